This design comes from an exercise in tuning for small area, a short achievable clock period and few clock cycles per item on the open sky130 flow, not from production work. The RTL was checked by simulation tests, not by an equivalence proof against the original design. The runs stand in the order in which they began. Some may have run side by side, so a run need not build on the results above it, and the first need not be the original design. Not every run is shown, and edits may drop behaviour that the tests do not exercise.

<file path="flow/design.v">
module JAM (
input CLK,
input RST,
output reg [2:0] W,
output reg [2:0] J,
input [6:0] Cost,
output reg [3:0] MatchCount,
output reg [9:0] MinCost,
output Valid );
reg [2:0] a [7:0];
reg [3:0] state,next_state;
reg [2:0] swap;
reg [9:0] cost_all; 
wire [3:0] b [7:0];
wire [2:0] position [5:0];
wire [9:0] cost_plus_Cost;
assign cost_plus_Cost = cost_all + Cost;
assign b[0] = 8;
assign b[1] = swap>=1||a[1]<a[swap] ? 8 : a[1];
assign b[2] = swap>=2||a[2]<a[swap] ? 8 : a[2];
assign b[3] = swap>=3||a[3]<a[swap] ? 8 : a[3];
assign b[4] = swap>=4||a[4]<a[swap] ? 8 : a[4];
assign b[5] = swap>=5||a[5]<a[swap] ? 8 : a[5];
assign b[6] = swap>=6||a[6]<a[swap] ? 8 : a[6];
assign b[7] = a[7]<=a[swap] ? 8 : a[7];
assign position[0] = b[2]<b[3] ? 2:3;
assign position[1] = b[4]<b[5] ? 4:5;
assign position[2] = b[6]<b[7] ? 6:7;
assign position[3] = b[1]<b[position[0]] ? 1:position[0];
assign position[4] = b[position[1]]<b[position[2]] ? position[1]:position[2];
assign position[5] = b[position[3]]<b[position[4]] ? position[3]:position[4];
always@(*) begin
	if(a[6]<a[7]) begin
		swap = 6;
	end
	else if(a[5]<a[6]) begin
		swap = 5;
	end
	else if(a[4]<a[5]) begin
		swap = 4;
	end
	else if(a[3]<a[4]) begin
		swap = 3;
	end
	else if(a[2]<a[3]) begin
		swap = 2;
	end
	else if(a[1]<a[2]) begin
		swap = 1;
	end
	else if(a[0]<a[1]) begin
		swap = 0;
	end
	else begin
		swap = 7;
	end
end
assign Valid = (state == 9)?1'b1:0;
always@(*) begin
	next_state = 4'dx;
	case (state)
		0 : next_state = 1;
		1 : next_state = 2;
		2 : next_state = 3;
		3 : next_state = 4;
		4 : next_state = 5;
		5 : next_state = 6;
		6 : next_state = 7;
		7 : next_state = 8;
		8 : next_state = (&W) ? 4'd9 : 4'd0;
		9 : next_state = 9;
	endcase
end
always@(posedge CLK or posedge RST) begin
	if(RST) state <= 0;
	else state <= next_state;
end
always@(posedge CLK or posedge RST) begin
	if(RST) begin
		a[0] <= 0;
		a[1] <= 1;
		a[2] <= 2;
		a[3] <= 3;
		a[4] <= 4;
		a[5] <= 5;
		a[6] <= 6;
		a[7] <= 7;
		MinCost <= 10'b1111111111;
		W <= 0;
		J <= 0;
	end
	else begin
		case(state)
			0: begin
				W <= a[1];
				J <= 1;
				cost_all <= 0;
			end
			1: begin
				W <= a[2];
				J <= 2;
				cost_all <= cost_plus_Cost;
			end
			2: begin
				W <= a[3];
				J <= 3;
				cost_all <= cost_plus_Cost;
			end
			3: begin
				W <= a[4];
				J <= 4;
				cost_all <= cost_plus_Cost;
			end
			4: begin
				W <= a[5];
				J <= 5;
				cost_all <= cost_plus_Cost;
			end
			5: begin
				W <= a[6];
				J <= 6;
				cost_all <= cost_plus_Cost;
			end
			6: begin
				W <= a[7];
				J <= 7;
				cost_all <= cost_plus_Cost;
			end
			7: begin
				cost_all <= cost_plus_Cost;
				a[swap] <= a[position[5]];
				a[position[5]] <= a[swap];
				W <= swap;
			end
			8:begin
				if(MinCost > cost_plus_Cost) begin
					MinCost <= cost_plus_Cost;
					MatchCount <= 1;
				end
				else if (MinCost == cost_plus_Cost) begin
					MatchCount <= MatchCount + 1;
				end
				case(W)
					0: begin
						a[1] <= a[7];
						a[2] <= a[6];
						a[3] <= a[5];
						a[4] <= a[4];
						a[5] <= a[3];
						a[6] <= a[2];
						a[7] <= a[1];
					end
					1: begin
						a[2] <= a[7];
						a[3] <= a[6];
						a[4] <= a[5];
						a[5] <= a[4];
						a[6] <= a[3];
						a[7] <= a[2];
					end
					2: begin
						a[3] <= a[7];
						a[4] <= a[6];
						a[6] <= a[4];
						a[7] <= a[3];
					end
					3: begin
						a[4] <= a[7];
						a[5] <= a[6];
						a[6] <= a[5];
						a[7] <= a[4];
					end
					4: begin
						a[5] <= a[7];
						a[7] <= a[5];
					end
					5: begin
						a[6] <= a[7];
						a[7] <= a[6];
					end
				endcase
				W <= a[0];
				J <= 0;
			end
		endcase
	end
end
endmodule
</file>
<file path="flow/run.sh">
#!/bin/bash
# synth_recipe.tcl (not shown) runs the flow's synth.tcl, then flattens the netlist and writes it again
# the make line also repeats each setting of config.mk as NAME=value (left out here)
make -C /OpenROAD-flow-scripts/flow DESIGN_CONFIG=/design/flow/config.mk WORK_HOME=/design/flow/orfs CLKGATE_MAP_FILE= SYNTH_SCRIPT=/design/flow/synth_recipe.tcl finish
</file>
<file path="flow/config.mk">
export PLATFORM = sky130hd
export DESIGN_NAME = JAM
export DESIGN_NICKNAME = JAM
export VERILOG_FILES = /design/flow/design.v
export SDC_FILE = /design/flow/constraint.sdc
export NUM_CORES = 4
export LEC_CHECK = 0
export CAP_MARGIN = 20
export CORE_MARGIN = 2
export CORE_UTILIZATION = 40
export SLEW_MARGIN = 20
</file>
<file path="flow/constraint.sdc">
create_clock -name core_clock -period 12.0 [get_ports {CLK}]
set_input_delay 2.4000 -clock core_clock [delete_from_list [all_inputs] [get_ports {CLK}]]
set_output_delay 2.4000 -clock core_clock [all_outputs]
set_load 0.01 [all_outputs]
</file>
==> reports/qor.csv, run 1 <==
metric;value;unit
drtIter0Drc;812;
crit_type;reg2reg;
port_buffers;29;
fillers;1659;
endpoint_kind;register;
die_x;134.8;um
setup-violations-final;0;
grt_pass1_wl;38210;um
via_per_inst;6.480;
final_core_util;0.4552;
cpMostUsedCell;ha_1;
arrival;11.32;ns
critPathMaxStageDelay;0.97;ns
dieArea;0.01816;sq mm
drt-pass1-iter-count;7;
start_util;0.4109;
cts_max_level;3;
syn_inst;874;
synthTopCellsByCount;nor2_1 (95), a21oi_1 (69), ha_1 (68);
path_clk_slew;0.05;ns
clk_root_buffer_cell;clkbuf_16;
wirelength;24100;um
ios;30;
cts_hold_buf;0;
num_rows;47;
grt_max_degree;45;
ys.warnings.count;2;
synthTopCellsByArea;ha_1 (12%), dfstp_2 (8.5%), dfrtp_1 (8.0%);
grt_pass1_vias;6619;
cts_sinks;58;
numCtsBuffers;9;
worstPathRequired;12.21;ns
syn_nets;952;
worstMarginPinSlew;1.100;ns
grt_use_total;0.2695;
dr.max_layer_used;met4;
layout.nets;956;
rsz0062_at_grt;false;
gp_congestion;0.9901;
ctsResizeCount;0;
path_delay_family;compound AO/OA/AOI/OAI gates;
yosysTopAreaCell;ha_1;
cts_tree;yes;
ys_ff_latch;58;
dp_slack;1.358;ns
clk_latency;0.33;ns
yosysTopAreaCellShare;0.1244;
synth_edf_count;14;
core_area;0.01664;sq mm
start_kind;register;
syn_to_final_growth;10.78;%
yosysMostFrequentCell;nor2_1;
fin_skew;0.006619;ns
wl_per_cell;21.85;um
die_y;134.8;um
avgSynthCellArea;7.825;sq um
crit_slowest_cell;o32ai_1;
max-cap-violations;0;
antennaDiodeCount;0;
cts_setup_buffers;0;
setup_ws;0.8830;ns
drv_slew;0;
hold_path.class;reg2reg;
path_buf_inv;3;
hold_violations;0;
vias;7147;
finalSetupTns;0;ns
period_share;0.9264;
syn-cell-area;0.006839;sq mm
critical_path.max_fanout;11;
ctsLongestPathBuffers;2;
synthFlopType;dfstp_2;
ys_types;86;
ant_nets;0;
grt_antenna_before_repair;0;
slew_headroom;0.2641;
synth-async-reset-ratio;0.7586;
met2_length;10470;um
max_freq;0.08995;GHz
place.detailed.hpwl;17710;um
fin_crit;11.12;ns
synth_seq_area_share;0.2265;
drc;0;
status;no timing/DRC/antenna violations;
hold_slack;0.4823;ns
wl_met1;10070;um
wl_met3;2448;um
grt-ovfl-total;0;
drive_gt1_frac;0.08947;
==> sequential cells by signal, indices dropped and copies added, names as in the netlist <==
name / count
W: 3
a: 24
cost_all: 10
MatchCount: 4
J: 3
state: 4
MinCost: 10
==> worst min-delay path, stage by stage (launching register included) <==
cell and delay [ns]:
dfstp_2 0.37, inv_1 0.05, mux2i_1 0.06
==> metrics by stage <==
| step | cell area (sq um) | instances |
|---|---|---|
| global placement | 7296 | 1087 |
| CTS | 7576 | 1103 |
| detailed placement | 7296 | 1087 |
| global route | 7576 | 1103 |
| finish | 7576 | 1103 |
| floorplan | 6839 | 874 |
==> metal layers <==
layer | track usage | vias to the layer above
met2 | 0.4174 | 418
met4 | 0.1082 | 0
met1 | 0.3750 | 3329
met5 | 0 | -
li1 | - | 3297
met3 | 0.04279 | 103
==> kinds of logic after synthesis <==
kind of cell / after synthesis / synth area share
AO/OA/AOI/OAI: 321 / 0.3293
XOR/XNOR: 11 / 0.01409
adder cells (fa/ha/maj): 70 / 0.1288
buffers and inverters: 101 / 0.05836
flip-flops: 58 / 0.2265
multiplexers: 34 / 0.05086
AND/OR/NAND/NOR: 279 / 0.1921
==> cells in the final DEF, fill, tap and decap left out, types with 5 or more instances in the layout <==
master | synthesis | final
a211oi_1 | 24 | 24
a21o_1 | 11 | 11
a21oi_1 | 69 | 69
a221oi_1 | 6 | 6
a22oi_1 | 9 | 9
a31oi_1 | 17 | 17
a32oi_1 | 5 | 5
and2_1 | 8 | 8
buf_4 | 0 | 11
clkbuf_16 | 0 | 9
clkdlybuf4s50_1 | 0 | 29
dfrtp_1 | 22 | 22
dfstp_2 | 22 | 22
edfxtp_1 | 14 | 14
ha_1 | 68 | 68
inv_1 | 52 | 51
mux2_2 | 6 | 6
mux2i_1 | 28 | 28
nand2_1 | 64 | 64
nand2b_1 | 7 | 7
nand3_1 | 26 | 26
nand4_1 | 7 | 7
nor2_1 | 95 | 95
nor2b_1 | 15 | 15
nor3_1 | 23 | 22
o211ai_1 | 18 | 18
o21a_1 | 23 | 23
o21ai_0 | 46 | 46
o21ai_1 | 8 | 8
o221ai_1 | 5 | 5
o22ai_1 | 11 | 11
o31a_1 | 5 | 5
o31ai_1 | 5 | 5
or2_2 | 6 | 6
or3_1 | 11 | 11
xnor2_1 | 6 | 6
xor2_1 | 5 | 5
==> final timing paths <==
kind	from	end	slack, ns	depth (start not counted)
max reg2reg	a[7][2]	a[2][0]	0.88	36
min	MinCost[2]	MinCost[2]	0.48	2
min in group asynchronous	RST	J[1]	2.69	2
min reg2reg	MinCost[2]	MinCost[2]	0.48	2
max in group asynchronous	RST	state[2]	8.70	2
max	a[7][2]	a[2][0]	0.88	36
==> area by class of cell <==
class | count | area (sq um) | share of cell area
Clock inverter | 4 | 43.79 | 0.005780
Timing Repair Buffer | 40 | 372.9 | 0.04922
Multi-Input combinational cell | 715 | 4896 | 0.6462
Tap cell | 220 | 275.3 | 0.03633
Inverter | 54 | 202.7 | 0.02675
Sequential cell | 58 | 1549 | 0.2045
Clock buffer | 12 | 236.5 | 0.03121
Testbench counts, summed over its fixed seeds: cycles 4,354,572, jobs 12.
Power of run 1 is not shown: the default activity estimate is doubtful for this run.
==> run 2: changes to the inputs <==
==> flow/design.v (replaced) <==
module JAM (
input CLK,
input RST,
output [2:0] W,
output [2:0] J,
input [6:0] Cost,
output [3:0] MatchCount,
output [9:0] MinCost,
output Valid );
reg [6:0] cnt;
reg [6:0] cr;
wire [5:0] q = cnt[5:0] - 6'd2;
wire run = (cnt >= 7'd2) && (cnt <= 7'd65);
wire [2:0] col = q[5:3];
wire [2:0] wk = q[2:0];
assign W = cnt[2:0];
assign J = cnt[5:3];
assign Valid = (cnt == 7'd66);
always @(posedge CLK or posedge RST)
  if (RST) cnt <= 7'd0;
  else if (cnt != 7'd66) cnt <= cnt + 7'd1;
always @(posedge CLK) cr <= Cost;
wire [7:0] act;
genvar gi;
generate for (gi = 0; gi < 8; gi = gi + 1) begin : ga
  assign act[gi] = run && (col == gi);
end endgenerate
wire [7:0] fle;
generate for (gi = 0; gi < 8; gi = gi + 1) begin : gf
  assign fle[gi] = (wk <= gi);
end endgenerate
reg [6:0] v1;
reg [6:0] v2;
reg [7:0] v3;
reg [1:0] n3;
reg [6:0] v4;
reg [7:0] v5;
reg [1:0] n5;
reg [7:0] v6;
reg [1:0] n6;
reg [8:0] v7;
reg [2:0] n7;
reg [6:0] v8;
reg [7:0] v9;
reg [1:0] n9;
reg [7:0] v10;
reg [1:0] n10;
reg [8:0] v11;
reg [2:0] n11;
reg [7:0] v12;
reg [1:0] n12;
reg [8:0] v13;
reg [2:0] n13;
reg [8:0] v14;
reg [2:0] n14;
reg [8:0] v15;
reg [3:0] n15;
reg [6:0] v16;
reg [7:0] v17;
reg [1:0] n17;
reg [7:0] v18;
reg [1:0] n18;
reg [8:0] v19;
reg [2:0] n19;
reg [7:0] v20;
reg [1:0] n20;
reg [8:0] v21;
reg [2:0] n21;
reg [8:0] v22;
reg [2:0] n22;
reg [8:0] v23;
reg [3:0] n23;
reg [7:0] v24;
reg [1:0] n24;
reg [8:0] v25;
reg [2:0] n25;
reg [8:0] v26;
reg [2:0] n26;
reg [8:0] v27;
reg [3:0] n27;
reg [8:0] v28;
reg [2:0] n28;
reg [8:0] v29;
reg [3:0] n29;
reg [8:0] v30;
reg [3:0] n30;
reg [9:0] v31;
reg [3:0] n31;
reg [6:0] v32;
reg [7:0] v33;
reg [1:0] n33;
reg [7:0] v34;
reg [1:0] n34;
reg [8:0] v35;
reg [2:0] n35;
reg [7:0] v36;
reg [1:0] n36;
reg [8:0] v37;
reg [2:0] n37;
reg [8:0] v38;
reg [2:0] n38;
reg [8:0] v39;
reg [3:0] n39;
reg [7:0] v40;
reg [1:0] n40;
reg [8:0] v41;
reg [2:0] n41;
reg [8:0] v42;
reg [2:0] n42;
reg [8:0] v43;
reg [3:0] n43;
reg [8:0] v44;
reg [2:0] n44;
reg [8:0] v45;
reg [3:0] n45;
reg [8:0] v46;
reg [3:0] n46;
reg [9:0] v47;
reg [3:0] n47;
reg [7:0] v48;
reg [1:0] n48;
reg [8:0] v49;
reg [2:0] n49;
reg [8:0] v50;
reg [2:0] n50;
reg [8:0] v51;
reg [3:0] n51;
reg [8:0] v52;
reg [2:0] n52;
reg [8:0] v53;
reg [3:0] n53;
reg [8:0] v54;
reg [3:0] n54;
reg [9:0] v55;
reg [3:0] n55;
reg [8:0] v56;
reg [2:0] n56;
reg [8:0] v57;
reg [3:0] n57;
reg [8:0] v58;
reg [3:0] n58;
reg [9:0] v59;
reg [3:0] n59;
reg [8:0] v60;
reg [3:0] n60;
reg [9:0] v61;
reg [3:0] n61;
reg [9:0] v62;
reg [3:0] n62;
reg [9:0] v63;
reg [3:0] n63;
reg [6:0] v64;
reg [7:0] v65;
reg [1:0] n65;
reg [7:0] v66;
reg [1:0] n66;
reg [8:0] v67;
reg [2:0] n67;
reg [7:0] v68;
reg [1:0] n68;
reg [8:0] v69;
reg [2:0] n69;
reg [8:0] v70;
reg [2:0] n70;
reg [8:0] v71;
reg [3:0] n71;
reg [7:0] v72;
reg [1:0] n72;
reg [8:0] v73;
reg [2:0] n73;
reg [8:0] v74;
reg [2:0] n74;
reg [8:0] v75;
reg [3:0] n75;
reg [8:0] v76;
reg [2:0] n76;
reg [8:0] v77;
reg [3:0] n77;
reg [8:0] v78;
reg [3:0] n78;
reg [9:0] v79;
reg [3:0] n79;
reg [7:0] v80;
reg [1:0] n80;
reg [8:0] v81;
reg [2:0] n81;
reg [8:0] v82;
reg [2:0] n82;
reg [8:0] v83;
reg [3:0] n83;
reg [8:0] v84;
reg [2:0] n84;
reg [8:0] v85;
reg [3:0] n85;
reg [8:0] v86;
reg [3:0] n86;
reg [9:0] v87;
reg [3:0] n87;
reg [8:0] v88;
reg [2:0] n88;
reg [8:0] v89;
reg [3:0] n89;
reg [8:0] v90;
reg [3:0] n90;
reg [9:0] v91;
reg [3:0] n91;
reg [8:0] v92;
reg [3:0] n92;
reg [9:0] v93;
reg [3:0] n93;
reg [9:0] v94;
reg [3:0] n94;
reg [9:0] v95;
reg [3:0] n95;
reg [7:0] v96;
reg [1:0] n96;
reg [8:0] v97;
reg [2:0] n97;
reg [8:0] v98;
reg [2:0] n98;
reg [8:0] v99;
reg [3:0] n99;
reg [8:0] v100;
reg [2:0] n100;
reg [8:0] v101;
reg [3:0] n101;
reg [8:0] v102;
reg [3:0] n102;
reg [9:0] v103;
reg [3:0] n103;
reg [8:0] v104;
reg [2:0] n104;
reg [8:0] v105;
reg [3:0] n105;
reg [8:0] v106;
reg [3:0] n106;
reg [9:0] v107;
reg [3:0] n107;
reg [8:0] v108;
reg [3:0] n108;
reg [9:0] v109;
reg [3:0] n109;
reg [9:0] v110;
reg [3:0] n110;
reg [9:0] v111;
reg [3:0] n111;
reg [8:0] v112;
reg [2:0] n112;
reg [8:0] v113;
reg [3:0] n113;
reg [8:0] v114;
reg [3:0] n114;
reg [9:0] v115;
reg [3:0] n115;
reg [8:0] v116;
reg [3:0] n116;
reg [9:0] v117;
reg [3:0] n117;
reg [9:0] v118;
reg [3:0] n118;
reg [9:0] v119;
reg [3:0] n119;
reg [8:0] v120;
reg [3:0] n120;
reg [9:0] v121;
reg [3:0] n121;
reg [9:0] v122;
reg [3:0] n122;
reg [9:0] v123;
reg [3:0] n123;
reg [9:0] v124;
reg [3:0] n124;
reg [9:0] v125;
reg [3:0] n125;
reg [9:0] v126;
reg [3:0] n126;
reg [9:0] v127;
reg [3:0] n127;
reg [6:0] v128;
reg [7:0] v129;
reg [1:0] n129;
reg [7:0] v130;
reg [1:0] n130;
reg [8:0] v131;
reg [2:0] n131;
reg [7:0] v132;
reg [1:0] n132;
reg [8:0] v133;
reg [2:0] n133;
reg [8:0] v134;
reg [2:0] n134;
reg [8:0] v135;
reg [3:0] n135;
reg [7:0] v136;
reg [1:0] n136;
reg [8:0] v137;
reg [2:0] n137;
reg [8:0] v138;
reg [2:0] n138;
reg [8:0] v139;
reg [3:0] n139;
reg [8:0] v140;
reg [2:0] n140;
reg [8:0] v141;
reg [3:0] n141;
reg [8:0] v142;
reg [3:0] n142;
reg [9:0] v143;
reg [3:0] n143;
reg [7:0] v144;
reg [1:0] n144;
reg [8:0] v145;
reg [2:0] n145;
reg [8:0] v146;
reg [2:0] n146;
reg [8:0] v147;
reg [3:0] n147;
reg [8:0] v148;
reg [2:0] n148;
reg [8:0] v149;
reg [3:0] n149;
reg [8:0] v150;
reg [3:0] n150;
reg [9:0] v151;
reg [3:0] n151;
reg [8:0] v152;
reg [2:0] n152;
reg [8:0] v153;
reg [3:0] n153;
reg [8:0] v154;
reg [3:0] n154;
reg [9:0] v155;
reg [3:0] n155;
reg [8:0] v156;
reg [3:0] n156;
reg [9:0] v157;
reg [3:0] n157;
reg [9:0] v158;
reg [3:0] n158;
reg [9:0] v159;
reg [3:0] n159;
reg [7:0] v160;
reg [1:0] n160;
reg [8:0] v161;
reg [2:0] n161;
reg [8:0] v162;
reg [2:0] n162;
reg [8:0] v163;
reg [3:0] n163;
reg [8:0] v164;
reg [2:0] n164;
reg [8:0] v165;
reg [3:0] n165;
reg [8:0] v166;
reg [3:0] n166;
reg [9:0] v167;
reg [3:0] n167;
reg [8:0] v168;
reg [2:0] n168;
reg [8:0] v169;
reg [3:0] n169;
reg [8:0] v170;
reg [3:0] n170;
reg [9:0] v171;
reg [3:0] n171;
reg [8:0] v172;
reg [3:0] n172;
reg [9:0] v173;
reg [3:0] n173;
reg [9:0] v174;
reg [3:0] n174;
reg [9:0] v175;
reg [3:0] n175;
reg [8:0] v176;
reg [2:0] n176;
reg [8:0] v177;
reg [3:0] n177;
reg [8:0] v178;
reg [3:0] n178;
reg [9:0] v179;
reg [3:0] n179;
reg [8:0] v180;
reg [3:0] n180;
reg [9:0] v181;
reg [3:0] n181;
reg [9:0] v182;
reg [3:0] n182;
reg [9:0] v183;
reg [3:0] n183;
reg [8:0] v184;
reg [3:0] n184;
reg [9:0] v185;
reg [3:0] n185;
reg [9:0] v186;
reg [3:0] n186;
reg [9:0] v187;
reg [3:0] n187;
reg [9:0] v188;
reg [3:0] n188;
reg [9:0] v189;
reg [3:0] n189;
reg [9:0] v190;
reg [3:0] n190;
reg [9:0] v191;
reg [3:0] n191;
reg [7:0] v192;
reg [1:0] n192;
reg [8:0] v193;
reg [2:0] n193;
reg [8:0] v194;
reg [2:0] n194;
reg [8:0] v195;
reg [3:0] n195;
reg [8:0] v196;
reg [2:0] n196;
reg [8:0] v197;
reg [3:0] n197;
reg [8:0] v198;
reg [3:0] n198;
reg [9:0] v199;
reg [3:0] n199;
reg [8:0] v200;
reg [2:0] n200;
reg [8:0] v201;
reg [3:0] n201;
reg [8:0] v202;
reg [3:0] n202;
reg [9:0] v203;
reg [3:0] n203;
reg [8:0] v204;
reg [3:0] n204;
reg [9:0] v205;
reg [3:0] n205;
reg [9:0] v206;
reg [3:0] n206;
reg [9:0] v207;
reg [3:0] n207;
reg [8:0] v208;
reg [2:0] n208;
reg [8:0] v209;
reg [3:0] n209;
reg [8:0] v210;
reg [3:0] n210;
reg [9:0] v211;
reg [3:0] n211;
reg [8:0] v212;
reg [3:0] n212;
reg [9:0] v213;
reg [3:0] n213;
reg [9:0] v214;
reg [3:0] n214;
reg [9:0] v215;
reg [3:0] n215;
reg [8:0] v216;
reg [3:0] n216;
reg [9:0] v217;
reg [3:0] n217;
reg [9:0] v218;
reg [3:0] n218;
reg [9:0] v219;
reg [3:0] n219;
reg [9:0] v220;
reg [3:0] n220;
reg [9:0] v221;
reg [3:0] n221;
reg [9:0] v222;
reg [3:0] n222;
reg [9:0] v223;
reg [3:0] n223;
reg [8:0] v224;
reg [2:0] n224;
reg [8:0] v225;
reg [3:0] n225;
reg [8:0] v226;
reg [3:0] n226;
reg [9:0] v227;
reg [3:0] n227;
reg [8:0] v228;
reg [3:0] n228;
reg [9:0] v229;
reg [3:0] n229;
reg [9:0] v230;
reg [3:0] n230;
reg [9:0] v231;
reg [3:0] n231;
reg [8:0] v232;
reg [3:0] n232;
reg [9:0] v233;
reg [3:0] n233;
reg [9:0] v234;
reg [3:0] n234;
reg [9:0] v235;
reg [3:0] n235;
reg [9:0] v236;
reg [3:0] n236;
reg [9:0] v237;
reg [3:0] n237;
reg [9:0] v238;
reg [3:0] n238;
reg [9:0] v239;
reg [3:0] n239;
reg [8:0] v240;
reg [3:0] n240;
reg [9:0] v241;
reg [3:0] n241;
reg [9:0] v242;
reg [3:0] n242;
reg [9:0] v243;
reg [3:0] n243;
reg [9:0] v244;
reg [3:0] n244;
reg [9:0] v245;
reg [3:0] n245;
reg [9:0] v246;
reg [3:0] n246;
reg [9:0] v247;
reg [3:0] n247;
reg [9:0] v248;
reg [3:0] n248;
reg [9:0] v249;
reg [3:0] n249;
reg [9:0] v250;
reg [3:0] n250;
reg [9:0] v251;
reg [3:0] n251;
reg [9:0] v252;
reg [3:0] n252;
reg [9:0] v253;
reg [3:0] n253;
reg [9:0] v254;
reg [3:0] n254;
reg [9:0] v255;
reg [3:0] n255;
wire [6:0] f_v1 = v1;
wire [6:0] f_v2 = v2;
wire [7:0] f_v3 = v3;
wire [1:0] f_n3 = n3;
wire [6:0] f_v4 = v4;
wire [7:0] f_v5 = v5;
wire [1:0] f_n5 = n5;
wire [7:0] f_v6 = v6;
wire [1:0] f_n6 = n6;
wire [8:0] f_v7 = v7;
wire [2:0] f_n7 = n7;
wire [6:0] f_v8 = v8;
wire [7:0] f_v9 = v9;
wire [1:0] f_n9 = n9;
wire [7:0] f_v10 = v10;
wire [1:0] f_n10 = n10;
wire [8:0] f_v11 = v11;
wire [2:0] f_n11 = n11;
wire [7:0] f_v12 = v12;
wire [1:0] f_n12 = n12;
wire [8:0] f_v13 = v13;
wire [2:0] f_n13 = n13;
wire [8:0] f_v14 = v14;
wire [2:0] f_n14 = n14;
wire [8:0] f_v15 = v15;
wire [3:0] f_n15 = n15;
wire [6:0] f_v16 = v16;
wire [7:0] f_v17 = v17;
wire [1:0] f_n17 = n17;
wire [7:0] f_v18 = v18;
wire [1:0] f_n18 = n18;
wire [8:0] f_v19 = v19;
wire [2:0] f_n19 = n19;
wire [7:0] f_v20 = v20;
wire [1:0] f_n20 = n20;
wire [8:0] f_v21 = v21;
wire [2:0] f_n21 = n21;
wire [8:0] f_v22 = v22;
wire [2:0] f_n22 = n22;
wire [8:0] f_v23 = v23;
wire [3:0] f_n23 = n23;
wire [7:0] f_v24 = v24;
wire [1:0] f_n24 = n24;
wire [8:0] f_v25 = v25;
wire [2:0] f_n25 = n25;
wire [8:0] f_v26 = v26;
wire [2:0] f_n26 = n26;
wire [8:0] f_v27 = v27;
wire [3:0] f_n27 = n27;
wire [8:0] f_v28 = v28;
wire [2:0] f_n28 = n28;
wire [8:0] f_v29 = v29;
wire [3:0] f_n29 = n29;
wire [8:0] f_v30 = v30;
wire [3:0] f_n30 = n30;
wire [9:0] f_v31 = v31;
wire [3:0] f_n31 = n31;
wire [6:0] f_v32 = v32;
wire [7:0] f_v33 = v33;
wire [1:0] f_n33 = n33;
wire [7:0] f_v34 = v34;
wire [1:0] f_n34 = n34;
wire [8:0] f_v35 = v35;
wire [2:0] f_n35 = n35;
wire [7:0] f_v36 = v36;
wire [1:0] f_n36 = n36;
wire [8:0] f_v37 = v37;
wire [2:0] f_n37 = n37;
wire [8:0] f_v38 = v38;
wire [2:0] f_n38 = n38;
wire [8:0] f_v39 = v39;
wire [3:0] f_n39 = n39;
wire [7:0] f_v40 = v40;
wire [1:0] f_n40 = n40;
wire [8:0] f_v41 = v41;
wire [2:0] f_n41 = n41;
wire [8:0] f_v42 = v42;
wire [2:0] f_n42 = n42;
wire [8:0] f_v43 = v43;
wire [3:0] f_n43 = n43;
wire [8:0] f_v44 = v44;
wire [2:0] f_n44 = n44;
wire [8:0] f_v45 = v45;
wire [3:0] f_n45 = n45;
wire [8:0] f_v46 = v46;
wire [3:0] f_n46 = n46;
wire [9:0] f_v47 = v47;
wire [3:0] f_n47 = n47;
wire [7:0] f_v48 = v48;
wire [1:0] f_n48 = n48;
wire [8:0] f_v49 = v49;
wire [2:0] f_n49 = n49;
wire [8:0] f_v50 = v50;
wire [2:0] f_n50 = n50;
wire [8:0] f_v51 = v51;
wire [3:0] f_n51 = n51;
wire [8:0] f_v52 = v52;
wire [2:0] f_n52 = n52;
wire [8:0] f_v53 = v53;
wire [3:0] f_n53 = n53;
wire [8:0] f_v54 = v54;
wire [3:0] f_n54 = n54;
wire [9:0] f_v55 = v55;
wire [3:0] f_n55 = n55;
wire [8:0] f_v56 = v56;
wire [2:0] f_n56 = n56;
wire [8:0] f_v57 = v57;
wire [3:0] f_n57 = n57;
wire [8:0] f_v58 = v58;
wire [3:0] f_n58 = n58;
wire [9:0] f_v59 = v59;
wire [3:0] f_n59 = n59;
wire [8:0] f_v60 = v60;
wire [3:0] f_n60 = n60;
wire [9:0] f_v61 = v61;
wire [3:0] f_n61 = n61;
wire [9:0] f_v62 = v62;
wire [3:0] f_n62 = n62;
wire [9:0] f_v63 = v63;
wire [3:0] f_n63 = n63;
wire [6:0] f_v64 = v64;
wire [7:0] f_v65 = v65;
wire [1:0] f_n65 = n65;
wire [7:0] f_v66 = v66;
wire [1:0] f_n66 = n66;
wire [8:0] f_v67 = v67;
wire [2:0] f_n67 = n67;
wire [7:0] f_v68 = v68;
wire [1:0] f_n68 = n68;
wire [8:0] f_v69 = v69;
wire [2:0] f_n69 = n69;
wire [8:0] f_v70 = v70;
wire [2:0] f_n70 = n70;
wire [8:0] f_v71 = v71;
wire [3:0] f_n71 = n71;
wire [7:0] f_v72 = v72;
wire [1:0] f_n72 = n72;
wire [8:0] f_v73 = v73;
wire [2:0] f_n73 = n73;
wire [8:0] f_v74 = v74;
wire [2:0] f_n74 = n74;
wire [8:0] f_v75 = v75;
wire [3:0] f_n75 = n75;
wire [8:0] f_v76 = v76;
wire [2:0] f_n76 = n76;
wire [8:0] f_v77 = v77;
wire [3:0] f_n77 = n77;
wire [8:0] f_v78 = v78;
wire [3:0] f_n78 = n78;
wire [9:0] f_v79 = v79;
wire [3:0] f_n79 = n79;
wire [7:0] f_v80 = v80;
wire [1:0] f_n80 = n80;
wire [8:0] f_v81 = v81;
wire [2:0] f_n81 = n81;
wire [8:0] f_v82 = v82;
wire [2:0] f_n82 = n82;
wire [8:0] f_v83 = v83;
wire [3:0] f_n83 = n83;
wire [8:0] f_v84 = v84;
wire [2:0] f_n84 = n84;
wire [8:0] f_v85 = v85;
wire [3:0] f_n85 = n85;
wire [8:0] f_v86 = v86;
wire [3:0] f_n86 = n86;
wire [9:0] f_v87 = v87;
wire [3:0] f_n87 = n87;
wire [8:0] f_v88 = v88;
wire [2:0] f_n88 = n88;
wire [8:0] f_v89 = v89;
wire [3:0] f_n89 = n89;
wire [8:0] f_v90 = v90;
wire [3:0] f_n90 = n90;
wire [9:0] f_v91 = v91;
wire [3:0] f_n91 = n91;
wire [8:0] f_v92 = v92;
wire [3:0] f_n92 = n92;
wire [9:0] f_v93 = v93;
wire [3:0] f_n93 = n93;
wire [9:0] f_v94 = v94;
wire [3:0] f_n94 = n94;
wire [9:0] f_v95 = v95;
wire [3:0] f_n95 = n95;
wire [7:0] f_v96 = v96;
wire [1:0] f_n96 = n96;
wire [8:0] f_v97 = v97;
wire [2:0] f_n97 = n97;
wire [8:0] f_v98 = v98;
wire [2:0] f_n98 = n98;
wire [8:0] f_v99 = v99;
wire [3:0] f_n99 = n99;
wire [8:0] f_v100 = v100;
wire [2:0] f_n100 = n100;
wire [8:0] f_v101 = v101;
wire [3:0] f_n101 = n101;
wire [8:0] f_v102 = v102;
wire [3:0] f_n102 = n102;
wire [9:0] f_v103 = v103;
wire [3:0] f_n103 = n103;
wire [8:0] f_v104 = v104;
wire [2:0] f_n104 = n104;
wire [8:0] f_v105 = v105;
wire [3:0] f_n105 = n105;
wire [8:0] f_v106 = v106;
wire [3:0] f_n106 = n106;
wire [9:0] f_v107 = v107;
wire [3:0] f_n107 = n107;
wire [8:0] f_v108 = v108;
wire [3:0] f_n108 = n108;
wire [9:0] f_v109 = v109;
wire [3:0] f_n109 = n109;
wire [9:0] f_v110 = v110;
wire [3:0] f_n110 = n110;
wire [9:0] f_v111 = v111;
wire [3:0] f_n111 = n111;
wire [8:0] f_v112 = v112;
wire [2:0] f_n112 = n112;
wire [8:0] f_v113 = v113;
wire [3:0] f_n113 = n113;
wire [8:0] f_v114 = v114;
wire [3:0] f_n114 = n114;
wire [9:0] f_v115 = v115;
wire [3:0] f_n115 = n115;
wire [8:0] f_v116 = v116;
wire [3:0] f_n116 = n116;
wire [9:0] f_v117 = v117;
wire [3:0] f_n117 = n117;
wire [9:0] f_v118 = v118;
wire [3:0] f_n118 = n118;
wire [9:0] f_v119 = v119;
wire [3:0] f_n119 = n119;
wire [8:0] f_v120 = v120;
wire [3:0] f_n120 = n120;
wire [9:0] f_v121 = v121;
wire [3:0] f_n121 = n121;
wire [9:0] f_v122 = v122;
wire [3:0] f_n122 = n122;
wire [9:0] f_v123 = v123;
wire [3:0] f_n123 = n123;
wire [9:0] f_v124 = v124;
wire [3:0] f_n124 = n124;
wire [9:0] f_v125 = v125;
wire [3:0] f_n125 = n125;
wire [9:0] f_v126 = v126;
wire [3:0] f_n126 = n126;
wire [9:0] f_v127 = v127;
wire [3:0] f_n127 = n127;
wire [6:0] f_v128 = act[0] ? cr : v128;
wire [7:0] c129 = v1 + cr;
wire l129 = fle[6] || (c129 < v129);
wire e129 = (c129 == v129);
wire [7:0] f_v129 = (act[1] && l129) ? c129 : v129;
wire [1:0] f_n129 = !act[1] ? n129 : l129 ? 1'b1 : e129 ? n129 + 1'b1 : n129;
wire [7:0] c130 = v2 + cr;
wire l130 = fle[5] || (c130 < v130);
wire e130 = (c130 == v130);
wire [7:0] f_v130 = (act[1] && l130) ? c130 : v130;
wire [1:0] f_n130 = !act[1] ? n130 : l130 ? 1'b1 : e130 ? n130 + 1'b1 : n130;
wire [8:0] c131 = v3 + cr;
wire l131 = fle[5] || (c131 < v131);
wire e131 = (c131 == v131);
wire [8:0] f_v131 = (act[2] && l131) ? c131 : v131;
wire [2:0] f_n131 = !act[2] ? n131 : l131 ? n3 : e131 ? n131 + n3 : n131;
wire [7:0] c132 = v4 + cr;
wire l132 = fle[4] || (c132 < v132);
wire e132 = (c132 == v132);
wire [7:0] f_v132 = (act[1] && l132) ? c132 : v132;
wire [1:0] f_n132 = !act[1] ? n132 : l132 ? 1'b1 : e132 ? n132 + 1'b1 : n132;
wire [8:0] c133 = v5 + cr;
wire l133 = fle[4] || (c133 < v133);
wire e133 = (c133 == v133);
wire [8:0] f_v133 = (act[2] && l133) ? c133 : v133;
wire [2:0] f_n133 = !act[2] ? n133 : l133 ? n5 : e133 ? n133 + n5 : n133;
wire [8:0] c134 = v6 + cr;
wire l134 = fle[4] || (c134 < v134);
wire e134 = (c134 == v134);
wire [8:0] f_v134 = (act[2] && l134) ? c134 : v134;
wire [2:0] f_n134 = !act[2] ? n134 : l134 ? n6 : e134 ? n134 + n6 : n134;
wire [8:0] c135 = v7 + cr;
wire l135 = fle[4] || (c135 < v135);
wire e135 = (c135 == v135);
wire [8:0] f_v135 = (act[3] && l135) ? c135 : v135;
wire [3:0] f_n135 = !act[3] ? n135 : l135 ? n7 : e135 ? n135 + n7 : n135;
wire [7:0] c136 = v8 + cr;
wire l136 = fle[3] || (c136 < v136);
wire e136 = (c136 == v136);
wire [7:0] f_v136 = (act[1] && l136) ? c136 : v136;
wire [1:0] f_n136 = !act[1] ? n136 : l136 ? 1'b1 : e136 ? n136 + 1'b1 : n136;
wire [8:0] c137 = v9 + cr;
wire l137 = fle[3] || (c137 < v137);
wire e137 = (c137 == v137);
wire [8:0] f_v137 = (act[2] && l137) ? c137 : v137;
wire [2:0] f_n137 = !act[2] ? n137 : l137 ? n9 : e137 ? n137 + n9 : n137;
wire [8:0] c138 = v10 + cr;
wire l138 = fle[3] || (c138 < v138);
wire e138 = (c138 == v138);
wire [8:0] f_v138 = (act[2] && l138) ? c138 : v138;
wire [2:0] f_n138 = !act[2] ? n138 : l138 ? n10 : e138 ? n138 + n10 : n138;
wire [8:0] c139 = v11 + cr;
wire l139 = fle[3] || (c139 < v139);
wire e139 = (c139 == v139);
wire [8:0] f_v139 = (act[3] && l139) ? c139 : v139;
wire [3:0] f_n139 = !act[3] ? n139 : l139 ? n11 : e139 ? n139 + n11 : n139;
wire [8:0] c140 = v12 + cr;
wire l140 = fle[3] || (c140 < v140);
wire e140 = (c140 == v140);
wire [8:0] f_v140 = (act[2] && l140) ? c140 : v140;
wire [2:0] f_n140 = !act[2] ? n140 : l140 ? n12 : e140 ? n140 + n12 : n140;
wire [8:0] c141 = v13 + cr;
wire l141 = fle[3] || (c141 < v141);
wire e141 = (c141 == v141);
wire [8:0] f_v141 = (act[3] && l141) ? c141 : v141;
wire [3:0] f_n141 = !act[3] ? n141 : l141 ? n13 : e141 ? n141 + n13 : n141;
wire [8:0] c142 = v14 + cr;
wire l142 = fle[3] || (c142 < v142);
wire e142 = (c142 == v142);
wire [8:0] f_v142 = (act[3] && l142) ? c142 : v142;
wire [3:0] f_n142 = !act[3] ? n142 : l142 ? n14 : e142 ? n142 + n14 : n142;
wire [9:0] c143 = v15 + cr;
wire l143 = fle[3] || (c143 < v143);
wire e143 = (c143 == v143);
wire [9:0] f_v143 = (act[4] && l143) ? c143 : v143;
wire [3:0] f_n143 = !act[4] ? n143 : l143 ? n15 : e143 ? n143 + n15 : n143;
wire [7:0] c144 = v16 + cr;
wire l144 = fle[2] || (c144 < v144);
wire e144 = (c144 == v144);
wire [7:0] f_v144 = (act[1] && l144) ? c144 : v144;
wire [1:0] f_n144 = !act[1] ? n144 : l144 ? 1'b1 : e144 ? n144 + 1'b1 : n144;
wire [8:0] c145 = v17 + cr;
wire l145 = fle[2] || (c145 < v145);
wire e145 = (c145 == v145);
wire [8:0] f_v145 = (act[2] && l145) ? c145 : v145;
wire [2:0] f_n145 = !act[2] ? n145 : l145 ? n17 : e145 ? n145 + n17 : n145;
wire [8:0] c146 = v18 + cr;
wire l146 = fle[2] || (c146 < v146);
wire e146 = (c146 == v146);
wire [8:0] f_v146 = (act[2] && l146) ? c146 : v146;
wire [2:0] f_n146 = !act[2] ? n146 : l146 ? n18 : e146 ? n146 + n18 : n146;
wire [8:0] c147 = v19 + cr;
wire l147 = fle[2] || (c147 < v147);
wire e147 = (c147 == v147);
wire [8:0] f_v147 = (act[3] && l147) ? c147 : v147;
wire [3:0] f_n147 = !act[3] ? n147 : l147 ? n19 : e147 ? n147 + n19 : n147;
wire [8:0] c148 = v20 + cr;
wire l148 = fle[2] || (c148 < v148);
wire e148 = (c148 == v148);
wire [8:0] f_v148 = (act[2] && l148) ? c148 : v148;
wire [2:0] f_n148 = !act[2] ? n148 : l148 ? n20 : e148 ? n148 + n20 : n148;
wire [8:0] c149 = v21 + cr;
wire l149 = fle[2] || (c149 < v149);
wire e149 = (c149 == v149);
wire [8:0] f_v149 = (act[3] && l149) ? c149 : v149;
wire [3:0] f_n149 = !act[3] ? n149 : l149 ? n21 : e149 ? n149 + n21 : n149;
wire [8:0] c150 = v22 + cr;
wire l150 = fle[2] || (c150 < v150);
wire e150 = (c150 == v150);
wire [8:0] f_v150 = (act[3] && l150) ? c150 : v150;
wire [3:0] f_n150 = !act[3] ? n150 : l150 ? n22 : e150 ? n150 + n22 : n150;
wire [9:0] c151 = v23 + cr;
wire l151 = fle[2] || (c151 < v151);
wire e151 = (c151 == v151);
wire [9:0] f_v151 = (act[4] && l151) ? c151 : v151;
wire [3:0] f_n151 = !act[4] ? n151 : l151 ? n23 : e151 ? n151 + n23 : n151;
wire [8:0] c152 = v24 + cr;
wire l152 = fle[2] || (c152 < v152);
wire e152 = (c152 == v152);
wire [8:0] f_v152 = (act[2] && l152) ? c152 : v152;
wire [2:0] f_n152 = !act[2] ? n152 : l152 ? n24 : e152 ? n152 + n24 : n152;
wire [8:0] c153 = v25 + cr;
wire l153 = fle[2] || (c153 < v153);
wire e153 = (c153 == v153);
wire [8:0] f_v153 = (act[3] && l153) ? c153 : v153;
wire [3:0] f_n153 = !act[3] ? n153 : l153 ? n25 : e153 ? n153 + n25 : n153;
wire [8:0] c154 = v26 + cr;
wire l154 = fle[2] || (c154 < v154);
wire e154 = (c154 == v154);
wire [8:0] f_v154 = (act[3] && l154) ? c154 : v154;
wire [3:0] f_n154 = !act[3] ? n154 : l154 ? n26 : e154 ? n154 + n26 : n154;
wire [9:0] c155 = v27 + cr;
wire l155 = fle[2] || (c155 < v155);
wire e155 = (c155 == v155);
wire [9:0] f_v155 = (act[4] && l155) ? c155 : v155;
wire [3:0] f_n155 = !act[4] ? n155 : l155 ? n27 : e155 ? n155 + n27 : n155;
wire [8:0] c156 = v28 + cr;
wire l156 = fle[2] || (c156 < v156);
wire e156 = (c156 == v156);
wire [8:0] f_v156 = (act[3] && l156) ? c156 : v156;
wire [3:0] f_n156 = !act[3] ? n156 : l156 ? n28 : e156 ? n156 + n28 : n156;
wire [9:0] c157 = v29 + cr;
wire l157 = fle[2] || (c157 < v157);
wire e157 = (c157 == v157);
wire [9:0] f_v157 = (act[4] && l157) ? c157 : v157;
wire [3:0] f_n157 = !act[4] ? n157 : l157 ? n29 : e157 ? n157 + n29 : n157;
wire [9:0] c158 = v30 + cr;
wire l158 = fle[2] || (c158 < v158);
wire e158 = (c158 == v158);
wire [9:0] f_v158 = (act[4] && l158) ? c158 : v158;
wire [3:0] f_n158 = !act[4] ? n158 : l158 ? n30 : e158 ? n158 + n30 : n158;
wire [9:0] c159 = v31 + cr;
wire l159 = fle[2] || (c159 < v159);
wire e159 = (c159 == v159);
wire [9:0] f_v159 = (act[5] && l159) ? c159 : v159;
wire [3:0] f_n159 = !act[5] ? n159 : l159 ? n31 : e159 ? n159 + n31 : n159;
wire [7:0] c160 = v32 + cr;
wire l160 = fle[1] || (c160 < v160);
wire e160 = (c160 == v160);
wire [7:0] f_v160 = (act[1] && l160) ? c160 : v160;
wire [1:0] f_n160 = !act[1] ? n160 : l160 ? 1'b1 : e160 ? n160 + 1'b1 : n160;
wire [8:0] c161 = v33 + cr;
wire l161 = fle[1] || (c161 < v161);
wire e161 = (c161 == v161);
wire [8:0] f_v161 = (act[2] && l161) ? c161 : v161;
wire [2:0] f_n161 = !act[2] ? n161 : l161 ? n33 : e161 ? n161 + n33 : n161;
wire [8:0] c162 = v34 + cr;
wire l162 = fle[1] || (c162 < v162);
wire e162 = (c162 == v162);
wire [8:0] f_v162 = (act[2] && l162) ? c162 : v162;
wire [2:0] f_n162 = !act[2] ? n162 : l162 ? n34 : e162 ? n162 + n34 : n162;
wire [8:0] c163 = v35 + cr;
wire l163 = fle[1] || (c163 < v163);
wire e163 = (c163 == v163);
wire [8:0] f_v163 = (act[3] && l163) ? c163 : v163;
wire [3:0] f_n163 = !act[3] ? n163 : l163 ? n35 : e163 ? n163 + n35 : n163;
wire [8:0] c164 = v36 + cr;
wire l164 = fle[1] || (c164 < v164);
wire e164 = (c164 == v164);
wire [8:0] f_v164 = (act[2] && l164) ? c164 : v164;
wire [2:0] f_n164 = !act[2] ? n164 : l164 ? n36 : e164 ? n164 + n36 : n164;
wire [8:0] c165 = v37 + cr;
wire l165 = fle[1] || (c165 < v165);
wire e165 = (c165 == v165);
wire [8:0] f_v165 = (act[3] && l165) ? c165 : v165;
wire [3:0] f_n165 = !act[3] ? n165 : l165 ? n37 : e165 ? n165 + n37 : n165;
wire [8:0] c166 = v38 + cr;
wire l166 = fle[1] || (c166 < v166);
wire e166 = (c166 == v166);
wire [8:0] f_v166 = (act[3] && l166) ? c166 : v166;
wire [3:0] f_n166 = !act[3] ? n166 : l166 ? n38 : e166 ? n166 + n38 : n166;
wire [9:0] c167 = v39 + cr;
wire l167 = fle[1] || (c167 < v167);
wire e167 = (c167 == v167);
wire [9:0] f_v167 = (act[4] && l167) ? c167 : v167;
wire [3:0] f_n167 = !act[4] ? n167 : l167 ? n39 : e167 ? n167 + n39 : n167;
wire [8:0] c168 = v40 + cr;
wire l168 = fle[1] || (c168 < v168);
wire e168 = (c168 == v168);
wire [8:0] f_v168 = (act[2] && l168) ? c168 : v168;
wire [2:0] f_n168 = !act[2] ? n168 : l168 ? n40 : e168 ? n168 + n40 : n168;
wire [8:0] c169 = v41 + cr;
wire l169 = fle[1] || (c169 < v169);
wire e169 = (c169 == v169);
wire [8:0] f_v169 = (act[3] && l169) ? c169 : v169;
wire [3:0] f_n169 = !act[3] ? n169 : l169 ? n41 : e169 ? n169 + n41 : n169;
wire [8:0] c170 = v42 + cr;
wire l170 = fle[1] || (c170 < v170);
wire e170 = (c170 == v170);
wire [8:0] f_v170 = (act[3] && l170) ? c170 : v170;
wire [3:0] f_n170 = !act[3] ? n170 : l170 ? n42 : e170 ? n170 + n42 : n170;
wire [9:0] c171 = v43 + cr;
wire l171 = fle[1] || (c171 < v171);
wire e171 = (c171 == v171);
wire [9:0] f_v171 = (act[4] && l171) ? c171 : v171;
wire [3:0] f_n171 = !act[4] ? n171 : l171 ? n43 : e171 ? n171 + n43 : n171;
wire [8:0] c172 = v44 + cr;
wire l172 = fle[1] || (c172 < v172);
wire e172 = (c172 == v172);
wire [8:0] f_v172 = (act[3] && l172) ? c172 : v172;
wire [3:0] f_n172 = !act[3] ? n172 : l172 ? n44 : e172 ? n172 + n44 : n172;
wire [9:0] c173 = v45 + cr;
wire l173 = fle[1] || (c173 < v173);
wire e173 = (c173 == v173);
wire [9:0] f_v173 = (act[4] && l173) ? c173 : v173;
wire [3:0] f_n173 = !act[4] ? n173 : l173 ? n45 : e173 ? n173 + n45 : n173;
wire [9:0] c174 = v46 + cr;
wire l174 = fle[1] || (c174 < v174);
wire e174 = (c174 == v174);
wire [9:0] f_v174 = (act[4] && l174) ? c174 : v174;
wire [3:0] f_n174 = !act[4] ? n174 : l174 ? n46 : e174 ? n174 + n46 : n174;
wire [9:0] c175 = v47 + cr;
wire l175 = fle[1] || (c175 < v175);
wire e175 = (c175 == v175);
wire [9:0] f_v175 = (act[5] && l175) ? c175 : v175;
wire [3:0] f_n175 = !act[5] ? n175 : l175 ? n47 : e175 ? n175 + n47 : n175;
wire [8:0] c176 = v48 + cr;
wire l176 = fle[1] || (c176 < v176);
wire e176 = (c176 == v176);
wire [8:0] f_v176 = (act[2] && l176) ? c176 : v176;
wire [2:0] f_n176 = !act[2] ? n176 : l176 ? n48 : e176 ? n176 + n48 : n176;
wire [8:0] c177 = v49 + cr;
wire l177 = fle[1] || (c177 < v177);
wire e177 = (c177 == v177);
wire [8:0] f_v177 = (act[3] && l177) ? c177 : v177;
wire [3:0] f_n177 = !act[3] ? n177 : l177 ? n49 : e177 ? n177 + n49 : n177;
wire [8:0] c178 = v50 + cr;
wire l178 = fle[1] || (c178 < v178);
wire e178 = (c178 == v178);
wire [8:0] f_v178 = (act[3] && l178) ? c178 : v178;
wire [3:0] f_n178 = !act[3] ? n178 : l178 ? n50 : e178 ? n178 + n50 : n178;
wire [9:0] c179 = v51 + cr;
wire l179 = fle[1] || (c179 < v179);
wire e179 = (c179 == v179);
wire [9:0] f_v179 = (act[4] && l179) ? c179 : v179;
wire [3:0] f_n179 = !act[4] ? n179 : l179 ? n51 : e179 ? n179 + n51 : n179;
wire [8:0] c180 = v52 + cr;
wire l180 = fle[1] || (c180 < v180);
wire e180 = (c180 == v180);
wire [8:0] f_v180 = (act[3] && l180) ? c180 : v180;
wire [3:0] f_n180 = !act[3] ? n180 : l180 ? n52 : e180 ? n180 + n52 : n180;
wire [9:0] c181 = v53 + cr;
wire l181 = fle[1] || (c181 < v181);
wire e181 = (c181 == v181);
wire [9:0] f_v181 = (act[4] && l181) ? c181 : v181;
wire [3:0] f_n181 = !act[4] ? n181 : l181 ? n53 : e181 ? n181 + n53 : n181;
wire [9:0] c182 = v54 + cr;
wire l182 = fle[1] || (c182 < v182);
wire e182 = (c182 == v182);
wire [9:0] f_v182 = (act[4] && l182) ? c182 : v182;
wire [3:0] f_n182 = !act[4] ? n182 : l182 ? n54 : e182 ? n182 + n54 : n182;
wire [9:0] c183 = v55 + cr;
wire l183 = fle[1] || (c183 < v183);
wire e183 = (c183 == v183);
wire [9:0] f_v183 = (act[5] && l183) ? c183 : v183;
wire [3:0] f_n183 = !act[5] ? n183 : l183 ? n55 : e183 ? n183 + n55 : n183;
wire [8:0] c184 = v56 + cr;
wire l184 = fle[1] || (c184 < v184);
wire e184 = (c184 == v184);
wire [8:0] f_v184 = (act[3] && l184) ? c184 : v184;
wire [3:0] f_n184 = !act[3] ? n184 : l184 ? n56 : e184 ? n184 + n56 : n184;
wire [9:0] c185 = v57 + cr;
wire l185 = fle[1] || (c185 < v185);
wire e185 = (c185 == v185);
wire [9:0] f_v185 = (act[4] && l185) ? c185 : v185;
wire [3:0] f_n185 = !act[4] ? n185 : l185 ? n57 : e185 ? n185 + n57 : n185;
wire [9:0] c186 = v58 + cr;
wire l186 = fle[1] || (c186 < v186);
wire e186 = (c186 == v186);
wire [9:0] f_v186 = (act[4] && l186) ? c186 : v186;
wire [3:0] f_n186 = !act[4] ? n186 : l186 ? n58 : e186 ? n186 + n58 : n186;
wire [9:0] c187 = v59 + cr;
wire l187 = fle[1] || (c187 < v187);
wire e187 = (c187 == v187);
wire [9:0] f_v187 = (act[5] && l187) ? c187 : v187;
wire [3:0] f_n187 = !act[5] ? n187 : l187 ? n59 : e187 ? n187 + n59 : n187;
wire [9:0] c188 = v60 + cr;
wire l188 = fle[1] || (c188 < v188);
wire e188 = (c188 == v188);
wire [9:0] f_v188 = (act[4] && l188) ? c188 : v188;
wire [3:0] f_n188 = !act[4] ? n188 : l188 ? n60 : e188 ? n188 + n60 : n188;
wire [9:0] c189 = v61 + cr;
wire l189 = fle[1] || (c189 < v189);
wire e189 = (c189 == v189);
wire [9:0] f_v189 = (act[5] && l189) ? c189 : v189;
wire [3:0] f_n189 = !act[5] ? n189 : l189 ? n61 : e189 ? n189 + n61 : n189;
wire [9:0] c190 = v62 + cr;
wire l190 = fle[1] || (c190 < v190);
wire e190 = (c190 == v190);
wire [9:0] f_v190 = (act[5] && l190) ? c190 : v190;
wire [3:0] f_n190 = !act[5] ? n190 : l190 ? n62 : e190 ? n190 + n62 : n190;
wire [9:0] c191 = v63 + cr;
wire l191 = fle[1] || (c191 < v191);
wire e191 = (c191 == v191);
wire [9:0] f_v191 = (act[6] && l191) ? c191 : v191;
wire [3:0] f_n191 = !act[6] ? n191 : l191 ? n63 : e191 ? n191 + n63 : n191;
wire [7:0] c192 = v64 + cr;
wire l192 = fle[0] || (c192 < v192);
wire e192 = (c192 == v192);
wire [7:0] f_v192 = (act[1] && l192) ? c192 : v192;
wire [1:0] f_n192 = !act[1] ? n192 : l192 ? 1'b1 : e192 ? n192 + 1'b1 : n192;
wire [8:0] c193 = v65 + cr;
wire l193 = fle[0] || (c193 < v193);
wire e193 = (c193 == v193);
wire [8:0] f_v193 = (act[2] && l193) ? c193 : v193;
wire [2:0] f_n193 = !act[2] ? n193 : l193 ? n65 : e193 ? n193 + n65 : n193;
wire [8:0] c194 = v66 + cr;
wire l194 = fle[0] || (c194 < v194);
wire e194 = (c194 == v194);
wire [8:0] f_v194 = (act[2] && l194) ? c194 : v194;
wire [2:0] f_n194 = !act[2] ? n194 : l194 ? n66 : e194 ? n194 + n66 : n194;
wire [8:0] c195 = v67 + cr;
wire l195 = fle[0] || (c195 < v195);
wire e195 = (c195 == v195);
wire [8:0] f_v195 = (act[3] && l195) ? c195 : v195;
wire [3:0] f_n195 = !act[3] ? n195 : l195 ? n67 : e195 ? n195 + n67 : n195;
wire [8:0] c196 = v68 + cr;
wire l196 = fle[0] || (c196 < v196);
wire e196 = (c196 == v196);
wire [8:0] f_v196 = (act[2] && l196) ? c196 : v196;
wire [2:0] f_n196 = !act[2] ? n196 : l196 ? n68 : e196 ? n196 + n68 : n196;
wire [8:0] c197 = v69 + cr;
wire l197 = fle[0] || (c197 < v197);
wire e197 = (c197 == v197);
wire [8:0] f_v197 = (act[3] && l197) ? c197 : v197;
wire [3:0] f_n197 = !act[3] ? n197 : l197 ? n69 : e197 ? n197 + n69 : n197;
wire [8:0] c198 = v70 + cr;
wire l198 = fle[0] || (c198 < v198);
wire e198 = (c198 == v198);
wire [8:0] f_v198 = (act[3] && l198) ? c198 : v198;
wire [3:0] f_n198 = !act[3] ? n198 : l198 ? n70 : e198 ? n198 + n70 : n198;
wire [9:0] c199 = v71 + cr;
wire l199 = fle[0] || (c199 < v199);
wire e199 = (c199 == v199);
wire [9:0] f_v199 = (act[4] && l199) ? c199 : v199;
wire [3:0] f_n199 = !act[4] ? n199 : l199 ? n71 : e199 ? n199 + n71 : n199;
wire [8:0] c200 = v72 + cr;
wire l200 = fle[0] || (c200 < v200);
wire e200 = (c200 == v200);
wire [8:0] f_v200 = (act[2] && l200) ? c200 : v200;
wire [2:0] f_n200 = !act[2] ? n200 : l200 ? n72 : e200 ? n200 + n72 : n200;
wire [8:0] c201 = v73 + cr;
wire l201 = fle[0] || (c201 < v201);
wire e201 = (c201 == v201);
wire [8:0] f_v201 = (act[3] && l201) ? c201 : v201;
wire [3:0] f_n201 = !act[3] ? n201 : l201 ? n73 : e201 ? n201 + n73 : n201;
wire [8:0] c202 = v74 + cr;
wire l202 = fle[0] || (c202 < v202);
wire e202 = (c202 == v202);
wire [8:0] f_v202 = (act[3] && l202) ? c202 : v202;
wire [3:0] f_n202 = !act[3] ? n202 : l202 ? n74 : e202 ? n202 + n74 : n202;
wire [9:0] c203 = v75 + cr;
wire l203 = fle[0] || (c203 < v203);
wire e203 = (c203 == v203);
wire [9:0] f_v203 = (act[4] && l203) ? c203 : v203;
wire [3:0] f_n203 = !act[4] ? n203 : l203 ? n75 : e203 ? n203 + n75 : n203;
wire [8:0] c204 = v76 + cr;
wire l204 = fle[0] || (c204 < v204);
wire e204 = (c204 == v204);
wire [8:0] f_v204 = (act[3] && l204) ? c204 : v204;
wire [3:0] f_n204 = !act[3] ? n204 : l204 ? n76 : e204 ? n204 + n76 : n204;
wire [9:0] c205 = v77 + cr;
wire l205 = fle[0] || (c205 < v205);
wire e205 = (c205 == v205);
wire [9:0] f_v205 = (act[4] && l205) ? c205 : v205;
wire [3:0] f_n205 = !act[4] ? n205 : l205 ? n77 : e205 ? n205 + n77 : n205;
wire [9:0] c206 = v78 + cr;
wire l206 = fle[0] || (c206 < v206);
wire e206 = (c206 == v206);
wire [9:0] f_v206 = (act[4] && l206) ? c206 : v206;
wire [3:0] f_n206 = !act[4] ? n206 : l206 ? n78 : e206 ? n206 + n78 : n206;
wire [9:0] c207 = v79 + cr;
wire l207 = fle[0] || (c207 < v207);
wire e207 = (c207 == v207);
wire [9:0] f_v207 = (act[5] && l207) ? c207 : v207;
wire [3:0] f_n207 = !act[5] ? n207 : l207 ? n79 : e207 ? n207 + n79 : n207;
wire [8:0] c208 = v80 + cr;
wire l208 = fle[0] || (c208 < v208);
wire e208 = (c208 == v208);
wire [8:0] f_v208 = (act[2] && l208) ? c208 : v208;
wire [2:0] f_n208 = !act[2] ? n208 : l208 ? n80 : e208 ? n208 + n80 : n208;
wire [8:0] c209 = v81 + cr;
wire l209 = fle[0] || (c209 < v209);
wire e209 = (c209 == v209);
wire [8:0] f_v209 = (act[3] && l209) ? c209 : v209;
wire [3:0] f_n209 = !act[3] ? n209 : l209 ? n81 : e209 ? n209 + n81 : n209;
wire [8:0] c210 = v82 + cr;
wire l210 = fle[0] || (c210 < v210);
wire e210 = (c210 == v210);
wire [8:0] f_v210 = (act[3] && l210) ? c210 : v210;
wire [3:0] f_n210 = !act[3] ? n210 : l210 ? n82 : e210 ? n210 + n82 : n210;
wire [9:0] c211 = v83 + cr;
wire l211 = fle[0] || (c211 < v211);
wire e211 = (c211 == v211);
wire [9:0] f_v211 = (act[4] && l211) ? c211 : v211;
wire [3:0] f_n211 = !act[4] ? n211 : l211 ? n83 : e211 ? n211 + n83 : n211;
wire [8:0] c212 = v84 + cr;
wire l212 = fle[0] || (c212 < v212);
wire e212 = (c212 == v212);
wire [8:0] f_v212 = (act[3] && l212) ? c212 : v212;
wire [3:0] f_n212 = !act[3] ? n212 : l212 ? n84 : e212 ? n212 + n84 : n212;
wire [9:0] c213 = v85 + cr;
wire l213 = fle[0] || (c213 < v213);
wire e213 = (c213 == v213);
wire [9:0] f_v213 = (act[4] && l213) ? c213 : v213;
wire [3:0] f_n213 = !act[4] ? n213 : l213 ? n85 : e213 ? n213 + n85 : n213;
wire [9:0] c214 = v86 + cr;
wire l214 = fle[0] || (c214 < v214);
wire e214 = (c214 == v214);
wire [9:0] f_v214 = (act[4] && l214) ? c214 : v214;
wire [3:0] f_n214 = !act[4] ? n214 : l214 ? n86 : e214 ? n214 + n86 : n214;
wire [9:0] c215 = v87 + cr;
wire l215 = fle[0] || (c215 < v215);
wire e215 = (c215 == v215);
wire [9:0] f_v215 = (act[5] && l215) ? c215 : v215;
wire [3:0] f_n215 = !act[5] ? n215 : l215 ? n87 : e215 ? n215 + n87 : n215;
wire [8:0] c216 = v88 + cr;
wire l216 = fle[0] || (c216 < v216);
wire e216 = (c216 == v216);
wire [8:0] f_v216 = (act[3] && l216) ? c216 : v216;
wire [3:0] f_n216 = !act[3] ? n216 : l216 ? n88 : e216 ? n216 + n88 : n216;
wire [9:0] c217 = v89 + cr;
wire l217 = fle[0] || (c217 < v217);
wire e217 = (c217 == v217);
wire [9:0] f_v217 = (act[4] && l217) ? c217 : v217;
wire [3:0] f_n217 = !act[4] ? n217 : l217 ? n89 : e217 ? n217 + n89 : n217;
wire [9:0] c218 = v90 + cr;
wire l218 = fle[0] || (c218 < v218);
wire e218 = (c218 == v218);
wire [9:0] f_v218 = (act[4] && l218) ? c218 : v218;
wire [3:0] f_n218 = !act[4] ? n218 : l218 ? n90 : e218 ? n218 + n90 : n218;
wire [9:0] c219 = v91 + cr;
wire l219 = fle[0] || (c219 < v219);
wire e219 = (c219 == v219);
wire [9:0] f_v219 = (act[5] && l219) ? c219 : v219;
wire [3:0] f_n219 = !act[5] ? n219 : l219 ? n91 : e219 ? n219 + n91 : n219;
wire [9:0] c220 = v92 + cr;
wire l220 = fle[0] || (c220 < v220);
wire e220 = (c220 == v220);
wire [9:0] f_v220 = (act[4] && l220) ? c220 : v220;
wire [3:0] f_n220 = !act[4] ? n220 : l220 ? n92 : e220 ? n220 + n92 : n220;
wire [9:0] c221 = v93 + cr;
wire l221 = fle[0] || (c221 < v221);
wire e221 = (c221 == v221);
wire [9:0] f_v221 = (act[5] && l221) ? c221 : v221;
wire [3:0] f_n221 = !act[5] ? n221 : l221 ? n93 : e221 ? n221 + n93 : n221;
wire [9:0] c222 = v94 + cr;
wire l222 = fle[0] || (c222 < v222);
wire e222 = (c222 == v222);
wire [9:0] f_v222 = (act[5] && l222) ? c222 : v222;
wire [3:0] f_n222 = !act[5] ? n222 : l222 ? n94 : e222 ? n222 + n94 : n222;
wire [9:0] c223 = v95 + cr;
wire l223 = fle[0] || (c223 < v223);
wire e223 = (c223 == v223);
wire [9:0] f_v223 = (act[6] && l223) ? c223 : v223;
wire [3:0] f_n223 = !act[6] ? n223 : l223 ? n95 : e223 ? n223 + n95 : n223;
wire [8:0] c224 = v96 + cr;
wire l224 = fle[0] || (c224 < v224);
wire e224 = (c224 == v224);
wire [8:0] f_v224 = (act[2] && l224) ? c224 : v224;
wire [2:0] f_n224 = !act[2] ? n224 : l224 ? n96 : e224 ? n224 + n96 : n224;
wire [8:0] c225 = v97 + cr;
wire l225 = fle[0] || (c225 < v225);
wire e225 = (c225 == v225);
wire [8:0] f_v225 = (act[3] && l225) ? c225 : v225;
wire [3:0] f_n225 = !act[3] ? n225 : l225 ? n97 : e225 ? n225 + n97 : n225;
wire [8:0] c226 = v98 + cr;
wire l226 = fle[0] || (c226 < v226);
wire e226 = (c226 == v226);
wire [8:0] f_v226 = (act[3] && l226) ? c226 : v226;
wire [3:0] f_n226 = !act[3] ? n226 : l226 ? n98 : e226 ? n226 + n98 : n226;
wire [9:0] c227 = v99 + cr;
wire l227 = fle[0] || (c227 < v227);
wire e227 = (c227 == v227);
wire [9:0] f_v227 = (act[4] && l227) ? c227 : v227;
wire [3:0] f_n227 = !act[4] ? n227 : l227 ? n99 : e227 ? n227 + n99 : n227;
wire [8:0] c228 = v100 + cr;
wire l228 = fle[0] || (c228 < v228);
wire e228 = (c228 == v228);
wire [8:0] f_v228 = (act[3] && l228) ? c228 : v228;
wire [3:0] f_n228 = !act[3] ? n228 : l228 ? n100 : e228 ? n228 + n100 : n228;
wire [9:0] c229 = v101 + cr;
wire l229 = fle[0] || (c229 < v229);
wire e229 = (c229 == v229);
wire [9:0] f_v229 = (act[4] && l229) ? c229 : v229;
wire [3:0] f_n229 = !act[4] ? n229 : l229 ? n101 : e229 ? n229 + n101 : n229;
wire [9:0] c230 = v102 + cr;
wire l230 = fle[0] || (c230 < v230);
wire e230 = (c230 == v230);
wire [9:0] f_v230 = (act[4] && l230) ? c230 : v230;
wire [3:0] f_n230 = !act[4] ? n230 : l230 ? n102 : e230 ? n230 + n102 : n230;
wire [9:0] c231 = v103 + cr;
wire l231 = fle[0] || (c231 < v231);
wire e231 = (c231 == v231);
wire [9:0] f_v231 = (act[5] && l231) ? c231 : v231;
wire [3:0] f_n231 = !act[5] ? n231 : l231 ? n103 : e231 ? n231 + n103 : n231;
wire [8:0] c232 = v104 + cr;
wire l232 = fle[0] || (c232 < v232);
wire e232 = (c232 == v232);
wire [8:0] f_v232 = (act[3] && l232) ? c232 : v232;
wire [3:0] f_n232 = !act[3] ? n232 : l232 ? n104 : e232 ? n232 + n104 : n232;
wire [9:0] c233 = v105 + cr;
wire l233 = fle[0] || (c233 < v233);
wire e233 = (c233 == v233);
wire [9:0] f_v233 = (act[4] && l233) ? c233 : v233;
wire [3:0] f_n233 = !act[4] ? n233 : l233 ? n105 : e233 ? n233 + n105 : n233;
wire [9:0] c234 = v106 + cr;
wire l234 = fle[0] || (c234 < v234);
wire e234 = (c234 == v234);
wire [9:0] f_v234 = (act[4] && l234) ? c234 : v234;
wire [3:0] f_n234 = !act[4] ? n234 : l234 ? n106 : e234 ? n234 + n106 : n234;
wire [9:0] c235 = v107 + cr;
wire l235 = fle[0] || (c235 < v235);
wire e235 = (c235 == v235);
wire [9:0] f_v235 = (act[5] && l235) ? c235 : v235;
wire [3:0] f_n235 = !act[5] ? n235 : l235 ? n107 : e235 ? n235 + n107 : n235;
wire [9:0] c236 = v108 + cr;
wire l236 = fle[0] || (c236 < v236);
wire e236 = (c236 == v236);
wire [9:0] f_v236 = (act[4] && l236) ? c236 : v236;
wire [3:0] f_n236 = !act[4] ? n236 : l236 ? n108 : e236 ? n236 + n108 : n236;
wire [9:0] c237 = v109 + cr;
wire l237 = fle[0] || (c237 < v237);
wire e237 = (c237 == v237);
wire [9:0] f_v237 = (act[5] && l237) ? c237 : v237;
wire [3:0] f_n237 = !act[5] ? n237 : l237 ? n109 : e237 ? n237 + n109 : n237;
wire [9:0] c238 = v110 + cr;
wire l238 = fle[0] || (c238 < v238);
wire e238 = (c238 == v238);
wire [9:0] f_v238 = (act[5] && l238) ? c238 : v238;
wire [3:0] f_n238 = !act[5] ? n238 : l238 ? n110 : e238 ? n238 + n110 : n238;
wire [9:0] c239 = v111 + cr;
wire l239 = fle[0] || (c239 < v239);
wire e239 = (c239 == v239);
wire [9:0] f_v239 = (act[6] && l239) ? c239 : v239;
wire [3:0] f_n239 = !act[6] ? n239 : l239 ? n111 : e239 ? n239 + n111 : n239;
wire [8:0] c240 = v112 + cr;
wire l240 = fle[0] || (c240 < v240);
wire e240 = (c240 == v240);
wire [8:0] f_v240 = (act[3] && l240) ? c240 : v240;
wire [3:0] f_n240 = !act[3] ? n240 : l240 ? n112 : e240 ? n240 + n112 : n240;
wire [9:0] c241 = v113 + cr;
wire l241 = fle[0] || (c241 < v241);
wire e241 = (c241 == v241);
wire [9:0] f_v241 = (act[4] && l241) ? c241 : v241;
wire [3:0] f_n241 = !act[4] ? n241 : l241 ? n113 : e241 ? n241 + n113 : n241;
wire [9:0] c242 = v114 + cr;
wire l242 = fle[0] || (c242 < v242);
wire e242 = (c242 == v242);
wire [9:0] f_v242 = (act[4] && l242) ? c242 : v242;
wire [3:0] f_n242 = !act[4] ? n242 : l242 ? n114 : e242 ? n242 + n114 : n242;
wire [9:0] c243 = v115 + cr;
wire l243 = fle[0] || (c243 < v243);
wire e243 = (c243 == v243);
wire [9:0] f_v243 = (act[5] && l243) ? c243 : v243;
wire [3:0] f_n243 = !act[5] ? n243 : l243 ? n115 : e243 ? n243 + n115 : n243;
wire [9:0] c244 = v116 + cr;
wire l244 = fle[0] || (c244 < v244);
wire e244 = (c244 == v244);
wire [9:0] f_v244 = (act[4] && l244) ? c244 : v244;
wire [3:0] f_n244 = !act[4] ? n244 : l244 ? n116 : e244 ? n244 + n116 : n244;
wire [9:0] c245 = v117 + cr;
wire l245 = fle[0] || (c245 < v245);
wire e245 = (c245 == v245);
wire [9:0] f_v245 = (act[5] && l245) ? c245 : v245;
wire [3:0] f_n245 = !act[5] ? n245 : l245 ? n117 : e245 ? n245 + n117 : n245;
wire [9:0] c246 = v118 + cr;
wire l246 = fle[0] || (c246 < v246);
wire e246 = (c246 == v246);
wire [9:0] f_v246 = (act[5] && l246) ? c246 : v246;
wire [3:0] f_n246 = !act[5] ? n246 : l246 ? n118 : e246 ? n246 + n118 : n246;
wire [9:0] c247 = v119 + cr;
wire l247 = fle[0] || (c247 < v247);
wire e247 = (c247 == v247);
wire [9:0] f_v247 = (act[6] && l247) ? c247 : v247;
wire [3:0] f_n247 = !act[6] ? n247 : l247 ? n119 : e247 ? n247 + n119 : n247;
wire [9:0] c248 = v120 + cr;
wire l248 = fle[0] || (c248 < v248);
wire e248 = (c248 == v248);
wire [9:0] f_v248 = (act[4] && l248) ? c248 : v248;
wire [3:0] f_n248 = !act[4] ? n248 : l248 ? n120 : e248 ? n248 + n120 : n248;
wire [9:0] c249 = v121 + cr;
wire l249 = fle[0] || (c249 < v249);
wire e249 = (c249 == v249);
wire [9:0] f_v249 = (act[5] && l249) ? c249 : v249;
wire [3:0] f_n249 = !act[5] ? n249 : l249 ? n121 : e249 ? n249 + n121 : n249;
wire [9:0] c250 = v122 + cr;
wire l250 = fle[0] || (c250 < v250);
wire e250 = (c250 == v250);
wire [9:0] f_v250 = (act[5] && l250) ? c250 : v250;
wire [3:0] f_n250 = !act[5] ? n250 : l250 ? n122 : e250 ? n250 + n122 : n250;
wire [9:0] c251 = v123 + cr;
wire l251 = fle[0] || (c251 < v251);
wire e251 = (c251 == v251);
wire [9:0] f_v251 = (act[6] && l251) ? c251 : v251;
wire [3:0] f_n251 = !act[6] ? n251 : l251 ? n123 : e251 ? n251 + n123 : n251;
wire [9:0] c252 = v124 + cr;
wire l252 = fle[0] || (c252 < v252);
wire e252 = (c252 == v252);
wire [9:0] f_v252 = (act[5] && l252) ? c252 : v252;
wire [3:0] f_n252 = !act[5] ? n252 : l252 ? n124 : e252 ? n252 + n124 : n252;
wire [9:0] c253 = v125 + cr;
wire l253 = fle[0] || (c253 < v253);
wire e253 = (c253 == v253);
wire [9:0] f_v253 = (act[6] && l253) ? c253 : v253;
wire [3:0] f_n253 = !act[6] ? n253 : l253 ? n125 : e253 ? n253 + n125 : n253;
wire [9:0] c254 = v126 + cr;
wire l254 = fle[0] || (c254 < v254);
wire e254 = (c254 == v254);
wire [9:0] f_v254 = (act[6] && l254) ? c254 : v254;
wire [3:0] f_n254 = !act[6] ? n254 : l254 ? n126 : e254 ? n254 + n126 : n254;
wire [9:0] c255 = v127 + cr;
wire l255 = fle[0] || (c255 < v255);
wire e255 = (c255 == v255);
wire [9:0] f_v255 = (act[7] && l255) ? c255 : v255;
wire [3:0] f_n255 = !act[7] ? n255 : l255 ? n127 : e255 ? n255 + n127 : n255;
always @(posedge CLK) begin
  v1 <= f_v2;
  v2 <= f_v4;
  v3 <= f_v6;
  n3 <= f_n6;
  v4 <= f_v8;
  v5 <= f_v10;
  n5 <= f_n10;
  v6 <= f_v12;
  n6 <= f_n12;
  v7 <= f_v14;
  n7 <= f_n14;
  v8 <= f_v16;
  v9 <= f_v18;
  n9 <= f_n18;
  v10 <= f_v20;
  n10 <= f_n20;
  v11 <= f_v22;
  n11 <= f_n22;
  v12 <= f_v24;
  n12 <= f_n24;
  v13 <= f_v26;
  n13 <= f_n26;
  v14 <= f_v28;
  n14 <= f_n28;
  v15 <= f_v30;
  n15 <= f_n30;
  v16 <= f_v32;
  v17 <= f_v34;
  n17 <= f_n34;
  v18 <= f_v36;
  n18 <= f_n36;
  v19 <= f_v38;
  n19 <= f_n38;
  v20 <= f_v40;
  n20 <= f_n40;
  v21 <= f_v42;
  n21 <= f_n42;
  v22 <= f_v44;
  n22 <= f_n44;
  v23 <= f_v46;
  n23 <= f_n46;
  v24 <= f_v48;
  n24 <= f_n48;
  v25 <= f_v50;
  n25 <= f_n50;
  v26 <= f_v52;
  n26 <= f_n52;
  v27 <= f_v54;
  n27 <= f_n54;
  v28 <= f_v56;
  n28 <= f_n56;
  v29 <= f_v58;
  n29 <= f_n58;
  v30 <= f_v60;
  n30 <= f_n60;
  v31 <= f_v62;
  n31 <= f_n62;
  v32 <= f_v64;
  v33 <= f_v66;
  n33 <= f_n66;
  v34 <= f_v68;
  n34 <= f_n68;
  v35 <= f_v70;
  n35 <= f_n70;
  v36 <= f_v72;
  n36 <= f_n72;
  v37 <= f_v74;
  n37 <= f_n74;
  v38 <= f_v76;
  n38 <= f_n76;
  v39 <= f_v78;
  n39 <= f_n78;
  v40 <= f_v80;
  n40 <= f_n80;
  v41 <= f_v82;
  n41 <= f_n82;
  v42 <= f_v84;
  n42 <= f_n84;
  v43 <= f_v86;
  n43 <= f_n86;
  v44 <= f_v88;
  n44 <= f_n88;
  v45 <= f_v90;
  n45 <= f_n90;
  v46 <= f_v92;
  n46 <= f_n92;
  v47 <= f_v94;
  n47 <= f_n94;
  v48 <= f_v96;
  n48 <= f_n96;
  v49 <= f_v98;
  n49 <= f_n98;
  v50 <= f_v100;
  n50 <= f_n100;
  v51 <= f_v102;
  n51 <= f_n102;
  v52 <= f_v104;
  n52 <= f_n104;
  v53 <= f_v106;
  n53 <= f_n106;
  v54 <= f_v108;
  n54 <= f_n108;
  v55 <= f_v110;
  n55 <= f_n110;
  v56 <= f_v112;
  n56 <= f_n112;
  v57 <= f_v114;
  n57 <= f_n114;
  v58 <= f_v116;
  n58 <= f_n116;
  v59 <= f_v118;
  n59 <= f_n118;
  v60 <= f_v120;
  n60 <= f_n120;
  v61 <= f_v122;
  n61 <= f_n122;
  v62 <= f_v124;
  n62 <= f_n124;
  v63 <= f_v126;
  n63 <= f_n126;
  v64 <= f_v128;
  v65 <= f_v130;
  n65 <= f_n130;
  v66 <= f_v132;
  n66 <= f_n132;
  v67 <= f_v134;
  n67 <= f_n134;
  v68 <= f_v136;
  n68 <= f_n136;
  v69 <= f_v138;
  n69 <= f_n138;
  v70 <= f_v140;
  n70 <= f_n140;
  v71 <= f_v142;
  n71 <= f_n142;
  v72 <= f_v144;
  n72 <= f_n144;
  v73 <= f_v146;
  n73 <= f_n146;
  v74 <= f_v148;
  n74 <= f_n148;
  v75 <= f_v150;
  n75 <= f_n150;
  v76 <= f_v152;
  n76 <= f_n152;
  v77 <= f_v154;
  n77 <= f_n154;
  v78 <= f_v156;
  n78 <= f_n156;
  v79 <= f_v158;
  n79 <= f_n158;
  v80 <= f_v160;
  n80 <= f_n160;
  v81 <= f_v162;
  n81 <= f_n162;
  v82 <= f_v164;
  n82 <= f_n164;
  v83 <= f_v166;
  n83 <= f_n166;
  v84 <= f_v168;
  n84 <= f_n168;
  v85 <= f_v170;
  n85 <= f_n170;
  v86 <= f_v172;
  n86 <= f_n172;
  v87 <= f_v174;
  n87 <= f_n174;
  v88 <= f_v176;
  n88 <= f_n176;
  v89 <= f_v178;
  n89 <= f_n178;
  v90 <= f_v180;
  n90 <= f_n180;
  v91 <= f_v182;
  n91 <= f_n182;
  v92 <= f_v184;
  n92 <= f_n184;
  v93 <= f_v186;
  n93 <= f_n186;
  v94 <= f_v188;
  n94 <= f_n188;
  v95 <= f_v190;
  n95 <= f_n190;
  v96 <= f_v192;
  n96 <= f_n192;
  v97 <= f_v194;
  n97 <= f_n194;
  v98 <= f_v196;
  n98 <= f_n196;
  v99 <= f_v198;
  n99 <= f_n198;
  v100 <= f_v200;
  n100 <= f_n200;
  v101 <= f_v202;
  n101 <= f_n202;
  v102 <= f_v204;
  n102 <= f_n204;
  v103 <= f_v206;
  n103 <= f_n206;
  v104 <= f_v208;
  n104 <= f_n208;
  v105 <= f_v210;
  n105 <= f_n210;
  v106 <= f_v212;
  n106 <= f_n212;
  v107 <= f_v214;
  n107 <= f_n214;
  v108 <= f_v216;
  n108 <= f_n216;
  v109 <= f_v218;
  n109 <= f_n218;
  v110 <= f_v220;
  n110 <= f_n220;
  v111 <= f_v222;
  n111 <= f_n222;
  v112 <= f_v224;
  n112 <= f_n224;
  v113 <= f_v226;
  n113 <= f_n226;
  v114 <= f_v228;
  n114 <= f_n228;
  v115 <= f_v230;
  n115 <= f_n230;
  v116 <= f_v232;
  n116 <= f_n232;
  v117 <= f_v234;
  n117 <= f_n234;
  v118 <= f_v236;
  n118 <= f_n236;
  v119 <= f_v238;
  n119 <= f_n238;
  v120 <= f_v240;
  n120 <= f_n240;
  v121 <= f_v242;
  n121 <= f_n242;
  v122 <= f_v244;
  n122 <= f_n244;
  v123 <= f_v246;
  n123 <= f_n246;
  v124 <= f_v248;
  n124 <= f_n248;
  v125 <= f_v250;
  n125 <= f_n250;
  v126 <= f_v252;
  n126 <= f_n252;
  v127 <= f_v254;
  n127 <= f_n254;
  v128 <= f_v1;
  v129 <= f_v3;
  n129 <= f_n3;
  v130 <= f_v5;
  n130 <= f_n5;
  v131 <= f_v7;
  n131 <= f_n7;
  v132 <= f_v9;
  n132 <= f_n9;
  v133 <= f_v11;
  n133 <= f_n11;
  v134 <= f_v13;
  n134 <= f_n13;
  v135 <= f_v15;
  n135 <= f_n15;
  v136 <= f_v17;
  n136 <= f_n17;
  v137 <= f_v19;
  n137 <= f_n19;
  v138 <= f_v21;
  n138 <= f_n21;
  v139 <= f_v23;
  n139 <= f_n23;
  v140 <= f_v25;
  n140 <= f_n25;
  v141 <= f_v27;
  n141 <= f_n27;
  v142 <= f_v29;
  n142 <= f_n29;
  v143 <= f_v31;
  n143 <= f_n31;
  v144 <= f_v33;
  n144 <= f_n33;
  v145 <= f_v35;
  n145 <= f_n35;
  v146 <= f_v37;
  n146 <= f_n37;
  v147 <= f_v39;
  n147 <= f_n39;
  v148 <= f_v41;
  n148 <= f_n41;
  v149 <= f_v43;
  n149 <= f_n43;
  v150 <= f_v45;
  n150 <= f_n45;
  v151 <= f_v47;
  n151 <= f_n47;
  v152 <= f_v49;
  n152 <= f_n49;
  v153 <= f_v51;
  n153 <= f_n51;
  v154 <= f_v53;
  n154 <= f_n53;
  v155 <= f_v55;
  n155 <= f_n55;
  v156 <= f_v57;
  n156 <= f_n57;
  v157 <= f_v59;
  n157 <= f_n59;
  v158 <= f_v61;
  n158 <= f_n61;
  v159 <= f_v63;
  n159 <= f_n63;
  v160 <= f_v65;
  n160 <= f_n65;
  v161 <= f_v67;
  n161 <= f_n67;
  v162 <= f_v69;
  n162 <= f_n69;
  v163 <= f_v71;
  n163 <= f_n71;
  v164 <= f_v73;
  n164 <= f_n73;
  v165 <= f_v75;
  n165 <= f_n75;
  v166 <= f_v77;
  n166 <= f_n77;
  v167 <= f_v79;
  n167 <= f_n79;
  v168 <= f_v81;
  n168 <= f_n81;
  v169 <= f_v83;
  n169 <= f_n83;
  v170 <= f_v85;
  n170 <= f_n85;
  v171 <= f_v87;
  n171 <= f_n87;
  v172 <= f_v89;
  n172 <= f_n89;
  v173 <= f_v91;
  n173 <= f_n91;
  v174 <= f_v93;
  n174 <= f_n93;
  v175 <= f_v95;
  n175 <= f_n95;
  v176 <= f_v97;
  n176 <= f_n97;
  v177 <= f_v99;
  n177 <= f_n99;
  v178 <= f_v101;
  n178 <= f_n101;
  v179 <= f_v103;
  n179 <= f_n103;
  v180 <= f_v105;
  n180 <= f_n105;
  v181 <= f_v107;
  n181 <= f_n107;
  v182 <= f_v109;
  n182 <= f_n109;
  v183 <= f_v111;
  n183 <= f_n111;
  v184 <= f_v113;
  n184 <= f_n113;
  v185 <= f_v115;
  n185 <= f_n115;
  v186 <= f_v117;
  n186 <= f_n117;
  v187 <= f_v119;
  n187 <= f_n119;
  v188 <= f_v121;
  n188 <= f_n121;
  v189 <= f_v123;
  n189 <= f_n123;
  v190 <= f_v125;
  n190 <= f_n125;
  v191 <= f_v127;
  n191 <= f_n127;
  v192 <= f_v129;
  n192 <= f_n129;
  v193 <= f_v131;
  n193 <= f_n131;
  v194 <= f_v133;
  n194 <= f_n133;
  v195 <= f_v135;
  n195 <= f_n135;
  v196 <= f_v137;
  n196 <= f_n137;
  v197 <= f_v139;
  n197 <= f_n139;
  v198 <= f_v141;
  n198 <= f_n141;
  v199 <= f_v143;
  n199 <= f_n143;
  v200 <= f_v145;
  n200 <= f_n145;
  v201 <= f_v147;
  n201 <= f_n147;
  v202 <= f_v149;
  n202 <= f_n149;
  v203 <= f_v151;
  n203 <= f_n151;
  v204 <= f_v153;
  n204 <= f_n153;
  v205 <= f_v155;
  n205 <= f_n155;
  v206 <= f_v157;
  n206 <= f_n157;
  v207 <= f_v159;
  n207 <= f_n159;
  v208 <= f_v161;
  n208 <= f_n161;
  v209 <= f_v163;
  n209 <= f_n163;
  v210 <= f_v165;
  n210 <= f_n165;
  v211 <= f_v167;
  n211 <= f_n167;
  v212 <= f_v169;
  n212 <= f_n169;
  v213 <= f_v171;
  n213 <= f_n171;
  v214 <= f_v173;
  n214 <= f_n173;
  v215 <= f_v175;
  n215 <= f_n175;
  v216 <= f_v177;
  n216 <= f_n177;
  v217 <= f_v179;
  n217 <= f_n179;
  v218 <= f_v181;
  n218 <= f_n181;
  v219 <= f_v183;
  n219 <= f_n183;
  v220 <= f_v185;
  n220 <= f_n185;
  v221 <= f_v187;
  n221 <= f_n187;
  v222 <= f_v189;
  n222 <= f_n189;
  v223 <= f_v191;
  n223 <= f_n191;
  v224 <= f_v193;
  n224 <= f_n193;
  v225 <= f_v195;
  n225 <= f_n195;
  v226 <= f_v197;
  n226 <= f_n197;
  v227 <= f_v199;
  n227 <= f_n199;
  v228 <= f_v201;
  n228 <= f_n201;
  v229 <= f_v203;
  n229 <= f_n203;
  v230 <= f_v205;
  n230 <= f_n205;
  v231 <= f_v207;
  n231 <= f_n207;
  v232 <= f_v209;
  n232 <= f_n209;
  v233 <= f_v211;
  n233 <= f_n211;
  v234 <= f_v213;
  n234 <= f_n213;
  v235 <= f_v215;
  n235 <= f_n215;
  v236 <= f_v217;
  n236 <= f_n217;
  v237 <= f_v219;
  n237 <= f_n219;
  v238 <= f_v221;
  n238 <= f_n221;
  v239 <= f_v223;
  n239 <= f_n223;
  v240 <= f_v225;
  n240 <= f_n225;
  v241 <= f_v227;
  n241 <= f_n227;
  v242 <= f_v229;
  n242 <= f_n229;
  v243 <= f_v231;
  n243 <= f_n231;
  v244 <= f_v233;
  n244 <= f_n233;
  v245 <= f_v235;
  n245 <= f_n235;
  v246 <= f_v237;
  n246 <= f_n237;
  v247 <= f_v239;
  n247 <= f_n239;
  v248 <= f_v241;
  n248 <= f_n241;
  v249 <= f_v243;
  n249 <= f_n243;
  v250 <= f_v245;
  n250 <= f_n245;
  v251 <= f_v247;
  n251 <= f_n247;
  v252 <= f_v249;
  n252 <= f_n249;
  v253 <= f_v251;
  n253 <= f_n251;
  v254 <= f_v253;
  n254 <= f_n253;
  v255 <= f_v255;
  n255 <= f_n255;
end
assign MinCost = v255;
assign MatchCount = n255;
endmodule
==> reports/qor.csv, run 2 <==
metric;value;unit;change
ctsResizeCount;0;;unchanged
syn_nets;20420;;+2000%
clk_latency;0.98;ns;+0.65 ns
drv_slew;0;;unchanged
fin_cells;23790;;+2100%
period_share;0.5226;;-0.4038
timing.critical_path.from;cr[1];;
worstMarginPinSlew;1.177;ns;+0.07619 ns
ant_nets;0;;unchanged
worstPathRequired;12.81;ns;+0.60 ns
die_x;653.0;um;+380%
port_buffers;29;;unchanged
place.detailed.hpwl;468300;um;+2500%
hold_path.class;reg2reg;;
finalSetupTns;0;ns;unchanged
ys.warnings.count;1;;-1
synth_seq_area_share;0.3853;;+0.1588
via_per_inst;5.394;;-17%
syn_inst;17750;;+1900%
ctsLongestPathBuffers;4;;+2
critical_path.max_fanout;64;;+53
grt_use_total;0.2684;;-0.001070
synth_edf_count;14;;unchanged
gp_congestion;0.9696;;-2.1%
cts_max_level;5;;+2
fin_skew;0.07635;ns;+0.06973 ns
max-cap-violations;0;;unchanged
drive_gt1_frac;0.08557;;-0.003896
start_util;0.4013;;-0.009689
cts_sinks;3234;;+5500%
vias;128300;;+1700%
grt_antenna_before_repair;77;;+77
ys_types;88;;+2.3%
cts_hold_buf;0;;unchanged
numCtsBuffers;352;;+343
synthFlopType;dfxtp_1;;
core_area;0.4199;sq mm;+2400%
clk_root_buffer_cell;clkbuf_16;;
grt_max_degree;106;;+140%
dieArea;0.4264;sq mm;+2200%
rsz0062_at_grt;false;;
num_rows;238;;+410%
avgSynthCellArea;9.494;sq um;+21%
slew_headroom;0.2156;;-0.04852
fillers;39880;;+2300%
die_y;653.0;um;+380%
grt_pass1_wl;831000;um;+2100%
crit_type;reg2reg;;
path_clk_slew;0.06;ns;about the same
start_kind;register;;
synth-async-reset-ratio;0.002165;;-0.7565
drtIter0Drc;11790;;+1400%
multi_input_area;0.09407;sq mm;+1800%
grt_pass1_vias;121100;;+1700%
yosysMostFrequentCell;dfxtp_1;;
status;no timing/DRC/antenna violations;;
ios;30;;unchanged
yosysTopAreaCell;dfxtp_1;;
layout.nets;20620;;+2100%
endpoint_kind;register;;
syn_to_final_growth;11.48;%;
drt-pass1-iter-count;9;;+2
hold_violations;0;;unchanged
syn-cell-area;0.1685;sq mm;+2400%
register_area;0.06494;sq mm;+4100%
setup-violations-final;0;;unchanged
layout_common_cells;dfxtp_1 (3,206), ha_1 (2,416), inv_1 (2,216), o21ai_0 (1,144), nand2_1 (1,109);;
ys_ff_latch;3234;;+5500%
min_from;v63[6];;
wl_per_cell;24.81;um;+14%
dp.cells;23110;;+2000%
yosysTopAreaCellShare;0.3818;;+0.2574
cts_tree;yes;;
synthTopCellsByArea;dfxtp_1 (38%), ha_1 (18%), inv_1 (4.9%);;
fin_crit;6.271;ns;-4.846 ns
grt-ovfl-total;0;;unchanged
synthTopCellsByCount;dfxtp_1 (3,213), ha_1 (2,416), inv_1 (2,217);;
wirelength;590300;um;+2300%
arrival;7.08;ns;-4.24 ns
drc;0;;unchanged
r2r-start;cr[1];;
max_freq;0.1595;GHz;+77%
cts_setup_buffers;0;;unchanged
layout_commonest_cell;dfxtp_1;;
-- run 2: worst max-delay path, stage by stage, from the launching register on --
cell and delay, ns:
dfxtp_4 0.87, buf_12 0.50, buf_4 0.77, ha_1 0.35, a21oi_1 0.15, nor2b_1 0.07
o21ai_0 0.13, a21boi_0 0.12, o41ai_1 0.84, nor2_1 0.17, ha_1 0.35, nand3_1 0.10
nor2_1 0.19, a21boi_0 0.22, o21a_1 0.30, nand2b_1 0.50, mux2_2 0.40
-- run 2: kinds of logic after synthesis --
group	share of synthesized area
DFF	0.3853
muxes	0.04887
and+or+nand+nor	0.1085
adders and majority gates	0.2088
buffers and inverters	0.05698
AOI/OAI and AO/OA	0.1474
xor gates and xnor gates	0.04418
-- run 2: path summary, 6_finish.rpt --
check	endpoint	slack, ns	cells past startpoint
min reg2reg	v159[6]	0.33	0
max	v91[8]	5.73	16
min in group asynchronous	cnt[0]	1.67	2
min	v159[6]	0.33	0
max in group asynchronous	cnt[4]	10.11	2
max reg2reg	v91[8]	5.73	16
-- run 2: metal layers --
metal	share of wire	vias up	global-route usage
li1	-	61930	-
met1	0.44	60940	0.3620
met2	0.43	4366	0.4153
met3	0.068	1052	0.03674
met4	0.062	12	0.1440
met5	0.00014	-	0
-- run 2: stage by stage --
stage                       util  setup WS [ns]  cell area, sq um  hold WS, ns
after floorplan                -          1.222            168500       0.3308
after global placement    0.4172          5.856            175200       0.3408
after detailed placement  0.4172          5.835            175200       0.3432
after CTS                 0.4471          5.789            187700       0.3189
after global routing      0.4472          5.388            187800       0.3204
final                     0.4473          5.729            187800       0.3345
-- run 2: final cells by class --
type / count / share of cell area
Clock inverter: 198 / 0.01460
Sequential cell: 3234 / 0.3458
Clock buffer: 451 / 0.05235
Tap cell: 5520 / 0.03677
Inverter: 2217 / 0.04435
Timing Repair Buffer: 97 / 0.004950
Multi-Input combinational cell: 12050 / 0.5008
Antenna cell: 27 / 0.0003597
Testbench counts for the RTL of run 2, summed over its fixed seeds: cycles 804, jobs 12.
Power of run 2 is not shown: the default activity estimate is doubtful for this run.
==> run 3: changes to the inputs <==
==> flow/design.v (replaced) <==
module JAM (
input CLK,
input RST,
output [2:0] W,
output [2:0] J,
input [6:0] Cost,
output [3:0] MatchCount,
output [9:0] MinCost,
output Valid );
reg [6:0] cnt;
reg [6:0] cr;
wire [5:0] q = cnt[5:0] - 6'd2;
wire run = (cnt >= 7'd2) && (cnt <= 7'd65);
wire [2:0] col = q[5:3];
wire [2:0] wk = q[2:0];
assign W = cnt[2:0];
assign J = cnt[5:3];
assign Valid = (cnt == 7'd66);
always @(posedge CLK or posedge RST)
  if (RST) cnt <= 7'd0;
  else if (cnt != 7'd66) cnt <= cnt + 7'd1;
always @(posedge CLK) cr <= Cost;
wire [7:0] act;
genvar gi;
generate for (gi = 0; gi < 8; gi = gi + 1) begin : ga
  assign act[gi] = run && (col == gi);
end endgenerate
wire [7:0] fle;
generate for (gi = 0; gi < 8; gi = gi + 1) begin : gf
  assign fle[gi] = (wk <= gi);
end endgenerate
reg [9:0] v0;
reg [3:0] n0;
reg [9:0] v1;
reg [3:0] n1;
reg [9:0] v2;
reg [3:0] n2;
reg [9:0] v3;
reg [3:0] n3;
reg [9:0] v4;
reg [3:0] n4;
reg [9:0] v5;
reg [3:0] n5;
reg [9:0] v6;
reg [3:0] n6;
reg [9:0] v7;
reg [3:0] n7;
reg [9:0] v8;
reg [3:0] n8;
reg [9:0] v9;
reg [3:0] n9;
reg [9:0] v10;
reg [3:0] n10;
reg [9:0] v11;
reg [3:0] n11;
reg [9:0] v12;
reg [3:0] n12;
reg [9:0] v13;
reg [3:0] n13;
reg [9:0] v14;
reg [3:0] n14;
reg [8:0] v15;
reg [3:0] n15;
reg [9:0] v16;
reg [3:0] n16;
reg [9:0] v17;
reg [3:0] n17;
reg [9:0] v18;
reg [3:0] n18;
reg [9:0] v19;
reg [3:0] n19;
reg [9:0] v20;
reg [3:0] n20;
reg [9:0] v21;
reg [3:0] n21;
reg [9:0] v22;
reg [3:0] n22;
reg [8:0] v23;
reg [3:0] n23;
reg [9:0] v24;
reg [3:0] n24;
reg [9:0] v25;
reg [3:0] n25;
reg [9:0] v26;
reg [3:0] n26;
reg [8:0] v27;
reg [3:0] n27;
reg [9:0] v28;
reg [3:0] n28;
reg [8:0] v29;
reg [3:0] n29;
reg [8:0] v30;
reg [3:0] n30;
reg [9:0] v32;
reg [3:0] n32;
reg [9:0] v33;
reg [3:0] n33;
reg [9:0] v34;
reg [3:0] n34;
reg [9:0] v35;
reg [3:0] n35;
reg [9:0] v36;
reg [3:0] n36;
reg [9:0] v37;
reg [3:0] n37;
reg [9:0] v38;
reg [3:0] n38;
reg [8:0] v39;
reg [3:0] n39;
reg [9:0] v40;
reg [3:0] n40;
reg [9:0] v41;
reg [3:0] n41;
reg [9:0] v42;
reg [3:0] n42;
reg [8:0] v43;
reg [3:0] n43;
reg [9:0] v44;
reg [3:0] n44;
reg [8:0] v45;
reg [3:0] n45;
reg [8:0] v46;
reg [3:0] n46;
reg [9:0] v48;
reg [3:0] n48;
reg [9:0] v49;
reg [3:0] n49;
reg [9:0] v50;
reg [3:0] n50;
reg [8:0] v51;
reg [3:0] n51;
reg [9:0] v52;
reg [3:0] n52;
reg [8:0] v53;
reg [3:0] n53;
reg [8:0] v54;
reg [3:0] n54;
reg [9:0] v56;
reg [3:0] n56;
reg [8:0] v57;
reg [3:0] n57;
reg [8:0] v58;
reg [3:0] n58;
reg [8:0] v60;
reg [3:0] n60;
reg [9:0] v64;
reg [3:0] n64;
reg [9:0] v65;
reg [3:0] n65;
reg [9:0] v66;
reg [3:0] n66;
reg [9:0] v67;
reg [3:0] n67;
reg [9:0] v68;
reg [3:0] n68;
reg [9:0] v69;
reg [3:0] n69;
reg [9:0] v70;
reg [3:0] n70;
reg [8:0] v71;
reg [3:0] n71;
reg [9:0] v72;
reg [3:0] n72;
reg [9:0] v73;
reg [3:0] n73;
reg [9:0] v74;
reg [3:0] n74;
reg [8:0] v75;
reg [3:0] n75;
reg [9:0] v76;
reg [3:0] n76;
reg [8:0] v77;
reg [3:0] n77;
reg [8:0] v78;
reg [3:0] n78;
reg [9:0] v80;
reg [3:0] n80;
reg [9:0] v81;
reg [3:0] n81;
reg [9:0] v82;
reg [3:0] n82;
reg [8:0] v83;
reg [3:0] n83;
reg [9:0] v84;
reg [3:0] n84;
reg [8:0] v85;
reg [3:0] n85;
reg [8:0] v86;
reg [3:0] n86;
reg [9:0] v88;
reg [3:0] n88;
reg [8:0] v89;
reg [3:0] n89;
reg [8:0] v90;
reg [3:0] n90;
reg [8:0] v92;
reg [3:0] n92;
reg [9:0] v96;
reg [3:0] n96;
reg [9:0] v97;
reg [3:0] n97;
reg [9:0] v98;
reg [3:0] n98;
reg [8:0] v99;
reg [3:0] n99;
reg [9:0] v100;
reg [3:0] n100;
reg [8:0] v101;
reg [3:0] n101;
reg [8:0] v102;
reg [3:0] n102;
reg [9:0] v104;
reg [3:0] n104;
reg [8:0] v105;
reg [3:0] n105;
reg [8:0] v106;
reg [3:0] n106;
reg [8:0] v108;
reg [3:0] n108;
reg [9:0] v112;
reg [3:0] n112;
reg [8:0] v113;
reg [3:0] n113;
reg [8:0] v114;
reg [3:0] n114;
reg [8:0] v116;
reg [3:0] n116;
reg [8:0] v120;
reg [3:0] n120;
reg [9:0] v128;
reg [3:0] n128;
reg [9:0] v129;
reg [3:0] n129;
reg [9:0] v130;
reg [3:0] n130;
reg [9:0] v131;
reg [3:0] n131;
reg [9:0] v132;
reg [3:0] n132;
reg [9:0] v133;
reg [3:0] n133;
reg [9:0] v134;
reg [3:0] n134;
reg [8:0] v135;
reg [3:0] n135;
reg [9:0] v136;
reg [3:0] n136;
reg [9:0] v137;
reg [3:0] n137;
reg [9:0] v138;
reg [3:0] n138;
reg [8:0] v139;
reg [3:0] n139;
reg [9:0] v140;
reg [3:0] n140;
reg [8:0] v141;
reg [3:0] n141;
reg [8:0] v142;
reg [3:0] n142;
reg [9:0] v144;
reg [3:0] n144;
reg [9:0] v145;
reg [3:0] n145;
reg [9:0] v146;
reg [3:0] n146;
reg [8:0] v147;
reg [3:0] n147;
reg [9:0] v148;
reg [3:0] n148;
reg [8:0] v149;
reg [3:0] n149;
reg [8:0] v150;
reg [3:0] n150;
reg [9:0] v152;
reg [3:0] n152;
reg [8:0] v153;
reg [3:0] n153;
reg [8:0] v154;
reg [3:0] n154;
reg [8:0] v156;
reg [3:0] n156;
reg [9:0] v160;
reg [3:0] n160;
reg [9:0] v161;
reg [3:0] n161;
reg [9:0] v162;
reg [3:0] n162;
reg [8:0] v163;
reg [3:0] n163;
reg [9:0] v164;
reg [3:0] n164;
reg [8:0] v165;
reg [3:0] n165;
reg [8:0] v166;
reg [3:0] n166;
reg [9:0] v168;
reg [3:0] n168;
reg [8:0] v169;
reg [3:0] n169;
reg [8:0] v170;
reg [3:0] n170;
reg [8:0] v172;
reg [3:0] n172;
reg [9:0] v176;
reg [3:0] n176;
reg [8:0] v177;
reg [3:0] n177;
reg [8:0] v178;
reg [3:0] n178;
reg [8:0] v180;
reg [3:0] n180;
reg [8:0] v184;
reg [3:0] n184;
reg [9:0] v192;
reg [3:0] n192;
reg [9:0] v193;
reg [3:0] n193;
reg [9:0] v194;
reg [3:0] n194;
reg [8:0] v195;
reg [3:0] n195;
reg [9:0] v196;
reg [3:0] n196;
reg [8:0] v197;
reg [3:0] n197;
reg [8:0] v198;
reg [3:0] n198;
reg [9:0] v200;
reg [3:0] n200;
reg [8:0] v201;
reg [3:0] n201;
reg [8:0] v202;
reg [3:0] n202;
reg [8:0] v204;
reg [3:0] n204;
reg [9:0] v208;
reg [3:0] n208;
reg [8:0] v209;
reg [3:0] n209;
reg [8:0] v210;
reg [3:0] n210;
reg [8:0] v212;
reg [3:0] n212;
reg [8:0] v216;
reg [3:0] n216;
reg [9:0] v224;
reg [3:0] n224;
reg [8:0] v225;
reg [3:0] n225;
reg [8:0] v226;
reg [3:0] n226;
reg [8:0] v228;
reg [3:0] n228;
reg [8:0] v232;
reg [3:0] n232;
reg [8:0] v240;
reg [3:0] n240;
wire [9:0] c0 = v128[9:0] + cr;
wire l0 = fle[0] || (c0 < v0[9:0]);
wire e0 = (c0 == v0[9:0]);
wire [9:0] u_v0 = l0 ? c0 : v0[9:0];
wire [3:0] u_n0 = l0 ? n128[3:0] : e0 ? n0[3:0] + n128[3:0] : n0[3:0];
wire [9:0] f_v0 = act[7] ? u_v0 : v0;
wire [3:0] f_n0 = act[7] ? u_n0 : n0;
wire [9:0] c1 = v129[9:0] + cr;
wire l1 = fle[0] || (c1 < v1[9:0]);
wire e1 = (c1 == v1[9:0]);
wire [9:0] u_v1 = l1 ? c1 : v1[9:0];
wire [3:0] u_n1 = l1 ? n129[3:0] : e1 ? n1[3:0] + n129[3:0] : n1[3:0];
wire [9:0] f_v1 = act[6] ? u_v1 : v1;
wire [3:0] f_n1 = act[6] ? u_n1 : n1;
wire [9:0] c2 = v130[9:0] + cr;
wire l2 = fle[0] || (c2 < v2[9:0]);
wire e2 = (c2 == v2[9:0]);
wire [9:0] u_v2 = l2 ? c2 : v2[9:0];
wire [3:0] u_n2 = l2 ? n130[3:0] : e2 ? n2[3:0] + n130[3:0] : n2[3:0];
wire [9:0] f_v2 = act[6] ? u_v2 : v2;
wire [3:0] f_n2 = act[6] ? u_n2 : n2;
wire [9:0] c3 = v131[9:0] + cr;
wire l3 = fle[0] || (c3 < v3[9:0]);
wire e3 = (c3 == v3[9:0]);
wire [9:0] u_v3 = l3 ? c3 : v3[9:0];
wire [3:0] u_n3 = l3 ? n131[3:0] : e3 ? n3[3:0] + n131[3:0] : n3[3:0];
wire [9:0] f_v3 = act[5] ? u_v3 : v3;
wire [3:0] f_n3 = act[5] ? u_n3 : n3;
wire [9:0] c4 = v132[9:0] + cr;
wire l4 = fle[0] || (c4 < v4[9:0]);
wire e4 = (c4 == v4[9:0]);
wire [9:0] u_v4 = l4 ? c4 : v4[9:0];
wire [3:0] u_n4 = l4 ? n132[3:0] : e4 ? n4[3:0] + n132[3:0] : n4[3:0];
wire [9:0] f_v4 = act[6] ? u_v4 : v4;
wire [3:0] f_n4 = act[6] ? u_n4 : n4;
wire [9:0] c5 = v133[9:0] + cr;
wire l5 = fle[0] || (c5 < v5[9:0]);
wire e5 = (c5 == v5[9:0]);
wire [9:0] u_v5 = l5 ? c5 : v5[9:0];
wire [3:0] u_n5 = l5 ? n133[3:0] : e5 ? n5[3:0] + n133[3:0] : n5[3:0];
wire [9:0] f_v5 = act[5] ? u_v5 : v5;
wire [3:0] f_n5 = act[5] ? u_n5 : n5;
wire [9:0] c6 = v134[9:0] + cr;
wire l6 = fle[0] || (c6 < v6[9:0]);
wire e6 = (c6 == v6[9:0]);
wire [9:0] u_v6 = l6 ? c6 : v6[9:0];
wire [3:0] u_n6 = l6 ? n134[3:0] : e6 ? n6[3:0] + n134[3:0] : n6[3:0];
wire [9:0] f_v6 = act[5] ? u_v6 : v6;
wire [3:0] f_n6 = act[5] ? u_n6 : n6;
wire [9:0] c7 = v120[8:0] + cr;
wire l7 = fle[0] || (c7 < v7[9:0]);
wire e7 = (c7 == v7[9:0]);
wire [9:0] u_v7 = l7 ? c7 : v7[9:0];
wire [3:0] u_n7 = l7 ? n120[3:0] : e7 ? n7[3:0] + n120[3:0] : n7[3:0];
wire [9:0] f_v7 = act[4] ? u_v7 : v7;
wire [3:0] f_n7 = act[4] ? u_n7 : n7;
wire [9:0] c8 = v136[9:0] + cr;
wire l8 = fle[0] || (c8 < v8[9:0]);
wire e8 = (c8 == v8[9:0]);
wire [9:0] u_v8 = l8 ? c8 : v8[9:0];
wire [3:0] u_n8 = l8 ? n136[3:0] : e8 ? n8[3:0] + n136[3:0] : n8[3:0];
wire [9:0] f_v8 = act[6] ? u_v8 : v8;
wire [3:0] f_n8 = act[6] ? u_n8 : n8;
wire [9:0] c9 = v137[9:0] + cr;
wire l9 = fle[0] || (c9 < v9[9:0]);
wire e9 = (c9 == v9[9:0]);
wire [9:0] u_v9 = l9 ? c9 : v9[9:0];
wire [3:0] u_n9 = l9 ? n137[3:0] : e9 ? n9[3:0] + n137[3:0] : n9[3:0];
wire [9:0] f_v9 = act[5] ? u_v9 : v9;
wire [3:0] f_n9 = act[5] ? u_n9 : n9;
wire [9:0] c10 = v138[9:0] + cr;
wire l10 = fle[0] || (c10 < v10[9:0]);
wire e10 = (c10 == v10[9:0]);
wire [9:0] u_v10 = l10 ? c10 : v10[9:0];
wire [3:0] u_n10 = l10 ? n138[3:0] : e10 ? n10[3:0] + n138[3:0] : n10[3:0];
wire [9:0] f_v10 = act[5] ? u_v10 : v10;
wire [3:0] f_n10 = act[5] ? u_n10 : n10;
wire [9:0] c11 = v116[8:0] + cr;
wire l11 = fle[0] || (c11 < v11[9:0]);
wire e11 = (c11 == v11[9:0]);
wire [9:0] u_v11 = l11 ? c11 : v11[9:0];
wire [3:0] u_n11 = l11 ? n116[3:0] : e11 ? n11[3:0] + n116[3:0] : n11[3:0];
wire [9:0] f_v11 = act[4] ? u_v11 : v11;
wire [3:0] f_n11 = act[4] ? u_n11 : n11;
wire [9:0] c12 = v140[9:0] + cr;
wire l12 = fle[0] || (c12 < v12[9:0]);
wire e12 = (c12 == v12[9:0]);
wire [9:0] u_v12 = l12 ? c12 : v12[9:0];
wire [3:0] u_n12 = l12 ? n140[3:0] : e12 ? n12[3:0] + n140[3:0] : n12[3:0];
wire [9:0] f_v12 = act[5] ? u_v12 : v12;
wire [3:0] f_n12 = act[5] ? u_n12 : n12;
wire [9:0] c13 = v114[8:0] + cr;
wire l13 = fle[0] || (c13 < v13[9:0]);
wire e13 = (c13 == v13[9:0]);
wire [9:0] u_v13 = l13 ? c13 : v13[9:0];
wire [3:0] u_n13 = l13 ? n114[3:0] : e13 ? n13[3:0] + n114[3:0] : n13[3:0];
wire [9:0] f_v13 = act[4] ? u_v13 : v13;
wire [3:0] f_n13 = act[4] ? u_n13 : n13;
wire [9:0] c14 = v113[8:0] + cr;
wire l14 = fle[0] || (c14 < v14[9:0]);
wire e14 = (c14 == v14[9:0]);
wire [9:0] u_v14 = l14 ? c14 : v14[9:0];
wire [3:0] u_n14 = l14 ? n113[3:0] : e14 ? n14[3:0] + n113[3:0] : n14[3:0];
wire [9:0] f_v14 = act[4] ? u_v14 : v14;
wire [3:0] f_n14 = act[4] ? u_n14 : n14;
wire [8:0] f_v15 = v15;
wire [3:0] f_n15 = n15;
wire [9:0] c16 = v144[9:0] + cr;
wire l16 = fle[0] || (c16 < v16[9:0]);
wire e16 = (c16 == v16[9:0]);
wire [9:0] u_v16 = l16 ? c16 : v16[9:0];
wire [3:0] u_n16 = l16 ? n144[3:0] : e16 ? n16[3:0] + n144[3:0] : n16[3:0];
wire [9:0] f_v16 = act[6] ? u_v16 : v16;
wire [3:0] f_n16 = act[6] ? u_n16 : n16;
wire [9:0] c17 = v145[9:0] + cr;
wire l17 = fle[0] || (c17 < v17[9:0]);
wire e17 = (c17 == v17[9:0]);
wire [9:0] u_v17 = l17 ? c17 : v17[9:0];
wire [3:0] u_n17 = l17 ? n145[3:0] : e17 ? n17[3:0] + n145[3:0] : n17[3:0];
wire [9:0] f_v17 = act[5] ? u_v17 : v17;
wire [3:0] f_n17 = act[5] ? u_n17 : n17;
wire [9:0] c18 = v146[9:0] + cr;
wire l18 = fle[0] || (c18 < v18[9:0]);
wire e18 = (c18 == v18[9:0]);
wire [9:0] u_v18 = l18 ? c18 : v18[9:0];
wire [3:0] u_n18 = l18 ? n146[3:0] : e18 ? n18[3:0] + n146[3:0] : n18[3:0];
wire [9:0] f_v18 = act[5] ? u_v18 : v18;
wire [3:0] f_n18 = act[5] ? u_n18 : n18;
wire [9:0] c19 = v108[8:0] + cr;
wire l19 = fle[0] || (c19 < v19[9:0]);
wire e19 = (c19 == v19[9:0]);
wire [9:0] u_v19 = l19 ? c19 : v19[9:0];
wire [3:0] u_n19 = l19 ? n108[3:0] : e19 ? n19[3:0] + n108[3:0] : n19[3:0];
wire [9:0] f_v19 = act[4] ? u_v19 : v19;
wire [3:0] f_n19 = act[4] ? u_n19 : n19;
wire [9:0] c20 = v148[9:0] + cr;
wire l20 = fle[0] || (c20 < v20[9:0]);
wire e20 = (c20 == v20[9:0]);
wire [9:0] u_v20 = l20 ? c20 : v20[9:0];
wire [3:0] u_n20 = l20 ? n148[3:0] : e20 ? n20[3:0] + n148[3:0] : n20[3:0];
wire [9:0] f_v20 = act[5] ? u_v20 : v20;
wire [3:0] f_n20 = act[5] ? u_n20 : n20;
wire [9:0] c21 = v106[8:0] + cr;
wire l21 = fle[0] || (c21 < v21[9:0]);
wire e21 = (c21 == v21[9:0]);
wire [9:0] u_v21 = l21 ? c21 : v21[9:0];
wire [3:0] u_n21 = l21 ? n106[3:0] : e21 ? n21[3:0] + n106[3:0] : n21[3:0];
wire [9:0] f_v21 = act[4] ? u_v21 : v21;
wire [3:0] f_n21 = act[4] ? u_n21 : n21;
wire [9:0] c22 = v105[8:0] + cr;
wire l22 = fle[0] || (c22 < v22[9:0]);
wire e22 = (c22 == v22[9:0]);
wire [9:0] u_v22 = l22 ? c22 : v22[9:0];
wire [3:0] u_n22 = l22 ? n105[3:0] : e22 ? n22[3:0] + n105[3:0] : n22[3:0];
wire [9:0] f_v22 = act[4] ? u_v22 : v22;
wire [3:0] f_n22 = act[4] ? u_n22 : n22;
wire [8:0] f_v23 = v23;
wire [3:0] f_n23 = n23;
wire [9:0] c24 = v152[9:0] + cr;
wire l24 = fle[0] || (c24 < v24[9:0]);
wire e24 = (c24 == v24[9:0]);
wire [9:0] u_v24 = l24 ? c24 : v24[9:0];
wire [3:0] u_n24 = l24 ? n152[3:0] : e24 ? n24[3:0] + n152[3:0] : n24[3:0];
wire [9:0] f_v24 = act[5] ? u_v24 : v24;
wire [3:0] f_n24 = act[5] ? u_n24 : n24;
wire [9:0] c25 = v102[8:0] + cr;
wire l25 = fle[0] || (c25 < v25[9:0]);
wire e25 = (c25 == v25[9:0]);
wire [9:0] u_v25 = l25 ? c25 : v25[9:0];
wire [3:0] u_n25 = l25 ? n102[3:0] : e25 ? n25[3:0] + n102[3:0] : n25[3:0];
wire [9:0] f_v25 = act[4] ? u_v25 : v25;
wire [3:0] f_n25 = act[4] ? u_n25 : n25;
wire [9:0] c26 = v101[8:0] + cr;
wire l26 = fle[0] || (c26 < v26[9:0]);
wire e26 = (c26 == v26[9:0]);
wire [9:0] u_v26 = l26 ? c26 : v26[9:0];
wire [3:0] u_n26 = l26 ? n101[3:0] : e26 ? n26[3:0] + n101[3:0] : n26[3:0];
wire [9:0] f_v26 = act[4] ? u_v26 : v26;
wire [3:0] f_n26 = act[4] ? u_n26 : n26;
wire [8:0] f_v27 = v27;
wire [3:0] f_n27 = n27;
wire [9:0] c28 = v99[8:0] + cr;
wire l28 = fle[0] || (c28 < v28[9:0]);
wire e28 = (c28 == v28[9:0]);
wire [9:0] u_v28 = l28 ? c28 : v28[9:0];
wire [3:0] u_n28 = l28 ? n99[3:0] : e28 ? n28[3:0] + n99[3:0] : n28[3:0];
wire [9:0] f_v28 = act[4] ? u_v28 : v28;
wire [3:0] f_n28 = act[4] ? u_n28 : n28;
wire [8:0] f_v29 = v29;
wire [3:0] f_n29 = n29;
wire [8:0] f_v30 = v30;
wire [3:0] f_n30 = n30;
wire [9:0] c32 = v160[9:0] + cr;
wire l32 = fle[0] || (c32 < v32[9:0]);
wire e32 = (c32 == v32[9:0]);
wire [9:0] u_v32 = l32 ? c32 : v32[9:0];
wire [3:0] u_n32 = l32 ? n160[3:0] : e32 ? n32[3:0] + n160[3:0] : n32[3:0];
wire [9:0] f_v32 = act[6] ? u_v32 : v32;
wire [3:0] f_n32 = act[6] ? u_n32 : n32;
wire [9:0] c33 = v161[9:0] + cr;
wire l33 = fle[0] || (c33 < v33[9:0]);
wire e33 = (c33 == v33[9:0]);
wire [9:0] u_v33 = l33 ? c33 : v33[9:0];
wire [3:0] u_n33 = l33 ? n161[3:0] : e33 ? n33[3:0] + n161[3:0] : n33[3:0];
wire [9:0] f_v33 = act[5] ? u_v33 : v33;
wire [3:0] f_n33 = act[5] ? u_n33 : n33;
wire [9:0] c34 = v162[9:0] + cr;
wire l34 = fle[0] || (c34 < v34[9:0]);
wire e34 = (c34 == v34[9:0]);
wire [9:0] u_v34 = l34 ? c34 : v34[9:0];
wire [3:0] u_n34 = l34 ? n162[3:0] : e34 ? n34[3:0] + n162[3:0] : n34[3:0];
wire [9:0] f_v34 = act[5] ? u_v34 : v34;
wire [3:0] f_n34 = act[5] ? u_n34 : n34;
wire [9:0] c35 = v92[8:0] + cr;
wire l35 = fle[0] || (c35 < v35[9:0]);
wire e35 = (c35 == v35[9:0]);
wire [9:0] u_v35 = l35 ? c35 : v35[9:0];
wire [3:0] u_n35 = l35 ? n92[3:0] : e35 ? n35[3:0] + n92[3:0] : n35[3:0];
wire [9:0] f_v35 = act[4] ? u_v35 : v35;
wire [3:0] f_n35 = act[4] ? u_n35 : n35;
wire [9:0] c36 = v164[9:0] + cr;
wire l36 = fle[0] || (c36 < v36[9:0]);
wire e36 = (c36 == v36[9:0]);
wire [9:0] u_v36 = l36 ? c36 : v36[9:0];
wire [3:0] u_n36 = l36 ? n164[3:0] : e36 ? n36[3:0] + n164[3:0] : n36[3:0];
wire [9:0] f_v36 = act[5] ? u_v36 : v36;
wire [3:0] f_n36 = act[5] ? u_n36 : n36;
wire [9:0] c37 = v90[8:0] + cr;
wire l37 = fle[0] || (c37 < v37[9:0]);
wire e37 = (c37 == v37[9:0]);
wire [9:0] u_v37 = l37 ? c37 : v37[9:0];
wire [3:0] u_n37 = l37 ? n90[3:0] : e37 ? n37[3:0] + n90[3:0] : n37[3:0];
wire [9:0] f_v37 = act[4] ? u_v37 : v37;
wire [3:0] f_n37 = act[4] ? u_n37 : n37;
wire [9:0] c38 = v89[8:0] + cr;
wire l38 = fle[0] || (c38 < v38[9:0]);
wire e38 = (c38 == v38[9:0]);
wire [9:0] u_v38 = l38 ? c38 : v38[9:0];
wire [3:0] u_n38 = l38 ? n89[3:0] : e38 ? n38[3:0] + n89[3:0] : n38[3:0];
wire [9:0] f_v38 = act[4] ? u_v38 : v38;
wire [3:0] f_n38 = act[4] ? u_n38 : n38;
wire [8:0] f_v39 = v39;
wire [3:0] f_n39 = n39;
wire [9:0] c40 = v168[9:0] + cr;
wire l40 = fle[0] || (c40 < v40[9:0]);
wire e40 = (c40 == v40[9:0]);
wire [9:0] u_v40 = l40 ? c40 : v40[9:0];
wire [3:0] u_n40 = l40 ? n168[3:0] : e40 ? n40[3:0] + n168[3:0] : n40[3:0];
wire [9:0] f_v40 = act[5] ? u_v40 : v40;
wire [3:0] f_n40 = act[5] ? u_n40 : n40;
wire [9:0] c41 = v86[8:0] + cr;
wire l41 = fle[0] || (c41 < v41[9:0]);
wire e41 = (c41 == v41[9:0]);
wire [9:0] u_v41 = l41 ? c41 : v41[9:0];
wire [3:0] u_n41 = l41 ? n86[3:0] : e41 ? n41[3:0] + n86[3:0] : n41[3:0];
wire [9:0] f_v41 = act[4] ? u_v41 : v41;
wire [3:0] f_n41 = act[4] ? u_n41 : n41;
wire [9:0] c42 = v85[8:0] + cr;
wire l42 = fle[0] || (c42 < v42[9:0]);
wire e42 = (c42 == v42[9:0]);
wire [9:0] u_v42 = l42 ? c42 : v42[9:0];
wire [3:0] u_n42 = l42 ? n85[3:0] : e42 ? n42[3:0] + n85[3:0] : n42[3:0];
wire [9:0] f_v42 = act[4] ? u_v42 : v42;
wire [3:0] f_n42 = act[4] ? u_n42 : n42;
wire [8:0] f_v43 = v43;
wire [3:0] f_n43 = n43;
wire [9:0] c44 = v83[8:0] + cr;
wire l44 = fle[0] || (c44 < v44[9:0]);
wire e44 = (c44 == v44[9:0]);
wire [9:0] u_v44 = l44 ? c44 : v44[9:0];
wire [3:0] u_n44 = l44 ? n83[3:0] : e44 ? n44[3:0] + n83[3:0] : n44[3:0];
wire [9:0] f_v44 = act[4] ? u_v44 : v44;
wire [3:0] f_n44 = act[4] ? u_n44 : n44;
wire [8:0] f_v45 = v45;
wire [3:0] f_n45 = n45;
wire [8:0] f_v46 = v46;
wire [3:0] f_n46 = n46;
wire [9:0] c48 = v176[9:0] + cr;
wire l48 = fle[0] || (c48 < v48[9:0]);
wire e48 = (c48 == v48[9:0]);
wire [9:0] u_v48 = l48 ? c48 : v48[9:0];
wire [3:0] u_n48 = l48 ? n176[3:0] : e48 ? n48[3:0] + n176[3:0] : n48[3:0];
wire [9:0] f_v48 = act[5] ? u_v48 : v48;
wire [3:0] f_n48 = act[5] ? u_n48 : n48;
wire [9:0] c49 = v78[8:0] + cr;
wire l49 = fle[0] || (c49 < v49[9:0]);
wire e49 = (c49 == v49[9:0]);
wire [9:0] u_v49 = l49 ? c49 : v49[9:0];
wire [3:0] u_n49 = l49 ? n78[3:0] : e49 ? n49[3:0] + n78[3:0] : n49[3:0];
wire [9:0] f_v49 = act[4] ? u_v49 : v49;
wire [3:0] f_n49 = act[4] ? u_n49 : n49;
wire [9:0] c50 = v77[8:0] + cr;
wire l50 = fle[0] || (c50 < v50[9:0]);
wire e50 = (c50 == v50[9:0]);
wire [9:0] u_v50 = l50 ? c50 : v50[9:0];
wire [3:0] u_n50 = l50 ? n77[3:0] : e50 ? n50[3:0] + n77[3:0] : n50[3:0];
wire [9:0] f_v50 = act[4] ? u_v50 : v50;
wire [3:0] f_n50 = act[4] ? u_n50 : n50;
wire [8:0] f_v51 = v51;
wire [3:0] f_n51 = n51;
wire [9:0] c52 = v75[8:0] + cr;
wire l52 = fle[0] || (c52 < v52[9:0]);
wire e52 = (c52 == v52[9:0]);
wire [9:0] u_v52 = l52 ? c52 : v52[9:0];
wire [3:0] u_n52 = l52 ? n75[3:0] : e52 ? n52[3:0] + n75[3:0] : n52[3:0];
wire [9:0] f_v52 = act[4] ? u_v52 : v52;
wire [3:0] f_n52 = act[4] ? u_n52 : n52;
wire [8:0] f_v53 = v53;
wire [3:0] f_n53 = n53;
wire [8:0] f_v54 = v54;
wire [3:0] f_n54 = n54;
wire [9:0] c56 = v71[8:0] + cr;
wire l56 = fle[0] || (c56 < v56[9:0]);
wire e56 = (c56 == v56[9:0]);
wire [9:0] u_v56 = l56 ? c56 : v56[9:0];
wire [3:0] u_n56 = l56 ? n71[3:0] : e56 ? n56[3:0] + n71[3:0] : n56[3:0];
wire [9:0] f_v56 = act[4] ? u_v56 : v56;
wire [3:0] f_n56 = act[4] ? u_n56 : n56;
wire [8:0] f_v57 = v57;
wire [3:0] f_n57 = n57;
wire [8:0] f_v58 = v58;
wire [3:0] f_n58 = n58;
wire [8:0] f_v60 = v60;
wire [3:0] f_n60 = n60;
wire [9:0] c64 = v192[9:0] + cr;
wire l64 = fle[1] || (c64 < v64[9:0]);
wire e64 = (c64 == v64[9:0]);
wire [9:0] u_v64 = l64 ? c64 : v64[9:0];
wire [3:0] u_n64 = l64 ? n192[3:0] : e64 ? n64[3:0] + n192[3:0] : n64[3:0];
wire [9:0] f_v64 = act[6] ? u_v64 : v64;
wire [3:0] f_n64 = act[6] ? u_n64 : n64;
wire [9:0] c65 = v193[9:0] + cr;
wire l65 = fle[1] || (c65 < v65[9:0]);
wire e65 = (c65 == v65[9:0]);
wire [9:0] u_v65 = l65 ? c65 : v65[9:0];
wire [3:0] u_n65 = l65 ? n193[3:0] : e65 ? n65[3:0] + n193[3:0] : n65[3:0];
wire [9:0] f_v65 = act[5] ? u_v65 : v65;
wire [3:0] f_n65 = act[5] ? u_n65 : n65;
wire [9:0] c66 = v194[9:0] + cr;
wire l66 = fle[1] || (c66 < v66[9:0]);
wire e66 = (c66 == v66[9:0]);
wire [9:0] u_v66 = l66 ? c66 : v66[9:0];
wire [3:0] u_n66 = l66 ? n194[3:0] : e66 ? n66[3:0] + n194[3:0] : n66[3:0];
wire [9:0] f_v66 = act[5] ? u_v66 : v66;
wire [3:0] f_n66 = act[5] ? u_n66 : n66;
wire [9:0] c67 = v60[8:0] + cr;
wire l67 = fle[1] || (c67 < v67[9:0]);
wire e67 = (c67 == v67[9:0]);
wire [9:0] u_v67 = l67 ? c67 : v67[9:0];
wire [3:0] u_n67 = l67 ? n60[3:0] : e67 ? n67[3:0] + n60[3:0] : n67[3:0];
wire [9:0] f_v67 = act[4] ? u_v67 : v67;
wire [3:0] f_n67 = act[4] ? u_n67 : n67;
wire [9:0] c68 = v196[9:0] + cr;
wire l68 = fle[1] || (c68 < v68[9:0]);
wire e68 = (c68 == v68[9:0]);
wire [9:0] u_v68 = l68 ? c68 : v68[9:0];
wire [3:0] u_n68 = l68 ? n196[3:0] : e68 ? n68[3:0] + n196[3:0] : n68[3:0];
wire [9:0] f_v68 = act[5] ? u_v68 : v68;
wire [3:0] f_n68 = act[5] ? u_n68 : n68;
wire [9:0] c69 = v58[8:0] + cr;
wire l69 = fle[1] || (c69 < v69[9:0]);
wire e69 = (c69 == v69[9:0]);
wire [9:0] u_v69 = l69 ? c69 : v69[9:0];
wire [3:0] u_n69 = l69 ? n58[3:0] : e69 ? n69[3:0] + n58[3:0] : n69[3:0];
wire [9:0] f_v69 = act[4] ? u_v69 : v69;
wire [3:0] f_n69 = act[4] ? u_n69 : n69;
wire [9:0] c70 = v57[8:0] + cr;
wire l70 = fle[1] || (c70 < v70[9:0]);
wire e70 = (c70 == v70[9:0]);
wire [9:0] u_v70 = l70 ? c70 : v70[9:0];
wire [3:0] u_n70 = l70 ? n57[3:0] : e70 ? n70[3:0] + n57[3:0] : n70[3:0];
wire [9:0] f_v70 = act[4] ? u_v70 : v70;
wire [3:0] f_n70 = act[4] ? u_n70 : n70;
wire [8:0] f_v71 = v71;
wire [3:0] f_n71 = n71;
wire [9:0] c72 = v200[9:0] + cr;
wire l72 = fle[1] || (c72 < v72[9:0]);
wire e72 = (c72 == v72[9:0]);
wire [9:0] u_v72 = l72 ? c72 : v72[9:0];
wire [3:0] u_n72 = l72 ? n200[3:0] : e72 ? n72[3:0] + n200[3:0] : n72[3:0];
wire [9:0] f_v72 = act[5] ? u_v72 : v72;
wire [3:0] f_n72 = act[5] ? u_n72 : n72;
wire [9:0] c73 = v54[8:0] + cr;
wire l73 = fle[1] || (c73 < v73[9:0]);
wire e73 = (c73 == v73[9:0]);
wire [9:0] u_v73 = l73 ? c73 : v73[9:0];
wire [3:0] u_n73 = l73 ? n54[3:0] : e73 ? n73[3:0] + n54[3:0] : n73[3:0];
wire [9:0] f_v73 = act[4] ? u_v73 : v73;
wire [3:0] f_n73 = act[4] ? u_n73 : n73;
wire [9:0] c74 = v53[8:0] + cr;
wire l74 = fle[1] || (c74 < v74[9:0]);
wire e74 = (c74 == v74[9:0]);
wire [9:0] u_v74 = l74 ? c74 : v74[9:0];
wire [3:0] u_n74 = l74 ? n53[3:0] : e74 ? n74[3:0] + n53[3:0] : n74[3:0];
wire [9:0] f_v74 = act[4] ? u_v74 : v74;
wire [3:0] f_n74 = act[4] ? u_n74 : n74;
wire [8:0] f_v75 = v75;
wire [3:0] f_n75 = n75;
wire [9:0] c76 = v51[8:0] + cr;
wire l76 = fle[1] || (c76 < v76[9:0]);
wire e76 = (c76 == v76[9:0]);
wire [9:0] u_v76 = l76 ? c76 : v76[9:0];
wire [3:0] u_n76 = l76 ? n51[3:0] : e76 ? n76[3:0] + n51[3:0] : n76[3:0];
wire [9:0] f_v76 = act[4] ? u_v76 : v76;
wire [3:0] f_n76 = act[4] ? u_n76 : n76;
wire [8:0] f_v77 = v77;
wire [3:0] f_n77 = n77;
wire [8:0] f_v78 = v78;
wire [3:0] f_n78 = n78;
wire [9:0] c80 = v208[9:0] + cr;
wire l80 = fle[1] || (c80 < v80[9:0]);
wire e80 = (c80 == v80[9:0]);
wire [9:0] u_v80 = l80 ? c80 : v80[9:0];
wire [3:0] u_n80 = l80 ? n208[3:0] : e80 ? n80[3:0] + n208[3:0] : n80[3:0];
wire [9:0] f_v80 = act[5] ? u_v80 : v80;
wire [3:0] f_n80 = act[5] ? u_n80 : n80;
wire [9:0] c81 = v46[8:0] + cr;
wire l81 = fle[1] || (c81 < v81[9:0]);
wire e81 = (c81 == v81[9:0]);
wire [9:0] u_v81 = l81 ? c81 : v81[9:0];
wire [3:0] u_n81 = l81 ? n46[3:0] : e81 ? n81[3:0] + n46[3:0] : n81[3:0];
wire [9:0] f_v81 = act[4] ? u_v81 : v81;
wire [3:0] f_n81 = act[4] ? u_n81 : n81;
wire [9:0] c82 = v45[8:0] + cr;
wire l82 = fle[1] || (c82 < v82[9:0]);
wire e82 = (c82 == v82[9:0]);
wire [9:0] u_v82 = l82 ? c82 : v82[9:0];
wire [3:0] u_n82 = l82 ? n45[3:0] : e82 ? n82[3:0] + n45[3:0] : n82[3:0];
wire [9:0] f_v82 = act[4] ? u_v82 : v82;
wire [3:0] f_n82 = act[4] ? u_n82 : n82;
wire [8:0] f_v83 = v83;
wire [3:0] f_n83 = n83;
wire [9:0] c84 = v43[8:0] + cr;
wire l84 = fle[1] || (c84 < v84[9:0]);
wire e84 = (c84 == v84[9:0]);
wire [9:0] u_v84 = l84 ? c84 : v84[9:0];
wire [3:0] u_n84 = l84 ? n43[3:0] : e84 ? n84[3:0] + n43[3:0] : n84[3:0];
wire [9:0] f_v84 = act[4] ? u_v84 : v84;
wire [3:0] f_n84 = act[4] ? u_n84 : n84;
wire [8:0] f_v85 = v85;
wire [3:0] f_n85 = n85;
wire [8:0] f_v86 = v86;
wire [3:0] f_n86 = n86;
wire [9:0] c88 = v39[8:0] + cr;
wire l88 = fle[1] || (c88 < v88[9:0]);
wire e88 = (c88 == v88[9:0]);
wire [9:0] u_v88 = l88 ? c88 : v88[9:0];
wire [3:0] u_n88 = l88 ? n39[3:0] : e88 ? n88[3:0] + n39[3:0] : n88[3:0];
wire [9:0] f_v88 = act[4] ? u_v88 : v88;
wire [3:0] f_n88 = act[4] ? u_n88 : n88;
wire [8:0] f_v89 = v89;
wire [3:0] f_n89 = n89;
wire [8:0] f_v90 = v90;
wire [3:0] f_n90 = n90;
wire [8:0] f_v92 = v92;
wire [3:0] f_n92 = n92;
wire [9:0] c96 = v224[9:0] + cr;
wire l96 = fle[2] || (c96 < v96[9:0]);
wire e96 = (c96 == v96[9:0]);
wire [9:0] u_v96 = l96 ? c96 : v96[9:0];
wire [3:0] u_n96 = l96 ? n224[3:0] : e96 ? n96[3:0] + n224[3:0] : n96[3:0];
wire [9:0] f_v96 = act[5] ? u_v96 : v96;
wire [3:0] f_n96 = act[5] ? u_n96 : n96;
wire [9:0] c97 = v30[8:0] + cr;
wire l97 = fle[2] || (c97 < v97[9:0]);
wire e97 = (c97 == v97[9:0]);
wire [9:0] u_v97 = l97 ? c97 : v97[9:0];
wire [3:0] u_n97 = l97 ? n30[3:0] : e97 ? n97[3:0] + n30[3:0] : n97[3:0];
wire [9:0] f_v97 = act[4] ? u_v97 : v97;
wire [3:0] f_n97 = act[4] ? u_n97 : n97;
wire [9:0] c98 = v29[8:0] + cr;
wire l98 = fle[2] || (c98 < v98[9:0]);
wire e98 = (c98 == v98[9:0]);
wire [9:0] u_v98 = l98 ? c98 : v98[9:0];
wire [3:0] u_n98 = l98 ? n29[3:0] : e98 ? n98[3:0] + n29[3:0] : n98[3:0];
wire [9:0] f_v98 = act[4] ? u_v98 : v98;
wire [3:0] f_n98 = act[4] ? u_n98 : n98;
wire [8:0] f_v99 = v99;
wire [3:0] f_n99 = n99;
wire [9:0] c100 = v27[8:0] + cr;
wire l100 = fle[2] || (c100 < v100[9:0]);
wire e100 = (c100 == v100[9:0]);
wire [9:0] u_v100 = l100 ? c100 : v100[9:0];
wire [3:0] u_n100 = l100 ? n27[3:0] : e100 ? n100[3:0] + n27[3:0] : n100[3:0];
wire [9:0] f_v100 = act[4] ? u_v100 : v100;
wire [3:0] f_n100 = act[4] ? u_n100 : n100;
wire [8:0] f_v101 = v101;
wire [3:0] f_n101 = n101;
wire [8:0] f_v102 = v102;
wire [3:0] f_n102 = n102;
wire [9:0] c104 = v23[8:0] + cr;
wire l104 = fle[2] || (c104 < v104[9:0]);
wire e104 = (c104 == v104[9:0]);
wire [9:0] u_v104 = l104 ? c104 : v104[9:0];
wire [3:0] u_n104 = l104 ? n23[3:0] : e104 ? n104[3:0] + n23[3:0] : n104[3:0];
wire [9:0] f_v104 = act[4] ? u_v104 : v104;
wire [3:0] f_n104 = act[4] ? u_n104 : n104;
wire [8:0] f_v105 = v105;
wire [3:0] f_n105 = n105;
wire [8:0] f_v106 = v106;
wire [3:0] f_n106 = n106;
wire [8:0] f_v108 = v108;
wire [3:0] f_n108 = n108;
wire [9:0] c112 = v15[8:0] + cr;
wire l112 = fle[3] || (c112 < v112[9:0]);
wire e112 = (c112 == v112[9:0]);
wire [9:0] u_v112 = l112 ? c112 : v112[9:0];
wire [3:0] u_n112 = l112 ? n15[3:0] : e112 ? n112[3:0] + n15[3:0] : n112[3:0];
wire [9:0] f_v112 = act[4] ? u_v112 : v112;
wire [3:0] f_n112 = act[4] ? u_n112 : n112;
wire [8:0] f_v113 = v113;
wire [3:0] f_n113 = n113;
wire [8:0] f_v114 = v114;
wire [3:0] f_n114 = n114;
wire [8:0] f_v116 = v116;
wire [3:0] f_n116 = n116;
wire [8:0] f_v120 = v120;
wire [3:0] f_n120 = n120;
wire [9:0] f_v128 = act[0] ? cr : v128;
wire [3:0] f_n128 = n128;
wire [7:0] c129 = v1[6:0] + cr;
wire l129 = fle[6] || (c129 < v129[7:0]);
wire e129 = (c129 == v129[7:0]);
wire [7:0] u_v129 = l129 ? c129 : v129[7:0];
wire [1:0] u_n129 = l129 ? 1'b1 : e129 ? n129[1:0] + 1'b1 : n129[1:0];
wire [9:0] f_v129 = act[1] ? u_v129 : v129;
wire [3:0] f_n129 = act[1] ? u_n129 : n129;
wire [7:0] c130 = v2[6:0] + cr;
wire l130 = fle[5] || (c130 < v130[7:0]);
wire e130 = (c130 == v130[7:0]);
wire [7:0] u_v130 = l130 ? c130 : v130[7:0];
wire [1:0] u_n130 = l130 ? 1'b1 : e130 ? n130[1:0] + 1'b1 : n130[1:0];
wire [9:0] f_v130 = act[1] ? u_v130 : v130;
wire [3:0] f_n130 = act[1] ? u_n130 : n130;
wire [8:0] c131 = v3[7:0] + cr;
wire l131 = fle[5] || (c131 < v131[8:0]);
wire e131 = (c131 == v131[8:0]);
wire [8:0] u_v131 = l131 ? c131 : v131[8:0];
wire [2:0] u_n131 = l131 ? n3[1:0] : e131 ? n131[2:0] + n3[1:0] : n131[2:0];
wire [9:0] f_v131 = act[2] ? u_v131 : v131;
wire [3:0] f_n131 = act[2] ? u_n131 : n131;
wire [7:0] c132 = v4[6:0] + cr;
wire l132 = fle[4] || (c132 < v132[7:0]);
wire e132 = (c132 == v132[7:0]);
wire [7:0] u_v132 = l132 ? c132 : v132[7:0];
wire [1:0] u_n132 = l132 ? 1'b1 : e132 ? n132[1:0] + 1'b1 : n132[1:0];
wire [9:0] f_v132 = act[1] ? u_v132 : v132;
wire [3:0] f_n132 = act[1] ? u_n132 : n132;
wire [8:0] c133 = v5[7:0] + cr;
wire l133 = fle[4] || (c133 < v133[8:0]);
wire e133 = (c133 == v133[8:0]);
wire [8:0] u_v133 = l133 ? c133 : v133[8:0];
wire [2:0] u_n133 = l133 ? n5[1:0] : e133 ? n133[2:0] + n5[1:0] : n133[2:0];
wire [9:0] f_v133 = act[2] ? u_v133 : v133;
wire [3:0] f_n133 = act[2] ? u_n133 : n133;
wire [8:0] c134 = v6[7:0] + cr;
wire l134 = fle[4] || (c134 < v134[8:0]);
wire e134 = (c134 == v134[8:0]);
wire [8:0] u_v134 = l134 ? c134 : v134[8:0];
wire [2:0] u_n134 = l134 ? n6[1:0] : e134 ? n134[2:0] + n6[1:0] : n134[2:0];
wire [9:0] f_v134 = act[2] ? u_v134 : v134;
wire [3:0] f_n134 = act[2] ? u_n134 : n134;
wire [8:0] c135 = v7[8:0] + cr;
wire l135 = fle[4] || (c135 < v135[8:0]);
wire e135 = (c135 == v135[8:0]);
wire [8:0] u_v135 = l135 ? c135 : v135[8:0];
wire [3:0] u_n135 = l135 ? n7[2:0] : e135 ? n135[3:0] + n7[2:0] : n135[3:0];
wire [8:0] f_v135 = act[3] ? u_v135 : v135;
wire [3:0] f_n135 = act[3] ? u_n135 : n135;
wire [7:0] c136 = v8[6:0] + cr;
wire l136 = fle[3] || (c136 < v136[7:0]);
wire e136 = (c136 == v136[7:0]);
wire [7:0] u_v136 = l136 ? c136 : v136[7:0];
wire [1:0] u_n136 = l136 ? 1'b1 : e136 ? n136[1:0] + 1'b1 : n136[1:0];
wire [9:0] f_v136 = act[1] ? u_v136 : v136;
wire [3:0] f_n136 = act[1] ? u_n136 : n136;
wire [8:0] c137 = v9[7:0] + cr;
wire l137 = fle[3] || (c137 < v137[8:0]);
wire e137 = (c137 == v137[8:0]);
wire [8:0] u_v137 = l137 ? c137 : v137[8:0];
wire [2:0] u_n137 = l137 ? n9[1:0] : e137 ? n137[2:0] + n9[1:0] : n137[2:0];
wire [9:0] f_v137 = act[2] ? u_v137 : v137;
wire [3:0] f_n137 = act[2] ? u_n137 : n137;
wire [8:0] c138 = v10[7:0] + cr;
wire l138 = fle[3] || (c138 < v138[8:0]);
wire e138 = (c138 == v138[8:0]);
wire [8:0] u_v138 = l138 ? c138 : v138[8:0];
wire [2:0] u_n138 = l138 ? n10[1:0] : e138 ? n138[2:0] + n10[1:0] : n138[2:0];
wire [9:0] f_v138 = act[2] ? u_v138 : v138;
wire [3:0] f_n138 = act[2] ? u_n138 : n138;
wire [8:0] c139 = v11[8:0] + cr;
wire l139 = fle[3] || (c139 < v139[8:0]);
wire e139 = (c139 == v139[8:0]);
wire [8:0] u_v139 = l139 ? c139 : v139[8:0];
wire [3:0] u_n139 = l139 ? n11[2:0] : e139 ? n139[3:0] + n11[2:0] : n139[3:0];
wire [8:0] f_v139 = act[3] ? u_v139 : v139;
wire [3:0] f_n139 = act[3] ? u_n139 : n139;
wire [8:0] c140 = v12[7:0] + cr;
wire l140 = fle[3] || (c140 < v140[8:0]);
wire e140 = (c140 == v140[8:0]);
wire [8:0] u_v140 = l140 ? c140 : v140[8:0];
wire [2:0] u_n140 = l140 ? n12[1:0] : e140 ? n140[2:0] + n12[1:0] : n140[2:0];
wire [9:0] f_v140 = act[2] ? u_v140 : v140;
wire [3:0] f_n140 = act[2] ? u_n140 : n140;
wire [8:0] c141 = v13[8:0] + cr;
wire l141 = fle[3] || (c141 < v141[8:0]);
wire e141 = (c141 == v141[8:0]);
wire [8:0] u_v141 = l141 ? c141 : v141[8:0];
wire [3:0] u_n141 = l141 ? n13[2:0] : e141 ? n141[3:0] + n13[2:0] : n141[3:0];
wire [8:0] f_v141 = act[3] ? u_v141 : v141;
wire [3:0] f_n141 = act[3] ? u_n141 : n141;
wire [8:0] c142 = v14[8:0] + cr;
wire l142 = fle[3] || (c142 < v142[8:0]);
wire e142 = (c142 == v142[8:0]);
wire [8:0] u_v142 = l142 ? c142 : v142[8:0];
wire [3:0] u_n142 = l142 ? n14[2:0] : e142 ? n142[3:0] + n14[2:0] : n142[3:0];
wire [8:0] f_v142 = act[3] ? u_v142 : v142;
wire [3:0] f_n142 = act[3] ? u_n142 : n142;
wire [7:0] c144 = v16[6:0] + cr;
wire l144 = fle[2] || (c144 < v144[7:0]);
wire e144 = (c144 == v144[7:0]);
wire [7:0] u_v144 = l144 ? c144 : v144[7:0];
wire [1:0] u_n144 = l144 ? 1'b1 : e144 ? n144[1:0] + 1'b1 : n144[1:0];
wire [9:0] f_v144 = act[1] ? u_v144 : v144;
wire [3:0] f_n144 = act[1] ? u_n144 : n144;
wire [8:0] c145 = v17[7:0] + cr;
wire l145 = fle[2] || (c145 < v145[8:0]);
wire e145 = (c145 == v145[8:0]);
wire [8:0] u_v145 = l145 ? c145 : v145[8:0];
wire [2:0] u_n145 = l145 ? n17[1:0] : e145 ? n145[2:0] + n17[1:0] : n145[2:0];
wire [9:0] f_v145 = act[2] ? u_v145 : v145;
wire [3:0] f_n145 = act[2] ? u_n145 : n145;
wire [8:0] c146 = v18[7:0] + cr;
wire l146 = fle[2] || (c146 < v146[8:0]);
wire e146 = (c146 == v146[8:0]);
wire [8:0] u_v146 = l146 ? c146 : v146[8:0];
wire [2:0] u_n146 = l146 ? n18[1:0] : e146 ? n146[2:0] + n18[1:0] : n146[2:0];
wire [9:0] f_v146 = act[2] ? u_v146 : v146;
wire [3:0] f_n146 = act[2] ? u_n146 : n146;
wire [8:0] c147 = v19[8:0] + cr;
wire l147 = fle[2] || (c147 < v147[8:0]);
wire e147 = (c147 == v147[8:0]);
wire [8:0] u_v147 = l147 ? c147 : v147[8:0];
wire [3:0] u_n147 = l147 ? n19[2:0] : e147 ? n147[3:0] + n19[2:0] : n147[3:0];
wire [8:0] f_v147 = act[3] ? u_v147 : v147;
wire [3:0] f_n147 = act[3] ? u_n147 : n147;
wire [8:0] c148 = v20[7:0] + cr;
wire l148 = fle[2] || (c148 < v148[8:0]);
wire e148 = (c148 == v148[8:0]);
wire [8:0] u_v148 = l148 ? c148 : v148[8:0];
wire [2:0] u_n148 = l148 ? n20[1:0] : e148 ? n148[2:0] + n20[1:0] : n148[2:0];
wire [9:0] f_v148 = act[2] ? u_v148 : v148;
wire [3:0] f_n148 = act[2] ? u_n148 : n148;
wire [8:0] c149 = v21[8:0] + cr;
wire l149 = fle[2] || (c149 < v149[8:0]);
wire e149 = (c149 == v149[8:0]);
wire [8:0] u_v149 = l149 ? c149 : v149[8:0];
wire [3:0] u_n149 = l149 ? n21[2:0] : e149 ? n149[3:0] + n21[2:0] : n149[3:0];
wire [8:0] f_v149 = act[3] ? u_v149 : v149;
wire [3:0] f_n149 = act[3] ? u_n149 : n149;
wire [8:0] c150 = v22[8:0] + cr;
wire l150 = fle[2] || (c150 < v150[8:0]);
wire e150 = (c150 == v150[8:0]);
wire [8:0] u_v150 = l150 ? c150 : v150[8:0];
wire [3:0] u_n150 = l150 ? n22[2:0] : e150 ? n150[3:0] + n22[2:0] : n150[3:0];
wire [8:0] f_v150 = act[3] ? u_v150 : v150;
wire [3:0] f_n150 = act[3] ? u_n150 : n150;
wire [8:0] c152 = v24[7:0] + cr;
wire l152 = fle[2] || (c152 < v152[8:0]);
wire e152 = (c152 == v152[8:0]);
wire [8:0] u_v152 = l152 ? c152 : v152[8:0];
wire [2:0] u_n152 = l152 ? n24[1:0] : e152 ? n152[2:0] + n24[1:0] : n152[2:0];
wire [9:0] f_v152 = act[2] ? u_v152 : v152;
wire [3:0] f_n152 = act[2] ? u_n152 : n152;
wire [8:0] c153 = v25[8:0] + cr;
wire l153 = fle[2] || (c153 < v153[8:0]);
wire e153 = (c153 == v153[8:0]);
wire [8:0] u_v153 = l153 ? c153 : v153[8:0];
wire [3:0] u_n153 = l153 ? n25[2:0] : e153 ? n153[3:0] + n25[2:0] : n153[3:0];
wire [8:0] f_v153 = act[3] ? u_v153 : v153;
wire [3:0] f_n153 = act[3] ? u_n153 : n153;
wire [8:0] c154 = v26[8:0] + cr;
wire l154 = fle[2] || (c154 < v154[8:0]);
wire e154 = (c154 == v154[8:0]);
wire [8:0] u_v154 = l154 ? c154 : v154[8:0];
wire [3:0] u_n154 = l154 ? n26[2:0] : e154 ? n154[3:0] + n26[2:0] : n154[3:0];
wire [8:0] f_v154 = act[3] ? u_v154 : v154;
wire [3:0] f_n154 = act[3] ? u_n154 : n154;
wire [8:0] c156 = v28[8:0] + cr;
wire l156 = fle[2] || (c156 < v156[8:0]);
wire e156 = (c156 == v156[8:0]);
wire [8:0] u_v156 = l156 ? c156 : v156[8:0];
wire [3:0] u_n156 = l156 ? n28[2:0] : e156 ? n156[3:0] + n28[2:0] : n156[3:0];
wire [8:0] f_v156 = act[3] ? u_v156 : v156;
wire [3:0] f_n156 = act[3] ? u_n156 : n156;
wire [7:0] c160 = v32[6:0] + cr;
wire l160 = fle[1] || (c160 < v160[7:0]);
wire e160 = (c160 == v160[7:0]);
wire [7:0] u_v160 = l160 ? c160 : v160[7:0];
wire [1:0] u_n160 = l160 ? 1'b1 : e160 ? n160[1:0] + 1'b1 : n160[1:0];
wire [9:0] f_v160 = act[1] ? u_v160 : v160;
wire [3:0] f_n160 = act[1] ? u_n160 : n160;
wire [8:0] c161 = v33[7:0] + cr;
wire l161 = fle[1] || (c161 < v161[8:0]);
wire e161 = (c161 == v161[8:0]);
wire [8:0] u_v161 = l161 ? c161 : v161[8:0];
wire [2:0] u_n161 = l161 ? n33[1:0] : e161 ? n161[2:0] + n33[1:0] : n161[2:0];
wire [9:0] f_v161 = act[2] ? u_v161 : v161;
wire [3:0] f_n161 = act[2] ? u_n161 : n161;
wire [8:0] c162 = v34[7:0] + cr;
wire l162 = fle[1] || (c162 < v162[8:0]);
wire e162 = (c162 == v162[8:0]);
wire [8:0] u_v162 = l162 ? c162 : v162[8:0];
wire [2:0] u_n162 = l162 ? n34[1:0] : e162 ? n162[2:0] + n34[1:0] : n162[2:0];
wire [9:0] f_v162 = act[2] ? u_v162 : v162;
wire [3:0] f_n162 = act[2] ? u_n162 : n162;
wire [8:0] c163 = v35[8:0] + cr;
wire l163 = fle[1] || (c163 < v163[8:0]);
wire e163 = (c163 == v163[8:0]);
wire [8:0] u_v163 = l163 ? c163 : v163[8:0];
wire [3:0] u_n163 = l163 ? n35[2:0] : e163 ? n163[3:0] + n35[2:0] : n163[3:0];
wire [8:0] f_v163 = act[3] ? u_v163 : v163;
wire [3:0] f_n163 = act[3] ? u_n163 : n163;
wire [8:0] c164 = v36[7:0] + cr;
wire l164 = fle[1] || (c164 < v164[8:0]);
wire e164 = (c164 == v164[8:0]);
wire [8:0] u_v164 = l164 ? c164 : v164[8:0];
wire [2:0] u_n164 = l164 ? n36[1:0] : e164 ? n164[2:0] + n36[1:0] : n164[2:0];
wire [9:0] f_v164 = act[2] ? u_v164 : v164;
wire [3:0] f_n164 = act[2] ? u_n164 : n164;
wire [8:0] c165 = v37[8:0] + cr;
wire l165 = fle[1] || (c165 < v165[8:0]);
wire e165 = (c165 == v165[8:0]);
wire [8:0] u_v165 = l165 ? c165 : v165[8:0];
wire [3:0] u_n165 = l165 ? n37[2:0] : e165 ? n165[3:0] + n37[2:0] : n165[3:0];
wire [8:0] f_v165 = act[3] ? u_v165 : v165;
wire [3:0] f_n165 = act[3] ? u_n165 : n165;
wire [8:0] c166 = v38[8:0] + cr;
wire l166 = fle[1] || (c166 < v166[8:0]);
wire e166 = (c166 == v166[8:0]);
wire [8:0] u_v166 = l166 ? c166 : v166[8:0];
wire [3:0] u_n166 = l166 ? n38[2:0] : e166 ? n166[3:0] + n38[2:0] : n166[3:0];
wire [8:0] f_v166 = act[3] ? u_v166 : v166;
wire [3:0] f_n166 = act[3] ? u_n166 : n166;
wire [8:0] c168 = v40[7:0] + cr;
wire l168 = fle[1] || (c168 < v168[8:0]);
wire e168 = (c168 == v168[8:0]);
wire [8:0] u_v168 = l168 ? c168 : v168[8:0];
wire [2:0] u_n168 = l168 ? n40[1:0] : e168 ? n168[2:0] + n40[1:0] : n168[2:0];
wire [9:0] f_v168 = act[2] ? u_v168 : v168;
wire [3:0] f_n168 = act[2] ? u_n168 : n168;
wire [8:0] c169 = v41[8:0] + cr;
wire l169 = fle[1] || (c169 < v169[8:0]);
wire e169 = (c169 == v169[8:0]);
wire [8:0] u_v169 = l169 ? c169 : v169[8:0];
wire [3:0] u_n169 = l169 ? n41[2:0] : e169 ? n169[3:0] + n41[2:0] : n169[3:0];
wire [8:0] f_v169 = act[3] ? u_v169 : v169;
wire [3:0] f_n169 = act[3] ? u_n169 : n169;
wire [8:0] c170 = v42[8:0] + cr;
wire l170 = fle[1] || (c170 < v170[8:0]);
wire e170 = (c170 == v170[8:0]);
wire [8:0] u_v170 = l170 ? c170 : v170[8:0];
wire [3:0] u_n170 = l170 ? n42[2:0] : e170 ? n170[3:0] + n42[2:0] : n170[3:0];
wire [8:0] f_v170 = act[3] ? u_v170 : v170;
wire [3:0] f_n170 = act[3] ? u_n170 : n170;
wire [8:0] c172 = v44[8:0] + cr;
wire l172 = fle[1] || (c172 < v172[8:0]);
wire e172 = (c172 == v172[8:0]);
wire [8:0] u_v172 = l172 ? c172 : v172[8:0];
wire [3:0] u_n172 = l172 ? n44[2:0] : e172 ? n172[3:0] + n44[2:0] : n172[3:0];
wire [8:0] f_v172 = act[3] ? u_v172 : v172;
wire [3:0] f_n172 = act[3] ? u_n172 : n172;
wire [8:0] c176 = v48[7:0] + cr;
wire l176 = fle[1] || (c176 < v176[8:0]);
wire e176 = (c176 == v176[8:0]);
wire [8:0] u_v176 = l176 ? c176 : v176[8:0];
wire [2:0] u_n176 = l176 ? n48[1:0] : e176 ? n176[2:0] + n48[1:0] : n176[2:0];
wire [9:0] f_v176 = act[2] ? u_v176 : v176;
wire [3:0] f_n176 = act[2] ? u_n176 : n176;
wire [8:0] c177 = v49[8:0] + cr;
wire l177 = fle[1] || (c177 < v177[8:0]);
wire e177 = (c177 == v177[8:0]);
wire [8:0] u_v177 = l177 ? c177 : v177[8:0];
wire [3:0] u_n177 = l177 ? n49[2:0] : e177 ? n177[3:0] + n49[2:0] : n177[3:0];
wire [8:0] f_v177 = act[3] ? u_v177 : v177;
wire [3:0] f_n177 = act[3] ? u_n177 : n177;
wire [8:0] c178 = v50[8:0] + cr;
wire l178 = fle[1] || (c178 < v178[8:0]);
wire e178 = (c178 == v178[8:0]);
wire [8:0] u_v178 = l178 ? c178 : v178[8:0];
wire [3:0] u_n178 = l178 ? n50[2:0] : e178 ? n178[3:0] + n50[2:0] : n178[3:0];
wire [8:0] f_v178 = act[3] ? u_v178 : v178;
wire [3:0] f_n178 = act[3] ? u_n178 : n178;
wire [8:0] c180 = v52[8:0] + cr;
wire l180 = fle[1] || (c180 < v180[8:0]);
wire e180 = (c180 == v180[8:0]);
wire [8:0] u_v180 = l180 ? c180 : v180[8:0];
wire [3:0] u_n180 = l180 ? n52[2:0] : e180 ? n180[3:0] + n52[2:0] : n180[3:0];
wire [8:0] f_v180 = act[3] ? u_v180 : v180;
wire [3:0] f_n180 = act[3] ? u_n180 : n180;
wire [8:0] c184 = v56[8:0] + cr;
wire l184 = fle[1] || (c184 < v184[8:0]);
wire e184 = (c184 == v184[8:0]);
wire [8:0] u_v184 = l184 ? c184 : v184[8:0];
wire [3:0] u_n184 = l184 ? n56[2:0] : e184 ? n184[3:0] + n56[2:0] : n184[3:0];
wire [8:0] f_v184 = act[3] ? u_v184 : v184;
wire [3:0] f_n184 = act[3] ? u_n184 : n184;
wire [7:0] c192 = v64[6:0] + cr;
wire l192 = fle[0] || (c192 < v192[7:0]);
wire e192 = (c192 == v192[7:0]);
wire [7:0] u_v192 = l192 ? c192 : v192[7:0];
wire [1:0] u_n192 = l192 ? 1'b1 : e192 ? n192[1:0] + 1'b1 : n192[1:0];
wire [9:0] f_v192 = act[1] ? u_v192 : v192;
wire [3:0] f_n192 = act[1] ? u_n192 : n192;
wire [8:0] c193 = v65[7:0] + cr;
wire l193 = fle[0] || (c193 < v193[8:0]);
wire e193 = (c193 == v193[8:0]);
wire [8:0] u_v193 = l193 ? c193 : v193[8:0];
wire [2:0] u_n193 = l193 ? n65[1:0] : e193 ? n193[2:0] + n65[1:0] : n193[2:0];
wire [9:0] f_v193 = act[2] ? u_v193 : v193;
wire [3:0] f_n193 = act[2] ? u_n193 : n193;
wire [8:0] c194 = v66[7:0] + cr;
wire l194 = fle[0] || (c194 < v194[8:0]);
wire e194 = (c194 == v194[8:0]);
wire [8:0] u_v194 = l194 ? c194 : v194[8:0];
wire [2:0] u_n194 = l194 ? n66[1:0] : e194 ? n194[2:0] + n66[1:0] : n194[2:0];
wire [9:0] f_v194 = act[2] ? u_v194 : v194;
wire [3:0] f_n194 = act[2] ? u_n194 : n194;
wire [8:0] c195 = v67[8:0] + cr;
wire l195 = fle[0] || (c195 < v195[8:0]);
wire e195 = (c195 == v195[8:0]);
wire [8:0] u_v195 = l195 ? c195 : v195[8:0];
wire [3:0] u_n195 = l195 ? n67[2:0] : e195 ? n195[3:0] + n67[2:0] : n195[3:0];
wire [8:0] f_v195 = act[3] ? u_v195 : v195;
wire [3:0] f_n195 = act[3] ? u_n195 : n195;
wire [8:0] c196 = v68[7:0] + cr;
wire l196 = fle[0] || (c196 < v196[8:0]);
wire e196 = (c196 == v196[8:0]);
wire [8:0] u_v196 = l196 ? c196 : v196[8:0];
wire [2:0] u_n196 = l196 ? n68[1:0] : e196 ? n196[2:0] + n68[1:0] : n196[2:0];
wire [9:0] f_v196 = act[2] ? u_v196 : v196;
wire [3:0] f_n196 = act[2] ? u_n196 : n196;
wire [8:0] c197 = v69[8:0] + cr;
wire l197 = fle[0] || (c197 < v197[8:0]);
wire e197 = (c197 == v197[8:0]);
wire [8:0] u_v197 = l197 ? c197 : v197[8:0];
wire [3:0] u_n197 = l197 ? n69[2:0] : e197 ? n197[3:0] + n69[2:0] : n197[3:0];
wire [8:0] f_v197 = act[3] ? u_v197 : v197;
wire [3:0] f_n197 = act[3] ? u_n197 : n197;
wire [8:0] c198 = v70[8:0] + cr;
wire l198 = fle[0] || (c198 < v198[8:0]);
wire e198 = (c198 == v198[8:0]);
wire [8:0] u_v198 = l198 ? c198 : v198[8:0];
wire [3:0] u_n198 = l198 ? n70[2:0] : e198 ? n198[3:0] + n70[2:0] : n198[3:0];
wire [8:0] f_v198 = act[3] ? u_v198 : v198;
wire [3:0] f_n198 = act[3] ? u_n198 : n198;
wire [8:0] c200 = v72[7:0] + cr;
wire l200 = fle[0] || (c200 < v200[8:0]);
wire e200 = (c200 == v200[8:0]);
wire [8:0] u_v200 = l200 ? c200 : v200[8:0];
wire [2:0] u_n200 = l200 ? n72[1:0] : e200 ? n200[2:0] + n72[1:0] : n200[2:0];
wire [9:0] f_v200 = act[2] ? u_v200 : v200;
wire [3:0] f_n200 = act[2] ? u_n200 : n200;
wire [8:0] c201 = v73[8:0] + cr;
wire l201 = fle[0] || (c201 < v201[8:0]);
wire e201 = (c201 == v201[8:0]);
wire [8:0] u_v201 = l201 ? c201 : v201[8:0];
wire [3:0] u_n201 = l201 ? n73[2:0] : e201 ? n201[3:0] + n73[2:0] : n201[3:0];
wire [8:0] f_v201 = act[3] ? u_v201 : v201;
wire [3:0] f_n201 = act[3] ? u_n201 : n201;
wire [8:0] c202 = v74[8:0] + cr;
wire l202 = fle[0] || (c202 < v202[8:0]);
wire e202 = (c202 == v202[8:0]);
wire [8:0] u_v202 = l202 ? c202 : v202[8:0];
wire [3:0] u_n202 = l202 ? n74[2:0] : e202 ? n202[3:0] + n74[2:0] : n202[3:0];
wire [8:0] f_v202 = act[3] ? u_v202 : v202;
wire [3:0] f_n202 = act[3] ? u_n202 : n202;
wire [8:0] c204 = v76[8:0] + cr;
wire l204 = fle[0] || (c204 < v204[8:0]);
wire e204 = (c204 == v204[8:0]);
wire [8:0] u_v204 = l204 ? c204 : v204[8:0];
wire [3:0] u_n204 = l204 ? n76[2:0] : e204 ? n204[3:0] + n76[2:0] : n204[3:0];
wire [8:0] f_v204 = act[3] ? u_v204 : v204;
wire [3:0] f_n204 = act[3] ? u_n204 : n204;
wire [8:0] c208 = v80[7:0] + cr;
wire l208 = fle[0] || (c208 < v208[8:0]);
wire e208 = (c208 == v208[8:0]);
wire [8:0] u_v208 = l208 ? c208 : v208[8:0];
wire [2:0] u_n208 = l208 ? n80[1:0] : e208 ? n208[2:0] + n80[1:0] : n208[2:0];
wire [9:0] f_v208 = act[2] ? u_v208 : v208;
wire [3:0] f_n208 = act[2] ? u_n208 : n208;
wire [8:0] c209 = v81[8:0] + cr;
wire l209 = fle[0] || (c209 < v209[8:0]);
wire e209 = (c209 == v209[8:0]);
wire [8:0] u_v209 = l209 ? c209 : v209[8:0];
wire [3:0] u_n209 = l209 ? n81[2:0] : e209 ? n209[3:0] + n81[2:0] : n209[3:0];
wire [8:0] f_v209 = act[3] ? u_v209 : v209;
wire [3:0] f_n209 = act[3] ? u_n209 : n209;
wire [8:0] c210 = v82[8:0] + cr;
wire l210 = fle[0] || (c210 < v210[8:0]);
wire e210 = (c210 == v210[8:0]);
wire [8:0] u_v210 = l210 ? c210 : v210[8:0];
wire [3:0] u_n210 = l210 ? n82[2:0] : e210 ? n210[3:0] + n82[2:0] : n210[3:0];
wire [8:0] f_v210 = act[3] ? u_v210 : v210;
wire [3:0] f_n210 = act[3] ? u_n210 : n210;
wire [8:0] c212 = v84[8:0] + cr;
wire l212 = fle[0] || (c212 < v212[8:0]);
wire e212 = (c212 == v212[8:0]);
wire [8:0] u_v212 = l212 ? c212 : v212[8:0];
wire [3:0] u_n212 = l212 ? n84[2:0] : e212 ? n212[3:0] + n84[2:0] : n212[3:0];
wire [8:0] f_v212 = act[3] ? u_v212 : v212;
wire [3:0] f_n212 = act[3] ? u_n212 : n212;
wire [8:0] c216 = v88[8:0] + cr;
wire l216 = fle[0] || (c216 < v216[8:0]);
wire e216 = (c216 == v216[8:0]);
wire [8:0] u_v216 = l216 ? c216 : v216[8:0];
wire [3:0] u_n216 = l216 ? n88[2:0] : e216 ? n216[3:0] + n88[2:0] : n216[3:0];
wire [8:0] f_v216 = act[3] ? u_v216 : v216;
wire [3:0] f_n216 = act[3] ? u_n216 : n216;
wire [8:0] c224 = v96[7:0] + cr;
wire l224 = fle[0] || (c224 < v224[8:0]);
wire e224 = (c224 == v224[8:0]);
wire [8:0] u_v224 = l224 ? c224 : v224[8:0];
wire [2:0] u_n224 = l224 ? n96[1:0] : e224 ? n224[2:0] + n96[1:0] : n224[2:0];
wire [9:0] f_v224 = act[2] ? u_v224 : v224;
wire [3:0] f_n224 = act[2] ? u_n224 : n224;
wire [8:0] c225 = v97[8:0] + cr;
wire l225 = fle[0] || (c225 < v225[8:0]);
wire e225 = (c225 == v225[8:0]);
wire [8:0] u_v225 = l225 ? c225 : v225[8:0];
wire [3:0] u_n225 = l225 ? n97[2:0] : e225 ? n225[3:0] + n97[2:0] : n225[3:0];
wire [8:0] f_v225 = act[3] ? u_v225 : v225;
wire [3:0] f_n225 = act[3] ? u_n225 : n225;
wire [8:0] c226 = v98[8:0] + cr;
wire l226 = fle[0] || (c226 < v226[8:0]);
wire e226 = (c226 == v226[8:0]);
wire [8:0] u_v226 = l226 ? c226 : v226[8:0];
wire [3:0] u_n226 = l226 ? n98[2:0] : e226 ? n226[3:0] + n98[2:0] : n226[3:0];
wire [8:0] f_v226 = act[3] ? u_v226 : v226;
wire [3:0] f_n226 = act[3] ? u_n226 : n226;
wire [8:0] c228 = v100[8:0] + cr;
wire l228 = fle[0] || (c228 < v228[8:0]);
wire e228 = (c228 == v228[8:0]);
wire [8:0] u_v228 = l228 ? c228 : v228[8:0];
wire [3:0] u_n228 = l228 ? n100[2:0] : e228 ? n228[3:0] + n100[2:0] : n228[3:0];
wire [8:0] f_v228 = act[3] ? u_v228 : v228;
wire [3:0] f_n228 = act[3] ? u_n228 : n228;
wire [8:0] c232 = v104[8:0] + cr;
wire l232 = fle[0] || (c232 < v232[8:0]);
wire e232 = (c232 == v232[8:0]);
wire [8:0] u_v232 = l232 ? c232 : v232[8:0];
wire [3:0] u_n232 = l232 ? n104[2:0] : e232 ? n232[3:0] + n104[2:0] : n232[3:0];
wire [8:0] f_v232 = act[3] ? u_v232 : v232;
wire [3:0] f_n232 = act[3] ? u_n232 : n232;
wire [8:0] c240 = v112[8:0] + cr;
wire l240 = fle[0] || (c240 < v240[8:0]);
wire e240 = (c240 == v240[8:0]);
wire [8:0] u_v240 = l240 ? c240 : v240[8:0];
wire [3:0] u_n240 = l240 ? n112[2:0] : e240 ? n240[3:0] + n112[2:0] : n240[3:0];
wire [8:0] f_v240 = act[3] ? u_v240 : v240;
wire [3:0] f_n240 = act[3] ? u_n240 : n240;
always @(posedge CLK) begin
  v0 <= f_v0;
  n0 <= f_n0;
  v1 <= f_v2;
  n1 <= f_n2;
  v2 <= f_v4;
  n2 <= f_n4;
  v3 <= f_v6;
  n3 <= f_n6;
  v4 <= f_v8;
  n4 <= f_n8;
  v5 <= f_v10;
  n5 <= f_n10;
  v6 <= f_v12;
  n6 <= f_n12;
  v7 <= f_v14;
  n7 <= f_n14;
  v8 <= f_v16;
  n8 <= f_n16;
  v9 <= f_v18;
  n9 <= f_n18;
  v10 <= f_v20;
  n10 <= f_n20;
  v11 <= f_v22;
  n11 <= f_n22;
  v12 <= f_v24;
  n12 <= f_n24;
  v13 <= f_v26;
  n13 <= f_n26;
  v14 <= f_v28;
  n14 <= f_n28;
  v15 <= f_v30;
  n15 <= f_n30;
  v16 <= f_v32;
  n16 <= f_n32;
  v17 <= f_v34;
  n17 <= f_n34;
  v18 <= f_v36;
  n18 <= f_n36;
  v19 <= f_v38;
  n19 <= f_n38;
  v20 <= f_v40;
  n20 <= f_n40;
  v21 <= f_v42;
  n21 <= f_n42;
  v22 <= f_v44;
  n22 <= f_n44;
  v23 <= f_v46;
  n23 <= f_n46;
  v24 <= f_v48;
  n24 <= f_n48;
  v25 <= f_v50;
  n25 <= f_n50;
  v26 <= f_v52;
  n26 <= f_n52;
  v27 <= f_v54;
  n27 <= f_n54;
  v28 <= f_v56;
  n28 <= f_n56;
  v29 <= f_v58;
  n29 <= f_n58;
  v30 <= f_v60;
  n30 <= f_n60;
  v32 <= f_v64;
  n32 <= f_n64;
  v33 <= f_v66;
  n33 <= f_n66;
  v34 <= f_v68;
  n34 <= f_n68;
  v35 <= f_v70;
  n35 <= f_n70;
  v36 <= f_v72;
  n36 <= f_n72;
  v37 <= f_v74;
  n37 <= f_n74;
  v38 <= f_v76;
  n38 <= f_n76;
  v39 <= f_v78;
  n39 <= f_n78;
  v40 <= f_v80;
  n40 <= f_n80;
  v41 <= f_v82;
  n41 <= f_n82;
  v42 <= f_v84;
  n42 <= f_n84;
  v43 <= f_v86;
  n43 <= f_n86;
  v44 <= f_v88;
  n44 <= f_n88;
  v45 <= f_v90;
  n45 <= f_n90;
  v46 <= f_v92;
  n46 <= f_n92;
  v48 <= f_v96;
  n48 <= f_n96;
  v49 <= f_v98;
  n49 <= f_n98;
  v50 <= f_v100;
  n50 <= f_n100;
  v51 <= f_v102;
  n51 <= f_n102;
  v52 <= f_v104;
  n52 <= f_n104;
  v53 <= f_v106;
  n53 <= f_n106;
  v54 <= f_v108;
  n54 <= f_n108;
  v56 <= f_v112;
  n56 <= f_n112;
  v57 <= f_v114;
  n57 <= f_n114;
  v58 <= f_v116;
  n58 <= f_n116;
  v60 <= f_v120;
  n60 <= f_n120;
  v64 <= f_v128;
  n64 <= f_n128;
  v65 <= f_v130;
  n65 <= f_n130;
  v66 <= f_v132;
  n66 <= f_n132;
  v67 <= f_v134;
  n67 <= f_n134;
  v68 <= f_v136;
  n68 <= f_n136;
  v69 <= f_v138;
  n69 <= f_n138;
  v70 <= f_v140;
  n70 <= f_n140;
  v71 <= f_v142;
  n71 <= f_n142;
  v72 <= f_v144;
  n72 <= f_n144;
  v73 <= f_v146;
  n73 <= f_n146;
  v74 <= f_v148;
  n74 <= f_n148;
  v75 <= f_v150;
  n75 <= f_n150;
  v76 <= f_v152;
  n76 <= f_n152;
  v77 <= f_v154;
  n77 <= f_n154;
  v78 <= f_v156;
  n78 <= f_n156;
  v80 <= f_v160;
  n80 <= f_n160;
  v81 <= f_v162;
  n81 <= f_n162;
  v82 <= f_v164;
  n82 <= f_n164;
  v83 <= f_v166;
  n83 <= f_n166;
  v84 <= f_v168;
  n84 <= f_n168;
  v85 <= f_v170;
  n85 <= f_n170;
  v86 <= f_v172;
  n86 <= f_n172;
  v88 <= f_v176;
  n88 <= f_n176;
  v89 <= f_v178;
  n89 <= f_n178;
  v90 <= f_v180;
  n90 <= f_n180;
  v92 <= f_v184;
  n92 <= f_n184;
  v96 <= f_v192;
  n96 <= f_n192;
  v97 <= f_v194;
  n97 <= f_n194;
  v98 <= f_v196;
  n98 <= f_n196;
  v99 <= f_v198;
  n99 <= f_n198;
  v100 <= f_v200;
  n100 <= f_n200;
  v101 <= f_v202;
  n101 <= f_n202;
  v102 <= f_v204;
  n102 <= f_n204;
  v104 <= f_v208;
  n104 <= f_n208;
  v105 <= f_v210;
  n105 <= f_n210;
  v106 <= f_v212;
  n106 <= f_n212;
  v108 <= f_v216;
  n108 <= f_n216;
  v112 <= f_v224;
  n112 <= f_n224;
  v113 <= f_v226;
  n113 <= f_n226;
  v114 <= f_v228;
  n114 <= f_n228;
  v116 <= f_v232;
  n116 <= f_n232;
  v120 <= f_v240;
  n120 <= f_n240;
  v128 <= f_v1;
  n128 <= f_n1;
  v129 <= f_v3;
  n129 <= f_n3;
  v130 <= f_v5;
  n130 <= f_n5;
  v131 <= f_v7;
  n131 <= f_n7;
  v132 <= f_v9;
  n132 <= f_n9;
  v133 <= f_v11;
  n133 <= f_n11;
  v134 <= f_v13;
  n134 <= f_n13;
  v135 <= f_v15;
  n135 <= f_n15;
  v136 <= f_v17;
  n136 <= f_n17;
  v137 <= f_v19;
  n137 <= f_n19;
  v138 <= f_v21;
  n138 <= f_n21;
  v139 <= f_v23;
  n139 <= f_n23;
  v140 <= f_v25;
  n140 <= f_n25;
  v141 <= f_v27;
  n141 <= f_n27;
  v142 <= f_v29;
  n142 <= f_n29;
  v144 <= f_v33;
  n144 <= f_n33;
  v145 <= f_v35;
  n145 <= f_n35;
  v146 <= f_v37;
  n146 <= f_n37;
  v147 <= f_v39;
  n147 <= f_n39;
  v148 <= f_v41;
  n148 <= f_n41;
  v149 <= f_v43;
  n149 <= f_n43;
  v150 <= f_v45;
  n150 <= f_n45;
  v152 <= f_v49;
  n152 <= f_n49;
  v153 <= f_v51;
  n153 <= f_n51;
  v154 <= f_v53;
  n154 <= f_n53;
  v156 <= f_v57;
  n156 <= f_n57;
  v160 <= f_v65;
  n160 <= f_n65;
  v161 <= f_v67;
  n161 <= f_n67;
  v162 <= f_v69;
  n162 <= f_n69;
  v163 <= f_v71;
  n163 <= f_n71;
  v164 <= f_v73;
  n164 <= f_n73;
  v165 <= f_v75;
  n165 <= f_n75;
  v166 <= f_v77;
  n166 <= f_n77;
  v168 <= f_v81;
  n168 <= f_n81;
  v169 <= f_v83;
  n169 <= f_n83;
  v170 <= f_v85;
  n170 <= f_n85;
  v172 <= f_v89;
  n172 <= f_n89;
  v176 <= f_v97;
  n176 <= f_n97;
  v177 <= f_v99;
  n177 <= f_n99;
  v178 <= f_v101;
  n178 <= f_n101;
  v180 <= f_v105;
  n180 <= f_n105;
  v184 <= f_v113;
  n184 <= f_n113;
  v192 <= f_v129;
  n192 <= f_n129;
  v193 <= f_v131;
  n193 <= f_n131;
  v194 <= f_v133;
  n194 <= f_n133;
  v195 <= f_v135;
  n195 <= f_n135;
  v196 <= f_v137;
  n196 <= f_n137;
  v197 <= f_v139;
  n197 <= f_n139;
  v198 <= f_v141;
  n198 <= f_n141;
  v200 <= f_v145;
  n200 <= f_n145;
  v201 <= f_v147;
  n201 <= f_n147;
  v202 <= f_v149;
  n202 <= f_n149;
  v204 <= f_v153;
  n204 <= f_n153;
  v208 <= f_v161;
  n208 <= f_n161;
  v209 <= f_v163;
  n209 <= f_n163;
  v210 <= f_v165;
  n210 <= f_n165;
  v212 <= f_v169;
  n212 <= f_n169;
  v216 <= f_v177;
  n216 <= f_n177;
  v224 <= f_v193;
  n224 <= f_n193;
  v225 <= f_v195;
  n225 <= f_n195;
  v226 <= f_v197;
  n226 <= f_n197;
  v228 <= f_v201;
  n228 <= f_n201;
  v232 <= f_v209;
  n232 <= f_n209;
  v240 <= f_v225;
  n240 <= f_n225;
end
assign MinCost = v0;
assign MatchCount = n0;
endmodule
==> reports/qor.csv, run 3 <==
metric;value;unit;change
dr.max_layer_used;met5;;
gp_congestion;0.9807;;+1.1%
ant_nets;0;;unchanged
yosysTopAreaCellShare;0.2989;;-0.08290
synthTopCellsByCount;ha_1 (2,395), dfxtp_1 (2,205), inv_1 (2,167);;
place.detailed.hpwl;420400;um;-10%
path_clk_slew;0.06;ns;about the same
ys_ff_latch;2226;;-31%
slew_headroom;0.2218;;+0.006169
die_y;611.6;um;-6.3%
cts_hold_buf;0;;unchanged
wl_met1;233400;um;-10%
status;no timing/DRC/antenna violations;;
vias;120200;;-6.3%
synthFlopType;dfxtp_1;;
worstPathCellList;buf_4 > buf_4 > ha_1 > a211oi_1 > o21ai_0 > and2_1 > o21ai_0 > a2111oi_0 > xor2_1 > ha_1 > and4_1 > o211ai_1 > a31oi_1 > nand2b_1 > mux2_2;;
syn_to_final_growth;10.01;%;
syn-cell-area;0.1477;sq mm;-12%
worstMarginPinSlew;1.155;ns;-0.02146 ns
wirelength;528400;um;-10%
clk_root_buffer_cell;clkbuf_16;;
synth_edf_count;14;;unchanged
synth_simple_gate_area_share;0.1169;;+0.008479
drive_gt1_frac;0.07930;;-0.006275
layout.nets;19310;;-6.3%
fin_crit;6.040;ns;-0.2310 ns
avgSynthCellArea;8.912;sq um;-6.1%
path_buf_inv;2;;unchanged
endpoint_kind;register;;
hold_violations;0;;unchanged
wl_met3;40350;um;+0.86%
ys.warnings.count;1;;unchanged
max_freq;0.1656;GHz;+3.8%
cts_sinks;2226;;-31%
arrival;6.85;ns;-0.23 ns
start_util;0.4010;;about the same
crit_type;reg2reg;;
yosysTopAreaCell;dfxtp_1;;
wl_per_cell;24.30;um;-2.1%
synth_seq_area_share;0.3029;;-0.08240
critPathMaxStageDelay;0.75;ns;-0.12 ns
ys_types;88;;unchanged
setup-violations-final;0;;unchanged
core_area;0.3683;sq mm;-12%
synth_compound_area_frac;0.1712;;+0.02373
critical_path.max_fanout;35;;-45%
syn_inst;16570;;-6.6%
grt-ovfl-total;0;;unchanged
start_kind;register;;
grt_max_degree;98;;-7.5%
layout_common_cells;ha_1 (2,395), dfxtp_1 (2,198), inv_1 (2,166), a21oi_1 (1,123), o21ai_0 (1,023);;
layout_commonest_cell;ha_1;;
path_delay_family;compound AO/OA/AOI/OAI gates;;
grt_antenna_before_repair;58;;-25%
synth-async-reset-ratio;0.003145;;+0.0009802
period_share;0.5034;;-0.01925
yosysMostFrequentCell;ha_1;;
final_core_util;0.4411;;-0.006169
worstPathRequired;12.81;ns;about the same
crit_slowest_cell;dfxtp_4;;
ctsLongestPathBuffers;4;;unchanged
drv_slew;0;;unchanged
rsz0062_at_grt;false;;
synthMuxAreaShare;0.06022;;+0.01136
dieArea;0.3741;sq mm;-12%
drtIter0Drc;11300;;-4.2%
clk_latency;0.91;ns;-0.07 ns
fillers;35780;;-10%
synth_top_family_by_area;adder cells;;
die_x;611.6;um;-6.3%
port_buffers;29;;unchanged
syn_nets;19200;;-5.9%
synth_fa_ha_area_frac;0.2335;;+0.02475
met2_length;226000;um;-11%
synthTopCellsByArea;dfxtp_1 (30%), ha_1 (20%), mux2_2 (5.5%);;
max-cap-violations;0;;unchanged
finalSetupTns;0;ns;unchanged
numCtsBuffers;264;;-25%
cts_tree;yes;;
ios;30;;unchanged
via_per_inst;5.529;;+2.5%
drc;0;;unchanged
cts_setup_buffers;0;;unchanged
cts_max_level;5;;unchanged
grt_pass1_vias;114200;;-5.7%
grt_use_total;0.2760;;+0.007548
synth-xor-area-share;0.05111;;+0.006929
ctsResizeCount;0;;unchanged
grt_pass1_wl;761300;um;-8.4%
hold_slack;0.3506;ns;+0.01615 ns
fin_skew;0.06559;ns;-0.01075 ns
drt-pass1-iter-count;6;;-3
num_rows;223;;-6.3%
hold_path.class;reg2reg;;
-- run 3: cell types whose count changed in the layout (fill, tap and decap cells not counted), sizes merged, moves of 58 or more --
cell    previous run  this run
mux2             708       777
dfxtp           3213      2205
o21ai           1165      1043
and2             141       200
o211ai            10        90
nor2            1142      1025
clkbuf           451       346
a21o             514       629
nand2           1115       992
nand4            192       128
nand3            183       241
inv             2251      2189
o22ai            160       279
-- run 3: path summary, 6_finish.rpt --
check | start | endpoint | slack [ns] | depth (start not counted)
max | cr[1] | v144[2] | 5.96 | 15
min | v106[4] | v53[4] | 0.35 | 0
max reg2reg | cr[1] | v144[2] | 5.96 | 15
min reg2reg | v106[4] | v53[4] | 0.35 | 0
max in group asynchronous | RST | cnt[1] | 10.09 | 2
min in group asynchronous | RST | cnt[3] | 1.71 | 2
-- run 3: layout make-up --
class	count	area (sq um)	share of cell area
antenna	23	57.56	0.0003542
clock buffer	346	7393	0.04551
clock inverter	126	1504	0.009257
inverter	2167	8142	0.05011
multi-input combinational	11910	93580	0.5760
sequential	2226	44760	0.2755
tap	4837	6052	0.03725
timing repair buffer	108	983.4	0.006053
-- run 3: per-layer routing --
metal  vias to the layer above  GRT usage
li1                      58120          -
met1                     56950     0.3737
met2                      4164     0.4289
met3                       979    0.04294
met4                        20     0.1286
met5                         -          0
-- run 3: stage by stage --
| stage | std cells | cell area [sq um] | worst slack [ns] |
|---|---|---|---|
| floorplan | 16570 | 147700 | 1.245 |
| global placement | 21250 | 153500 | 6.136 |
| detailed placement | 21250 | 153500 | 5.996 |
| CTS | 21720 | 162400 | 5.987 |
| global route | 21740 | 162500 | 5.619 |
| finish | 21750 | 162500 | 5.960 |
-- run 3: kinds of logic (layout without fill, tap and decap cells) --
group	after synthesis	in the layout
AOI/OAI and AO/OA	4068	4068
xor gates and xnor gates	861	861
adders and majority gates	2621	2621
buffers and inverters	2434	2747
DFF	2226	2226
muxes	787	787
other	0	23
and+or+nand+nor	3576	3576
-- run 3: worst register-to-register path: stages, from the launching register on --
cell and delay (ns):
dfxtp_4 0.75, buf_4 0.50, buf_4 0.70, ha_1 0.31
a211oi_1 0.06, o21ai_0 0.19, and2_1 0.17, o21ai_0 0.12
a2111oi_0 0.62, xor2_1 0.18, ha_1 0.35, and4_1 0.23
o211ai_1 0.12, a31oi_1 0.67, nand2b_1 0.56, mux2_2 0.40
Testbench counts for the RTL of run 3, summed over its fixed seeds: cycles 804, jobs 12.
Power of run 3 is not shown: the default activity estimate is doubtful for this run.
==> run 4: changes to the inputs <==
==> flow/design.v (replaced) <==
module JAM (
input CLK,
input RST,
output [2:0] W,
output [2:0] J,
input [6:0] Cost,
output [3:0] MatchCount,
output [9:0] MinCost,
output Valid );
reg [6:0] cnt;
wire [5:0] q = cnt[5:0] - 6'd2;
wire run = (cnt >= 7'd2) && (cnt <= 7'd65);
wire [2:0] col = q[5:3];
wire [2:0] wk = q[2:0];
assign W = cnt[2:0];
assign J = cnt[5:3];
reg vr;
assign Valid = vr;
always @(posedge CLK or posedge RST)
  if (RST) vr <= 1'b0;
  else if (cnt == 7'd65) vr <= 1'b1;
always @(posedge CLK or posedge RST)
  if (RST) cnt <= 7'd0;
  else if (cnt != 7'd66) cnt <= cnt + 7'd1;
wire [5:0] qn = cnt[5:0] - 6'd1;
wire runn = (cnt >= 7'd1) && (cnt <= 7'd64);
reg [6:0] cr0;
always @(posedge CLK) cr0 <= (runn && qn[5:3] == 3'd0) ? Cost : 7'd0;
reg [6:0] cr1;
always @(posedge CLK) cr1 <= (runn && qn[5:3] == 3'd1) ? Cost : 7'd0;
reg [6:0] cr2;
always @(posedge CLK) cr2 <= (runn && qn[5:3] == 3'd2) ? Cost : 7'd0;
reg [6:0] cr3;
always @(posedge CLK) cr3 <= (runn && qn[5:3] == 3'd3) ? Cost : 7'd0;
reg [6:0] cr4;
always @(posedge CLK) cr4 <= (runn && qn[5:3] == 3'd4) ? Cost : 7'd0;
reg [6:0] cr5;
always @(posedge CLK) cr5 <= (runn && qn[5:3] == 3'd5) ? Cost : 7'd0;
reg [6:0] cr6;
always @(posedge CLK) cr6 <= (runn && qn[5:3] == 3'd6) ? Cost : 7'd0;
reg [6:0] cr7;
always @(posedge CLK) cr7 <= (runn && qn[5:3] == 3'd7) ? Cost : 7'd0;
wire [7:0] act;
genvar gi;
generate for (gi = 0; gi < 8; gi = gi + 1) begin : ga
  assign act[gi] = run && (col == gi);
end endgenerate
wire [7:0] fle;
generate for (gi = 0; gi < 8; gi = gi + 1) begin : gf
  assign fle[gi] = (wk <= gi);
end endgenerate
reg [9:0] v0;
reg [3:0] n0;
reg [9:0] v1;
reg [3:0] n1;
reg [9:0] v2;
reg [3:0] n2;
reg [9:0] v3;
reg [3:0] n3;
reg [9:0] v4;
reg [3:0] n4;
reg [9:0] v5;
reg [3:0] n5;
reg [9:0] v6;
reg [3:0] n6;
reg [9:0] v7;
reg [3:0] n7;
reg [9:0] v8;
reg [3:0] n8;
reg [9:0] v9;
reg [3:0] n9;
reg [9:0] v10;
reg [3:0] n10;
reg [9:0] v11;
reg [3:0] n11;
reg [9:0] v12;
reg [3:0] n12;
reg [9:0] v13;
reg [3:0] n13;
reg [9:0] v14;
reg [3:0] n14;
reg [8:0] v15;
reg [3:0] n15;
reg [9:0] v16;
reg [3:0] n16;
reg [9:0] v17;
reg [3:0] n17;
reg [9:0] v18;
reg [3:0] n18;
reg [9:0] v19;
reg [3:0] n19;
reg [9:0] v20;
reg [3:0] n20;
reg [9:0] v21;
reg [3:0] n21;
reg [9:0] v22;
reg [3:0] n22;
reg [8:0] v23;
reg [3:0] n23;
reg [9:0] v24;
reg [3:0] n24;
reg [9:0] v25;
reg [3:0] n25;
reg [9:0] v26;
reg [3:0] n26;
reg [8:0] v27;
reg [3:0] n27;
reg [9:0] v28;
reg [3:0] n28;
reg [8:0] v29;
reg [3:0] n29;
reg [8:0] v30;
reg [3:0] n30;
reg [9:0] v32;
reg [3:0] n32;
reg [9:0] v33;
reg [3:0] n33;
reg [9:0] v34;
reg [3:0] n34;
reg [9:0] v35;
reg [3:0] n35;
reg [9:0] v36;
reg [3:0] n36;
reg [9:0] v37;
reg [3:0] n37;
reg [9:0] v38;
reg [3:0] n38;
reg [8:0] v39;
reg [3:0] n39;
reg [9:0] v40;
reg [3:0] n40;
reg [9:0] v41;
reg [3:0] n41;
reg [9:0] v42;
reg [3:0] n42;
reg [8:0] v43;
reg [3:0] n43;
reg [9:0] v44;
reg [3:0] n44;
reg [8:0] v45;
reg [3:0] n45;
reg [8:0] v46;
reg [3:0] n46;
reg [9:0] v48;
reg [3:0] n48;
reg [9:0] v49;
reg [3:0] n49;
reg [9:0] v50;
reg [3:0] n50;
reg [8:0] v51;
reg [3:0] n51;
reg [9:0] v52;
reg [3:0] n52;
reg [8:0] v53;
reg [3:0] n53;
reg [8:0] v54;
reg [3:0] n54;
reg [9:0] v56;
reg [3:0] n56;
reg [8:0] v57;
reg [3:0] n57;
reg [8:0] v58;
reg [3:0] n58;
reg [8:0] v60;
reg [3:0] n60;
reg [9:0] v64;
reg [3:0] n64;
reg [9:0] v65;
reg [3:0] n65;
reg [9:0] v66;
reg [3:0] n66;
reg [9:0] v67;
reg [3:0] n67;
reg [9:0] v68;
reg [3:0] n68;
reg [9:0] v69;
reg [3:0] n69;
reg [9:0] v70;
reg [3:0] n70;
reg [8:0] v71;
reg [3:0] n71;
reg [9:0] v72;
reg [3:0] n72;
reg [9:0] v73;
reg [3:0] n73;
reg [9:0] v74;
reg [3:0] n74;
reg [8:0] v75;
reg [3:0] n75;
reg [9:0] v76;
reg [3:0] n76;
reg [8:0] v77;
reg [3:0] n77;
reg [8:0] v78;
reg [3:0] n78;
reg [9:0] v80;
reg [3:0] n80;
reg [9:0] v81;
reg [3:0] n81;
reg [9:0] v82;
reg [3:0] n82;
reg [8:0] v83;
reg [3:0] n83;
reg [9:0] v84;
reg [3:0] n84;
reg [8:0] v85;
reg [3:0] n85;
reg [8:0] v86;
reg [3:0] n86;
reg [9:0] v88;
reg [3:0] n88;
reg [8:0] v89;
reg [3:0] n89;
reg [8:0] v90;
reg [3:0] n90;
reg [8:0] v92;
reg [3:0] n92;
reg [9:0] v96;
reg [3:0] n96;
reg [9:0] v97;
reg [3:0] n97;
reg [9:0] v98;
reg [3:0] n98;
reg [8:0] v99;
reg [3:0] n99;
reg [9:0] v100;
reg [3:0] n100;
reg [8:0] v101;
reg [3:0] n101;
reg [8:0] v102;
reg [3:0] n102;
reg [9:0] v104;
reg [3:0] n104;
reg [8:0] v105;
reg [3:0] n105;
reg [8:0] v106;
reg [3:0] n106;
reg [8:0] v108;
reg [3:0] n108;
reg [9:0] v112;
reg [3:0] n112;
reg [8:0] v113;
reg [3:0] n113;
reg [8:0] v114;
reg [3:0] n114;
reg [8:0] v116;
reg [3:0] n116;
reg [8:0] v120;
reg [3:0] n120;
reg [9:0] v128;
reg [3:0] n128;
reg [9:0] v129;
reg [3:0] n129;
reg [9:0] v130;
reg [3:0] n130;
reg [9:0] v131;
reg [3:0] n131;
reg [9:0] v132;
reg [3:0] n132;
reg [9:0] v133;
reg [3:0] n133;
reg [9:0] v134;
reg [3:0] n134;
reg [8:0] v135;
reg [3:0] n135;
reg [9:0] v136;
reg [3:0] n136;
reg [9:0] v137;
reg [3:0] n137;
reg [9:0] v138;
reg [3:0] n138;
reg [8:0] v139;
reg [3:0] n139;
reg [9:0] v140;
reg [3:0] n140;
reg [8:0] v141;
reg [3:0] n141;
reg [8:0] v142;
reg [3:0] n142;
reg [9:0] v144;
reg [3:0] n144;
reg [9:0] v145;
reg [3:0] n145;
reg [9:0] v146;
reg [3:0] n146;
reg [8:0] v147;
reg [3:0] n147;
reg [9:0] v148;
reg [3:0] n148;
reg [8:0] v149;
reg [3:0] n149;
reg [8:0] v150;
reg [3:0] n150;
reg [9:0] v152;
reg [3:0] n152;
reg [8:0] v153;
reg [3:0] n153;
reg [8:0] v154;
reg [3:0] n154;
reg [8:0] v156;
reg [3:0] n156;
reg [9:0] v160;
reg [3:0] n160;
reg [9:0] v161;
reg [3:0] n161;
reg [9:0] v162;
reg [3:0] n162;
reg [8:0] v163;
reg [3:0] n163;
reg [9:0] v164;
reg [3:0] n164;
reg [8:0] v165;
reg [3:0] n165;
reg [8:0] v166;
reg [3:0] n166;
reg [9:0] v168;
reg [3:0] n168;
reg [8:0] v169;
reg [3:0] n169;
reg [8:0] v170;
reg [3:0] n170;
reg [8:0] v172;
reg [3:0] n172;
reg [9:0] v176;
reg [3:0] n176;
reg [8:0] v177;
reg [3:0] n177;
reg [8:0] v178;
reg [3:0] n178;
reg [8:0] v180;
reg [3:0] n180;
reg [8:0] v184;
reg [3:0] n184;
reg [9:0] v192;
reg [3:0] n192;
reg [9:0] v193;
reg [3:0] n193;
reg [9:0] v194;
reg [3:0] n194;
reg [8:0] v195;
reg [3:0] n195;
reg [9:0] v196;
reg [3:0] n196;
reg [8:0] v197;
reg [3:0] n197;
reg [8:0] v198;
reg [3:0] n198;
reg [9:0] v200;
reg [3:0] n200;
reg [8:0] v201;
reg [3:0] n201;
reg [8:0] v202;
reg [3:0] n202;
reg [8:0] v204;
reg [3:0] n204;
reg [9:0] v208;
reg [3:0] n208;
reg [8:0] v209;
reg [3:0] n209;
reg [8:0] v210;
reg [3:0] n210;
reg [8:0] v212;
reg [3:0] n212;
reg [8:0] v216;
reg [3:0] n216;
reg [9:0] v224;
reg [3:0] n224;
reg [8:0] v225;
reg [3:0] n225;
reg [8:0] v226;
reg [3:0] n226;
reg [8:0] v228;
reg [3:0] n228;
reg [8:0] v232;
reg [3:0] n232;
reg [8:0] v240;
reg [3:0] n240;
wire [9:0] c0 = v128[9:0] + cr7;
wire l0 = fle[0] || (c0 < v0[9:0]);
wire e0 = (c0 == v0[9:0]);
wire u0 = act[7] && l0;
wire q0 = act[7] && e0;
wire [9:0] f_v0 = u0 ? c0 : v0;
wire [3:0] f_n0 = u0 ? n128[3:0] : q0 ? n0[3:0] + n128[3:0] : n0;
wire [9:0] c1 = v129[9:0] + cr6;
wire l1 = fle[0] || (c1 < v1[9:0]);
wire e1 = (c1 == v1[9:0]);
wire u1 = act[6] && l1;
wire q1 = act[6] && e1;
wire [9:0] f_v1 = u1 ? c1 : v1;
wire [3:0] f_n1 = u1 ? n129[3:0] : q1 ? n1[3:0] + n129[3:0] : n1;
wire [9:0] c2 = v130[9:0] + cr6;
wire l2 = fle[0] || (c2 < v2[9:0]);
wire e2 = (c2 == v2[9:0]);
wire u2 = act[6] && l2;
wire q2 = act[6] && e2;
wire [9:0] f_v2 = u2 ? c2 : v2;
wire [3:0] f_n2 = u2 ? n130[3:0] : q2 ? n2[3:0] + n130[3:0] : n2;
wire [9:0] c3 = v131[9:0] + cr5;
wire l3 = fle[0] || (c3 < v3[9:0]);
wire e3 = (c3 == v3[9:0]);
wire u3 = act[5] && l3;
wire q3 = act[5] && e3;
wire [9:0] f_v3 = u3 ? c3 : v3;
wire [3:0] f_n3 = u3 ? n131[3:0] : q3 ? n3[3:0] + n131[3:0] : n3;
wire [9:0] c4 = v132[9:0] + cr6;
wire l4 = fle[0] || (c4 < v4[9:0]);
wire e4 = (c4 == v4[9:0]);
wire u4 = act[6] && l4;
wire q4 = act[6] && e4;
wire [9:0] f_v4 = u4 ? c4 : v4;
wire [3:0] f_n4 = u4 ? n132[3:0] : q4 ? n4[3:0] + n132[3:0] : n4;
wire [9:0] c5 = v133[9:0] + cr5;
wire l5 = fle[0] || (c5 < v5[9:0]);
wire e5 = (c5 == v5[9:0]);
wire u5 = act[5] && l5;
wire q5 = act[5] && e5;
wire [9:0] f_v5 = u5 ? c5 : v5;
wire [3:0] f_n5 = u5 ? n133[3:0] : q5 ? n5[3:0] + n133[3:0] : n5;
wire [9:0] c6 = v134[9:0] + cr5;
wire l6 = fle[0] || (c6 < v6[9:0]);
wire e6 = (c6 == v6[9:0]);
wire u6 = act[5] && l6;
wire q6 = act[5] && e6;
wire [9:0] f_v6 = u6 ? c6 : v6;
wire [3:0] f_n6 = u6 ? n134[3:0] : q6 ? n6[3:0] + n134[3:0] : n6;
wire [9:0] c7 = v120[8:0] + cr4;
wire l7 = fle[0] || (c7 < v7[9:0]);
wire e7 = (c7 == v7[9:0]);
wire u7 = act[4] && l7;
wire q7 = act[4] && e7;
wire [9:0] f_v7 = u7 ? c7 : v7;
wire [3:0] f_n7 = u7 ? n120[3:0] : q7 ? n7[3:0] + n120[3:0] : n7;
wire [9:0] c8 = v136[9:0] + cr6;
wire l8 = fle[0] || (c8 < v8[9:0]);
wire e8 = (c8 == v8[9:0]);
wire u8 = act[6] && l8;
wire q8 = act[6] && e8;
wire [9:0] f_v8 = u8 ? c8 : v8;
wire [3:0] f_n8 = u8 ? n136[3:0] : q8 ? n8[3:0] + n136[3:0] : n8;
wire [9:0] c9 = v137[9:0] + cr5;
wire l9 = fle[0] || (c9 < v9[9:0]);
wire e9 = (c9 == v9[9:0]);
wire u9 = act[5] && l9;
wire q9 = act[5] && e9;
wire [9:0] f_v9 = u9 ? c9 : v9;
wire [3:0] f_n9 = u9 ? n137[3:0] : q9 ? n9[3:0] + n137[3:0] : n9;
wire [9:0] c10 = v138[9:0] + cr5;
wire l10 = fle[0] || (c10 < v10[9:0]);
wire e10 = (c10 == v10[9:0]);
wire u10 = act[5] && l10;
wire q10 = act[5] && e10;
wire [9:0] f_v10 = u10 ? c10 : v10;
wire [3:0] f_n10 = u10 ? n138[3:0] : q10 ? n10[3:0] + n138[3:0] : n10;
wire [9:0] c11 = v116[8:0] + cr4;
wire l11 = fle[0] || (c11 < v11[9:0]);
wire e11 = (c11 == v11[9:0]);
wire u11 = act[4] && l11;
wire q11 = act[4] && e11;
wire [9:0] f_v11 = u11 ? c11 : v11;
wire [3:0] f_n11 = u11 ? n116[3:0] : q11 ? n11[3:0] + n116[3:0] : n11;
wire [9:0] c12 = v140[9:0] + cr5;
wire l12 = fle[0] || (c12 < v12[9:0]);
wire e12 = (c12 == v12[9:0]);
wire u12 = act[5] && l12;
wire q12 = act[5] && e12;
wire [9:0] f_v12 = u12 ? c12 : v12;
wire [3:0] f_n12 = u12 ? n140[3:0] : q12 ? n12[3:0] + n140[3:0] : n12;
wire [9:0] c13 = v114[8:0] + cr4;
wire l13 = fle[0] || (c13 < v13[9:0]);
wire e13 = (c13 == v13[9:0]);
wire u13 = act[4] && l13;
wire q13 = act[4] && e13;
wire [9:0] f_v13 = u13 ? c13 : v13;
wire [3:0] f_n13 = u13 ? n114[3:0] : q13 ? n13[3:0] + n114[3:0] : n13;
wire [9:0] c14 = v113[8:0] + cr4;
wire l14 = fle[0] || (c14 < v14[9:0]);
wire e14 = (c14 == v14[9:0]);
wire u14 = act[4] && l14;
wire q14 = act[4] && e14;
wire [9:0] f_v14 = u14 ? c14 : v14;
wire [3:0] f_n14 = u14 ? n113[3:0] : q14 ? n14[3:0] + n113[3:0] : n14;
wire [8:0] f_v15 = v15;
wire [3:0] f_n15 = n15;
wire [9:0] c16 = v144[9:0] + cr6;
wire l16 = fle[0] || (c16 < v16[9:0]);
wire e16 = (c16 == v16[9:0]);
wire u16 = act[6] && l16;
wire q16 = act[6] && e16;
wire [9:0] f_v16 = u16 ? c16 : v16;
wire [3:0] f_n16 = u16 ? n144[3:0] : q16 ? n16[3:0] + n144[3:0] : n16;
wire [9:0] c17 = v145[9:0] + cr5;
wire l17 = fle[0] || (c17 < v17[9:0]);
wire e17 = (c17 == v17[9:0]);
wire u17 = act[5] && l17;
wire q17 = act[5] && e17;
wire [9:0] f_v17 = u17 ? c17 : v17;
wire [3:0] f_n17 = u17 ? n145[3:0] : q17 ? n17[3:0] + n145[3:0] : n17;
wire [9:0] c18 = v146[9:0] + cr5;
wire l18 = fle[0] || (c18 < v18[9:0]);
wire e18 = (c18 == v18[9:0]);
wire u18 = act[5] && l18;
wire q18 = act[5] && e18;
wire [9:0] f_v18 = u18 ? c18 : v18;
wire [3:0] f_n18 = u18 ? n146[3:0] : q18 ? n18[3:0] + n146[3:0] : n18;
wire [9:0] c19 = v108[8:0] + cr4;
wire l19 = fle[0] || (c19 < v19[9:0]);
wire e19 = (c19 == v19[9:0]);
wire u19 = act[4] && l19;
wire q19 = act[4] && e19;
wire [9:0] f_v19 = u19 ? c19 : v19;
wire [3:0] f_n19 = u19 ? n108[3:0] : q19 ? n19[3:0] + n108[3:0] : n19;
wire [9:0] c20 = v148[9:0] + cr5;
wire l20 = fle[0] || (c20 < v20[9:0]);
wire e20 = (c20 == v20[9:0]);
wire u20 = act[5] && l20;
wire q20 = act[5] && e20;
wire [9:0] f_v20 = u20 ? c20 : v20;
wire [3:0] f_n20 = u20 ? n148[3:0] : q20 ? n20[3:0] + n148[3:0] : n20;
wire [9:0] c21 = v106[8:0] + cr4;
wire l21 = fle[0] || (c21 < v21[9:0]);
wire e21 = (c21 == v21[9:0]);
wire u21 = act[4] && l21;
wire q21 = act[4] && e21;
wire [9:0] f_v21 = u21 ? c21 : v21;
wire [3:0] f_n21 = u21 ? n106[3:0] : q21 ? n21[3:0] + n106[3:0] : n21;
wire [9:0] c22 = v105[8:0] + cr4;
wire l22 = fle[0] || (c22 < v22[9:0]);
wire e22 = (c22 == v22[9:0]);
wire u22 = act[4] && l22;
wire q22 = act[4] && e22;
wire [9:0] f_v22 = u22 ? c22 : v22;
wire [3:0] f_n22 = u22 ? n105[3:0] : q22 ? n22[3:0] + n105[3:0] : n22;
wire [8:0] f_v23 = v23;
wire [3:0] f_n23 = n23;
wire [9:0] c24 = v152[9:0] + cr5;
wire l24 = fle[0] || (c24 < v24[9:0]);
wire e24 = (c24 == v24[9:0]);
wire u24 = act[5] && l24;
wire q24 = act[5] && e24;
wire [9:0] f_v24 = u24 ? c24 : v24;
wire [3:0] f_n24 = u24 ? n152[3:0] : q24 ? n24[3:0] + n152[3:0] : n24;
wire [9:0] c25 = v102[8:0] + cr4;
wire l25 = fle[0] || (c25 < v25[9:0]);
wire e25 = (c25 == v25[9:0]);
wire u25 = act[4] && l25;
wire q25 = act[4] && e25;
wire [9:0] f_v25 = u25 ? c25 : v25;
wire [3:0] f_n25 = u25 ? n102[3:0] : q25 ? n25[3:0] + n102[3:0] : n25;
wire [9:0] c26 = v101[8:0] + cr4;
wire l26 = fle[0] || (c26 < v26[9:0]);
wire e26 = (c26 == v26[9:0]);
wire u26 = act[4] && l26;
wire q26 = act[4] && e26;
wire [9:0] f_v26 = u26 ? c26 : v26;
wire [3:0] f_n26 = u26 ? n101[3:0] : q26 ? n26[3:0] + n101[3:0] : n26;
wire [8:0] f_v27 = v27;
wire [3:0] f_n27 = n27;
wire [9:0] c28 = v99[8:0] + cr4;
wire l28 = fle[0] || (c28 < v28[9:0]);
wire e28 = (c28 == v28[9:0]);
wire u28 = act[4] && l28;
wire q28 = act[4] && e28;
wire [9:0] f_v28 = u28 ? c28 : v28;
wire [3:0] f_n28 = u28 ? n99[3:0] : q28 ? n28[3:0] + n99[3:0] : n28;
wire [8:0] f_v29 = v29;
wire [3:0] f_n29 = n29;
wire [8:0] f_v30 = v30;
wire [3:0] f_n30 = n30;
wire [9:0] c32 = v160[9:0] + cr6;
wire l32 = fle[0] || (c32 < v32[9:0]);
wire e32 = (c32 == v32[9:0]);
wire u32 = act[6] && l32;
wire q32 = act[6] && e32;
wire [9:0] f_v32 = u32 ? c32 : v32;
wire [3:0] f_n32 = u32 ? n160[3:0] : q32 ? n32[3:0] + n160[3:0] : n32;
wire [9:0] c33 = v161[9:0] + cr5;
wire l33 = fle[0] || (c33 < v33[9:0]);
wire e33 = (c33 == v33[9:0]);
wire u33 = act[5] && l33;
wire q33 = act[5] && e33;
wire [9:0] f_v33 = u33 ? c33 : v33;
wire [3:0] f_n33 = u33 ? n161[3:0] : q33 ? n33[3:0] + n161[3:0] : n33;
wire [9:0] c34 = v162[9:0] + cr5;
wire l34 = fle[0] || (c34 < v34[9:0]);
wire e34 = (c34 == v34[9:0]);
wire u34 = act[5] && l34;
wire q34 = act[5] && e34;
wire [9:0] f_v34 = u34 ? c34 : v34;
wire [3:0] f_n34 = u34 ? n162[3:0] : q34 ? n34[3:0] + n162[3:0] : n34;
wire [9:0] c35 = v92[8:0] + cr4;
wire l35 = fle[0] || (c35 < v35[9:0]);
wire e35 = (c35 == v35[9:0]);
wire u35 = act[4] && l35;
wire q35 = act[4] && e35;
wire [9:0] f_v35 = u35 ? c35 : v35;
wire [3:0] f_n35 = u35 ? n92[3:0] : q35 ? n35[3:0] + n92[3:0] : n35;
wire [9:0] c36 = v164[9:0] + cr5;
wire l36 = fle[0] || (c36 < v36[9:0]);
wire e36 = (c36 == v36[9:0]);
wire u36 = act[5] && l36;
wire q36 = act[5] && e36;
wire [9:0] f_v36 = u36 ? c36 : v36;
wire [3:0] f_n36 = u36 ? n164[3:0] : q36 ? n36[3:0] + n164[3:0] : n36;
wire [9:0] c37 = v90[8:0] + cr4;
wire l37 = fle[0] || (c37 < v37[9:0]);
wire e37 = (c37 == v37[9:0]);
wire u37 = act[4] && l37;
wire q37 = act[4] && e37;
wire [9:0] f_v37 = u37 ? c37 : v37;
wire [3:0] f_n37 = u37 ? n90[3:0] : q37 ? n37[3:0] + n90[3:0] : n37;
wire [9:0] c38 = v89[8:0] + cr4;
wire l38 = fle[0] || (c38 < v38[9:0]);
wire e38 = (c38 == v38[9:0]);
wire u38 = act[4] && l38;
wire q38 = act[4] && e38;
wire [9:0] f_v38 = u38 ? c38 : v38;
wire [3:0] f_n38 = u38 ? n89[3:0] : q38 ? n38[3:0] + n89[3:0] : n38;
wire [8:0] f_v39 = v39;
wire [3:0] f_n39 = n39;
wire [9:0] c40 = v168[9:0] + cr5;
wire l40 = fle[0] || (c40 < v40[9:0]);
wire e40 = (c40 == v40[9:0]);
wire u40 = act[5] && l40;
wire q40 = act[5] && e40;
wire [9:0] f_v40 = u40 ? c40 : v40;
wire [3:0] f_n40 = u40 ? n168[3:0] : q40 ? n40[3:0] + n168[3:0] : n40;
wire [9:0] c41 = v86[8:0] + cr4;
wire l41 = fle[0] || (c41 < v41[9:0]);
wire e41 = (c41 == v41[9:0]);
wire u41 = act[4] && l41;
wire q41 = act[4] && e41;
wire [9:0] f_v41 = u41 ? c41 : v41;
wire [3:0] f_n41 = u41 ? n86[3:0] : q41 ? n41[3:0] + n86[3:0] : n41;
wire [9:0] c42 = v85[8:0] + cr4;
wire l42 = fle[0] || (c42 < v42[9:0]);
wire e42 = (c42 == v42[9:0]);
wire u42 = act[4] && l42;
wire q42 = act[4] && e42;
wire [9:0] f_v42 = u42 ? c42 : v42;
wire [3:0] f_n42 = u42 ? n85[3:0] : q42 ? n42[3:0] + n85[3:0] : n42;
wire [8:0] f_v43 = v43;
wire [3:0] f_n43 = n43;
wire [9:0] c44 = v83[8:0] + cr4;
wire l44 = fle[0] || (c44 < v44[9:0]);
wire e44 = (c44 == v44[9:0]);
wire u44 = act[4] && l44;
wire q44 = act[4] && e44;
wire [9:0] f_v44 = u44 ? c44 : v44;
wire [3:0] f_n44 = u44 ? n83[3:0] : q44 ? n44[3:0] + n83[3:0] : n44;
wire [8:0] f_v45 = v45;
wire [3:0] f_n45 = n45;
wire [8:0] f_v46 = v46;
wire [3:0] f_n46 = n46;
wire [9:0] c48 = v176[9:0] + cr5;
wire l48 = fle[0] || (c48 < v48[9:0]);
wire e48 = (c48 == v48[9:0]);
wire u48 = act[5] && l48;
wire q48 = act[5] && e48;
wire [9:0] f_v48 = u48 ? c48 : v48;
wire [3:0] f_n48 = u48 ? n176[3:0] : q48 ? n48[3:0] + n176[3:0] : n48;
wire [9:0] c49 = v78[8:0] + cr4;
wire l49 = fle[0] || (c49 < v49[9:0]);
wire e49 = (c49 == v49[9:0]);
wire u49 = act[4] && l49;
wire q49 = act[4] && e49;
wire [9:0] f_v49 = u49 ? c49 : v49;
wire [3:0] f_n49 = u49 ? n78[3:0] : q49 ? n49[3:0] + n78[3:0] : n49;
wire [9:0] c50 = v77[8:0] + cr4;
wire l50 = fle[0] || (c50 < v50[9:0]);
wire e50 = (c50 == v50[9:0]);
wire u50 = act[4] && l50;
wire q50 = act[4] && e50;
wire [9:0] f_v50 = u50 ? c50 : v50;
wire [3:0] f_n50 = u50 ? n77[3:0] : q50 ? n50[3:0] + n77[3:0] : n50;
wire [8:0] f_v51 = v51;
wire [3:0] f_n51 = n51;
wire [9:0] c52 = v75[8:0] + cr4;
wire l52 = fle[0] || (c52 < v52[9:0]);
wire e52 = (c52 == v52[9:0]);
wire u52 = act[4] && l52;
wire q52 = act[4] && e52;
wire [9:0] f_v52 = u52 ? c52 : v52;
wire [3:0] f_n52 = u52 ? n75[3:0] : q52 ? n52[3:0] + n75[3:0] : n52;
wire [8:0] f_v53 = v53;
wire [3:0] f_n53 = n53;
wire [8:0] f_v54 = v54;
wire [3:0] f_n54 = n54;
wire [9:0] c56 = v71[8:0] + cr4;
wire l56 = fle[0] || (c56 < v56[9:0]);
wire e56 = (c56 == v56[9:0]);
wire u56 = act[4] && l56;
wire q56 = act[4] && e56;
wire [9:0] f_v56 = u56 ? c56 : v56;
wire [3:0] f_n56 = u56 ? n71[3:0] : q56 ? n56[3:0] + n71[3:0] : n56;
wire [8:0] f_v57 = v57;
wire [3:0] f_n57 = n57;
wire [8:0] f_v58 = v58;
wire [3:0] f_n58 = n58;
wire [8:0] f_v60 = v60;
wire [3:0] f_n60 = n60;
wire [9:0] c64 = v192[9:0] + cr6;
wire l64 = fle[1] || (c64 < v64[9:0]);
wire e64 = (c64 == v64[9:0]);
wire u64 = act[6] && l64;
wire q64 = act[6] && e64;
wire [9:0] f_v64 = u64 ? c64 : v64;
wire [3:0] f_n64 = u64 ? n192[3:0] : q64 ? n64[3:0] + n192[3:0] : n64;
wire [9:0] c65 = v193[9:0] + cr5;
wire l65 = fle[1] || (c65 < v65[9:0]);
wire e65 = (c65 == v65[9:0]);
wire u65 = act[5] && l65;
wire q65 = act[5] && e65;
wire [9:0] f_v65 = u65 ? c65 : v65;
wire [3:0] f_n65 = u65 ? n193[3:0] : q65 ? n65[3:0] + n193[3:0] : n65;
wire [9:0] c66 = v194[9:0] + cr5;
wire l66 = fle[1] || (c66 < v66[9:0]);
wire e66 = (c66 == v66[9:0]);
wire u66 = act[5] && l66;
wire q66 = act[5] && e66;
wire [9:0] f_v66 = u66 ? c66 : v66;
wire [3:0] f_n66 = u66 ? n194[3:0] : q66 ? n66[3:0] + n194[3:0] : n66;
wire [9:0] c67 = v60[8:0] + cr4;
wire l67 = fle[1] || (c67 < v67[9:0]);
wire e67 = (c67 == v67[9:0]);
wire u67 = act[4] && l67;
wire q67 = act[4] && e67;
wire [9:0] f_v67 = u67 ? c67 : v67;
wire [3:0] f_n67 = u67 ? n60[3:0] : q67 ? n67[3:0] + n60[3:0] : n67;
wire [9:0] c68 = v196[9:0] + cr5;
wire l68 = fle[1] || (c68 < v68[9:0]);
wire e68 = (c68 == v68[9:0]);
wire u68 = act[5] && l68;
wire q68 = act[5] && e68;
wire [9:0] f_v68 = u68 ? c68 : v68;
wire [3:0] f_n68 = u68 ? n196[3:0] : q68 ? n68[3:0] + n196[3:0] : n68;
wire [9:0] c69 = v58[8:0] + cr4;
wire l69 = fle[1] || (c69 < v69[9:0]);
wire e69 = (c69 == v69[9:0]);
wire u69 = act[4] && l69;
wire q69 = act[4] && e69;
wire [9:0] f_v69 = u69 ? c69 : v69;
wire [3:0] f_n69 = u69 ? n58[3:0] : q69 ? n69[3:0] + n58[3:0] : n69;
wire [9:0] c70 = v57[8:0] + cr4;
wire l70 = fle[1] || (c70 < v70[9:0]);
wire e70 = (c70 == v70[9:0]);
wire u70 = act[4] && l70;
wire q70 = act[4] && e70;
wire [9:0] f_v70 = u70 ? c70 : v70;
wire [3:0] f_n70 = u70 ? n57[3:0] : q70 ? n70[3:0] + n57[3:0] : n70;
wire [8:0] f_v71 = v71;
wire [3:0] f_n71 = n71;
wire [9:0] c72 = v200[9:0] + cr5;
wire l72 = fle[1] || (c72 < v72[9:0]);
wire e72 = (c72 == v72[9:0]);
wire u72 = act[5] && l72;
wire q72 = act[5] && e72;
wire [9:0] f_v72 = u72 ? c72 : v72;
wire [3:0] f_n72 = u72 ? n200[3:0] : q72 ? n72[3:0] + n200[3:0] : n72;
wire [9:0] c73 = v54[8:0] + cr4;
wire l73 = fle[1] || (c73 < v73[9:0]);
wire e73 = (c73 == v73[9:0]);
wire u73 = act[4] && l73;
wire q73 = act[4] && e73;
wire [9:0] f_v73 = u73 ? c73 : v73;
wire [3:0] f_n73 = u73 ? n54[3:0] : q73 ? n73[3:0] + n54[3:0] : n73;
wire [9:0] c74 = v53[8:0] + cr4;
wire l74 = fle[1] || (c74 < v74[9:0]);
wire e74 = (c74 == v74[9:0]);
wire u74 = act[4] && l74;
wire q74 = act[4] && e74;
wire [9:0] f_v74 = u74 ? c74 : v74;
wire [3:0] f_n74 = u74 ? n53[3:0] : q74 ? n74[3:0] + n53[3:0] : n74;
wire [8:0] f_v75 = v75;
wire [3:0] f_n75 = n75;
wire [9:0] c76 = v51[8:0] + cr4;
wire l76 = fle[1] || (c76 < v76[9:0]);
wire e76 = (c76 == v76[9:0]);
wire u76 = act[4] && l76;
wire q76 = act[4] && e76;
wire [9:0] f_v76 = u76 ? c76 : v76;
wire [3:0] f_n76 = u76 ? n51[3:0] : q76 ? n76[3:0] + n51[3:0] : n76;
wire [8:0] f_v77 = v77;
wire [3:0] f_n77 = n77;
wire [8:0] f_v78 = v78;
wire [3:0] f_n78 = n78;
wire [9:0] c80 = v208[9:0] + cr5;
wire l80 = fle[1] || (c80 < v80[9:0]);
wire e80 = (c80 == v80[9:0]);
wire u80 = act[5] && l80;
wire q80 = act[5] && e80;
wire [9:0] f_v80 = u80 ? c80 : v80;
wire [3:0] f_n80 = u80 ? n208[3:0] : q80 ? n80[3:0] + n208[3:0] : n80;
wire [9:0] c81 = v46[8:0] + cr4;
wire l81 = fle[1] || (c81 < v81[9:0]);
wire e81 = (c81 == v81[9:0]);
wire u81 = act[4] && l81;
wire q81 = act[4] && e81;
wire [9:0] f_v81 = u81 ? c81 : v81;
wire [3:0] f_n81 = u81 ? n46[3:0] : q81 ? n81[3:0] + n46[3:0] : n81;
wire [9:0] c82 = v45[8:0] + cr4;
wire l82 = fle[1] || (c82 < v82[9:0]);
wire e82 = (c82 == v82[9:0]);
wire u82 = act[4] && l82;
wire q82 = act[4] && e82;
wire [9:0] f_v82 = u82 ? c82 : v82;
wire [3:0] f_n82 = u82 ? n45[3:0] : q82 ? n82[3:0] + n45[3:0] : n82;
wire [8:0] f_v83 = v83;
wire [3:0] f_n83 = n83;
wire [9:0] c84 = v43[8:0] + cr4;
wire l84 = fle[1] || (c84 < v84[9:0]);
wire e84 = (c84 == v84[9:0]);
wire u84 = act[4] && l84;
wire q84 = act[4] && e84;
wire [9:0] f_v84 = u84 ? c84 : v84;
wire [3:0] f_n84 = u84 ? n43[3:0] : q84 ? n84[3:0] + n43[3:0] : n84;
wire [8:0] f_v85 = v85;
wire [3:0] f_n85 = n85;
wire [8:0] f_v86 = v86;
wire [3:0] f_n86 = n86;
wire [9:0] c88 = v39[8:0] + cr4;
wire l88 = fle[1] || (c88 < v88[9:0]);
wire e88 = (c88 == v88[9:0]);
wire u88 = act[4] && l88;
wire q88 = act[4] && e88;
wire [9:0] f_v88 = u88 ? c88 : v88;
wire [3:0] f_n88 = u88 ? n39[3:0] : q88 ? n88[3:0] + n39[3:0] : n88;
wire [8:0] f_v89 = v89;
wire [3:0] f_n89 = n89;
wire [8:0] f_v90 = v90;
wire [3:0] f_n90 = n90;
wire [8:0] f_v92 = v92;
wire [3:0] f_n92 = n92;
wire [9:0] c96 = v224[9:0] + cr5;
wire l96 = fle[2] || (c96 < v96[9:0]);
wire e96 = (c96 == v96[9:0]);
wire u96 = act[5] && l96;
wire q96 = act[5] && e96;
wire [9:0] f_v96 = u96 ? c96 : v96;
wire [3:0] f_n96 = u96 ? n224[3:0] : q96 ? n96[3:0] + n224[3:0] : n96;
wire [9:0] c97 = v30[8:0] + cr4;
wire l97 = fle[2] || (c97 < v97[9:0]);
wire e97 = (c97 == v97[9:0]);
wire u97 = act[4] && l97;
wire q97 = act[4] && e97;
wire [9:0] f_v97 = u97 ? c97 : v97;
wire [3:0] f_n97 = u97 ? n30[3:0] : q97 ? n97[3:0] + n30[3:0] : n97;
wire [9:0] c98 = v29[8:0] + cr4;
wire l98 = fle[2] || (c98 < v98[9:0]);
wire e98 = (c98 == v98[9:0]);
wire u98 = act[4] && l98;
wire q98 = act[4] && e98;
wire [9:0] f_v98 = u98 ? c98 : v98;
wire [3:0] f_n98 = u98 ? n29[3:0] : q98 ? n98[3:0] + n29[3:0] : n98;
wire [8:0] f_v99 = v99;
wire [3:0] f_n99 = n99;
wire [9:0] c100 = v27[8:0] + cr4;
wire l100 = fle[2] || (c100 < v100[9:0]);
wire e100 = (c100 == v100[9:0]);
wire u100 = act[4] && l100;
wire q100 = act[4] && e100;
wire [9:0] f_v100 = u100 ? c100 : v100;
wire [3:0] f_n100 = u100 ? n27[3:0] : q100 ? n100[3:0] + n27[3:0] : n100;
wire [8:0] f_v101 = v101;
wire [3:0] f_n101 = n101;
wire [8:0] f_v102 = v102;
wire [3:0] f_n102 = n102;
wire [9:0] c104 = v23[8:0] + cr4;
wire l104 = fle[2] || (c104 < v104[9:0]);
wire e104 = (c104 == v104[9:0]);
wire u104 = act[4] && l104;
wire q104 = act[4] && e104;
wire [9:0] f_v104 = u104 ? c104 : v104;
wire [3:0] f_n104 = u104 ? n23[3:0] : q104 ? n104[3:0] + n23[3:0] : n104;
wire [8:0] f_v105 = v105;
wire [3:0] f_n105 = n105;
wire [8:0] f_v106 = v106;
wire [3:0] f_n106 = n106;
wire [8:0] f_v108 = v108;
wire [3:0] f_n108 = n108;
wire [9:0] c112 = v15[8:0] + cr4;
wire l112 = fle[3] || (c112 < v112[9:0]);
wire e112 = (c112 == v112[9:0]);
wire u112 = act[4] && l112;
wire q112 = act[4] && e112;
wire [9:0] f_v112 = u112 ? c112 : v112;
wire [3:0] f_n112 = u112 ? n15[3:0] : q112 ? n112[3:0] + n15[3:0] : n112;
wire [8:0] f_v113 = v113;
wire [3:0] f_n113 = n113;
wire [8:0] f_v114 = v114;
wire [3:0] f_n114 = n114;
wire [8:0] f_v116 = v116;
wire [3:0] f_n116 = n116;
wire [8:0] f_v120 = v120;
wire [3:0] f_n120 = n120;
wire [9:0] f_v128 = act[0] ? cr0 : v128;
wire [3:0] f_n128 = n128;
wire [7:0] c129 = v1[6:0] + cr1;
wire l129 = fle[6] || (c129 < v129[7:0]);
wire e129 = (c129 == v129[7:0]);
wire u129 = act[1] && l129;
wire q129 = act[1] && e129;
wire [9:0] f_v129 = u129 ? c129 : v129;
wire [3:0] f_n129 = u129 ? 1'b1 : q129 ? n129[1:0] + 1'b1 : n129;
wire [7:0] c130 = v2[6:0] + cr1;
wire l130 = fle[5] || (c130 < v130[7:0]);
wire e130 = (c130 == v130[7:0]);
wire u130 = act[1] && l130;
wire q130 = act[1] && e130;
wire [9:0] f_v130 = u130 ? c130 : v130;
wire [3:0] f_n130 = u130 ? 1'b1 : q130 ? n130[1:0] + 1'b1 : n130;
wire [8:0] c131 = v3[7:0] + cr2;
wire l131 = fle[5] || (c131 < v131[8:0]);
wire e131 = (c131 == v131[8:0]);
wire u131 = act[2] && l131;
wire q131 = act[2] && e131;
wire [9:0] f_v131 = u131 ? c131 : v131;
wire [3:0] f_n131 = u131 ? n3[1:0] : q131 ? n131[2:0] + n3[1:0] : n131;
wire [7:0] c132 = v4[6:0] + cr1;
wire l132 = fle[4] || (c132 < v132[7:0]);
wire e132 = (c132 == v132[7:0]);
wire u132 = act[1] && l132;
wire q132 = act[1] && e132;
wire [9:0] f_v132 = u132 ? c132 : v132;
wire [3:0] f_n132 = u132 ? 1'b1 : q132 ? n132[1:0] + 1'b1 : n132;
wire [8:0] c133 = v5[7:0] + cr2;
wire l133 = fle[4] || (c133 < v133[8:0]);
wire e133 = (c133 == v133[8:0]);
wire u133 = act[2] && l133;
wire q133 = act[2] && e133;
wire [9:0] f_v133 = u133 ? c133 : v133;
wire [3:0] f_n133 = u133 ? n5[1:0] : q133 ? n133[2:0] + n5[1:0] : n133;
wire [8:0] c134 = v6[7:0] + cr2;
wire l134 = fle[4] || (c134 < v134[8:0]);
wire e134 = (c134 == v134[8:0]);
wire u134 = act[2] && l134;
wire q134 = act[2] && e134;
wire [9:0] f_v134 = u134 ? c134 : v134;
wire [3:0] f_n134 = u134 ? n6[1:0] : q134 ? n134[2:0] + n6[1:0] : n134;
wire [8:0] c135 = v7[8:0] + cr3;
wire l135 = fle[4] || (c135 < v135[8:0]);
wire e135 = (c135 == v135[8:0]);
wire u135 = act[3] && l135;
wire q135 = act[3] && e135;
wire [8:0] f_v135 = u135 ? c135 : v135;
wire [3:0] f_n135 = u135 ? n7[2:0] : q135 ? n135[3:0] + n7[2:0] : n135;
wire [7:0] c136 = v8[6:0] + cr1;
wire l136 = fle[3] || (c136 < v136[7:0]);
wire e136 = (c136 == v136[7:0]);
wire u136 = act[1] && l136;
wire q136 = act[1] && e136;
wire [9:0] f_v136 = u136 ? c136 : v136;
wire [3:0] f_n136 = u136 ? 1'b1 : q136 ? n136[1:0] + 1'b1 : n136;
wire [8:0] c137 = v9[7:0] + cr2;
wire l137 = fle[3] || (c137 < v137[8:0]);
wire e137 = (c137 == v137[8:0]);
wire u137 = act[2] && l137;
wire q137 = act[2] && e137;
wire [9:0] f_v137 = u137 ? c137 : v137;
wire [3:0] f_n137 = u137 ? n9[1:0] : q137 ? n137[2:0] + n9[1:0] : n137;
wire [8:0] c138 = v10[7:0] + cr2;
wire l138 = fle[3] || (c138 < v138[8:0]);
wire e138 = (c138 == v138[8:0]);
wire u138 = act[2] && l138;
wire q138 = act[2] && e138;
wire [9:0] f_v138 = u138 ? c138 : v138;
wire [3:0] f_n138 = u138 ? n10[1:0] : q138 ? n138[2:0] + n10[1:0] : n138;
wire [8:0] c139 = v11[8:0] + cr3;
wire l139 = fle[3] || (c139 < v139[8:0]);
wire e139 = (c139 == v139[8:0]);
wire u139 = act[3] && l139;
wire q139 = act[3] && e139;
wire [8:0] f_v139 = u139 ? c139 : v139;
wire [3:0] f_n139 = u139 ? n11[2:0] : q139 ? n139[3:0] + n11[2:0] : n139;
wire [8:0] c140 = v12[7:0] + cr2;
wire l140 = fle[3] || (c140 < v140[8:0]);
wire e140 = (c140 == v140[8:0]);
wire u140 = act[2] && l140;
wire q140 = act[2] && e140;
wire [9:0] f_v140 = u140 ? c140 : v140;
wire [3:0] f_n140 = u140 ? n12[1:0] : q140 ? n140[2:0] + n12[1:0] : n140;
wire [8:0] c141 = v13[8:0] + cr3;
wire l141 = fle[3] || (c141 < v141[8:0]);
wire e141 = (c141 == v141[8:0]);
wire u141 = act[3] && l141;
wire q141 = act[3] && e141;
wire [8:0] f_v141 = u141 ? c141 : v141;
wire [3:0] f_n141 = u141 ? n13[2:0] : q141 ? n141[3:0] + n13[2:0] : n141;
wire [8:0] c142 = v14[8:0] + cr3;
wire l142 = fle[3] || (c142 < v142[8:0]);
wire e142 = (c142 == v142[8:0]);
wire u142 = act[3] && l142;
wire q142 = act[3] && e142;
wire [8:0] f_v142 = u142 ? c142 : v142;
wire [3:0] f_n142 = u142 ? n14[2:0] : q142 ? n142[3:0] + n14[2:0] : n142;
wire [7:0] c144 = v16[6:0] + cr1;
wire l144 = fle[2] || (c144 < v144[7:0]);
wire e144 = (c144 == v144[7:0]);
wire u144 = act[1] && l144;
wire q144 = act[1] && e144;
wire [9:0] f_v144 = u144 ? c144 : v144;
wire [3:0] f_n144 = u144 ? 1'b1 : q144 ? n144[1:0] + 1'b1 : n144;
wire [8:0] c145 = v17[7:0] + cr2;
wire l145 = fle[2] || (c145 < v145[8:0]);
wire e145 = (c145 == v145[8:0]);
wire u145 = act[2] && l145;
wire q145 = act[2] && e145;
wire [9:0] f_v145 = u145 ? c145 : v145;
wire [3:0] f_n145 = u145 ? n17[1:0] : q145 ? n145[2:0] + n17[1:0] : n145;
wire [8:0] c146 = v18[7:0] + cr2;
wire l146 = fle[2] || (c146 < v146[8:0]);
wire e146 = (c146 == v146[8:0]);
wire u146 = act[2] && l146;
wire q146 = act[2] && e146;
wire [9:0] f_v146 = u146 ? c146 : v146;
wire [3:0] f_n146 = u146 ? n18[1:0] : q146 ? n146[2:0] + n18[1:0] : n146;
wire [8:0] c147 = v19[8:0] + cr3;
wire l147 = fle[2] || (c147 < v147[8:0]);
wire e147 = (c147 == v147[8:0]);
wire u147 = act[3] && l147;
wire q147 = act[3] && e147;
wire [8:0] f_v147 = u147 ? c147 : v147;
wire [3:0] f_n147 = u147 ? n19[2:0] : q147 ? n147[3:0] + n19[2:0] : n147;
wire [8:0] c148 = v20[7:0] + cr2;
wire l148 = fle[2] || (c148 < v148[8:0]);
wire e148 = (c148 == v148[8:0]);
wire u148 = act[2] && l148;
wire q148 = act[2] && e148;
wire [9:0] f_v148 = u148 ? c148 : v148;
wire [3:0] f_n148 = u148 ? n20[1:0] : q148 ? n148[2:0] + n20[1:0] : n148;
wire [8:0] c149 = v21[8:0] + cr3;
wire l149 = fle[2] || (c149 < v149[8:0]);
wire e149 = (c149 == v149[8:0]);
wire u149 = act[3] && l149;
wire q149 = act[3] && e149;
wire [8:0] f_v149 = u149 ? c149 : v149;
wire [3:0] f_n149 = u149 ? n21[2:0] : q149 ? n149[3:0] + n21[2:0] : n149;
wire [8:0] c150 = v22[8:0] + cr3;
wire l150 = fle[2] || (c150 < v150[8:0]);
wire e150 = (c150 == v150[8:0]);
wire u150 = act[3] && l150;
wire q150 = act[3] && e150;
wire [8:0] f_v150 = u150 ? c150 : v150;
wire [3:0] f_n150 = u150 ? n22[2:0] : q150 ? n150[3:0] + n22[2:0] : n150;
wire [8:0] c152 = v24[7:0] + cr2;
wire l152 = fle[2] || (c152 < v152[8:0]);
wire e152 = (c152 == v152[8:0]);
wire u152 = act[2] && l152;
wire q152 = act[2] && e152;
wire [9:0] f_v152 = u152 ? c152 : v152;
wire [3:0] f_n152 = u152 ? n24[1:0] : q152 ? n152[2:0] + n24[1:0] : n152;
wire [8:0] c153 = v25[8:0] + cr3;
wire l153 = fle[2] || (c153 < v153[8:0]);
wire e153 = (c153 == v153[8:0]);
wire u153 = act[3] && l153;
wire q153 = act[3] && e153;
wire [8:0] f_v153 = u153 ? c153 : v153;
wire [3:0] f_n153 = u153 ? n25[2:0] : q153 ? n153[3:0] + n25[2:0] : n153;
wire [8:0] c154 = v26[8:0] + cr3;
wire l154 = fle[2] || (c154 < v154[8:0]);
wire e154 = (c154 == v154[8:0]);
wire u154 = act[3] && l154;
wire q154 = act[3] && e154;
wire [8:0] f_v154 = u154 ? c154 : v154;
wire [3:0] f_n154 = u154 ? n26[2:0] : q154 ? n154[3:0] + n26[2:0] : n154;
wire [8:0] c156 = v28[8:0] + cr3;
wire l156 = fle[2] || (c156 < v156[8:0]);
wire e156 = (c156 == v156[8:0]);
wire u156 = act[3] && l156;
wire q156 = act[3] && e156;
wire [8:0] f_v156 = u156 ? c156 : v156;
wire [3:0] f_n156 = u156 ? n28[2:0] : q156 ? n156[3:0] + n28[2:0] : n156;
wire [7:0] c160 = v32[6:0] + cr1;
wire l160 = fle[1] || (c160 < v160[7:0]);
wire e160 = (c160 == v160[7:0]);
wire u160 = act[1] && l160;
wire q160 = act[1] && e160;
wire [9:0] f_v160 = u160 ? c160 : v160;
wire [3:0] f_n160 = u160 ? 1'b1 : q160 ? n160[1:0] + 1'b1 : n160;
wire [8:0] c161 = v33[7:0] + cr2;
wire l161 = fle[1] || (c161 < v161[8:0]);
wire e161 = (c161 == v161[8:0]);
wire u161 = act[2] && l161;
wire q161 = act[2] && e161;
wire [9:0] f_v161 = u161 ? c161 : v161;
wire [3:0] f_n161 = u161 ? n33[1:0] : q161 ? n161[2:0] + n33[1:0] : n161;
wire [8:0] c162 = v34[7:0] + cr2;
wire l162 = fle[1] || (c162 < v162[8:0]);
wire e162 = (c162 == v162[8:0]);
wire u162 = act[2] && l162;
wire q162 = act[2] && e162;
wire [9:0] f_v162 = u162 ? c162 : v162;
wire [3:0] f_n162 = u162 ? n34[1:0] : q162 ? n162[2:0] + n34[1:0] : n162;
wire [8:0] c163 = v35[8:0] + cr3;
wire l163 = fle[1] || (c163 < v163[8:0]);
wire e163 = (c163 == v163[8:0]);
wire u163 = act[3] && l163;
wire q163 = act[3] && e163;
wire [8:0] f_v163 = u163 ? c163 : v163;
wire [3:0] f_n163 = u163 ? n35[2:0] : q163 ? n163[3:0] + n35[2:0] : n163;
wire [8:0] c164 = v36[7:0] + cr2;
wire l164 = fle[1] || (c164 < v164[8:0]);
wire e164 = (c164 == v164[8:0]);
wire u164 = act[2] && l164;
wire q164 = act[2] && e164;
wire [9:0] f_v164 = u164 ? c164 : v164;
wire [3:0] f_n164 = u164 ? n36[1:0] : q164 ? n164[2:0] + n36[1:0] : n164;
wire [8:0] c165 = v37[8:0] + cr3;
wire l165 = fle[1] || (c165 < v165[8:0]);
wire e165 = (c165 == v165[8:0]);
wire u165 = act[3] && l165;
wire q165 = act[3] && e165;
wire [8:0] f_v165 = u165 ? c165 : v165;
wire [3:0] f_n165 = u165 ? n37[2:0] : q165 ? n165[3:0] + n37[2:0] : n165;
wire [8:0] c166 = v38[8:0] + cr3;
wire l166 = fle[1] || (c166 < v166[8:0]);
wire e166 = (c166 == v166[8:0]);
wire u166 = act[3] && l166;
wire q166 = act[3] && e166;
wire [8:0] f_v166 = u166 ? c166 : v166;
wire [3:0] f_n166 = u166 ? n38[2:0] : q166 ? n166[3:0] + n38[2:0] : n166;
wire [8:0] c168 = v40[7:0] + cr2;
wire l168 = fle[1] || (c168 < v168[8:0]);
wire e168 = (c168 == v168[8:0]);
wire u168 = act[2] && l168;
wire q168 = act[2] && e168;
wire [9:0] f_v168 = u168 ? c168 : v168;
wire [3:0] f_n168 = u168 ? n40[1:0] : q168 ? n168[2:0] + n40[1:0] : n168;
wire [8:0] c169 = v41[8:0] + cr3;
wire l169 = fle[1] || (c169 < v169[8:0]);
wire e169 = (c169 == v169[8:0]);
wire u169 = act[3] && l169;
wire q169 = act[3] && e169;
wire [8:0] f_v169 = u169 ? c169 : v169;
wire [3:0] f_n169 = u169 ? n41[2:0] : q169 ? n169[3:0] + n41[2:0] : n169;
wire [8:0] c170 = v42[8:0] + cr3;
wire l170 = fle[1] || (c170 < v170[8:0]);
wire e170 = (c170 == v170[8:0]);
wire u170 = act[3] && l170;
wire q170 = act[3] && e170;
wire [8:0] f_v170 = u170 ? c170 : v170;
wire [3:0] f_n170 = u170 ? n42[2:0] : q170 ? n170[3:0] + n42[2:0] : n170;
wire [8:0] c172 = v44[8:0] + cr3;
wire l172 = fle[1] || (c172 < v172[8:0]);
wire e172 = (c172 == v172[8:0]);
wire u172 = act[3] && l172;
wire q172 = act[3] && e172;
wire [8:0] f_v172 = u172 ? c172 : v172;
wire [3:0] f_n172 = u172 ? n44[2:0] : q172 ? n172[3:0] + n44[2:0] : n172;
wire [8:0] c176 = v48[7:0] + cr2;
wire l176 = fle[1] || (c176 < v176[8:0]);
wire e176 = (c176 == v176[8:0]);
wire u176 = act[2] && l176;
wire q176 = act[2] && e176;
wire [9:0] f_v176 = u176 ? c176 : v176;
wire [3:0] f_n176 = u176 ? n48[1:0] : q176 ? n176[2:0] + n48[1:0] : n176;
wire [8:0] c177 = v49[8:0] + cr3;
wire l177 = fle[1] || (c177 < v177[8:0]);
wire e177 = (c177 == v177[8:0]);
wire u177 = act[3] && l177;
wire q177 = act[3] && e177;
wire [8:0] f_v177 = u177 ? c177 : v177;
wire [3:0] f_n177 = u177 ? n49[2:0] : q177 ? n177[3:0] + n49[2:0] : n177;
wire [8:0] c178 = v50[8:0] + cr3;
wire l178 = fle[1] || (c178 < v178[8:0]);
wire e178 = (c178 == v178[8:0]);
wire u178 = act[3] && l178;
wire q178 = act[3] && e178;
wire [8:0] f_v178 = u178 ? c178 : v178;
wire [3:0] f_n178 = u178 ? n50[2:0] : q178 ? n178[3:0] + n50[2:0] : n178;
wire [8:0] c180 = v52[8:0] + cr3;
wire l180 = fle[1] || (c180 < v180[8:0]);
wire e180 = (c180 == v180[8:0]);
wire u180 = act[3] && l180;
wire q180 = act[3] && e180;
wire [8:0] f_v180 = u180 ? c180 : v180;
wire [3:0] f_n180 = u180 ? n52[2:0] : q180 ? n180[3:0] + n52[2:0] : n180;
wire [8:0] c184 = v56[8:0] + cr3;
wire l184 = fle[1] || (c184 < v184[8:0]);
wire e184 = (c184 == v184[8:0]);
wire u184 = act[3] && l184;
wire q184 = act[3] && e184;
wire [8:0] f_v184 = u184 ? c184 : v184;
wire [3:0] f_n184 = u184 ? n56[2:0] : q184 ? n184[3:0] + n56[2:0] : n184;
wire [7:0] c192 = v64[6:0] + cr1;
wire l192 = fle[0] || (c192 < v192[7:0]);
wire e192 = (c192 == v192[7:0]);
wire u192 = act[1] && l192;
wire q192 = act[1] && e192;
wire [9:0] f_v192 = u192 ? c192 : v192;
wire [3:0] f_n192 = u192 ? 1'b1 : q192 ? n192[1:0] + 1'b1 : n192;
wire [8:0] c193 = v65[7:0] + cr2;
wire l193 = fle[0] || (c193 < v193[8:0]);
wire e193 = (c193 == v193[8:0]);
wire u193 = act[2] && l193;
wire q193 = act[2] && e193;
wire [9:0] f_v193 = u193 ? c193 : v193;
wire [3:0] f_n193 = u193 ? n65[1:0] : q193 ? n193[2:0] + n65[1:0] : n193;
wire [8:0] c194 = v66[7:0] + cr2;
wire l194 = fle[0] || (c194 < v194[8:0]);
wire e194 = (c194 == v194[8:0]);
wire u194 = act[2] && l194;
wire q194 = act[2] && e194;
wire [9:0] f_v194 = u194 ? c194 : v194;
wire [3:0] f_n194 = u194 ? n66[1:0] : q194 ? n194[2:0] + n66[1:0] : n194;
wire [8:0] c195 = v67[8:0] + cr3;
wire l195 = fle[0] || (c195 < v195[8:0]);
wire e195 = (c195 == v195[8:0]);
wire u195 = act[3] && l195;
wire q195 = act[3] && e195;
wire [8:0] f_v195 = u195 ? c195 : v195;
wire [3:0] f_n195 = u195 ? n67[2:0] : q195 ? n195[3:0] + n67[2:0] : n195;
wire [8:0] c196 = v68[7:0] + cr2;
wire l196 = fle[0] || (c196 < v196[8:0]);
wire e196 = (c196 == v196[8:0]);
wire u196 = act[2] && l196;
wire q196 = act[2] && e196;
wire [9:0] f_v196 = u196 ? c196 : v196;
wire [3:0] f_n196 = u196 ? n68[1:0] : q196 ? n196[2:0] + n68[1:0] : n196;
wire [8:0] c197 = v69[8:0] + cr3;
wire l197 = fle[0] || (c197 < v197[8:0]);
wire e197 = (c197 == v197[8:0]);
wire u197 = act[3] && l197;
wire q197 = act[3] && e197;
wire [8:0] f_v197 = u197 ? c197 : v197;
wire [3:0] f_n197 = u197 ? n69[2:0] : q197 ? n197[3:0] + n69[2:0] : n197;
wire [8:0] c198 = v70[8:0] + cr3;
wire l198 = fle[0] || (c198 < v198[8:0]);
wire e198 = (c198 == v198[8:0]);
wire u198 = act[3] && l198;
wire q198 = act[3] && e198;
wire [8:0] f_v198 = u198 ? c198 : v198;
wire [3:0] f_n198 = u198 ? n70[2:0] : q198 ? n198[3:0] + n70[2:0] : n198;
wire [8:0] c200 = v72[7:0] + cr2;
wire l200 = fle[0] || (c200 < v200[8:0]);
wire e200 = (c200 == v200[8:0]);
wire u200 = act[2] && l200;
wire q200 = act[2] && e200;
wire [9:0] f_v200 = u200 ? c200 : v200;
wire [3:0] f_n200 = u200 ? n72[1:0] : q200 ? n200[2:0] + n72[1:0] : n200;
wire [8:0] c201 = v73[8:0] + cr3;
wire l201 = fle[0] || (c201 < v201[8:0]);
wire e201 = (c201 == v201[8:0]);
wire u201 = act[3] && l201;
wire q201 = act[3] && e201;
wire [8:0] f_v201 = u201 ? c201 : v201;
wire [3:0] f_n201 = u201 ? n73[2:0] : q201 ? n201[3:0] + n73[2:0] : n201;
wire [8:0] c202 = v74[8:0] + cr3;
wire l202 = fle[0] || (c202 < v202[8:0]);
wire e202 = (c202 == v202[8:0]);
wire u202 = act[3] && l202;
wire q202 = act[3] && e202;
wire [8:0] f_v202 = u202 ? c202 : v202;
wire [3:0] f_n202 = u202 ? n74[2:0] : q202 ? n202[3:0] + n74[2:0] : n202;
wire [8:0] c204 = v76[8:0] + cr3;
wire l204 = fle[0] || (c204 < v204[8:0]);
wire e204 = (c204 == v204[8:0]);
wire u204 = act[3] && l204;
wire q204 = act[3] && e204;
wire [8:0] f_v204 = u204 ? c204 : v204;
wire [3:0] f_n204 = u204 ? n76[2:0] : q204 ? n204[3:0] + n76[2:0] : n204;
wire [8:0] c208 = v80[7:0] + cr2;
wire l208 = fle[0] || (c208 < v208[8:0]);
wire e208 = (c208 == v208[8:0]);
wire u208 = act[2] && l208;
wire q208 = act[2] && e208;
wire [9:0] f_v208 = u208 ? c208 : v208;
wire [3:0] f_n208 = u208 ? n80[1:0] : q208 ? n208[2:0] + n80[1:0] : n208;
wire [8:0] c209 = v81[8:0] + cr3;
wire l209 = fle[0] || (c209 < v209[8:0]);
wire e209 = (c209 == v209[8:0]);
wire u209 = act[3] && l209;
wire q209 = act[3] && e209;
wire [8:0] f_v209 = u209 ? c209 : v209;
wire [3:0] f_n209 = u209 ? n81[2:0] : q209 ? n209[3:0] + n81[2:0] : n209;
wire [8:0] c210 = v82[8:0] + cr3;
wire l210 = fle[0] || (c210 < v210[8:0]);
wire e210 = (c210 == v210[8:0]);
wire u210 = act[3] && l210;
wire q210 = act[3] && e210;
wire [8:0] f_v210 = u210 ? c210 : v210;
wire [3:0] f_n210 = u210 ? n82[2:0] : q210 ? n210[3:0] + n82[2:0] : n210;
wire [8:0] c212 = v84[8:0] + cr3;
wire l212 = fle[0] || (c212 < v212[8:0]);
wire e212 = (c212 == v212[8:0]);
wire u212 = act[3] && l212;
wire q212 = act[3] && e212;
wire [8:0] f_v212 = u212 ? c212 : v212;
wire [3:0] f_n212 = u212 ? n84[2:0] : q212 ? n212[3:0] + n84[2:0] : n212;
wire [8:0] c216 = v88[8:0] + cr3;
wire l216 = fle[0] || (c216 < v216[8:0]);
wire e216 = (c216 == v216[8:0]);
wire u216 = act[3] && l216;
wire q216 = act[3] && e216;
wire [8:0] f_v216 = u216 ? c216 : v216;
wire [3:0] f_n216 = u216 ? n88[2:0] : q216 ? n216[3:0] + n88[2:0] : n216;
wire [8:0] c224 = v96[7:0] + cr2;
wire l224 = fle[0] || (c224 < v224[8:0]);
wire e224 = (c224 == v224[8:0]);
wire u224 = act[2] && l224;
wire q224 = act[2] && e224;
wire [9:0] f_v224 = u224 ? c224 : v224;
wire [3:0] f_n224 = u224 ? n96[1:0] : q224 ? n224[2:0] + n96[1:0] : n224;
wire [8:0] c225 = v97[8:0] + cr3;
wire l225 = fle[0] || (c225 < v225[8:0]);
wire e225 = (c225 == v225[8:0]);
wire u225 = act[3] && l225;
wire q225 = act[3] && e225;
wire [8:0] f_v225 = u225 ? c225 : v225;
wire [3:0] f_n225 = u225 ? n97[2:0] : q225 ? n225[3:0] + n97[2:0] : n225;
wire [8:0] c226 = v98[8:0] + cr3;
wire l226 = fle[0] || (c226 < v226[8:0]);
wire e226 = (c226 == v226[8:0]);
wire u226 = act[3] && l226;
wire q226 = act[3] && e226;
wire [8:0] f_v226 = u226 ? c226 : v226;
wire [3:0] f_n226 = u226 ? n98[2:0] : q226 ? n226[3:0] + n98[2:0] : n226;
wire [8:0] c228 = v100[8:0] + cr3;
wire l228 = fle[0] || (c228 < v228[8:0]);
wire e228 = (c228 == v228[8:0]);
wire u228 = act[3] && l228;
wire q228 = act[3] && e228;
wire [8:0] f_v228 = u228 ? c228 : v228;
wire [3:0] f_n228 = u228 ? n100[2:0] : q228 ? n228[3:0] + n100[2:0] : n228;
wire [8:0] c232 = v104[8:0] + cr3;
wire l232 = fle[0] || (c232 < v232[8:0]);
wire e232 = (c232 == v232[8:0]);
wire u232 = act[3] && l232;
wire q232 = act[3] && e232;
wire [8:0] f_v232 = u232 ? c232 : v232;
wire [3:0] f_n232 = u232 ? n104[2:0] : q232 ? n232[3:0] + n104[2:0] : n232;
wire [8:0] c240 = v112[8:0] + cr3;
wire l240 = fle[0] || (c240 < v240[8:0]);
wire e240 = (c240 == v240[8:0]);
wire u240 = act[3] && l240;
wire q240 = act[3] && e240;
wire [8:0] f_v240 = u240 ? c240 : v240;
wire [3:0] f_n240 = u240 ? n112[2:0] : q240 ? n240[3:0] + n112[2:0] : n240;
always @(posedge CLK) begin
  v0 <= f_v0;
  n0 <= f_n0;
  v1 <= f_v2;
  n1 <= f_n2;
  v2 <= f_v4;
  n2 <= f_n4;
  v3 <= f_v6;
  n3 <= f_n6;
  v4 <= f_v8;
  n4 <= f_n8;
  v5 <= f_v10;
  n5 <= f_n10;
  v6 <= f_v12;
  n6 <= f_n12;
  v7 <= f_v14;
  n7 <= f_n14;
  v8 <= f_v16;
  n8 <= f_n16;
  v9 <= f_v18;
  n9 <= f_n18;
  v10 <= f_v20;
  n10 <= f_n20;
  v11 <= f_v22;
  n11 <= f_n22;
  v12 <= f_v24;
  n12 <= f_n24;
  v13 <= f_v26;
  n13 <= f_n26;
  v14 <= f_v28;
  n14 <= f_n28;
  v15 <= f_v30;
  n15 <= f_n30;
  v16 <= f_v32;
  n16 <= f_n32;
  v17 <= f_v34;
  n17 <= f_n34;
  v18 <= f_v36;
  n18 <= f_n36;
  v19 <= f_v38;
  n19 <= f_n38;
  v20 <= f_v40;
  n20 <= f_n40;
  v21 <= f_v42;
  n21 <= f_n42;
  v22 <= f_v44;
  n22 <= f_n44;
  v23 <= f_v46;
  n23 <= f_n46;
  v24 <= f_v48;
  n24 <= f_n48;
  v25 <= f_v50;
  n25 <= f_n50;
  v26 <= f_v52;
  n26 <= f_n52;
  v27 <= f_v54;
  n27 <= f_n54;
  v28 <= f_v56;
  n28 <= f_n56;
  v29 <= f_v58;
  n29 <= f_n58;
  v30 <= f_v60;
  n30 <= f_n60;
  v32 <= f_v64;
  n32 <= f_n64;
  v33 <= f_v66;
  n33 <= f_n66;
  v34 <= f_v68;
  n34 <= f_n68;
  v35 <= f_v70;
  n35 <= f_n70;
  v36 <= f_v72;
  n36 <= f_n72;
  v37 <= f_v74;
  n37 <= f_n74;
  v38 <= f_v76;
  n38 <= f_n76;
  v39 <= f_v78;
  n39 <= f_n78;
  v40 <= f_v80;
  n40 <= f_n80;
  v41 <= f_v82;
  n41 <= f_n82;
  v42 <= f_v84;
  n42 <= f_n84;
  v43 <= f_v86;
  n43 <= f_n86;
  v44 <= f_v88;
  n44 <= f_n88;
  v45 <= f_v90;
  n45 <= f_n90;
  v46 <= f_v92;
  n46 <= f_n92;
  v48 <= f_v96;
  n48 <= f_n96;
  v49 <= f_v98;
  n49 <= f_n98;
  v50 <= f_v100;
  n50 <= f_n100;
  v51 <= f_v102;
  n51 <= f_n102;
  v52 <= f_v104;
  n52 <= f_n104;
  v53 <= f_v106;
  n53 <= f_n106;
  v54 <= f_v108;
  n54 <= f_n108;
  v56 <= f_v112;
  n56 <= f_n112;
  v57 <= f_v114;
  n57 <= f_n114;
  v58 <= f_v116;
  n58 <= f_n116;
  v60 <= f_v120;
  n60 <= f_n120;
  v64 <= f_v128;
  n64 <= f_n128;
  v65 <= f_v130;
  n65 <= f_n130;
  v66 <= f_v132;
  n66 <= f_n132;
  v67 <= f_v134;
  n67 <= f_n134;
  v68 <= f_v136;
  n68 <= f_n136;
  v69 <= f_v138;
  n69 <= f_n138;
  v70 <= f_v140;
  n70 <= f_n140;
  v71 <= f_v142;
  n71 <= f_n142;
  v72 <= f_v144;
  n72 <= f_n144;
  v73 <= f_v146;
  n73 <= f_n146;
  v74 <= f_v148;
  n74 <= f_n148;
  v75 <= f_v150;
  n75 <= f_n150;
  v76 <= f_v152;
  n76 <= f_n152;
  v77 <= f_v154;
  n77 <= f_n154;
  v78 <= f_v156;
  n78 <= f_n156;
  v80 <= f_v160;
  n80 <= f_n160;
  v81 <= f_v162;
  n81 <= f_n162;
  v82 <= f_v164;
  n82 <= f_n164;
  v83 <= f_v166;
  n83 <= f_n166;
  v84 <= f_v168;
  n84 <= f_n168;
  v85 <= f_v170;
  n85 <= f_n170;
  v86 <= f_v172;
  n86 <= f_n172;
  v88 <= f_v176;
  n88 <= f_n176;
  v89 <= f_v178;
  n89 <= f_n178;
  v90 <= f_v180;
  n90 <= f_n180;
  v92 <= f_v184;
  n92 <= f_n184;
  v96 <= f_v192;
  n96 <= f_n192;
  v97 <= f_v194;
  n97 <= f_n194;
  v98 <= f_v196;
  n98 <= f_n196;
  v99 <= f_v198;
  n99 <= f_n198;
  v100 <= f_v200;
  n100 <= f_n200;
  v101 <= f_v202;
  n101 <= f_n202;
  v102 <= f_v204;
  n102 <= f_n204;
  v104 <= f_v208;
  n104 <= f_n208;
  v105 <= f_v210;
  n105 <= f_n210;
  v106 <= f_v212;
  n106 <= f_n212;
  v108 <= f_v216;
  n108 <= f_n216;
  v112 <= f_v224;
  n112 <= f_n224;
  v113 <= f_v226;
  n113 <= f_n226;
  v114 <= f_v228;
  n114 <= f_n228;
  v116 <= f_v232;
  n116 <= f_n232;
  v120 <= f_v240;
  n120 <= f_n240;
  v128 <= f_v1;
  n128 <= f_n1;
  v129 <= f_v3;
  n129 <= f_n3;
  v130 <= f_v5;
  n130 <= f_n5;
  v131 <= f_v7;
  n131 <= f_n7;
  v132 <= f_v9;
  n132 <= f_n9;
  v133 <= f_v11;
  n133 <= f_n11;
  v134 <= f_v13;
  n134 <= f_n13;
  v135 <= f_v15;
  n135 <= f_n15;
  v136 <= f_v17;
  n136 <= f_n17;
  v137 <= f_v19;
  n137 <= f_n19;
  v138 <= f_v21;
  n138 <= f_n21;
  v139 <= f_v23;
  n139 <= f_n23;
  v140 <= f_v25;
  n140 <= f_n25;
  v141 <= f_v27;
  n141 <= f_n27;
  v142 <= f_v29;
  n142 <= f_n29;
  v144 <= f_v33;
  n144 <= f_n33;
  v145 <= f_v35;
  n145 <= f_n35;
  v146 <= f_v37;
  n146 <= f_n37;
  v147 <= f_v39;
  n147 <= f_n39;
  v148 <= f_v41;
  n148 <= f_n41;
  v149 <= f_v43;
  n149 <= f_n43;
  v150 <= f_v45;
  n150 <= f_n45;
  v152 <= f_v49;
  n152 <= f_n49;
  v153 <= f_v51;
  n153 <= f_n51;
  v154 <= f_v53;
  n154 <= f_n53;
  v156 <= f_v57;
  n156 <= f_n57;
  v160 <= f_v65;
  n160 <= f_n65;
  v161 <= f_v67;
  n161 <= f_n67;
  v162 <= f_v69;
  n162 <= f_n69;
  v163 <= f_v71;
  n163 <= f_n71;
  v164 <= f_v73;
  n164 <= f_n73;
  v165 <= f_v75;
  n165 <= f_n75;
  v166 <= f_v77;
  n166 <= f_n77;
  v168 <= f_v81;
  n168 <= f_n81;
  v169 <= f_v83;
  n169 <= f_n83;
  v170 <= f_v85;
  n170 <= f_n85;
  v172 <= f_v89;
  n172 <= f_n89;
  v176 <= f_v97;
  n176 <= f_n97;
  v177 <= f_v99;
  n177 <= f_n99;
  v178 <= f_v101;
  n178 <= f_n101;
  v180 <= f_v105;
  n180 <= f_n105;
  v184 <= f_v113;
  n184 <= f_n113;
  v192 <= f_v129;
  n192 <= f_n129;
  v193 <= f_v131;
  n193 <= f_n131;
  v194 <= f_v133;
  n194 <= f_n133;
  v195 <= f_v135;
  n195 <= f_n135;
  v196 <= f_v137;
  n196 <= f_n137;
  v197 <= f_v139;
  n197 <= f_n139;
  v198 <= f_v141;
  n198 <= f_n141;
  v200 <= f_v145;
  n200 <= f_n145;
  v201 <= f_v147;
  n201 <= f_n147;
  v202 <= f_v149;
  n202 <= f_n149;
  v204 <= f_v153;
  n204 <= f_n153;
  v208 <= f_v161;
  n208 <= f_n161;
  v209 <= f_v163;
  n209 <= f_n163;
  v210 <= f_v165;
  n210 <= f_n165;
  v212 <= f_v169;
  n212 <= f_n169;
  v216 <= f_v177;
  n216 <= f_n177;
  v224 <= f_v193;
  n224 <= f_n193;
  v225 <= f_v195;
  n225 <= f_n195;
  v226 <= f_v197;
  n226 <= f_n197;
  v228 <= f_v201;
  n228 <= f_n201;
  v232 <= f_v209;
  n232 <= f_n209;
  v240 <= f_v225;
  n240 <= f_n225;
end
assign MinCost = v0;
assign MatchCount = n0;
endmodule
==> reports/qor.csv, run 4 <==
metric;value;unit;change
cts_sinks;2276;;+2.2%
num_rows;227;;+1.8%
layout_common_cells;ha_1 (2,403), dfxtp_1 (2,226), inv_1 (1,946), mux2_2 (1,435), o21ai_0 (860);;
arrival;6.53;ns;-0.32 ns
drc;0;;unchanged
finalSetupTns;0;ns;unchanged
synth-async-reset-ratio;0.003515;;+0.0003703
min_from;v23[0];;
setup-violations-final;0;;unchanged
hold_path.class;reg2reg;;
wl_per_cell;26.24;um;+8.0%
vias;123700;;+2.9%
syn_inst;16480;;-0.55%
via_per_inst;5.647;;+2.1%
whs_endpoint;v139[0];;
worstPathRequired;12.84;ns;+0.03 ns
ant_nets;0;;unchanged
start_util;0.4023;;+0.001337
max_freq;0.1755;GHz;+6.0%
cts_max_level;4;;-1
fin_crit;5.697;ns;-0.3434 ns
cts_setup_buffers;0;;unchanged
gp_congestion;1.007;;+2.7%
grt_antenna_before_repair;52;;-10%
ys_types;91;;+3.4%
hold_violations;0;;unchanged
start_kind;register;;
place.detailed.hpwl;454200;um;+8.0%
wl_met1;246800;um;+5.8%
met2_length;243600;um;+7.8%
core_area;0.3826;sq mm;+3.9%
grt_max_degree;47;;-52%
final_core_util;0.4431;;+0.001979
clk_latency;0.96;ns;+0.05 ns
cts_hold_buf;0;;unchanged
slew_headroom;0.2179;;-0.003855
ctsLongestPathBuffers;4;;unchanged
timing.rr.end;n21[0];;
grt_pass1_wl;811400;um;+6.6%
layout_commonest_cell;ha_1;;
max-cap-violations;0;;unchanged
clk_root_buffer_cell;clkbuf_16;;
synth_edf_count;14;;unchanged
numCtsBuffers;249;;-5.7%
drtIter0Drc;11860;;+5.0%
wirelength;574600;um;+8.7%
yosysTopAreaCell;dfxtp_1;;
layout.nets;19260;;-0.27%
syn_to_final_growth;10.13;%;
dieArea;0.3898;sq mm;+4.2%
r2r_setup_slack;6.30;ns;+0.34 ns
synthFlopType;dfxtp_1;;
drv_slew;0;;unchanged
path_clk_slew;0.07;ns;about the same
fillers;36800;;+2.8%
period_share;0.4747;;-0.02862
status;no timing/DRC/antenna violations;;
port_buffers;29;;unchanged
rsz0062_at_grt;false;;
synth_seq_area_share;0.2972;;-0.005736
fin_skew;0.06813;ns;+0.002533 ns
yosysMostFrequentCell;ha_1;;
die_y;624.3;um;+2.1%
register_area;0.04582;sq mm;+2.4%
synthTopCellsByCount;ha_1 (2,403), dfxtp_1 (2,254), inv_1 (1,948);;
drt-pass1-iter-count;6;;unchanged
die_x;624.3;um;+2.1%
reg2regPathDepth;10;;-5
r2r-start;cnt[2];;
synthTopCellsByArea;dfxtp_1 (29%), ha_1 (20%), mux2_2 (10%);;
crit_type;reg2reg;;
ios;30;;unchanged
critical_path.max_fanout;46;;+31%
wl_met3;46430;um;+15%
ys_ff_latch;2276;;+2.2%
dr.max_layer_used;met5;;
ctsResizeCount;0;;unchanged
syn_nets;19120;;-0.43%
worstMarginPinSlew;1.158;ns;+0.003286 ns
grt-ovfl-total;0;;unchanged
drive_gt1_frac;0.1330;;+0.05374
syn-cell-area;0.1539;sq mm;+4.2%
endpoint_kind;register;;
hold_path_depth;0;;unchanged
avgSynthCellArea;9.339;sq um;+4.8%
grt_pass1_vias;116200;;+1.8%
cts_tree;yes;;
yosysTopAreaCellShare;0.2931;;-0.005735
grt_use_total;0.2858;;+0.009816
ys.warnings.count;1;;unchanged
multi_input_area;0.1001;sq mm;+6.9%
-- run 4: logic make-up (layout without fill, tap and decap cells) --
group / Yosys count / count (layout) / synth area share
and+or+nand+nor: 3498 / 3498 / 0.1158
xor gates and xnor gates: 865 / 865 / 0.04922
AOI/OAI and AO/OA: 3360 / 3360 / 0.1393
muxes: 1648 / 1648 / 0.1191
buffers and inverters: 2206 / 2554 / 0.05469
other: 0 / 31 / 0
adders and majority gates: 2629 / 2629 / 0.2247
DFF: 2276 / 2276 / 0.2972
-- run 4: per-stage QoR --
step	hold slack, ns	worst slack (ns)	area [sq um]	std cells
final	0.3277	6.303	169500	21900
after global placement	0.3441	6.403	160600	21400
after floorplan	0.3345	6.244	153900	16480
after detailed placement	0.3451	6.448	160600	21410
after CTS	0.3233	6.438	169400	21870
after global routing	0.3399	6.093	169500	21870
-- run 4: final cells by class --
class	count	area share
inverter	1949	0.04317
multi-input combinational	12000	0.5902
clock buffer	320	0.04155
antenna	31	0.0004576
sequential	2276	0.2703
tap	5038	0.03718
timing repair buffer	143	0.006856
clock inverter	142	0.01034
-- run 4: routing by layer --
layer / track usage / vias to the layer above
li1: - / 58760
met4: 0.1635 / 18
met3: 0.05421 / 1176
met5: 0 / -
met2: 0.4364 / 4498
met1: 0.3762 / 59210
-- run 4: critical path: stages (launching register included) --
cell and delay, ns:
dfrtp_1 0.61, inv_1 0.23, ha_1 0.43, o41ai_2 0.38, buf_4 0.66, nand4_1 1.04, buf_4 0.66, buf_4 0.46
or2_2 0.47, mux2_2 0.28, mux2_2 0.27
-- run 4: worst max-delay path by stage --
stage                   end    from  depth (start not counted)
floorplan           n102[1]  cr3[1]                         12
global route        v212[4]  cr3[1]                         15
detailed placement   v89[2]  cr3[1]                         13
finish               n21[0]  cnt[2]                         10
global placement     n86[0]  cr3[1]                         14
CTS                  n75[2]  cr3[1]                         14
Testbench counts for the RTL of run 4, summed over its fixed seeds: cycles 804, jobs 12.
Power of run 4 is not shown: the default activity estimate is doubtful for this run.
==> run 5: changes to the inputs <==
==> flow/flow/run.sh (new file) <==
#!/bin/bash
# Standard layout, with the timing repair steps aiming 8 ns above the required slack.
set -euo pipefail
export SETUP_SLACK_MARGIN=8
bash standard.sh > standard.log 2>&1
==> flow/standard.sh (new file) <==
#!/bin/bash
# synth_recipe.tcl (not shown) runs the flow's synth.tcl, then flattens the netlist and writes it again
# the make line also repeats each setting of config.mk as NAME=value (left out here)
make -C /OpenROAD-flow-scripts/flow DESIGN_CONFIG=/design/flow/config.mk WORK_HOME=/design/flow/orfs CLKGATE_MAP_FILE= SYNTH_SCRIPT=/design/flow/synth_recipe.tcl "${@:-finish}"
removed: flow/run.sh
==> reports/qor.csv, run 5 <==
metric;value;unit;change
status;no timing/DRC/antenna violations;;
die_y;624.3;um;unchanged
gp_congestion;0.9991;;-0.78%
synth_seq_area_share;0.2972;;unchanged
dp_slack;6.699;ns;+0.2516 ns
max_freq;0.2374;GHz;+35%
syn-cell-area;0.1539;sq mm;unchanged
wl_per_cell;27.92;um;+6.4%
core_area;0.3826;sq mm;unchanged
crit_type;reg2reg;;
grt_use_total;0.3050;;+0.01922
cts_max_level;5;;+1
hold_violations;0;;unchanged
critPathMaxStageDelay;0.52;ns;-0.52 ns
syn_inst;16480;;unchanged
via_per_inst;5.779;;+2.3%
grt_pass1_vias;119800;;+3.1%
setup-violations-final;0;;unchanged
drv_slew;0;;unchanged
setup_ws;7.788;ns;+1.485 ns
synth_edf_count;14;;unchanged
drt-pass1-iter-count;7;;+1
ctsLongestPathBuffers;4;;unchanged
vias;132100;;+6.8%
ios;30;;unchanged
hold_path.class;reg2reg;;
worstPathRequired;12.81;ns;-0.03 ns
place.detailed.hpwl;469600;um;+3.4%
ant_nets;0;;unchanged
worstMarginPinSlew;1.261;ns;+0.1021 ns
synthTopCellsByCount;ha_1 (2,403), dfxtp_1 (2,254), inv_1 (1,948);;
syn_nets;19120;;unchanged
worstPathCellList;buf_16 > buf_12 > buf_8 > ha_4 > fa_2 > a21o_1 > a21oi_2 > o21ai_2 > or4_4 > nand4_1 > ha_1 > nand4_1 > or3_4 > or2_4 > mux2_4 > mux2_4;;
layout_common_cells;ha_1 (2,287), dfxtp_1 (2,208), inv_1 (1,920), mux2_2 (1,053), nor2_1 (789);;
num_rows;227;;unchanged
endpoint_kind;register;;
dp.cells;21400;;-0.014%
dieArea;0.3898;sq mm;unchanged
critical_path.max_fanout;4;;-91%
grt_max_degree;64;;+36%
drive_gt1_frac;0.2502;;+0.1171
fillers;34720;;-5.7%
fin_cells;22850;;+4.4%
clk_latency;0.94;ns;-0.02 ns
die_x;624.3;um;unchanged
wirelength;638100;um;+11%
synth-async-reset-ratio;0.003515;;unchanged
grt_pass1_wl;857500;um;+5.7%
start_kind;register;;
grt-ovfl-total;0;;unchanged
crit_slowest_cell;or4_4;;
yosysTopAreaCell;dfxtp_1;;
yosysTopAreaCellShare;0.2931;;unchanged
arrival;5.02;ns;-1.51 ns
period_share;0.3510;;-0.1238
syn_to_final_growth;23.03;%;
clk_root_buffer_cell;clkbuf_16;;
cts_sinks;2276;;unchanged
fin_crit;4.212;ns;-1.485 ns
drc;0;;unchanged
start_util;0.4023;;unchanged
path_buf_inv;3;;-1
finalSetupTns;0;ns;unchanged
numCtsBuffers;266;;+6.8%
max-cap-violations;0;;unchanged
synthFlopType;dfxtp_1;;
slew_headroom;0.1596;;-0.05827
fin_skew;0.04353;ns;-0.02460 ns
path_clk_slew;0.06;ns;about the same
drtIter0Drc;13370;;+13%
layout_commonest_cell;ha_1;;
port_buffers;29;;unchanged
cts_tree;yes;;
synthTopCellsByArea;dfxtp_1 (29%), ha_1 (20%), mux2_2 (10%);;
yosysMostFrequentCell;ha_1;;
avgSynthCellArea;9.339;sq um;unchanged
grt_antenna_before_repair;100;;+92%
ys_types;91;;unchanged
rsz0062_at_grt;true;;
layout.nets;20170;;+4.7%
ys_ff_latch;2276;;unchanged
path_delay_family;simple AND/OR/NAND/NOR gates;;
ys.warnings.count;1;;unchanged
==> run 5: cell type report <==
class                   count  area [sq um]  share of cell area
well taps                5038          6304             0.03329
inverters                1949          7331             0.03871
repair buffers           1000         10750             0.05677
flip-flops and latches   2276         45880              0.2422
diodes                     75         187.7           0.0009910
clock buffers             363          7695             0.04063
multi-input cells       12040        109800              0.5799
repair inverters            1         7.507          0.00003964
clock inverters           112          1405            0.007420
==> run 5: layer usage <==
metal  routed length, um  GRT usage
met3               66780    0.06310
met2              260600     0.4489
met4               47980     0.1852
met5                 150          0
met1              262600     0.4080
==> run 5: final timing paths <==
check | slack (ns) | to | start | cells after the start
setup reg to reg | 7.79 | n210[0] | cr3[0] | 16
min in group asynchronous | 1.75 | cnt[4] | RST | 2
hold reg to reg | 0.35 | n60[0] | n120[0] | 0
max in group asynchronous | 9.97 | cnt[4] | RST | 2
hold / removal | 0.35 | n60[0] | n120[0] | 0
setup / recovery | 7.79 | n210[0] | cr3[0] | 16
==> run 5: what timing repair did <==
| action | CTS | global route |
|---|---|---|
| hold endpoints to repair | 0 | 0 |
| gates cloned | 35 | 58 |
| endpoints found under the setup margin | 1695 | 1629 |
| hold buffers | 0 | 0 |
| pin swaps | 201 | 810 |
| gates resized for setup | 757 | 1420 |
| buffers inserted | 353 | 451 |
==> run 5: cells by family (layout without fill, tap and decap cells) <==
kind of cell / after synthesis / in the layout / share of synthesized area
and+or+nand+nor: 3498 / 3521 / 0.1158
other: 0 / 75 / 0
AOI/OAI and AO/OA: 3360 / 3375 / 0.1393
DFF: 2276 / 2276 / 0.2972
muxes: 1648 / 1648 / 0.1191
buffers and inverters: 2206 / 3425 / 0.05469
adders and majority gates: 2629 / 2629 / 0.2247
xor gates and xnor gates: 865 / 865 / 0.04922
==> run 5: stage by stage <==
step | hold slack [ns] | instance area, sq um | utilization
finish | 0.3545 | 189400 | 0.4950
global route | 0.3574 | 189200 | 0.4946
CTS | 0.3559 | 178100 | 0.4656
detailed placement | 0.3434 | 162700 | 0.4252
global placement | 0.3374 | 162600 | 0.4250
floorplan | 0.3345 | 156300 | -
Power of run 5 is not shown: the default activity estimate is doubtful for this run.
--- run 6: outline of the changes from run 5 ---
flow/design.v: 1669 -> 10386 lines; modules unchanged: 0
  JAM: edited, 1669 -> 10386 lines, shown in part
==> module JAM, changes in run 6, first 52 of 10262 lines <==
@@ -377,105 +377,1181 @@
 reg [3:0] n240;
-wire [9:0] c0 = v128[9:0] + cr7;
-wire l0 = fle[0] || (c0 < v0[9:0]);
-wire e0 = (c0 == v0[9:0]);
-wire u0 = act[7] && l0;
-wire q0 = act[7] && e0;
+wire ag0_0 = v128[0] & cr7[0];
+wire ap0_0 = v128[0] ^ cr7[0];
+wire ag0_1 = v128[1] & cr7[1];
+wire ap0_1 = v128[1] ^ cr7[1];
+wire ag0_2 = v128[2] & cr7[2];
+wire ap0_2 = v128[2] ^ cr7[2];
+wire ag0_3 = v128[3] & cr7[3];
+wire ap0_3 = v128[3] ^ cr7[3];
+wire ag0_4 = v128[4] & cr7[4];
+wire ap0_4 = v128[4] ^ cr7[4];
+wire ag0_5 = v128[5] & cr7[5];
+wire ap0_5 = v128[5] ^ cr7[5];
+wire ag0_6 = v128[6] & cr7[6];
+wire ap0_6 = v128[6] ^ cr7[6];
+wire sg0_1_1 = ag0_1 | (ap0_1 & ag0_0);
+wire sp0_1_1 = ap0_1 & ap0_0;
+wire sg0_1_3 = ag0_3 | (ap0_3 & ag0_2);
+wire sp0_1_3 = ap0_3 & ap0_2;
+wire sg0_1_5 = ag0_5 | (ap0_5 & ag0_4);
+wire sp0_1_5 = ap0_5 & ap0_4;
+wire sg0_1_7 = 1'b0 | (v128[7] & ag0_6);
+wire sp0_1_7 = v128[7] & ap0_6;
+wire sg0_2_2 = ag0_2 | (ap0_2 & sg0_1_1);
+wire sp0_2_2 = ap0_2 & sp0_1_1;
+wire sg0_2_3 = sg0_1_3 | (sp0_1_3 & sg0_1_1);
+wire sp0_2_3 = sp0_1_3 & sp0_1_1;
+wire sg0_2_6 = ag0_6 | (ap0_6 & sg0_1_5);
+wire sp0_2_6 = ap0_6 & sp0_1_5;
+wire sg0_2_7 = sg0_1_7 | (sp0_1_7 & sg0_1_5);
+wire sp0_2_7 = sp0_1_7 & sp0_1_5;
+wire sg0_4_4 = ag0_4 | (ap0_4 & sg0_2_3);
+wire sp0_4_4 = ap0_4 & sp0_2_3;
+wire sg0_4_5 = sg0_1_5 | (sp0_1_5 & sg0_2_3);
+wire sp0_4_5 = sp0_1_5 & sp0_2_3;
+wire sg0_4_6 = sg0_2_6 | (sp0_2_6 & sg0_2_3);
+wire sp0_4_6 = sp0_2_6 & sp0_2_3;
+wire sg0_4_7 = sg0_2_7 | (sp0_2_7 & sg0_2_3);
+wire sp0_4_7 = sp0_2_7 & sp0_2_3;
+wire sg0_8_8 = 1'b0 | (v128[8] & sg0_4_7);
+wire sp0_8_8 = v128[8] & sp0_4_7;
+wire sg0_8_9 = 1'b0 | (v128[9] & sg0_4_7);
+wire sp0_8_9 = v128[9] & sp0_4_7;
+wire [9:0] c0;
+assign c0[0] = ap0_0;
+assign c0[1] = ap0_1 ^ ag0_0;
==> reports/qor.csv, run 6 <==
metric;value;unit;change
period_share;0.3548;;+0.003798
wirelength;583200;um;-8.6%
syn-cell-area;0.1453;sq mm;-5.6%
wl_per_cell;27.43;um;-1.8%
die_y;606.7;um;-2.8%
layout_commonest_cell;dfxtp_1;;
finalSetupTns;0;ns;unchanged
worstMarginPinSlew;1.141;ns;-0.1200 ns
rsz0062_at_grt;true;;
numCtsBuffers;245;;-7.9%
path_delay_family;compound AO/OA/AOI/OAI gates;;
crit_slowest_cell;fa_1;;
synth_top_family_by_area;adder cells;;
yosysMostFrequentCell;ha_1;;
cts_sinks;2276;;unchanged
hold_violations;0;;unchanged
cts_hold_buf;0;;unchanged
place.detailed.hpwl;425600;um;-9.4%
cpMostUsedCell;o21ai_2;;
cts_max_level;4;;-1
synth_compound_area_frac;0.1193;;-0.02001
critPathMaxStageDelay;0.42;ns;-0.10 ns
synthFlopType;dfxtp_1;;
drtIter0Drc;10990;;-18%
grt_antenna_before_repair;61;;-39%
endpoint_kind;register;;
start_kind;register;;
gp_congestion;1.020;;+2.1%
clk_root_buffer_cell;clkbuf_16;;
multi_input_area;0.1050;sq mm;-4.4%
hold_path.class;reg2reg;;
synth-xor-area-share;0.03876;;-0.01046
dieArea;0.3681;sq mm;-5.6%
drc;0;;unchanged
max-cap-violations;0;;unchanged
max_freq;0.2349;GHz;-1.1%
worstPathRequired;12.84;ns;+0.03 ns
register_area;0.04586;sq mm;about the same
synthTopCellsByCount;ha_1 (2,339), dfxtp_1 (2,254), inv_1 (1,717);;
crit_type;reg2reg;;
synth_edf_count;14;;unchanged
fin_crit;4.257;ns;+0.04557 ns
yosysTopAreaCellShare;0.3106;;+0.01743
die_x;606.7;um;-2.8%
grt_pass1_wl;788300;um;-8.1%
grt_use_total;0.2980;;-0.006974
critical_path.max_fanout;7;;+3
layout_common_cells;dfxtp_1 (2,213), ha_1 (2,141), inv_1 (1,606), buf_4 (796), nand2_1 (720);;
synth_seq_area_share;0.3148;;+0.01767
port_buffers;29;;unchanged
path_clk_slew;0.06;ns;about the same
yosysTopAreaCell;dfxtp_1;;
layout.nets;19060;;-5.5%
arrival;5.10;ns;+0.08 ns
synth-async-reset-ratio;0.003515;;unchanged
ys.warnings.count;1;;unchanged
via_per_inst;5.631;;-2.6%
slew_headroom;0.2338;;+0.07416
grt-ovfl-total;0;;unchanged
drive_gt1_frac;0.2730;;+0.02277
vias;119700;;-9.3%
ant_nets;0;;unchanged
syn_nets;17760;;-7.1%
synthTopCellsByArea;dfxtp_1 (31%), ha_1 (20%), fa_1 (6.6%);;
ios;30;;unchanged
cts_tree;yes;;
num_rows;221;;-2.6%
syn_inst;14930;;-9.4%
syn_to_final_growth;27.87;%;
synth_simple_gate_area_share;0.1085;;-0.007320
ctsLongestPathBuffers;4;;unchanged
avgSynthCellArea;9.733;sq um;+4.2%
path_buf_inv;7;;+4
ys_ff_latch;2276;;unchanged
start_util;0.4014;;-0.0009516
worstPathCellList;buf_12 > buf_16 > buf_6 > ha_4 > inv_2 > fa_2 > nor2b_2 > o21ai_2 > nand2_1 > fa_1 > xnor2_2 > ha_1 > a21oi_1 > o21ai_2 > o211ai_1 > buf_4 > a31oi_4 > buf_4 > buf_6 > nand2b_1 > o21ai_2;;
clk_latency;0.98;ns;+0.04 ns
drv_slew;0;;unchanged
ys_types;84;;-7.7%
core_area;0.3620;sq mm;-5.4%
fillers;31710;;-8.7%
synth_fa_ha_area_frac;0.2676;;+0.04285
status;no timing/DRC/antenna violations;;
drt-pass1-iter-count;8;;+1
setup-violations-final;0;;unchanged
grt_max_degree;36;;-44%
synthMuxAreaShare;0.09810;;-0.02098
fin_skew;0.05937;ns;+0.01585 ns
grt_pass1_vias;112200;;-6.3%
[run 6: cells by family (layout without fill, tap and decap cells)]
kind of cell | count (synthesis) | after routing
and+or+nand+nor | 3136 | 3136
muxes | 1337 | 1337
xor gates and xnor gates | 643 | 643
adders and majority gates | 2819 | 2819
other | 0 | 24
AOI/OAI and AO/OA | 2702 | 2734
buffers and inverters | 2015 | 3501
DFF | 2276 | 2276
[run 6: cell type report]
class,instances,share of cell area
timing repair buffer,1305,0.07236
inverter,1736,0.03535
multi-input combinational,10670,0.5650
antenna,24,0.0003233
tap,4794,0.03229
clock inverter,142,0.01076
sequential,2276,0.2468
clock buffer,318,0.03710
[run 6: path summary, 6_finish.rpt]
| kind | from | endpoint | slack [ns] | depth (start not counted) |
|---|---|---|---|---|
| min in group asynchronous | RST | vr | 1.68 | 2 |
| max in group asynchronous | RST | cnt[3] | 10.04 | 2 |
| min reg2reg | n75[2] | n165[2] | 0.35 | 0 |
| max | cr4[0] | v134[7] | 7.74 | 21 |
| max reg2reg | cr4[0] | v134[7] | 7.74 | 21 |
| min | n75[2] | n165[2] | 0.35 | 0 |
[run 6: what timing repair did]
| action | in CTS | in global routing |
|---|---|---|
| pin swaps | 321 | 1022 |
| gates cloned | 45 | 50 |
| gates resized for setup | 1099 | 2161 |
| endpoints found under the hold margin | 0 | 0 |
| setup buffers | 427 | 603 |
| setup endpoints to repair | 1698 | 1418 |
[run 6: metrics by stage]
stage          setup WS, ns    util  cell area [sq um]  std cells  hold WS, ns
3_3_place_gp          6.523  0.4239             153400      19660       0.3370
3_5_place_dp          6.437  0.4240             153500      19660       0.3369
6_report              7.743  0.5133             185800      21260       0.3508
4_1_cts               7.790  0.4728             171100      20590       0.3505
5_1_grt               7.620  0.5132             185800      21250       0.3542
2_1_floorplan         7.892       -             146700      14930       0.3308
[run 6: metal layers]
layer | routed length, um | track usage | up-vias
met5 | 100 | 0 | -
met4 | 50770 | 0.2029 | 16
met3 | 52700 | 0.05913 | 1594
met2 | 246100 | 0.4510 | 5070
met1 | 233500 | 0.3826 | 58170
li1 | - | - | 54890
Testbench counts for the RTL of run 6, summed over its fixed seeds: cycles 804, jobs 12.
Power of run 6 is not shown: the default activity estimate is doubtful for this run.
--- run 7: outline of the changes from run 6 ---
flow/design.v: 10386 -> 7240 lines; modules unchanged: 0
  JAM: edited, 10386 -> 7240 lines, shown in part
==> module JAM as of run 7, first 52 of 7240 lines <==
module JAM (
input CLK,
input RST,
output [2:0] W,
output [2:0] J,
input [6:0] Cost,
output [3:0] MatchCount,
output [9:0] MinCost,
output Valid );
reg [6:0] cnt;
wire [5:0] q = cnt[5:0] - 6'd2;
wire run = (cnt >= 7'd2) && (cnt <= 7'd65);
wire [2:0] col = q[5:3];
wire [2:0] wk = q[2:0];
assign W = cnt[2:0];
assign J = cnt[5:3];
reg vr;
assign Valid = vr;
always @(posedge CLK or posedge RST)
  if (RST) vr <= 1'b0;
  else if (cnt == 7'd65) vr <= 1'b1;
always @(posedge CLK or posedge RST)
  if (RST) cnt <= 7'd0;
  else if (cnt != 7'd66) cnt <= cnt + 7'd1;
wire [5:0] qn = cnt[5:0] - 6'd1;
wire runn = (cnt >= 7'd1) && (cnt <= 7'd64);
reg [6:0] cr0;
always @(posedge CLK) cr0 <= (runn && qn[5:3] == 3'd0) ? Cost : 7'd0;
reg [6:0] cr1;
always @(posedge CLK) cr1 <= (runn && qn[5:3] == 3'd1) ? Cost : 7'd0;
reg [6:0] cr2;
always @(posedge CLK) cr2 <= (runn && qn[5:3] == 3'd2) ? Cost : 7'd0;
reg [6:0] cr3;
always @(posedge CLK) cr3 <= (runn && qn[5:3] == 3'd3) ? Cost : 7'd0;
reg [6:0] cr4;
always @(posedge CLK) cr4 <= (runn && qn[5:3] == 3'd4) ? Cost : 7'd0;
reg [6:0] cr5;
always @(posedge CLK) cr5 <= (runn && qn[5:3] == 3'd5) ? Cost : 7'd0;
reg [6:0] cr6;
always @(posedge CLK) cr6 <= (runn && qn[5:3] == 3'd6) ? Cost : 7'd0;
reg [6:0] cr7;
always @(posedge CLK) cr7 <= (runn && qn[5:3] == 3'd7) ? Cost : 7'd0;
reg [7:0] act;
reg [7:0] fle;
always @(posedge CLK) act[0] <= runn && (qn[5:3] == 3'd0);
always @(posedge CLK) fle[0] <= (qn[2:0] <= 3'd0);
always @(posedge CLK) act[1] <= runn && (qn[5:3] == 3'd1);
always @(posedge CLK) fle[1] <= (qn[2:0] <= 3'd1);
always @(posedge CLK) act[2] <= runn && (qn[5:3] == 3'd2);
always @(posedge CLK) fle[2] <= (qn[2:0] <= 3'd2);
always @(posedge CLK) act[3] <= runn && (qn[5:3] == 3'd3);
always @(posedge CLK) fle[3] <= (qn[2:0] <= 3'd3);
==> flow/flow/run.sh (replaced) <==
#!/bin/bash
# Standard layout, with the timing repair steps aiming 7.2 ns above the required slack.
set -euo pipefail
export SETUP_SLACK_MARGIN=7.2
bash standard.sh > standard.log 2>&1
==> reports/qor.csv, run 7 <==
metric;value;unit;change
status;no timing/DRC/antenna violations;;
port_buffers;29;;unchanged
hold_path.class;reg2reg;;
num_rows;193;;-13%
synth_edf_count;14;;unchanged
ios;30;;unchanged
wirelength;560000;um;-4.0%
critPathMaxStageDelay;0.83;ns;+0.41 ns
drive_gt1_frac;0.1461;;-0.1269
cts_hold_buf;0;;unchanged
worstPathCellList;buf_6 > clkinv_1 > buf_8 > nand2_8 > buf_4 > inv_1 > fa_1 > ha_1 > nand4_1 > or4_4 > or4b_1 > a21o_1 > nand3_1;;
ys_ff_latch;1815;;-20%
avgSynthCellArea;9.467;sq um;-2.7%
yosysTopAreaCell;dfxtp_1;;
dieArea;0.2815;sq mm;-24%
clk_root_buffer_cell;clkbuf_16;;
start_util;0.4015;;about the same
path_clk_slew;0.06;ns;about the same
gp_congestion;1.037;;+1.7%
fin_crit;4.853;ns;+0.5961 ns
critical_path.max_fanout;10;;+3
yosysMostFrequentCell;dfxtp_1;;
met2_length;219700;um;-11%
drv_slew;0;;unchanged
grt_pass1_vias;91250;;-19%
ys_types;85;;+1.2%
vias;97930;;-18%
fin_skew;0.09654;ns;+0.03716 ns
grt_antenna_before_repair;90;;+48%
synth-async-reset-ratio;0.004408;;+0.0008928
rsz0062_at_grt;true;;
drc;0;;unchanged
slew_headroom;0.1462;;-0.08758
setup_ws;7.147;ns;-0.5961 ns
drtIter0Drc;12640;;+15%
hold_violations;0;;unchanged
arrival;5.65;ns;+0.55 ns
dp_slack;5.769;ns;-0.6682 ns
drt-pass1-iter-count;8;;unchanged
synthTopCellsByArea;dfxtp_1 (32%), ha_1 (18%), fa_1 (5.8%);;
core_area;0.2763;sq mm;-24%
layout.nets;14090;;-26%
cts_max_level;4;;unchanged
yosysTopAreaCellShare;0.3236;;+0.01306
cts_tree;yes;;
start_kind;register;;
synthFlopType;dfxtp_1;;
worstMarginPinSlew;1.281;ns;+0.1401 ns
period_share;0.4044;;+0.04968
layout_commonest_cell;dfxtp_1;;
dp.cells;15260;;-22%
dr.max_layer_used;met5;;
grt-ovfl-total;0;;unchanged
syn-cell-area;0.1109;sq mm;-24%
die_y;530.6;um;-13%
numCtsBuffers;217;;-11%
via_per_inst;6.074;;+7.9%
place.detailed.hpwl;415200;um;-2.4%
setup-violations-final;0;;unchanged
crit_type;reg2reg;;
grt_use_total;0.3808;;+0.08277
ctsLongestPathBuffers;4;;unchanged
fin_cells;16120;;-24%
wl_met1;224900;um;-3.7%
syn_nets;13610;;-23%
cts_sinks;1815;;-20%
endpoint_kind;register;;
wl_per_cell;34.73;um;+27%
ant_nets;0;;unchanged
clk_latency;0.96;ns;-0.02 ns
grt_max_degree;80;;+120%
ys.warnings.count;1;;unchanged
crit_slowest_cell;inv_1;;
synthTopCellsByCount;dfxtp_1 (1,793), ha_1 (1,566), inv_1 (1,082);;
layout_common_cells;dfxtp_1 (1,764), ha_1 (1,537), inv_1 (1,065), nand2_1 (779), o21ai_0 (593);;
fillers;25720;;-19%
finalSetupTns;0;ns;unchanged
wl_met3;67570;um;+28%
worstPathRequired;12.79;ns;-0.05 ns
die_x;530.6;um;-13%
grt_pass1_wl;736800;um;-6.5%
syn_to_final_growth;19.36;%;
syn_inst;11720;;-22%
max_freq;0.2060;GHz;-12%
max-cap-violations;0;;unchanged
synth_seq_area_share;0.3292;;+0.01439
[run 7: cell count changes after synthesis, moves of 160 or more]
cell / previous run / this run
fa_1: 480 / 320
mux2_2: 695 / 224
ha_1: 2339 / 1566
a22o_1: 12 / 309
a21oi_1: 746 / 561
inv_1: 1717 / 1082
nor2b_1: 344 / 170
dfxtp_1: 2254 / 1793
and2_1: 188 / 457
mux2i_1: 642 / 473
xnor2_1: 414 / 216
[run 7: logic make-up (layout without fill, tap and decap cells)]
group	after synthesis	count (layout)	synth area share
XOR/XNOR	423	423	0.03340
flip-flops	1815	1815	0.3292
other	0	42	0
AND/OR/NAND/NOR	2786	2791	0.1278
buffers and inverters	1464	2105	0.05108
adder cells (fa/ha/maj)	1886	1886	0.2344
multiplexers	699	699	0.06563
AO/OA/AOI/OAI	2642	2656	0.1584
[run 7: path summary, 6_finish.rpt]
path,cells past startpoint,start,endpoint,slack (ns)
worst max-delay path,13,cr5[2],nB1_5[3],7.15
worst min-delay path,0,nB5_0[2],nB5_7[2],0.33
worst max register to register,13,cr5[2],nB1_5[3],7.15
worst min register to register,0,nB5_0[2],nB5_7[2],0.33
max in group asynchronous,2,RST,cnt[1],9.97
min in group asynchronous,2,RST,cnt[4],1.79
[run 7: layout make-up]
| class | instances | area [sq um] | share of cell area |
|---|---|---|---|
| Multi-Input combinational cell | 8455 | 72130 | 0.5449 |
| Clock buffer | 297 | 6248 | 0.04720 |
| Inverter | 1082 | 4096 | 0.03094 |
| Tap cell | 3705 | 4636 | 0.03502 |
| Sequential cell | 1815 | 36570 | 0.2763 |
| Timing Repair Buffer | 628 | 7229 | 0.05461 |
| Clock inverter | 98 | 1366 | 0.01032 |
| Antenna cell | 42 | 105.1 | 0.0007939 |
[run 7: critical path: cells and delay by family (launching register included)]
kind	cells	cell delay (ns)
adder cells (fa/ha/maj)	2	0.98
AO/OA/AOI/OAI	1	0.20
buffers and inverters	5	1.64
flip-flops	1	0.31
AND/OR/NAND/NOR	5	1.52
[run 7: what timing repair did]
action	CTS	global route
gates cloned	36	25
buffers inserted	188	174
resized for setup	326	393
setup endpoints to repair	947	579
pin swaps	105	227
[run 7: per-stage QoR]
step	instance area (sq um)	utilization	hold slack, ns
after floorplan	111700	-	0.3230
after global placement	116600	0.4219	0.3317
after detailed placement	116600	0.4222	0.3329
after CTS	128600	0.4654	0.3277
after global routing	132300	0.4789	0.3515
final	132400	0.4792	0.3342
[run 7: per-layer routing]
metal,global-route usage,vias to the layer above
met3,0.1005,1418
met1,0.5064,48230
met2,0.5318,5870
li1,-,42400
met5,0,-
met4,0.2666,16
Testbench counts for the RTL of run 7, summed over its fixed seeds: cycles 804, jobs 12.
Power of run 7 is not shown: the default activity estimate is doubtful for this run.
==> run 8: too many edits to list; what changed since run 7 <==
flow/design.v: 7240 -> 3025 lines; modules unchanged: 0
  JAM: edited, 7240 -> 3025 lines, shown in part
==> module JAM as of run 8, first 52 of 3025 lines <==
module JAM (
input CLK,
input RST,
output [2:0] W,
output [2:0] J,
input [6:0] Cost,
output [3:0] MatchCount,
output [9:0] MinCost,
output Valid );
reg [6:0] cnt;
wire [5:0] q = cnt[5:0] - 6'd2;
wire run = (cnt >= 7'd2) && (cnt <= 7'd65);
wire [2:0] col = q[5:3];
wire [2:0] wk = q[2:0];
assign W = cnt[2:0];
assign J = cnt[5:3];
reg vr;
assign Valid = vr;
always @(posedge CLK or posedge RST)
  if (RST) vr <= 1'b0;
  else if (cnt == 7'd65) vr <= 1'b1;
always @(posedge CLK or posedge RST)
  if (RST) cnt <= 7'd0;
  else if (cnt != 7'd66) cnt <= cnt + 7'd1;
wire [5:0] qn = cnt[5:0] - 6'd1;
wire runn = (cnt >= 7'd1) && (cnt <= 7'd64);
reg [6:0] cr0;
always @(posedge CLK) cr0 <= (runn && qn[5:3] == 3'd0) ? Cost : 7'd0;
reg [6:0] cr1;
always @(posedge CLK) cr1 <= (runn && qn[5:3] == 3'd1) ? Cost : 7'd0;
reg [6:0] cr2;
always @(posedge CLK) cr2 <= (runn && qn[5:3] == 3'd2) ? Cost : 7'd0;
reg [6:0] cr3;
always @(posedge CLK) cr3 <= (runn && qn[5:3] == 3'd3) ? Cost : 7'd0;
reg [6:0] cr4;
always @(posedge CLK) cr4 <= (runn && qn[5:3] == 3'd4) ? Cost : 7'd0;
reg [6:0] cr5;
always @(posedge CLK) cr5 <= (runn && qn[5:3] == 3'd5) ? Cost : 7'd0;
reg [6:0] cr6;
always @(posedge CLK) cr6 <= (runn && qn[5:3] == 3'd6) ? Cost : 7'd0;
reg [6:0] cr7;
always @(posedge CLK) cr7 <= (runn && qn[5:3] == 3'd7) ? Cost : 7'd0;
reg [7:0] act;
reg [7:0] fle;
always @(posedge CLK) act[0] <= runn && (qn[5:3] == 3'd0);
always @(posedge CLK) fle[0] <= (qn[2:0] <= 3'd0);
always @(posedge CLK) act[1] <= runn && (qn[5:3] == 3'd1);
always @(posedge CLK) fle[1] <= (qn[2:0] <= 3'd1);
always @(posedge CLK) act[2] <= runn && (qn[5:3] == 3'd2);
always @(posedge CLK) fle[2] <= (qn[2:0] <= 3'd2);
always @(posedge CLK) act[3] <= runn && (qn[5:3] == 3'd3);
always @(posedge CLK) fle[3] <= (qn[2:0] <= 3'd3);
==> flow/flow/run.sh (replaced) <==
#!/bin/bash
# Standard layout; the timing repair steps aim 8 ns above the required slack
# and work on the worst 5% of the endpoints below that.
set -euo pipefail
export SETUP_SLACK_MARGIN=8
export TNS_END_PERCENT=5
bash standard.sh > standard.log 2>&1
==> reports/qor.csv, run 8 <==
metric;value;unit;change
ant_nets;0;;unchanged
hold_slack;0.3117;ns;-0.02246 ns
grt-ovfl-total;0;;unchanged
arrival;5.40;ns;-0.25 ns
ys_ff_latch;1815;;unchanged
syn_nets;14030;;+3.0%
synthFlopType;dfxtp_1;;
clk_root_buffer_cell;clkbuf_16;;
setup-violations-final;0;;unchanged
yosysTopAreaCell;dfxtp_1;;
cts_tree;yes;;
grt_antenna_before_repair;127;;+41%
syn_to_final_growth;21.11;%;
port_buffers;29;;unchanged
num_rows;193;;unchanged
crit_type;reg2reg;;
hold_path.class;reg2reg;;
fin_skew;0.08366;ns;-0.01288 ns
status;no timing/DRC/antenna violations;;
final_core_util;0.4874;;+0.008211
multi_input_area;0.07445;sq mm;+3.2%
grt_pass1_vias;91100;;-0.17%
critical_path.max_fanout;11;;+1
rsz0062_at_grt;true;;
layout.nets;14580;;+3.4%
worstMarginPinSlew;1.187;ns;-0.09377 ns
reg2regPathDepth;19;;+6
place.detailed.hpwl;390900;um;-5.9%
ios;30;;unchanged
timing.rr.end;nA2_4[3];;
synthTopCellsByArea;dfxtp_1 (32%), ha_1 (18%), o21ai_0 (4.4%);;
start_util;0.4024;;+0.0009753
whs_endpoint;vB2r_1[3];;
fin_crit;4.653;ns;-0.2002 ns
cts_sinks;1815;;unchanged
r2r-start;act[4];;
ys.warnings.count;1;;unchanged
min_from;vB2r_0[3];;
drv_slew;0;;unchanged
endpoint_kind;register;;
path_clk_slew;0.07;ns;about the same
clk_latency;0.91;ns;-0.05 ns
worstPathRequired;12.75;ns;-0.04 ns
yosysMostFrequentCell;dfxtp_1;;
die_x;531.4;um;+0.16%
finalSetupTns;0;ns;unchanged
grt_pass1_wl;714400;um;-3.0%
fillers;25760;;+0.14%
start_kind;register;;
numCtsBuffers;202;;-6.9%
slew_headroom;0.2077;;+0.06143
core_area;0.2765;sq mm;about the same
grt_use_total;0.3604;;-0.02041
synth_edf_count;14;;unchanged
drive_gt1_frac;0.1577;;+0.01155
synthTopCellsByCount;dfxtp_1 (1,793), ha_1 (1,585), nand2_1 (994);;
synth_seq_area_share;0.3281;;-0.001085
drtIter0Drc;14510;;+15%
yosysTopAreaCellShare;0.3226;;-0.001066
gp_congestion;1.080;;+4.2%
layout_commonest_cell;dfxtp_1;;
grt_max_degree;50;;-38%
ctsLongestPathBuffers;3;;-1
hold_violations;0;;unchanged
syn_inst;12270;;+4.7%
syn-cell-area;0.1113;sq mm;+0.33%
wirelength;541400;um;-3.3%
max-cap-violations;0;;unchanged
ys_types;80;;-5.9%
vias;102300;;+4.4%
period_share;0.3878;;-0.01668
hold_path_depth;0;;unchanged
die_y;531.4;um;+0.16%
avgSynthCellArea;9.068;sq um;-4.2%
via_per_inst;6.092;;+0.28%
cts_max_level;4;;unchanged
drt-pass1-iter-count;13;;+5
register_area;0.03661;sq mm;about the same
cts_hold_buf;0;;unchanged
synth-async-reset-ratio;0.004408;;unchanged
wl_per_cell;32.25;um;-7.1%
max_freq;0.2149;GHz;+4.3%
layout_common_cells;dfxtp_1 (1,755), ha_1 (1,500), nand2_1 (955), a21oi_1 (795), o21ai_0 (793);;
r2r_setup_slack;7.35;ns;+0.20 ns
dieArea;0.2824;sq mm;+0.33%
drc;0;;unchanged
run 8: changes by cell type after synthesis, sizes merged, moves of 54 or more:
cell / previous run / this run
o21ai: 650 / 996
nand4: 137 / 83
a31oi: 109 / 30
a211oi: 58 / 159
a21oi: 563 / 885
mux2: 226 / 123
nand2: 789 / 994
fa: 320 / 160
nand2b: 54 / 122
inv: 1082 / 799
xor2: 207 / 382
run 8: what timing repair did:
action                      CTS  global route
setup endpoints to repair  1123          1123
pin swaps                   233           337
gates resized for setup     725           482
gates cloned                 79            28
buffers inserted            295           203
run 8: area by class of cell:
class,count,share of cell area
Antenna cell,84,0.001560
Clock buffer,267,0.04234
Clock inverter,112,0.01007
Inverter,799,0.02238
Multi-Input combinational cell,9270,0.5524
Sequential cell,1815,0.2716
Tap cell,3705,0.03440
Timing Repair Buffer,734,0.06522
run 8: worst max path at each step:
stage | slack (ns) | depth (start not counted) | end | startpoint
after floorplan | 7.72 | 22 | vA1_5[0] | act[2]
after global placement | 5.69 | 19 | nA2_5[1] | act[4]
after detailed placement | 5.61 | 19 | vA2_5[0] | act[4]
after CTS | 7.55 | 22 | nA2_1[3] | act[4]
after global routing | 7.27 | 19 | nB4r_1[3] | act[3]
final | 7.35 | 19 | nA2_4[3] | act[4]
run 8: worst max-delay path, stage by stage (launching register included):
cell       delay, ns
dfxtp_4         0.36
buf_12          0.15
buf_12          0.16
bufbuf_16       0.31
a22o_4          0.28
fa_2            0.39
a21o_1          0.17
a21oi_2         0.19
o21ai_2         0.09
nor2_1          0.14
xor2_1          0.30
ha_1            0.32
and3_1          0.18
nand3_1         0.12
o22ai_2         0.10
o31a_4          0.35
buf_6           0.16
or3b_1          0.43
a211oi_2        0.20
a221oi_1        0.07
run 8: metal layers:
layer | vias to the layer above | GRT usage | share of wire
met2 | 7095 | 0.4950 | 0.38
li1 | 44860 | - | -
met3 | 1999 | 0.1142 | 0.14
met5 | - | 0.005735 | 0.0018
met1 | 48260 | 0.4535 | 0.37
met4 | 42 | 0.3053 | 0.11
run 8: kinds of logic after synthesis:
group | count (synthesis) | share of synthesized area
fa+ha+maj | 1745 | 0.2070
xor+xnor | 641 | 0.05045
mux | 575 | 0.05311
simple gates | 3066 | 0.1371
buf+inv | 1232 | 0.04394
flops | 1815 | 0.3281
compound gates | 3197 | 0.1802
run 8: metrics by stage:
| stage | setup WS, ns | cell area, sq um | std cells |
|---|---|---|---|
| after floorplan | 7.716 | 112400 | 12270 |
| after global placement | 5.693 | 116100 | 15720 |
| after detailed placement | 5.605 | 116100 | 15720 |
| after CTS | 7.553 | 130300 | 16470 |
| after global routing | 7.267 | 134600 | 16720 |
| final | 7.347 | 134800 | 16790 |
Testbench counts for the RTL of run 8, summed over its fixed seeds: cycles 804, jobs 12.
Power of run 8 is not shown: the default activity estimate is doubtful for this run.
## Run 9: large edit since run 8, in outline
flow/design.v: 3025 -> 3025 lines; modules unchanged: 0
  JAM: edited, 3025 -> 3025 lines, shown in part
==> module JAM, changes in run 9, first 99 of 2411 lines <==
@@ -172,33 +172,33 @@
 reg [3:0] nA6_7;
-reg [9:0] vB0_0;
+reg [8:0] vB0_0;
 reg [3:0] nB0_0;
-reg [9:0] vB0_1;
+reg [8:0] vB0_1;
 reg [3:0] nB0_1;
-reg [9:0] vB0_2;
+reg [8:0] vB0_2;
 reg [3:0] nB0_2;
-reg [9:0] vB0_3;
+reg [8:0] vB0_3;
 reg [3:0] nB0_3;
-reg [9:0] vB0_4;
+reg [8:0] vB0_4;
 reg [3:0] nB0_4;
-reg [9:0] vB0_5;
+reg [8:0] vB0_5;
 reg [3:0] nB0_5;
-reg [9:0] vB0_6;
+reg [8:0] vB0_6;
 reg [3:0] nB0_6;
-reg [9:0] vB0_7;
+reg [8:0] vB0_7;
 reg [3:0] nB0_7;
-reg [9:0] vB1_0;
+reg [8:0] vB1_0;
 reg [3:0] nB1_0;
-reg [9:0] vB1_1;
+reg [8:0] vB1_1;
 reg [3:0] nB1_1;
-reg [9:0] vB1_2;
+reg [8:0] vB1_2;
 reg [3:0] nB1_2;
-reg [9:0] vB1_3;
+reg [8:0] vB1_3;
 reg [3:0] nB1_3;
-reg [9:0] vB1_4;
+reg [8:0] vB1_4;
 reg [3:0] nB1_4;
-reg [9:0] vB1_5;
+reg [8:0] vB1_5;
 reg [3:0] nB1_5;
-reg [9:0] vB1_6;
+reg [8:0] vB1_6;
 reg [3:0] nB1_6;
-reg [9:0] vB1_7;
+reg [8:0] vB1_7;
 reg [3:0] nB1_7;
@@ -220,17 +220,17 @@
 reg [3:0] nB2_7;
-reg [8:0] vB3_0;
+reg [9:0] vB3_0;
 reg [3:0] nB3_0;
-reg [8:0] vB3_1;
+reg [9:0] vB3_1;
 reg [3:0] nB3_1;
-reg [8:0] vB3_2;
+reg [9:0] vB3_2;
 reg [3:0] nB3_2;
-reg [8:0] vB3_3;
+reg [9:0] vB3_3;
 reg [3:0] nB3_3;
-reg [8:0] vB3_4;
+reg [9:0] vB3_4;
 reg [3:0] nB3_4;
-reg [8:0] vB3_5;
+reg [9:0] vB3_5;
 reg [3:0] nB3_5;
-reg [8:0] vB3_6;
+reg [9:0] vB3_6;
 reg [3:0] nB3_6;
-reg [8:0] vB3_7;
+reg [9:0] vB3_7;
 reg [3:0] nB3_7;
@@ -252,17 +252,17 @@
 reg [3:0] nB4_7;
-reg [8:0] vB5_0;
+reg [9:0] vB5_0;
 reg [3:0] nB5_0;
-reg [8:0] vB5_1;
+reg [9:0] vB5_1;
 reg [3:0] nB5_1;
-reg [8:0] vB5_2;
+reg [9:0] vB5_2;
 reg [3:0] nB5_2;
-reg [8:0] vB5_3;
+reg [9:0] vB5_3;
 reg [3:0] nB5_3;
-reg [8:0] vB5_4;
+reg [9:0] vB5_4;
 reg [3:0] nB5_4;
-reg [8:0] vB5_5;
+reg [9:0] vB5_5;
 reg [3:0] nB5_5;
-reg [8:0] vB5_6;
+reg [9:0] vB5_6;
 reg [3:0] nB5_6;
==> reports/qor.csv, run 9 <==
metric;value;unit;change
status;no timing/DRC/antenna violations;;
rsz0062_at_grt;true;;
final_core_util;0.4781;;-0.009328
critical_path.max_fanout;51;;+40
synthFlopType;dfxtp_1;;
ios;30;;unchanged
grt-ovfl-total;0;;unchanged
slew_headroom;0.2046;;-0.003091
numCtsBuffers;215;;+6.4%
clk_root_buffer_cell;clkbuf_16;;
ys_types;101;;+26%
synth-async-reset-ratio;0.004408;;unchanged
finalSetupTns;0;ns;unchanged
yosysTopAreaCellShare;0.3298;;+0.007182
hold_path.class;reg2reg;;
worstMarginPinSlew;1.193;ns;+0.006261 ns
cts_sinks;1815;;unchanged
die_x;525.7;um;-1.1%
period_share;0.3634;;-0.02437
drc;0;;unchanged
arrival;5.19;ns;-0.21 ns
max-cap-violations;0;;unchanged
num_rows;191;;-1.0%
hold_path_depth;0;;unchanged
synthTopCellsByArea;dfxtp_1 (33%), ha_1 (18%), mux2i_1 (4.6%);;
layout_commonest_cell;dfxtp_1;;
fillers;25240;;-2.0%
avgSynthCellArea;9.283;sq um;+2.4%
drive_gt1_frac;0.1385;;-0.01918
grt_pass1_wl;696600;um;-2.5%
fin_skew;0.08758;ns;+0.003921 ns
vias;96540;;-5.6%
cts_max_level;4;;unchanged
via_per_inst;6.004;;-1.4%
ctsLongestPathBuffers;4;;+1
ant_nets;0;;unchanged
hold_violations;0;;unchanged
yosysTopAreaCell;dfxtp_1;;
grt_use_total;0.3615;;+0.001141
clk_latency;0.97;ns;+0.06 ns
fin_crit;4.361;ns;-0.2925 ns
die_y;525.7;um;-1.1%
layout.nets;14050;;-3.6%
layout_common_cells;dfxtp_1 (1,756), ha_1 (1,535), nand2_1 (913), inv_1 (889), o21ai_0 (753);;
syn_inst;11730;;-4.4%
synthTopCellsByCount;dfxtp_1 (1,793), ha_1 (1,582), nand2_1 (933);;
syn_to_final_growth;18.92;%;
grt_max_degree;52;;+4.0%
start_kind;register;;
yosysMostFrequentCell;dfxtp_1;;
core_area;0.2708;sq mm;-2.1%
crit_type;reg2reg;;
synth_edf_count;14;;unchanged
setup_ws;7.639;ns;+0.2925 ns
drt-pass1-iter-count;6;;-7
port_buffers;29;;unchanged
wl_per_cell;32.57;um;+0.98%
synth_seq_area_share;0.3355;;+0.007306
ys.warnings.count;1;;unchanged
worstPathRequired;12.83;ns;+0.08 ns
drv_slew;0;;unchanged
setup-violations-final;0;;unchanged
start_util;0.4020;;-0.0004297
syn_nets;13480;;-3.9%
dp_slack;5.965;ns;+0.3592 ns
wirelength;523700;um;-3.3%
gp_congestion;1.025;;-5.1%
cts_tree;yes;;
grt_pass1_vias;88390;;-3.0%
grt_antenna_before_repair;79;;-38%
dieArea;0.2763;sq mm;-2.2%
drtIter0Drc;11150;;-23%
path_clk_slew;0.07;ns;about the same
endpoint_kind;register;;
syn-cell-area;0.1089;sq mm;-2.2%
ys_ff_latch;1815;;unchanged
reg2regPathDepth;15;;-4
max_freq;0.2293;GHz;+6.7%
place.detailed.hpwl;409400;um;+4.7%
run 9: cell count changes in the layout (fill, tap and decap cells not counted), sizes merged, moves of 101 or more:
cell,delta
a21oi,-202
a22o,-132
and2,-332
buf,-121
inv,+101
o21ai,-125
run 9: repair_timing:
item                       in CTS  in global routing
hold buffers                    0                  0
pin swaps                     106                183
resized for setup             425                391
cloned                         30                 17
setup buffers                 205                211
setup endpoints to repair    1123               1097
run 9: cell families after synthesis:
| family | synth area share |
|---|---|
| AO/OA/AOI/OAI | 0.1745 |
| flip-flops | 0.3355 |
| AND/OR/NAND/NOR | 0.1306 |
| buffers and inverters | 0.04179 |
| XOR/XNOR | 0.04779 |
| adder cells (fa/ha/maj) | 0.2116 |
| multiplexers | 0.05823 |
run 9: routing by layer:
metal	up-vias	track usage	share of wire
met4	12	0.2459	0.081
met1	47040	0.4837	0.41
li1	43440	-	-
met2	4915	0.5209	0.40
met5	-	0	0.00020
met3	1128	0.07326	0.10
run 9: worst paths after layout:
check	slack [ns]	start	endpoint
min in group asynchronous	1.71	RST	vr
hold / removal	0.34	nB6_0[1]	nB6_7[1]
hold reg to reg	0.34	nB6_0[1]	nB6_7[1]
setup reg to reg	7.64	act[4]	nA0_2[3]
max in group asynchronous	10.03	RST	cnt[3]
setup / recovery	7.64	act[4]	nA0_2[3]
run 9: cell type report:
type | instances | area, sq um | share of cell area
inverters | 896 | 3378 | 0.02610
clock inverters | 109 | 1350 | 0.01043
well taps | 3570 | 4467 | 0.03451
repair buffers | 576 | 5889 | 0.04550
multi-input cells | 8797 | 71500 | 0.5523
diodes | 31 | 77.57 | 0.0005993
flip-flops and latches | 1815 | 36610 | 0.2828
clock buffers | 286 | 6182 | 0.04776
run 9: through the flow:
| step | std cells | hold WS (ns) | area, sq um |
|---|---|---|---|
| after CTS | 15820 | 0.3159 | 125500 |
| after global placement | 15190 | 0.3337 | 113600 |
| final | 16080 | 0.3355 | 129400 |
| after detailed placement | 15190 | 0.3414 | 113600 |
| after global routing | 16070 | 0.3202 | 129400 |
| after floorplan | 11730 | 0.3230 | 109100 |
run 9: worst max-delay path, stage by stage (launching register included):
cell	delay [ns]
dfxtp_4	0.44
buf_12	0.12
buf_4	0.20
bufbuf_16	0.57
or2_1	0.78
nor2_2	0.04
buf_4	0.24
nor2_1	0.13
mux2i_2	0.10
ha_1	0.31
and4_1	0.23
nand3_2	0.12
or3_4	0.37
nor4_2	0.28
a211oi_1	0.09
a22oi_1	0.16
Testbench counts for the RTL of run 9, summed over its fixed seeds: cycles 804, jobs 12.
Power of run 9 is not shown: the default activity estimate is doubtful for this run.
==> run 10: changes to the inputs <==
--- a/flow/config.mk
+++ b/flow/config.mk
@@ -10,2 +10,4 @@
 export CORE_UTILIZATION = 40
+export CTS_CLUSTER_DIAMETER = 90
+export CTS_CLUSTER_SIZE = 25
 export SLEW_MARGIN = 20
==> reports/qor.csv, run 10 <==
metric;value;unit;change
status;no timing/DRC/antenna violations;;
clk_root_buffer_cell;clkbuf_16;;
synthTopCellsByCount;dfxtp_1 (1,793), ha_1 (1,582), nand2_1 (933);;
arrival;5.02;ns;-0.17 ns
fillers;25510;;+1.0%
r2r-start;cr3[0];;
core_area;0.2708;sq mm;unchanged
finalSetupTns;0;ns;unchanged
slew_headroom;0.08868;;-0.1159
fin_skew;0.08293;ns;-0.004647 ns
wirelength;519600;um;-0.79%
syn_nets;13480;;unchanged
drt-pass1-iter-count;8;;+2
layout_commonest_cell;dfxtp_1;;
crit_type;reg2reg;;
drive_gt1_frac;0.1307;;-0.007755
ys_ff_latch;1815;;unchanged
fin_cells;15890;;-1.2%
max-cap-violations;0;;unchanged
rsz0062_at_grt;true;;
ys_types;101;;unchanged
synth_compound_area_frac;0.1745;;unchanged
hold_violations;0;;unchanged
start_util;0.4020;;unchanged
path_delay_family;compound AO/OA/AOI/OAI gates;;
fin_crit;4.257;ns;-0.1040 ns
wl_per_cell;32.69;um;+0.37%
critPathMaxStageDelay;0.79;ns;about the same
r2r_setup_slack;7.74;ns;+0.10 ns
numCtsBuffers;115;;-47%
port_buffers;29;;unchanged
max_freq;0.2349;GHz;+2.4%
grt_pass1_wl;691200;um;-0.78%
grt-ovfl-total;0;;unchanged
setup_ws;7.743;ns;+0.1040 ns
synth_seq_area_share;0.3355;;unchanged
num_rows;191;;unchanged
synth-async-reset-ratio;0.004408;;unchanged
start_kind;register;;
dp_slack;5.965;ns;unchanged
place.detailed.hpwl;409400;um;unchanged
grt_antenna_before_repair;85;;+7.6%
worstMarginPinSlew;1.367;ns;+0.1738 ns
synth_fa_ha_area_frac;0.2116;;unchanged
path_clk_slew;0.11;ns;+0.04 ns
dp.cells;15190;;unchanged
drtIter0Drc;11380;;+2.1%
timing.critical_path.from;cr3[0];;
cts_max_level;3;;-1
grt_use_total;0.3589;;-0.002667
die_y;525.7;um;unchanged
period_share;0.3547;;-0.008668
clk_latency;0.89;ns;-0.08 ns
avgSynthCellArea;9.283;sq um;unchanged
synthMuxAreaShare;0.05823;;unchanged
vias;95740;;-0.83%
ant_nets;0;;unchanged
yosysTopAreaCell;dfxtp_1;;
worstPathRequired;12.76;ns;-0.07 ns
fin_area;0.1264;sq mm;-2.3%
synth_simple_gate_area_share;0.1306;;unchanged
layout.nets;13950;;-0.74%
syn-cell-area;0.1089;sq mm;unchanged
synth-xor-area-share;0.04779;;unchanged
via_per_inst;6.024;;+0.33%
syn_to_final_growth;16.13;%;
syn_inst;11730;;unchanged
synth_edf_count;14;;unchanged
placed_area;0.1136;sq mm;unchanged
synth_top_family_by_area;adder cells;;
ios;30;;unchanged
cts_sinks;1815;;unchanged
drc;0;;unchanged
grt_max_degree;52;;unchanged
synthFlopType;dfxtp_1;;
setup-violations-final;0;;unchanged
min_from;vB4_3[2];;
grt_pass1_vias;87540;;-0.95%
dieArea;0.2763;sq mm;unchanged
cts_hold_buf;0;;unchanged
critical_path.max_fanout;12;;-76%
cts_tree;yes;;
yosysTopAreaCellShare;0.3298;;unchanged
crit_slowest_cell;xor2_1;;
endpoint_kind;register;;
drv_slew;0;;unchanged
layout_common_cells;dfxtp_1 (1,757), ha_1 (1,532), nand2_1 (910), inv_1 (888), o21ai_0 (741);;
worstPathCellList;buf_16 > or3_4 > buf_12 > ha_4 > a21o_1 > a21oi_1 > xor2_1 > ha_1 > nand3_1 > o221ai_1 > a21oi_2 > o21ai_4 > o21ba_2 > a311oi_2;;
synthTopCellsByArea;dfxtp_1 (33%), ha_1 (18%), mux2i_1 (4.6%);;
gp_congestion;1.025;;unchanged
hold_path.class;reg2reg;;
die_x;525.7;um;unchanged
ys.warnings.count;1;;unchanged
ctsLongestPathBuffers;3;;-1
path_buf_inv;2;;-2
yosysMostFrequentCell;dfxtp_1;;
-- run 10: cell counts after synthesis --
Identical to the previous run, type by type.
-- run 10: worst register-to-register path: stages, from the launching register on --
cell	delay (ns)
dfxtp_4	0.37
buf_16	0.17
or3_4	0.48
buf_12	0.18
ha_4	0.17
a21o_1	0.17
a21oi_1	0.17
xor2_1	0.79
ha_1	0.40
nand3_1	0.18
o221ai_1	0.18
a21oi_2	0.30
o21ai_4	0.15
o21ba_2	0.24
a311oi_2	0.21
-- run 10: area by class of cell --
| type | count | area (sq um) | area share |
|---|---|---|---|
| Multi-Input combinational cell | 8799 | 71850 | 0.5683 |
| Sequential cell | 1815 | 36610 | 0.2896 |
| Timing Repair Buffer | 570 | 5866 | 0.04640 |
| Tap cell | 3570 | 4467 | 0.03534 |
| Inverter | 896 | 3383 | 0.02676 |
| Clock buffer | 125 | 2997 | 0.02371 |
| Clock inverter | 81 | 1154 | 0.009126 |
| Antenna cell | 38 | 95.09 | 0.0007522 |
-- run 10: cell families (layout without fill, tap and decap cells) --
group | after synthesis | in the layout
and+or+nand+nor | 2888 | 2894
adders and majority gates | 1746 | 1746
DFF | 1815 | 1815
muxes | 618 | 618
buffers and inverters | 1146 | 1672
other | 0 | 38
xor gates and xnor gates | 594 | 594
AOI/OAI and AO/OA | 2919 | 2947
-- run 10: final timing paths --
path / to / cells after the start
hold / removal: vB4_2[2] / 0
setup reg to reg: nB3_4[3] / 14
min in group asynchronous: vr / 2
setup / recovery: nB3_4[3] / 14
hold reg to reg: vB4_2[2] / 0
max in group asynchronous: cnt[2] / 2
-- run 10: layer usage --
| metal | share of wire | track usage | up-vias |
|---|---|---|---|
| li1 | - | - | 43140 |
| met1 | 0.41 | 0.4792 | 46730 |
| met2 | 0.41 | 0.5224 | 4778 |
| met3 | 0.10 | 0.07420 | 1066 |
| met4 | 0.080 | 0.2322 | 26 |
| met5 | 0.00039 | 0 | - |
-- run 10: what timing repair did --
action | 4_1_cts | 5_1_grt
cloned | 31 | 15
setup buffers | 230 | 183
setup endpoints to repair | 1123 | 1097
pin swaps | 121 | 191
gates resized for setup | 470 | 432
-- run 10: per-stage QoR --
step | hold slack [ns] | utilization
global placement | 0.3337 | 0.4196
finish | 0.3262 | 0.4669
global route | 0.3360 | 0.4667
detailed placement | 0.3414 | 0.4196
floorplan | 0.3230 | -
CTS | 0.3277 | 0.4526
Power of run 10 is not shown: the default activity estimate is doubtful for this run.
==> run 11: changes to the inputs <==
--- a/flow/design.v
+++ b/flow/design.v
@@ -26,18 +26,23 @@
 wire runn = (cnt >= 7'd1) && (cnt <= 7'd64);
-reg [6:0] cr0;
-always @(posedge CLK) cr0 <= (runn && qn[5:3] == 3'd0) ? Cost : 7'd0;
-reg [6:0] cr1;
-always @(posedge CLK) cr1 <= (runn && qn[5:3] == 3'd1) ? Cost : 7'd0;
-reg [6:0] cr2;
-always @(posedge CLK) cr2 <= (runn && qn[5:3] == 3'd2) ? Cost : 7'd0;
-reg [6:0] cr3;
-always @(posedge CLK) cr3 <= (runn && qn[5:3] == 3'd3) ? Cost : 7'd0;
-reg [6:0] cr4;
-always @(posedge CLK) cr4 <= (runn && qn[5:3] == 3'd4) ? Cost : 7'd0;
-reg [6:0] cr5;
-always @(posedge CLK) cr5 <= (runn && qn[5:3] == 3'd5) ? Cost : 7'd0;
-reg [6:0] cr6;
-always @(posedge CLK) cr6 <= (runn && qn[5:3] == 3'd6) ? Cost : 7'd0;
-reg [6:0] cr7;
-always @(posedge CLK) cr7 <= (runn && qn[5:3] == 3'd7) ? Cost : 7'd0;
+wire selA = runn && !qn[3];
+wire selB = runn && qn[3] && (qn[5:3] != 3'd7);
+wire selZ = runn && (qn[5:3] == 3'd7);
+reg [6:0] crA0;
+always @(posedge CLK) crA0 <= selA ? Cost : 7'd0;
+reg [6:0] crA1;
+always @(posedge CLK) crA1 <= selA ? Cost : 7'h7f;
+reg [6:0] crA2;
+always @(posedge CLK) crA2 <= selA ? ~Cost : 7'd0;
+reg [6:0] crA3;
+always @(posedge CLK) crA3 <= selA ? ~Cost : 7'h7f;
+reg [6:0] crB0;
+always @(posedge CLK) crB0 <= selB ? Cost : 7'd0;
+reg [6:0] crB1;
+always @(posedge CLK) crB1 <= selB ? Cost : 7'h7f;
+reg [6:0] crB2;
+always @(posedge CLK) crB2 <= selB ? ~Cost : 7'd0;
+reg [6:0] crB3;
+always @(posedge CLK) crB3 <= selB ? ~Cost : 7'h7f;
+reg [6:0] crZ;
+always @(posedge CLK) crZ <= selZ ? Cost : 7'd0;
 reg [7:0] act;
@@ -316,3 +321,3 @@
 wire [3:0] snA0_0 = nB3_1;
-wire [6:0] kA0_0 = cr6;
+wire [6:0] kA0_0 = crA1;
 wire acA0_0 = act[6];
@@ -346,3 +351,3 @@
 wire [3:0] snA0_1 = nB2_2;
-wire [6:0] kA0_1 = cr4 | cr6;
+wire [6:0] kA0_1 = (~crA2);
 wire acA0_1 = act[4] | act[6];
@@ -376,3 +381,3 @@
 wire [3:0] snA0_2 = nB5_3;
-wire [6:0] kA0_2 = cr2 | cr4 | cr6;
+wire [6:0] kA0_2 = (~crA3);
 wire acA0_2 = act[2] | act[4] | act[6];
@@ -406,3 +411,3 @@
 wire [3:0] snA0_3 = ({4{act[0]}} & 4'd1) | ({4{(act[2] | act[4] | act[6])}} & nB4r_0);
-wire [6:0] kA0_3 = cr0 | cr2 | cr4 | cr6;
+wire [6:0] kA0_3 = crA0;
 wire acA0_3 = act[0] | act[2] | act[4] | act[6];
@@ -436,3 +441,3 @@
 wire [3:0] snA0_4 = nB5_0;
-wire [6:0] kA0_4 = cr6;
+wire [6:0] kA0_4 = crA1;
 wire acA0_4 = act[6];
@@ -466,3 +471,3 @@
 wire [3:0] snA0_5 = ({4{act[4]}} & nB4_1) | ({4{act[6]}} & nB2_0);
-wire [6:0] kA0_5 = cr4 | cr6;
+wire [6:0] kA0_5 = (~crA2);
 wire acA0_5 = act[4] | act[6];
@@ -496,3 +501,3 @@
 wire [3:0] snA0_6 = nB3_0;
-wire [6:0] kA0_6 = cr2 | cr4 | cr6;
+wire [6:0] kA0_6 = (~crA3);
 wire acA0_6 = act[2] | act[4] | act[6];
@@ -528,3 +533,3 @@
 wire [3:0] snA1_0 = nB4_3;
-wire [6:0] kA1_0 = cr2 | cr4;
+wire [6:0] kA1_0 = (~crA2);
 wire acA1_0 = act[2] | act[4];
@@ -560,3 +565,3 @@
 wire [3:0] snA1_2 = nB4r_1;
-wire [6:0] kA1_2 = cr2 | cr4;
+wire [6:0] kA1_2 = crA0;
 wire acA1_2 = act[2] | act[4];
@@ -590,3 +595,3 @@
 wire [3:0] snA1_3 = nB7_6;
-wire [6:0] kA1_3 = cr4;
+wire [6:0] kA1_3 = crA1;
 wire acA1_3 = act[4];
@@ -620,3 +625,3 @@
 wire [3:0] snA1_4 = ({4{act[2]}} & nB4_1) | ({4{act[4]}} & nB2_0);
-wire [6:0] kA1_4 = cr2 | cr4;
+wire [6:0] kA1_4 = (~crA2);
 wire acA1_4 = act[2] | act[4];
@@ -654,3 +659,3 @@
 wire [3:0] snA1_7 = nB1_2;
-wire [6:0] kA1_7 = cr4;
+wire [6:0] kA1_7 = crA1;
 wire acA1_7 = act[4];
@@ -686,3 +691,3 @@
 wire [3:0] snA2_1 = nB0_3;
-wire [6:0] kA2_1 = cr4;
+wire [6:0] kA2_1 = crA0;
 wire acA2_1 = act[4];
@@ -716,3 +721,3 @@
 wire [3:0] snA2_2 = ({4{act[2]}} & nB3_3) | ({4{act[4]}} & nB1_4);
-wire [6:0] kA2_2 = cr2 | cr4;
+wire [6:0] kA2_2 = crA1;
 wire acA2_2 = act[2] | act[4];
@@ -746,3 +751,3 @@
 wire [3:0] snA2_3 = ({4{act[2]}} & nB4_6) | ({4{act[4]}} & nB2_5);
-wire [6:0] kA2_3 = cr2 | cr4;
+wire [6:0] kA2_3 = (~crA2);
 wire acA2_3 = act[2] | act[4];
@@ -776,3 +781,3 @@
 wire [3:0] snA2_4 = nB3_6;
-wire [6:0] kA2_4 = cr2 | cr4;
+wire [6:0] kA2_4 = (~crA3);
 wire acA2_4 = act[2] | act[4];
@@ -806,3 +811,3 @@
 wire [3:0] snA2_5 = nB0_0;
-wire [6:0] kA2_5 = cr4;
+wire [6:0] kA2_5 = crA0;
 wire acA2_5 = act[4];
@@ -840,3 +845,3 @@
 wire [3:0] snA3_0 = nB5_0;
-wire [6:0] kA3_0 = cr2 | cr4;
+wire [6:0] kA3_0 = crA0;
 wire acA3_0 = act[2] | act[4];
@@ -872,3 +877,3 @@
 wire [3:0] snA3_2 = nB1_1;
-wire [6:0] kA3_2 = cr4;
+wire [6:0] kA3_2 = (~crA2);
 wire acA3_2 = act[4];
@@ -904,3 +909,3 @@
 wire [3:0] snA3_4 = nB3_1;
-wire [6:0] kA3_4 = cr2 | cr4;
+wire [6:0] kA3_4 = crA0;
 wire acA3_4 = act[2] | act[4];
@@ -936,3 +941,3 @@
 wire [3:0] snA3_6 = nB7_1;
-wire [6:0] kA3_6 = cr4;
+wire [6:0] kA3_6 = (~crA2);
 wire acA3_6 = act[4];
@@ -966,3 +971,3 @@
 wire [3:0] snA3_7 = ({4{act[2]}} & nB4r_2) | ({4{act[4]}} & nB2r_0);
-wire [6:0] kA3_7 = cr2 | cr4;
+wire [6:0] kA3_7 = (~crA3);
 wire acA3_7 = act[2] | act[4];
@@ -996,3 +1001,3 @@
 wire [3:0] snA4_0 = nB6_6;
-wire [6:0] kA4_0 = cr4;
+wire [6:0] kA4_0 = crA1;
 wire acA4_0 = act[4];
@@ -1026,3 +1031,3 @@
 wire [3:0] snA4_1 = ({4{act[2]}} & nB3_7) | ({4{act[4]}} & nB1_0);
-wire [6:0] kA4_1 = cr2 | cr4;
+wire [6:0] kA4_1 = (~crA2);
 wire acA4_1 = act[2] | act[4];
@@ -1060,3 +1065,3 @@
 wire [3:0] snA4_4 = nB0_2;
-wire [6:0] kA4_4 = cr4;
+wire [6:0] kA4_4 = crA1;
 wire acA4_4 = act[4];
@@ -1092,3 +1097,3 @@
 wire [3:0] snA4_6 = nB4_4;
-wire [6:0] kA4_6 = cr2 | cr4;
+wire [6:0] kA4_6 = (~crA3);
 wire acA4_6 = act[2] | act[4];
@@ -1122,3 +1127,3 @@
 wire [3:0] snA4_7 = nB5_5;
-wire [6:0] kA4_7 = cr2 | cr4;
+wire [6:0] kA4_7 = crA0;
 wire acA4_7 = act[2] | act[4];
@@ -1152,3 +1157,3 @@
 wire [3:0] snA5_0 = ({4{act[2]}} & nB4_2) | ({4{act[4]}} & nB2_1);
-wire [6:0] kA5_0 = cr2 | cr4;
+wire [6:0] kA5_0 = (~crA2);
 wire acA5_0 = act[2] | act[4];
@@ -1184,3 +1189,3 @@
 wire [3:0] snA5_2 = nB6_1;
-wire [6:0] kA5_2 = cr4;
+wire [6:0] kA5_2 = crA0;
 wire acA5_2 = act[4];
@@ -1214,3 +1219,3 @@
 wire [3:0] snA5_3 = ({4{act[2]}} & nB5_2) | ({4{act[4]}} & nB7_0);
-wire [6:0] kA5_3 = cr2 | cr4;
+wire [6:0] kA5_3 = crA1;
 wire acA5_3 = act[2] | act[4];
@@ -1246,3 +1251,3 @@
 wire [3:0] snA5_5 = nB5_1;
-wire [6:0] kA5_5 = cr2 | cr4;
+wire [6:0] kA5_5 = (~crA3);
 wire acA5_5 = act[2] | act[4];
@@ -1276,3 +1281,3 @@
 wire [3:0] snA5_6 = nB6_0;
-wire [6:0] kA5_6 = cr4;
+wire [6:0] kA5_6 = crA0;
 wire acA5_6 = act[4];
@@ -1310,3 +1315,3 @@
 wire [3:0] snA6_1 = nB3_2;
-wire [6:0] kA6_1 = cr2 | cr4;
+wire [6:0] kA6_1 = crA0;
 wire acA6_1 = act[2] | act[4];
@@ -1340,3 +1345,3 @@
 wire [3:0] snA6_2 = nB6_3;
-wire [6:0] kA6_2 = cr4;
+wire [6:0] kA6_2 = crA1;
 wire acA6_2 = act[4];
@@ -1370,3 +1375,3 @@
 wire [3:0] snA6_3 = ({4{act[2]}} & nB5_6) | ({4{act[4]}} & nB7_4);
-wire [6:0] kA6_3 = cr2 | cr4;
+wire [6:0] kA6_3 = (~crA2);
 wire acA6_3 = act[2] | act[4];
@@ -1400,3 +1405,3 @@
 wire [3:0] snA6_4 = nB4_0;
-wire [6:0] kA6_4 = cr2 | cr4;
+wire [6:0] kA6_4 = (~crA3);
 wire acA6_4 = act[2] | act[4];
@@ -1432,3 +1437,3 @@
 wire [3:0] snA6_6 = nB0_1;
-wire [6:0] kA6_6 = cr4;
+wire [6:0] kA6_6 = crA1;
 wire acA6_6 = act[4];
@@ -1472,3 +1477,3 @@
 wire [3:0] snB0_4 = nA2_1;
-wire [6:0] kB0_4 = cr3;
+wire [6:0] kB0_4 = (~crB2);
 wire acB0_4 = act[3];
@@ -1500,3 +1505,3 @@
 wire [3:0] snB0_5 = nA6_2;
-wire [6:0] kB0_5 = cr3;
+wire [6:0] kB0_5 = (~crB3);
 wire acB0_5 = act[3];
@@ -1528,3 +1533,3 @@
 wire [3:0] snB0_6 = nA4_0;
-wire [6:0] kB0_6 = cr3;
+wire [6:0] kB0_6 = crB0;
 wire acB0_6 = act[3];
@@ -1556,3 +1561,3 @@
 wire [3:0] snB0_7 = nA2_5;
-wire [6:0] kB0_7 = cr3;
+wire [6:0] kB0_7 = crB1;
 wire acB0_7 = act[3];
@@ -1590,3 +1595,3 @@
 wire [3:0] snB1_3 = nA2_0;
-wire [6:0] kB1_3 = cr3;
+wire [6:0] kB1_3 = (~crB2);
 wire acB1_3 = act[3];
@@ -1620,3 +1625,3 @@
 wire [3:0] snB1_5 = nA3_6;
-wire [6:0] kB1_5 = cr3;
+wire [6:0] kB1_5 = crB0;
 wire acB1_5 = act[3];
@@ -1648,3 +1653,3 @@
 wire [3:0] snB1_6 = nA1_3;
-wire [6:0] kB1_6 = cr3;
+wire [6:0] kB1_6 = crB1;
 wire acB1_6 = act[3];
@@ -1676,3 +1681,3 @@
 wire [3:0] snB1_7 = nA6_5;
-wire [6:0] kB1_7 = cr3;
+wire [6:0] kB1_7 = (~crB2);
 wire acB1_7 = act[3];
@@ -1706,3 +1711,3 @@
 wire [3:0] snB2_1 = nA2_7;
-wire [6:0] kB2_1 = cr5;
+wire [6:0] kB2_1 = crB1;
 wire acB2_1 = act[5];
@@ -1738,3 +1743,3 @@
 wire [3:0] snB2_3 = nA6_0;
-wire [6:0] kB2_3 = cr3 | cr5;
+wire [6:0] kB2_3 = (~crB3);
 wire acB2_3 = act[3] | act[5];
@@ -1768,3 +1773,3 @@
 wire [3:0] snB2_4 = nA3_5;
-wire [6:0] kB2_4 = cr3 | cr5;
+wire [6:0] kB2_4 = crB0;
 wire acB2_4 = act[3] | act[5];
@@ -1798,3 +1803,3 @@
 wire [3:0] snB2_5 = nA5_4;
-wire [6:0] kB2_5 = cr5;
+wire [6:0] kB2_5 = crB1;
 wire acB2_5 = act[5];
@@ -1828,3 +1833,3 @@
 wire [3:0] snB2_6 = ({4{act[3]}} & nA0_5) | ({4{act[5]}} & nA3_1);
-wire [6:0] kB2_6 = cr3 | cr5;
+wire [6:0] kB2_6 = (~crB2);
 wire acB2_6 = act[3] | act[5];
@@ -1858,3 +1863,3 @@
 wire [3:0] snB2_7 = nA4_2;
-wire [6:0] kB2_7 = cr3 | cr5;
+wire [6:0] kB2_7 = (~crB3);
 wire acB2_7 = act[3] | act[5];
@@ -1892,3 +1897,3 @@
 wire [3:0] snB3_2 = nA2_0;
-wire [6:0] kB3_2 = cr5;
+wire [6:0] kB3_2 = (~crB3);
 wire acB3_2 = act[5];
@@ -1922,3 +1927,3 @@
 wire [3:0] snB3_3 = nA4_5;
-wire [6:0] kB3_3 = cr3 | cr5;
+wire [6:0] kB3_3 = crB0;
 wire acB3_3 = act[3] | act[5];
@@ -1952,3 +1957,3 @@
 wire [3:0] snB3_4 = ({4{act[1]}} & nA0_2) | ({4{(act[3] | act[5])}} & nA1_1);
-wire [6:0] kB3_4 = cr1 | cr3 | cr5;
+wire [6:0] kB3_4 = crB1;
 wire acB3_4 = act[1] | act[3] | act[5];
@@ -1982,3 +1987,3 @@
 wire [3:0] snB3_5 = nA0_4;
-wire [6:0] kB3_5 = cr1 | cr3 | cr5;
+wire [6:0] kB3_5 = (~crB2);
 wire acB3_5 = act[1] | act[3] | act[5];
@@ -2012,3 +2017,3 @@
 wire [3:0] snB3_6 = nA6_5;
-wire [6:0] kB3_6 = cr5;
+wire [6:0] kB3_6 = (~crB3);
 wire acB3_6 = act[5];
@@ -2042,3 +2047,3 @@
 wire [3:0] snB3_7 = nA2_6;
-wire [6:0] kB3_7 = cr3 | cr5;
+wire [6:0] kB3_7 = crB0;
 wire acB3_7 = act[3] | act[5];
@@ -2076,3 +2081,3 @@
 wire [3:0] snB4_2 = nA2_7;
-wire [6:0] kB4_2 = cr3;
+wire [6:0] kB4_2 = crB0;
 wire acB4_2 = act[3];
@@ -2108,3 +2113,3 @@
 wire [3:0] snB4_5 = nA0_1;
-wire [6:0] kB4_5 = cr1 | cr3;
+wire [6:0] kB4_5 = (~crB3);
 wire acB4_5 = act[1] | act[3];
@@ -2136,3 +2141,3 @@
 wire [3:0] snB4_6 = nA5_4;
-wire [6:0] kB4_6 = cr3;
+wire [6:0] kB4_6 = crB0;
 wire acB4_6 = act[3];
@@ -2164,3 +2169,3 @@
 wire [3:0] snB4_7 = ({4{act[1]}} & nA0_5) | ({4{act[3]}} & nA3_1);
-wire [6:0] kB4_7 = cr1 | cr3;
+wire [6:0] kB4_7 = crB1;
 wire acB4_7 = act[1] | act[3];
@@ -2194,3 +2199,3 @@
 wire [3:0] snB5_1 = nA4_3;
-wire [6:0] kB5_1 = cr5;
+wire [6:0] kB5_1 = crB0;
 wire acB5_1 = act[5];
@@ -2224,3 +2229,3 @@
 wire [3:0] snB5_2 = nA6_7;
-wire [6:0] kB5_2 = cr3 | cr5;
+wire [6:0] kB5_2 = crB1;
 wire acB5_2 = act[3] | act[5];
@@ -2256,3 +2261,3 @@
 wire [3:0] snB5_4 = nA0_0;
-wire [6:0] kB5_4 = cr1 | cr3 | cr5;
+wire [6:0] kB5_4 = (~crB3);
 wire acB5_4 = act[1] | act[3] | act[5];
@@ -2286,3 +2291,3 @@
 wire [3:0] snB5_5 = nA5_1;
-wire [6:0] kB5_5 = cr5;
+wire [6:0] kB5_5 = crB0;
 wire acB5_5 = act[5];
@@ -2316,3 +2321,3 @@
 wire [3:0] snB5_6 = nA5_7;
-wire [6:0] kB5_6 = cr3 | cr5;
+wire [6:0] kB5_6 = crB1;
 wire acB5_6 = act[3] | act[5];
@@ -2346,3 +2351,3 @@
 wire [3:0] snB5_7 = ({4{act[1]}} & nA0_6) | ({4{(act[3] | act[5])}} & nA1_5);
-wire [6:0] kB5_7 = cr1 | cr3 | cr5;
+wire [6:0] kB5_7 = (~crB2);
 wire acB5_7 = act[1] | act[3] | act[5];
@@ -2380,3 +2385,3 @@
 wire [3:0] snB6_2 = nA4_4;
-wire [6:0] kB6_2 = cr3;
+wire [6:0] kB6_2 = (~crB2);
 wire acB6_2 = act[3];
@@ -2410,3 +2415,3 @@
 wire [3:0] snB6_4 = nA5_2;
-wire [6:0] kB6_4 = cr3;
+wire [6:0] kB6_4 = crB0;
 wire acB6_4 = act[3];
@@ -2438,3 +2443,3 @@
 wire [3:0] snB6_5 = nA5_6;
-wire [6:0] kB6_5 = cr3;
+wire [6:0] kB6_5 = crB1;
 wire acB6_5 = act[3];
@@ -2468,3 +2473,3 @@
 wire [3:0] snB6_7 = nA6_6;
-wire [6:0] kB6_7 = cr3;
+wire [6:0] kB6_7 = (~crB3);
 wire acB6_7 = act[3];
@@ -2500,3 +2505,3 @@
 wire [3:0] snB7_2 = nA1_7;
-wire [6:0] kB7_2 = cr3;
+wire [6:0] kB7_2 = (~crB3);
 wire acB7_2 = act[3];
@@ -2528,3 +2533,3 @@
 wire [3:0] snB7_3 = nA5_1;
-wire [6:0] kB7_3 = cr3;
+wire [6:0] kB7_3 = crB0;
 wire acB7_3 = act[3];
@@ -2558,3 +2563,3 @@
 wire [3:0] snB7_5 = nA3_2;
-wire [6:0] kB7_5 = cr3;
+wire [6:0] kB7_5 = (~crB2);
 wire acB7_5 = act[3];
@@ -2588,3 +2593,3 @@
 wire [3:0] snB7_7 = nA4_3;
-wire [6:0] kB7_7 = cr3;
+wire [6:0] kB7_7 = crB0;
 wire acB7_7 = act[3];
@@ -2618,3 +2623,3 @@
 wire [3:0] snB4r_1 = nA1_6;
-wire [6:0] kB4r_1 = cr5;
+wire [6:0] kB4r_1 = crB1;
 wire acB4r_1 = act[5];
@@ -2648,3 +2653,3 @@
 wire [3:0] snB4r_2 = nA3_3;
-wire [6:0] kB4r_2 = cr3 | cr5;
+wire [6:0] kB4r_2 = (~crB2);
 wire acB4r_2 = act[3] | act[5];
@@ -2678,3 +2683,3 @@
 wire [3:0] snB4r_3 = nA0_7;
-wire [6:0] kB4r_3 = cr1 | cr3 | cr5;
+wire [6:0] kB4r_3 = (~crB3);
 wire acB4r_3 = act[1] | act[3] | act[5];
@@ -2710,3 +2715,3 @@
 wire [3:0] snB2r_1 = nA1_6;
-wire [6:0] kB2r_1 = cr3;
+wire [6:0] kB2r_1 = (~crB3);
 wire acB2r_1 = act[3];
@@ -2738,3 +2743,3 @@
 wire [3:0] snZ_0 = nA0_7;
-wire [6:0] kZ_0 = cr7;
+wire [6:0] kZ_0 = crZ;
 wire acZ_0 = act[7];
==> flow/flow/run.sh (replaced) <==
#!/bin/bash
# Standard layout, except: the timing repair steps aim 8 ns above the required
# slack and work on the worst 5% of the endpoints below that, and the port
# buffers are buf_4 cells.
set -euo pipefail
export SETUP_SLACK_MARGIN=8
export TNS_END_PERCENT=5
export BUFFER_PORTS_ARGS="-buffer_cell sky130_fd_sc_hd__buf_4"
bash standard.sh > standard.log 2>&1
==> reports/qor.csv, run 11 <==
metric;value;unit;change
status;no timing/DRC/antenna violations;;
port_buffers;29;;unchanged
max-cap-violations;0;;unchanged
drtIter0Drc;10590;;-6.9%
via_per_inst;5.991;;-0.53%
period_share;0.3659;;+0.01118
layout_common_cells;dfxtp_1 (1,763), ha_1 (1,514), inv_1 (880), nand2_1 (842), o21ai_0 (766);;
setup-violations-final;0;;unchanged
cts_hold_buf;0;;unchanged
start_util;0.4018;;about the same
worstPathRequired;12.75;ns;about the same
core_area;0.2595;sq mm;-4.2%
hold_path_depth;0;;unchanged
r2r_setup_slack;7.61;ns;-0.13 ns
synth-async-reset-ratio;0.004391;;-0.00001693
drv_slew;0;;unchanged
ios;30;;unchanged
r2r-start;crB0[2];;
crit_type;reg2reg;;
avgSynthCellArea;9.382;sq um;+1.1%
grt_pass1_vias;83940;;-4.1%
numCtsBuffers;116;;+0.87%
fin_crit;4.391;ns;+0.1342 ns
vias;90670;;-5.3%
synthTopCellsByArea;dfxtp_1 (35%), ha_1 (19%), mux2i_1 (4.7%);;
cts_sinks;1822;;+0.39%
num_rows;187;;-2.1%
grt_max_degree;53;;+1.9%
clk_latency;0.86;ns;-0.03 ns
cts_max_level;3;;unchanged
yosysMostFrequentCell;dfxtp_1;;
grt_pass1_wl;674100;um;-2.5%
fillers;24110;;-5.5%
finalSetupTns;0;ns;unchanged
drive_gt1_frac;0.1356;;+0.004883
final_core_util;0.4688;;+0.001920
wl_per_cell;33.83;um;+3.5%
rsz0062_at_grt;true;;
placed_area;0.1094;sq mm;-3.7%
grt_use_total;0.3707;;+0.01181
start_kind;register;;
ys_types;84;;-17%
syn_to_final_growth;16.66;%;
fin_skew;0.07363;ns;-0.009306 ns
layout.nets;13320;;-4.5%
synthFlopType;dfxtp_1;;
grt-ovfl-total;0;;unchanged
clk_root_buffer_cell;clkbuf_16;;
drt-pass1-iter-count;6;;-2
ant_nets;0;;unchanged
syn_inst;11110;;-5.2%
layout_commonest_cell;dfxtp_1;;
critical_path.max_fanout;10;;-2
min_from;vA2_6[0];;
whs_endpoint;vA2_5[0];;
yosysTopAreaCell;dfxtp_1;;
drc;0;;unchanged
reg2regPathDepth;17;;+3
synth_edf_count;14;;unchanged
synthTopCellsByCount;dfxtp_1 (1,800), ha_1 (1,571), inv_1 (904);;
worstMarginPinSlew;1.391;ns;+0.02355 ns
die_x;514.6;um;-2.1%
synth_seq_area_share;0.3515;;+0.01609
wirelength;512000;um;-1.5%
max_freq;0.2278;GHz;-3.1%
slew_headroom;0.07298;;-0.01570
ys.warnings.count;1;;unchanged
timing.rr.end;nB5_4[3];;
place.detailed.hpwl;395500;um;-3.4%
hold_violations;0;;unchanged
cts_tree;yes;;
ctsLongestPathBuffers;3;;unchanged
arrival;5.14;ns;+0.12 ns
syn-cell-area;0.1043;sq mm;-4.2%
endpoint_kind;register;;
ys_ff_latch;1822;;+0.39%
grt_antenna_before_repair;85;;unchanged
dp.cells;14440;;-4.9%
dieArea;0.2648;sq mm;-4.2%
yosysTopAreaCellShare;0.3456;;+0.01584
syn_nets;12850;;-4.6%
die_y;514.6;um;-2.1%
path_clk_slew;0.09;ns;-0.02 ns
gp_congestion;1.028;;+0.37%
fin_area;0.1216;sq mm;-3.8%
fin_cells;15130;;-4.8%
hold_path.class;reg2reg;;
==> run 11: kinds of logic (layout without fill, tap and decap cells) <==
group | after synthesis | count (layout) | share of synthesized area
other | 0 | 57 | 0
buffers and inverters | 1171 | 1706 | 0.04394
and+or+nand+nor | 2384 | 2389 | 0.1071
adders and majority gates | 1729 | 1729 | 0.2189
xor gates and xnor gates | 629 | 629 | 0.05284
muxes | 603 | 603 | 0.05921
AOI/OAI and AO/OA | 2776 | 2796 | 0.1665
DFF | 1822 | 1822 | 0.3515
==> run 11: how the worst max path moves through the flow <==
stage / end / cells past startpoint / start
CTS: nA2_3[3] / 17 / crA3[1]
global placement: nB5_6[3] / 20 / act[3]
finish: nB5_4[3] / 17 / crB0[2]
floorplan: nB2_5[3] / 21 / act[3]
global route: nA4_0[3] / 21 / act[2]
detailed placement: nA0_2[3] / 19 / act[4]
==> run 11: routing by layer <==
metal | track usage | wire, um | vias to the layer above
li1 | - | - | 40390
met4 | 0.2961 | 49270 | 34
met3 | 0.08888 | 51290 | 1303
met1 | 0.4693 | 202800 | 44010
met5 | 0 | 232 | -
met2 | 0.5364 | 208300 | 4925
==> run 11: cell type report <==
cell class | instances | area [sq um] | area share
multi-input cells | 8146 | 66910 | 0.5501
flip-flops and latches | 1822 | 36740 | 0.3021
repair buffers | 591 | 5932 | 0.04877
well taps | 3402 | 4257 | 0.03499
inverters | 904 | 3431 | 0.02820
clock buffers | 126 | 3044 | 0.02503
clock inverters | 85 | 1181 | 0.009710
diodes | 57 | 142.6 | 0.001173
==> run 11: critical path: stages, from the launching register on <==
cell and delay (ns):
dfxtp_2 0.34, buf_8 0.33, ha_1 0.35, nor2b_1 0.15, o21ai_0 0.23, a21oi_1 0.15
o31a_1 0.31, o21ai_0 0.29, xnor2_2 0.19, inv_1 0.13, ha_1 0.40, nand3_1 0.15
nand2b_1 0.33, a31oi_4 0.29, buf_12 0.15, nor2_1 0.04, mux2_2 0.26, a31oi_1 0.18
==> run 11: metrics by stage <==
step                      hold slack, ns  worst slack (ns)
after floorplan                   0.3230             7.862
after global routing              0.3611             7.556
after detailed placement          0.3399             6.440
after global placement            0.3387             6.473
after CTS                         0.3418             7.776
final                             0.3523             7.609
==> run 11: timing repair <==
action	in CTS	in global routing
endpoints found under the setup margin	1053	953
pin swaps	219	162
resized for setup	559	304
setup buffers	249	129
gates cloned	36	11
Testbench counts for the RTL of run 11, summed over its fixed seeds: cycles 804, jobs 12.
Power of run 11 is not shown: the default activity estimate is doubtful for this run.
==> run 12: changes to the inputs <==
--- a/flow/config.mk
+++ b/flow/config.mk
@@ -9,3 +9,3 @@
 export CORE_MARGIN = 2
-export CORE_UTILIZATION = 40
+export CORE_UTILIZATION = 50
 export CTS_CLUSTER_DIAMETER = 90
==> reports/qor.csv, run 12 <==
metric;value;unit;change
period_share;0.3741;;+0.008164
yosysMostFrequentCell;dfxtp_1;;
r2r-start;vA4_3[1];;
grt_max_degree;33;;-38%
endpoint_kind;register;;
clk_latency;0.87;ns;about the same
place.detailed.hpwl;382200;um;-3.4%
start_kind;register;;
hold_path_depth;0;;unchanged
fin_skew;0.05098;ns;-0.02264 ns
via_per_inst;6.270;;+4.7%
fin_crit;4.489;ns;+0.09797 ns
timing.rr.end;nB5_0[3];;
fillers;18140;;-25%
clk_root_buffer_cell;clkbuf_16;;
setup_ws;7.511;ns;-0.09797 ns
ys.warnings.count;1;;unchanged
hold_path.class;reg2reg;;
status;no timing/DRC/antenna violations;;
dp_slack;6.207;ns;-0.2334 ns
finalSetupTns;0;ns;unchanged
path_clk_slew;0.11;ns;+0.02 ns
drtIter0Drc;10650;;+0.56%
synth_seq_area_share;0.3515;;unchanged
synthTopCellsByArea;dfxtp_1 (35%), ha_1 (19%), mux2i_1 (4.7%);;
syn_to_final_growth;15.33;%;
start_util;0.5030;;+0.1012
yosysTopAreaCellShare;0.3456;;unchanged
die_x;460.7;um;-10%
ant_nets;0;;unchanged
syn_nets;12850;;unchanged
ctsLongestPathBuffers;3;;unchanged
drc;0;;unchanged
gp_congestion;1.060;;+3.1%
register_area;0.03673;sq mm;about the same
cts_tree;yes;;
port_buffers;29;;unchanged
wl_per_cell;34.64;um;+2.4%
layout.nets;13290;;-0.23%
synthTopCellsByCount;dfxtp_1 (1,800), ha_1 (1,571), inv_1 (904);;
core_area;0.2073;sq mm;-20%
hold_violations;0;;unchanged
setup-violations-final;0;;unchanged
grt_antenna_before_repair;66;;-22%
critical_path.max_fanout;4;;-6
synth-async-reset-ratio;0.004391;;unchanged
drive_gt1_frac;0.1302;;-0.005390
arrival;5.20;ns;+0.06 ns
worstMarginPinSlew;1.356;ns;-0.03482 ns
slew_headroom;0.09285;;+0.01987
drt-pass1-iter-count;8;;+2
num_rows;167;;-11%
hold_slack;0.3499;ns;-0.002421 ns
cts_max_level;3;;unchanged
numCtsBuffers;112;;-3.4%
r2r_setup_slack;7.51;ns;-0.10 ns
reg2regPathDepth;14;;-3
min_from;vB1_4[5];;
layout_commonest_cell;dfxtp_1;;
grt-ovfl-total;0;;unchanged
avgSynthCellArea;9.382;sq um;unchanged
worstPathCellList;ha_1 > a211oi_1 > o21ai_0 > a2111oi_0 > or3_1 > nor2_1 > xnor2_1 > ha_1 > o31ai_2 > a31oi_4 > buf_2 > buf_4 > o32ai_1 > a31oi_1;;
multi_input_area;0.06679;sq mm;-0.17%
synth_edf_count;14;;unchanged
crit_slowest_cell;dfxtp_1;;
ys_ff_latch;1822;;unchanged
grt_use_total;0.4535;;+0.08289
syn-cell-area;0.1043;sq mm;unchanged
cts_sinks;1822;;unchanged
layout_common_cells;dfxtp_1 (1,765), ha_1 (1,528), inv_1 (873), nand2_1 (842), o21ai_0 (783);;
die_y;460.7;um;-10%
max-cap-violations;0;;unchanged
rsz0062_at_grt;true;;
max_freq;0.2228;GHz;-2.2%
ys_types;84;;unchanged
critPathMaxStageDelay;0.74;ns;+0.34 ns
final_core_util;0.5801;;+0.1113
worstPathRequired;12.71;ns;-0.04 ns
wirelength;501300;um;-2.1%
yosysTopAreaCell;dfxtp_1;;
whs_endpoint;vB1_3[5];;
vias;90750;;+0.094%
syn_inst;11110;;unchanged
cpMostUsedCell;ha_1;;
grt_pass1_wl;657800;um;-2.4%
ios;30;;unchanged
crit_type;reg2reg;;
dieArea;0.2122;sq mm;-20%
drv_slew;0;;unchanged
grt_pass1_vias;82720;;-1.5%
synthFlopType;dfxtp_1;;
## run 12: what timing repair did
item | 4_1_cts | 5_1_grt
buffers inserted | 184 | 185
resized for setup | 392 | 427
pin swaps | 138 | 204
setup endpoints to repair | 1073 | 997
cloned | 28 | 18
hold buffers | 0 | 0
## run 12: metal layers
metal / up-vias / part of all wire / track usage / wire length [um]
li1: 40290 / - / - / -
met5: - / 0.00042 / 0 / 210
met2: 5205 / 0.40 / 0.6428 / 201500
met4: 32 / 0.11 / 0.4075 / 54490
met3: 1522 / 0.11 / 0.1389 / 55240
met1: 43710 / 0.38 / 0.5502 / 189900
## run 12: layout make-up
cell class              instances  area share
diodes                         51    0.001061
clock buffers                 124     0.02437
clock inverters                75    0.008647
inverters                     904     0.02862
multi-input cells            8150      0.5555
flip-flops and latches       1822      0.3055
well taps                    2788     0.02901
repair buffers                560     0.04734
## run 12: critical path: cells and delay by family (launching register included)
kind	cells	cell delay (ns)
compound gates	7	1.76
flops	1	0.74
fa+ha+maj	2	0.74
xor+xnor	1	0.46
buf+inv	2	0.38
simple gates	2	0.29
## run 12: stage by stage
stage          cells  area, sq um
2_1_floorplan  11110       104700
3_3_place_gp   13810       108400
3_5_place_dp   13810       108500
4_1_cts        14220       116300
5_1_grt        14440       120200
6_report       14470       120200
## run 12: how the worst max path moves through the flow
stage	from	endpoint	slack, ns	cells past startpoint
global placement	act[4]	nA5_7[3]	6.14	18
global route	crB1[0]	nB1_5[3]	7.56	16
finish	vA4_3[1]	nB5_0[3]	7.51	14
CTS	crA1[0]	nA4_7[2]	7.75	16
detailed placement	act[4]	nA5_7[3]	6.21	18
floorplan	act[3]	nB2_5[3]	7.86	21
## run 12: cell families (layout without fill, tap and decap cells)
kind of cell               count (synthesis)  after routing  share of synthesized area
and+or+nand+nor                         2384           2391                     0.1071
buffers and inverters                   1171           1663                    0.04394
AOI/OAI and AO/OA                       2776           2798                     0.1665
adders and majority gates               1729           1729                     0.2189
other                                      0             51                          0
muxes                                    603            603                    0.05921
xor gates and xnor gates                 629            629                    0.05284
DFF                                     1822           1822                     0.3515
Power of run 12 is not shown: the default activity estimate is doubtful for this run.
==> run 13: changes to the inputs <==
==> flow/flow/run.sh (replaced) <==
#!/bin/bash
# Standard layout, except: the timing repair steps aim 8 ns above the required
# slack and work on the worst 10% of the endpoints below that, and the port
# buffers are buf_4 cells.
set -euo pipefail
export SETUP_SLACK_MARGIN=8
export TNS_END_PERCENT=10
export BUFFER_PORTS_ARGS="-buffer_cell sky130_fd_sc_hd__buf_4"
bash standard.sh > standard.log 2>&1
--- a/flow/config.mk
+++ b/flow/config.mk
@@ -9,3 +9,3 @@
 export CORE_MARGIN = 2
-export CORE_UTILIZATION = 50
+export CORE_UTILIZATION = 40
 export CTS_CLUSTER_DIAMETER = 90
==> reports/qor.csv, run 13 <==
metric;value;unit;change
fillers;23970;;+32%
path_buf_inv;3;;+1
cts_tree;yes;;
via_per_inst;6.004;;-4.2%
syn_inst;11110;;unchanged
synth-async-reset-ratio;0.004391;;unchanged
finalSetupTns;0;ns;unchanged
max_freq;0.2313;GHz;+3.8%
dieArea;0.2648;sq mm;+25%
wl_per_cell;34.21;um;-1.2%
synth_fa_ha_area_frac;0.2189;;unchanged
synthTopCellsByCount;dfxtp_1 (1,800), ha_1 (1,571), inv_1 (904);;
grt_pass1_vias;83690;;+1.2%
crit_type;reg2reg;;
ys_types;84;;unchanged
core_area;0.2595;sq mm;+25%
setup-violations-final;0;;unchanged
synthTopCellsByArea;dfxtp_1 (35%), ha_1 (19%), mux2i_1 (4.7%);;
slew_headroom;0.1096;;+0.01671
fin_skew;0.06614;ns;+0.01515 ns
cts_hold_buf;0;;unchanged
place.detailed.hpwl;399900;um;+4.6%
synth_edf_count;14;;unchanged
vias;91240;;+0.54%
register_area;0.03676;sq mm;about the same
die_x;514.6;um;+12%
yosysTopAreaCellShare;0.3456;;unchanged
reg2regPathDepth;19;;+5
layout.nets;13410;;+0.90%
crit_cells;19;;+5
ant_nets;0;;unchanged
ys.warnings.count;1;;unchanged
max-cap-violations;0;;unchanged
fin_crit;4.324;ns;-0.1645 ns
drive_gt1_frac;0.1584;;+0.02821
yosysTopAreaCell;dfxtp_1;;
r2r_setup_slack;7.68;ns;+0.16 ns
hold_path.class;reg2reg;;
grt_max_degree;53;;+61%
drc;0;;unchanged
crit_slowest_cell;or3b_4;;
clk_root_buffer_cell;clkbuf_16;;
grt_pass1_wl;678200;um;+3.1%
synth-xor-area-share;0.05283;;unchanged
synthMuxAreaShare;0.05921;;unchanged
drtIter0Drc;10600;;-0.51%
layout_commonest_cell;dfxtp_1;;
drv_slew;0;;unchanged
hold_violations;0;;unchanged
cts_sinks;1822;;unchanged
port_buffers;29;;unchanged
worstPathRequired;12.73;ns;+0.02 ns
grt-ovfl-total;0;;unchanged
ctsLongestPathBuffers;3;;unchanged
start_util;0.4018;;-0.1012
ys_ff_latch;1822;;unchanged
drt-pass1-iter-count;7;;-1
hold_path_depth;0;;unchanged
ios;30;;unchanged
syn_nets;12850;;unchanged
syn_to_final_growth;18.63;%;
cts_max_level;3;;unchanged
wirelength;519800;um;+3.7%
path_clk_slew;0.10;ns;about the same
worstPathCellList;buf_12 > or2_4 > buf_12 > buf_12 > a22o_1 > ha_4 > nand3_1 > o211ai_1 > nand2b_1 > nand4_1 > xnor2_1 > nand2_1 > ha_1 > nor3_1 > nor2_1 > o21a_4 > or3b_4 > a21oi_2 > a211oi_2;;
multi_input_area;0.06827;sq mm;+2.2%
die_y;514.6;um;+12%
syn-cell-area;0.1043;sq mm;unchanged
worstMarginPinSlew;1.326;ns;-0.02959 ns
clk_latency;0.87;ns;about the same
synthFlopType;dfxtp_1;;
rsz0062_at_grt;true;;
start_kind;register;;
path_delay_family;simple AND/OR/NAND/NOR gates;;
synth_seq_area_share;0.3515;;unchanged
critPathMaxStageDelay;0.38;ns;-0.36 ns
layout_common_cells;dfxtp_1 (1,753), ha_1 (1,498), inv_1 (871), nand2_1 (828), o21ai_0 (727);;
endpoint_kind;register;;
synth_top_family_by_area;adder cells;;
grt_antenna_before_repair;87;;+32%
status;no timing/DRC/antenna violations;;
avgSynthCellArea;9.382;sq um;unchanged
yosysMostFrequentCell;dfxtp_1;;
synth_simple_gate_area_share;0.1071;;unchanged
grt_use_total;0.3742;;-0.07930
synth_compound_area_frac;0.1665;;unchanged
numCtsBuffers;107;;-4.5%
critical_path.max_fanout;5;;+1
num_rows;187;;+12%
gp_congestion;1.046;;-1.3%
cpMostUsedCell;buf_12;;
arrival;5.05;ns;-0.15 ns
period_share;0.3604;;-0.01370
==> run 13: cell count changes in the layout (fill, tap and decap cells not counted), sizes merged, moves of 2 or more <==
cell / change
a21oi: -2
buf: +116
bufbuf: +3
clkbuf: +2
clkinvlp: +6
inv: -12
diode: -3
==> run 13: what timing repair did <==
item / CTS / global route
setup buffers: 230 / 242
resized for setup: 545 / 705
endpoints found under the setup margin: 1058 / 1039
pin swaps: 150 / 336
gates cloned: 40 / 20
==> run 13: metrics by stage <==
step | worst slack (ns) | util | hold WS [ns] | area [sq um] | cells
CTS | 7.753 | 0.4555 | 0.3519 | 118200 | 14890
global route | 7.565 | 0.4764 | 0.3624 | 123600 | 15160
floorplan | 7.862 | - | 0.3230 | 104700 | 11110
detailed placement | 5.937 | 0.4212 | 0.3428 | 109300 | 14430
global placement | 6.067 | 0.4211 | 0.3338 | 109300 | 14430
finish | 7.676 | 0.4767 | 0.3464 | 123700 | 15200
==> run 13: logic make-up (layout without fill, tap and decap cells) <==
kind of cell | after synthesis | count (layout)
AO/OA/AOI/OAI | 2776 | 2797
AND/OR/NAND/NOR | 2384 | 2390
flip-flops | 1822 | 1822
adder cells (fa/ha/maj) | 1729 | 1729
buffers and inverters | 1171 | 1777
XOR/XNOR | 629 | 629
multiplexers | 603 | 603
other | 0 | 48
==> run 13: final timing paths <==
| path | endpoint | start |
|---|---|---|
| max in group asynchronous | cnt[1] | RST |
| setup / recovery | nB3_3[3] | act[5] |
| setup reg to reg | nB3_3[3] | act[5] |
| hold reg to reg | vB6_2[1] | vB6_3[1] |
| hold / removal | vB6_2[1] | vB6_3[1] |
| min in group asynchronous | cnt[5] | RST |
==> run 13: per-layer routing <==
layer  vias up  share of wire  routed length (um)  global-route usage
li1      40480              -                   -                   -
met1     44530           0.40              208200              0.4818
met2      4928           0.41              211200              0.5440
met3      1259          0.099               51390             0.08218
met4        41          0.093               48460              0.2833
met5         -         0.0010                 528            0.006210
==> run 13: final cells by class <==
| cell class | count | area share |
|---|---|---|
| flip-flops and latches | 1822 | 0.2972 |
| diodes | 48 | 0.0009711 |
| clock buffers | 119 | 0.02234 |
| well taps | 3402 | 0.03441 |
| multi-input cells | 8148 | 0.5520 |
| clock inverters | 68 | 0.007212 |
| repair buffers | 686 | 0.05794 |
| inverters | 904 | 0.02799 |
==> run 13: worst reg2reg max path, cell delays in order, from the launching register on <==
cell	delay [ns]
dfxtp_2	0.34
buf_12	0.14
or2_4	0.34
buf_12	0.18
buf_12	0.13
a22o_1	0.28
ha_4	0.34
nand3_1	0.07
o211ai_1	0.28
nand2b_1	0.18
nand4_1	0.12
xnor2_1	0.18
nand2_1	0.18
ha_1	0.35
nor3_1	0.18
nor2_1	0.11
o21a_4	0.23
or3b_4	0.38
a21oi_2	0.15
a211oi_2	0.05
Power of run 13 is not shown: the default activity estimate is doubtful for this run.
==> run 14: changes to the inputs <==
==> flow/flow/run.sh (replaced) <==
#!/bin/bash
# Standard layout, except: the timing repair steps aim 8.4 ns above the required
# slack and work on the worst 5% of the endpoints below that, and the port
# buffers are buf_4 cells.
set -euo pipefail
export SETUP_SLACK_MARGIN=8.4
export TNS_END_PERCENT=5
export BUFFER_PORTS_ARGS="-buffer_cell sky130_fd_sc_hd__buf_4"
bash standard.sh > standard.log 2>&1
==> reports/qor.csv, run 14 <==
metric;value;unit;change
syn-cell-area;0.1043;sq mm;unchanged
hold_path.class;reg2reg;;
start_kind;register;;
synth_edf_count;14;;unchanged
synth-async-reset-ratio;0.004391;;unchanged
max-cap-violations;0;;unchanged
via_per_inst;5.953;;-0.84%
gp_congestion;1.054;;+0.75%
port_buffers;29;;unchanged
place.detailed.hpwl;394300;um;-1.4%
ys_ff_latch;1822;;unchanged
syn_to_final_growth;18.26;%;
arrival;4.99;ns;-0.06 ns
synth_seq_area_share;0.3515;;unchanged
synth_top_family_by_area;adder cells;;
cts_sinks;1822;;unchanged
synth_compound_area_frac;0.1665;;unchanged
met2_length;207300;um;-1.8%
drv_slew;0;;unchanged
r2r-start;act[4];;
grt-ovfl-total;0;;unchanged
numCtsBuffers;108;;+0.93%
ys_types;84;;unchanged
worstMarginPinSlew;1.162;ns;-0.1645 ns
rsz0062_at_grt;true;;
synth_fa_ha_area_frac;0.2189;;unchanged
wirelength;512500;um;-1.4%
clk_latency;0.86;ns;about the same
critical_path.max_fanout;8;;+3
synthTopCellsByCount;dfxtp_1 (1,800), ha_1 (1,571), inv_1 (904);;
grt_antenna_before_repair;76;;-13%
endpoint_kind;register;;
crit_type;reg2reg;;
grt_pass1_wl;671900;um;-0.92%
num_rows;187;;unchanged
dr.max_layer_used;met5;;
crit_path_end;nA2_1[3];;
layout_common_cells;dfxtp_1 (1,749), ha_1 (1,494), inv_1 (872), nand2_1 (837), o21ai_0 (738);;
drive_gt1_frac;0.1520;;-0.006405
drc;0;;unchanged
die_y;514.6;um;unchanged
timing.rr.end;nA2_1[3];;
timing.critical_path.from;act[4];;
dp.cells;14430;;-0.021%
synth-xor-area-share;0.05283;;unchanged
ys.warnings.count;1;;unchanged
syn_inst;11110;;unchanged
yosysTopAreaCellShare;0.3456;;unchanged
synth_simple_gate_area_share;0.1071;;unchanged
cts_max_level;3;;unchanged
reg2regPathDepth;17;;-2
drtIter0Drc;10340;;-2.4%
core_area;0.2595;sq mm;unchanged
fin_cells;15170;;-0.18%
wl_per_cell;33.79;um;-1.2%
finalSetupTns;0;ns;unchanged
status;no timing/DRC/antenna violations;;
wl_met3;50980;um;-0.81%
vias;90310;;-1.0%
clk_root_buffer_cell;clkbuf_16;;
dieArea;0.2648;sq mm;unchanged
period_share;0.3588;;-0.001508
cts_tree;yes;;
grt_use_total;0.3686;;-0.005636
die_x;514.6;um;unchanged
grt_max_degree;48;;-9.4%
layout_commonest_cell;dfxtp_1;;
yosysMostFrequentCell;dfxtp_1;;
fin_crit;4.306;ns;-0.01810 ns
ant_nets;0;;unchanged
yosysTopAreaCell;dfxtp_1;;
max_freq;0.2322;GHz;+0.42%
grt_pass1_vias;83860;;+0.19%
ctsLongestPathBuffers;3;;unchanged
fin_skew;0.05002;ns;-0.01612 ns
path_clk_slew;0.11;ns;about the same
avgSynthCellArea;9.382;sq um;unchanged
synthFlopType;dfxtp_1;;
fillers;24020;;+0.21%
synthTopCellsByArea;dfxtp_1 (35%), ha_1 (19%), mux2i_1 (4.7%);;
layout.nets;13400;;-0.082%
r2r_setup_slack;7.69;ns;+0.02 ns
slew_headroom;0.2245;;+0.1150
hold_violations;0;;unchanged
wl_met1;201100;um;-3.4%
start_util;0.4018;;unchanged
ios;30;;unchanged
drt-pass1-iter-count;6;;-1
syn_nets;12850;;unchanged
worstPathRequired;12.68;ns;-0.05 ns
synthMuxAreaShare;0.05921;;unchanged
setup-violations-final;0;;unchanged
[run 14: cell types whose count changed in the layout (fill, tap and decap cells not counted), sizes merged, moves of 3 or more]
cell      before  now
buf          662  653
clkbuf       129  134
clkinv        28   31
clkinvlp      15    6
diode         48   25
inv          927  934
bufbuf        14    9
[run 14: layout make-up]
type | instances | area [sq um] | share of cell area
Multi-Input combinational cell | 8149 | 68070 | 0.5521
Timing Repair Buffer | 673 | 6837 | 0.05544
Clock buffer | 123 | 2872 | 0.02329
Sequential cell | 1822 | 36770 | 0.2982
Inverter | 904 | 3446 | 0.02795
Antenna cell | 25 | 62.56 | 0.0005074
Clock inverter | 71 | 987.2 | 0.008006
Tap cell | 3402 | 4257 | 0.03452
[run 14: worst min path at each step]
stage / from / to / slack, ns / cells after the start
5_1_grt: vB7_0[4] / vB7_7[4] / 0.35 / 0
6_report: vB7_0[4] / vB7_7[4] / 0.35 / 0
2_1_floorplan: vB4r_0[0] / vB4r_3[0] / 0.32 / 0
3_3_place_gp: vB7_0[4] / vB7_7[4] / 0.34 / 0
4_1_cts: vB7_0[5] / vB7_7[5] / 0.35 / 0
3_5_place_dp: vB0_1[0] / vB0_0[0] / 0.35 / 0
[run 14: critical path, stage by stage, from the launching register on]
cell and delay (ns):
dfxtp_4 0.43, buf_16 0.20, buf_16 0.16, buf_4 0.15, a22o_1 0.26, ha_1 0.30, a21o_1 0.21, a211oi_2 0.27
o21bai_1 0.14, xnor2_1 0.24, ha_1 0.30, a21o_1 0.19, a211oi_1 0.25, o22a_1 0.23, a211oi_4 0.09, or3b_4 0.43
a211oi_2 0.20, a221oi_2 0.05
[run 14: kinds of logic after synthesis]
logic type	after synthesis
adders and majority gates	1729
AOI/OAI and AO/OA	2776
muxes	603
and+or+nand+nor	2384
xor gates and xnor gates	629
buffers and inverters	1171
DFF	1822
[run 14: per-stage QoR]
step | setup WS [ns] | hold slack [ns] | area, sq um | utilization
6_report | 7.694 | 0.3468 | 123300 | 0.4752
4_1_cts | 7.743 | 0.3487 | 118600 | 0.4572
2_1_floorplan | 7.862 | 0.3230 | 104900 | -
5_1_grt | 7.504 | 0.3471 | 123300 | 0.4750
3_3_place_gp | 6.200 | 0.3438 | 109400 | 0.4217
3_5_place_dp | 6.300 | 0.3488 | 109400 | 0.4217
[run 14: metal layers]
metal  vias up  global-route usage
met5         -                   0
met4        24              0.2992
met3      1294             0.08058
met2      4714              0.5368
met1     43820              0.4670
li1      40460                   -
[run 14: what timing repair did]
action	in CTS	in global routing
pin swaps	169	281
hold endpoints to repair	0	0
buffers inserted	249	220
cloned	36	17
resized for setup	536	554
hold buffers	0	0
setup endpoints to repair	1124	1124
Power of run 14 is not shown: the default activity estimate is doubtful for this run.
==> run 15: changes to the inputs <==
--- a/flow/config.mk
+++ b/flow/config.mk
@@ -9,5 +9,6 @@
 export CORE_MARGIN = 2
-export CORE_UTILIZATION = 40
+export CORE_UTILIZATION = 45
 export CTS_CLUSTER_DIAMETER = 90
 export CTS_CLUSTER_SIZE = 25
+export PLACE_DENSITY = 0.65
 export SLEW_MARGIN = 20
==> reports/qor.csv, run 15 <==
metric;value;unit;change
vias;91630;;+1.5%
grt-ovfl-total;0;;unchanged
path_clk_slew;0.10;ns;about the same
cts_hold_buf;0;;unchanged
crit_type;reg2reg;;
worstPathRequired;12.67;ns;about the same
critical_path.max_fanout;8;;unchanged
timing.critical_path.from;crB2[2];;
wirelength;520000;um;+1.5%
port_buffers;29;;unchanged
dieArea;0.2356;sq mm;-11%
ys.warnings.count;1;;unchanged
clk_latency;0.86;ns;about the same
grt_pass1_wl;679400;um;+1.1%
layout_commonest_cell;dfxtp_1;;
ys_types;84;;unchanged
drt-pass1-iter-count;6;;unchanged
drc;0;;unchanged
ys_ff_latch;1822;;unchanged
final_core_util;0.5348;;+0.05961
r2r_setup_slack;7.63;ns;-0.07 ns
hold_path.class;reg2reg;;
status;no timing/DRC/antenna violations;;
place.detailed.hpwl;403100;um;+2.3%
dp.cells;14070;;-2.5%
grt_max_degree;43;;-10%
grt_antenna_before_repair;79;;+3.9%
drive_gt1_frac;0.1547;;+0.002699
syn_inst;11110;;unchanged
arrival;5.05;ns;+0.06 ns
syn-cell-area;0.1043;sq mm;unchanged
synthTopCellsByCount;dfxtp_1 (1,800), ha_1 (1,571), inv_1 (904);;
core_area;0.2301;sq mm;-11%
layout.nets;13390;;-0.015%
start_kind;register;;
r2r-start;crB2[2];;
worstMarginPinSlew;1.349;ns;+0.1874 ns
syn_to_final_growth;18.03;%;
wl_per_cell;34.99;um;+3.6%
synth_seq_area_share;0.3515;;unchanged
rsz0062_at_grt;true;;
clk_root_buffer_cell;clkbuf_16;;
synth_edf_count;14;;unchanged
cts_sinks;1822;;unchanged
yosysTopAreaCell;dfxtp_1;;
yosysTopAreaCellShare;0.3456;;unchanged
grt_pass1_vias;84250;;+0.47%
period_share;0.3645;;+0.005661
syn_nets;12850;;unchanged
max_freq;0.2286;GHz;-1.6%
yosysMostFrequentCell;dfxtp_1;;
slew_headroom;0.1007;;-0.1238
hold_violations;0;;unchanged
timing.rr.end;nB7_4[3];;
cts_max_level;3;;unchanged
drv_slew;0;;unchanged
ant_nets;0;;unchanged
max-cap-violations;0;;unchanged
gp_congestion;1.058;;+0.36%
endpoint_kind;register;;
synthFlopType;dfxtp_1;;
cts_tree;yes;;
grt_use_total;0.4211;;+0.05245
drtIter0Drc;10240;;-0.96%
numCtsBuffers;113;;+4.6%
reg2regPathDepth;16;;-1
fin_crit;4.374;ns;+0.06793 ns
fin_cells;14860;;-2.0%
crit_path_end;nB7_4[3];;
via_per_inst;6.165;;+3.5%
avgSynthCellArea;9.382;sq um;unchanged
start_util;0.4531;;+0.05126
finalSetupTns;0;ns;unchanged
layout_common_cells;dfxtp_1 (1,758), ha_1 (1,486), inv_1 (870), nand2_1 (832), o21ai_0 (706);;
synthTopCellsByArea;dfxtp_1 (35%), ha_1 (19%), mux2i_1 (4.7%);;
setup-violations-final;0;;unchanged
die_y;485.4;um;-5.7%
ios;30;;unchanged
ctsLongestPathBuffers;3;;unchanged
synth-async-reset-ratio;0.004391;;unchanged
fin_skew;0.05653;ns;+0.006514 ns
num_rows;176;;-5.9%
die_x;485.4;um;-5.7%
## run 15: cell counts after synthesis
Identical to the previous run, type by type.
## run 15: cell type report
class | instances | area [sq um]
tap | 3026 | 3786
inverter | 904 | 3460
clock inverter | 77 | 1074
multi-input combinational | 8142 | 67910
fill | 20730 | 107000
sequential | 1822 | 36760
clock buffer | 126 | 2982
antenna | 94 | 235.2
timing repair buffer | 673 | 6870
## run 15: logic make-up (layout without fill, tap and decap cells)
| kind of cell | count (synthesis) | count (layout) | synth area share |
|---|---|---|---|
| AOI/OAI and AO/OA | 2776 | 2794 | 0.1665 |
| xor gates and xnor gates | 629 | 629 | 0.05284 |
| adders and majority gates | 1729 | 1729 | 0.2189 |
| buffers and inverters | 1171 | 1780 | 0.04394 |
| DFF | 1822 | 1822 | 0.3515 |
| muxes | 603 | 603 | 0.05921 |
| other | 0 | 94 | 0 |
| and+or+nand+nor | 2384 | 2387 | 0.1071 |
## run 15: critical path, stage by stage, from the launching register on
cell	delay [ns]
dfxtp_1	0.34
inv_4	0.23
buf_8	0.27
ha_1	0.31
a21o_1	0.21
a21oi_2	0.19
o21ai_1	0.13
o21a_1	0.18
o21ai_1	0.14
xor2_1	0.31
ha_2	0.24
nor3_1	0.05
o211ai_1	0.19
o311ai_4	0.18
buf_12	0.22
a21o_1	0.18
a311oi_4	0.76
## run 15: worst min path at each step
| stage | from | to | slack, ns | depth (start not counted) |
|---|---|---|---|---|
| floorplan | vB4r_0[0] | vB4r_3[0] | 0.32 | 0 |
| global placement | vB1_4[3] | vB1_3[3] | 0.34 | 0 |
| detailed placement | vB1_4[1] | vB1_3[1] | 0.34 | 0 |
| CTS | vB1_4[1] | vB1_3[1] | 0.35 | 0 |
| global route | vB1_4[3] | vB1_3[3] | 0.36 | 0 |
| finish | vB1_4[1] | vB1_3[1] | 0.35 | 0 |
## run 15: timing repair
action	4_1_cts	5_1_grt
resized for setup	568	590
cloned	29	21
setup endpoints to repair	1124	1124
pin swaps	186	239
buffers inserted	239	205
## run 15: metal layers
layer  up-vias  track usage  wire [um]
met5         -            0        245
met1     44480       0.5249     200600
li1      40550            -          -
met4        31       0.3493      51290
met3      1406       0.1179      57270
met2      5164       0.6020     210600
## run 15: through the flow
stage	hold WS [ns]	setup WS, ns	cell area [sq um]
finish	0.3465	7.626	123100
global route	0.3558	7.534	122900
global placement	0.3361	6.288	109100
CTS	0.3500	7.783	118300
detailed placement	0.3386	6.201	109100
floorplan	0.3230	7.862	104900
Power of run 15 is not shown: the default activity estimate is doubtful for this run.
==> run 16: changes to the inputs <==
==> flow/flow/run.sh (replaced) <==
#!/bin/bash
# Standard layout, except: the timing repair steps aim 8.8 ns above the required
# slack and work on the worst 5% of the endpoints below that, and the port
# buffers are buf_4 cells.
set -euo pipefail
export SETUP_SLACK_MARGIN=8.8
export TNS_END_PERCENT=5
export BUFFER_PORTS_ARGS="-buffer_cell sky130_fd_sc_hd__buf_4"
bash standard.sh > standard.log 2>&1
--- a/flow/config.mk
+++ b/flow/config.mk
@@ -9,6 +9,5 @@
 export CORE_MARGIN = 2
-export CORE_UTILIZATION = 45
+export CORE_UTILIZATION = 40
 export CTS_CLUSTER_DIAMETER = 90
 export CTS_CLUSTER_SIZE = 25
-export PLACE_DENSITY = 0.65
 export SLEW_MARGIN = 20
==> reports/qor.csv, run 16 <==
metric;value;unit;change
grt-ovfl-total;0;;unchanged
drc;0;;unchanged
start_util;0.4018;;-0.05126
grt_max_degree;45;;+4.7%
grt_pass1_wl;671200;um;-1.2%
ys_ff_latch;1822;;unchanged
port_buffers;29;;unchanged
cts_hold_buf;0;;unchanged
synthTopCellsByArea;dfxtp_1 (35%), ha_1 (19%), mux2i_1 (4.7%);;
core_area;0.2595;sq mm;+13%
critPathMaxStageDelay;0.43;ns;-0.33 ns
synth_edf_count;14;;unchanged
final_core_util;0.4740;;-0.06078
drtIter0Drc;10010;;-2.3%
synthFlopType;dfxtp_1;;
die_x;514.6;um;+6.0%
fin_crit;4.357;ns;-0.01757 ns
yosysTopAreaCellShare;0.3456;;unchanged
slew_headroom;0.08715;;-0.01353
cts_sinks;1822;;unchanged
grt_pass1_vias;83280;;-1.2%
start_kind;register;;
ios;30;;unchanged
synthTopCellsByCount;dfxtp_1 (1,800), ha_1 (1,571), inv_1 (904);;
worstPathCellList;buf_16 > buf_4 > buf_4 > a22o_1 > ha_2 > o21ai_2 > a21oi_2 > o31ai_1 > a21oi_1 > xor2_2 > ha_1 > and3_4 > nand3_4 > o22ai_2 > o21a_2 > or3b_1 > a211oi_2 > a221oi_2;;
crit_slowest_cell;ha_2;;
syn_inst;11110;;unchanged
max-cap-violations;0;;unchanged
finalSetupTns;0;ns;unchanged
clk_root_buffer_cell;clkbuf_16;;
placed_area;0.1095;sq mm;+0.38%
path_clk_slew;0.09;ns;about the same
fillers;24150;;+16%
ant_nets;0;;unchanged
drt-pass1-iter-count;7;;+1
ys_types;84;;unchanged
grt_use_total;0.3687;;-0.05239
yosysMostFrequentCell;dfxtp_1;;
arrival;5.04;ns;about the same
layout_commonest_cell;dfxtp_1;;
wl_per_cell;33.69;um;-3.7%
worstPathRequired;12.68;ns;about the same
vias;90440;;-1.3%
gp_congestion;1.048;;-0.95%
critical_path.max_fanout;11;;+3
fin_area;0.1230;sq mm;about the same
period_share;0.3630;;-0.001464
path_delay_family;compound AO/OA/AOI/OAI gates;;
yosysTopAreaCell;dfxtp_1;;
dp_slack;6.372;ns;+0.1711 ns
setup-violations-final;0;;unchanged
layout_common_cells;dfxtp_1 (1,758), ha_1 (1,489), inv_1 (876), nand2_1 (831), o21ai_0 (699);;
dieArea;0.2648;sq mm;+12%
wirelength;510500;um;-1.8%
max_freq;0.2295;GHz;+0.40%
grt_antenna_before_repair;79;;unchanged
ctsLongestPathBuffers;3;;unchanged
cpMostUsedCell;buf_4;;
cts_tree;yes;;
num_rows;187;;+6.3%
drv_slew;0;;unchanged
hold_violations;0;;unchanged
rsz0062_at_grt;true;;
syn_nets;12850;;unchanged
crit_type;reg2reg;;
syn-cell-area;0.1043;sq mm;unchanged
cts_max_level;3;;unchanged
hold_path.class;reg2reg;;
endpoint_kind;register;;
synth-async-reset-ratio;0.004391;;unchanged
layout.nets;13370;;-0.21%
path_buf_inv;3;;unchanged
avgSynthCellArea;9.382;sq um;unchanged
worstMarginPinSlew;1.364;ns;+0.01525 ns
clk_latency;0.88;ns;+0.02 ns
place.detailed.hpwl;397000;um;-1.5%
synth_seq_area_share;0.3515;;unchanged
via_per_inst;5.968;;-3.2%
numCtsBuffers;108;;-4.4%
setup_ws;7.643;ns;+0.01757 ns
drive_gt1_frac;0.1516;;-0.003112
ys.warnings.count;1;;unchanged
status;no timing/DRC/antenna violations;;
fin_skew;0.05224;ns;-0.004290 ns
syn_to_final_growth;17.97;%;about the same
die_y;514.6;um;+6.0%
## run 16: area by class of cell
type,instances,area (sq um),share of cell area
Multi-Input combinational cell,8148,68100,0.5537
Sequential cell,1822,36750,0.2988
Timing Repair Buffer,644,6589,0.05357
Tap cell,3402,4257,0.03461
Inverter,904,3457,0.02811
Clock buffer,118,2813,0.02287
Clock inverter,72,919.6,0.007477
Antenna cell,44,110.1,0.0008952
## run 16: routing by layer
metal	vias to the layer above	wire length (um)	track usage	part of all wire
met1	44130	203900	0.4738	0.40
met4	18	48650	0.2963	0.095
li1	40410	-	-	-
met2	4692	208500	0.5273	0.41
met3	1186	49300	0.08420	0.097
met5	-	173	0	0.00034
## run 16: worst paths after layout
path                       startpoint  endpoint  slack [ns]  depth (start not counted)
max in group asynchronous         RST    cnt[2]       10.26                          2
hold reg to reg              vA6_0[6]  vA6_7[6]        0.35                          0
hold / removal               vA6_0[6]  vA6_7[6]        0.35                          0
setup reg to reg               act[4]  nA2_2[3]        7.64                         18
min in group asynchronous         RST    cnt[3]        1.50                          2
setup / recovery               act[4]  nA2_2[3]        7.64                         18
## run 16: through the flow
step	hold slack, ns	instances
2_1_floorplan	0.3230	11110
3_3_place_gp	0.3407	14430
3_5_place_dp	0.3456	14430
4_1_cts	0.3505	14850
5_1_grt	0.3686	15120
6_report	0.3494	15150
## run 16: cell families (layout without fill, tap and decap cells)
kind of cell | after synthesis | count (layout) | share of synthesized area
xor gates and xnor gates | 629 | 629 | 0.05284
DFF | 1822 | 1822 | 0.3515
other | 0 | 44 | 0
AOI/OAI and AO/OA | 2776 | 2798 | 0.1665
buffers and inverters | 1171 | 1738 | 0.04394
and+or+nand+nor | 2384 | 2389 | 0.1071
muxes | 603 | 603 | 0.05921
adders and majority gates | 1729 | 1729 | 0.2189
## run 16: what timing repair did
item | CTS | global route
setup endpoints to repair | 1124 | 1124
pin swaps | 147 | 295
buffers inserted | 199 | 235
gates resized for setup | 498 | 641
cloned | 32 | 23
Power of run 16 is not shown: the default activity estimate is doubtful for this run.

-- separate check: timing with driven ports --
The flow's constraints put no driver on any port. The routed layouts listed below were extracted and timed again, unchanged, in two steps.
Step 1: set_driving_cell puts a clkbuf_16 on CLK and a buf_2 on each other input, an assumption about the parent block.
Step 2 times the ports against the registers' clock, not the clock port: input delays grow and output delays shrink by t, the midpoint of the rising clock arrivals with the driver on.
Slacks: ideal ports / drivers / drivers and shift; pairs: ideal ports / drivers.
| run | t (ns) | setup WS [ns] | hold slack, ns | slew at the worst register clock pin (ns) | worst data-port slew with drivers (ns) |
|---|---|---|---|---|---|
| run 1 | 0.366 | 0.883 / 0.883 / 0.883 | 0.482 / 0.482 / 0.482 | 0.05 / 0.05 | 0.03 |
| run 2 | 1.064 | 5.729 / 5.729 / 5.729 | 0.334 / 0.334 / 0.334 | 0.07 / 0.07 | 0.06 |
| run 3 | 1.004 | 5.960 / 5.960 / 5.960 | 0.351 / 0.351 / 0.351 | 0.07 / 0.07 | 0.05 |
| run 4 | 1.041 | 6.303 / 6.303 / 6.303 | 0.328 / 0.328 / 0.328 | 0.07 / 0.07 | 0.04 |
| run 5 | 1.034 | 7.788 / 7.788 / 7.788 | 0.354 / 0.354 / 0.354 | 0.08 / 0.08 | 0.04 |
| run 6 | 1.056 | 7.743 / 7.743 / 7.635 | 0.351 / 0.351 / 0.351 | 0.07 / 0.07 | 0.03 |
| run 7 | 1.019 | 7.147 / 7.147 / 7.147 | 0.334 / 0.334 / 0.334 | 0.07 / 0.07 | 0.04 |
| run 8 | 0.988 | 7.347 / 7.347 / 7.347 | 0.312 / 0.312 / 0.312 | 0.07 / 0.07 | 0.03 |
| run 9 | 1.021 | 7.639 / 7.632 / 7.639 | 0.336 / 0.336 / 0.336 | 0.07 / 0.07 | 0.03 |
| run 10 | 0.957 | 7.743 / 7.652 / 7.743 | 0.326 / 0.326 / 0.326 | 0.11 / 0.11 | 0.03 |
| run 11 | 0.926 | 7.609 / 7.609 / 7.609 | 0.352 / 0.352 / 0.352 | 0.11 / 0.11 | 0.03 |
| run 12 | 0.947 | 7.511 / 7.511 / 7.511 | 0.350 / 0.350 / 0.350 | 0.12 / 0.12 | 0.03 |
| run 13 | 0.930 | 7.676 / 7.676 / 7.676 | 0.346 / 0.346 / 0.346 | 0.11 / 0.11 | 0.03 |
| run 14 | 0.939 | 7.694 / 7.694 / 7.694 | 0.347 / 0.347 / 0.347 | 0.11 / 0.11 | 0.03 |
| run 15 | 0.933 | 7.626 / 7.626 / 7.626 | 0.347 / 0.347 / 0.347 | 0.11 / 0.11 | 0.03 |
| run 16 | 0.939 | 7.643 / 7.643 / 7.643 | 0.349 / 0.349 / 0.349 | 0.11 / 0.11 | 0.03 |
After both steps setup and hold are still met in every run listed. For run 6, which loses most, drivers alone change the setup slack by 0.000 ns; drivers and shift together by -0.108 ns.
